This design comes from an exercise in tuning for small area and a short achievable clock period on the open sky130 flow, not from production work.
At most, simulation tests tie the RTL to the original design; equivalence was not proved.
Runs are listed by start time; runs that overlapped did not see each other's results, and the first one shown may already differ from the original design.
The series may have gaps, and a smaller design here may also do less where the tests do not look.
No functional check of the RTL was part of runs 2, 3, 9, 12, 15, 16, 19, 25, 39 and 41 to 43.
Power is estimated from default activity; no workload was simulated.

==> flow/design.v <==
module sig_altmult_add
(
	input signed [15:0] dataa, datab, datac, datad,
	input 		clock, aclr,
	output reg 	[32:0] result
);
	reg signed	[15:0] dataa_reg, datab_reg, datac_reg, datad_reg;
	reg signed	[31:0] mult0_result, mult1_result;
	always @ (posedge clock or posedge aclr) begin
    	if (aclr) begin
			dataa_reg <= {16{1'b0}};
			datab_reg <= {16{1'b0}};
			datac_reg <= {16{1'b0}};
			datad_reg <= {16{1'b0}};
			mult0_result <= {32{1'b0}};
			mult1_result <= {32{1'b0}};
			result <= {33{1'b0}};
		end
		else begin
			dataa_reg <= dataa;
			datab_reg <= datab;
			datac_reg <= datac;
			datad_reg <= datad;
			mult0_result <= dataa_reg * datab_reg;
			mult1_result <= datac_reg * datad_reg;
			result <= mult0_result + mult1_result;
		end
	end
endmodule
==> flow/run.sh <==
#!/bin/bash
# synth_recipe.tcl (not shown) runs the flow's synth.tcl, then flattens the netlist and writes it again
# the make line also repeats each setting of config.mk as NAME=value (left out here)
make -C /OpenROAD-flow-scripts/flow DESIGN_CONFIG=/design/flow/config.mk WORK_HOME=/design/flow/orfs CLKGATE_MAP_FILE= SYNTH_SCRIPT=/design/flow/synth_recipe.tcl finish
==> flow/config.mk <==
export PLATFORM = sky130hd
export DESIGN_NAME = sig_altmult_add
export DESIGN_NICKNAME = sig_altmult_add
export VERILOG_FILES = /design/flow/design.v
export SDC_FILE = /design/flow/constraint.sdc
export NUM_CORES = 4
export LEC_CHECK = 0
export CAP_MARGIN = 20
export CORE_MARGIN = 2
export CORE_UTILIZATION = 40
export SLEW_MARGIN = 20
==> flow/constraint.sdc <==
create_clock -name core_clock -period 7.0 [get_ports {clock}]
set_input_delay 1.4000 -clock core_clock [delete_from_list [all_inputs] [get_ports {clock}]]
set_output_delay 1.4000 -clock core_clock [all_outputs]
set_load 0.01 [all_outputs]
==> impl_metrics.toml, run 1 <==
[finish]
n_antenna_cell = 0
reg.largest.list = "result x33, mult0_result x32, mult1_result x32"
drive_gt1_frac = 0.0310
area_growth_pct = 9.93
largest_register = "result"
fin_nets = 3449
finish.utilization = 0.445
largest_reg_flops = 33

[logic_synthesis]
synth-edff-count = 0
syn_inst = 2596
netlist_area_um2 = 25500
syn_area_per_cell_um2 = 9.83
synthSimpleGateAreaFrac = 0.136
synth_top_area_frac = 0.412
ys_seq_area_frac = 0.158
synth_ff_type = "dfrtp_1"
synth_area_leaders = "fa_1, dfrtp_1, ha_1"
synth.ff_latch_count = 161
synthArstFlopShare = 1.00
synth_top_cell_by_area = "fa_1"
synthXorXnorAreaFrac = 0.0305
synth_cell_types = 71
synth_warnings = 1
synth.net_count = 3383
synth_top_family_by_area = "adder cells"
synth_compound_area_frac = 0.0637
yosys.area_share.adder = 0.508
muxShareOfSynthArea = 0.00196

[critical_path]
crit_top_cell = "fa_1"
cp_data_arrival_time_ps = 7030
slowest_stage = "dfrtp_1"
cp-end-kind = "flip-flop"
crit_fanout = 16
path_cells = "nand2_1 > fa_1 > inv_1 > fa_1 > inv_1 > fa_1 > inv_1 > fa_1 > fa_1 > inv_1 > fa_1 > inv_1 > ha_1 > a21o_1 > a21o_1 > a221o_1 > a21oi_1 > a21oi_1 > o21ai_1 > nor4bb_1 > a311o_1"
cp.required_ps = 7360
cpPeakStageDelay_ps = 800
worstSetupPathType = "reg -> reg"
cp-start-kind = "flip-flop"

[timing]
worst_hold_slack_ps = 492
slew_headroom = 0.481
finalCritPeriodShare = 0.953
slew_viol_final = 0
skew_ps = 22.2
setup_viol = 0
fmax_mhz = 150
tightest_slew_ps = 779
setup_tns_ps = 0
rsz0062_at_grt = "false"
post-route-min-period_ps = 6670
finalHoldViolations = 0

[place]
port_buffers = 98
globalplace.congestion = 0.877
detailed_place_hpwl_mm = 47.4

[clocking]
cts_tree = "yes"
clk_pin_slew_ps = 80
cts_buffer_depth = 2
clock_latency_ps = 490
ctsHtreeMaxLevel = 4
clock_sinks = 161
cts_made_buffers = 17
root_buffer = "clkbuf_16"
cts_setup_buffers = 0

[global_route]
grt_max_degree = 61
grt.total_usage = 0.188
grt_pass1_vias = 19600
antenna_found_initial = 1
grt_pass1_wl_mm = 98.2
global_route.overflow_total = 0

[floorplan]
fp.dieW_um = 257
initial_core_util = 0.405
die_area_um2 = 65900
coreArea_um2 = 63100
ios = 99
die_h_um = 257
rows = 92

[outcome]
run_status = "complete, no violations"

[min_path]
holdCritPathClass = "reg -> reg"

[route]
drc_errors = 0
viasPerCell = 4.95
wl_per_cell_um = 16.1
postRouteWirelength_mm = 56.7
ant_nets = 0
drt_iter0_drc = 895
vias = 17400
drt-pass1-iter-count = 5

[job]
cap_violations = 0
Yosys cell counts, types with 10 or more instances:
library cell,n
o21a_1,15
and2_1,246
ha_1,196
fa_1,525
dfrtp_1,161
xnor2_1,66
nor3_1,20
a21oi_1,59
nand3_1,17
nor2_1,75
xor2_1,23
a211oi_1,10
a21o_1,37
clkbuf_1,69
inv_1,617
a31oi_1,13
nand2b_1,17
o21ai_0,31
nand2_1,275
nor2b_1,12
repair_timing:
item,in CTS,in global routing
gates resized for setup,0,2
hold buffers,0,0
setup endpoints to repair,0,1
endpoints found under the hold margin,0,0
per-stage QoR:
step	setup slack, ps	cells	cell area (um2)
after detailed placement	329	3489	27500
after CTS	271	3521	28100
after global placement	469	3489	27500
after floorplan	721	2596	25500
final	332	3521	28100
after global routing	16.1	3521	28100
routing by layer:
layer  track usage  up-vias  routed length [um]
li1              -     7901                   -
met1         0.241     9060               23800
met2         0.327      378               29100
met3        0.0288       76                2720
met4        0.0568        0                1160
met5             0        -                   0
worst max-delay path: cells and delay by family, from the launching register on:
kind	cells	cell delay, ps
AOI/OAI and AO/OA	7	1890
adders and majority gates	7	3300
buffers and inverters	5	250
DFF	1	800
and+or+nand+nor	2	280
final timing paths:
kind                                           start                    endpoint  slack [ps]  cells after the start
setup reg to reg              datab_reg[9]$_DFF_PP0_  mult0_result[29]$_DFF_PP0_         330                     21
min in group asynchronous                       aclr         result[0]$_DFF_PP0_        1370                      2
setup / recovery              datab_reg[9]$_DFF_PP0_  mult0_result[29]$_DFF_PP0_         330                     21
hold / removal             mult0_result[0]$_DFF_PP0_         result[0]$_DFF_PP0_         490                      1
max in group asynchronous                       aclr     datac_reg[13]$_DFF_PP0_        4390                      3
hold reg to reg            mult0_result[0]$_DFF_PP0_         result[0]$_DFF_PP0_         490                      1
logic make-up (layout without fill, tap and decap cells):
| logic type | after synthesis | count (layout) |
|---|---|---|
| compound gates | 232 | 232 |
| xor+xnor | 89 | 89 |
| fa+ha+maj | 721 | 721 |
| buf+inv | 693 | 772 |
| flops | 161 | 161 |
| mux | 5 | 5 |
| simple gates | 695 | 695 |
layout make-up:
class	instances	area, um2
repair buffers	123	1170
clock inverters	15	170
flip-flops and latches	161	4030
well taps	846	1060
fillers	6110	35000
inverters	617	2320
clock buffers	17	425
multi-input cells	1742	18900
cell usage in the layout (no fill, tap or decap), types with 15 or more instances in the layout:
cell type,netlist,final
clkbuf_16,0,17
o21a_1,15,15
nor3_1,20,20
a21o_1,37,37
o21ai_0,31,31
nand2b_1,17,17
a21oi_1,59,59
nor2_1,75,75
clkdlybuf4s50_1,0,98
buf_4,2,25
and2_1,246,246
inv_1,617,616
xnor2_1,66,66
fa_1,525,525
xor2_1,23,23
nand2_1,275,275
ha_1,196,196
nand3_1,17,17
dfrtp_1,161,159
Power of run 1 is left out: the tool's default activity adds up to more than one toggle a clock period on the data nets, which glitch-free logic cannot reach.
==> run 2: too many edits to list; what changed since run 1 <==
flow/design.v: 29 -> 2104 lines; modules unchanged: 0
  sig_altmult_add: edited, 29 -> 2104 lines, shown in part
==> module sig_altmult_add, changes in run 2, first 47 of 2124 lines <==
@@ -4,26 +4,2101 @@
 	input 		clock, aclr,
 	output reg 	[32:0] result
 );
-	reg signed	[15:0] dataa_reg, datab_reg, datac_reg, datad_reg;
-	reg signed	[31:0] mult0_result, mult1_result;
-	always @ (posedge clock or posedge aclr) begin
-    	if (aclr) begin
-			dataa_reg <= {16{1'b0}};
-			datab_reg <= {16{1'b0}};
-			datac_reg <= {16{1'b0}};
-			datad_reg <= {16{1'b0}};
-			mult0_result <= {32{1'b0}};
-			mult1_result <= {32{1'b0}};
-			result <= {33{1'b0}};
-		end
-		else begin
-			dataa_reg <= dataa;
-			datab_reg <= datab;
-			datac_reg <= datac;
-			datad_reg <= datad;
-			mult0_result <= dataa_reg * datab_reg;
-			mult1_result <= datac_reg * datad_reg;
-			result <= mult0_result + mult1_result;
-		end
-	end
+  reg [15:0] a_r, b_r, c_r, d_r;
+  reg [85:0] t_r;
+  reg v1, v2;
+  wire m0_one0, m0_two0, m0_neg0;
+  wire m0_pp0_0;
+  wire m0_pp0_1;
+  wire m0_pp0_2;
+  wire m0_pp0_3;
+  wire m0_pp0_4;
+  wire m0_pp0_5;
+  wire m0_pp0_6;
+  wire m0_pp0_7;
+  wire m0_pp0_8;
+  wire m0_pp0_9;
+  wire m0_pp0_10;
+  wire m0_pp0_11;
+  wire m0_pp0_12;
+  wire m0_pp0_13;
+  wire m0_pp0_14;
+  wire m0_pp0_15;
+  wire m0_pp0_16;
--- a/flow/config.mk
+++ b/flow/config.mk
@@ -5,6 +5,7 @@
 export SDC_FILE = /design/flow/constraint.sdc
 export NUM_CORES = 4
 export LEC_CHECK = 0
+export ABC_AREA = 1
 export CAP_MARGIN = 20
 export CORE_MARGIN = 2
 export CORE_UTILIZATION = 40
==> impl_metrics.toml, run 2 <==
[outcome]
run_status = "complete, no violations"

[timing]
slew_viol_final = 0
rsz0062_at_grt = "false"
post-route-min-period_ps = 4890
fmax_mhz = 204
setup_tns_ps = 0
setup_viol = 0
finalHoldViolations = 0
skew_ps = 12.7
tightest_slew_ps = 913
finalCritPeriodShare = 0.699
slew_headroom = 0.392

[critical_path]
cp-end-kind = "flip-flop"
cp-start-kind = "flip-flop"
crit_fanout = 15
reg2regPathDepth = 9
worstSetupPathType = "reg -> reg"
r2r-start = "d_r[5]$_DFF_P_"
cp_data_arrival_time_ps = 5250
cp.required_ps = 7360
crit_start = "d_r[5]$_DFF_P_"

[logic_synthesis]
synth.net_count = 2109
syn_inst = 1755
synth-edff-count = 0
syn_area_per_cell_um2 = 9.33
synth_top_cell_by_area = "fa_1"
synth_cell_types = 35
netlist_area_um2 = 16400
synth_top_area_frac = 0.280
synth_most_common_cell = "inv_1"
synthArstFlopShare = 0.189
synth.ff_latch_count = 185
synth_ff_type = "dfxtp_1"
synth_warnings = 1
yosys-top-cells-count = "inv_1, xor2_1, o22ai_1"
ys_seq_area_frac = 0.237
synth_area_leaders = "fa_1, dfxtp_1, xor2_1"

[floorplan]
die_area_um2 = 42600
initial_core_util = 0.403
die_h_um = 206
fp.dieW_um = 206
rows = 74
ios = 99
coreArea_um2 = 40600

[finish]
n_antenna_cell = 0
final_common_cell = "inv_1"
area_growth_pct = 10.6
reg.largest.list = "t_r x86, result x33"
largest_reg_flops = 86
largest_register = "t_r"
fin_nets = 2126
final_cell_mix = "inv_1, xor2_1, o22ai_1, fa_1, dfxtp_1"
drive_gt1_frac = 0.0504

[min_path]
holdCritPathClass = "reg -> reg"
min_from = "v1$_DFF_PP0_"
whs_path_depth = 0

[global_route]
global_route.overflow_total = 0
grt_max_degree = 36
grt_pass1_vias = 12200
antenna_found_initial = 0
grt.total_usage = 0.228
grt_pass1_wl_mm = 72.8

[clocking]
cts_setup_buffers = 0
root_buffer = "clkbuf_16"
post_cts_resized = 0
cts_made_buffers = 17
cts_tree = "yes"
clock_sinks = 185
holdBufCountCts = 0
cts_buffer_depth = 2
clock_latency_ps = 480
clk_pin_slew_ps = 80
ctsHtreeMaxLevel = 4

[route]
postRouteWirelength_mm = 47.0
drt-pass1-iter-count = 5
wl_met1_mm = 21.5
wl_per_cell_um = 20.3
dr_wl_met3_mm = 4.58
top_layer_used = "met4"
route.met2.wl_mm = 20.1
drc_errors = 0
drt_iter0_drc = 1260
vias = 12300
ant_nets = 0
viasPerCell = 5.32

[job]
cap_violations = 0

[place]
port_buffers = 98
detailed_place_hpwl_mm = 36.1
globalplace.congestion = 0.941
run 2: cell count changes after synthesis, moves of 65 or more:
| cell | change |
|---|---|
| and2_1 | -245 |
| dfrtp_1 | -126 |
| dfxtp_1 | +150 |
| fa_1 | -296 |
| ha_1 | -137 |
| inv_1 | -309 |
| nand2_1 | -132 |
| o22ai_1 | +237 |
| xnor2_1 | -65 |
| xor2_1 | +232 |
run 2: final timing paths:
kind | end | slack [ps]
hold / removal | v2$_DFF_PP0_ | 350
min in group asynchronous | result[14]$_DFF_PP0_ | 1340
setup reg to reg | t_r[13]$_DFF_P_ | 2110
setup / recovery | t_r[13]$_DFF_P_ | 2110
hold reg to reg | v2$_DFF_PP0_ | 350
max in group asynchronous | result[22]$_DFF_PP0_ | 5320
run 2: routing by layer:
metal  GRT usage  vias up
met5           0        -
met4      0.0592        0
met3      0.0553       62
met2       0.332      584
met1       0.337     6092
li1            -     5595
run 2: logic make-up after synthesis:
kind of cell | share of synthesized area
other | 0.000229
adders and majority gates | 0.325
AOI/OAI and AO/OA | 0.124
buffers and inverters | 0.106
DFF | 0.237
xor gates and xnor gates | 0.137
and+or+nand+nor | 0.0707
run 2: critical path, cell delays in order, from the launching register on:
cell     delay [ps]
dfxtp_1         840
inv_1           610
o21ai_2         810
o22ai_1         170
xor2_1          200
fa_1            540
fa_1            570
inv_1            60
fa_1            460
fa_1            490
run 2: area by class of cell:
cell class / count / area (um2)
Clock buffer: 17 / 425
Clock inverter: 15 / 190
Fill cell: 3889 / 22500
Inverter: 322 / 1210
Multi-Input combinational cell: 1147 / 10800
Sequential cell: 185 / 3880
Tap cell: 532 / 666
Timing Repair Buffer: 99 / 988
run 2: stage by stage:
stage / utilization / hold slack, ps / setup slack (ps) / cells / cell area [um2]
floorplan: - / 331 / 3480 / 1755 / 16400
global placement: 0.431 / 333 / 2300 / 2285 / 17500
detailed placement: 0.431 / 336 / 2210 / 2285 / 17500
CTS: 0.446 / 355 / 2200 / 2317 / 18100
global route: 0.446 / 376 / 2070 / 2317 / 18100
finish: 0.446 / 350 / 2110 / 2317 / 18100
Power of run 2 is not shown: the default activity estimate is doubtful for this run.
==> run 3: changes to the inputs <==
--- a/flow/config.mk
+++ b/flow/config.mk
@@ -8,5 +8,5 @@
 export ABC_AREA = 1
 export CAP_MARGIN = 20
 export CORE_MARGIN = 2
-export CORE_UTILIZATION = 40
+export CORE_UTILIZATION = 65
 export SLEW_MARGIN = 20
==> impl_metrics.toml, run 3 <==
[outcome]
run_status = "complete, no violations"

[logic_synthesis]
synth.net_count = 2109
synth-edff-count = 0
ys_seq_area_frac = 0.237
syn_inst = 1755
syn_area_per_cell_um2 = 9.33
yosys-top-cells-count = "inv_1, xor2_1, o22ai_1"
netlist_area_um2 = 16400
synth.ff_latch_count = 185
synth_warnings = 1
synth_top_cell_by_area = "fa_1"
synth_most_common_cell = "inv_1"
synthArstFlopShare = 0.189
synth_area_leaders = "fa_1, dfxtp_1, xor2_1"
synth_cell_types = 35
synth_ff_type = "dfxtp_1"
synth_top_area_frac = 0.280

[clocking]
clock_latency_ps = 460
cts_made_buffers = 17
cts_tree = "yes"
post_cts_resized = 0
clock_sinks = 185
root_buffer = "clkbuf_16"
holdBufCountCts = 0
clk_pin_slew_ps = 80
cts_setup_buffers = 0
cts_buffer_depth = 2
ctsHtreeMaxLevel = 4

[finish]
largest_register = "t_r"
area_growth_pct = 8.92
final_common_cell = "inv_1"
reg.largest.list = "t_r x86, result x33"
fill_cells = 1940
register_area_um2 = 3880
finish.utilization = 0.715
largest_reg_flops = 86
final_cell_mix = "inv_1, xor2_1, o22ai_1, fa_1, dfxtp_1"
drive_gt1_frac = 0.0499
multi_input_area_um2 = 10800
n_antenna_cell = 0
fin_nets = 2126

[floorplan]
rows = 58
initial_core_util = 0.656
coreArea_um2 = 25000
ios = 99
fp.dieW_um = 163
die_area_um2 = 26500
die_h_um = 163

[route]
wl_per_cell_um = 21.9
wl_met1_mm = 19.2
top_layer_used = "met4"
postRouteWirelength_mm = 46.4
drt-pass1-iter-count = 5
vias = 12600
ant_nets = 0
drt_iter0_drc = 1120
dr_wl_met3_mm = 5.74
drc_errors = 0
viasPerCell = 5.97
route.met2.wl_mm = 20.1

[critical_path]
crit_family = "adder cells"
worstSetupPathType = "reg -> reg"
cp.required_ps = 7330
path_cells = "inv_1 > o21ai_2 > o22ai_1 > xor2_1 > fa_1 > inv_1 > fa_1 > fa_1 > inv_1 > fa_1"
cp-start-kind = "flip-flop"
crit_fanout = 15
slowest_stage = "dfxtp_1"
cp_data_arrival_time_ps = 5040
crit_top_cell = "fa_1"
cpPeakStageDelay_ps = 760
worstPathBufferInverterCount = 3
cp-end-kind = "flip-flop"

[global_route]
grt_pass1_wl_mm = 72.1
global_route.overflow_total = 0
grt.total_usage = 0.362
antenna_found_initial = 0
grt_pass1_vias = 12600
grt_max_degree = 22

[timing]
tightest_slew_ps = 863
setup_tns_ps = 0
fmax_mhz = 212
slew_headroom = 0.425
worst_hold_slack_ps = 367
skew_ps = 24.6
finalCritPeriodShare = 0.673
post-route-min-period_ps = 4710
setup_viol = 0
rsz0062_at_grt = "false"
slew_viol_final = 0
finalHoldViolations = 0

[job]
cap_violations = 0

[place]
detailed_place_hpwl_mm = 34.9
port_buffers = 98
globalplace.congestion = 1.08

[min_path]
holdCritPathClass = "reg -> reg"
[run 3: cell counts after synthesis]
No cell type changed its count.
[run 3: final timing paths]
check	startpoint	endpoint	slack, ps	depth (start not counted)
max in group asynchronous	aclr	result[27]$_DFF_PP0_	4970	3
hold reg to reg	v1$_DFF_PP0_	v2$_DFF_PP0_	370	0
setup / recovery	b_r[13]$_DFF_P_	t_r[46]$_DFF_P_	2290	10
min in group asynchronous	aclr	result[8]$_DFF_PP0_	1310	2
setup reg to reg	b_r[13]$_DFF_P_	t_r[46]$_DFF_P_	2290	10
hold / removal	v1$_DFF_PP0_	v2$_DFF_PP0_	370	0
[run 3: logic make-up after synthesis]
group,after synthesis,synth area share
other cells,1,0.000229
simple gates,272,0.0707
compound gates,330,0.124
xor+xnor,256,0.137
flops,185,0.237
fa+ha+maj,288,0.325
buf+inv,423,0.106
[run 3: metrics by stage]
stage / instance area [um2] / setup slack [ps] / cells
2_1_floorplan: 16400 / 3480 / 1755
3_3_place_gp: 17200 / 2420 / 2083
3_5_place_dp: 17200 / 2340 / 2083
4_1_cts: 17800 / 2330 / 2115
5_1_grt: 17800 / 2090 / 2115
6_report: 17800 / 2290 / 2115
[run 3: layout make-up]
class                           count  share of cell area
Tap cell                          330              0.0231
Timing Repair Buffer               99              0.0554
Multi-Input combinational cell   1147               0.603
Sequential cell                   185               0.217
Clock inverter                     14             0.00891
Inverter                          322              0.0678
Clock buffer                       18              0.0241
[run 3: metal layers]
metal / track usage / vias up
li1: - / 5609
met1: 0.515 / 6118
met2: 0.546 / 801
met3: 0.0965 / 108
met4: 0.108 / 0
met5: 0 / -
[run 3: worst register-to-register path: stages, from the launching register on]
cell,delay (ps)
dfxtp_1,760
inv_1,560
o21ai_2,720
o22ai_1,170
xor2_1,220
fa_1,600
inv_1,90
fa_1,450
fa_1,540
inv_1,50
fa_1,440
Power of run 3 is not shown: the default activity estimate is doubtful for this run.
--- run 4: outline of the changes from run 3 ---
flow/design.v: 2104 -> 2101 lines; modules unchanged: 0
  sig_altmult_add: edited, 2104 -> 2101 lines, not shown
--- a/flow/config.mk
+++ b/flow/config.mk
@@ -8,5 +8,6 @@
 export ABC_AREA = 1
 export CAP_MARGIN = 20
 export CORE_MARGIN = 2
-export CORE_UTILIZATION = 65
+export CORE_UTILIZATION = 40
+export SETUP_SLACK_MARGIN = 4.0
 export SLEW_MARGIN = 20
==> impl_metrics.toml, run 4 <==
[outcome]
run_status = "complete, no violations"

[route]
drt-pass1-iter-count = 6
drc_errors = 0
drt_iter0_drc = 1392
wl_per_cell_um = 22.0
viasPerCell = 5.39
postRouteWirelength_mm = 58.0
ant_nets = 0
vias = 14200

[finish]
area_growth_pct = 39.0
final_common_cell = "inv_1"
fin_nets = 2443
reg.largest.list = "t_r x92, result x33"
drive_gt1_frac = 0.340
final_cell_mix = "inv_1, xor2_1, buf_4, fa_1, o22ai_1"
largest_reg_flops = 92
largest_register = "t_r"
n_antenna_cell = 0
fill_cells = 3548

[timing]
slew_headroom = 0.511
tightest_slew_ps = 725
skew_ps = 18.1
rsz0062_at_grt = "true"
finalCritPeriodShare = 0.436
setup_tns_ps = 0
slew_viol_final = 0
setup_viol = 0
post-route-min-period_ps = 3050
setup_slack_ps = 3950
finalHoldViolations = 0
fmax_mhz = 328

[logic_synthesis]
synth.net_count = 2112
synth_ff_type = "dfxtp_1"
yosys-top-cells-count = "inv_1, xor2_1, o22ai_1"
synth.ff_latch_count = 207
synth_top_cell_by_area = "fa_1"
netlist_area_um2 = 16700
synth_most_common_cell = "inv_1"
syn_inst = 1758
synth_warnings = 1
ys_seq_area_frac = 0.258
synth-edff-count = 0
synth_area_leaders = "fa_1, dfxtp_1, xor2_1"
synth_top_area_frac = 0.274
synth_cell_types = 34
syn_area_per_cell_um2 = 9.52
synthArstFlopShare = 0.169

[critical_path]
slowest_stage = "fa_2"
cp-start-kind = "flip-flop"
cp.required_ps = 7490
crit_family = "adder cells"
crit_fanout = 7
worstSetupPathType = "reg -> reg"
cpPeakStageDelay_ps = 530
path_cells = "clkinvlp_4 > buf_6 > o22ai_4 > xor2_2 > fa_1 > inv_1 > fa_1 > fa_2 > fa_2"
worstPathBufferInverterCount = 3
r2r_slack_ps = 3950
cp_data_arrival_time_ps = 3540
cp-end-kind = "flip-flop"

[global_route]
grt.busiest_layer = "met2"
grt_pass1_wl_mm = 85.5
grt_use_met1 = 0.341
grt_use_met2 = 0.405
grtUsageMet3 = 0.0682
grt_pass1_vias = 14300
global_route.overflow_total = 0
grt.total_usage = 0.258
grt_max_degree = 36
antenna_found_initial = 0

[floorplan]
rows = 74
coreArea_um2 = 41100
die_area_um2 = 43500
die_h_um = 209
ios = 99
fp.dieW_um = 209
initial_core_util = 0.407

[clocking]
ctsHtreeMaxLevel = 1
holdBufCountCts = 0
root_buffer = "clkbuf_16"
clock_sinks = 207
clk_pin_slew_ps = 70
cts_made_buffers = 25
cts_tree = "yes"
clock_latency_ps = 550
cts_buffer_depth = 3

[place]
detailed_place_hpwl_mm = 39.3
globalplace.congestion = 0.949
place_worst_setup_slack_ps = 3360
port_buffers = 98

[min_path]
holdCritPathClass = "reg -> reg"

[job]
cap_violations = 0
==> run 4: cell count changes in the layout (fill, tap and decap cells not counted), moves of 29 or more <==
cell,delta
buf_12,+32
buf_4,+229
clkinvlp_4,+73
dfxtp_1,-42
dfxtp_2,+35
dfxtp_4,+29
fa_1,-46
fa_2,+46
inv_1,-55
nand2_1,-51
o22ai_1,-73
o22ai_2,+65
xor2_2,+38
==> run 4: final cells by class <==
cell class | instances | area (um2) | share of cell area
Clock inverter | 8 | 126 | 0.00543
Timing Repair inverter | 7 | 45.0 | 0.00194
Clock buffer | 36 | 739 | 0.0318
Tap cell | 532 | 666 | 0.0286
Sequential cell | 207 | 4470 | 0.192
Inverter | 355 | 1600 | 0.0690
Multi-Input combinational cell | 1109 | 12000 | 0.515
Timing Repair Buffer | 384 | 3620 | 0.156
==> run 4: stage by stage <==
step	utilization	instance area, um2	hold WS [ps]	std cells
after detailed placement	0.440	18100	337	2304
after global routing	0.566	23300	367	2638
after global placement	0.440	18100	331	2304
final	0.566	23300	347	2638
after floorplan	-	16800	331	1758
after CTS	0.522	21500	349	2565
==> run 4: repair_timing <==
item	CTS	global route
resized for setup	184	266
setup endpoints to repair	76	54
pin swaps	23	72
setup buffers	212	70
gates cloned	5	3
==> run 4: cell families after synthesis <==
family                   count (synthesis)  share of synthesized area
AO/OA/AOI/OAI                          313                      0.113
XOR/XNOR                               301                      0.158
adder cells (fa/ha/maj)                288                      0.318
buffers and inverters                  443                      0.102
flip-flops                             207                      0.258
other                                    1                   0.000224
AND/OR/NAND/NOR                        205                     0.0518
==> run 4: metal layers <==
| metal | wire length, um | up-vias | part of all wire |
|---|---|---|---|
| li1 | - | 6162 | - |
| met1 | 23400 | 6982 | 0.40 |
| met2 | 25500 | 870 | 0.44 |
| met3 | 6270 | 209 | 0.11 |
| met4 | 2780 | 0 | 0.048 |
| met5 | 0 | - | 0 |
==> run 4: worst paths after layout <==
kind                                        end                start  cells past startpoint
max                             t_r[42]$_DFF_P_  m0_one_r[2]$_DFF_P_                      9
min                                v2$_DFF_PP0_         v1$_DFF_PP0_                      0
max reg2reg                     t_r[42]$_DFF_P_  m0_one_r[2]$_DFF_P_                      9
min reg2reg                        v2$_DFF_PP0_         v1$_DFF_PP0_                      0
max in group asynchronous  result[22]$_DFF_PP0_                 aclr                      3
min in group asynchronous  result[15]$_DFF_PP0_                 aclr                      3
Power of run 4 is not shown: the default activity estimate is doubtful for this run.
==> run 5: changes to the inputs <==
--- a/flow/config.mk
+++ b/flow/config.mk
@@ -9,5 +9,5 @@
 export CAP_MARGIN = 20
 export CORE_MARGIN = 2
 export CORE_UTILIZATION = 40
-export SETUP_SLACK_MARGIN = 4.0
+export SETUP_SLACK_MARGIN = 3.5
 export SLEW_MARGIN = 20
==> impl_metrics.toml, run 5 <==
[logic_synthesis]
synth_cell_types = 34
yosys-top-cells-count = "inv_1, xor2_1, o22ai_1"
syn_area_per_cell_um2 = 9.52
synth_warnings = 1
synth_most_common_cell = "inv_1"
ys_seq_area_frac = 0.258
synth.net_count = 2112
synth-edff-count = 0
synth.ff_latch_count = 207
syn_inst = 1758
netlist_area_um2 = 16700
synth_area_leaders = "fa_1, dfxtp_1, xor2_1"
synth_top_area_frac = 0.274
synth_ff_type = "dfxtp_1"
synthArstFlopShare = 0.169
synth_top_cell_by_area = "fa_1"

[critical_path]
worstSetupPathType = "reg -> reg"
cp-start-kind = "flip-flop"
crit_top_cell = "fa_1"
rr_endpoint = "t_r[42]$_DFF_P_"
slowest_stage = "dfxtp_1"
cp.required_ps = 7420
r2r_slack_ps = 3530
cpPeakStageDelay_ps = 570
crit_fanout = 12
r2r-start = "m0_neg_r[1]$_DFF_P_"
reg2regPathDepth = 7
path_cells = "inv_1 > xor2_1 > fa_1 > fa_1 > inv_1 > fa_1 > fa_1"
cp_data_arrival_time_ps = 3890
cp-end-kind = "flip-flop"

[timing]
post-route-min-period_ps = 3470
tightest_slew_ps = 755
rsz0062_at_grt = "true"
slew_headroom = 0.496
finalHoldViolations = 0
fmax_mhz = 288
setup_tns_ps = 0
finalCritPeriodShare = 0.496
slew_viol_final = 0
setup_viol = 0
skew_ps = 25.7

[clocking]
clock_sinks = 207
clk_pin_slew_ps = 60
cts_buffer_depth = 3
root_buffer = "clkbuf_16"
clock_latency_ps = 550
cts_made_buffers = 25
holdBufCountCts = 0
cts_tree = "yes"
ctsHtreeMaxLevel = 1

[job]
cap_violations = 0

[global_route]
grt_max_degree = 36
grt.total_usage = 0.234
global_route.overflow_total = 0
grt_pass1_wl_mm = 77.0
antenna_found_initial = 1
grt_pass1_vias = 12700

[floorplan]
rows = 74
die_area_um2 = 43500
coreArea_um2 = 41100
initial_core_util = 0.407
die_h_um = 209
ios = 99
fp.dieW_um = 209

[finish]
n_antenna_cell = 0
final_common_cell = "inv_1"
largest_reg_flops = 92
final_cell_mix = "inv_1, xor2_1, o22ai_1, fa_1, dfxtp_1"
largest_register = "t_r"
area_growth_pct = 13.4
fin_nets = 2161
drive_gt1_frac = 0.0488
reg.largest.list = "t_r x92, result x33"

[min_path]
holdCritPathClass = "reg -> reg"
min_from = "v1$_DFF_PP0_"
whs_path_depth = 0
worstHoldEndpoint = "v2$_DFF_PP0_"

[place]
port_buffers = 98
detailed_place_hpwl_mm = 39.1
globalplace.congestion = 0.945

[outcome]
run_status = "complete, no violations"

[route]
viasPerCell = 5.22
postRouteWirelength_mm = 50.1
drt_iter0_drc = 1006
drt-pass1-iter-count = 5
vias = 12300
wl_per_cell_um = 21.3
drc_errors = 0
ant_nets = 0
run 5: cell count changes in the layout (fill, tap and decap cells not counted), moves of 46 or more:
cell        previous run  this run
inv_1                253       338
fa_1                 183       229
fa_2                  46         0
dfxtp_1              108       170
buf_4                230        12
o22ai_2               65         0
clkinvlp_4            73         5
o22ai_1              165       240
run 5: final cells by class:
cell class,instances,area (um2)
Clock inverter,8,100
Timing Repair Buffer,110,1070
Sequential cell,207,4320
Fill cell,3964,22100
Clock buffer,36,749
Tap cell,532,666
Inverter,355,1350
Multi-Input combinational cell,1108,10700
run 5: kinds of logic after synthesis:
kind of cell	Yosys count	share of synthesized area
simple gates	205	0.0518
other cells	1	0.000224
buf+inv	443	0.102
compound gates	313	0.113
fa+ha+maj	288	0.318
flops	207	0.258
xor+xnor	301	0.158
run 5: timing repair:
item / in CTS / in global routing
endpoints found under the hold margin: 0 / 0
setup buffers: 2 / 7
gates resized for setup: 2 / 6
endpoints found under the setup margin: 9 / 8
run 5: metal layers:
layer	global-route usage	vias up	routed length, um
met2	0.355	578	21400
met4	0.0665	0	1460
met1	0.320	5998	21500
met5	0	-	0
met3	0.0731	98	5720
li1	-	5629	-
run 5: how the worst max path moves through the flow:
| stage | from | end | slack [ps] | cells past startpoint |
|---|---|---|---|---|
| floorplan | m0_neg_r[3]$_DFF_P_ | t_r[42]$_DFF_P_ | 3880 | 9 |
| global placement | m1_neg_r[0]$_DFF_P_ | t_r[29]$_DFF_P_ | 3400 | 7 |
| detailed placement | m1_neg_r[0]$_DFF_P_ | t_r[29]$_DFF_P_ | 3320 | 7 |
| CTS | m0_neg_r[3]$_DFF_P_ | t_r[42]$_DFF_P_ | 3540 | 7 |
| global route | m0_neg_r[1]$_DFF_P_ | t_r[42]$_DFF_P_ | 3470 | 7 |
| finish | m0_neg_r[1]$_DFF_P_ | t_r[42]$_DFF_P_ | 3530 | 7 |
run 5: worst max-delay path: cells and delay by family, from the launching register on:
kind       cells  cell delay, ps
buf+inv        2             500
fa+ha+maj      4            1970
flops          1             570
xor+xnor       1             300
run 5: per-stage QoR:
step           std cells  hold WS (ps)  setup WS (ps)   util  instance area [um2]
2_1_floorplan       1758           331           3880      -                16700
3_3_place_gp        2303           332           3400  0.439                18000
3_5_place_dp        2303           336           3320  0.439                18000
4_1_cts             2349           350           3540  0.460                18900
5_1_grt             2356           354           3470  0.462                19000
6_report            2356           350           3530  0.462                19000
Power of run 5 is not shown: the default activity estimate is doubtful for this run.
==> run 6: changes to the inputs <==
--- a/flow/config.mk
+++ b/flow/config.mk
@@ -8,6 +8,7 @@
 export ABC_AREA = 1
 export CAP_MARGIN = 20
 export CORE_MARGIN = 2
-export CORE_UTILIZATION = 40
+export CORE_UTILIZATION = 60
+export CTS_BUF_LIST = sky130_fd_sc_hd__clkbuf_4 sky130_fd_sc_hd__clkbuf_8
 export SETUP_SLACK_MARGIN = 3.5
 export SLEW_MARGIN = 20
==> impl_metrics.toml, run 6 <==
[critical_path]
cp-end-kind = "flip-flop"
rr_endpoint = "t_r[70]$_DFF_P_"
reg2regPathDepth = 7
worstSetupPathType = "reg -> reg"
crit_fanout = 11
r2r_slack_ps = 3570
cp.required_ps = 7410
cp-start-kind = "flip-flop"
cp_data_arrival_time_ps = 3850
r2r-start = "m1_neg_r[2]$_DFF_P_"

[finish]
area_growth_pct = 12.9
drive_gt1_frac = 0.0720
largest_reg_flops = 92
final_common_cell = "inv_1"
reg.largest.list = "t_r x92, result x33"
n_antenna_cell = 0
finish.utilization = 0.684
largest_register = "t_r"
final_cell_mix = "inv_1, xor2_1, o22ai_1, fa_1, dfxtp_1"
fin_nets = 2186

[logic_synthesis]
yosys.area_share.adder = 0.318
ys_seq_area_frac = 0.258
syn_inst = 1758
muxShareOfSynthArea = 0
synth_ff_type = "dfxtp_1"
synth_most_common_cell = "inv_1"
synthXorXnorAreaFrac = 0.158
synthSimpleGateAreaFrac = 0.0518
synth_compound_area_frac = 0.113
synthArstFlopShare = 0.169
netlist_area_um2 = 16700
synth_warnings = 1
synth_top_family_by_area = "adder cells"
synth_top_cell_by_area = "fa_1"
yosys-top-cells-count = "inv_1, xor2_1, o22ai_1"
synth_area_leaders = "fa_1, dfxtp_1, xor2_1"
syn_area_per_cell_um2 = 9.52
synth_cell_types = 34
synth_top_area_frac = 0.274
synth.ff_latch_count = 207
synth.net_count = 2112
synth-edff-count = 0

[floorplan]
initial_core_util = 0.606
die_area_um2 = 29200
fp.dieW_um = 171
coreArea_um2 = 27600
rows = 61
ios = 99
die_h_um = 171

[global_route]
grt_pass1_vias = 12300
global_route.overflow_total = 0
grt_max_degree = 36
grt_pass1_wl_mm = 72.9
grt.total_usage = 0.332
antenna_found_initial = 0

[timing]
setup_tns_ps = 0
finalHoldViolations = 0
slew_headroom = 0.403
tightest_slew_ps = 896
finalCritPeriodShare = 0.491
setup_viol = 0
rsz0062_at_grt = "true"
skew_ps = 44.8
post-route-min-period_ps = 3430
fmax_mhz = 291
slew_viol_final = 0

[clocking]
cts_made_buffers = 38
cts_tree = "yes"
clock_latency_ps = 580
ctsHtreeMaxLevel = 2
clock_sinks = 207
cts_buffer_depth = 3
root_buffer = "clkbuf_8"
clk_pin_slew_ps = 70

[place]
detailed_place_hpwl_mm = 35.8
port_buffers = 98
globalplace.congestion = 1.00

[min_path]
worstHoldEndpoint = "v2$_DFF_PP0_"
holdCritPathClass = "reg -> reg"
min_from = "v1$_DFF_PP0_"
whs_path_depth = 0

[route]
drt-pass1-iter-count = 6
vias = 12500
drc_errors = 0
wl_per_cell_um = 21.0
postRouteWirelength_mm = 47.0
ant_nets = 0
viasPerCell = 5.59
drt_iter0_drc = 1173

[outcome]
run_status = "complete, no violations"

[job]
cap_violations = 0
run 6: cell counts after synthesis:
Identical to the previous run, type by type.
run 6: layer usage:
layer  vias to the layer above  global-route usage  share of wire
li1                       5681                   -              -
met1                      6024               0.472           0.43
met2                       701               0.486           0.42
met3                       111               0.112           0.12
met4                         0              0.0910          0.029
met5                         -                   0              0
run 6: stage by stage:
step                worst slack (ps)  area (um2)  hold slack [ps]  cells
finish                          3570       18900              360   2238
global route                    3470       18900              376   2238
CTS                             3560       18700              364   2215
detailed placement              3480       17800              341   2147
global placement                3490       17800              336   2147
floorplan                       3880       16700              331   1758
run 6: logic make-up (layout without fill, tap and decap cells):
family                     count (synthesis)  count (layout)
AOI/OAI and AO/OA                        313             313
other                                      1               1
adders and majority gates                288             288
and+or+nand+nor                          205             205
xor gates and xnor gates                 301             301
DFF                                      207             207
buffers and inverters                    443             545
run 6: worst max-delay path by stage:
stage                                    from         endpoint  slack [ps]  cells past startpoint
after floorplan           m0_neg_r[3]$_DFF_P_  t_r[42]$_DFF_P_        3880                      9
after global placement    m0_neg_r[2]$_DFF_P_  t_r[42]$_DFF_P_        3490                      7
after detailed placement  m0_neg_r[2]$_DFF_P_  t_r[42]$_DFF_P_        3480                      7
after CTS                 m0_neg_r[4]$_DFF_P_  t_r[42]$_DFF_P_        3560                      7
after global routing      m1_neg_r[0]$_DFF_P_  t_r[29]$_DFF_P_        3470                      8
final                     m1_neg_r[2]$_DFF_P_  t_r[70]$_DFF_P_        3570                      7
run 6: final cells by class:
class,count,area (um2)
clock inverters,18,231
flip-flops and latches,207,4330
inverters,355,1350
repair buffers,122,1160
well taps,378,473
fillers,2274,8730
clock buffers,50,644
multi-input cells,1108,10700
run 6: worst max-delay path: stages, from the launching register on:
cell     delay (ps)
dfxtp_1         620
inv_1           440
xor2_1          500
fa_1            530
fa_1            460
inv_1           100
fa_1            200
fa_1            430
run 6: repair_timing:
item / CTS / global route
hold buffers: 0 / 0
resized for setup: 1 / 9
setup endpoints to repair: 2 / 10
setup buffers: 0 / 23
Power of run 6 is not shown: the default activity estimate is doubtful for this run.
==> run 7: changes to the inputs <==
--- a/flow/config.mk
+++ b/flow/config.mk
@@ -8,7 +8,6 @@
 export ABC_AREA = 1
 export CAP_MARGIN = 20
 export CORE_MARGIN = 2
-export CORE_UTILIZATION = 60
-export CTS_BUF_LIST = sky130_fd_sc_hd__clkbuf_4 sky130_fd_sc_hd__clkbuf_8
-export SETUP_SLACK_MARGIN = 3.5
+export CORE_UTILIZATION = 40
+export SETUP_SLACK_MARGIN = 3.0
 export SLEW_MARGIN = 20
==> impl_metrics.toml, run 7 <==
[logic_synthesis]
synth_warnings = 1
synth.ff_latch_count = 207
synthArstFlopShare = 0.169
synth.net_count = 2112
yosys-top-cells-count = "inv_1, xor2_1, o22ai_1"
synth_top_cell_by_area = "fa_1"
synth_top_area_frac = 0.274
syn_inst = 1758
syn_area_per_cell_um2 = 9.52
netlist_area_um2 = 16700
synth_cell_types = 34
synth-edff-count = 0
synth_area_leaders = "fa_1, dfxtp_1, xor2_1"
synth_ff_type = "dfxtp_1"
ys_seq_area_frac = 0.258
synth_most_common_cell = "inv_1"

[timing]
rsz0062_at_grt = "false"
setup_tns_ps = 0
fmax_mhz = 271
finalHoldViolations = 0
setup_viol = 0
tightest_slew_ps = 790
slew_viol_final = 0
finalCritPeriodShare = 0.526
slew_headroom = 0.472
skew_ps = 26.1
post-route-min-period_ps = 3690

[critical_path]
crit_fanout = 11
crit_top_cell = "fa_1"
crit_family = "adder cells"
worstPathBufferInverterCount = 2
cp.required_ps = 7430
cp_data_arrival_time_ps = 4120
r2r_slack_ps = 3310
worstSetupPathType = "reg -> reg"
cp-end-kind = "flip-flop"
cp-start-kind = "flip-flop"
cp.depth = 7
reg2regPathDepth = 7
r2r-start = "m1_neg_r[0]$_DFF_P_"
cpPeakStageDelay_ps = 760
slowest_stage = "dfxtp_1"
path_cells = "inv_1 > xor2_1 > fa_1 > fa_1 > fa_1 > inv_1 > fa_1"
rr_endpoint = "t_r[29]$_DFF_P_"

[route]
drt_iter0_drc = 1107
dr_wl_met3_mm = 5.63
drc_errors = 0
drt-pass1-iter-count = 6
vias = 12300
ant_nets = 0
viasPerCell = 5.25
top_layer_used = "met4"
route.met2.wl_mm = 21.3
wl_met1_mm = 21.6
postRouteWirelength_mm = 49.9
wl_per_cell_um = 21.3

[clocking]
clock_sinks = 207
clk_pin_slew_ps = 70
cts_tree = "yes"
clock_latency_ps = 550
cts_made_buffers = 25
ctsHtreeMaxLevel = 1
holdBufCountCts = 0
cts_setup_buffers = 0
root_buffer = "clkbuf_16"
cts_buffer_depth = 3
post_cts_resized = 0

[finish]
register_area_um2 = 4320
final_cell_mix = "inv_1, xor2_1, o22ai_1, fa_1, dfxtp_1"
largest_register = "t_r"
multi_input_area_um2 = 10700
n_antenna_cell = 0
drive_gt1_frac = 0.0408
area_growth_pct = 12.8
largest_reg_flops = 92
reg.largest.list = "t_r x92, result x33"
fin_nets = 2152
finish.utilization = 0.459
final_common_cell = "inv_1"
fill_cells = 3969
fin_cells = 2347

[min_path]
holdCritPathClass = "reg -> reg"
whs_path_depth = 0
worstHoldEndpoint = "v2$_DFF_PP0_"
min_from = "v1$_DFF_PP0_"

[floorplan]
coreArea_um2 = 41100
rows = 74
fp.dieW_um = 209
die_area_um2 = 43500
initial_core_util = 0.407
die_h_um = 209
ios = 99

[global_route]
grt_pass1_wl_mm = 77.1
antenna_found_initial = 1
grt.total_usage = 0.234
grt_pass1_vias = 12700
global_route.overflow_total = 0
grt_max_degree = 36

[place]
port_buffers = 98
detailed_place_hpwl_mm = 39.1
place_inst = 2303
globalplace.congestion = 0.945

[outcome]
run_status = "complete, no violations"

[job]
cap_violations = 0
==> run 7: cell counts after synthesis <==
Identical to the previous run, type by type.
==> run 7: cell type report <==
type                    instances  share of cell area
multi-input cells            1108               0.567
flip-flops and latches        207               0.229
inverters                     355              0.0706
repair buffers                101              0.0531
clock buffers                  36              0.0397
well taps                     532              0.0352
clock inverters                 8             0.00530
==> run 7: worst max path at each step <==
stage / start / endpoint / slack [ps]
2_1_floorplan: m0_neg_r[3]$_DFF_P_ / t_r[42]$_DFF_P_ / 3880
3_3_place_gp: m1_neg_r[0]$_DFF_P_ / t_r[29]$_DFF_P_ / 3400
3_5_place_dp: m1_neg_r[0]$_DFF_P_ / t_r[29]$_DFF_P_ / 3320
4_1_cts: m1_neg_r[0]$_DFF_P_ / t_r[29]$_DFF_P_ / 3320
5_1_grt: m1_neg_r[0]$_DFF_P_ / t_r[29]$_DFF_P_ / 3260
6_report: m1_neg_r[0]$_DFF_P_ / t_r[29]$_DFF_P_ / 3310
==> run 7: cells by family after synthesis <==
family          synth area share
compound gates             0.113
flops                      0.258
simple gates              0.0518
fa+ha+maj                  0.318
buf+inv                    0.102
xor+xnor                   0.158
other cells             0.000224
==> run 7: through the flow <==
| stage | setup slack [ps] | area (um2) | hold WS [ps] |
|---|---|---|---|
| after floorplan | 3880 | 16700 | 331 |
| after global placement | 3400 | 18000 | 332 |
| after detailed placement | 3320 | 18000 | 336 |
| after CTS | 3320 | 18900 | 350 |
| after global routing | 3260 | 18900 | 354 |
| final | 3310 | 18900 | 349 |
==> run 7: per-layer routing <==
| layer | track usage | vias up |
|---|---|---|
| li1 | - | 5601 |
| met1 | 0.321 | 6044 |
| met2 | 0.354 | 570 |
| met3 | 0.0734 | 105 |
| met4 | 0.0660 | 0 |
| met5 | 0 | - |
Power of run 7 is not shown: the default activity estimate is doubtful for this run.
==> run 8: changes to the inputs <==
==> flow/flow/run.sh (new file) <==
#!/bin/bash
# The standard layout (standard.sh), with two changes: Yosys's generic
# pre-mapping abc pass is skipped (SYNTH_ARGS=-noabc) so the full adders it
# extracts keep their natural polarity, and the ports are buffered with
# buf_1 cells. The make output goes to run_make.log, each tool's log to
# orfs/logs/.
set -uo pipefail
bash standard.sh "SYNTH_ARGS=-noabc" "BUFFER_PORTS_ARGS=-buffer_cell sky130_fd_sc_hd__buf_1" finish > run_make.log 2>&1
status=$?
tail -20 run_make.log
exit $status
==> flow/standard.sh (new file) <==
#!/bin/bash
# synth_recipe.tcl (not shown) runs the flow's synth.tcl, then flattens the netlist and writes it again
# the make line also repeats each setting of config.mk as NAME=value (left out here)
make -C /OpenROAD-flow-scripts/flow DESIGN_CONFIG=/design/flow/config.mk WORK_HOME=/design/flow/orfs CLKGATE_MAP_FILE= SYNTH_SCRIPT=/design/flow/synth_recipe.tcl "${@:-finish}"
--- a/flow/config.mk
+++ b/flow/config.mk
@@ -5,9 +5,8 @@
 export SDC_FILE = /design/flow/constraint.sdc
 export NUM_CORES = 4
 export LEC_CHECK = 0
-export ABC_AREA = 1
 export CAP_MARGIN = 20
 export CORE_MARGIN = 2
 export CORE_UTILIZATION = 40
-export SETUP_SLACK_MARGIN = 3.0
+export SETUP_SLACK_MARGIN = 3.5
 export SLEW_MARGIN = 20
removed: flow/run.sh
==> impl_metrics.toml, run 8 <==
[place]
port_buffers = 98
globalplace.congestion = 0.939
place_worst_setup_slack_ps = 3540
detailed_place_hpwl_mm = 32.4
place_inst = 1927

[clocking]
clock_latency_ps = 540
holdBufCountCts = 0
ctsHtreeMaxLevel = 1
cts_buffer_depth = 3
cts_made_buffers = 24
root_buffer = "clkbuf_16"
clock_sinks = 207
cts_tree = "yes"
clk_pin_slew_ps = 60
cts_setup_buffers = 0

[critical_path]
crit_fanout = 16
worstSetupPathType = "reg -> reg"
cp_data_arrival_time_ps = 3800
cp.required_ps = 7400
cp-end-kind = "flip-flop"
cp-start-kind = "flip-flop"

[logic_synthesis]
synth_ff_type = "dfxtp_1"
syn_area_per_cell_um2 = 11.2
synth_top_cell_by_area = "fa_1"
synth_cell_types = 47
synth.ff_latch_count = 207
synth_area_leaders = "fa_1, dfxtp_1, xnor2_1"
syn_inst = 1439
netlist_area_um2 = 16100
synth_most_common_cell = "xnor2_1"
synth-edff-count = 0
synth.net_count = 1804
yosys-top-cells-count = "xnor2_1, a22oi_1, fa_1"
synthArstFlopShare = 0.169
synth_top_area_frac = 0.286
synth_warnings = 1
ys_seq_area_frac = 0.268

[global_route]
grt_max_degree = 36
global_route.overflow_total = 0
grt_pass1_vias = 11200
grt_use_met1 = 0.316
antenna_found_initial = 0
grt.busiest_layer = "met2"
grtUsageMet3 = 0.0469
grt_use_met2 = 0.318
grt_pass1_wl_mm = 68.8
grt.total_usage = 0.215

[timing]
fmax_mhz = 294
finalHoldViolations = 0
tightest_slew_ps = 968
slew_viol_final = 0
post-route-min-period_ps = 3400
rsz0062_at_grt = "false"
setup_slack_ps = 3600
setup_tns_ps = 0
setup_viol = 0
finalCritPeriodShare = 0.486
slew_headroom = 0.354
skew_ps = 14.6

[finish]
reg.largest.list = "t_r x92, result x33"
area_growth_pct = 8.77
largest_reg_flops = 92
fin_cells = 1971
fin_nets = 1793
final_cell_mix = "xnor2_1, a22oi_1, fa_1, dfxtp_1, buf_1"
finish.utilization = 0.441
drive_gt1_frac = 0.0498
n_antenna_cell = 0
largest_register = "t_r"
final_common_cell = "xnor2_1"
fill_cells = 3758

[route]
drc_errors = 0
wl_per_cell_um = 22.6
vias = 10900
ant_nets = 0
drt_iter0_drc = 1382
viasPerCell = 5.53
postRouteWirelength_mm = 44.6
drt-pass1-iter-count = 6

[floorplan]
rows = 73
ios = 99
die_h_um = 205
fp.dieW_um = 205
die_area_um2 = 41900
coreArea_um2 = 39700
initial_core_util = 0.406

[min_path]
holdCritPathClass = "reg -> reg"

[outcome]
run_status = "complete, no violations"

[job]
cap_violations = 0
## run 8: cell types whose count changed after synthesis, sizes merged, moves of 32 or more
| cell | delta |
|---|---|
| o22ai | -240 |
| clkbuf | +104 |
| xor2 | -237 |
| nand2 | -84 |
| inv | -304 |
| xnor2 | +242 |
| a21oi | -32 |
| a22oi | +241 |
| nor2 | -35 |
| buf | -47 |
## run 8: path summary, 6_finish.rpt
check	start	endpoint	slack [ps]	cells after the start
worst max-delay path	m1_two_r[4]$_DFF_P_	t_r[42]$_DFF_P_	3600	6
worst min-delay path	v1$_DFF_PP0_	v2$_DFF_PP0_	350	0
max in group asynchronous	aclr	result[0]$_DFF_PP0_	5750	3
worst max register to register	m1_two_r[4]$_DFF_P_	t_r[42]$_DFF_P_	3600	6
min in group asynchronous	aclr	result[32]$_DFF_PP0_	920	3
worst min register to register	v1$_DFF_PP0_	v2$_DFF_PP0_	350	0
## run 8: cell type report
class / count / area, um2 / share of cell area
sequential: 207 / 4330 / 0.247
timing repair buffer: 108 / 443 / 0.0253
clock inverter: 10 / 118 / 0.00671
clock buffer: 34 / 719 / 0.0410
inverter: 50 / 188 / 0.0107
tap: 525 / 657 / 0.0375
multi-input combinational: 1037 / 11100 / 0.632
## run 8: metrics by stage
step	area (um2)	hold WS, ps
floorplan	16100	331
global placement	16700	332
detailed placement	16700	335
CTS	17500	348
global route	17500	361
finish	17500	345
## run 8: cells by family (layout without fill, tap and decap cells)
family | count (synthesis) | count (layout) | synth area share
AO/OA/AOI/OAI | 323 | 323 | 0.148
flip-flops | 207 | 207 | 0.268
XOR/XNOR | 306 | 306 | 0.166
buffers and inverters | 195 | 202 | 0.0454
adder cells (fa/ha/maj) | 299 | 299 | 0.339
AND/OR/NAND/NOR | 108 | 108 | 0.0331
other | 1 | 1 | 0.000233
## run 8: worst max-delay path, stage by stage (launching register included)
cell and delay (ps):
dfxtp_1 950, a22oi_1 230, xnor2_1 200, fa_1 460, fa_1 460, fa_1 510
fa_1 460
## run 8: what timing repair did
item	4_1_cts	5_1_grt
endpoints found under the hold margin	0	0
gates resized for setup	0	5
endpoints found under the setup margin	0	9
## run 8: per-layer routing
metal | share of wire | vias to the layer above
li1 | - | 4804
met1 | 0.45 | 5442
met2 | 0.43 | 574
met3 | 0.099 | 73
met4 | 0.021 | 0
met5 | 0 | -
Power of run 8 is not shown: the default activity estimate is doubtful for this run.
==> run 9: too many edits to list; what changed since run 8 <==
flow/design.v: 2101 -> 2093 lines; modules unchanged: 0
  sig_altmult_add: edited, 2101 -> 2093 lines, not shown
==> impl_metrics.toml, run 9 <==
[route]
drt-pass1-iter-count = 6
vias = 11000
drc_errors = 0
ant_nets = 0
wl_per_cell_um = 21.5
viasPerCell = 5.50
postRouteWirelength_mm = 42.8
drt_iter0_drc = 1208

[timing]
setup_viol = 0
slew_viol_final = 0
skew_ps = 11.4
worst_hold_slack_ps = 347
rsz0062_at_grt = "true"
slew_headroom = 0.278
setup_tns_ps = 0
fmax_mhz = 282
setup_slack_ps = 3450
finalCritPeriodShare = 0.507
post-route-min-period_ps = 3550
finalHoldViolations = 0
tightest_slew_ps = 1080

[power_and_ir_drop]
powerDensity_nw_per_um2 = 522
total_leakage_power_uw = 0.00687
peakVddDrop_uv = 300

[outcome]
run_status = "complete, no violations"

[logic_synthesis]
syn_area_per_cell_um2 = 11.2
synth.ff_latch_count = 208
synth_area_leaders = "fa_1, dfxtp_1, xnor2_1"
synth_cell_types = 42
synth_ff_type = "dfxtp_1"
syn_inst = 1466
synth_top_area_frac = 0.286
synthArstFlopShare = 0.173
synth_top_cell_by_area = "fa_1"
synth-edff-count = 0
synth.net_count = 1834
synth_warnings = 1
yosys-top-cells-count = "xnor2_1, a22oi_1, fa_1"
netlist_area_um2 = 16400
synth_most_common_cell = "xnor2_1"
ys_seq_area_frac = 0.265

[floorplan]
rows = 74
coreArea_um2 = 40600
ios = 99
initial_core_util = 0.403
die_h_um = 206
die_area_um2 = 42600
fp.dieW_um = 206

[place]
detailed_place_hpwl_mm = 31.8
globalplace.congestion = 0.919
place_inst = 1942
placed_cell_area_um2 = 16800
place_worst_setup_slack_ps = 3360
port_buffers = 98

[finish]
final_common_cell = "xnor2_1"
fill_cells = 3768
multi_input_area_um2 = 11200
n_antenna_cell = 0
fin_cells = 1994
final_cell_mix = "xnor2_1, a22oi_1, fa_1, dfxtp_1, buf_1"
largest_reg_flops = 92
area_growth_pct = 8.66
register_area_um2 = 4350
largest_register = "t_r"
fin_area_um2 = 17800
reg.largest.list = "t_r x92, s_r x33"
fin_nets = 1813
drive_gt1_frac = 0.0581

[global_route]
grt_max_degree = 37
grt.total_usage = 0.204
antenna_found_initial = 0
grt_pass1_wl_mm = 66.4
grt_pass1_vias = 11200
global_route.overflow_total = 0

[clocking]
clock_sinks = 208
clk_pin_slew_ps = 60
cts_made_buffers = 23
cts_buffer_depth = 3
ctsHtreeMaxLevel = 1
clock_latency_ps = 540
cts_tree = "yes"
root_buffer = "clkbuf_16"
holdBufCountCts = 0

[critical_path]
cpPeakStageDelay_ps = 360
path_cells = "nand4_1 > nor4_4 > and3_4 > and2_4 > nand3_2 > xnor2_2 > buf_2"
cp.required_ps = 5600
cp-end-kind = "output pin"
worstPathBufferInverterCount = 1
worstSetupPathType = "reg -> out"
crit_fanout = 3
crit_family = "simple AND/OR/NAND/NOR gates"
cp-start-kind = "flip-flop"
r2r_slack_ps = 3530
cp_data_arrival_time_ps = 2150
slowest_stage = "dfrtp_1"

[job]
cap_violations = 0

[min_path]
holdCritPathClass = "reg -> reg"
-- run 9: cell types whose count changed after synthesis, moves of 4 or more --
cell,before,now
and2_1,7,14
buf_2,0,15
nor2_1,31,20
xnor2_1,256,263
fa_1,230,234
clkbuf_1,144,129
buf_4,0,17
nor3_1,4,8
-- run 9: stage by stage --
stage           util  total power (uW)
6_report       0.438              9290
5_1_grt        0.438             10300
3_3_place_gp   0.413              7630
3_5_place_dp   0.413              7750
4_1_cts        0.436              9200
2_1_floorplan      -              6210
-- run 9: logic make-up after synthesis --
| logic type | after synthesis | share of synthesized area |
|---|---|---|
| xor+xnor | 314 | 0.168 |
| compound gates | 307 | 0.135 |
| fa+ha+maj | 302 | 0.338 |
| buf+inv | 215 | 0.0543 |
| flops | 208 | 0.265 |
| simple gates | 117 | 0.0377 |
| mux | 2 | 0.00122 |
| other cells | 1 | 0.000229 |
-- run 9: final timing paths --
check                                     from  depth (start not counted)                end
max                          s_r[26]$_DFF_PP0_                          7         result[32]
max in group asynchronous                 aclr                          3   s_r[4]$_DFF_PP0_
min reg2reg                       v1$_DFF_PP0_                          0       v2$_DFF_PP0_
max reg2reg                m1_two_r[5]$_DFF_P_                          6    t_r[46]$_DFF_P_
min in group asynchronous                 aclr                          3  s_r[28]$_DFF_PP0_
min                               v1$_DFF_PP0_                          0       v2$_DFF_PP0_
-- run 9: repair_timing --
item	in CTS	in global routing
buffers inserted	6	3
resized for setup	10	12
setup endpoints to repair	9	15
pin swaps	9	5
-- run 9: where the power goes --
group          switching, uW  internal, uW
Clock                    512           820
Sequential               348          1680
Combinational           3060          2870
Total                   3920          5370
-- run 9: layout make-up --
cell class	instances	area share
timing repair buffer	118	0.0298
clock inverter	15	0.0131
sequential	208	0.245
multi-input combinational	1043	0.630
clock buffer	27	0.0343
tap	532	0.0374
inverter	51	0.0108
-- run 9: metal layers --
metal / vias up / GRT usage / part of all wire
met2: 526 / 0.304 / 0.43
li1: 4834 / - / -
met5: - / 0 / 0
met4: 0 / 0.0541 / 0.016
met1: 5537 / 0.295 / 0.46
met3: 61 / 0.0484 / 0.092
-- run 9: worst register-to-register path, cell delays in order, from the launching register on --
cell and delay (ps):
dfxtp_1 890, a22oi_1 240, xnor2_1 210, fa_1 530, fa_1 530, fa_1 400, fa_1 540
==> run 10: changes to the inputs <==
==> flow/design.v: back to that of run 4 <==
--- a/flow/config.mk
+++ b/flow/config.mk
@@ -8,5 +8,8 @@
 export CAP_MARGIN = 20
 export CORE_MARGIN = 2
 export CORE_UTILIZATION = 40
+export CTS_BUF_LIST = sky130_fd_sc_hd__clkbuf_4
+export CTS_CLUSTER_DIAMETER = 50
+export CTS_CLUSTER_SIZE = 10
 export SETUP_SLACK_MARGIN = 3.5
 export SLEW_MARGIN = 20
==> impl_metrics.toml, run 10 <==
[critical_path]
path_cells = "a22oi_1 > xnor2_1 > fa_1 > fa_1 > fa_1 > fa_1"
cp-end-kind = "flip-flop"
crit_family = "adder cells"
reg2regPathDepth = 6
worstPathBufferInverterCount = 0
cp-start-kind = "flip-flop"
slowest_stage = "dfxtp_1"
cpPeakStageDelay_ps = 980
worstSetupPathType = "reg -> reg"
cp.depth = 6
crit_fanout = 17
crit_top_cell = "fa_1"
cp.required_ps = 7590
cp_data_arrival_time_ps = 4050

[finish]
largest_reg_flops = 92
largest_register = "t_r"
finish.utilization = 0.433
area_growth_pct = 6.61
final_cell_mix = "xnor2_1, a22oi_1, fa_1, dfxtp_1, buf_1"
reg.largest.list = "t_r x92, result x33"
fin_nets = 1800
final_common_cell = "xnor2_1"
fill_cells = 3811
drive_gt1_frac = 0.0571

[route]
drt_iter0_drc = 1205
postRouteWirelength_mm = 44.6
wl_per_cell_um = 22.5
vias = 11000
viasPerCell = 5.54
drc_errors = 0
drt-pass1-iter-count = 6
ant_nets = 0

[floorplan]
die_area_um2 = 41900
ios = 99
fp.dieW_um = 205
initial_core_util = 0.406
die_h_um = 205
coreArea_um2 = 39700
rows = 73

[clocking]
cts_made_buffers = 31
root_buffer = "clkbuf_4"
clock_latency_ps = 810
clk_pin_slew_ps = 110
cts_buffer_depth = 3
cts_setup_buffers = 0
cts_tree = "yes"
post_cts_resized = 0
holdBufCountCts = 0
ctsHtreeMaxLevel = 1
clock_sinks = 207

[timing]
finalHoldViolations = 0
finalCritPeriodShare = 0.494
worst_hold_slack_ps = 360
setup_tns_ps = 0
slew_headroom = 0.342
slew_viol_final = 0
skew_ps = 97.2
setup_viol = 0
fmax_mhz = 289
rsz0062_at_grt = "true"
tightest_slew_ps = 986
post-route-min-period_ps = 3460

[global_route]
grt_use_met1 = 0.315
grtUsageMet3 = 0.0511
grt_use_met2 = 0.313
grt.busiest_layer = "met1"
grt_pass1_vias = 11200
global_route.overflow_total = 0
grt_pass1_wl_mm = 68.6
grt_max_degree = 36
grt.total_usage = 0.215
antenna_found_initial = 1

[min_path]
whs_path_depth = 0
holdCritPathClass = "reg -> reg"

[logic_synthesis]
synth_area_leaders = "fa_1, dfxtp_1, xnor2_1"
synth_warnings = 1
synthArstFlopShare = 0.169
yosys-top-cells-count = "xnor2_1, a22oi_1, fa_1"
synth_top_area_frac = 0.286
synth_top_cell_by_area = "fa_1"
ys_seq_area_frac = 0.268
synth_most_common_cell = "xnor2_1"
synth_cell_types = 47
synth_ff_type = "dfxtp_1"
synth.net_count = 1804
synth.ff_latch_count = 207
netlist_area_um2 = 16100
syn_inst = 1439
synth-edff-count = 0
syn_area_per_cell_um2 = 11.2

[place]
detailed_place_hpwl_mm = 32.4
globalplace.congestion = 0.939
port_buffers = 98

[outcome]
run_status = "complete, no violations"

[job]
cap_violations = 0
## run 10: cell families after synthesis
logic type,share of synthesized area
simple gates,0.0331
xor+xnor,0.166
compound gates,0.148
buf+inv,0.0454
flops,0.268
other cells,0.000233
fa+ha+maj,0.339
## run 10: worst paths after layout
| kind | startpoint | endpoint | slack [ps] |
|---|---|---|---|
| setup / recovery | m1_one_r[4]$_DFF_P_ | t_r[54]$_DFF_P_ | 3540 |
| hold / removal | v1$_DFF_PP0_ | v2$_DFF_PP0_ | 360 |
| setup reg to reg | m1_one_r[4]$_DFF_P_ | t_r[54]$_DFF_P_ | 3540 |
| hold reg to reg | v1$_DFF_PP0_ | v2$_DFF_PP0_ | 360 |
| max in group asynchronous | aclr | result[22]$_DFF_PP0_ | 5960 |
| min in group asynchronous | aclr | result[8]$_DFF_PP0_ | 650 |
## run 10: area by class of cell
| class | count | area, um2 | share of cell area |
|---|---|---|---|
| tap | 525 | 657 | 0.0382 |
| clock buffer | 36 | 270 | 0.0157 |
| multi-input combinational | 1037 | 11100 | 0.645 |
| antenna | 1 | 2.50 | 0.000146 |
| timing repair buffer | 108 | 443 | 0.0258 |
| inverter | 50 | 188 | 0.0109 |
| sequential | 207 | 4330 | 0.252 |
| clock inverter | 16 | 201 | 0.0117 |
## run 10: stage by stage
| stage | setup WS (ps) | cells | area (um2) |
|---|---|---|---|
| floorplan | 3700 | 1439 | 16100 |
| global placement | 3560 | 1927 | 16700 |
| detailed placement | 3540 | 1927 | 16700 |
| CTS | 3540 | 1979 | 17100 |
| global route | 3480 | 1980 | 17200 |
| finish | 3540 | 1980 | 17200 |
## run 10: per-layer routing
layer | vias up | wire length [um] | share of wire
met5 | - | 0 | 0
met4 | 0 | 1150 | 0.026
met3 | 93 | 4440 | 0.099
met2 | 586 | 19100 | 0.43
met1 | 5466 | 20000 | 0.45
li1 | 4832 | - | -
Power of run 10 is not shown: the default activity estimate is doubtful for this run.
==> run 11: changes to the inputs <==
--- a/flow/config.mk
+++ b/flow/config.mk
@@ -8,8 +8,6 @@
 export CAP_MARGIN = 20
 export CORE_MARGIN = 2
 export CORE_UTILIZATION = 40
-export CTS_BUF_LIST = sky130_fd_sc_hd__clkbuf_4
-export CTS_CLUSTER_DIAMETER = 50
-export CTS_CLUSTER_SIZE = 10
+export CTS_BUF_LIST = sky130_fd_sc_hd__clkbuf_8
 export SETUP_SLACK_MARGIN = 3.5
 export SLEW_MARGIN = 20
==> impl_metrics.toml, run 11 <==
[outcome]
run_status = "complete, no violations"

[logic_synthesis]
synthArstFlopShare = 0.169
syn_inst = 1439
synth_top_area_frac = 0.286
synth-edff-count = 0
synth.ff_latch_count = 207
syn_area_per_cell_um2 = 11.2
synth_top_cell_by_area = "fa_1"
synth.net_count = 1804
ys_seq_area_frac = 0.268
netlist_area_um2 = 16100
synth_most_common_cell = "xnor2_1"
synth_warnings = 1
synth_area_leaders = "fa_1, dfxtp_1, xnor2_1"
synth_cell_types = 47
yosys-top-cells-count = "xnor2_1, a22oi_1, fa_1"
synth_ff_type = "dfxtp_1"

[clocking]
cts_setup_buffers = 0
clock_sinks = 207
cts_made_buffers = 38
ctsHtreeMaxLevel = 2
cts_tree = "yes"
clk_pin_slew_ps = 60
cts_buffer_depth = 3
root_buffer = "clkbuf_8"
post_cts_resized = 0
holdBufCountCts = 0
clock_latency_ps = 570

[finish]
final_cell_mix = "xnor2_1, a22oi_1, fa_1, dfxtp_1, buf_1"
drive_gt1_frac = 0.0632
final_common_cell = "xnor2_1"
largest_reg_flops = 92
fill_cells = 3792
finish.utilization = 0.440
area_growth_pct = 8.55
reg.largest.list = "t_r x92, result x33"
n_antenna_cell = 0
largest_register = "t_r"
fin_nets = 1807

[timing]
finalCritPeriodShare = 0.487
worst_hold_slack_ps = 346
skew_ps = 22.8
setup_viol = 0
post-route-min-period_ps = 3410
rsz0062_at_grt = "false"
tightest_slew_ps = 1020
slew_headroom = 0.322
slew_viol_final = 0
fmax_mhz = 293
finalHoldViolations = 0
setup_tns_ps = 0

[floorplan]
die_h_um = 205
coreArea_um2 = 39700
die_area_um2 = 41900
initial_core_util = 0.406
ios = 99
rows = 73
fp.dieW_um = 205

[route]
postRouteWirelength_mm = 44.7
wl_per_cell_um = 22.4
wl_met1_mm = 19.8
viasPerCell = 5.54
drc_errors = 0
top_layer_used = "met4"
route.met2.wl_mm = 19.2
ant_nets = 0
drt-pass1-iter-count = 6
drt_iter0_drc = 1190
dr_wl_met3_mm = 4.57
vias = 11100

[critical_path]
cpPeakStageDelay_ps = 870
cp-end-kind = "flip-flop"
cp_data_arrival_time_ps = 3840
worstPathBufferInverterCount = 1
crit_fanout = 16
crit_family = "adder cells"
slowest_stage = "dfxtp_1"
path_cells = "a22oi_1 > xor2_1 > fa_1 > inv_1 > fa_1 > fa_1 > fa_1"
cp.required_ps = 7440
worstSetupPathType = "reg -> reg"
cp-start-kind = "flip-flop"
crit_top_cell = "fa_1"

[global_route]
grt_max_degree = 36
grt_pass1_vias = 11300
antenna_found_initial = 0
global_route.overflow_total = 0
grt.total_usage = 0.217
grt_pass1_wl_mm = 68.8

[place]
globalplace.congestion = 0.939
detailed_place_hpwl_mm = 32.4
port_buffers = 98

[job]
cap_violations = 0

[min_path]
holdCritPathClass = "reg -> reg"
-- run 11: cell types whose count changed in the layout (fill, tap and decap cells not counted), sizes merged --
cell / previous run / this run
clkinv: 7 / 11
bufinv: 4 / 3
clkbuf: 36 / 43
diode: 1 / 0
inv: 52 / 59
-- run 11: layout make-up --
class / instances / area, um2 / share of cell area
multi-input combinational: 1037 / 11100 / 0.633
timing repair buffer: 108 / 443 / 0.0253
clock inverter: 26 / 220 / 0.0126
clock buffer: 43 / 592 / 0.0338
sequential: 207 / 4330 / 0.247
inverter: 50 / 188 / 0.0107
tap: 525 / 657 / 0.0375
-- run 11: worst paths after layout --
kind	start	end	slack, ps	cells after the start
setup / recovery	a_r[5]$_DFF_P_	t_r[70]$_DFF_P_	3590	7
hold / removal	v1$_DFF_PP0_	v2$_DFF_PP0_	350	0
setup reg to reg	a_r[5]$_DFF_P_	t_r[70]$_DFF_P_	3590	7
hold reg to reg	v1$_DFF_PP0_	v2$_DFF_PP0_	350	0
max in group asynchronous	aclr	result[0]$_DFF_PP0_	5760	3
min in group asynchronous	aclr	result[32]$_DFF_PP0_	900	3
-- run 11: logic make-up (layout without fill, tap and decap cells) --
group           after synthesis  count (layout)  synth area share
compound gates              323             323             0.148
xor+xnor                    306             306             0.166
fa+ha+maj                   299             299             0.339
buf+inv                     195             227            0.0454
flops                       207             207             0.268
other cells                   1               1          0.000233
simple gates                108             108            0.0331
-- run 11: through the flow --
step,setup slack (ps),instances,cell area [um2]
after floorplan,3700,1439,16100
after global placement,3560,1927,16700
after detailed placement,3540,1927,16700
after CTS,3560,1996,17500
after global routing,3500,1996,17500
final,3590,1996,17500
-- run 11: layer usage --
metal	vias to the layer above	track usage
li1	4840	-
met1	5530	0.313
met2	610	0.318
met3	80	0.0542
met4	0	0.0660
met5	-	0
-- run 11: worst reg2reg max path, delay by kind of cell (launching register included) --
kind / cells / cell delay (ps)
xor gates and xnor gates: 1 / 250
AOI/OAI and AO/OA: 1 / 230
buffers and inverters: 1 / 50
adders and majority gates: 4 / 1890
DFF: 1 / 870
Power of run 11 is not shown: the default activity estimate is doubtful for this run.
## Run 12: large edit since run 11, in outline
flow/design.v: 2101 -> 2095 lines; modules unchanged: 0
  sig_altmult_add: edited, 2101 -> 2095 lines, not shown
==> flow/flow/run.sh (replaced) <==
#!/bin/bash
set -uo pipefail
here=$(pwd)
bash standard.sh "SYNTH_ARGS=-noabc" \
  "BUFFER_PORTS_ARGS=-buffer_cell sky130_fd_sc_hd__buf_1" \
  "POST_FLOORPLAN_TCL=$here/flow/upsize.tcl" finish > run_make.log 2>&1
status=$?
tail -20 run_make.log
exit $status
==> flow/flow/upsize.tcl (new file) <==
foreach inst [get_cells -quiet {a_r* c_r* m0_* m1_*}] {
  if {[get_property [get_lib_cells -of_objects $inst] name] == "sky130_fd_sc_hd__dfxtp_1"} {
    replace_cell $inst sky130_fd_sc_hd__dfxtp_4
  }
}
--- a/flow/config.mk
+++ b/flow/config.mk
@@ -8,6 +8,5 @@
 export CAP_MARGIN = 20
 export CORE_MARGIN = 2
 export CORE_UTILIZATION = 40
-export CTS_BUF_LIST = sky130_fd_sc_hd__clkbuf_8
 export SETUP_SLACK_MARGIN = 3.5
 export SLEW_MARGIN = 20
==> impl_metrics.toml, run 12 <==
[logic_synthesis]
ys_seq_area_frac = 0.261
synth_compound_area_frac = 0.146
syn_area_per_cell_um2 = 11.1
synth.ff_latch_count = 201
muxShareOfSynthArea = 0.00125
synth-edff-count = 0
yosys.area_share.adder = 0.340
synth_top_area_frac = 0.287
synth_top_family_by_area = "adder cells"
synth.net_count = 1815
yosys-top-cells-count = "xnor2_1, a22oi_1, fa_1"
synthArstFlopShare = 0.174
netlist_area_um2 = 16100
synth_top_cell_by_area = "fa_1"
synth_warnings = 1
synth_cell_types = 52
syn_inst = 1450
synthXorXnorAreaFrac = 0.164
synth_area_leaders = "fa_1, dfxtp_1, xnor2_1"
synth_most_common_cell = "xnor2_1"
synth_ff_type = "dfxtp_1"
synthSimpleGateAreaFrac = 0.0410

[critical_path]
reg2regPathDepth = 11
cpPeakStageDelay_ps = 500
worstPathBufferInverterCount = 1
path_cells = "ha_1 > fa_1 > fa_1 > ha_1 > a21o_1 > a221o_2 > a211oi_2 > nor2_1 > o41ai_4 > buf_4 > o211ai_1"
slowest_stage = "fa_1"
crit_fanout = 4
crit_family = "adder cells"
cp-end-kind = "flip-flop"
worstSetupPathType = "reg -> reg"
r2r-start = "t_r[36]$_DFF_P_"
cp.required_ps = 7410
cp-start-kind = "flip-flop"
crit_start = "t_r[36]$_DFF_P_"
cp.depth = 11
cp_data_arrival_time_ps = 3740

[floorplan]
die_h_um = 204
ios = 99
rows = 73
fp.dieW_um = 204
coreArea_um2 = 39700
initial_core_util = 0.404
die_area_um2 = 41800

[finish]
fill_cells = 3665
fin_nets = 1797
area_growth_pct = 10.1
reg.largest.list = "t_r x86, result x33"
final_cell_mix = "xnor2_1, a22oi_1, fa_1, buf_1, dfxtp_1"
n_antenna_cell = 0
final_common_cell = "xnor2_1"
drive_gt1_frac = 0.0905
largest_register = "t_r"
largest_reg_flops = 86

[clocking]
cts_buffer_depth = 3
cts_made_buffers = 23
clock_sinks = 201
ctsHtreeMaxLevel = 1
cts_tree = "yes"
clock_latency_ps = 530
clk_pin_slew_ps = 60
root_buffer = "clkbuf_16"

[route]
drt_iter0_drc = 1159
route.met2.wl_mm = 19.1
dr_wl_met3_mm = 4.63
wl_per_cell_um = 22.3
wl_met1_mm = 19.6
drc_errors = 0
drt-pass1-iter-count = 5
top_layer_used = "met5"
viasPerCell = 5.57
postRouteWirelength_mm = 44.1
vias = 11000
ant_nets = 0

[global_route]
grt_pass1_vias = 11500
global_route.overflow_total = 0
grt_max_degree = 36
grt.total_usage = 0.215
grt_pass1_wl_mm = 69.5
antenna_found_initial = 2

[timing]
slew_viol_final = 0
rsz0062_at_grt = "true"
skew_ps = 10.8
tightest_slew_ps = 566
slew_headroom = 0.623
setup_tns_ps = 0
finalCritPeriodShare = 0.475
finalHoldViolations = 0
fmax_mhz = 301
post-route-min-period_ps = 3330
worst_hold_slack_ps = 348
setup_viol = 0

[job]
cap_violations = 0

[min_path]
whs_path_depth = 0
min_from = "v1$_DFF_PP0_"
holdCritPathClass = "reg -> reg"

[place]
detailed_place_hpwl_mm = 32.3
port_buffers = 98
globalplace.congestion = 0.910

[outcome]
run_status = "complete, no violations"
[run 12: changes by cell type in the layout (fill, tap and decap cells not counted), moves of 4 or more]
cell	delta
clkinv_2	-4
xnor2_1	-5
a21o_1	-5
nor2_1	-5
nand2_1	+5
dfxtp_4	+80
dfxtp_2	-8
clkbuf_16	+26
dfxtp_1	-78
clkbuf_1	+8
buf_4	-6
clkbuf_8	-42
[run 12: path summary, 6_finish.rpt]
kind | end | slack (ps)
worst max-delay path | result[31]$_DFF_PP0_ | 3670
worst min-delay path | v2$_DFF_PP0_ | 350
worst max register to register | result[31]$_DFF_PP0_ | 3670
worst min register to register | v2$_DFF_PP0_ | 350
max in group asynchronous | result[29]$_DFF_PP0_ | 5750
min in group asynchronous | result[13]$_DFF_PP0_ | 950
[run 12: final cells by class]
type / instances / area [um2] / share of cell area
clock buffers: 35 / 694 / 0.0392
clock inverters: 6 / 80.1 / 0.00452
inverters: 53 / 199 / 0.0112
multi-input cells: 1051 / 11200 / 0.631
flip-flops and latches: 201 / 4500 / 0.254
well taps: 525 / 657 / 0.0371
repair buffers: 102 / 398 / 0.0225
[run 12: cell families (layout without fill, tap and decap cells)]
| group | count (synthesis) | in the layout |
|---|---|---|
| DFF | 201 | 201 |
| adders and majority gates | 299 | 299 |
| muxes | 2 | 2 |
| AOI/OAI and AO/OA | 320 | 320 |
| other | 1 | 1 |
| and+or+nand+nor | 129 | 129 |
| buffers and inverters | 198 | 196 |
| xor gates and xnor gates | 300 | 300 |
[run 12: what timing repair did]
item | 4_1_cts | 5_1_grt
hold buffers | 0 | 0
gates resized for setup | 0 | 6
endpoints found under the setup margin | 0 | 9
setup buffers | 0 | 2
hold endpoints to repair | 0 | 0
[run 12: per-layer routing]
layer	vias to the layer above	track usage
met1	5520	0.313
met2	566	0.323
met5	-	0
li1	4841	-
met3	64	0.0494
met4	4	0.0505
[run 12: through the flow]
| stage | cell area [um2] | util | cells | setup WS (ps) |
|---|---|---|---|---|
| after floorplan | 16100 | - | 1450 | 3610 |
| after global placement | 16900 | 0.425 | 1930 | 3600 |
| after detailed placement | 16900 | 0.425 | 1930 | 3530 |
| after CTS | 17600 | 0.444 | 1971 | 3520 |
| after global routing | 17700 | 0.445 | 1973 | 3460 |
| final | 17700 | 0.445 | 1973 | 3670 |
Power of run 12 is not shown: the default activity estimate is doubtful for this run.
==> run 13: changes to the inputs <==
==> flow/design.v: back to that of run 4 <==
==> impl_metrics.toml, run 13 <==
[finish]
n_antenna_cell = 0
final_cell_mix = "xnor2_1, a22oi_1, fa_1, buf_1, dfxtp_1"
fin_area_um2 = 17700
fin_nets = 1784
finish.utilization = 0.447
reg.largest.list = "t_r x92, result x33"
final_common_cell = "xnor2_1"
largest_register = "t_r"
largest_reg_flops = 92
area_growth_pct = 10.1
drive_gt1_frac = 0.0926

[route]
top_layer_used = "met4"
drt-pass1-iter-count = 6
route.met2.wl_mm = 18.8
drc_errors = 0
dr_wl_met3_mm = 4.06
viasPerCell = 5.50
vias = 10800
wl_met1_mm = 19.3
postRouteWirelength_mm = 42.9
ant_nets = 0
wl_per_cell_um = 21.8
drt_iter0_drc = 1167

[timing]
fmax_mhz = 302
slew_viol_final = 0
setup_tns_ps = 0
setup_viol = 0
rsz0062_at_grt = "false"
slew_headroom = 0.496
skew_ps = 9.75
finalHoldViolations = 0
tightest_slew_ps = 752
finalCritPeriodShare = 0.474
worst_hold_slack_ps = 346
post-route-min-period_ps = 3310

[critical_path]
worstSetupPathType = "reg -> reg"
cp-end-kind = "flip-flop"
path_cells = "ha_1 > fa_1 > fa_1 > ha_1 > a21o_1 > o21bai_1 > o2111ai_1 > a21oi_1 > a41o_4 > a41oi_4 > xor2_1 > nor2_1"
slowest_stage = "fa_1"
cp-start-kind = "flip-flop"
cpPeakStageDelay_ps = 470
cp.required_ps = 7400
crit_fanout = 7
cp_data_arrival_time_ps = 3710

[logic_synthesis]
synth-edff-count = 0
synth_top_family_by_area = "adder cells"
synth.net_count = 1804
yosys-top-cells-count = "xnor2_1, a22oi_1, fa_1"
synth_compound_area_frac = 0.148
syn_area_per_cell_um2 = 11.2
syn_inst = 1439
yosys.area_share.adder = 0.339
netlist_area_um2 = 16100
synth_most_common_cell = "xnor2_1"
synthArstFlopShare = 0.169
synth_area_leaders = "fa_1, dfxtp_1, xnor2_1"
synth_top_cell_by_area = "fa_1"
synthSimpleGateAreaFrac = 0.0331
synth_ff_type = "dfxtp_1"
synth_cell_types = 47
synth_top_area_frac = 0.286
muxShareOfSynthArea = 0
synth.ff_latch_count = 207
ys_seq_area_frac = 0.268
synthXorXnorAreaFrac = 0.166
synth_warnings = 1

[floorplan]
die_area_um2 = 41900
coreArea_um2 = 39700
rows = 73
initial_core_util = 0.406
fp.dieW_um = 205
ios = 99
die_h_um = 205

[global_route]
antenna_found_initial = 0
grt_max_degree = 36
grt.total_usage = 0.208
grt_pass1_vias = 11100
global_route.overflow_total = 0
grt_pass1_wl_mm = 67.5

[clocking]
clock_sinks = 207
holdBufCountCts = 0
cts_tree = "yes"
cts_buffer_depth = 3
clk_pin_slew_ps = 60
cts_made_buffers = 24
ctsHtreeMaxLevel = 1
clock_latency_ps = 530
root_buffer = "clkbuf_16"

[outcome]
run_status = "complete, no violations"

[place]
globalplace.congestion = 0.948
placed_cell_area_um2 = 16900
port_buffers = 98
detailed_place_hpwl_mm = 31.9

[min_path]
holdCritPathClass = "reg -> reg"

[job]
cap_violations = 0
[run 13: timing repair]
| action | in CTS | in global routing |
|---|---|---|
| setup buffers | 0 | 0 |
| setup endpoints to repair | 0 | 1 |
| resized for setup | 0 | 1 |
[run 13: final timing paths]
kind | slack, ps | endpoint | cells after the start | from
min in group asynchronous | 910 | result[31]$_DFF_PP0_ | 3 | aclr
setup / recovery | 3690 | result[27]$_DFF_PP0_ | 12 | t_r[52]$_DFF_P_
hold / removal | 350 | v2$_DFF_PP0_ | 0 | v1$_DFF_PP0_
setup reg to reg | 3690 | result[27]$_DFF_PP0_ | 12 | t_r[52]$_DFF_P_
hold reg to reg | 350 | v2$_DFF_PP0_ | 0 | v1$_DFF_PP0_
max in group asynchronous | 5760 | result[2]$_DFF_PP0_ | 3 | aclr
[run 13: layer usage]
layer / GRT usage / vias to the layer above
li1: - / 4786
met1: 0.307 / 5453
met2: 0.311 / 508
met3: 0.0457 / 43
met4: 0.0497 / 0
met5: 0 / -
[run 13: through the flow]
step                      instances  setup WS (ps)
after detailed placement       1918           3660
after global placement         1918           3740
after CTS                      1962           3650
final                          1962           3690
after floorplan                1439           3700
after global routing           1962           3520
[run 13: worst max-delay path: cells and delay by family (launching register included)]
family | cells | cell delay [ps]
AND/OR/NAND/NOR | 1 | 60
AO/OA/AOI/OAI | 6 | 1120
flip-flops | 1 | 310
adder cells (fa/ha/maj) | 4 | 1520
XOR/XNOR | 1 | 170
[run 13: kinds of logic (layout without fill, tap and decap cells)]
group / after synthesis / after routing
compound gates: 323 / 323
xor+xnor: 306 / 306
fa+ha+maj: 299 / 299
flops: 207 / 207
buf+inv: 195 / 193
simple gates: 108 / 108
other cells: 1 / 1
[run 13: layout make-up]
cell class,instances,area [um2]
fillers,3701,22000
multi-input cells,1037,11100
flip-flops and latches,207,4620
clock buffers,35,724
well taps,525,657
repair buffers,99,375
inverters,50,188
clock inverters,9,104
Power of run 13 is not shown: the default activity estimate is doubtful for this run.
==> run 14: changes to the inputs <==
--- a/flow/config.mk
+++ b/flow/config.mk
@@ -8,5 +8,5 @@
 export CAP_MARGIN = 20
 export CORE_MARGIN = 2
 export CORE_UTILIZATION = 40
-export SETUP_SLACK_MARGIN = 3.5
+export SETUP_SLACK_MARGIN = 3.65
 export SLEW_MARGIN = 20
==> impl_metrics.toml, run 14 <==
[outcome]
run_status = "complete, no violations"

[timing]
finalCritPeriodShare = 0.458
slew_viol_final = 0
rsz0062_at_grt = "false"
skew_ps = 8.65
finalHoldViolations = 0
setup_tns_ps = 0
setup_viol = 0
worst_hold_slack_ps = 346
slew_headroom = 0.494
fmax_mhz = 312
post-route-min-period_ps = 3210
tightest_slew_ps = 754

[place]
globalplace.congestion = 0.948
port_buffers = 98
detailed_place_hpwl_mm = 31.9

[logic_synthesis]
synth_most_common_cell = "xnor2_1"
synth.net_count = 1804
netlist_area_um2 = 16100
synth.ff_latch_count = 207
synth_area_leaders = "fa_1, dfxtp_1, xnor2_1"
synth_ff_type = "dfxtp_1"
syn_area_per_cell_um2 = 11.2
synth_top_cell_by_area = "fa_1"
synth-edff-count = 0
synthArstFlopShare = 0.169
synth_warnings = 1
synth_top_area_frac = 0.286
syn_inst = 1439
synth_cell_types = 47
yosys-top-cells-count = "xnor2_1, a22oi_1, fa_1"
ys_seq_area_frac = 0.268

[critical_path]
cp_data_arrival_time_ps = 3600
rr_endpoint = "result[30]$_DFF_PP0_"
r2r_slack_ps = 3790
worstSetupPathType = "reg -> reg"
cp.required_ps = 7400
cp-end-kind = "flip-flop"
r2r-start = "t_r[52]$_DFF_P_"
cp-start-kind = "flip-flop"
crit_fanout = 7
reg2regPathDepth = 12

[min_path]
min_from = "v1$_DFF_PP0_"
whs_path_depth = 0
worstHoldEndpoint = "v2$_DFF_PP0_"
holdCritPathClass = "reg -> reg"

[finish]
n_antenna_cell = 0
largest_reg_flops = 92
fin_nets = 1787
area_growth_pct = 10.6
largest_register = "t_r"
final_cell_mix = "xnor2_1, a22oi_1, fa_1, buf_1, dfxtp_1"
final_common_cell = "xnor2_1"
reg.largest.list = "t_r x92, result x33"
drive_gt1_frac = 0.0979

[floorplan]
fp.dieW_um = 205
die_area_um2 = 41900
die_h_um = 205
rows = 73
initial_core_util = 0.406
ios = 99
coreArea_um2 = 39700

[clocking]
clock_sinks = 207
cts_tree = "yes"
clk_pin_slew_ps = 60
root_buffer = "clkbuf_16"
ctsHtreeMaxLevel = 1
cts_made_buffers = 24
clock_latency_ps = 530
cts_buffer_depth = 3

[global_route]
grt_pass1_vias = 11100
grt.total_usage = 0.209
global_route.overflow_total = 0
grt_max_degree = 36
grt_pass1_wl_mm = 67.5
antenna_found_initial = 0

[route]
postRouteWirelength_mm = 43.1
drt_iter0_drc = 1150
wl_per_cell_um = 21.9
drc_errors = 0
ant_nets = 0
drt-pass1-iter-count = 6
viasPerCell = 5.50
vias = 10800

[job]
cap_violations = 0
run 14: metal layers:
layer,up-vias,track usage,share of wire
met3,52,0.0457,0.096
met5,-,0,0
met2,510,0.311,0.44
met1,5462,0.307,0.45
met4,0,0.0497,0.017
li1,4787,-,-
run 14: area by class of cell:
cell class                 count  area (um2)
timing repair buffer         102         398
sequential                   207        4620
tap                          525         657
clock buffer                  35         724
inverter                      50         188
multi-input combinational   1037       11100
clock inverter                 9         104
fill                        3696       21900
run 14: worst max-delay path, cell delays in order (launching register included):
cell and delay (ps):
dfxtp_1 310, ha_1 300, fa_1 390, fa_1 540
ha_4 230, a21o_1 180, o21bai_1 160, o2111ai_1 100
a21oi_1 110, a41o_4 290, a41oi_1 240, xor2_1 170
nor2_1 50
run 14: worst max-delay path by stage:
stage / from / endpoint / depth (start not counted)
after floorplan: m0_neg_r[4]$_DFF_P_ / t_r[46]$_DFF_P_ / 7
after global placement: t_r[52]$_DFF_P_ / result[27]$_DFF_PP0_ / 12
after detailed placement: t_r[52]$_DFF_P_ / result[27]$_DFF_PP0_ / 12
after CTS: t_r[43]$_DFF_P_ / result[27]$_DFF_PP0_ / 12
after global routing: t_r[52]$_DFF_P_ / result[30]$_DFF_PP0_ / 12
final: t_r[52]$_DFF_P_ / result[30]$_DFF_PP0_ / 12
run 14: cell families (layout without fill, tap and decap cells):
kind of cell,after synthesis,count (layout),share of synthesized area
compound gates,323,323,0.148
xor+xnor,306,306,0.166
fa+ha+maj,299,299,0.339
buf+inv,195,196,0.0454
flops,207,207,0.268
other cells,1,1,0.000233
simple gates,108,108,0.0331
run 14: metrics by stage:
stage | area [um2] | worst slack (ps) | cells | utilization
2_1_floorplan | 16100 | 3700 | 1439 | -
3_3_place_gp | 16900 | 3740 | 1918 | 0.426
3_5_place_dp | 16900 | 3660 | 1918 | 0.426
4_1_cts | 17700 | 3680 | 1962 | 0.447
5_1_grt | 17800 | 3660 | 1965 | 0.449
6_report | 17800 | 3790 | 1965 | 0.449
run 14: what timing repair did:
action | CTS | global route
setup endpoints to repair | 1 | 8
pin swaps | 0 | 7
setup buffers | 0 | 3
hold buffers | 0 | 0
resized for setup | 1 | 7
Power of run 14 is not shown: the default activity estimate is doubtful for this run.
--- run 15: outline of the changes from run 14 ---
flow/design.v: 2101 -> 2093 lines; modules unchanged: 0
  sig_altmult_add: edited, 2101 -> 2093 lines, not shown
--- a/flow/config.mk
+++ b/flow/config.mk
@@ -8,5 +8,5 @@
 export CAP_MARGIN = 20
 export CORE_MARGIN = 2
 export CORE_UTILIZATION = 40
-export SETUP_SLACK_MARGIN = 3.65
+export SETUP_SLACK_MARGIN = 3.8
 export SLEW_MARGIN = 20
==> impl_metrics.toml, run 15 <==
[outcome]
run_status = "complete, no violations"

[timing]
post-route-min-period_ps = 3570
setup_viol = 0
fmax_mhz = 281
worst_hold_slack_ps = 351
setup_tns_ps = 0
rsz0062_at_grt = "true"
finalHoldViolations = 0
finalCritPeriodShare = 0.509
skew_ps = 15.3
slew_viol_final = 0

[floorplan]
rows = 73
ios = 99
die_area_um2 = 42300
fp.dieW_um = 206
die_h_um = 206
initial_core_util = 0.408
coreArea_um2 = 39900

[finish]
reg.largest.list = "t_r x92, s_r x33"
fin_area_um2 = 18200
largest_register = "t_r"
final_common_cell = "xnor2_1"
finish.utilization = 0.457
fill_cells = 3683
area_growth_pct = 12.1
fin_nets = 1830
largest_reg_flops = 92
n_antenna_cell = 0
final_cell_mix = "xnor2_1, a22oi_1, fa_1, dfxtp_1, buf_1"
drive_gt1_frac = 0.125

[route]
wl_per_cell_um = 21.3
viasPerCell = 5.48
ant_nets = 0
drc_errors = 0
vias = 11000
drt-pass1-iter-count = 6
postRouteWirelength_mm = 42.7
drt_iter0_drc = 943

[logic_synthesis]
synth_top_area_frac = 0.288
synth-edff-count = 0
synth_cell_types = 44
synthArstFlopShare = 0.0144
synth.net_count = 1837
synth.ff_latch_count = 209
synth_top_cell_by_area = "fa_1"
yosys-top-cells-count = "xnor2_1, a22oi_1, fa_1"
synth_area_leaders = "fa_1, dfxtp_1, xnor2_1"
ys_seq_area_frac = 0.258
syn_area_per_cell_um2 = 11.1
syn_inst = 1469
netlist_area_um2 = 16300
synth_warnings = 1
synth_most_common_cell = "xnor2_1"
synth_ff_type = "dfxtp_1"

[global_route]
grt_pass1_vias = 11800
grt_pass1_wl_mm = 68.1
grt_max_degree = 34
global_route.overflow_total = 0
grt.total_usage = 0.209
antenna_found_initial = 1

[place]
placed_cell_area_um2 = 17000
port_buffers = 98
globalplace.congestion = 0.854
detailed_place_hpwl_mm = 31.4

[critical_path]
cp_data_arrival_time_ps = 2170
cp-end-kind = "output pin"
worstSetupPathType = "reg -> out"
crit_fanout = 3
cp.required_ps = 5600
cp-start-kind = "flip-flop"

[clocking]
cts_made_buffers = 25
holdBufCountCts = 0
clk_pin_slew_ps = 60
clock_sinks = 209
ctsHtreeMaxLevel = 1
cts_buffer_depth = 3
root_buffer = "clkbuf_16"
clock_latency_ps = 540
cts_tree = "yes"

[job]
cap_violations = 0

[min_path]
holdCritPathClass = "reg -> reg"

[power_and_ir_drop]
peakVddDrop_uv = 410
powerDensity_nw_per_um2 = 539
total_leakage_power_uw = 0.00681
-- run 15: per-stage QoR --
stage,setup WS [ps],std cells,power (uW)
after floorplan,3870,1469,6210
after global placement,3600,1945,7770
after detailed placement,3590,1945,7900
after CTS,3380,1997,9570
after global routing,3310,2005,10900
final,3440,2005,9830
-- run 15: metal layers --
layer	vias up	track usage	routed length, um
met5	-	0	9
met4	2	0.0689	1270
met3	88	0.0293	2750
met2	406	0.353	21200
met1	5601	0.275	17500
li1	4899	-	-
-- run 15: cell type report --
class                   count  area, um2  area share
clock buffers              32        726      0.0398
multi-input cells        1060      11500       0.628
well taps                 525        657      0.0360
inverters                  53        199      0.0109
flip-flops and latches    209       4520       0.248
repair buffers            113        502      0.0275
clock inverters            13        179     0.00981
-- run 15: critical path, cell delays in order, from the launching register on --
cell	delay (ps)
dfxtp_2	360
nand4_4	110
nor4_4	350
nand4_2	180
or3_4	350
a21boi_2	120
buf_2	150
-- run 15: what timing repair did --
item	CTS	global route
endpoints found under the setup margin	39	21
setup buffers	7	8
gates resized for setup	22	35
pin swaps	10	16
cloned	0	0
-- run 15: worst paths after layout --
kind | from | to | slack (ps) | depth (start not counted)
setup reg to reg | t_r[39]$_DFF_P_ | s_r[26]$_DFF_P_ | 3820 | 10
hold reg to reg | v2$_DFF_PP0_ | v3$_DFF_PP0_ | 350 | 0
hold / removal | v2$_DFF_PP0_ | v3$_DFF_PP0_ | 350 | 0
min in group asynchronous | aclr | v1$_DFF_PP0_ | 690 | 2
setup / recovery | s_r[25]$_DFF_P_ | result[32] | 3440 | 6
max in group asynchronous | aclr | v3$_DFF_PP0_ | 6170 | 2
-- run 15: cell families (layout without fill, tap and decap cells) --
logic type                 Yosys count  count (layout)  share of synthesized area
adders and majority gates          302             302                      0.340
DFF                                209             209                      0.258
buffers and inverters              200             211                     0.0474
AOI/OAI and AO/OA                  316             316                      0.139
xor gates and xnor gates           317             317                      0.171
other                                1               1                   0.000230
and+or+nand+nor                    124             124                     0.0444
-- run 15: where the power goes --
| part | internal (uW) | switching (uW) |
|---|---|---|
| sequential | 1770 | 384 |
| clock | 881 | 508 |
| combinational | 3050 | 3240 |
| total | 5700 | 4130 |
## Run 16: large edit since run 15, in outline
flow/design.v: 2093 -> 2104 lines; modules unchanged: 0
  sig_altmult_add: edited, 2093 -> 2104 lines, not shown
==> impl_metrics.toml, run 16 <==
[finish]
largest_register = "t_r"
drive_gt1_frac = 0.110
area_growth_pct = 11.2
fin_area_um2 = 17900
final_common_cell = "xnor2_1"
fill_cells = 3667
final_cell_mix = "xnor2_1, a22oi_1, fa_1, dfxtp_1, buf_1"
reg.largest.list = "t_r x92, s_r x33"
fin_nets = 1808
n_antenna_cell = 0
largest_reg_flops = 92

[outcome]
run_status = "complete, no violations"

[global_route]
antenna_found_initial = 0
grt_max_degree = 34
grt_pass1_vias = 11400
grt_pass1_wl_mm = 68.6
grt.total_usage = 0.212
global_route.overflow_total = 0

[critical_path]
cp-start-kind = "flip-flop"
path_cells = "ha_4 > fa_2 > fa_2 > ha_4 > nand4_1 > a21oi_1 > or3_1 > a21oi_2 > a31oi_1 > a211o_1 > a21oi_2 > xnor2_1"
cpPeakStageDelay_ps = 560
worstSetupPathType = "reg -> reg"
cp-end-kind = "flip-flop"
slowest_stage = "fa_2"
crit_family = "adder cells"
crit_fanout = 3
cp_data_arrival_time_ps = 3790
worstPathBufferInverterCount = 0
cp.required_ps = 7460

[logic_synthesis]
synth_warnings = 1
synthArstFlopShare = 0.0144
synth.net_count = 1826
synth_cell_types = 46
synth.ff_latch_count = 208
synth-edff-count = 0
yosys-top-cells-count = "xnor2_1, a22oi_1, fa_1"
synth_top_area_frac = 0.286
syn_inst = 1461
synth_area_leaders = "fa_1, dfxtp_1, xnor2_1"
synth_ff_type = "dfxtp_1"
ys_seq_area_frac = 0.260
synth_top_cell_by_area = "fa_1"
netlist_area_um2 = 16100
syn_area_per_cell_um2 = 11.0
synth_most_common_cell = "xnor2_1"

[route]
vias = 10900
drt_iter0_drc = 1115
drc_errors = 0
wl_per_cell_um = 22.1
ant_nets = 0
viasPerCell = 5.51
drt-pass1-iter-count = 6
postRouteWirelength_mm = 43.8

[floorplan]
die_area_um2 = 41800
rows = 73
ios = 99
initial_core_util = 0.405
fp.dieW_um = 205
coreArea_um2 = 39700
die_h_um = 205

[clocking]
cts_made_buffers = 24
cts_tree = "yes"
clk_pin_slew_ps = 60
ctsHtreeMaxLevel = 1
clock_latency_ps = 540
root_buffer = "clkbuf_16"
clock_sinks = 208
cts_buffer_depth = 3

[place]
placed_cell_area_um2 = 16900
globalplace.congestion = 0.902
detailed_place_hpwl_mm = 32.0
port_buffers = 98

[timing]
slew_viol_final = 0
rsz0062_at_grt = "true"
setup_tns_ps = 0
finalCritPeriodShare = 0.475
finalHoldViolations = 0
setup_viol = 0
fmax_mhz = 301
skew_ps = 14.8
post-route-min-period_ps = 3330

[job]
cap_violations = 0

[min_path]
holdCritPathClass = "reg -> reg"
run 16: changes by cell type in the layout (fill, tap and decap cells not counted), moves of 7 or more:
cell     previous run  this run
nor2_1             11        19
dfxtp_1           115       122
buf_4              13         3
buf_1              87        98
buf_2               9         0
run 16: what timing repair did:
action	CTS	global route
hold buffers	0	0
hold endpoints to repair	0	0
setup buffers	3	1
setup endpoints to repair	43	11
pin swaps	12	4
resized for setup	19	11
run 16: per-stage QoR:
stage	setup WS, ps	utilization	hold WS, ps	std cells
after floorplan	3820	-	331	1461
after global placement	3600	0.425	336	1938
after detailed placement	3560	0.425	337	1938
after CTS	3640	0.449	351	1984
after global routing	3560	0.450	360	1985
final	3670	0.450	348	1985
run 16: worst reg2reg max path, delay by kind of cell (launching register included):
kind,cells,cell delay [ps]
adder cells (fa/ha/maj),4,1450
AO/OA/AOI/OAI,5,860
AND/OR/NAND/NOR,2,510
flip-flops,1,330
XOR/XNOR,1,120
run 16: logic make-up (layout without fill, tap and decap cells):
kind of cell | Yosys count | count (layout) | share of synthesized area
compound gates | 313 | 313 | 0.141
xor+xnor | 307 | 307 | 0.167
fa+ha+maj | 299 | 299 | 0.340
buf+inv | 197 | 196 | 0.0460
flops | 208 | 208 | 0.260
mux | 1 | 1 | 0.000622
other cells | 1 | 1 | 0.000233
simple gates | 135 | 135 | 0.0455
run 16: routing by layer:
layer | global-route usage | part of all wire
met1 | 0.308 | 0.45
met2 | 0.315 | 0.43
met3 | 0.0501 | 0.096
met4 | 0.0611 | 0.020
met5 | 0 | 0
run 16: path summary, 6_finish.rpt:
kind                            startpoint         endpoint  slack [ps]  cells past startpoint
max                        t_r[52]$_DFF_P_  s_r[26]$_DFF_P_        3670                     12
min                           v2$_DFF_PP0_     v3$_DFF_PP0_         350                      0
max reg2reg                t_r[52]$_DFF_P_  s_r[26]$_DFF_P_        3670                     12
min reg2reg                   v2$_DFF_PP0_     v3$_DFF_PP0_         350                      0
max in group asynchronous             aclr     v3$_DFF_PP0_        6160                      2
min in group asynchronous             aclr     v1$_DFF_PP0_         700                      2
run 16: layout make-up:
class | instances | area [um2] | share of cell area
inverters | 51 | 191 | 0.0107
clock buffers | 32 | 702 | 0.0392
multi-input cells | 1056 | 11300 | 0.633
repair buffers | 102 | 402 | 0.0224
flip-flops and latches | 208 | 4480 | 0.251
well taps | 525 | 657 | 0.0367
clock inverters | 11 | 123 | 0.00685
Power of run 16 is not shown: the default activity estimate is doubtful for this run.
==> run 17: changes to the inputs <==
--- a/flow/design.v
+++ b/flow/design.v
@@ -707,92 +707,120 @@
   wire c422;
   wire s423;
   wire c424;
-  wire s425;
-  wire c426;
-  wire s427;
-  wire c428;
-  wire s429;
-  wire c430;
-  wire s431;
-  wire c432;
-  wire s433;
-  wire c434;
-  wire s435;
-  wire c436;
-  wire s437;
-  wire c438;
+  wire q425;
+  wire q426;
+  wire co427;
+  wire s428;
+  wire c429;
+  wire s430;
+  wire c431;
+  wire s432;
+  wire c433;
+  wire s434;
+  wire c435;
+  wire q436;
+  wire q437;
+  wire co438;
   wire s439;
   wire c440;
-  wire s441;
-  wire c442;
-  wire s443;
-  wire c444;
-  wire s445;
-  wire c446;
-  wire s447;
-  wire c448;
+  wire q441;
+  wire q442;
+  wire co443;
+  wire s444;
+  wire c445;
+  wire q446;
+  wire q447;
+  wire co448;
   wire s449;
   wire c450;
-  wire s451;
-  wire c452;
-  wire s453;
-  wire c454;
-  wire s455;
-  wire c456;
-  wire s457;
-  wire c458;
+  wire q451;
+  wire q452;
+  wire co453;
+  wire s454;
+  wire c455;
+  wire q456;
+  wire q457;
+  wire co458;
   wire s459;
   wire c460;
-  wire s461;
-  wire c462;
-  wire s463;
-  wire c464;
-  wire s465;
-  wire c466;
-  wire s467;
-  wire c468;
+  wire q461;
+  wire q462;
+  wire co463;
+  wire s464;
+  wire c465;
+  wire q466;
+  wire q467;
+  wire co468;
   wire s469;
   wire c470;
-  wire s471;
-  wire c472;
-  wire s473;
-  wire c474;
-  wire s475;
-  wire c476;
-  wire s477;
-  wire c478;
+  wire q471;
+  wire q472;
+  wire co473;
+  wire s474;
+  wire c475;
+  wire q476;
+  wire q477;
+  wire co478;
   wire s479;
   wire c480;
-  wire s481;
-  wire c482;
-  wire s483;
-  wire c484;
-  wire s485;
-  wire c486;
-  wire s487;
-  wire c488;
+  wire q481;
+  wire q482;
+  wire co483;
+  wire s484;
+  wire c485;
+  wire q486;
+  wire q487;
+  wire co488;
   wire s489;
   wire c490;
-  wire s491;
-  wire c492;
-  wire s493;
-  wire c494;
-  wire s495;
-  wire c496;
-  wire s497;
-  wire c498;
+  wire q491;
+  wire q492;
+  wire co493;
+  wire s494;
+  wire c495;
+  wire q496;
+  wire q497;
+  wire co498;
   wire s499;
   wire c500;
-  wire s501;
-  wire c502;
-  wire s503;
-  wire c504;
-  wire s505;
-  wire c506;
-  wire s507;
-  wire c508;
+  wire q501;
+  wire q502;
+  wire co503;
+  wire s504;
+  wire c505;
+  wire q506;
+  wire q507;
+  wire co508;
   wire s509;
   wire c510;
+  wire q511;
+  wire q512;
+  wire co513;
+  wire s514;
+  wire c515;
+  wire q516;
+  wire q517;
+  wire co518;
+  wire s519;
+  wire c520;
+  wire s521;
+  wire c522;
+  wire s523;
+  wire c524;
+  wire q525;
+  wire q526;
+  wire co527;
+  wire s528;
+  wire c529;
+  wire s530;
+  wire c531;
+  wire q532;
+  wire q533;
+  wire co534;
+  wire s535;
+  wire c536;
+  wire s537;
+  wire c538;
   wire [32:0] g0, p0;
   wire cg1_1;
   wire cp1_1;
@@ -1701,94 +1729,122 @@
   assign c422 = (t_r[56] & t_r[57]) | (t_r[56] & t_r[58]) | (t_r[57] & t_r[58]);
   assign s423 = t_r[61] ^ t_r[62];
   assign c424 = t_r[61] & t_r[62];
-  assign s425 = t_r[14] ^ t_r[15];
-  assign c426 = t_r[14] & t_r[15];
-  assign s427 = t_r[18] ^ t_r[19];
-  assign c428 = t_r[18] & t_r[19];
-  assign s429 = t_r[21] ^ t_r[22];
-  assign c430 = t_r[21] & t_r[22];
-  assign s431 = t_r[24] ^ t_r[25];
-  assign c432 = t_r[24] & t_r[25];
-  assign s433 = t_r[27] ^ t_r[28];
-  assign c434 = t_r[27] & t_r[28];
-  assign s435 = t_r[32] ^ t_r[33] ^ t_r[34];
-  assign c436 = (t_r[32] & t_r[33]) | (t_r[32] & t_r[34]) | (t_r[33] & t_r[34]);
-  assign s437 = t_r[37] ^ t_r[38] ^ c410;
-  assign c438 = (t_r[37] & t_r[38]) | (t_r[37] & c410) | (t_r[38] & c410);
-  assign s439 = t_r[41] ^ t_r[42] ^ c412;
-  assign c440 = (t_r[41] & t_r[42]) | (t_r[41] & c412) | (t_r[42] & c412);
-  assign s441 = t_r[45] ^ t_r[46] ^ c414;
-  assign c442 = (t_r[45] & t_r[46]) | (t_r[45] & c414) | (t_r[46] & c414);
-  assign s443 = t_r[50] ^ t_r[51] ^ c416;
-  assign c444 = (t_r[50] & t_r[51]) | (t_r[50] & c416) | (t_r[51] & c416);
-  assign s445 = t_r[54] ^ t_r[55] ^ s419;
-  assign c446 = (t_r[54] & t_r[55]) | (t_r[54] & s419) | (t_r[55] & s419);
-  assign s447 = t_r[59] ^ t_r[60] ^ c420;
-  assign c448 = (t_r[59] & t_r[60]) | (t_r[59] & c420) | (t_r[60] & c420);
-  assign s449 = t_r[63] ^ t_r[64] ^ s423;
-  assign c450 = (t_r[63] & t_r[64]) | (t_r[63] & s423) | (t_r[64] & s423);
-  assign s451 = t_r[65] ^ t_r[66] ^ t_r[67];
-  assign c452 = (t_r[65] & t_r[66]) | (t_r[65] & t_r[67]) | (t_r[66] & t_r[67]);
-  assign s453 = t_r[68] ^ t_r[69];
-  assign c454 = t_r[68] & t_r[69];
-  assign s455 = t_r[71] ^ t_r[72] ^ t_r[73];
-  assign c456 = (t_r[71] & t_r[72]) | (t_r[71] & t_r[73]) | (t_r[72] & t_r[73]);
-  assign s457 = t_r[75] ^ t_r[76];
-  assign c458 = t_r[75] & t_r[76];
-  assign s459 = t_r[5] ^ t_r[6];
-  assign c460 = t_r[5] & t_r[6];
-  assign s461 = t_r[8] ^ t_r[9];
-  assign c462 = t_r[8] & t_r[9];
-  assign s463 = t_r[10] ^ t_r[11];
-  assign c464 = t_r[10] & t_r[11];
-  assign s465 = t_r[12] ^ t_r[13];
-  assign c466 = t_r[12] & t_r[13];
-  assign s467 = t_r[16] ^ t_r[17] ^ s425;
-  assign c468 = (t_r[16] & t_r[17]) | (t_r[16] & s425) | (t_r[17] & s425);
-  assign s469 = t_r[20] ^ c426 ^ s427;
-  assign c470 = (t_r[20] & c426) | (t_r[20] & s427) | (c426 & s427);
-  assign s471 = t_r[23] ^ c428 ^ s429;
-  assign c472 = (t_r[23] & c428) | (t_r[23] & s429) | (c428 & s429);
-  assign s473 = t_r[26] ^ c430 ^ s431;
-  assign c474 = (t_r[26] & c430) | (t_r[26] & s431) | (c430 & s431);
-  assign s475 = t_r[29] ^ c432 ^ s433;
-  assign c476 = (t_r[29] & c432) | (t_r[29] & s433) | (c432 & s433);
-  assign s477 = c434 ^ s409 ^ s435;
-  assign c478 = (c434 & s409) | (c434 & s435) | (s409 & s435);
-  assign s479 = s411 ^ c436 ^ s437;
-  assign c480 = (s411 & c436) | (s411 & s437) | (c436 & s437);
-  assign s481 = s413 ^ c438 ^ s439;
-  assign c482 = (s413 & c438) | (s413 & s439) | (c438 & s439);
-  assign s483 = s415 ^ c440 ^ s441;
-  assign c484 = (s415 & c440) | (s415 & s441) | (c440 & s441);
-  assign s485 = s417 ^ c442 ^ s443;
-  assign c486 = (s417 & c442) | (s417 & s443) | (c442 & s443);
-  assign s487 = c418 ^ c444 ^ s445;
-  assign c488 = (c418 & c444) | (c418 & s445) | (c444 & s445);
-  assign s489 = s421 ^ c446 ^ s447;
-  assign c490 = (s421 & c446) | (s421 & s447) | (c446 & s447);
-  assign s491 = c422 ^ c448 ^ s449;
-  assign c492 = (c422 & c448) | (c422 & s449) | (c448 & s449);
-  assign s493 = c424 ^ s451 ^ c450;
-  assign c494 = (c424 & s451) | (c424 & c450) | (s451 & c450);
-  assign s495 = t_r[70] ^ s453 ^ c452;
-  assign c496 = (t_r[70] & s453) | (t_r[70] & c452) | (s453 & c452);
-  assign s497 = t_r[74] ^ c454 ^ s455;
-  assign c498 = (t_r[74] & c454) | (t_r[74] & s455) | (c454 & s455);
-  assign s499 = t_r[77] ^ s457 ^ c456;
-  assign c500 = (t_r[77] & s457) | (t_r[77] & c456) | (s457 & c456);
-  assign s501 = t_r[78] ^ t_r[79] ^ c458;
-  assign c502 = (t_r[78] & t_r[79]) | (t_r[78] & c458) | (t_r[79] & c458);
-  assign s503 = t_r[80] ^ t_r[81];
-  assign c504 = t_r[80] & t_r[81];
-  assign s505 = t_r[82] ^ t_r[83] ^ t_r[84];
-  assign c506 = (t_r[82] & t_r[83]) | (t_r[82] & t_r[84]) | (t_r[83] & t_r[84]);
-  assign s507 = t_r[85] ^ t_r[86];
-  assign c508 = t_r[85] & t_r[86];
-  assign s509 = t_r[88] ^ t_r[89];
-  assign c510 = t_r[88] & t_r[89];
-  assign row0 = {1'b1, t_r[91], t_r[90], t_r[87], s507, c504, s503, s501, c498, c496, s495, s493, c490, s489, c486, c484, c482, c480, c478, c476, c474, c472, c470, c468, c466, c464, c462, c460, t_r[7], t_r[4], t_r[3], t_r[2], t_r[0]};
-  assign row1 = {1'b0, c510, s509, c508, c506, s505, c502, c500, s499, s497, c494, c492, s491, c488, s487, s485, s483, s481, s479, s477, s475, s473, s471, s469, s467, s465, s463, s461, s459, 1'b0, 1'b0, 1'b0, t_r[1]};
+  assign q425 = t_r[5] ^ t_r[6];
+  assign q426 = q425 ^ t_r[7] ^ 1'b0;
+  assign co427 = q425 ? t_r[7] : t_r[5];
+  assign s428 = q426 ^ 1'b0;
+  assign c429 = q426 ? 1'b0 : 1'b0;
+  assign s430 = t_r[8] ^ t_r[9] ^ co427;
+  assign c431 = (t_r[8] & t_r[9]) | (t_r[8] & co427) | (t_r[9] & co427);
+  assign s432 = t_r[10] ^ t_r[11];
+  assign c433 = t_r[10] & t_r[11];
+  assign s434 = t_r[12] ^ t_r[13];
+  assign c435 = t_r[12] & t_r[13];
+  assign q436 = t_r[14] ^ t_r[15];
+  assign q437 = q436 ^ t_r[16] ^ t_r[17];
+  assign co438 = q436 ? t_r[16] : t_r[14];
+  assign s439 = q437 ^ 1'b0;
+  assign c440 = q437 ? 1'b0 : t_r[17];
+  assign q441 = t_r[18] ^ t_r[19];
+  assign q442 = q441 ^ t_r[20] ^ 1'b0;
+  assign co443 = q441 ? t_r[20] : t_r[18];
+  assign s444 = q442 ^ co438;
+  assign c445 = q442 ? co438 : 1'b0;
+  assign q446 = t_r[21] ^ t_r[22];
+  assign q447 = q446 ^ t_r[23] ^ 1'b0;
+  assign co448 = q446 ? t_r[23] : t_r[21];
+  assign s449 = q447 ^ co443;
+  assign c450 = q447 ? co443 : 1'b0;
+  assign q451 = t_r[24] ^ t_r[25];
+  assign q452 = q451 ^ t_r[26] ^ 1'b0;
+  assign co453 = q451 ? t_r[26] : t_r[24];
+  assign s454 = q452 ^ co448;
+  assign c455 = q452 ? co448 : 1'b0;
+  assign q456 = t_r[27] ^ t_r[28];
+  assign q457 = q456 ^ t_r[29] ^ 1'b0;
+  assign co458 = q456 ? t_r[29] : t_r[27];
+  assign s459 = q457 ^ co453;
+  assign c460 = q457 ? co453 : 1'b0;
+  assign q461 = t_r[32] ^ t_r[33];
+  assign q462 = q461 ^ t_r[34] ^ s409;
+  assign co463 = q461 ? t_r[34] : t_r[32];
+  assign s464 = q462 ^ co458;
+  assign c465 = q462 ? co458 : s409;
+  assign q466 = t_r[37] ^ t_r[38];
+  assign q467 = q466 ^ c410 ^ s411;
+  assign co468 = q466 ? c410 : t_r[37];
+  assign s469 = q467 ^ co463;
+  assign c470 = q467 ? co463 : s411;
+  assign q471 = t_r[41] ^ t_r[42];
+  assign q472 = q471 ^ c412 ^ s413;
+  assign co473 = q471 ? c412 : t_r[41];
+  assign s474 = q472 ^ co468;
+  assign c475 = q472 ? co468 : s413;
+  assign q476 = t_r[45] ^ t_r[46];
+  assign q477 = q476 ^ c414 ^ s415;
+  assign co478 = q476 ? c414 : t_r[45];
+  assign s479 = q477 ^ co473;
+  assign c480 = q477 ? co473 : s415;
+  assign q481 = t_r[50] ^ t_r[51];
+  assign q482 = q481 ^ c416 ^ s417;
+  assign co483 = q481 ? c416 : t_r[50];
+  assign s484 = q482 ^ co478;
+  assign c485 = q482 ? co478 : s417;
+  assign q486 = t_r[54] ^ t_r[55];
+  assign q487 = q486 ^ s419 ^ c418;
+  assign co488 = q486 ? s419 : t_r[54];
+  assign s489 = q487 ^ co483;
+  assign c490 = q487 ? co483 : c418;
+  assign q491 = t_r[59] ^ t_r[60];
+  assign q492 = q491 ^ c420 ^ s421;
+  assign co493 = q491 ? c420 : t_r[59];
+  assign s494 = q492 ^ co488;
+  assign c495 = q492 ? co488 : s421;
+  assign q496 = t_r[63] ^ t_r[64];
+  assign q497 = q496 ^ s423 ^ c422;
+  assign co498 = q496 ? s423 : t_r[63];
+  assign s499 = q497 ^ co493;
+  assign c500 = q497 ? co493 : c422;
+  assign q501 = t_r[65] ^ t_r[66];
+  assign q502 = q501 ^ t_r[67] ^ c424;
+  assign co503 = q501 ? t_r[67] : t_r[65];
+  assign s504 = q502 ^ co498;
+  assign c505 = q502 ? co498 : c424;
+  assign q506 = t_r[68] ^ t_r[69];
+  assign q507 = q506 ^ t_r[70] ^ 1'b0;
+  assign co508 = q506 ? t_r[70] : t_r[68];
+  assign s509 = q507 ^ co503;
+  assign c510 = q507 ? co503 : 1'b0;
+  assign q511 = t_r[71] ^ t_r[72];
+  assign q512 = q511 ^ t_r[73] ^ t_r[74];
+  assign co513 = q511 ? t_r[73] : t_r[71];
+  assign s514 = q512 ^ co508;
+  assign c515 = q512 ? co508 : t_r[74];
+  assign q516 = t_r[75] ^ t_r[76];
+  assign q517 = q516 ^ t_r[77] ^ 1'b0;
+  assign co518 = q516 ? t_r[77] : t_r[75];
+  assign s519 = q517 ^ co513;
+  assign c520 = q517 ? co513 : 1'b0;
+  assign s521 = t_r[78] ^ t_r[79] ^ co518;
+  assign c522 = (t_r[78] & t_r[79]) | (t_r[78] & co518) | (t_r[79] & co518);
+  assign s523 = t_r[80] ^ t_r[81];
+  assign c524 = t_r[80] & t_r[81];
+  assign q525 = t_r[82] ^ t_r[83];
+  assign q526 = q525 ^ t_r[84] ^ 1'b0;
+  assign co527 = q525 ? t_r[84] : t_r[82];
+  assign s528 = q526 ^ 1'b0;
+  assign c529 = q526 ? 1'b0 : 1'b0;
+  assign s530 = t_r[85] ^ t_r[86] ^ co527;
+  assign c531 = (t_r[85] & t_r[86]) | (t_r[85] & co527) | (t_r[86] & co527);
+  assign q532 = t_r[88] ^ t_r[89];
+  assign q533 = q532 ^ t_r[90] ^ 1'b0;
+  assign co534 = q532 ? t_r[90] : t_r[88];
+  assign s535 = q533 ^ 1'b0;
+  assign c536 = q533 ? 1'b0 : 1'b0;
+  assign s537 = t_r[91] ^ co534;
+  assign c538 = t_r[91] & co534;
+  assign row0 = {c538, c536, s535, c531, c529, c524, c522, c520, c515, c510, c505, c500, c495, c490, c485, c480, c475, c470, c465, c460, c455, c450, c445, c440, c435, c433, c431, c429, s428, t_r[4], t_r[3], t_r[2], t_r[0]};
+  assign row1 = {1'b1, s537, 1'b0, t_r[87], s530, s528, s523, s521, s519, s514, s509, s504, s499, s494, s489, s484, s479, s474, s469, s464, s459, s454, s449, s444, s439, s434, s432, s430, 1'b0, 1'b0, 1'b0, 1'b0, t_r[1]};
   assign g0 = row0 & row1;
   assign p0 = row0 ^ row1;
   assign cg1_1 = g0[1] | (p0[1] & g0[0]);
==> impl_metrics.toml, run 17 <==
[logic_synthesis]
synth_area_leaders = "dfxtp_1, fa_1, xnor2_1"
syn_area_per_cell_um2 = 10.8
synthArstFlopShare = 0.0144
netlist_area_um2 = 16300
syn_inst = 1511
ys_seq_area_frac = 0.256
synth_most_common_cell = "xnor2_1"
synth-edff-count = 0
yosys-top-cells-count = "xnor2_1, a22oi_1, dfxtp_1"
synth_warnings = 1
synth_cell_types = 54
synth_ff_type = "dfxtp_1"
synth.net_count = 1841
synth_top_area_frac = 0.252
synth_top_cell_by_area = "dfxtp_1"
synth.ff_latch_count = 208

[finish]
largest_register = "t_r"
reg.largest.list = "t_r x92, s_r x33"
drive_gt1_frac = 0.120
final_common_cell = "xnor2_1"
fin_nets = 1829
final_cell_mix = "xnor2_1, a22oi_1, fa_1, dfxtp_1, buf_1"
fill_cells = 3766
n_antenna_cell = 0
multi_input_area_um2 = 11600
largest_reg_flops = 92
register_area_um2 = 4480
area_growth_pct = 11.4

[floorplan]
initial_core_util = 0.407
die_area_um2 = 42400
fp.dieW_um = 206
die_h_um = 206
rows = 73
coreArea_um2 = 40000
ios = 99

[critical_path]
r2r-start = "t_r[52]$_DFF_P_"
crit_fanout = 5
worstPathBufferInverterCount = 0
slowest_stage = "or4b_1"
cpPeakStageDelay_ps = 520
cp-start-kind = "flip-flop"
cp.required_ps = 7470
cp-end-kind = "flip-flop"
worstSetupPathType = "reg -> reg"
crit_family = "simple AND/OR/NAND/NOR gates"
path_cells = "ha_4 > maj3_2 > xnor2_2 > xnor2_2 > ha_4 > and2_4 > a211o_1 > a31oi_4 > nand2b_4 > a31oi_4 > or4b_1 > nand4b_1"
rr_endpoint = "s_r[26]$_DFF_P_"
r2r_slack_ps = 3840
reg2regPathDepth = 12
cp_data_arrival_time_ps = 3630

[clocking]
ctsHtreeMaxLevel = 1
clock_sinks = 208
clock_latency_ps = 530
cts_made_buffers = 23
cts_tree = "yes"
root_buffer = "clkbuf_16"
cts_buffer_depth = 3
clk_pin_slew_ps = 60

[global_route]
grt_pass1_wl_mm = 67.8
antenna_found_initial = 0
grt_max_degree = 34
global_route.overflow_total = 0
grt.total_usage = 0.208
grt_pass1_vias = 11400

[min_path]
worstHoldEndpoint = "v3$_DFF_PP0_"
whs_path_depth = 0
holdCritPathClass = "reg -> reg"
min_from = "v2$_DFF_PP0_"

[route]
drt-pass1-iter-count = 6
drc_errors = 0
drt_iter0_drc = 1259
ant_nets = 0
wl_per_cell_um = 21.4
viasPerCell = 5.51
vias = 11200
postRouteWirelength_mm = 43.7

[outcome]
run_status = "complete, no violations"

[place]
globalplace.congestion = 0.909
detailed_place_hpwl_mm = 32.2
port_buffers = 98

[timing]
skew_ps = 13.2
fmax_mhz = 316
finalHoldViolations = 0
rsz0062_at_grt = "true"
finalCritPeriodShare = 0.452
post-route-min-period_ps = 3160
slew_viol_final = 0
setup_tns_ps = 0
setup_viol = 0

[job]
cap_violations = 0
-- run 17: cell types whose count changed in the layout (fill, tap and decap cells not counted), sizes merged, moves of 4 or more --
cell	previous run	this run
a21oi	16	12
and3	6	2
buf	102	108
clkinv	3	7
fa	230	203
ha	69	61
maj3	0	30
nand2	30	34
nand3	6	2
nor2	20	16
xnor2	255	311
-- run 17: what timing repair did --
action,CTS,global route
buffers inserted,1,9
pin swaps,5,26
hold endpoints to repair,0,0
setup endpoints to repair,41,12
hold buffers,0,0
resized for setup,9,39
-- run 17: how the worst max path moves through the flow --
stage / start / end / slack, ps / cells after the start
6_report: t_r[52]$_DFF_P_ / s_r[26]$_DFF_P_ / 3840 / 12
5_1_grt: t_r[52]$_DFF_P_ / s_r[26]$_DFF_P_ / 3750 / 12
4_1_cts: t_r[52]$_DFF_P_ / s_r[26]$_DFF_P_ / 3710 / 12
3_5_place_dp: t_r[52]$_DFF_P_ / s_r[26]$_DFF_P_ / 3610 / 12
3_3_place_gp: t_r[52]$_DFF_P_ / s_r[26]$_DFF_P_ / 3650 / 12
2_1_floorplan: m1_neg_r[7]$_DFF_P_ / t_r[46]$_DFF_P_ / 3820 / 7
-- run 17: area by class of cell --
class,count,area share
inverters,54,0.0112
repair buffers,108,0.0244
well taps,525,0.0362
flip-flops and latches,208,0.247
clock inverters,11,0.00365
clock buffers,30,0.0378
multi-input cells,1104,0.640
-- run 17: layer usage --
metal  wire length [um]  track usage  share of wire
met4               1040       0.0617          0.024
met5                  0            0              0
met2              19300        0.319           0.44
met1              19500        0.296           0.45
met3               3870       0.0421          0.089
-- run 17: logic make-up (layout without fill, tap and decap cells) --
group,Yosys count,after routing,share of synthesized area
xor gates and xnor gates,367,367,0.198
AOI/OAI and AO/OA,313,313,0.141
adders and majority gates,294,294,0.315
DFF,208,208,0.256
buffers and inverters,199,203,0.0458
and+or+nand+nor,129,129,0.0437
other,1,1,0.000230
-- run 17: per-stage QoR --
stage	std cells	cell area (um2)	util	setup slack (ps)	hold slack (ps)
final	2040	18200	0.454	3840	360
after global routing	2040	18200	0.454	3750	374
after CTS	2031	17900	0.447	3710	363
after detailed placement	1989	17100	0.427	3610	350
after global placement	1989	17100	0.427	3650	332
after floorplan	1511	16300	-	3820	331
Power of run 17 is not shown: the default activity estimate is doubtful for this run.
==> run 18: changes to the inputs <==
==> flow/design.v: back to that of run 4 <==
==> impl_metrics.toml, run 18 <==
[logic_synthesis]
ys_seq_area_frac = 0.268
muxShareOfSynthArea = 0
synth_top_area_frac = 0.286
synth_warnings = 1
synth_area_leaders = "fa_1, dfxtp_1, xnor2_1"
synth_compound_area_frac = 0.148
synth.net_count = 1804
synth_cell_types = 47
yosys.area_share.adder = 0.339
netlist_area_um2 = 16100
synth_ff_type = "dfxtp_1"
synthSimpleGateAreaFrac = 0.0331
synth-edff-count = 0
synthXorXnorAreaFrac = 0.166
synth_most_common_cell = "xnor2_1"
synth.ff_latch_count = 207
yosys-top-cells-count = "xnor2_1, a22oi_1, fa_1"
synth_top_cell_by_area = "fa_1"
syn_inst = 1439
synth_top_family_by_area = "adder cells"
synthArstFlopShare = 0.169
syn_area_per_cell_um2 = 11.2

[timing]
skew_ps = 16.8
rsz0062_at_grt = "true"
slew_headroom = 0.468
setup_slack_ps = 3840
finalCritPeriodShare = 0.452
setup_viol = 0
fmax_mhz = 316
slew_viol_final = 0
post-route-min-period_ps = 3160
finalHoldViolations = 0
tightest_slew_ps = 793
setup_tns_ps = 0

[place]
globalplace.congestion = 0.932
place_worst_setup_slack_ps = 3710
port_buffers = 98
placed_cell_area_um2 = 16900
detailed_place_hpwl_mm = 31.9

[global_route]
global_route.overflow_total = 0
grt_pass1_vias = 11100
grt.busiest_layer = "met2"
grt.total_usage = 0.210
antenna_found_initial = 0
grtUsageMet3 = 0.0589
grt_use_met2 = 0.311
grt_use_met1 = 0.298
grt_max_degree = 36
grt_pass1_wl_mm = 67.5

[critical_path]
cpPeakStageDelay_ps = 520
slowest_stage = "fa_1"
crit_family = "adder cells"
cp.required_ps = 7400
cp-start-kind = "flip-flop"
path_cells = "ha_4 > fa_1 > fa_1 > ha_4 > nand4_1 > or2_4 > o21ai_4 > a41o_4 > a41oi_2 > xor2_1 > nor2_1"
worstPathBufferInverterCount = 0
cp_data_arrival_time_ps = 3560
worstSetupPathType = "reg -> reg"
cp-end-kind = "flip-flop"
crit_fanout = 7

[floorplan]
coreArea_um2 = 39700
ios = 99
die_area_um2 = 41900
fp.dieW_um = 205
die_h_um = 205
rows = 73
initial_core_util = 0.406

[finish]
final_cell_mix = "xnor2_1, a22oi_1, fa_1, buf_1, dfxtp_1"
drive_gt1_frac = 0.118
largest_register = "t_r"
reg.largest.list = "t_r x92, result x33"
n_antenna_cell = 0
final_common_cell = "xnor2_1"
fin_area_um2 = 18000
largest_reg_flops = 92
area_growth_pct = 11.8
fin_nets = 1791
finish.utilization = 0.454

[route]
vias = 10800
viasPerCell = 5.46
drt_iter0_drc = 877
ant_nets = 0
postRouteWirelength_mm = 43.4
drt-pass1-iter-count = 6
drc_errors = 0
wl_per_cell_um = 22.0

[clocking]
cts_made_buffers = 24
root_buffer = "clkbuf_16"
holdBufCountCts = 0
clk_pin_slew_ps = 60
cts_buffer_depth = 3
clock_latency_ps = 540
clock_sinks = 207
ctsHtreeMaxLevel = 1
cts_tree = "yes"

[outcome]
run_status = "complete, no violations"

[min_path]
holdCritPathClass = "reg -> reg"

[job]
cap_violations = 0
-- run 18: logic make-up (layout without fill, tap and decap cells) --
kind of cell / count (synthesis) / after routing
XOR/XNOR: 306 / 306
other: 1 / 1
flip-flops: 207 / 207
buffers and inverters: 195 / 200
adder cells (fa/ha/maj): 299 / 299
AO/OA/AOI/OAI: 323 / 323
AND/OR/NAND/NOR: 108 / 108
-- run 18: layout make-up --
| type | instances | area [um2] |
|---|---|---|
| clock buffers | 35 | 747 |
| clock inverters | 9 | 62.6 |
| fillers | 3644 | 21700 |
| inverters | 50 | 188 |
| multi-input cells | 1037 | 11300 |
| flip-flops and latches | 207 | 4630 |
| well taps | 525 | 657 |
| repair buffers | 106 | 428 |
-- run 18: path summary, 6_finish.rpt --
path                                   endpoint  cells past startpoint            start  slack (ps)
max                        result[30]$_DFF_PP0_                     11  t_r[31]$_DFF_P_        3840
min                                v2$_DFF_PP0_                      0     v1$_DFF_PP0_         360
max reg2reg                result[30]$_DFF_PP0_                     11  t_r[31]$_DFF_P_        3840
min reg2reg                        v2$_DFF_PP0_                      0     v1$_DFF_PP0_         360
max in group asynchronous          v2$_DFF_PP0_                      3             aclr        5750
min in group asynchronous  result[24]$_DFF_PP0_                      3             aclr         910
-- run 18: routing by layer --
layer  routed length, um  vias up
met4                 920        0
met5                   0        -
met3                4360       50
met1               19400     5430
met2               18700      474
li1                    -     4803
-- run 18: through the flow --
step | cells | hold slack [ps]
after global placement | 1918 | 333
final | 1969 | 360
after detailed placement | 1918 | 336
after CTS | 1965 | 359
after floorplan | 1439 | 331
after global routing | 1969 | 368
-- run 18: repair_timing --
| action | in CTS | in global routing |
|---|---|---|
| setup buffers | 3 | 4 |
| resized for setup | 10 | 30 |
| setup endpoints to repair | 8 | 13 |
| endpoints found under the hold margin | 0 | 0 |
| pin swaps | 6 | 20 |
Power of run 18 is not shown: the default activity estimate is doubtful for this run.
--- run 19: outline of the changes from run 18 ---
flow/design.v: 2101 -> 2137 lines; modules unchanged: 0
  sig_altmult_add: edited, 2101 -> 2137 lines, shown in part
==> module sig_altmult_add, changes in run 19, first 72 of 1373 lines <==
@@ -6,8 +6,9 @@
 );
   reg [15:0] a_r, c_r;
   reg [7:0] m0_one_r, m0_two_r, m0_neg_r, m1_one_r, m1_two_r, m1_neg_r;
-  reg [91:0] t_r;
-  reg v1, v2;
+  reg [76:0] t_r;
+  reg [32:0] s_r;
+  reg v1, v2, v3;
   wire [7:0] one0, two0, neg0;
   wire [7:0] one1, two1, neg1;
   wire m0_pp0_0;
@@ -720,241 +721,265 @@
   wire c436;
   wire s437;
   wire c438;
-  wire s439;
-  wire c440;
-  wire s441;
-  wire c442;
-  wire s443;
-  wire c444;
-  wire s445;
-  wire c446;
-  wire s447;
-  wire c448;
-  wire s449;
-  wire c450;
-  wire s451;
-  wire c452;
-  wire s453;
-  wire c454;
+  wire q439;
+  wire q440;
+  wire co441;
+  wire s442;
+  wire c443;
+  wire s444;
+  wire c445;
+  wire s446;
+  wire c447;
+  wire s448;
+  wire c449;
+  wire s450;
+  wire c451;
+  wire q452;
+  wire q453;
+  wire co454;
   wire s455;
   wire c456;
-  wire s457;
-  wire c458;
-  wire s459;
-  wire c460;
-  wire s461;
-  wire c462;
-  wire s463;
-  wire c464;
+  wire q457;
+  wire q458;
+  wire co459;
+  wire s460;
+  wire c461;
+  wire q462;
+  wire q463;
+  wire co464;
   wire s465;
   wire c466;
-  wire s467;
-  wire c468;
-  wire s469;
-  wire c470;
--- a/flow/config.mk
+++ b/flow/config.mk
@@ -8,5 +8,5 @@
 export CAP_MARGIN = 20
 export CORE_MARGIN = 2
 export CORE_UTILIZATION = 40
-export SETUP_SLACK_MARGIN = 3.8
+export SETUP_SLACK_MARGIN = 4.1
 export SLEW_MARGIN = 20
==> impl_metrics.toml, run 19 <==
[logic_synthesis]
synth.ff_latch_count = 193
synth_ff_type = "dfxtp_1"
synth_top_cell_by_area = "fa_1"
ys_seq_area_frac = 0.244
synth.net_count = 1816
synth_most_common_cell = "xnor2_1"
synth_top_area_frac = 0.272
synthArstFlopShare = 0.0155
synth_cell_types = 41
syn_inst = 1476
synth-edff-count = 0
synth_warnings = 1
syn_area_per_cell_um2 = 10.8
netlist_area_um2 = 15900
synth_area_leaders = "fa_1, dfxtp_1, xnor2_1"
yosys-top-cells-count = "xnor2_1, a22oi_1, fa_1"

[critical_path]
r2r_slack_ps = 3900
r2r-start = "m0_two_r[1]$_DFF_P_"
cp_data_arrival_time_ps = 3440
crit_family = "adder cells"
worstPathBufferInverterCount = 0
cp-start-kind = "flip-flop"
cpPeakStageDelay_ps = 590
reg2regPathDepth = 7
crit_top_cell = "fa_1"
rr_endpoint = "t_r[38]$_DFF_P_"
crit_fanout = 16
path_cells = "a22oi_2 > xnor2_1 > fa_1 > fa_1 > fa_2 > fa_2 > fa_1"
cp.required_ps = 7340
worstSetupPathType = "reg -> reg"
cp-end-kind = "flip-flop"
slowest_stage = "fa_1"

[timing]
worst_hold_slack_ps = 356
slew_viol_final = 0
finalHoldViolations = 0
post-route-min-period_ps = 3100
tightest_slew_ps = 492
slew_headroom = 0.669
setup_tns_ps = 0
setup_viol = 0
finalCritPeriodShare = 0.443
fmax_mhz = 323
skew_ps = 12.4
rsz0062_at_grt = "true"

[finish]
fin_cells = 2086
n_antenna_cell = 0
area_growth_pct = 19.8
largest_reg_flops = 77
fin_nets = 1888
finish.utilization = 0.483
drive_gt1_frac = 0.277
final_common_cell = "xnor2_1"
largest_register = "t_r"
reg.largest.list = "t_r x77, s_r x33"
final_cell_mix = "xnor2_1, a22oi_1, fa_1, dfxtp_1, buf_1"

[job]
cap_violations = 0

[global_route]
grt_pass1_vias = 11300
grt.total_usage = 0.216
grt_pass1_wl_mm = 67.6
grt_max_degree = 21
antenna_found_initial = 0
global_route.overflow_total = 0

[route]
ant_nets = 0
drt_iter0_drc = 1080
drc_errors = 0
viasPerCell = 5.43
wl_per_cell_um = 21.2
postRouteWirelength_mm = 44.2
vias = 11300
drt-pass1-iter-count = 6

[clocking]
clock_sinks = 193
clk_pin_slew_ps = 70
cts_buffer_depth = 2
clock_latency_ps = 470
cts_made_buffers = 17
root_buffer = "clkbuf_16"
holdBufCountCts = 0
cts_tree = "yes"
ctsHtreeMaxLevel = 4

[floorplan]
ios = 99
rows = 73
fp.dieW_um = 203
coreArea_um2 = 39500
initial_core_util = 0.403
die_h_um = 203
die_area_um2 = 41400

[place]
detailed_place_hpwl_mm = 31.4
globalplace.congestion = 0.905
port_buffers = 98
place_inst = 1953

[power_and_ir_drop]
powerDensity_nw_per_um2 = 529
peakVddDrop_uv = 258
total_leakage_power_uw = 0.00691

[min_path]
holdCritPathClass = "reg -> reg"
whs_path_depth = 0
worstHoldEndpoint = "v3$_DFF_PP0_"
min_from = "v2$_DFF_PP0_"

[outcome]
run_status = "complete, no violations"
run 19: changes by cell type after synthesis, moves of 6 or more:
cell / previous run / this run
and2_1: 7 / 36
dfrtp_1: 35 / 3
dfxtp_1: 172 / 190
fa_1: 230 / 216
ha_1: 69 / 58
maj3_1: 0 / 19
nor2_1: 31 / 19
o21ai_0: 33 / 40
xnor2_1: 256 / 289
xor2_1: 50 / 56
run 19: logic make-up (layout without fill, tap and decap cells):
kind of cell	after synthesis	in the layout	share of synthesized area
xor gates and xnor gates	346	346	0.192
AOI/OAI and AO/OA	316	316	0.144
adders and majority gates	293	293	0.330
buffers and inverters	196	281	0.0463
DFF	193	193	0.244
and+or+nand+nor	131	131	0.0444
other	1	1	0.000236
run 19: final cells by class:
type | instances | area, um2
clock buffer | 17 | 425
clock inverter | 15 | 195
fill | 3637 | 20400
inverter | 50 | 188
multi-input combinational | 1087 | 12200
sequential | 193 | 4190
tap | 525 | 657
timing repair buffer | 199 | 1220
run 19: report_power, final:
part           leakage, uW  internal (uW)  switching [uW]
registers          0.00167           1620             354
clock network     0.000300            515             486
logic              0.00495           3570            3540
run 19: through the flow:
step / total power (uW) / cell area (um2) / setup WS, ps
6_report: 10100 / 19100 / 3900
5_1_grt: 11000 / 19100 / 3840
4_1_cts: 9660 / 18500 / 3920
3_5_place_dp: 7970 / 17000 / 3840
3_3_place_gp: 7840 / 17000 / 3880
2_1_floorplan: 6380 / 17000 / 3940
run 19: worst max-delay path by stage:
stage                     slack (ps)  cells after the start               to                 from
after global routing            3840                      7  t_r[38]$_DFF_P_  m0_two_r[3]$_DFF_P_
final                           3900                      7  t_r[38]$_DFF_P_  m0_two_r[1]$_DFF_P_
after detailed placement        3840                     10  s_r[32]$_DFF_P_      t_r[25]$_DFF_P_
after global placement          3880                     10  s_r[32]$_DFF_P_      t_r[24]$_DFF_P_
after floorplan                 3940                      9  t_r[38]$_DFF_P_      a_r[11]$_DFF_P_
after CTS                       3920                      8  t_r[45]$_DFF_P_      a_r[11]$_DFF_P_
run 19: what timing repair did:
action	in CTS	in global routing
pin swaps	42	36
setup endpoints to repair	70	56
buffers inserted	71	30
resized for setup	78	81
run 19: layer usage:
layer / up-vias / routed length, um / global-route usage
met1: 5672 / 20000 / 0.310
met3: 52 / 3490 / 0.0499
met5: - / 0 / 0
met4: 0 / 769 / 0.0568
li1: 5084 / - / -
met2: 512 / 20000 / 0.327
==> run 20: changes to the inputs <==
==> flow/design.v: back to that of run 17 <==
==> impl_metrics.toml, run 20 <==
[route]
postRouteWirelength_mm = 46.7
vias = 11800
drt_iter0_drc = 1220
viasPerCell = 5.53
drc_errors = 0
wl_per_cell_um = 21.9
ant_nets = 0
drt-pass1-iter-count = 6

[logic_synthesis]
ys_seq_area_frac = 0.256
netlist_area_um2 = 16300
synth_cell_types = 54
syn_inst = 1511
synthArstFlopShare = 0.0144
synth-edff-count = 0
synth_top_cell_by_area = "dfxtp_1"
synth_area_leaders = "dfxtp_1, fa_1, xnor2_1"
synth.net_count = 1841
synth_warnings = 1
synth_top_area_frac = 0.252
synth_ff_type = "dfxtp_1"
yosys-top-cells-count = "xnor2_1, a22oi_1, dfxtp_1"
synth_most_common_cell = "xnor2_1"
syn_area_per_cell_um2 = 10.8
synth.ff_latch_count = 208

[global_route]
grt_max_degree = 19
antenna_found_initial = 0
global_route.overflow_total = 0
grt_pass1_wl_mm = 69.9
grt.total_usage = 0.215
grt_pass1_vias = 11700

[critical_path]
worstSetupPathType = "reg -> reg"
r2r_slack_ps = 3940
cp-start-kind = "flip-flop"
slowest_stage = "a221o_2"
crit_fanout = 5
cp.required_ps = 7440
path_cells = "ha_4 > maj3_2 > xnor2_2 > xnor2_2 > ha_4 > and4_1 > a221o_2 > o21a_1 > o21a_4 > or4_4 > o311ai_2"
cpPeakStageDelay_ps = 420
cp_data_arrival_time_ps = 3500
cp-end-kind = "flip-flop"

[finish]
drive_gt1_frac = 0.233
fin_nets = 1919
final_cell_mix = "xnor2_1, a22oi_1, fa_1, dfxtp_1, buf_4"
n_antenna_cell = 0
largest_reg_flops = 92
largest_register = "t_r"
area_growth_pct = 19.3
reg.largest.list = "t_r x92, s_r x33"
final_common_cell = "xnor2_1"

[clocking]
clock_latency_ps = 530
ctsHtreeMaxLevel = 1
root_buffer = "clkbuf_16"
cts_tree = "yes"
holdBufCountCts = 0
clk_pin_slew_ps = 60
clock_sinks = 208
cts_buffer_depth = 3
cts_made_buffers = 24

[floorplan]
die_area_um2 = 42400
ios = 99
rows = 73
die_h_um = 206
fp.dieW_um = 206
initial_core_util = 0.407
coreArea_um2 = 40000

[timing]
setup_tns_ps = 0
setup_slack_ps = 3940
skew_ps = 11.0
fmax_mhz = 327
slew_headroom = 0.647
tightest_slew_ps = 524
setup_viol = 0
slew_viol_final = 0
finalHoldViolations = 0
rsz0062_at_grt = "true"
finalCritPeriodShare = 0.437
post-route-min-period_ps = 3060

[place]
place_worst_setup_slack_ps = 3770
port_buffers = 98
detailed_place_hpwl_mm = 32.3
globalplace.congestion = 0.910

[outcome]
run_status = "complete, no violations"

[job]
cap_violations = 0

[min_path]
holdCritPathClass = "reg -> reg"
==> run 20: changes by cell type after synthesis, sizes merged, moves of 4 or more <==
cell    before  now
buf          1    5
fa         216  203
dfxtp      190  205
maj3        19   30
clkbuf     145  140
inv         50   54
a21o         9    4
nand3        7    2
xnor2      289  311
o21ai       40   34
==> run 20: timing repair <==
| action | CTS | global route |
|---|---|---|
| resized for setup | 46 | 115 |
| pin swaps | 31 | 55 |
| setup endpoints to repair | 51 | 50 |
| cloned | 0 | 1 |
| buffers inserted | 15 | 83 |
==> run 20: area by class of cell <==
class / count / area (um2)
clock buffers: 32 / 713
clock inverters: 12 / 106
fillers: 3643 / 20600
inverters: 54 / 203
multi-input cells: 1104 / 12000
flip-flops and latches: 208 / 4490
well taps: 525 / 657
repair buffers: 197 / 1240
==> run 20: path summary, 6_finish.rpt <==
path,startpoint,end,cells after the start
worst max register to register,t_r[31]$_DFF_P_,s_r[19]$_DFF_P_,11
min in group asynchronous,aclr,v1$_DFF_PP0_,2
worst min register to register,v2$_DFF_PP0_,v3$_DFF_PP0_,0
max in group asynchronous,aclr,v3$_DFF_PP0_,2
worst max-delay path,t_r[31]$_DFF_P_,s_r[19]$_DFF_P_,11
worst min-delay path,v2$_DFF_PP0_,v3$_DFF_PP0_,0
==> run 20: critical path, delay by kind of cell (launching register included) <==
| kind | cells | cell delay (ps) |
|---|---|---|
| XOR/XNOR | 2 | 330 |
| AO/OA/AOI/OAI | 4 | 950 |
| flip-flops | 1 | 330 |
| AND/OR/NAND/NOR | 2 | 610 |
| adder cells (fa/ha/maj) | 3 | 730 |
==> run 20: per-layer routing <==
layer	vias up	GRT usage	wire, um
li1	5216	-	-
met1	5845	0.305	20300
met2	614	0.333	21200
met3	108	0.0442	4040
met4	0	0.0569	1230
met5	-	0	0
==> run 20: cell families (layout without fill, tap and decap cells) <==
logic type,Yosys count,after routing,synth area share
and+or+nand+nor,129,129,0.0437
AOI/OAI and AO/OA,313,313,0.141
adders and majority gates,294,294,0.315
xor gates and xnor gates,367,367,0.198
buffers and inverters,199,295,0.0458
other,1,1,0.000230
DFF,208,208,0.256
==> run 20: per-stage QoR <==
step / instance area [um2] / hold slack [ps] / std cells / utilization
finish: 19400 / 355 / 2132 / 0.486
global route: 19400 / 363 / 2132 / 0.486
CTS: 18400 / 360 / 2048 / 0.459
detailed placement: 17200 / 336 / 1989 / 0.430
global placement: 17200 / 337 / 1989 / 0.430
floorplan: 16600 / 331 / 1511 / -
Power of run 20 is not shown: the default activity estimate is doubtful for this run.
==> run 21: changes to the inputs <==
--- a/flow/config.mk
+++ b/flow/config.mk
@@ -8,5 +8,5 @@
 export CAP_MARGIN = 20
 export CORE_MARGIN = 2
 export CORE_UTILIZATION = 40
-export SETUP_SLACK_MARGIN = 4.1
+export SETUP_SLACK_MARGIN = 3.95
 export SLEW_MARGIN = 20
==> impl_metrics.toml, run 21 <==
[logic_synthesis]
synth_top_family_by_area = "adder cells"
synth-edff-count = 0
synth_warnings = 1
synthXorXnorAreaFrac = 0.198
synth_cell_types = 54
netlist_area_um2 = 16300
synth_ff_type = "dfxtp_1"
synth.ff_latch_count = 208
synth_area_leaders = "dfxtp_1, fa_1, xnor2_1"
yosys.area_share.adder = 0.315
synth_top_cell_by_area = "dfxtp_1"
yosys-top-cells-count = "xnor2_1, a22oi_1, dfxtp_1"
synth_compound_area_frac = 0.141
synth.net_count = 1841
synthArstFlopShare = 0.0144
synth_top_area_frac = 0.252
synth_most_common_cell = "xnor2_1"
muxShareOfSynthArea = 0
syn_area_per_cell_um2 = 10.8
syn_inst = 1511
synthSimpleGateAreaFrac = 0.0437
ys_seq_area_frac = 0.256

[finish]
area_growth_pct = 12.0
fin_nets = 1830
reg.largest.list = "t_r x92, s_r x33"
n_antenna_cell = 0
largest_reg_flops = 92
largest_register = "t_r"
drive_gt1_frac = 0.126
final_cell_mix = "xnor2_1, a22oi_1, fa_1, dfxtp_1, buf_1"
final_common_cell = "xnor2_1"

[route]
drt-pass1-iter-count = 6
vias = 11300
drt_iter0_drc = 1410
ant_nets = 0
viasPerCell = 5.51
postRouteWirelength_mm = 43.8
drc_errors = 0
wl_per_cell_um = 21.4

[clocking]
cts_buffer_depth = 3
ctsHtreeMaxLevel = 1
cts_tree = "yes"
clk_pin_slew_ps = 60
holdBufCountCts = 0
cts_made_buffers = 24
root_buffer = "clkbuf_16"
clock_latency_ps = 540
clock_sinks = 208

[global_route]
global_route.overflow_total = 0
grt_pass1_vias = 11500
antenna_found_initial = 0
grt_max_degree = 34
grt_pass1_wl_mm = 68.3
grt.total_usage = 0.210

[critical_path]
cp-end-kind = "flip-flop"
r2r_slack_ps = 3950
reg2regPathDepth = 11
worstSetupPathType = "reg -> reg"
cp.required_ps = 7470
crit_fanout = 4
cp_data_arrival_time_ps = 3520
cp-start-kind = "flip-flop"

[min_path]
holdCritPathClass = "reg -> reg"
whs_path_depth = 0

[floorplan]
die_h_um = 206
coreArea_um2 = 40000
fp.dieW_um = 206
initial_core_util = 0.407
ios = 99
die_area_um2 = 42400
rows = 73

[outcome]
run_status = "complete, no violations"

[place]
port_buffers = 98
globalplace.congestion = 0.881
place_worst_setup_slack_ps = 3720
detailed_place_hpwl_mm = 32.1

[timing]
tightest_slew_ps = 508
rsz0062_at_grt = "true"
skew_ps = 12.3
slew_viol_final = 0
finalHoldViolations = 0
slew_headroom = 0.658
setup_tns_ps = 0
post-route-min-period_ps = 3050
finalCritPeriodShare = 0.435
setup_slack_ps = 3950
fmax_mhz = 328
setup_viol = 0

[job]
cap_violations = 0
run 21: final cells by class:
cell class	count	area, um2
sequential	208	4490
multi-input combinational	1104	11700
tap	525	657
clock inverter	16	151
fill	3727	21800
clock buffer	28	651
timing repair buffer	108	447
inverter	54	203
run 21: metrics by stage:
| step | cells | hold WS (ps) | util | area, um2 |
|---|---|---|---|---|
| floorplan | 1511 | 331 | - | 16400 |
| CTS | 2039 | 349 | 0.453 | 18100 |
| detailed placement | 1989 | 336 | 0.428 | 17100 |
| global route | 2043 | 350 | 0.456 | 18300 |
| finish | 2043 | 348 | 0.456 | 18300 |
| global placement | 1989 | 334 | 0.428 | 17100 |
run 21: kinds of logic (layout without fill, tap and decap cells):
logic type	after synthesis	in the layout
simple gates	129	129
fa+ha+maj	294	294
xor+xnor	367	367
compound gates	313	313
flops	208	208
buf+inv	199	206
other cells	1	1
run 21: timing repair:
item | CTS | global route
setup endpoints to repair | 43 | 14
resized for setup | 33 | 21
pin swaps | 18 | 21
setup buffers | 6 | 4
endpoints found under the hold margin | 0 | 0
run 21: path summary, 6_finish.rpt:
| path | start | end |
|---|---|---|
| max in group asynchronous | aclr | v3$_DFF_PP0_ |
| hold / removal | v2$_DFF_PP0_ | v3$_DFF_PP0_ |
| min in group asynchronous | aclr | v1$_DFF_PP0_ |
| setup reg to reg | t_r[49]$_DFF_P_ | s_r[26]$_DFF_P_ |
| setup / recovery | t_r[49]$_DFF_P_ | s_r[26]$_DFF_P_ |
| hold reg to reg | v2$_DFF_PP0_ | v3$_DFF_PP0_ |
run 21: critical path, cell delays in order, from the launching register on:
cell	delay (ps)
dfxtp_2	320
fa_1	510
xnor2_1	160
xnor2_1	270
ha_4	270
a21o_1	160
a211o_1	320
a31oi_4	190
nand2b_4	160
a31oi_4	80
or4b_1	460
nand4b_1	90
run 21: per-layer routing:
metal	vias to the layer above	wire length [um]	GRT usage	part of all wire
li1	5046	-	-	-
met1	5588	19300	0.299	0.44
met2	536	19100	0.317	0.44
met3	84	4360	0.0527	0.10
met4	0	972	0.0574	0.022
met5	-	0	0	0
Power of run 21 is not shown: the default activity estimate is doubtful for this run.
==> run 22: changes to the inputs <==
==> flow/flow/upsize.tcl (replaced) <==
foreach inst [get_cells -quiet {a_r* c_r* m0_* m1_*}] {
  if {[get_property [get_lib_cells -of_objects $inst] name] == "sky130_fd_sc_hd__dfxtp_1"} {
    replace_cell $inst sky130_fd_sc_hd__dfxtp_2
  }
}
==> impl_metrics.toml, run 22 <==
[timing]
setup_slack_ps = 3940
post-route-min-period_ps = 3060
skew_ps = 10.5
slew_headroom = 0.553
setup_viol = 0
tightest_slew_ps = 671
setup_tns_ps = 0
fmax_mhz = 327
rsz0062_at_grt = "true"
finalHoldViolations = 0
finalCritPeriodShare = 0.437
slew_viol_final = 0

[clocking]
holdBufCountCts = 0
cts_made_buffers = 23
cts_buffer_depth = 3
root_buffer = "clkbuf_16"
cts_tree = "yes"
ctsHtreeMaxLevel = 1
clock_latency_ps = 530
clk_pin_slew_ps = 60
clock_sinks = 208

[critical_path]
path_cells = "ha_4 > xnor2_2 > xnor2_2 > maj3_2 > ha_4 > and4_1 > a221o_2 > o21a_1 > o21a_4 > or4_4 > o311ai_2"
cp-end-kind = "flip-flop"
cp_data_arrival_time_ps = 3490
reg2regPathDepth = 11
cpPeakStageDelay_ps = 430
cp.depth = 11
slowest_stage = "a221o_2"
r2r_slack_ps = 3940
worstPathBufferInverterCount = 0
worstSetupPathType = "reg -> reg"
cp.required_ps = 7440
cp-start-kind = "flip-flop"
crit_family = "compound AO/OA/AOI/OAI gates"
rr_endpoint = "s_r[19]$_DFF_P_"
crit_fanout = 5
r2r-start = "t_r[30]$_DFF_P_"

[global_route]
antenna_found_initial = 1
grt_pass1_wl_mm = 69.0
grt_max_degree = 34
grt.total_usage = 0.210
grt_pass1_vias = 11500
global_route.overflow_total = 0

[place]
port_buffers = 98
place_inst = 1989
detailed_place_hpwl_mm = 32.0
place_worst_setup_slack_ps = 3720
globalplace.congestion = 0.907

[route]
postRouteWirelength_mm = 44.2
wl_per_cell_um = 21.6
vias = 11400
viasPerCell = 5.59
drt_iter0_drc = 1148
drc_errors = 0
ant_nets = 0
drt-pass1-iter-count = 6

[floorplan]
fp.dieW_um = 206
coreArea_um2 = 40000
ios = 99
die_h_um = 206
rows = 73
die_area_um2 = 42400
initial_core_util = 0.407

[finish]
reg.largest.list = "t_r x92, s_r x33"
largest_register = "t_r"
largest_reg_flops = 92
finish.utilization = 0.459
final_cell_mix = "xnor2_1, a22oi_1, fa_1, dfxtp_1, buf_1"
fin_cells = 2044
final_common_cell = "xnor2_1"
register_area_um2 = 4450
n_antenna_cell = 0
multi_input_area_um2 = 11800
fin_nets = 1833
drive_gt1_frac = 0.136
fill_cells = 3708
area_growth_pct = 12.7

[logic_synthesis]
syn_inst = 1511
synth_top_cell_by_area = "dfxtp_1"
synthXorXnorAreaFrac = 0.198
ys_seq_area_frac = 0.256
synth_compound_area_frac = 0.141
synth_most_common_cell = "xnor2_1"
muxShareOfSynthArea = 0
synth_top_area_frac = 0.252
synth_warnings = 1
synth.net_count = 1841
synth-edff-count = 0
yosys.area_share.adder = 0.315
yosys-top-cells-count = "xnor2_1, a22oi_1, dfxtp_1"
synth.ff_latch_count = 208
synthSimpleGateAreaFrac = 0.0437
synth_ff_type = "dfxtp_1"
synth_area_leaders = "dfxtp_1, fa_1, xnor2_1"
netlist_area_um2 = 16300
synth_top_family_by_area = "adder cells"
synthArstFlopShare = 0.0144
syn_area_per_cell_um2 = 10.8
synth_cell_types = 54

[min_path]
worstHoldEndpoint = "v3$_DFF_PP0_"
holdCritPathClass = "reg -> reg"
min_from = "v2$_DFF_PP0_"
whs_path_depth = 0

[job]
cap_violations = 0

[outcome]
run_status = "complete, no violations"
[run 22: cell counts after synthesis]
Identical to the previous run, type by type.
[run 22: routing by layer]
layer / share of wire / up-vias / GRT usage
li1: - / 5049 / -
met1: 0.45 / 5744 / 0.304
met2: 0.44 / 538 / 0.317
met3: 0.089 / 100 / 0.0460
met4: 0.023 / 2 / 0.0569
met5: 0.00029 / - / 0
[run 22: worst max-delay path by stage]
stage | startpoint | to
floorplan | m1_neg_r[2]$_DFF_P_ | t_r[46]$_DFF_P_
detailed placement | t_r[35]$_DFF_P_ | s_r[32]$_DFF_P_
CTS | t_r[30]$_DFF_P_ | s_r[19]$_DFF_P_
global route | t_r[30]$_DFF_P_ | s_r[19]$_DFF_P_
global placement | t_r[30]$_DFF_P_ | s_r[21]$_DFF_P_
finish | t_r[30]$_DFF_P_ | s_r[19]$_DFF_P_
[run 22: cells by family (layout without fill, tap and decap cells)]
| group | after synthesis | count (layout) |
|---|---|---|
| other | 1 | 1 |
| AOI/OAI and AO/OA | 313 | 313 |
| adders and majority gates | 294 | 294 |
| buffers and inverters | 199 | 207 |
| xor gates and xnor gates | 367 | 367 |
| and+or+nand+nor | 129 | 129 |
| DFF | 208 | 208 |
[run 22: area by class of cell]
type | instances | area share
Clock inverter | 8 | 0.00708
Timing Repair Buffer | 112 | 0.0260
Sequential cell | 208 | 0.242
Multi-Input combinational cell | 1104 | 0.643
Inverter | 54 | 0.0110
Clock buffer | 33 | 0.0350
Tap cell | 525 | 0.0358
[run 22: timing repair]
| item | CTS | global route |
|---|---|---|
| pin swaps | 24 | 30 |
| setup endpoints to repair | 45 | 62 |
| resized for setup | 29 | 114 |
| buffers inserted | 6 | 8 |
| endpoints found under the hold margin | 0 | 0 |
[run 22: metrics by stage]
step / cell area [um2] / hold WS (ps)
2_1_floorplan: 16400 / 331
3_3_place_gp: 16900 / 338
3_5_place_dp: 16900 / 336
4_1_cts: 17900 / 349
5_1_grt: 18400 / 355
6_report: 18400 / 347
Power of run 22 is not shown: the default activity estimate is doubtful for this run.
==> run 23: changes to the inputs <==
==> flow/flow/upsize.tcl (replaced) <==
foreach inst [get_cells -quiet {a_r* c_r* m0_* m1_*}] {
  if {[get_property [get_lib_cells -of_objects $inst] name] == "sky130_fd_sc_hd__dfxtp_1"} {
    replace_cell $inst sky130_fd_sc_hd__dfxtp_4
  }
}
--- a/flow/config.mk
+++ b/flow/config.mk
@@ -7,6 +7,6 @@
 export LEC_CHECK = 0
 export CAP_MARGIN = 20
 export CORE_MARGIN = 2
-export CORE_UTILIZATION = 40
+export CORE_UTILIZATION = 55
 export SETUP_SLACK_MARGIN = 3.95
 export SLEW_MARGIN = 20
==> impl_metrics.toml, run 23 <==
[outcome]
run_status = "complete, no violations"

[timing]
slew_viol_final = 0
fmax_mhz = 321
finalCritPeriodShare = 0.444
setup_slack_ps = 3890
setup_viol = 0
setup_tns_ps = 0
tightest_slew_ps = 499
rsz0062_at_grt = "true"
skew_ps = 14.9
finalHoldViolations = 0
post-route-min-period_ps = 3110
slew_headroom = 0.664

[clocking]
root_buffer = "clkbuf_16"
clk_pin_slew_ps = 60
cts_buffer_depth = 3
cts_tree = "yes"
ctsHtreeMaxLevel = 1
holdBufCountCts = 0
cts_made_buffers = 24
clock_sinks = 208
clock_latency_ps = 540

[global_route]
grt_pass1_vias = 11100
antenna_found_initial = 0
grt_pass1_wl_mm = 67.0
grtUsageMet3 = 0.0676
grt_use_met1 = 0.433
grt.total_usage = 0.282
grt.busiest_layer = "met1"
grt_max_degree = 34
global_route.overflow_total = 0
grt_use_met2 = 0.405

[finish]
n_antenna_cell = 0
largest_register = "t_r"
final_cell_mix = "xnor2_1, a22oi_1, fa_1, dfxtp_1, buf_1"
fin_nets = 1855
final_common_cell = "xnor2_1"
reg.largest.list = "t_r x92, s_r x33"
drive_gt1_frac = 0.150
largest_reg_flops = 92
area_growth_pct = 13.2

[place]
globalplace.congestion = 0.905
port_buffers = 98
place_worst_setup_slack_ps = 3770
detailed_place_hpwl_mm = 30.9

[min_path]
whs_path_depth = 0
min_from = "v2$_DFF_PP0_"
holdCritPathClass = "reg -> reg"

[logic_synthesis]
synth_warnings = 1
yosys-top-cells-count = "xnor2_1, a22oi_1, dfxtp_1"
syn_area_per_cell_um2 = 10.8
synth_most_common_cell = "xnor2_1"
synth_cell_types = 54
synth.net_count = 1841
synth_top_area_frac = 0.252
synth_ff_type = "dfxtp_1"
synth_top_cell_by_area = "dfxtp_1"
synth-edff-count = 0
ys_seq_area_frac = 0.256
syn_inst = 1511
synth_area_leaders = "dfxtp_1, fa_1, xnor2_1"
synth.ff_latch_count = 208
netlist_area_um2 = 16300
synthArstFlopShare = 0.0144

[route]
postRouteWirelength_mm = 43.3
ant_nets = 0
drt-pass1-iter-count = 5
vias = 11300
viasPerCell = 5.85
drt_iter0_drc = 1084
drc_errors = 0
wl_per_cell_um = 22.4

[critical_path]
reg2regPathDepth = 11
worstSetupPathType = "reg -> reg"
rr_endpoint = "s_r[26]$_DFF_P_"
r2r-start = "t_r[49]$_DFF_P_"
slowest_stage = "fa_1"
cp.required_ps = 7470
r2r_slack_ps = 3890
crit_fanout = 4
worstSetupEndpoint = "s_r[26]$_DFF_P_"
cp-end-kind = "flip-flop"
path_cells = "fa_1 > xnor2_1 > xnor2_1 > ha_4 > a21o_1 > a211o_1 > a31oi_4 > nand2b_4 > a31oi_4 > or4b_1 > nand4b_1"
cp-start-kind = "flip-flop"
cpPeakStageDelay_ps = 510
cp_data_arrival_time_ps = 3580
crit_start = "t_r[49]$_DFF_P_"

[floorplan]
die_h_um = 176
die_area_um2 = 31000
coreArea_um2 = 29400
fp.dieW_um = 176
rows = 63
initial_core_util = 0.554
ios = 99

[job]
cap_violations = 0
run 23: layout make-up:
cell class / count / area [um2]
clock buffer: 34 / 722
clock inverter: 10 / 133
fill: 2383 / 10900
inverter: 54 / 203
multi-input combinational: 1104 / 11800
sequential: 208 / 4480
tap: 390 / 488
timing repair buffer: 133 / 659
run 23: worst min-delay path by stage:
stage,endpoint
detailed placement,v3$_DFF_PP0_
CTS,v2$_DFF_PP0_
global placement,v2$_DFF_PP0_
finish,v3$_DFF_PP0_
floorplan,v2$_DFF_PP0_
global route,v3$_DFF_PP0_
run 23: cells by family (layout without fill, tap and decap cells):
kind of cell | Yosys count | count (layout) | share of synthesized area
compound gates | 313 | 313 | 0.141
xor+xnor | 367 | 367 | 0.198
fa+ha+maj | 294 | 294 | 0.315
buf+inv | 199 | 231 | 0.0458
flops | 208 | 208 | 0.256
other cells | 1 | 1 | 0.000230
simple gates | 129 | 129 | 0.0437
run 23: per-stage QoR:
step           hold slack (ps)  instance area [um2]  utilization  std cells
2_1_floorplan              331                16400            -       1511
3_3_place_gp               336                16900        0.576       1854
3_5_place_dp               342                16900        0.576       1854
4_1_cts                    359                18000        0.612       1903
5_1_grt                    365                18500        0.628       1933
6_report                   355                18500        0.628       1933
run 23: what timing repair did:
action / 4_1_cts / 5_1_grt
pin swaps: 20 / 31
cloned: 0 / 0
buffers inserted: 5 / 30
setup endpoints to repair: 43 / 14
gates resized for setup: 28 / 45
run 23: metal layers:
| layer | wire [um] | vias to the layer above |
|---|---|---|
| li1 | - | 5097 |
| met1 | 20000 | 5629 |
| met3 | 4400 | 59 |
| met2 | 18100 | 515 |
| met5 | 0 | - |
| met4 | 806 | 0 |
run 23: worst max-delay path, delay by kind of cell (launching register included):
| kind | cells | cell delay (ps) |
|---|---|---|
| and+or+nand+nor | 3 | 790 |
| adders and majority gates | 2 | 770 |
| AOI/OAI and AO/OA | 4 | 750 |
| xor gates and xnor gates | 2 | 420 |
| DFF | 1 | 320 |
Power of run 23 is not shown: the default activity estimate is doubtful for this run.
==> run 24: changes to the inputs <==
--- a/flow/config.mk
+++ b/flow/config.mk
@@ -7,6 +7,9 @@
 export LEC_CHECK = 0
 export CAP_MARGIN = 20
 export CORE_MARGIN = 2
-export CORE_UTILIZATION = 55
-export SETUP_SLACK_MARGIN = 3.95
+export CORE_UTILIZATION = 40
+export CTS_BUF_LIST = sky130_fd_sc_hd__clkbuf_8
+export CTS_CLUSTER_DIAMETER = 60
+export CTS_CLUSTER_SIZE = 16
+export SETUP_SLACK_MARGIN = 4.05
 export SLEW_MARGIN = 20
==> impl_metrics.toml, run 24 <==
[finish]
final_cell_mix = "xnor2_1, a22oi_1, fa_1, dfxtp_1"
largest_reg_flops = 92
register_area_um2 = 4490
largest_register = "t_r"
final_common_cell = "xnor2_1"
fin_nets = 1910
reg.largest.list = "t_r x92, s_r x33"
drive_gt1_frac = 0.218
multi_input_area_um2 = 11800
fill_cells = 3705
finish.utilization = 0.475
n_antenna_cell = 0
area_growth_pct = 16.5

[timing]
slew_viol_final = 0
setup_tns_ps = 0
rsz0062_at_grt = "true"
skew_ps = 28.2
fmax_mhz = 325
post-route-min-period_ps = 3080
worst_hold_slack_ps = 364
finalCritPeriodShare = 0.440
setup_viol = 0
finalHoldViolations = 0

[critical_path]
cp-start-kind = "flip-flop"
cp.required_ps = 7510
path_cells = "fa_1 > xnor2_1 > xnor2_1 > ha_4 > a21o_1 > a211o_1 > a31oi_4 > nand2b_4 > a31oi_4 > or4b_1 > nand4b_1"
cpPeakStageDelay_ps = 500
cp_data_arrival_time_ps = 3590
cp-end-kind = "flip-flop"
crit_fanout = 3
worstSetupPathType = "reg -> reg"
slowest_stage = "fa_1"

[route]
top_layer_used = "met4"
wl_per_cell_um = 21.9
drc_errors = 0
viasPerCell = 5.49
wl_met1_mm = 19.8
vias = 11600
drt-pass1-iter-count = 8
postRouteWirelength_mm = 46.4
route.met2.wl_mm = 20.9
drt_iter0_drc = 1325
ant_nets = 0
dr_wl_met3_mm = 4.14

[logic_synthesis]
synth-edff-count = 0
synth_warnings = 1
syn_area_per_cell_um2 = 10.8
syn_inst = 1511
synth_top_area_frac = 0.252
synth_ff_type = "dfxtp_1"
ys_seq_area_frac = 0.256
netlist_area_um2 = 16300
synth_area_leaders = "dfxtp_1, fa_1, xnor2_1"
synth_top_cell_by_area = "dfxtp_1"
synth.ff_latch_count = 208
yosys-top-cells-count = "xnor2_1, a22oi_1, dfxtp_1"
synth_cell_types = 54
synth.net_count = 1841
synth_most_common_cell = "xnor2_1"
synthArstFlopShare = 0.0144

[floorplan]
die_area_um2 = 42400
coreArea_um2 = 40000
fp.dieW_um = 206
ios = 99
rows = 73
initial_core_util = 0.407
die_h_um = 206

[job]
cap_violations = 0

[clocking]
clk_pin_slew_ps = 90
clock_latency_ps = 580
cts_made_buffers = 22
root_buffer = "clkbuf_8"
clock_sinks = 208
holdBufCountCts = 0
cts_tree = "yes"
cts_buffer_depth = 3
ctsHtreeMaxLevel = 1

[min_path]
holdCritPathClass = "reg -> reg"

[place]
globalplace.congestion = 0.895
detailed_place_hpwl_mm = 32.3
port_buffers = 98

[global_route]
grt_pass1_wl_mm = 70.5
grt.total_usage = 0.216
global_route.overflow_total = 0
grt_max_degree = 19
grt_pass1_vias = 11700
antenna_found_initial = 0

[outcome]
run_status = "complete, no violations"
[run 24: cell counts after synthesis]
Identical to the previous run, type by type.
[run 24: area by class of cell]
type,count,area share
clock buffers,25,0.0181
repair buffers,190,0.0689
clock inverters,14,0.00837
well taps,525,0.0346
flip-flops and latches,208,0.236
multi-input cells,1104,0.623
inverters,54,0.0107
[run 24: metal layers]
| metal | up-vias | global-route usage |
|---|---|---|
| met5 | - | 0 |
| met4 | 0 | 0.0615 |
| met3 | 116 | 0.0424 |
| met2 | 578 | 0.337 |
| met1 | 5760 | 0.305 |
| li1 | 5189 | - |
[run 24: path summary, 6_finish.rpt]
kind | from | endpoint | slack (ps) | cells after the start
worst max register to register | t_r[47]$_DFF_P_ | s_r[26]$_DFF_P_ | 3920 | 11
max in group asynchronous | aclr | v3$_DFF_PP0_ | 6200 | 2
worst max-delay path | t_r[47]$_DFF_P_ | s_r[26]$_DFF_P_ | 3920 | 11
worst min register to register | v2$_DFF_PP0_ | v3$_DFF_PP0_ | 360 | 0
min in group asynchronous | aclr | v1$_DFF_PP0_ | 640 | 2
worst min-delay path | v2$_DFF_PP0_ | v3$_DFF_PP0_ | 360 | 0
[run 24: critical path: cells and delay by family (launching register included)]
kind | cells | cell delay, ps
DFF | 1 | 330
AOI/OAI and AO/OA | 4 | 760
xor gates and xnor gates | 2 | 420
adders and majority gates | 2 | 760
and+or+nand+nor | 3 | 760
[run 24: logic make-up (layout without fill, tap and decap cells)]
group | Yosys count | count (layout) | synth area share
compound gates | 313 | 313 | 0.141
xor+xnor | 367 | 367 | 0.198
fa+ha+maj | 294 | 294 | 0.315
buf+inv | 199 | 283 | 0.0458
flops | 208 | 208 | 0.256
other cells | 1 | 1 | 0.000230
simple gates | 129 | 129 | 0.0437
[run 24: repair_timing]
action                                  CTS  global route
pin swaps                                32            29
resized for setup                        66            80
buffers inserted                         16            75
gates cloned                              1             0
endpoints found under the setup margin   48            57
[run 24: through the flow]
stage                     instances  cell area [um2]  setup slack, ps
final                          2120            19000             3920
after CTS                      2045            18100             3850
after global placement         1989            17200             3850
after global routing           2120            19000             3820
after detailed placement       1989            17200             3780
after floorplan                1511            16500             4000
Power of run 24 is not shown: the default activity estimate is doubtful for this run.
==> run 25: changes to the inputs <==
--- a/flow/design.v
+++ b/flow/design.v
@@ -8,7 +8,7 @@
   reg [7:0] m0_one_r, m0_two_r, m0_neg_r, m1_one_r, m1_two_r, m1_neg_r;
   reg [91:0] t_r;
   reg [32:0] s_r;
-  reg v1, v2, v3;
+  reg v1, v2;
   wire [7:0] one0, two0, neg0;
   wire [7:0] one1, two1, neg1;
   wire m0_pp0_0;
@@ -2143,18 +2143,17 @@
     t_r[89] <= c292;
     t_r[90] <= c408;
     t_r[91] <= c178;
-    s_r <= sum;
   end
   always @(posedge clock or posedge aclr) begin
     if (aclr) begin
       v1 <= 1'b0;
       v2 <= 1'b0;
-      v3 <= 1'b0;
+      s_r <= {33{1'b0}};
     end else begin
       v1 <= 1'b1;
       v2 <= v1;
-      v3 <= v2;
+      s_r <= v2 ? sum : {33{1'b0}};
     end
   end
-  always @* result = s_r & {33{v3}};
+  always @* result = s_r;
 endmodule
--- a/flow/config.mk
+++ b/flow/config.mk
@@ -11,5 +11,5 @@
 export CTS_BUF_LIST = sky130_fd_sc_hd__clkbuf_8
 export CTS_CLUSTER_DIAMETER = 60
 export CTS_CLUSTER_SIZE = 16
-export SETUP_SLACK_MARGIN = 4.05
+export SETUP_SLACK_MARGIN = 3.95
 export SLEW_MARGIN = 20
==> impl_metrics.toml, run 25 <==
[min_path]
whs_path_depth = 0
holdCritPathClass = "reg -> reg"

[timing]
finalHoldViolations = 0
post-route-min-period_ps = 3080
fmax_mhz = 324
rsz0062_at_grt = "true"
slew_viol_final = 0
setup_viol = 0
finalCritPeriodShare = 0.441
skew_ps = 21.5
setup_tns_ps = 0
tightest_slew_ps = 692
slew_headroom = 0.539

[route]
ant_nets = 0
vias = 11300
drc_errors = 0
drt_iter0_drc = 1035
postRouteWirelength_mm = 44.1
drt-pass1-iter-count = 8
viasPerCell = 5.52
wl_per_cell_um = 21.6

[floorplan]
die_area_um2 = 42400
ios = 99
rows = 74
fp.dieW_um = 206
coreArea_um2 = 40600
initial_core_util = 0.403
die_h_um = 206

[global_route]
grt_use_met2 = 0.315
grt_pass1_vias = 11400
grt_pass1_wl_mm = 68.1
grt_use_met1 = 0.305
grt.total_usage = 0.209
grtUsageMet3 = 0.0426
grt_max_degree = 36
grt.busiest_layer = "met2"
global_route.overflow_total = 0
antenna_found_initial = 1

[logic_synthesis]
ys_seq_area_frac = 0.265
synth_top_area_frac = 0.249
synth.net_count = 1827
synth_most_common_cell = "xnor2_1"
synth_warnings = 1
netlist_area_um2 = 16300
synthArstFlopShare = 0.169
synth_ff_type = "dfxtp_1"
syn_inst = 1497
synth_cell_types = 54
synth-edff-count = 0
yosys-top-cells-count = "xnor2_1, a22oi_1, fa_1"
synth_top_cell_by_area = "fa_1"
syn_area_per_cell_um2 = 10.9
synth_area_leaders = "fa_1, dfxtp_1, xnor2_1"
synth.ff_latch_count = 207

[finish]
fin_nets = 1828
register_area_um2 = 4630
final_common_cell = "xnor2_1"
largest_register = "t_r"
largest_reg_flops = 92
reg.largest.list = "t_r x92, s_r x33"
drive_gt1_frac = 0.145
fill_cells = 3819
n_antenna_cell = 0
fin_cells = 2045
multi_input_area_um2 = 11700
area_growth_pct = 11.7
final_cell_mix = "xnor2_1, a22oi_1, fa_1, buf_1, dfxtp_1"

[outcome]
run_status = "complete, no violations"

[clocking]
cts_made_buffers = 21
cts_buffer_depth = 3
clock_latency_ps = 570
ctsHtreeMaxLevel = 1
clk_pin_slew_ps = 100
clock_sinks = 207
cts_tree = "yes"
root_buffer = "clkbuf_8"

[critical_path]
cp-end-kind = "flip-flop"
crit_fanout = 6
cp.required_ps = 7500
cp-start-kind = "flip-flop"
reg2regPathDepth = 12
cp_data_arrival_time_ps = 3590
worstSetupPathType = "reg -> reg"

[job]
cap_violations = 0

[place]
globalplace.congestion = 0.926
detailed_place_hpwl_mm = 32.1
port_buffers = 98
place_inst = 1984
## run 25: cell count changes after synthesis, moves of 6 or more
cell     delta
dfxtp_1    -33
dfrtp_1    +32
and2_1     -25
nor2_1      +7
nand2_1     +6
xor2_1      -6
## run 25: kinds of logic (layout without fill, tap and decap cells)
logic type | after synthesis | count (layout) | share of synthesized area
compound gates | 317 | 317 | 0.142
simple gates | 119 | 119 | 0.0381
fa+ha+maj | 294 | 294 | 0.314
buf+inv | 195 | 211 | 0.0448
flops | 207 | 207 | 0.265
mux | 3 | 3 | 0.00184
xor+xnor | 361 | 361 | 0.195
other cells | 1 | 1 | 0.000230
## run 25: worst max-delay path: stages, from the launching register on
cell	delay, ps
dfxtp_1	320
ha_2	200
xnor2_2	150
xnor2_2	170
maj3_2	350
ha_4	250
a21o_1	170
a21o_1	180
a21oi_2	210
o211ai_4	150
a221o_2	410
a2111o_1	370
nand3_1	80
## run 25: path summary, 6_finish.rpt
check / slack, ps / endpoint / from
max in group asynchronous: 5780 / s_r[18]$_DFF_PP0_ / aclr
worst min-delay path: 360 / v2$_DFF_PP0_ / v1$_DFF_PP0_
worst max register to register: 3920 / s_r[31]$_DFF_PP0_ / t_r[39]$_DFF_P_
worst max-delay path: 3920 / s_r[31]$_DFF_PP0_ / t_r[39]$_DFF_P_
worst min register to register: 360 / v2$_DFF_PP0_ / v1$_DFF_PP0_
min in group asynchronous: 880 / s_r[31]$_DFF_PP0_ / aclr
## run 25: timing repair
action                                  4_1_cts  5_1_grt
pin swaps                                    15       26
resized for setup                            13       54
gates cloned                                  0        0
hold buffers                                  0        0
buffers inserted                              6       17
endpoints found under the setup margin        8       18
## run 25: area by class of cell
| cell class | count | share of cell area |
|---|---|---|
| clock inverter | 17 | 0.0108 |
| inverter | 50 | 0.0103 |
| tap | 532 | 0.0365 |
| timing repair buffer | 123 | 0.0305 |
| clock buffer | 21 | 0.0159 |
| sequential | 207 | 0.254 |
| multi-input combinational | 1095 | 0.642 |
## run 25: metal layers
layer	wire (um)	vias up
met5	0	-
met4	796	0
met3	3940	58
met2	19600	521
met1	19800	5672
li1	-	5030
## run 25: through the flow
| stage | setup slack [ps] | hold slack (ps) | util | cell area (um2) |
|---|---|---|---|---|
| final | 3920 | 356 | 0.450 | 18200 |
| after global routing | 3800 | 365 | 0.450 | 18200 |
| after CTS | 3820 | 360 | 0.438 | 17800 |
| after detailed placement | 3760 | 337 | 0.424 | 17200 |
| after global placement | 3820 | 333 | 0.424 | 17200 |
| after floorplan | 3920 | 331 | - | 16400 |
Power of run 25 is not shown: the default activity estimate is doubtful for this run.
==> run 26: changes to the inputs <==
--- a/flow/design.v
+++ b/flow/design.v
@@ -8,7 +8,7 @@
   reg [7:0] m0_one_r, m0_two_r, m0_neg_r, m1_one_r, m1_two_r, m1_neg_r;
   reg [91:0] t_r;
   reg [32:0] s_r;
-  reg v1, v2;
+  reg v1, v2, v3;
   wire [7:0] one0, two0, neg0;
   wire [7:0] one1, two1, neg1;
   wire m0_pp0_0;
@@ -2143,17 +2143,18 @@
     t_r[89] <= c292;
     t_r[90] <= c408;
     t_r[91] <= c178;
+    s_r <= sum;
   end
   always @(posedge clock or posedge aclr) begin
     if (aclr) begin
       v1 <= 1'b0;
       v2 <= 1'b0;
-      s_r <= {33{1'b0}};
+      v3 <= 1'b0;
     end else begin
       v1 <= 1'b1;
       v2 <= v1;
-      s_r <= v2 ? sum : {33{1'b0}};
+      v3 <= v2;
     end
   end
-  always @* result = s_r;
+  always @* result = s_r & {33{v3}};
 endmodule
--- a/flow/config.mk
+++ b/flow/config.mk
@@ -13,3 +13,4 @@
 export CTS_CLUSTER_SIZE = 16
 export SETUP_SLACK_MARGIN = 3.95
 export SLEW_MARGIN = 20
+export TNS_END_PERCENT = 10
==> impl_metrics.toml, run 26 <==
[critical_path]
cp.required_ps = 7470
cp-end-kind = "flip-flop"
worstSetupPathType = "reg -> reg"
crit_fanout = 5
cp_data_arrival_time_ps = 3620
r2r_slack_ps = 3850
cp-start-kind = "flip-flop"

[logic_synthesis]
synth-edff-count = 0
synth_most_common_cell = "xnor2_1"
synthArstFlopShare = 0.0144
netlist_area_um2 = 16300
ys_seq_area_frac = 0.256
synth_top_area_frac = 0.252
synth_top_cell_by_area = "dfxtp_1"
synth_ff_type = "dfxtp_1"
yosys-top-cells-count = "xnor2_1, a22oi_1, dfxtp_1"
synth_cell_types = 54
synth.net_count = 1841
syn_inst = 1511
synth_area_leaders = "dfxtp_1, fa_1, xnor2_1"
synth.ff_latch_count = 208
syn_area_per_cell_um2 = 10.8
synth_warnings = 1

[floorplan]
ios = 99
die_h_um = 206
fp.dieW_um = 206
initial_core_util = 0.407
die_area_um2 = 42400
rows = 73
coreArea_um2 = 40000

[clocking]
cts_tree = "yes"
ctsHtreeMaxLevel = 1
cts_buffer_depth = 3
root_buffer = "clkbuf_8"
clock_latency_ps = 570
cts_made_buffers = 21
holdBufCountCts = 0
clock_sinks = 208
clk_pin_slew_ps = 100

[place]
globalplace.congestion = 0.904
detailed_place_hpwl_mm = 32.1
port_buffers = 98
place_inst = 1989
place_worst_setup_slack_ps = 3680

[route]
postRouteWirelength_mm = 43.4
ant_nets = 0
drt_iter0_drc = 1183
wl_per_cell_um = 21.4
viasPerCell = 5.49
drt-pass1-iter-count = 6
drc_errors = 0
vias = 11200

[job]
cap_violations = 0

[finish]
fin_cells = 2033
fin_nets = 1825
multi_input_area_um2 = 11600
register_area_um2 = 4490
reg.largest.list = "t_r x92, s_r x33"
drive_gt1_frac = 0.114
n_antenna_cell = 0
fill_cells = 3785
final_cell_mix = "xnor2_1, a22oi_1, fa_1, dfxtp_1, buf_1"
area_growth_pct = 9.60
largest_register = "t_r"
final_common_cell = "xnor2_1"
largest_reg_flops = 92

[timing]
worst_hold_slack_ps = 358
finalHoldViolations = 0
fmax_mhz = 318
setup_viol = 0
setup_slack_ps = 3850
rsz0062_at_grt = "true"
setup_tns_ps = 0
finalCritPeriodShare = 0.450
slew_viol_final = 0
skew_ps = 24.4
post-route-min-period_ps = 3150

[global_route]
grt_max_degree = 34
antenna_found_initial = 0
grt_pass1_vias = 11400
grt.total_usage = 0.208
grt_pass1_wl_mm = 68.0
global_route.overflow_total = 0

[outcome]
run_status = "complete, no violations"

[min_path]
holdCritPathClass = "reg -> reg"
-- run 26: cell types whose count changed after synthesis, moves of 6 or more --
| cell | before | now |
|---|---|---|
| dfxtp_1 | 172 | 205 |
| and2_1 | 9 | 34 |
| xor2_1 | 49 | 55 |
| dfrtp_1 | 35 | 3 |
| nor2_1 | 22 | 15 |
| nand2_1 | 40 | 34 |
-- run 26: area by class of cell --
| cell class | instances | area share |
|---|---|---|
| Multi-Input combinational cell | 1104 | 0.650 |
| Sequential cell | 208 | 0.251 |
| Tap cell | 525 | 0.0368 |
| Timing Repair Buffer | 106 | 0.0239 |
| Clock buffer | 22 | 0.0169 |
| Inverter | 54 | 0.0113 |
| Clock inverter | 14 | 0.00952 |
-- run 26: stage by stage --
| step | instance area, um2 | utilization |
|---|---|---|
| final | 17900 | 0.447 |
| after global routing | 17900 | 0.447 |
| after CTS | 17800 | 0.444 |
| after detailed placement | 17100 | 0.427 |
| after global placement | 17100 | 0.427 |
| after floorplan | 16300 | - |
-- run 26: kinds of logic after synthesis --
| family | share of synthesized area |
|---|---|
| and+or+nand+nor | 0.0437 |
| other | 0.000230 |
| AOI/OAI and AO/OA | 0.141 |
| buffers and inverters | 0.0458 |
| adders and majority gates | 0.315 |
| DFF | 0.256 |
| xor gates and xnor gates | 0.198 |
-- run 26: repair_timing --
action,4_1_cts,5_1_grt
setup buffers,8,0
endpoints found under the setup margin,46,21
pin swaps,25,8
resized for setup,26,19
-- run 26: critical path, stage by stage, from the launching register on --
cell,delay [ps]
dfxtp_2,320
ha_2,190
maj3_2,350
xnor2_2,210
xnor2_2,150
ha_4,240
and4_1,190
a221o_2,420
o21a_1,240
o21a_4,240
or4_1,400
o311ai_1,100
-- run 26: final timing paths --
| kind | start | cells after the start | endpoint |
|---|---|---|---|
| worst max-delay path | t_r[30]$_DFF_P_ | 11 | s_r[19]$_DFF_P_ |
| worst min-delay path | v2$_DFF_PP0_ | 0 | v3$_DFF_PP0_ |
| worst max register to register | t_r[30]$_DFF_P_ | 11 | s_r[19]$_DFF_P_ |
| worst min register to register | v2$_DFF_PP0_ | 0 | v3$_DFF_PP0_ |
| max in group asynchronous | aclr | 2 | v3$_DFF_PP0_ |
| min in group asynchronous | aclr | 2 | v2$_DFF_PP0_ |
-- run 26: routing by layer --
layer | vias to the layer above | wire length [um] | global-route usage
met4 | 0 | 751 | 0.0503
met3 | 57 | 3860 | 0.0410
met5 | - | 0 | 0
li1 | 5025 | - | -
met2 | 475 | 19300 | 0.321
met1 | 5608 | 19600 | 0.300
Power of run 26 is not shown: the default activity estimate is doubtful for this run.
==> run 27: changes to the inputs <==
--- a/flow/config.mk
+++ b/flow/config.mk
@@ -13,4 +13,4 @@
 export CTS_CLUSTER_SIZE = 16
 export SETUP_SLACK_MARGIN = 3.95
 export SLEW_MARGIN = 20
-export TNS_END_PERCENT = 10
+export TNS_END_PERCENT = 30
==> impl_metrics.toml, run 27 <==
[clocking]
clock_sinks = 208
clk_pin_slew_ps = 100
root_buffer = "clkbuf_8"
cts_buffer_depth = 3
cts_tree = "yes"
clock_latency_ps = 560
cts_made_buffers = 21
ctsHtreeMaxLevel = 1

[finish]
n_antenna_cell = 0
multi_input_area_um2 = 11600
largest_register = "t_r"
area_growth_pct = 9.56
final_common_cell = "xnor2_1"
reg.largest.list = "t_r x92, s_r x33"
drive_gt1_frac = 0.117
fill_cells = 3822
final_cell_mix = "xnor2_1, a22oi_1, fa_1, dfxtp_1, buf_1"
fin_nets = 1827
largest_reg_flops = 92
register_area_um2 = 4490

[global_route]
grt_pass1_vias = 11500
grt.total_usage = 0.209
global_route.overflow_total = 0
antenna_found_initial = 0
grt_max_degree = 34
grt_pass1_wl_mm = 68.4

[logic_synthesis]
synth-edff-count = 0
ys_seq_area_frac = 0.256
synthArstFlopShare = 0.0144
syn_area_per_cell_um2 = 10.8
synth_most_common_cell = "xnor2_1"
synth_top_area_frac = 0.252
syn_inst = 1511
synth.ff_latch_count = 208
synth_cell_types = 54
synth_ff_type = "dfxtp_1"
synth_warnings = 1
synth_top_cell_by_area = "dfxtp_1"
synth_area_leaders = "dfxtp_1, fa_1, xnor2_1"
synth.net_count = 1841
yosys-top-cells-count = "xnor2_1, a22oi_1, dfxtp_1"
netlist_area_um2 = 16300

[floorplan]
die_area_um2 = 42400
die_h_um = 206
rows = 73
coreArea_um2 = 40000
ios = 99
fp.dieW_um = 206
initial_core_util = 0.407

[critical_path]
cp-end-kind = "flip-flop"
worstSetupPathType = "reg -> reg"
cp-start-kind = "flip-flop"
cp_data_arrival_time_ps = 3610
slowest_stage = "fa_1"
path_cells = "fa_1 > xnor2_1 > xnor2_1 > ha_4 > a21o_1 > a211o_1 > a31oi_4 > nand2b_4 > a31oi_4 > or4b_4 > nand4b_1"
cpPeakStageDelay_ps = 520
crit_fanout = 3
worstPathBufferInverterCount = 0
cp.required_ps = 7510
crit_family = "compound AO/OA/AOI/OAI gates"

[job]
cap_violations = 0

[min_path]
holdCritPathClass = "reg -> reg"

[route]
drc_errors = 0
drt_iter0_drc = 1140
vias = 11200
postRouteWirelength_mm = 43.7
viasPerCell = 5.51
ant_nets = 0
drt-pass1-iter-count = 5
wl_per_cell_um = 21.5

[timing]
fmax_mhz = 322
post-route-min-period_ps = 3110
skew_ps = 22.9
rsz0062_at_grt = "true"
setup_tns_ps = 0
setup_viol = 0
slew_viol_final = 0
finalHoldViolations = 0
finalCritPeriodShare = 0.444

[place]
port_buffers = 98
globalplace.congestion = 0.908
detailed_place_hpwl_mm = 32.2

[outcome]
run_status = "complete, no violations"
-- run 27: area by class of cell --
cell class              count  area share
repair buffers            108      0.0250
flip-flops and latches    208       0.251
well taps                 525      0.0368
multi-input cells        1104       0.651
clock inverters            13     0.00638
clock buffers              23      0.0177
inverters                  54      0.0113
-- run 27: through the flow --
| step | setup slack [ps] | instances | instance area (um2) | hold slack, ps | utilization |
|---|---|---|---|---|---|
| final | 3890 | 2035 | 17900 | 357 | 0.446 |
| after global routing | 3800 | 2035 | 17900 | 369 | 0.446 |
| after CTS | 3830 | 2032 | 17700 | 355 | 0.443 |
| after detailed placement | 3660 | 1989 | 17100 | 336 | 0.427 |
| after global placement | 3730 | 1989 | 17100 | 334 | 0.427 |
| after floorplan | 3910 | 1511 | 16300 | 331 | - |
-- run 27: final timing paths --
kind | to | slack, ps | startpoint | depth (start not counted)
setup reg to reg | s_r[26]$_DFF_P_ | 3890 | t_r[47]$_DFF_P_ | 11
min in group asynchronous | v1$_DFF_PP0_ | 650 | aclr | 2
max in group asynchronous | v3$_DFF_PP0_ | 6210 | aclr | 2
hold reg to reg | v2$_DFF_PP0_ | 360 | v1$_DFF_PP0_ | 0
hold / removal | v2$_DFF_PP0_ | 360 | v1$_DFF_PP0_ | 0
setup / recovery | s_r[26]$_DFF_P_ | 3890 | t_r[47]$_DFF_P_ | 11
-- run 27: timing repair --
item / CTS / global route
buffers inserted: 7 / 3
resized for setup: 27 / 22
pin swaps: 22 / 27
endpoints found under the setup margin: 45 / 19
hold buffers: 0 / 0
-- run 27: kinds of logic after synthesis --
| kind of cell | Yosys count | synth area share |
|---|---|---|
| XOR/XNOR | 367 | 0.198 |
| AO/OA/AOI/OAI | 313 | 0.141 |
| buffers and inverters | 199 | 0.0458 |
| adder cells (fa/ha/maj) | 294 | 0.315 |
| flip-flops | 208 | 0.256 |
| other | 1 | 0.000230 |
| AND/OR/NAND/NOR | 129 | 0.0437 |
-- run 27: layer usage --
metal | global-route usage | vias to the layer above | share of wire
met1 | 0.302 | 5593 | 0.46
met5 | 0 | - | 0
met4 | 0.0584 | 0 | 0.023
met3 | 0.0394 | 75 | 0.084
li1 | - | 5031 | -
met2 | 0.319 | 512 | 0.43
Power of run 27 is not shown: the default activity estimate is doubtful for this run.
==> run 28: changes to the inputs <==
--- a/flow/config.mk
+++ b/flow/config.mk
@@ -13,4 +13,3 @@
 export CTS_CLUSTER_SIZE = 16
 export SETUP_SLACK_MARGIN = 3.95
 export SLEW_MARGIN = 20
-export TNS_END_PERCENT = 30
==> impl_metrics.toml, run 28 <==
[floorplan]
die_h_um = 206
die_area_um2 = 42400
rows = 73
fp.dieW_um = 206
initial_core_util = 0.407
ios = 99
coreArea_um2 = 40000

[place]
port_buffers = 98
globalplace.congestion = 0.881
detailed_place_hpwl_mm = 32.1
place_worst_setup_slack_ps = 3720

[clocking]
holdBufCountCts = 0
root_buffer = "clkbuf_8"
clock_sinks = 208
ctsHtreeMaxLevel = 1
clock_latency_ps = 580
clk_pin_slew_ps = 100
cts_buffer_depth = 3
cts_made_buffers = 21
cts_tree = "yes"

[route]
drc_errors = 0
drt-pass1-iter-count = 6
ant_nets = 0
postRouteWirelength_mm = 44.2
wl_per_cell_um = 21.6
vias = 11300
drt_iter0_drc = 1347
viasPerCell = 5.51

[logic_synthesis]
ys_seq_area_frac = 0.256
synth_area_leaders = "dfxtp_1, fa_1, xnor2_1"
synth-edff-count = 0
synth_warnings = 1
synth.ff_latch_count = 208
netlist_area_um2 = 16300
synth_cell_types = 54
synthArstFlopShare = 0.0144
synth.net_count = 1841
synth_most_common_cell = "xnor2_1"
synth_top_area_frac = 0.252
yosys-top-cells-count = "xnor2_1, a22oi_1, dfxtp_1"
syn_inst = 1511
synth_top_cell_by_area = "dfxtp_1"
synth_ff_type = "dfxtp_1"
syn_area_per_cell_um2 = 10.8

[min_path]
holdCritPathClass = "reg -> reg"
min_from = "v1$_DFF_PP0_"

[finish]
largest_reg_flops = 92
final_cell_mix = "xnor2_1, a22oi_1, fa_1, dfxtp_1, buf_1"
largest_register = "t_r"
final_common_cell = "xnor2_1"
drive_gt1_frac = 0.135
fill_cells = 3759
reg.largest.list = "t_r x92, s_r x33"
area_growth_pct = 10.9
fin_nets = 1841
n_antenna_cell = 0

[timing]
setup_tns_ps = 0
setup_viol = 0
rsz0062_at_grt = "true"
skew_ps = 41.7
fmax_mhz = 328
finalCritPeriodShare = 0.436
finalHoldViolations = 0
slew_viol_final = 0
post-route-min-period_ps = 3050
setup_slack_ps = 3950

[critical_path]
path_cells = "fa_1 > xnor2_1 > xnor2_1 > ha_4 > a21o_1 > a211o_1 > a31oi_4 > nand2b_4 > a31oi_4 > or4b_1 > nand4b_1"
slowest_stage = "fa_1"
cp-start-kind = "flip-flop"
cp.required_ps = 7510
r2r_slack_ps = 3950
cp-end-kind = "flip-flop"
crit_start = "t_r[49]$_DFF_P_"
cpPeakStageDelay_ps = 510
crit_fanout = 3
worstSetupPathType = "reg -> reg"
cp_data_arrival_time_ps = 3560
r2r-start = "t_r[49]$_DFF_P_"

[global_route]
grt_max_degree = 34
grt_pass1_vias = 11500
global_route.overflow_total = 0
antenna_found_initial = 0
grt_pass1_wl_mm = 68.5
grt.total_usage = 0.210

[job]
cap_violations = 0

[outcome]
run_status = "complete, no violations"
-- run 28: cell type report --
class | instances | area [um2] | area share
tap | 525 | 657 | 0.0363
clock buffer | 25 | 344 | 0.0190
clock inverter | 11 | 104 | 0.00574
inverter | 54 | 203 | 0.0112
multi-input combinational | 1104 | 11700 | 0.649
timing repair buffer | 122 | 552 | 0.0305
sequential | 208 | 4490 | 0.248
-- run 28: cell families after synthesis --
kind of cell,share of synthesized area
xor gates and xnor gates,0.198
AOI/OAI and AO/OA,0.141
adders and majority gates,0.315
DFF,0.256
buffers and inverters,0.0458
and+or+nand+nor,0.0437
other,0.000230
-- run 28: metrics by stage --
stage / hold slack [ps] / utilization / cell area [um2] / cells
global placement: 334 / 0.428 / 17100 / 1989
global route: 361 / 0.452 / 18100 / 2049
floorplan: 331 / - / 16400 / 1511
CTS: 355 / 0.446 / 17900 / 2041
finish: 351 / 0.452 / 18100 / 2049
detailed placement: 336 / 0.428 / 17100 / 1989
-- run 28: path summary, 6_finish.rpt --
path / cells after the start / endpoint
min in group asynchronous: 2 / v3$_DFF_PP0_
hold reg to reg: 0 / v2$_DFF_PP0_
setup / recovery: 11 / s_r[26]$_DFF_P_
hold / removal: 0 / v2$_DFF_PP0_
max in group asynchronous: 2 / v3$_DFF_PP0_
setup reg to reg: 11 / s_r[26]$_DFF_P_
-- run 28: metal layers --
metal  track usage  up-vias  wire (um)
li1              -     5062          -
met4        0.0566        0       1030
met5             0        -          0
met2         0.320      551      19300
met3        0.0509       84       4220
met1         0.299     5585      19700
-- run 28: critical path: cells and delay by family, from the launching register on --
kind | cells | cell delay, ps
fa+ha+maj | 2 | 770
flops | 1 | 330
xor+xnor | 2 | 410
compound gates | 4 | 750
simple gates | 3 | 720
-- run 28: timing repair --
action / in CTS / in global routing
resized for setup: 36 / 29
endpoints found under the setup margin: 43 / 29
pin swaps: 20 / 15
setup buffers: 16 / 8
Power of run 28 is not shown: the default activity estimate is doubtful for this run.
==> run 29: changes to the inputs <==
==> flow/flow/run.sh (replaced) <==
#!/bin/bash
# The standard layout (standard.sh), with two changes: Yosys's generic
# pre-mapping abc pass is skipped (SYNTH_ARGS=-noabc) so the full adders it
# extracts keep their natural polarity, and the ports are buffered with
# buf_1 cells. The make output goes to run_make.log, each tool's log to
# orfs/logs/.
set -uo pipefail
bash standard.sh "SYNTH_ARGS=-noabc" "BUFFER_PORTS_ARGS=-buffer_cell sky130_fd_sc_hd__buf_1" finish > run_make.log 2>&1
status=$?
tail -20 run_make.log
exit $status
removed: flow/flow/upsize.tcl
==> impl_metrics.toml, run 29 <==
[clocking]
cts_tree = "yes"
cts_buffer_depth = 3
clock_latency_ps = 590
clock_sinks = 208
ctsHtreeMaxLevel = 1
holdBufCountCts = 0
clk_pin_slew_ps = 100
root_buffer = "clkbuf_8"
cts_made_buffers = 22

[logic_synthesis]
syn_inst = 1511
syn_area_per_cell_um2 = 10.8
synth-edff-count = 0
synth_area_leaders = "dfxtp_1, fa_1, xnor2_1"
synth.net_count = 1841
synth_ff_type = "dfxtp_1"
synth_top_cell_by_area = "dfxtp_1"
synth_warnings = 1
ys_seq_area_frac = 0.256
synth_top_area_frac = 0.252
synth_cell_types = 54
netlist_area_um2 = 16300
synth.ff_latch_count = 208
synth_most_common_cell = "xnor2_1"
synthArstFlopShare = 0.0144
yosys-top-cells-count = "xnor2_1, a22oi_1, dfxtp_1"

[critical_path]
r2r_slack_ps = 3880
slowest_stage = "or4b_1"
cp.required_ps = 7530
reg2regPathDepth = 12
rr_endpoint = "s_r[26]$_DFF_P_"
path_cells = "ha_4 > maj3_2 > xnor2_2 > xnor2_2 > ha_4 > a21o_4 > a211o_1 > a31oi_4 > nand2b_4 > a31oi_4 > or4b_1 > nand4b_1"
crit_family = "adder cells"
cpPeakStageDelay_ps = 500
r2r-start = "t_r[53]$_DFF_P_"
cp-start-kind = "flip-flop"
cp_data_arrival_time_ps = 3650
cp-end-kind = "flip-flop"
worstPathBufferInverterCount = 0
crit_fanout = 3
worstSetupPathType = "reg -> reg"

[timing]
slew_viol_final = 0
slew_headroom = 0.600
finalHoldViolations = 0
tightest_slew_ps = 600
setup_viol = 0
setup_tns_ps = 0
rsz0062_at_grt = "true"
skew_ps = 27.1
fmax_mhz = 321
finalCritPeriodShare = 0.446
worst_hold_slack_ps = 361
post-route-min-period_ps = 3120

[route]
wl_per_cell_um = 22.2
postRouteWirelength_mm = 45.5
drt_iter0_drc = 1181
drc_errors = 0
drt-pass1-iter-count = 7
ant_nets = 0
viasPerCell = 5.58
vias = 11500

[finish]
fin_cells = 2052
reg.largest.list = "t_r x92, s_r x33"
drive_gt1_frac = 0.132
register_area_um2 = 4410
area_growth_pct = 10.6
fill_cells = 3764
finish.utilization = 0.451
fin_nets = 1843
final_cell_mix = "xnor2_1, a22oi_1, fa_1, dfxtp_1, buf_1"
n_antenna_cell = 0
largest_reg_flops = 92
largest_register = "t_r"
final_common_cell = "xnor2_1"
multi_input_area_um2 = 11700

[global_route]
grt_pass1_wl_mm = 69.7
antenna_found_initial = 0
grt.total_usage = 0.215
global_route.overflow_total = 0
grt_max_degree = 34
grt_pass1_vias = 11600

[place]
port_buffers = 98
detailed_place_hpwl_mm = 32.6
place_inst = 2000
globalplace.congestion = 0.935

[outcome]
run_status = "complete, no violations"

[floorplan]
initial_core_util = 0.407
die_area_um2 = 42400
rows = 73
die_h_um = 206
fp.dieW_um = 206
coreArea_um2 = 40000
ios = 99

[min_path]
whs_path_depth = 0
holdCritPathClass = "reg -> reg"
worstHoldEndpoint = "v2$_DFF_PP0_"
min_from = "v1$_DFF_PP0_"

[job]
cap_violations = 0
[run 29: cell counts after synthesis]
No cell type changed its count.
[run 29: worst reg2reg max path, cell delays in order, from the launching register on]
cell and delay (ps):
dfxtp_2 340, ha_4 240, maj3_2 340, xnor2_2 220, xnor2_2 150, ha_4 240, a21o_4 200, a211o_1 300
a31oi_4 190, nand2b_4 170, a31oi_4 100, or4b_1 500, nand4b_1 90
[run 29: cell type report]
cell class / instances / area share
Multi-Input combinational cell: 1104 / 0.651
Sequential cell: 208 / 0.245
Tap cell: 525 / 0.0364
Timing Repair Buffer: 123 / 0.0312
Clock buffer: 24 / 0.0183
Inverter: 54 / 0.0112
Clock inverter: 14 / 0.00694
[run 29: per-layer routing]
metal	global-route usage	vias up	wire (um)
li1	-	5064	-
met1	0.313	5709	20300
met2	0.321	596	20000
met3	0.0446	88	4200
met4	0.0617	0	957
met5	0	-	0
[run 29: cell families (layout without fill, tap and decap cells)]
group	after synthesis	after routing	share of synthesized area
XOR/XNOR	367	367	0.198
AO/OA/AOI/OAI	313	313	0.141
adder cells (fa/ha/maj)	294	294	0.315
flip-flops	208	208	0.256
buffers and inverters	199	215	0.0458
AND/OR/NAND/NOR	129	129	0.0437
other	1	1	0.000230
[run 29: worst max-delay path by stage]
stage                        start              end  slack (ps)  cells past startpoint
3_3_place_gp   m0_neg_r[7]$_DFF_P_  t_r[70]$_DFF_P_        3630                      6
3_5_place_dp   m0_neg_r[7]$_DFF_P_  t_r[55]$_DFF_P_        3580                      5
6_report           t_r[53]$_DFF_P_  s_r[26]$_DFF_P_        3880                     12
2_1_floorplan  m1_neg_r[2]$_DFF_P_  t_r[46]$_DFF_P_        3920                      7
5_1_grt            t_r[33]$_DFF_P_  s_r[19]$_DFF_P_        3760                     11
4_1_cts            t_r[53]$_DFF_P_  s_r[26]$_DFF_P_        3820                     12
[run 29: timing repair]
action,4_1_cts,5_1_grt
pin swaps,23,25
resized for setup,102,92
setup buffers,8,6
endpoints found under the setup margin,85,40
[run 29: through the flow]
stage | worst slack, ps | area (um2)
after floorplan | 3920 | 16400
final | 3880 | 18000
after CTS | 3820 | 17600
after global routing | 3760 | 18000
after detailed placement | 3580 | 16900
after global placement | 3630 | 16900
Power of run 29 is not shown: the default activity estimate is doubtful for this run.
==> run 30: changes to the inputs <==
--- a/flow/design.v
+++ b/flow/design.v
@@ -8,7 +8,7 @@
   reg [7:0] m0_one_r, m0_two_r, m0_neg_r, m1_one_r, m1_two_r, m1_neg_r;
   reg [91:0] t_r;
   reg [32:0] s_r;
-  reg v1, v2, v3;
+  reg v1, v2;
   wire [7:0] one0, two0, neg0;
   wire [7:0] one1, two1, neg1;
   wire m0_pp0_0;
@@ -822,168 +822,6 @@
   wire s537;
   wire c538;
   wire [32:0] g0, p0;
-  wire cg1_1;
-  wire cp1_1;
-  wire cg1_3;
-  wire cp1_3;
-  wire cg1_5;
-  wire cp1_5;
-  wire cg1_7;
-  wire cp1_7;
-  wire cg1_9;
-  wire cp1_9;
-  wire cg1_11;
-  wire cp1_11;
-  wire cg1_13;
-  wire cp1_13;
-  wire cg1_15;
-  wire cp1_15;
-  wire cg1_17;
-  wire cp1_17;
-  wire cg1_19;
-  wire cp1_19;
-  wire cg1_21;
-  wire cp1_21;
-  wire cg1_23;
-  wire cp1_23;
-  wire cg1_25;
-  wire cp1_25;
-  wire cg1_27;
-  wire cp1_27;
-  wire cg1_29;
-  wire cp1_29;
-  wire cg1_31;
-  wire cp1_31;
-  wire cg2_2;
-  wire cp2_2;
-  wire cg2_3;
-  wire cp2_3;
-  wire cg2_6;
-  wire cp2_6;
-  wire cg2_7;
-  wire cp2_7;
-  wire cg2_10;
-  wire cp2_10;
-  wire cg2_11;
-  wire cp2_11;
-  wire cg2_14;
-  wire cp2_14;
-  wire cg2_15;
-  wire cp2_15;
-  wire cg2_18;
-  wire cp2_18;
-  wire cg2_19;
-  wire cp2_19;
-  wire cg2_22;
-  wire cp2_22;
-  wire cg2_23;
-  wire cp2_23;
-  wire cg2_26;
-  wire cp2_26;
-  wire cg2_27;
-  wire cp2_27;
-  wire cg2_30;
-  wire cp2_30;
-  wire cg2_31;
-  wire cp2_31;
-  wire cg3_4;
-  wire cp3_4;
-  wire cg3_5;
-  wire cp3_5;
-  wire cg3_6;
-  wire cp3_6;
-  wire cg3_7;
-  wire cp3_7;
-  wire cg3_12;
-  wire cp3_12;
-  wire cg3_13;
-  wire cp3_13;
-  wire cg3_14;
-  wire cp3_14;
-  wire cg3_15;
-  wire cp3_15;
-  wire cg3_20;
-  wire cp3_20;
-  wire cg3_21;
-  wire cp3_21;
-  wire cg3_22;
-  wire cp3_22;
-  wire cg3_23;
-  wire cp3_23;
-  wire cg3_28;
-  wire cp3_28;
-  wire cg3_29;
-  wire cp3_29;
-  wire cg3_30;
-  wire cp3_30;
-  wire cg3_31;
-  wire cp3_31;
-  wire cg4_8;
-  wire cp4_8;
-  wire cg4_9;
-  wire cp4_9;
-  wire cg4_10;
-  wire cp4_10;
-  wire cg4_11;
-  wire cp4_11;
-  wire cg4_12;
-  wire cp4_12;
-  wire cg4_13;
-  wire cp4_13;
-  wire cg4_14;
-  wire cp4_14;
-  wire cg4_15;
-  wire cp4_15;
-  wire cg4_24;
-  wire cp4_24;
-  wire cg4_25;
-  wire cp4_25;
-  wire cg4_26;
-  wire cp4_26;
-  wire cg4_27;
-  wire cp4_27;
-  wire cg4_28;
-  wire cp4_28;
-  wire cg4_29;
-  wire cp4_29;
-  wire cg4_30;
-  wire cp4_30;
-  wire cg4_31;
-  wire cp4_31;
-  wire cg5_16;
-  wire cp5_16;
-  wire cg5_17;
-  wire cp5_17;
-  wire cg5_18;
-  wire cp5_18;
-  wire cg5_19;
-  wire cp5_19;
-  wire cg5_20;
-  wire cp5_20;
-  wire cg5_21;
-  wire cp5_21;
-  wire cg5_22;
-  wire cp5_22;
-  wire cg5_23;
-  wire cp5_23;
-  wire cg5_24;
-  wire cp5_24;
-  wire cg5_25;
-  wire cp5_25;
-  wire cg5_26;
-  wire cp5_26;
-  wire cg5_27;
-  wire cp5_27;
-  wire cg5_28;
-  wire cp5_28;
-  wire cg5_29;
-  wire cp5_29;
-  wire cg5_30;
-  wire cp5_30;
-  wire cg5_31;
-  wire cp5_31;
-  wire cg6_32;
-  wire cp6_32;
   wire [32:0] row0, row1, sum;
   assign one0[0] = datab[0] ^ 1'b0;
   assign two0[0] = (datab[1] ^ datab[0]) & ~(datab[0] ^ 1'b0);
@@ -1847,201 +1685,7 @@
   assign row1 = {1'b1, s537, 1'b0, t_r[87], s530, s528, s523, s521, s519, s514, s509, s504, s499, s494, s489, s484, s479, s474, s469, s464, s459, s454, s449, s444, s439, s434, s432, s430, 1'b0, 1'b0, 1'b0, 1'b0, t_r[1]};
   assign g0 = row0 & row1;
   assign p0 = row0 ^ row1;
-  assign cg1_1 = g0[1] | (p0[1] & g0[0]);
-  assign cp1_1 = p0[1] & p0[0];
-  assign cg1_3 = g0[3] | (p0[3] & g0[2]);
-  assign cp1_3 = p0[3] & p0[2];
-  assign cg1_5 = g0[5] | (p0[5] & g0[4]);
-  assign cp1_5 = p0[5] & p0[4];
-  assign cg1_7 = g0[7] | (p0[7] & g0[6]);
-  assign cp1_7 = p0[7] & p0[6];
-  assign cg1_9 = g0[9] | (p0[9] & g0[8]);
-  assign cp1_9 = p0[9] & p0[8];
-  assign cg1_11 = g0[11] | (p0[11] & g0[10]);
-  assign cp1_11 = p0[11] & p0[10];
-  assign cg1_13 = g0[13] | (p0[13] & g0[12]);
-  assign cp1_13 = p0[13] & p0[12];
-  assign cg1_15 = g0[15] | (p0[15] & g0[14]);
-  assign cp1_15 = p0[15] & p0[14];
-  assign cg1_17 = g0[17] | (p0[17] & g0[16]);
-  assign cp1_17 = p0[17] & p0[16];
-  assign cg1_19 = g0[19] | (p0[19] & g0[18]);
-  assign cp1_19 = p0[19] & p0[18];
-  assign cg1_21 = g0[21] | (p0[21] & g0[20]);
-  assign cp1_21 = p0[21] & p0[20];
-  assign cg1_23 = g0[23] | (p0[23] & g0[22]);
-  assign cp1_23 = p0[23] & p0[22];
-  assign cg1_25 = g0[25] | (p0[25] & g0[24]);
-  assign cp1_25 = p0[25] & p0[24];
-  assign cg1_27 = g0[27] | (p0[27] & g0[26]);
-  assign cp1_27 = p0[27] & p0[26];
-  assign cg1_29 = g0[29] | (p0[29] & g0[28]);
-  assign cp1_29 = p0[29] & p0[28];
-  assign cg1_31 = g0[31] | (p0[31] & g0[30]);
-  assign cp1_31 = p0[31] & p0[30];
-  assign cg2_2 = g0[2] | (p0[2] & cg1_1);
-  assign cp2_2 = p0[2] & cp1_1;
-  assign cg2_3 = cg1_3 | (cp1_3 & cg1_1);
-  assign cp2_3 = cp1_3 & cp1_1;
-  assign cg2_6 = g0[6] | (p0[6] & cg1_5);
-  assign cp2_6 = p0[6] & cp1_5;
-  assign cg2_7 = cg1_7 | (cp1_7 & cg1_5);
-  assign cp2_7 = cp1_7 & cp1_5;
-  assign cg2_10 = g0[10] | (p0[10] & cg1_9);
-  assign cp2_10 = p0[10] & cp1_9;
-  assign cg2_11 = cg1_11 | (cp1_11 & cg1_9);
-  assign cp2_11 = cp1_11 & cp1_9;
-  assign cg2_14 = g0[14] | (p0[14] & cg1_13);
-  assign cp2_14 = p0[14] & cp1_13;
-  assign cg2_15 = cg1_15 | (cp1_15 & cg1_13);
-  assign cp2_15 = cp1_15 & cp1_13;
-  assign cg2_18 = g0[18] | (p0[18] & cg1_17);
-  assign cp2_18 = p0[18] & cp1_17;
-  assign cg2_19 = cg1_19 | (cp1_19 & cg1_17);
-  assign cp2_19 = cp1_19 & cp1_17;
-  assign cg2_22 = g0[22] | (p0[22] & cg1_21);
-  assign cp2_22 = p0[22] & cp1_21;
-  assign cg2_23 = cg1_23 | (cp1_23 & cg1_21);
-  assign cp2_23 = cp1_23 & cp1_21;
-  assign cg2_26 = g0[26] | (p0[26] & cg1_25);
-  assign cp2_26 = p0[26] & cp1_25;
-  assign cg2_27 = cg1_27 | (cp1_27 & cg1_25);
-  assign cp2_27 = cp1_27 & cp1_25;
-  assign cg2_30 = g0[30] | (p0[30] & cg1_29);
-  assign cp2_30 = p0[30] & cp1_29;
-  assign cg2_31 = cg1_31 | (cp1_31 & cg1_29);
-  assign cp2_31 = cp1_31 & cp1_29;
-  assign cg3_4 = g0[4] | (p0[4] & cg2_3);
-  assign cp3_4 = p0[4] & cp2_3;
-  assign cg3_5 = cg1_5 | (cp1_5 & cg2_3);
-  assign cp3_5 = cp1_5 & cp2_3;
-  assign cg3_6 = cg2_6 | (cp2_6 & cg2_3);
-  assign cp3_6 = cp2_6 & cp2_3;
-  assign cg3_7 = cg2_7 | (cp2_7 & cg2_3);
-  assign cp3_7 = cp2_7 & cp2_3;
-  assign cg3_12 = g0[12] | (p0[12] & cg2_11);
-  assign cp3_12 = p0[12] & cp2_11;
-  assign cg3_13 = cg1_13 | (cp1_13 & cg2_11);
-  assign cp3_13 = cp1_13 & cp2_11;
-  assign cg3_14 = cg2_14 | (cp2_14 & cg2_11);
-  assign cp3_14 = cp2_14 & cp2_11;
-  assign cg3_15 = cg2_15 | (cp2_15 & cg2_11);
-  assign cp3_15 = cp2_15 & cp2_11;
-  assign cg3_20 = g0[20] | (p0[20] & cg2_19);
-  assign cp3_20 = p0[20] & cp2_19;
-  assign cg3_21 = cg1_21 | (cp1_21 & cg2_19);
-  assign cp3_21 = cp1_21 & cp2_19;
-  assign cg3_22 = cg2_22 | (cp2_22 & cg2_19);
-  assign cp3_22 = cp2_22 & cp2_19;
-  assign cg3_23 = cg2_23 | (cp2_23 & cg2_19);
-  assign cp3_23 = cp2_23 & cp2_19;
-  assign cg3_28 = g0[28] | (p0[28] & cg2_27);
-  assign cp3_28 = p0[28] & cp2_27;
-  assign cg3_29 = cg1_29 | (cp1_29 & cg2_27);
-  assign cp3_29 = cp1_29 & cp2_27;
-  assign cg3_30 = cg2_30 | (cp2_30 & cg2_27);
-  assign cp3_30 = cp2_30 & cp2_27;
-  assign cg3_31 = cg2_31 | (cp2_31 & cg2_27);
-  assign cp3_31 = cp2_31 & cp2_27;
-  assign cg4_8 = g0[8] | (p0[8] & cg3_7);
-  assign cp4_8 = p0[8] & cp3_7;
-  assign cg4_9 = cg1_9 | (cp1_9 & cg3_7);
-  assign cp4_9 = cp1_9 & cp3_7;
-  assign cg4_10 = cg2_10 | (cp2_10 & cg3_7);
-  assign cp4_10 = cp2_10 & cp3_7;
-  assign cg4_11 = cg2_11 | (cp2_11 & cg3_7);
-  assign cp4_11 = cp2_11 & cp3_7;
-  assign cg4_12 = cg3_12 | (cp3_12 & cg3_7);
-  assign cp4_12 = cp3_12 & cp3_7;
-  assign cg4_13 = cg3_13 | (cp3_13 & cg3_7);
-  assign cp4_13 = cp3_13 & cp3_7;
-  assign cg4_14 = cg3_14 | (cp3_14 & cg3_7);
-  assign cp4_14 = cp3_14 & cp3_7;
-  assign cg4_15 = cg3_15 | (cp3_15 & cg3_7);
-  assign cp4_15 = cp3_15 & cp3_7;
-  assign cg4_24 = g0[24] | (p0[24] & cg3_23);
-  assign cp4_24 = p0[24] & cp3_23;
-  assign cg4_25 = cg1_25 | (cp1_25 & cg3_23);
-  assign cp4_25 = cp1_25 & cp3_23;
-  assign cg4_26 = cg2_26 | (cp2_26 & cg3_23);
-  assign cp4_26 = cp2_26 & cp3_23;
-  assign cg4_27 = cg2_27 | (cp2_27 & cg3_23);
-  assign cp4_27 = cp2_27 & cp3_23;
-  assign cg4_28 = cg3_28 | (cp3_28 & cg3_23);
-  assign cp4_28 = cp3_28 & cp3_23;
-  assign cg4_29 = cg3_29 | (cp3_29 & cg3_23);
-  assign cp4_29 = cp3_29 & cp3_23;
-  assign cg4_30 = cg3_30 | (cp3_30 & cg3_23);
-  assign cp4_30 = cp3_30 & cp3_23;
-  assign cg4_31 = cg3_31 | (cp3_31 & cg3_23);
-  assign cp4_31 = cp3_31 & cp3_23;
-  assign cg5_16 = g0[16] | (p0[16] & cg4_15);
-  assign cp5_16 = p0[16] & cp4_15;
-  assign cg5_17 = cg1_17 | (cp1_17 & cg4_15);
-  assign cp5_17 = cp1_17 & cp4_15;
-  assign cg5_18 = cg2_18 | (cp2_18 & cg4_15);
-  assign cp5_18 = cp2_18 & cp4_15;
-  assign cg5_19 = cg2_19 | (cp2_19 & cg4_15);
-  assign cp5_19 = cp2_19 & cp4_15;
-  assign cg5_20 = cg3_20 | (cp3_20 & cg4_15);
-  assign cp5_20 = cp3_20 & cp4_15;
-  assign cg5_21 = cg3_21 | (cp3_21 & cg4_15);
-  assign cp5_21 = cp3_21 & cp4_15;
-  assign cg5_22 = cg3_22 | (cp3_22 & cg4_15);
-  assign cp5_22 = cp3_22 & cp4_15;
-  assign cg5_23 = cg3_23 | (cp3_23 & cg4_15);
-  assign cp5_23 = cp3_23 & cp4_15;
-  assign cg5_24 = cg4_24 | (cp4_24 & cg4_15);
-  assign cp5_24 = cp4_24 & cp4_15;
-  assign cg5_25 = cg4_25 | (cp4_25 & cg4_15);
-  assign cp5_25 = cp4_25 & cp4_15;
-  assign cg5_26 = cg4_26 | (cp4_26 & cg4_15);
-  assign cp5_26 = cp4_26 & cp4_15;
-  assign cg5_27 = cg4_27 | (cp4_27 & cg4_15);
-  assign cp5_27 = cp4_27 & cp4_15;
-  assign cg5_28 = cg4_28 | (cp4_28 & cg4_15);
-  assign cp5_28 = cp4_28 & cp4_15;
-  assign cg5_29 = cg4_29 | (cp4_29 & cg4_15);
-  assign cp5_29 = cp4_29 & cp4_15;
-  assign cg5_30 = cg4_30 | (cp4_30 & cg4_15);
-  assign cp5_30 = cp4_30 & cp4_15;
-  assign cg5_31 = cg4_31 | (cp4_31 & cg4_15);
-  assign cp5_31 = cp4_31 & cp4_15;
-  assign cg6_32 = g0[32] | (p0[32] & cg5_31);
-  assign cp6_32 = p0[32] & cp5_31;
-  assign sum[0] = p0[0];
-  assign sum[1] = p0[1] ^ g0[0];
-  assign sum[2] = p0[2] ^ cg1_1;
-  assign sum[3] = p0[3] ^ cg2_2;
-  assign sum[4] = p0[4] ^ cg2_3;
-  assign sum[5] = p0[5] ^ cg3_4;
-  assign sum[6] = p0[6] ^ cg3_5;
-  assign sum[7] = p0[7] ^ cg3_6;
-  assign sum[8] = p0[8] ^ cg3_7;
-  assign sum[9] = p0[9] ^ cg4_8;
-  assign sum[10] = p0[10] ^ cg4_9;
-  assign sum[11] = p0[11] ^ cg4_10;
-  assign sum[12] = p0[12] ^ cg4_11;
-  assign sum[13] = p0[13] ^ cg4_12;
-  assign sum[14] = p0[14] ^ cg4_13;
-  assign sum[15] = p0[15] ^ cg4_14;
-  assign sum[16] = p0[16] ^ cg4_15;
-  assign sum[17] = p0[17] ^ cg5_16;
-  assign sum[18] = p0[18] ^ cg5_17;
-  assign sum[19] = p0[19] ^ cg5_18;
-  assign sum[20] = p0[20] ^ cg5_19;
-  assign sum[21] = p0[21] ^ cg5_20;
-  assign sum[22] = p0[22] ^ cg5_21;
-  assign sum[23] = p0[23] ^ cg5_22;
-  assign sum[24] = p0[24] ^ cg5_23;
-  assign sum[25] = p0[25] ^ cg5_24;
-  assign sum[26] = p0[26] ^ cg5_25;
-  assign sum[27] = p0[27] ^ cg5_26;
-  assign sum[28] = p0[28] ^ cg5_27;
-  assign sum[29] = p0[29] ^ cg5_28;
-  assign sum[30] = p0[30] ^ cg5_29;
-  assign sum[31] = p0[31] ^ cg5_30;
-  assign sum[32] = p0[32] ^ cg5_31;
+  assign sum = row0 + row1;
   always @(posedge clock) begin
     a_r <= dataa;
     c_r <= datac;
@@ -2143,18 +1787,17 @@
     t_r[89] <= c292;
     t_r[90] <= c408;
     t_r[91] <= c178;
-    s_r <= sum;
   end
   always @(posedge clock or posedge aclr) begin
     if (aclr) begin
       v1 <= 1'b0;
       v2 <= 1'b0;
-      v3 <= 1'b0;
+      s_r <= {33{1'b0}};
     end else begin
       v1 <= 1'b1;
       v2 <= v1;
-      v3 <= v2;
+      s_r <= v2 ? sum : {33{1'b0}};
     end
   end
-  always @* result = s_r & {33{v3}};
+  always @* result = s_r;
 endmodule
==> flow/flow/run.sh (replaced) <==
#!/bin/bash
set -uo pipefail
here=$(pwd)
bash standard.sh "SYNTH_ARGS=-noabc" \
  "BUFFER_PORTS_ARGS=-buffer_cell sky130_fd_sc_hd__buf_1" \
  "POST_FLOORPLAN_TCL=$here/flow/upsize.tcl" finish > run_make.log 2>&1
status=$?
tail -20 run_make.log
exit $status
==> flow/flow/upsize.tcl (new file) <==
foreach inst [get_cells -quiet {a_r* c_r* m0_* m1_*}] {
  if {[get_property [get_lib_cells -of_objects $inst] name] == "sky130_fd_sc_hd__dfxtp_1"} {
    replace_cell $inst sky130_fd_sc_hd__dfxtp_4
  }
}
==> impl_metrics.toml, run 30 <==
[outcome]
run_status = "complete, no violations"

[floorplan]
coreArea_um2 = 41000
die_area_um2 = 43400
rows = 74
die_h_um = 208
fp.dieW_um = 208
ios = 99
initial_core_util = 0.408

[route]
drt-pass1-iter-count = 6
vias = 11700
postRouteWirelength_mm = 45.6
wl_per_cell_um = 21.8
drc_errors = 0
ant_nets = 0
viasPerCell = 5.57
drt_iter0_drc = 1155

[logic_synthesis]
synth.net_count = 1887
synthArstFlopShare = 0.169
synth.ff_latch_count = 207
synth_most_common_cell = "xnor2_1"
synth_cell_types = 58
ys_seq_area_frac = 0.258
synth_area_leaders = "fa_1, dfxtp_1, xnor2_1"
synth_ff_type = "dfxtp_1"
netlist_area_um2 = 16700
syn_area_per_cell_um2 = 10.7
synth_warnings = 1
synth_top_cell_by_area = "fa_1"
synth-edff-count = 0
synth_top_area_frac = 0.241
yosys-top-cells-count = "xnor2_1, a22oi_1, fa_1"
syn_inst = 1561

[timing]
skew_ps = 19.0
setup_tns_ps = 0
fmax_mhz = 338
slew_viol_final = 0
setup_viol = 0
finalHoldViolations = 0
rsz0062_at_grt = "true"
post-route-min-period_ps = 2950
finalCritPeriodShare = 0.422

[critical_path]
worstSetupPathType = "reg -> reg"
cp-start-kind = "flip-flop"
r2r_slack_ps = 4050
crit_start = "t_r[61]$_DFF_P_"
cp.required_ps = 7490
cp-end-kind = "flip-flop"
reg2regPathDepth = 12
worstSetupEndpoint = "s_r[26]$_DFF_PP0_"
cp_data_arrival_time_ps = 3450
rr_endpoint = "s_r[26]$_DFF_PP0_"
crit_fanout = 4
r2r-start = "t_r[61]$_DFF_P_"

[finish]
final_cell_mix = "xnor2_1, a22oi_1, fa_1, buf_1, dfxtp_1"
fin_cells = 2093
final_common_cell = "xnor2_1"
reg.largest.list = "t_r x92, s_r x33"
largest_reg_flops = 92
fin_nets = 1871
area_growth_pct = 10.1
finish.utilization = 0.449
largest_register = "t_r"
n_antenna_cell = 0
drive_gt1_frac = 0.129

[global_route]
grt.busiest_layer = "met2"
grt_use_met2 = 0.325
grtUsageMet3 = 0.0439
grt_pass1_wl_mm = 71.5
grt_max_degree = 42
grt.total_usage = 0.209
antenna_found_initial = 0
grt_use_met1 = 0.296
grt_pass1_vias = 11900
global_route.overflow_total = 0

[place]
place_inst = 2042
globalplace.congestion = 0.907
detailed_place_hpwl_mm = 33.4
port_buffers = 98

[clocking]
clk_pin_slew_ps = 90
cts_made_buffers = 23
clock_sinks = 207
cts_tree = "yes"
cts_buffer_depth = 3
holdBufCountCts = 0
ctsHtreeMaxLevel = 1
root_buffer = "clkbuf_8"
clock_latency_ps = 600

[job]
cap_violations = 0

[min_path]
holdCritPathClass = "reg -> reg"
## run 30: repair_timing
| action | 4_1_cts | 5_1_grt |
|---|---|---|
| setup endpoints to repair | 6 | 13 |
| pin swaps | 7 | 23 |
| resized for setup | 16 | 45 |
| buffers inserted | 2 | 8 |
## run 30: worst max-delay path, cell delays in order, from the launching register on
cell	delay, ps
dfxtp_2	340
ha_4	250
maj3_2	330
xnor2_2	200
xnor2_2	150
ha_4	250
a21oi_2	160
o21ai_1	100
a21o_1	180
a221o_1	330
a41oi_4	290
xnor2_1	90
and2_1	160
## run 30: area by class of cell
cell class / count / area (um2)
inverter: 56 / 210
clock buffer: 25 / 344
timing repair buffer: 110 / 458
tap: 532 / 666
multi-input combinational: 1147 / 11900
clock inverter: 16 / 203
fill: 3842 / 22600
sequential: 207 / 4620
## run 30: worst min-delay path by stage
stage,depth (start not counted),slack [ps],endpoint,from
floorplan,0,330,v2$_DFF_PP0_,v1$_DFF_PP0_
global placement,0,330,v2$_DFF_PP0_,v1$_DFF_PP0_
detailed placement,0,340,v2$_DFF_PP0_,v1$_DFF_PP0_
CTS,0,360,v2$_DFF_PP0_,v1$_DFF_PP0_
global route,0,360,v2$_DFF_PP0_,v1$_DFF_PP0_
finish,0,360,v2$_DFF_PP0_,v1$_DFF_PP0_
## run 30: logic make-up after synthesis
family                     Yosys count  share of synthesized area
muxes                                6                    0.00359
adders and majority gates          290                      0.303
AOI/OAI and AO/OA                  343                      0.149
buffers and inverters              207                     0.0471
DFF                                207                      0.258
other                                1                   0.000224
and+or+nand+nor                    140                     0.0461
xor gates and xnor gates           367                      0.193
## run 30: layer usage
metal / wire [um] / share of wire
met1: 20200 / 0.44
met2: 20500 / 0.45
met4: 939 / 0.021
met5: 0 / 0
met3: 3990 / 0.088
## run 30: per-stage QoR
step / worst slack [ps] / hold slack, ps / instance area [um2]
2_1_floorplan: 3920 / 331 / 16700
3_3_place_gp: 3780 / 333 / 17500
3_5_place_dp: 3780 / 343 / 17500
4_1_cts: 3970 / 362 / 18100
5_1_grt: 3920 / 364 / 18400
6_report: 4050 / 355 / 18400
Power of run 30 is not shown: the default activity estimate is doubtful for this run.
==> run 31: changes to the inputs <==
==> flow/design.v: back to that of run 17 <==
--- a/flow/config.mk
+++ b/flow/config.mk
@@ -8,8 +8,8 @@
 export CAP_MARGIN = 20
 export CORE_MARGIN = 2
 export CORE_UTILIZATION = 40
-export CTS_BUF_LIST = sky130_fd_sc_hd__clkbuf_8
-export CTS_CLUSTER_DIAMETER = 60
-export CTS_CLUSTER_SIZE = 16
+export CTS_BUF_LIST = sky130_fd_sc_hd__clkbuf_16
+export CTS_CLUSTER_DIAMETER = 100
+export CTS_CLUSTER_SIZE = 28
 export SETUP_SLACK_MARGIN = 3.95
 export SLEW_MARGIN = 20
==> impl_metrics.toml, run 31 <==
[logic_synthesis]
synth-edff-count = 0
yosys-top-cells-count = "xnor2_1, a22oi_1, dfxtp_1"
synthArstFlopShare = 0.0144
synth.ff_latch_count = 208
synth_cell_types = 54
synth_ff_type = "dfxtp_1"
netlist_area_um2 = 16300
synth_area_leaders = "dfxtp_1, fa_1, xnor2_1"
syn_inst = 1511
syn_area_per_cell_um2 = 10.8
synth_top_area_frac = 0.252
synth_warnings = 1
synth_top_cell_by_area = "dfxtp_1"
synth_most_common_cell = "xnor2_1"
synth.net_count = 1841
ys_seq_area_frac = 0.256

[critical_path]
cp-start-kind = "flip-flop"
cp.required_ps = 7450
crit_start = "t_r[49]$_DFF_P_"
r2r_slack_ps = 3940
worstSetupPathType = "reg -> reg"
rr_endpoint = "s_r[26]$_DFF_P_"
cp_data_arrival_time_ps = 3510
cp-end-kind = "flip-flop"
r2r-start = "t_r[49]$_DFF_P_"
reg2regPathDepth = 11
crit_fanout = 4

[floorplan]
coreArea_um2 = 40000
initial_core_util = 0.407
fp.dieW_um = 206
die_h_um = 206
rows = 73
die_area_um2 = 42400
ios = 99

[clocking]
clock_latency_ps = 500
root_buffer = "clkbuf_16"
cts_tree = "yes"
cts_made_buffers = 12
ctsHtreeMaxLevel = 1
clk_pin_slew_ps = 100
cts_buffer_depth = 3
clock_sinks = 208

[timing]
finalCritPeriodShare = 0.437
post-route-min-period_ps = 3060
fmax_mhz = 327
rsz0062_at_grt = "true"
skew_ps = 25.9
slew_viol_final = 0
setup_tns_ps = 0
finalHoldViolations = 0
setup_viol = 0

[route]
drc_errors = 0
vias = 11100
wl_per_cell_um = 21.5
ant_nets = 0
viasPerCell = 5.50
postRouteWirelength_mm = 43.4
drt_iter0_drc = 1313
drt-pass1-iter-count = 5

[min_path]
worstHoldEndpoint = "v3$_DFF_PP0_"
whs_path_depth = 0
min_from = "v2$_DFF_PP0_"
holdCritPathClass = "reg -> reg"

[place]
port_buffers = 98
detailed_place_hpwl_mm = 32.1
placed_cell_area_um2 = 17100
globalplace.congestion = 0.881
place_inst = 1989

[global_route]
grt_max_degree = 34
global_route.overflow_total = 0
grt.total_usage = 0.208
grt_pass1_vias = 11400
grt_pass1_wl_mm = 67.6
antenna_found_initial = 0

[finish]
fill_cells = 3770
fin_area_um2 = 17800
drive_gt1_frac = 0.105
area_growth_pct = 9.16
fin_nets = 1816
n_antenna_cell = 0
fin_cells = 2017
final_cell_mix = "xnor2_1, a22oi_1, fa_1, dfxtp_1, buf_1"
largest_reg_flops = 92
final_common_cell = "xnor2_1"
reg.largest.list = "t_r x92, s_r x33"
largest_register = "t_r"

[outcome]
run_status = "complete, no violations"

[job]
cap_violations = 0
-- run 31: worst max-delay path, cell delays in order (launching register included) --
cell and delay, ps:
dfxtp_2 340, fa_1 510, xnor2_1 160, xnor2_1 270
ha_4 270, a21o_1 160, a211o_1 320, a31oi_4 180
nand2b_4 160, a31oi_4 90, or4b_1 470, nand4b_1 90
-- run 31: kinds of logic (layout without fill, tap and decap cells) --
kind of cell    count (synthesis)  count (layout)  synth area share
simple gates                  129             129            0.0437
other cells                     1               1          0.000230
buf+inv                       199             180            0.0458
fa+ha+maj                     294             294             0.315
flops                         208             208             0.256
compound gates                313             313             0.141
xor+xnor                      367             367             0.198
-- run 31: timing repair --
| item | 4_1_cts | 5_1_grt |
|---|---|---|
| gates resized for setup | 27 | 19 |
| endpoints found under the setup margin | 43 | 43 |
| pin swaps | 17 | 21 |
| hold buffers | 0 | 0 |
| setup buffers | 6 | 2 |
-- run 31: worst max path at each step --
stage                           end  slack [ps]  cells past startpoint
floorplan           t_r[46]$_DFF_P_        3920                      7
finish              s_r[26]$_DFF_P_        3940                     11
global route        s_r[32]$_DFF_P_        3790                     12
CTS                 s_r[26]$_DFF_P_        3870                     12
global placement    s_r[21]$_DFF_P_        3790                     11
detailed placement  s_r[21]$_DFF_P_        3720                     11
-- run 31: area by class of cell --
| cell class | count | area (um2) | share of cell area |
|---|---|---|---|
| repair buffers | 106 | 428 | 0.0240 |
| flip-flops and latches | 208 | 4490 | 0.252 |
| multi-input cells | 1104 | 11600 | 0.653 |
| inverters | 54 | 203 | 0.0114 |
| well taps | 525 | 657 | 0.0369 |
| clock inverters | 6 | 55.1 | 0.00309 |
| clock buffers | 14 | 350 | 0.0197 |
-- run 31: layer usage --
layer  global-route usage  routed length [um]  vias to the layer above
met5                    0                   0                        -
met4               0.0559                 925                        0
li1                     -                   -                     5000
met1                0.298               19600                     5580
met3               0.0471                3660                       65
met2                0.316               19200                      440
-- run 31: stage by stage --
step | setup WS (ps) | util | hold slack (ps)
after global placement | 3790 | 0.428 | 334
after CTS | 3870 | 0.442 | 358
after detailed placement | 3720 | 0.428 | 336
after global routing | 3790 | 0.445 | 362
final | 3940 | 0.445 | 359
after floorplan | 3920 | - | 331
Power of run 31 is not shown: the default activity estimate is doubtful for this run.
==> run 32: changes to the inputs <==
==> flow/design.v: back to that of run 30 <==
--- a/flow/config.mk
+++ b/flow/config.mk
@@ -11,5 +11,5 @@
 export CTS_BUF_LIST = sky130_fd_sc_hd__clkbuf_16
 export CTS_CLUSTER_DIAMETER = 100
 export CTS_CLUSTER_SIZE = 28
-export SETUP_SLACK_MARGIN = 3.95
+export SETUP_SLACK_MARGIN = 4.1
 export SLEW_MARGIN = 20
==> impl_metrics.toml, run 32 <==
[logic_synthesis]
synth_area_leaders = "fa_1, dfxtp_1, xnor2_1"
synth_most_common_cell = "xnor2_1"
synth_ff_type = "dfxtp_1"
ys_seq_area_frac = 0.258
synth.net_count = 1887
synthArstFlopShare = 0.169
synth.ff_latch_count = 207
netlist_area_um2 = 16700
syn_inst = 1561
synth_top_cell_by_area = "fa_1"
synth_top_area_frac = 0.241
synth-edff-count = 0
synth_warnings = 1
synth_cell_types = 58
yosys-top-cells-count = "xnor2_1, a22oi_1, fa_1"
syn_area_per_cell_um2 = 10.7

[timing]
skew_ps = 25.9
worst_hold_slack_ps = 360
slew_viol_final = 0
rsz0062_at_grt = "true"
setup_tns_ps = 0
post-route-min-period_ps = 2960
fmax_mhz = 338
finalHoldViolations = 0
setup_viol = 0
finalCritPeriodShare = 0.423

[finish]
largest_register = "t_r"
fill_cells = 3740
n_antenna_cell = 0
finish.utilization = 0.466
drive_gt1_frac = 0.191
final_cell_mix = "xnor2_1, a22oi_1, fa_1, buf_1, dfxtp_1"
largest_reg_flops = 92
fin_area_um2 = 19100
area_growth_pct = 14.4
final_common_cell = "xnor2_1"
reg.largest.list = "t_r x92, s_r x33"
fin_nets = 1937

[route]
postRouteWirelength_mm = 47.1
vias = 12100
drt-pass1-iter-count = 6
wl_per_cell_um = 21.9
drt_iter0_drc = 1254
ant_nets = 0
viasPerCell = 5.61
drc_errors = 0

[floorplan]
die_h_um = 208
coreArea_um2 = 41000
initial_core_util = 0.408
ios = 99
rows = 74
fp.dieW_um = 208
die_area_um2 = 43400

[critical_path]
cp-end-kind = "flip-flop"
crit_start = "t_r[52]$_DFF_P_"
cp-start-kind = "flip-flop"
cpPeakStageDelay_ps = 390
r2r-start = "t_r[52]$_DFF_P_"
worstPathBufferInverterCount = 0
worstSetupPathType = "reg -> reg"
crit_family = "adder cells"
slowest_stage = "maj3_1"
crit_fanout = 5
cp.required_ps = 7410
r2r_slack_ps = 4040
path_cells = "ha_1 > maj3_1 > maj3_2 > ha_2 > a21oi_2 > o21ai_1 > a21o_1 > a221o_1 > a41oi_4 > xnor2_1 > and2_1"
cp_data_arrival_time_ps = 3370

[place]
globalplace.congestion = 0.891
detailed_place_hpwl_mm = 33.3
port_buffers = 98
placed_cell_area_um2 = 17500

[global_route]
grt_max_degree = 42
antenna_found_initial = 0
grt.total_usage = 0.209
grt_pass1_vias = 11900
grt_pass1_wl_mm = 71.3
global_route.overflow_total = 0

[min_path]
holdCritPathClass = "reg -> reg"
min_from = "v1$_DFF_PP0_"

[clocking]
cts_made_buffers = 12
clk_pin_slew_ps = 110
cts_buffer_depth = 3
cts_tree = "yes"
root_buffer = "clkbuf_16"
clock_latency_ps = 510
clock_sinks = 207
holdBufCountCts = 0
ctsHtreeMaxLevel = 1

[outcome]
run_status = "complete, no violations"

[job]
cap_violations = 0
==> run 32: cell count changes in the layout (fill, tap and decap cells not counted), sizes merged, moves of 6 or more <==
cell   previous run  this run
nand2            34        45
dfxtp           205       172
buf             106       186
dfrtp             3        35
nand3             2         8
and2             34        22
a21oi            12        25
mux2i             0         6
o21ai            34        42
==> run 32: logic make-up after synthesis <==
group           count (synthesis)  share of synthesized area
mux                             6                    0.00359
buf+inv                       207                     0.0471
fa+ha+maj                     290                      0.303
other cells                     1                   0.000224
compound gates                343                      0.149
xor+xnor                      367                      0.193
simple gates                  140                     0.0461
flops                         207                      0.258
==> run 32: repair_timing <==
action | in CTS | in global routing
pin swaps | 18 | 45
gates resized for setup | 31 | 94
setup buffers | 21 | 66
endpoints found under the setup margin | 17 | 37
==> run 32: cell type report <==
cell class	instances	area [um2]	area share
flip-flops and latches	207	4630	0.242
clock inverters	7	53.8	0.00281
clock buffers	13	325	0.0170
multi-input cells	1147	12100	0.635
well taps	532	666	0.0348
repair buffers	187	1110	0.0580
inverters	56	210	0.0110
==> run 32: path summary, 6_finish.rpt <==
path	cells past startpoint	endpoint
max	11	s_r[26]$_DFF_PP0_
min	0	v2$_DFF_PP0_
max reg2reg	11	s_r[26]$_DFF_PP0_
min reg2reg	0	v2$_DFF_PP0_
max in group asynchronous	3	s_r[9]$_DFF_PP0_
min in group asynchronous	3	s_r[17]$_DFF_PP0_
==> run 32: per-stage QoR <==
stage / std cells / worst slack [ps]
detailed placement: 2042 / 3880
CTS: 2083 / 4020
finish: 2149 / 4040
global route: 2149 / 3920
global placement: 2042 / 3920
floorplan: 1561 / 4070
==> run 32: metal layers <==
layer	vias up	part of all wire	wire, um	track usage
met2	601	0.45	21200	0.324
met5	-	0	0	0
met4	0	0.027	1270	0.0595
met3	101	0.084	3940	0.0356
met1	6011	0.44	20700	0.299
li1	5344	-	-	-
Power of run 32 is not shown: the default activity estimate is doubtful for this run.
==> run 33: changes to the inputs <==
--- a/flow/config.mk
+++ b/flow/config.mk
@@ -11,5 +11,6 @@
 export CTS_BUF_LIST = sky130_fd_sc_hd__clkbuf_16
 export CTS_CLUSTER_DIAMETER = 100
 export CTS_CLUSTER_SIZE = 28
-export SETUP_SLACK_MARGIN = 4.1
+export PLACE_DENSITY = 0.8
+export SETUP_SLACK_MARGIN = 3.95
 export SLEW_MARGIN = 20
==> impl_metrics.toml, run 33 <==
[logic_synthesis]
synthArstFlopShare = 0.169
synth_ff_type = "dfxtp_1"
netlist_area_um2 = 16700
synth.net_count = 1887
synth-edff-count = 0
synth_warnings = 1
yosys-top-cells-count = "xnor2_1, a22oi_1, fa_1"
syn_inst = 1561
synth_top_cell_by_area = "fa_1"
synth_cell_types = 58
synth_most_common_cell = "xnor2_1"
synth.ff_latch_count = 207
synth_top_area_frac = 0.241
syn_area_per_cell_um2 = 10.7
ys_seq_area_frac = 0.258
synth_area_leaders = "fa_1, dfxtp_1, xnor2_1"

[clocking]
clk_pin_slew_ps = 100
root_buffer = "clkbuf_16"
cts_tree = "yes"
clock_sinks = 207
clock_latency_ps = 500
ctsHtreeMaxLevel = 1
cts_made_buffers = 12
cts_buffer_depth = 3

[floorplan]
ios = 99
coreArea_um2 = 41000
fp.dieW_um = 208
die_area_um2 = 43400
initial_core_util = 0.408
die_h_um = 208
rows = 74

[route]
vias = 11900
viasPerCell = 5.72
postRouteWirelength_mm = 44.9
drc_errors = 0
drt_iter0_drc = 1195
ant_nets = 0
wl_per_cell_um = 21.6
drt-pass1-iter-count = 8

[place]
globalplace.congestion = 0.953
detailed_place_hpwl_mm = 32.9
port_buffers = 98

[timing]
fmax_mhz = 334
finalCritPeriodShare = 0.428
slew_viol_final = 0
rsz0062_at_grt = "true"
skew_ps = 17.0
post-route-min-period_ps = 3000
worst_hold_slack_ps = 358
setup_tns_ps = 0
setup_viol = 0
finalHoldViolations = 0

[job]
cap_violations = 0

[global_route]
grt_max_degree = 42
antenna_found_initial = 1
grt.total_usage = 0.205
grt_pass1_vias = 12300
global_route.overflow_total = 0
grt_pass1_wl_mm = 70.7

[critical_path]
crit_fanout = 4
cp-start-kind = "flip-flop"
cpPeakStageDelay_ps = 370
cp_data_arrival_time_ps = 3390
reg2regPathDepth = 12
worstSetupPathType = "reg -> reg"
path_cells = "ha_4 > xnor2_2 > xnor2_2 > maj3_2 > ha_4 > a21oi_4 > o21ai_2 > a21o_1 > a221o_1 > a41oi_4 > xnor2_1 > and2_1"
cp-end-kind = "flip-flop"
r2r_slack_ps = 4000
cp.required_ps = 7390
slowest_stage = "a221o_1"

[finish]
final_common_cell = "xnor2_1"
n_antenna_cell = 0
largest_register = "t_r"
final_cell_mix = "xnor2_1, a22oi_1, fa_1, buf_1, dfxtp_1"
largest_reg_flops = 92
fin_nets = 1864
reg.largest.list = "t_r x92, s_r x33"
drive_gt1_frac = 0.127
area_growth_pct = 10.1

[min_path]
holdCritPathClass = "reg -> reg"
whs_path_depth = 0

[outcome]
run_status = "complete, no violations"
[run 33: metal layers]
metal / vias to the layer above / track usage / part of all wire
met5: - / 0 / 0.00036
met4: 2 / 0.0727 / 0.030
met3: 116 / 0.0533 / 0.10
met2: 669 / 0.328 / 0.46
met1: 5879 / 0.270 / 0.41
li1: 5206 / - / -
[run 33: worst max-delay path, delay by kind of cell (launching register included)]
kind / cells / cell delay (ps)
flip-flops: 1 / 340
adder cells (fa/ha/maj): 3 / 890
XOR/XNOR: 3 / 440
AO/OA/AOI/OAI: 5 / 1080
AND/OR/NAND/NOR: 1 / 160
[run 33: area by class of cell]
cell class	count	area, um2
clock inverter	7	63.8
clock buffer	13	325
sequential	207	4630
fill	3683	22600
tap	532	666
multi-input combinational	1147	12000
inverter	56	210
timing repair buffer	114	488
[run 33: repair_timing]
action / CTS / global route
setup endpoints to repair: 7 / 16
gates resized for setup: 17 / 65
hold buffers: 0 / 0
pin swaps: 5 / 35
buffers inserted: 3 / 11
[run 33: cell families (layout without fill, tap and decap cells)]
logic type | count (synthesis) | after routing | share of synthesized area
buf+inv | 207 | 190 | 0.0471
flops | 207 | 207 | 0.258
other cells | 1 | 1 | 0.000224
fa+ha+maj | 290 | 290 | 0.303
mux | 6 | 6 | 0.00359
simple gates | 140 | 140 | 0.0461
compound gates | 343 | 343 | 0.149
xor+xnor | 367 | 367 | 0.193
[run 33: path summary, 6_finish.rpt]
path	from	to
max	t_r[61]$_DFF_P_	s_r[26]$_DFF_PP0_
min	v1$_DFF_PP0_	v2$_DFF_PP0_
min in group asynchronous	aclr	s_r[13]$_DFF_PP0_
min reg2reg	v1$_DFF_PP0_	v2$_DFF_PP0_
max in group asynchronous	aclr	s_r[5]$_DFF_PP0_
max reg2reg	t_r[61]$_DFF_P_	s_r[26]$_DFF_PP0_
[run 33: per-stage QoR]
| stage | util | std cells | setup slack (ps) | area, um2 |
|---|---|---|---|---|
| final | 0.449 | 2076 | 4000 | 18400 |
| after global routing | 0.449 | 2076 | 3880 | 18400 |
| after CTS | 0.439 | 2065 | 3930 | 18000 |
| after floorplan | - | 1561 | 3920 | 16700 |
| after detailed placement | 0.426 | 2042 | 3740 | 17500 |
| after global placement | 0.426 | 2042 | 3820 | 17500 |
Power of run 33 is not shown: the default activity estimate is doubtful for this run.
==> run 34: changes to the inputs <==
--- a/flow/config.mk
+++ b/flow/config.mk
@@ -11,6 +11,5 @@
 export CTS_BUF_LIST = sky130_fd_sc_hd__clkbuf_16
 export CTS_CLUSTER_DIAMETER = 100
 export CTS_CLUSTER_SIZE = 28
-export PLACE_DENSITY = 0.8
-export SETUP_SLACK_MARGIN = 3.95
+export SETUP_SLACK_MARGIN = 3.85
 export SLEW_MARGIN = 20
==> impl_metrics.toml, run 34 <==
[logic_synthesis]
synth_cell_types = 58
syn_inst = 1561
ys_seq_area_frac = 0.258
synth_compound_area_frac = 0.149
synth-edff-count = 0
synthSimpleGateAreaFrac = 0.0461
synth_ff_type = "dfxtp_1"
muxShareOfSynthArea = 0.00359
synth_top_area_frac = 0.241
synth_most_common_cell = "xnor2_1"
synth_area_leaders = "fa_1, dfxtp_1, xnor2_1"
synthArstFlopShare = 0.169
netlist_area_um2 = 16700
synthXorXnorAreaFrac = 0.193
syn_area_per_cell_um2 = 10.7
synth.ff_latch_count = 207
yosys-top-cells-count = "xnor2_1, a22oi_1, fa_1"
synth_top_family_by_area = "adder cells"
yosys.area_share.adder = 0.303
synth_top_cell_by_area = "fa_1"
synth.net_count = 1887
synth_warnings = 1

[min_path]
holdCritPathClass = "reg -> reg"

[finish]
area_growth_pct = 8.11
largest_reg_flops = 92
n_antenna_cell = 0
fin_area_um2 = 18100
final_cell_mix = "xnor2_1, a22oi_1, fa_1, buf_1, dfxtp_1"
largest_register = "t_r"
fin_nets = 1853
final_common_cell = "xnor2_1"
fin_cells = 2065
drive_gt1_frac = 0.0933
reg.largest.list = "t_r x92, s_r x33"

[clocking]
cts_tree = "yes"
clock_latency_ps = 510
clk_pin_slew_ps = 110
cts_buffer_depth = 3
cts_made_buffers = 13
holdBufCountCts = 0
root_buffer = "clkbuf_16"
ctsHtreeMaxLevel = 1
clock_sinks = 207

[critical_path]
cp-end-kind = "flip-flop"
cp-start-kind = "flip-flop"
crit_fanout = 4
cp_data_arrival_time_ps = 3420
worstSetupPathType = "reg -> reg"
cp.required_ps = 7380

[timing]
setup_tns_ps = 0
slew_viol_final = 0
post-route-min-period_ps = 3040
rsz0062_at_grt = "true"
skew_ps = 24.4
setup_viol = 0
fmax_mhz = 329
finalCritPeriodShare = 0.434
worst_hold_slack_ps = 367
finalHoldViolations = 0

[global_route]
grt_pass1_vias = 11600
grt_pass1_wl_mm = 69.6
grt_max_degree = 42
antenna_found_initial = 0
global_route.overflow_total = 0
grt.total_usage = 0.204

[route]
ant_nets = 0
postRouteWirelength_mm = 44.5
drt-pass1-iter-count = 6
viasPerCell = 5.54
vias = 11400
drc_errors = 0
drt_iter0_drc = 1205
wl_per_cell_um = 21.6

[place]
globalplace.congestion = 0.945
place_inst = 2042
detailed_place_hpwl_mm = 33.3
placed_cell_area_um2 = 17500
port_buffers = 98

[floorplan]
initial_core_util = 0.408
coreArea_um2 = 41000
die_h_um = 208
rows = 74
ios = 99
fp.dieW_um = 208
die_area_um2 = 43400

[outcome]
run_status = "complete, no violations"

[job]
cap_violations = 0
run 34: cell counts after synthesis:
No cell type changed its count.
run 34: routing by layer:
metal	vias to the layer above	GRT usage	part of all wire	routed length (um)
li1	5171	-	-	-
met1	5723	0.294	0.45	20300
met2	484	0.312	0.44	19700
met3	57	0.0403	0.084	3760
met4	0	0.0543	0.018	811
met5	-	0	0	0
run 34: cell families after synthesis:
logic type,after synthesis
muxes,6
AOI/OAI and AO/OA,343
buffers and inverters,207
adders and majority gates,290
other,1
and+or+nand+nor,140
DFF,207
xor gates and xnor gates,367
run 34: what timing repair did:
item / CTS / global route
pin swaps: 4 / 9
endpoints found under the setup margin: 4 / 10
setup buffers: 1 / 1
resized for setup: 7 / 22
hold endpoints to repair: 0 / 0
run 34: critical path, cell delays in order, from the launching register on:
cell and delay (ps):
dfxtp_1 320, ha_1 310, maj3_2 320, xnor2_1 140, xnor2_1 240, ha_4 260, a21oi_2 130, o21ai_0 130
a21o_1 190, a221o_1 350, a41oi_4 280, o21ai_1 110, mux2i_1 130
run 34: path summary, 6_finish.rpt:
check                      depth (start not counted)                 to  slack [ps]       startpoint
hold / removal                                     0       v2$_DFF_PP0_         370     v1$_DFF_PP0_
max in group asynchronous                          3  s_r[30]$_DFF_PP0_        5720             aclr
hold reg to reg                                    0       v2$_DFF_PP0_         370     v1$_DFF_PP0_
setup reg to reg                                  12  s_r[30]$_DFF_PP0_        3960  t_r[61]$_DFF_P_
setup / recovery                                  12  s_r[30]$_DFF_PP0_        3960  t_r[61]$_DFF_P_
min in group asynchronous                          3  s_r[13]$_DFF_PP0_         950             aclr
run 34: through the flow:
stage | setup WS, ps | util
final | 3960 | 0.441
after global routing | 3810 | 0.441
after CTS | 3860 | 0.438
after detailed placement | 3770 | 0.426
after global placement | 3770 | 0.426
after floorplan | 3890 | -
run 34: area by class of cell:
cell class / count / area, um2
Multi-Input combinational cell: 1147 / 11800
Fill cell: 3875 / 22900
Tap cell: 532 / 666
Sequential cell: 207 / 4620
Timing Repair Buffer: 102 / 398
Clock inverter: 8 / 88.8
Clock buffer: 13 / 325
Inverter: 56 / 210
Power of run 34 is not shown: the default activity estimate is doubtful for this run.
==> run 35: changes to the inputs <==
--- a/flow/config.mk
+++ b/flow/config.mk
@@ -9,7 +9,7 @@
 export CORE_MARGIN = 2
 export CORE_UTILIZATION = 40
 export CTS_BUF_LIST = sky130_fd_sc_hd__clkbuf_16
-export CTS_CLUSTER_DIAMETER = 100
-export CTS_CLUSTER_SIZE = 28
-export SETUP_SLACK_MARGIN = 3.85
+export CTS_CLUSTER_DIAMETER = 120
+export CTS_CLUSTER_SIZE = 33
+export SETUP_SLACK_MARGIN = 3.95
 export SLEW_MARGIN = 20
==> impl_metrics.toml, run 35 <==
[floorplan]
ios = 99
coreArea_um2 = 41000
die_h_um = 208
rows = 74
die_area_um2 = 43400
fp.dieW_um = 208
initial_core_util = 0.408

[global_route]
grt.total_usage = 0.207
grt_pass1_wl_mm = 71.0
grt_max_degree = 42
grt_pass1_vias = 11800
antenna_found_initial = 0
global_route.overflow_total = 0

[clocking]
cts_made_buffers = 11
cts_tree = "yes"
ctsHtreeMaxLevel = 1
clk_pin_slew_ps = 120
root_buffer = "clkbuf_16"
clock_sinks = 207
clock_latency_ps = 500
cts_buffer_depth = 3

[finish]
final_cell_mix = "xnor2_1, a22oi_1, fa_1, buf_1, dfxtp_1"
fin_nets = 1857
n_antenna_cell = 0
fill_cells = 3847
reg.largest.list = "t_r x92, s_r x33"
drive_gt1_frac = 0.111
finish.utilization = 0.444
largest_reg_flops = 92
area_growth_pct = 8.90
fin_area_um2 = 18200
largest_register = "t_r"
final_common_cell = "xnor2_1"

[logic_synthesis]
synth_cell_types = 58
synth_top_cell_by_area = "fa_1"
ys_seq_area_frac = 0.258
synth_warnings = 1
syn_area_per_cell_um2 = 10.7
syn_inst = 1561
synth.ff_latch_count = 207
synth_most_common_cell = "xnor2_1"
synth-edff-count = 0
synthArstFlopShare = 0.169
synth_top_area_frac = 0.241
synth_ff_type = "dfxtp_1"
yosys-top-cells-count = "xnor2_1, a22oi_1, fa_1"
synth_area_leaders = "fa_1, dfxtp_1, xnor2_1"
netlist_area_um2 = 16700
synth.net_count = 1887

[timing]
skew_ps = 26.0
fmax_mhz = 336
setup_viol = 0
finalCritPeriodShare = 0.425
slew_viol_final = 0
setup_tns_ps = 0
post-route-min-period_ps = 2970
worst_hold_slack_ps = 365
rsz0062_at_grt = "true"
finalHoldViolations = 0

[critical_path]
crit_start = "t_r[35]$_DFF_P_"
rr_endpoint = "s_r[27]$_DFF_PP0_"
slowest_stage = "maj3_2"
r2r-start = "t_r[35]$_DFF_P_"
worstSetupEndpoint = "s_r[27]$_DFF_PP0_"
cp.required_ps = 7410
cp-start-kind = "flip-flop"
cp_data_arrival_time_ps = 3380
worstSetupPathType = "reg -> reg"
cp-end-kind = "flip-flop"
reg2regPathDepth = 12
r2r_slack_ps = 4030
crit_fanout = 7
path_cells = "ha_1 > maj3_2 > xnor2_2 > xnor2_1 > ha_4 > a21o_1 > a21oi_2 > o21bai_1 > a21o_1 > a221oi_2 > xnor2_1 > and2_1"
cpPeakStageDelay_ps = 340

[route]
drt_iter0_drc = 1075
postRouteWirelength_mm = 45.2
ant_nets = 0
vias = 11500
drt-pass1-iter-count = 6
viasPerCell = 5.58
drc_errors = 0
wl_per_cell_um = 21.8

[place]
placed_cell_area_um2 = 17500
globalplace.congestion = 0.907
detailed_place_hpwl_mm = 33.4
port_buffers = 98

[job]
cap_violations = 0

[outcome]
run_status = "complete, no violations"

[min_path]
holdCritPathClass = "reg -> reg"
min_from = "v1$_DFF_PP0_"
-- run 35: cell counts after synthesis --
No cell type changed its count.
-- run 35: worst min path at each step --
stage / to / slack (ps) / cells past startpoint
3_5_place_dp: v2$_DFF_PP0_ / 340 / 0
3_3_place_gp: v2$_DFF_PP0_ / 330 / 0
6_report: v2$_DFF_PP0_ / 370 / 0
4_1_cts: v2$_DFF_PP0_ / 370 / 0
2_1_floorplan: v2$_DFF_PP0_ / 330 / 0
5_1_grt: v2$_DFF_PP0_ / 370 / 0
-- run 35: cell type report --
cell class,count,area [um2],share of cell area
multi-input combinational,1147,11900,0.653
inverter,56,210,0.0115
clock inverter,6,108,0.00591
clock buffer,11,275,0.0151
sequential,207,4620,0.254
timing repair buffer,108,443,0.0243
tap,532,666,0.0366
-- run 35: kinds of logic (layout without fill, tap and decap cells) --
group                      Yosys count  count (layout)  synth area share
adders and majority gates          290             290             0.303
buffers and inverters              207             181            0.0471
xor gates and xnor gates           367             367             0.193
DFF                                207             207             0.258
other                                1               1          0.000224
muxes                                6               6           0.00359
AOI/OAI and AO/OA                  343             343             0.149
and+or+nand+nor                    140             140            0.0461
-- run 35: repair_timing --
action,in CTS,in global routing
setup endpoints to repair,6,11
buffers inserted,1,7
resized for setup,15,43
pin swaps,7,22
cloned,0,0
hold buffers,0,0
-- run 35: metal layers --
| metal | up-vias | part of all wire | global-route usage |
|---|---|---|---|
| met5 | - | 0 | 0 |
| met4 | 0 | 0.017 | 0.0432 |
| met3 | 66 | 0.091 | 0.0394 |
| met2 | 546 | 0.45 | 0.325 |
| met1 | 5741 | 0.44 | 0.297 |
| li1 | 5174 | - | - |
-- run 35: worst max-delay path: cells and delay by family, from the launching register on --
| kind | cells | cell delay, ps |
|---|---|---|
| adder cells (fa/ha/maj) | 3 | 850 |
| AND/OR/NAND/NOR | 1 | 150 |
| flip-flops | 1 | 320 |
| XOR/XNOR | 3 | 520 |
| AO/OA/AOI/OAI | 5 | 1030 |
-- run 35: through the flow --
step	worst slack (ps)	instances
CTS	3950	2060
global route	3900	2067
global placement	3780	2042
floorplan	3920	1561
detailed placement	3780	2042
finish	4030	2067
Power of run 35 is not shown: the default activity estimate is doubtful for this run.
==> run 36: changes to the inputs <==
--- a/flow/config.mk
+++ b/flow/config.mk
@@ -9,7 +9,7 @@
 export CORE_MARGIN = 2
 export CORE_UTILIZATION = 40
 export CTS_BUF_LIST = sky130_fd_sc_hd__clkbuf_16
-export CTS_CLUSTER_DIAMETER = 120
-export CTS_CLUSTER_SIZE = 33
-export SETUP_SLACK_MARGIN = 3.95
+export CTS_CLUSTER_DIAMETER = 100
+export CTS_CLUSTER_SIZE = 28
+export SETUP_SLACK_MARGIN = 4.0
 export SLEW_MARGIN = 20
==> impl_metrics.toml, run 36 <==
[outcome]
run_status = "complete, no violations"

[min_path]
holdCritPathClass = "reg -> reg"
min_from = "v1$_DFF_PP0_"
whs_path_depth = 0
worstHoldEndpoint = "v2$_DFF_PP0_"

[floorplan]
initial_core_util = 0.408
die_area_um2 = 43400
rows = 74
coreArea_um2 = 41000
fp.dieW_um = 208
ios = 99
die_h_um = 208

[finish]
final_common_cell = "xnor2_1"
largest_reg_flops = 92
final_cell_mix = "xnor2_1, a22oi_1, fa_1, buf_1, dfxtp_1"
n_antenna_cell = 0
largest_register = "t_r"
fin_nets = 1880
area_growth_pct = 11.0
reg.largest.list = "t_r x92, s_r x33"
fill_cells = 3801
drive_gt1_frac = 0.140

[clocking]
ctsHtreeMaxLevel = 1
holdBufCountCts = 0
clock_latency_ps = 510
root_buffer = "clkbuf_16"
clock_sinks = 207
clk_pin_slew_ps = 100
cts_made_buffers = 13
cts_buffer_depth = 3
cts_tree = "yes"

[global_route]
grt_pass1_wl_mm = 70.0
antenna_found_initial = 0
global_route.overflow_total = 0
grt_max_degree = 42
grt.total_usage = 0.205
grt_pass1_vias = 11600

[route]
vias = 11600
drc_errors = 0
viasPerCell = 5.54
drt-pass1-iter-count = 6
wl_per_cell_um = 21.5
ant_nets = 0
postRouteWirelength_mm = 45.0
drt_iter0_drc = 1067

[timing]
finalCritPeriodShare = 0.421
rsz0062_at_grt = "true"
setup_viol = 0
setup_tns_ps = 0
fmax_mhz = 339
post-route-min-period_ps = 2950
setup_slack_ps = 4050
finalHoldViolations = 0
slew_viol_final = 0
skew_ps = 31.7

[logic_synthesis]
synthArstFlopShare = 0.169
synth_top_area_frac = 0.241
synth_cell_types = 58
ys_seq_area_frac = 0.258
syn_inst = 1561
synth_most_common_cell = "xnor2_1"
synth-edff-count = 0
synth_warnings = 1
synth.ff_latch_count = 207
syn_area_per_cell_um2 = 10.7
synth_top_cell_by_area = "fa_1"
netlist_area_um2 = 16700
synth.net_count = 1887
synth_ff_type = "dfxtp_1"
synth_area_leaders = "fa_1, dfxtp_1, xnor2_1"
yosys-top-cells-count = "xnor2_1, a22oi_1, fa_1"

[job]
cap_violations = 0

[place]
detailed_place_hpwl_mm = 33.3
place_worst_setup_slack_ps = 3760
port_buffers = 98
globalplace.congestion = 0.921

[critical_path]
cp.required_ps = 7390
r2r_slack_ps = 4050
reg2regPathDepth = 7
cp_data_arrival_time_ps = 3340
cp-end-kind = "flip-flop"
rr_endpoint = "t_r[79]$_DFF_P_"
crit_fanout = 13
worstSetupPathType = "reg -> reg"
cp-start-kind = "flip-flop"
r2r-start = "a_r[12]$_DFF_P_"
[run 36: area by class of cell]
class                      instances  area, um2  share of cell area
timing repair buffer             129        601              0.0324
multi-input combinational       1147      12000               0.649
tap                              532        666              0.0359
sequential                       207       4620               0.249
clock buffer                      13        325              0.0175
inverter                          56        210              0.0113
clock inverter                     8       91.3             0.00492
[run 36: kinds of logic after synthesis]
group	Yosys count	synth area share
AO/OA/AOI/OAI	343	0.149
XOR/XNOR	367	0.193
adder cells (fa/ha/maj)	290	0.303
buffers and inverters	207	0.0471
flip-flops	207	0.258
multiplexers	6	0.00359
other	1	0.000224
AND/OR/NAND/NOR	140	0.0461
[run 36: how the worst max path moves through the flow]
stage          slack (ps)                end  cells after the start           startpoint
2_1_floorplan        3980    t_r[46]$_DFF_P_                      8  m0_one_r[0]$_DFF_P_
3_3_place_gp         3780  s_r[30]$_DFF_PP0_                     12      t_r[61]$_DFF_P_
3_5_place_dp         3760  s_r[28]$_DFF_PP0_                     12      t_r[61]$_DFF_P_
4_1_cts              4000  s_r[28]$_DFF_PP0_                     11      t_r[39]$_DFF_P_
5_1_grt              3930  s_r[26]$_DFF_PP0_                     12      t_r[61]$_DFF_P_
6_report             4050    t_r[79]$_DFF_P_                      7      a_r[12]$_DFF_P_
[run 36: stage by stage]
| stage | hold slack, ps | cells | utilization | area (um2) |
|---|---|---|---|---|
| 3_5_place_dp | 336 | 2042 | 0.426 | 17500 |
| 3_3_place_gp | 332 | 2042 | 0.426 | 17500 |
| 4_1_cts | 361 | 2066 | 0.440 | 18100 |
| 5_1_grt | 371 | 2092 | 0.453 | 18600 |
| 6_report | 356 | 2092 | 0.453 | 18600 |
| 2_1_floorplan | 331 | 1561 | - | 16800 |
[run 36: critical path, stage by stage (launching register included)]
cell and delay [ps]:
dfxtp_4 410, buf_4 170, a22oi_1 220, xnor2_1 130
fa_1 460, fa_1 560, fa_1 440, fa_1 450
[run 36: repair_timing]
action                                  in CTS  in global routing
setup buffers                                3                 26
gates resized for setup                     26                 60
pin swaps                                   15                 45
endpoints found under the setup margin       8                 14
hold endpoints to repair                     0                  0
[run 36: per-layer routing]
metal  part of all wire  global-route usage  vias to the layer above
met4              0.016              0.0434                        0
met2               0.45               0.323                      458
met5                  0                   0                        -
met1               0.45               0.297                     5845
li1                   -                   -                     5230
met3              0.081              0.0326                       50
Power of run 36 is not shown: the default activity estimate is doubtful for this run.
==> run 37: changes to the inputs <==
--- a/flow/config.mk
+++ b/flow/config.mk
@@ -11,5 +11,5 @@
 export CTS_BUF_LIST = sky130_fd_sc_hd__clkbuf_16
 export CTS_CLUSTER_DIAMETER = 100
 export CTS_CLUSTER_SIZE = 28
-export SETUP_SLACK_MARGIN = 4.0
+export SETUP_SLACK_MARGIN = 3.95
 export SLEW_MARGIN = 20
==> impl_metrics.toml, run 37 <==
[finish]
final_common_cell = "xnor2_1"
n_antenna_cell = 0
reg.largest.list = "t_r x92, s_r x33"
drive_gt1_frac = 0.119
area_growth_pct = 9.43
fin_nets = 1860
largest_reg_flops = 92
largest_register = "t_r"
final_cell_mix = "xnor2_1, a22oi_1, fa_1, buf_1, dfxtp_1"
finish.utilization = 0.446

[logic_synthesis]
synth_top_area_frac = 0.241
synth_ff_type = "dfxtp_1"
synth_most_common_cell = "xnor2_1"
synth-edff-count = 0
yosys-top-cells-count = "xnor2_1, a22oi_1, fa_1"
synthArstFlopShare = 0.169
synthSimpleGateAreaFrac = 0.0461
yosys.area_share.adder = 0.303
muxShareOfSynthArea = 0.00359
synth.net_count = 1887
synthXorXnorAreaFrac = 0.193
synth.ff_latch_count = 207
syn_inst = 1561
synth_warnings = 1
synth_compound_area_frac = 0.149
synth_cell_types = 58
ys_seq_area_frac = 0.258
synth_top_cell_by_area = "fa_1"
netlist_area_um2 = 16700
synth_area_leaders = "fa_1, dfxtp_1, xnor2_1"
synth_top_family_by_area = "adder cells"
syn_area_per_cell_um2 = 10.7

[clocking]
root_buffer = "clkbuf_16"
cts_buffer_depth = 3
clock_latency_ps = 510
cts_made_buffers = 13
ctsHtreeMaxLevel = 1
clk_pin_slew_ps = 100
cts_tree = "yes"
clock_sinks = 207
holdBufCountCts = 0

[timing]
setup_tns_ps = 0
finalHoldViolations = 0
rsz0062_at_grt = "true"
finalCritPeriodShare = 0.423
slew_viol_final = 0
post-route-min-period_ps = 2960
fmax_mhz = 338
setup_viol = 0
skew_ps = 26.2

[route]
viasPerCell = 5.61
vias = 11600
wl_per_cell_um = 22.0
ant_nets = 0
drc_errors = 0
postRouteWirelength_mm = 45.5
drt-pass1-iter-count = 6
drt_iter0_drc = 1069

[global_route]
grt.total_usage = 0.208
global_route.overflow_total = 0
grt_max_degree = 42
grt_pass1_wl_mm = 71.1
grt_pass1_vias = 11800
antenna_found_initial = 0

[place]
port_buffers = 98
globalplace.congestion = 0.907
detailed_place_hpwl_mm = 33.4

[floorplan]
rows = 74
fp.dieW_um = 208
initial_core_util = 0.408
die_h_um = 208
ios = 99
coreArea_um2 = 41000
die_area_um2 = 43400

[critical_path]
path_cells = "ha_1 > xnor2_2 > xnor2_1 > maj3_1 > ha_4 > a21o_1 > a21oi_2 > o21bai_1 > a21o_1 > a221oi_2 > xnor2_1 > and2_1"
cp-end-kind = "flip-flop"
slowest_stage = "maj3_1"
cpPeakStageDelay_ps = 410
cp-start-kind = "flip-flop"
cp.required_ps = 7400
cp_data_arrival_time_ps = 3360
worstSetupPathType = "reg -> reg"
crit_fanout = 7

[job]
cap_violations = 0

[min_path]
holdCritPathClass = "reg -> reg"

[outcome]
run_status = "complete, no violations"
-- run 37: cell counts after synthesis --
No cell type changed its count.
-- run 37: final timing paths --
kind                                 startpoint           endpoint  slack, ps  cells past startpoint
worst max-delay path            t_r[35]$_DFF_P_  s_r[27]$_DFF_PP0_       4040                     12
worst min-delay path               v1$_DFF_PP0_       v2$_DFF_PP0_        360                      0
worst max register to register  t_r[35]$_DFF_P_  s_r[27]$_DFF_PP0_       4040                     12
worst min register to register     v1$_DFF_PP0_       v2$_DFF_PP0_        360                      0
max in group asynchronous                  aclr  s_r[28]$_DFF_PP0_       5730                      3
min in group asynchronous                  aclr  s_r[15]$_DFF_PP0_        950                      3
-- run 37: final cells by class --
cell class	count	area, um2
fill	3843	22700
multi-input combinational	1147	11900
sequential	207	4620
tap	532	666
timing repair buffer	109	450
clock buffer	14	350
inverter	56	210
clock inverter	7	68.8
-- run 37: worst max-delay path: cells and delay by family (launching register included) --
family	cells	cell delay, ps
AO/OA/AOI/OAI	5	1050
adder cells (fa/ha/maj)	3	930
flip-flops	1	320
XOR/XNOR	3	390
AND/OR/NAND/NOR	1	150
-- run 37: through the flow --
stage | hold WS, ps | cells | cell area, um2 | setup slack, ps
2_1_floorplan | 331 | 1561 | 16700 | 3920
3_3_place_gp | 333 | 2042 | 17500 | 3780
3_5_place_dp | 343 | 2042 | 17500 | 3780
4_1_cts | 367 | 2065 | 18000 | 3960
5_1_grt | 369 | 2072 | 18300 | 3920
6_report | 361 | 2072 | 18300 | 4040
-- run 37: routing by layer --
metal  vias up  share of wire  routed length (um)  track usage
met5         -              0                   0            0
li1       5189              -                   -            -
met1      5822           0.44               20200        0.297
met4         0          0.019                 852       0.0491
met3        72          0.088                4000       0.0392
met2       537           0.45               20500        0.325
-- run 37: what timing repair did --
item	in CTS	in global routing
setup buffers	2	7
setup endpoints to repair	6	13
resized for setup	16	51
hold endpoints to repair	0	0
pin swaps	7	25
-- run 37: cell families (layout without fill, tap and decap cells) --
kind of cell             Yosys count  count (layout)
AO/OA/AOI/OAI                    343             343
XOR/XNOR                         367             367
adder cells (fa/ha/maj)          290             290
buffers and inverters            207             186
flip-flops                       207             207
multiplexers                       6               6
other                              1               1
AND/OR/NAND/NOR                  140             140
Power of run 37 is not shown: the default activity estimate is doubtful for this run.
==> run 38: changes to the inputs <==
--- a/flow/config.mk
+++ b/flow/config.mk
@@ -11,5 +11,6 @@
 export CTS_BUF_LIST = sky130_fd_sc_hd__clkbuf_16
 export CTS_CLUSTER_DIAMETER = 100
 export CTS_CLUSTER_SIZE = 28
+export GPL_ROUTABILITY_DRIVEN = 0
 export SETUP_SLACK_MARGIN = 3.95
 export SLEW_MARGIN = 20
==> impl_metrics.toml, run 38 <==
[critical_path]
worstSetupPathType = "reg -> reg"
cp-end-kind = "flip-flop"
cp.required_ps = 7380
cp-start-kind = "flip-flop"
r2r-start = "t_r[30]$_DFF_P_"
r2r_slack_ps = 4000
rr_endpoint = "s_r[32]$_DFF_PP0_"
crit_fanout = 5
reg2regPathDepth = 12
cp_data_arrival_time_ps = 3380

[logic_synthesis]
synth_ff_type = "dfxtp_1"
synth_most_common_cell = "xnor2_1"
synthXorXnorAreaFrac = 0.193
synthArstFlopShare = 0.169
yosys-top-cells-count = "xnor2_1, a22oi_1, fa_1"
yosys.area_share.adder = 0.303
synth_top_cell_by_area = "fa_1"
synth.net_count = 1887
muxShareOfSynthArea = 0.00359
synth_compound_area_frac = 0.149
synth_area_leaders = "fa_1, dfxtp_1, xnor2_1"
synth_cell_types = 58
synthSimpleGateAreaFrac = 0.0461
syn_inst = 1561
synth_top_area_frac = 0.241
synth-edff-count = 0
synth_warnings = 1
synth.ff_latch_count = 207
netlist_area_um2 = 16700
synth_top_family_by_area = "adder cells"
syn_area_per_cell_um2 = 10.7
ys_seq_area_frac = 0.258

[global_route]
grt_max_degree = 42
grt.total_usage = 0.205
global_route.overflow_total = 0
antenna_found_initial = 0
grt_pass1_vias = 11800
grt_pass1_wl_mm = 70.5

[timing]
post-route-min-period_ps = 3000
finalHoldViolations = 0
slew_viol_final = 0
finalCritPeriodShare = 0.428
rsz0062_at_grt = "true"
setup_viol = 0
skew_ps = 24.9
setup_tns_ps = 0
fmax_mhz = 334

[finish]
largest_reg_flops = 92
largest_register = "t_r"
finish.utilization = 0.446
final_cell_mix = "xnor2_1, a22oi_1, fa_1, buf_1, dfxtp_1"
drive_gt1_frac = 0.112
area_growth_pct = 9.30
fin_nets = 1862
fill_cells = 3820
reg.largest.list = "t_r x92, s_r x33"
multi_input_area_um2 = 11900
register_area_um2 = 4620
final_common_cell = "xnor2_1"
n_antenna_cell = 0

[clocking]
ctsHtreeMaxLevel = 1
clock_latency_ps = 510
clk_pin_slew_ps = 110
cts_buffer_depth = 3
clock_sinks = 207
cts_made_buffers = 13
holdBufCountCts = 0
cts_tree = "yes"
root_buffer = "clkbuf_16"

[floorplan]
ios = 99
rows = 74
coreArea_um2 = 41000
die_area_um2 = 43400
initial_core_util = 0.408
die_h_um = 208
fp.dieW_um = 208

[route]
postRouteWirelength_mm = 44.8
viasPerCell = 5.62
drc_errors = 0
vias = 11700
drt_iter0_drc = 977
ant_nets = 0
drt-pass1-iter-count = 5
wl_per_cell_um = 21.6

[place]
port_buffers = 98
detailed_place_hpwl_mm = 33.1

[outcome]
run_status = "complete, no violations"

[min_path]
min_from = "v1$_DFF_PP0_"
holdCritPathClass = "reg -> reg"
whs_path_depth = 0
worstHoldEndpoint = "v2$_DFF_PP0_"

[job]
cap_violations = 0
==> run 38: cell counts after synthesis <==
Identical to the previous run, type by type.
==> run 38: cell families after synthesis <==
logic type,after synthesis
adder cells (fa/ha/maj),290
other,1
multiplexers,6
AND/OR/NAND/NOR,140
flip-flops,207
buffers and inverters,207
AO/OA/AOI/OAI,343
XOR/XNOR,367
==> run 38: what timing repair did <==
action / CTS / global route
resized for setup: 23 / 33
setup endpoints to repair: 7 / 13
buffers inserted: 3 / 8
pin swaps: 6 / 21
==> run 38: per-stage QoR <==
step	std cells	instance area [um2]	worst slack, ps	hold WS [ps]
finish	2074	18300	4000	365
global route	2074	18300	3920	378
CTS	2066	18000	3930	368
detailed placement	2042	17500	3720	343
global placement	2042	17500	3810	331
floorplan	1561	16700	3920	331
==> run 38: worst max-delay path by stage <==
stage,start,endpoint,slack (ps),cells after the start
final,t_r[30]$_DFF_P_,s_r[32]$_DFF_PP0_,4000,12
after global routing,t_r[43]$_DFF_P_,s_r[30]$_DFF_PP0_,3920,12
after CTS,t_r[61]$_DFF_P_,s_r[30]$_DFF_PP0_,3930,12
after detailed placement,t_r[61]$_DFF_P_,s_r[32]$_DFF_PP0_,3720,12
after global placement,t_r[61]$_DFF_P_,s_r[30]$_DFF_PP0_,3810,12
after floorplan,m1_neg_r[2]$_DFF_P_,t_r[46]$_DFF_P_,3920,7
==> run 38: area by class of cell <==
| type | count | area share |
|---|---|---|
| multi-input combinational | 1147 | 0.651 |
| clock inverter | 8 | 0.00486 |
| inverter | 56 | 0.0115 |
| clock buffer | 13 | 0.0178 |
| timing repair buffer | 111 | 0.0255 |
| sequential | 207 | 0.253 |
| tap | 532 | 0.0364 |
==> run 38: critical path, stage by stage (launching register included) <==
cell     delay (ps)
dfxtp_1         320
ha_1            220
xnor2_1         260
xnor2_2         120
maj3_1          410
ha_4            260
a21oi_2         130
o21ai_2          80
a21o_1          200
a221o_1         330
a41oi_4         290
o22ai_2         120
mux2i_1         130
==> run 38: per-layer routing <==
layer  vias up  wire (um)  track usage
li1       5197          -            -
met5         -          0            0
met1      5834      19900        0.296
met3        70       3920       0.0343
met4         0        973       0.0556
met2       561      20000        0.319
Power of run 38 is not shown: the default activity estimate is doubtful for this run.
--- run 39: outline of the changes from run 38 ---
flow/design.v: 1803 -> 1793 lines; modules unchanged: 0
  sig_altmult_add: edited, 1803 -> 1793 lines, shown in part
==> module sig_altmult_add, changes in run 39, first 69 of 849 lines <==
@@ -6,7 +6,7 @@
 );
   reg [15:0] a_r, c_r;
   reg [7:0] m0_one_r, m0_two_r, m0_neg_r, m1_one_r, m1_two_r, m1_neg_r;
-  reg [91:0] t_r;
+  reg [85:0] t_r;
   reg [32:0] s_r;
   reg v1, v2;
   wire [7:0] one0, two0, neg0;
@@ -707,120 +707,118 @@
   wire c422;
   wire s423;
   wire c424;
-  wire q425;
-  wire q426;
-  wire co427;
-  wire s428;
-  wire c429;
-  wire s430;
-  wire c431;
+  wire s425;
+  wire c426;
+  wire s427;
+  wire c428;
+  wire q429;
+  wire q430;
+  wire co431;
   wire s432;
   wire c433;
   wire s434;
   wire c435;
-  wire q436;
-  wire q437;
-  wire co438;
-  wire s439;
-  wire c440;
-  wire q441;
-  wire q442;
-  wire co443;
-  wire s444;
-  wire c445;
-  wire q446;
-  wire q447;
-  wire co448;
-  wire s449;
-  wire c450;
-  wire q451;
-  wire q452;
-  wire co453;
-  wire s454;
-  wire c455;
-  wire q456;
-  wire q457;
-  wire co458;
-  wire s459;
-  wire c460;
-  wire q461;
-  wire q462;
-  wire co463;
-  wire s464;
-  wire c465;
-  wire q466;
-  wire q467;
-  wire co468;
-  wire s469;
-  wire c470;
-  wire q471;
-  wire q472;
-  wire co473;
--- a/flow/config.mk
+++ b/flow/config.mk
@@ -11,6 +11,5 @@
 export CTS_BUF_LIST = sky130_fd_sc_hd__clkbuf_16
 export CTS_CLUSTER_DIAMETER = 100
 export CTS_CLUSTER_SIZE = 28
-export GPL_ROUTABILITY_DRIVEN = 0
 export SETUP_SLACK_MARGIN = 3.95
 export SLEW_MARGIN = 20
==> impl_metrics.toml, run 39 <==
[global_route]
grt_pass1_vias = 11800
grt.total_usage = 0.208
grt_pass1_wl_mm = 71.2
antenna_found_initial = 0
global_route.overflow_total = 0
grt_max_degree = 36

[critical_path]
crit_fanout = 15
cp-start-kind = "flip-flop"
worstPathBufferInverterCount = 2
cp_data_arrival_time_ps = 3360
cpPeakStageDelay_ps = 520
crit_family = "adder cells"
worstSetupPathType = "reg -> reg"
cp.required_ps = 7370
cp-end-kind = "flip-flop"
slowest_stage = "fa_1"
path_cells = "buf_4 > a22oi_1 > xor2_1 > fa_1 > inv_1 > fa_1 > fa_1 > fa_1"
crit_top_cell = "fa_1"

[logic_synthesis]
synthArstFlopShare = 0.174
syn_area_per_cell_um2 = 10.6
synthXorXnorAreaFrac = 0.190
synth_compound_area_frac = 0.153
synth_top_cell_by_area = "fa_1"
synth-edff-count = 0
synth_cell_types = 54
muxShareOfSynthArea = 0.00302
synth_most_common_cell = "xnor2_1"
yosys.area_share.adder = 0.308
synth.ff_latch_count = 201
synth_ff_type = "dfxtp_1"
synth_warnings = 1
synth_top_area_frac = 0.247
synth_top_family_by_area = "adder cells"
synthSimpleGateAreaFrac = 0.0472
synth.net_count = 1901
ys_seq_area_frac = 0.253
synth_area_leaders = "fa_1, dfxtp_1, xnor2_1"
yosys-top-cells-count = "xnor2_1, a22oi_1, fa_1"
netlist_area_um2 = 16600
syn_inst = 1571

[finish]
final_cell_mix = "xnor2_1, a22oi_1, fa_1, buf_1, dfxtp_1"
largest_register = "t_r"
register_area_um2 = 4500
fill_cells = 3903
final_common_cell = "xnor2_1"
n_antenna_cell = 0
largest_reg_flops = 86
area_growth_pct = 8.57
drive_gt1_frac = 0.0977
fin_nets = 1870
reg.largest.list = "t_r x86, s_r x33"
multi_input_area_um2 = 11800

[timing]
setup_slack_ps = 4010
skew_ps = 22.4
rsz0062_at_grt = "true"
setup_tns_ps = 0
slew_headroom = 0.511
finalHoldViolations = 0
tightest_slew_ps = 733
setup_viol = 0
finalCritPeriodShare = 0.427
post-route-min-period_ps = 2990
fmax_mhz = 335
slew_viol_final = 0

[route]
drt-pass1-iter-count = 5
drt_iter0_drc = 1284
drc_errors = 0
viasPerCell = 5.62
ant_nets = 0
wl_per_cell_um = 21.8
vias = 11700
postRouteWirelength_mm = 45.2

[clocking]
root_buffer = "clkbuf_16"
ctsHtreeMaxLevel = 1
clock_latency_ps = 500
cts_tree = "yes"
cts_made_buffers = 12
holdBufCountCts = 0
clock_sinks = 201
clk_pin_slew_ps = 100
cts_buffer_depth = 3

[place]
detailed_place_hpwl_mm = 33.6
globalplace.congestion = 0.910
place_worst_setup_slack_ps = 3690
port_buffers = 98

[outcome]
run_status = "complete, no violations"

[floorplan]
initial_core_util = 0.405
rows = 74
ios = 99
die_area_um2 = 43100
coreArea_um2 = 40900
die_h_um = 208
fp.dieW_um = 208

[min_path]
holdCritPathClass = "reg -> reg"

[job]
cap_violations = 0
-- run 39: changes by cell type after synthesis, moves of 4 or more --
cell	previous run	this run
nor3_1	2	9
dfxtp_1	172	166
fa_1	201	205
and2_1	22	8
a21oi_1	25	20
nand2_1	44	48
nor2_1	12	34
inv_1	56	49
a21o_1	9	15
maj3_1	30	26
xnor2_1	314	304
clkbuf_1	148	154
o21ai_0	37	42
-- run 39: cell families (layout without fill, tap and decap cells) --
family / Yosys count / in the layout
DFF: 201 / 201
AOI/OAI and AO/OA: 355 / 355
xor gates and xnor gates: 358 / 358
other: 1 / 1
buffers and inverters: 204 / 179
adders and majority gates: 290 / 290
muxes: 5 / 5
and+or+nand+nor: 157 / 157
-- run 39: what timing repair did --
action                                  CTS  global route
gates resized for setup                   9            36
endpoints found under the setup margin   13            16
pin swaps                                 2            15
buffers inserted                          1            10
-- run 39: metrics by stage --
step | std cells | cell area (um2) | util | hold WS, ps
final | 2078 | 18000 | 0.440 | 365
after global routing | 2078 | 18000 | 0.440 | 400
after CTS | 2068 | 17800 | 0.435 | 367
after detailed placement | 2047 | 17300 | 0.424 | 347
after global placement | 2047 | 17300 | 0.424 | 333
after floorplan | 1571 | 16700 | - | 331
-- run 39: final cells by class --
| cell class | instances | share of cell area |
|---|---|---|
| multi-input cells | 1166 | 0.656 |
| clock inverters | 7 | 0.00382 |
| clock buffers | 13 | 0.0181 |
| well taps | 532 | 0.0370 |
| repair buffers | 110 | 0.0254 |
| inverters | 49 | 0.0102 |
| flip-flops and latches | 201 | 0.250 |
-- run 39: per-layer routing --
layer  track usage  part of all wire
met1         0.298              0.45
met2         0.321              0.44
met3        0.0461             0.093
met4        0.0487             0.022
met5             0                 0
-- run 39: final timing paths --
path | slack [ps] | cells past startpoint | endpoint | from
max | 4010 | 8 | t_r[46]$_DFF_P_ | m0_one_r[1]$_DFF_P_
min | 360 | 0 | v2$_DFF_PP0_ | v1$_DFF_PP0_
max reg2reg | 4010 | 8 | t_r[46]$_DFF_P_ | m0_one_r[1]$_DFF_P_
min reg2reg | 360 | 0 | v2$_DFF_PP0_ | v1$_DFF_PP0_
max in group asynchronous | 5700 | 3 | s_r[19]$_DFF_PP0_ | aclr
min in group asynchronous | 970 | 3 | s_r[4]$_DFF_PP0_ | aclr
-- run 39: worst register-to-register path, delay by kind of cell (launching register included) --
family          cells  cell delay (ps)
fa+ha+maj           4             1810
flops               1              420
buf+inv             2              310
compound gates      1              200
xor+xnor            1              120
Power of run 39 is not shown: the default activity estimate is doubtful for this run.
==> run 40: changes to the inputs <==
--- a/flow/design.v
+++ b/flow/design.v
@@ -1439,74 +1439,74 @@
   assign c296 = (s11 & s9) | (s11 & c182) | (s9 & c182);
   assign s297 = s15 ^ c184 ^ s185;
   assign c298 = (s15 & c184) | (s15 & s185) | (c184 & s185);
-  assign s299 = c186 ^ s187 ^ s189;
-  assign c300 = (c186 & s187) | (c186 & s189) | (s187 & s189);
-  assign s301 = s25 ^ c188 ^ c190;
-  assign c302 = (s25 & c188) | (s25 & c190) | (c188 & c190);
+  assign s299 = s187 ^ c186 ^ s189;
+  assign c300 = (s187 & c186) | (s187 & s189) | (c186 & s189);
+  assign s301 = s25 ^ c188 ^ s191;
+  assign c302 = (s25 & c188) | (s25 & s191) | (c188 & s191);
   assign s303 = c192 ^ c194 ^ s195;
   assign c304 = (c192 & c194) | (c192 & s195) | (c194 & s195);
-  assign s305 = s37 ^ s39 ^ c196;
-  assign c306 = (s37 & s39) | (s37 & c196) | (s39 & c196);
-  assign s307 = c198 ^ s199 ^ s201;
-  assign c308 = (c198 & s199) | (c198 & s201) | (s199 & s201);
-  assign s309 = c200 ^ c202 ^ s203;
-  assign c310 = (c200 & c202) | (c200 & s203) | (c202 & s203);
+  assign s305 = s37 ^ s39 ^ s199;
+  assign c306 = (s37 & s39) | (s37 & s199) | (s39 & s199);
+  assign s307 = c196 ^ c198 ^ s201;
+  assign c308 = (c196 & c198) | (c196 & s201) | (c198 & s201);
+  assign s309 = c200 ^ s203 ^ c202;
+  assign c310 = (c200 & s203) | (c200 & c202) | (s203 & c202);
   assign s311 = s53 ^ s55 ^ c204;
   assign c312 = (s53 & s55) | (s53 & c204) | (s55 & c204);
-  assign s313 = c206 ^ c208 ^ s209;
-  assign c314 = (c206 & c208) | (c206 & s209) | (c208 & s209);
-  assign s315 = s65 ^ c210 ^ c212;
-  assign c316 = (s65 & c210) | (s65 & c212) | (c210 & c212);
-  assign s317 = s213 ^ s215 ^ s217;
-  assign c318 = (s213 & s215) | (s213 & s217) | (s215 & s217);
+  assign s313 = s209 ^ c206 ^ c208;
+  assign c314 = (s209 & c206) | (s209 & c208) | (c206 & c208);
+  assign s315 = s65 ^ c210 ^ s213;
+  assign c316 = (s65 & c210) | (s65 & s213) | (c210 & s213);
+  assign s317 = c212 ^ s215 ^ s217;
+  assign c318 = (c212 & s215) | (c212 & s217) | (s215 & s217);
   assign s319 = s71 ^ s73 ^ c214;
   assign c320 = (s71 & s73) | (s71 & c214) | (s73 & c214);
-  assign s321 = c216 ^ c218 ^ s219;
-  assign c322 = (c216 & c218) | (c216 & s219) | (c218 & s219);
+  assign s321 = s219 ^ s221 ^ c216;
+  assign c322 = (s219 & s221) | (s219 & c216) | (s221 & c216);
   assign s323 = s85 ^ c220 ^ c222;
   assign c324 = (s85 & c220) | (s85 & c222) | (c220 & c222);
-  assign s325 = c224 ^ s225 ^ s227;
-  assign c326 = (c224 & s225) | (c224 & s227) | (s225 & s227);
-  assign s327 = c226 ^ c228 ^ c230;
-  assign c328 = (c226 & c228) | (c226 & c230) | (c228 & c230);
-  assign s329 = s231 ^ s233 ^ s235;
-  assign c330 = (s231 & s233) | (s231 & s235) | (s233 & s235);
+  assign s325 = s225 ^ c224 ^ s227;
+  assign c326 = (s225 & c224) | (s225 & s227) | (c224 & s227);
+  assign s327 = c226 ^ s231 ^ s233;
+  assign c328 = (c226 & s231) | (c226 & s233) | (s231 & s233);
+  assign s329 = c228 ^ c230 ^ s235;
+  assign c330 = (c228 & c230) | (c228 & s235) | (c230 & s235);
   assign s331 = s97 ^ s99 ^ c232;
   assign c332 = (s97 & s99) | (s97 & c232) | (s99 & c232);
-  assign s333 = c234 ^ c236 ^ c238;
-  assign c334 = (c234 & c236) | (c234 & c238) | (c236 & c238);
-  assign s335 = s239 ^ s241 ^ s243;
-  assign c336 = (s239 & s241) | (s239 & s243) | (s241 & s243);
+  assign s333 = c234 ^ s239 ^ s241;
+  assign c334 = (c234 & s239) | (c234 & s241) | (s239 & s241);
+  assign s335 = c236 ^ c238 ^ s243;
+  assign c336 = (c236 & c238) | (c236 & s243) | (c238 & s243);
   assign s337 = s115 ^ c240 ^ c242;
   assign c338 = (s115 & c240) | (s115 & c242) | (c240 & c242);
-  assign s339 = c244 ^ s245 ^ s247;
-  assign c340 = (c244 & s245) | (c244 & s247) | (s245 & s247);
-  assign s341 = s125 ^ c246 ^ c248;
-  assign c342 = (s125 & c246) | (s125 & c248) | (c246 & c248);
-  assign s343 = c250 ^ s251 ^ s253;
-  assign c344 = (c250 & s251) | (c250 & s253) | (s251 & s253);
-  assign s345 = c252 ^ c254 ^ c256;
-  assign c346 = (c252 & c254) | (c252 & c256) | (c254 & c256);
-  assign s347 = s257 ^ s259 ^ s261;
-  assign c348 = (s257 & s259) | (s257 & s261) | (s259 & s261);
-  assign s349 = c258 ^ c260 ^ c262;
-  assign c350 = (c258 & c260) | (c258 & c262) | (c260 & c262);
-  assign s351 = s263 ^ s265 ^ s267;
-  assign c352 = (s263 & s265) | (s263 & s267) | (s265 & s267);
+  assign s339 = s245 ^ c244 ^ s247;
+  assign c340 = (s245 & c244) | (s245 & s247) | (c244 & s247);
+  assign s341 = s125 ^ c246 ^ s251;
+  assign c342 = (s125 & c246) | (s125 & s251) | (c246 & s251);
+  assign s343 = c248 ^ c250 ^ s253;
+  assign c344 = (c248 & c250) | (c248 & s253) | (c250 & s253);
+  assign s345 = c252 ^ s257 ^ c254;
+  assign c346 = (c252 & s257) | (c252 & c254) | (s257 & c254);
+  assign s347 = c256 ^ s259 ^ s261;
+  assign c348 = (c256 & s259) | (c256 & s261) | (s259 & s261);
+  assign s349 = c258 ^ s263 ^ c260;
+  assign c350 = (c258 & s263) | (c258 & c260) | (s263 & c260);
+  assign s351 = c262 ^ s265 ^ s267;
+  assign c352 = (c262 & s265) | (c262 & s267) | (s265 & s267);
   assign s353 = s145 ^ s147 ^ c264;
   assign c354 = (s145 & s147) | (s145 & c264) | (s147 & c264);
-  assign s355 = c266 ^ c268 ^ s269;
-  assign c356 = (c266 & c268) | (c266 & s269) | (c268 & s269);
+  assign s355 = s269 ^ c266 ^ c268;
+  assign c356 = (s269 & c266) | (s269 & c268) | (c266 & c268);
   assign s357 = s151 ^ s153 ^ c270;
   assign c358 = (s151 & s153) | (s151 & c270) | (s153 & c270);
-  assign s359 = c272 ^ s273 ^ s275;
-  assign c360 = (c272 & s273) | (c272 & s275) | (s273 & s275);
-  assign s361 = s157 ^ c274 ^ c276;
-  assign c362 = (s157 & c274) | (s157 & c276) | (c274 & c276);
+  assign s359 = s273 ^ c272 ^ s275;
+  assign c360 = (s273 & c272) | (s273 & s275) | (c272 & s275);
+  assign s361 = s157 ^ c274 ^ s277;
+  assign c362 = (s157 & c274) | (s157 & s277) | (c274 & s277);
   assign s363 = s161 ^ s163 ^ c278;
   assign c364 = (s161 & s163) | (s161 & c278) | (s163 & c278);
-  assign s365 = s165 ^ s167 ^ c282;
-  assign c366 = (s165 & s167) | (s165 & c282) | (s167 & c282);
+  assign s365 = s165 ^ s167 ^ s283;
+  assign c366 = (s165 & s167) | (s165 & s283) | (s167 & s283);
   assign s367 = s169 ^ s171 ^ c284;
   assign c368 = (s169 & s171) | (s169 & c284) | (s171 & c284);
   assign s369 = s173 ^ c286 ^ s287;
@@ -1515,50 +1515,50 @@
   assign c372 = (s175 & c288) | (s175 & s289) | (c288 & s289);
   assign s373 = s7 ^ s181 ^ c294;
   assign c374 = (s7 & s181) | (s7 & c294) | (s181 & c294);
-  assign s375 = s191 ^ s193 ^ c300;
-  assign c376 = (s191 & s193) | (s191 & c300) | (s193 & c300);
+  assign s375 = c190 ^ s193 ^ c300;
+  assign c376 = (c190 & s193) | (c190 & c300) | (s193 & c300);
   assign s377 = s197 ^ c302 ^ s303;
   assign c378 = (s197 & c302) | (s197 & s303) | (c302 & s303);
   assign s379 = c304 ^ s305 ^ s307;
   assign c380 = (c304 & s305) | (c304 & s307) | (s305 & s307);
   assign s381 = s205 ^ s207 ^ c306;
   assign c382 = (s205 & s207) | (s205 & c306) | (s207 & c306);
-  assign s383 = s211 ^ c310 ^ s311;
-  assign c384 = (s211 & c310) | (s211 & s311) | (c310 & s311);
+  assign s383 = s211 ^ s311 ^ c310;
+  assign c384 = (s211 & s311) | (s211 & c310) | (s311 & c310);
   assign s385 = c312 ^ c314 ^ s315;
   assign c386 = (c312 & c314) | (c312 & s315) | (c314 & s315);
-  assign s387 = s221 ^ s223 ^ c316;
-  assign c388 = (s221 & s223) | (s221 & c316) | (s223 & c316);
-  assign s389 = c318 ^ s319 ^ s321;
-  assign c390 = (c318 & s319) | (c318 & s321) | (s319 & s321);
-  assign s391 = s229 ^ c320 ^ c322;
-  assign c392 = (s229 & c320) | (s229 & c322) | (c320 & c322);
+  assign s387 = c218 ^ s223 ^ s319;
+  assign c388 = (c218 & s223) | (c218 & s319) | (s223 & s319);
+  assign s389 = c316 ^ c318 ^ s321;
+  assign c390 = (c316 & c318) | (c316 & s321) | (c318 & s321);
+  assign s391 = s229 ^ c320 ^ s323;
+  assign c392 = (s229 & c320) | (s229 & s323) | (c320 & s323);
   assign s393 = s237 ^ c324 ^ c326;
   assign c394 = (s237 & c324) | (s237 & c326) | (c324 & c326);
-  assign s395 = c328 ^ c330 ^ s331;
-  assign c396 = (c328 & c330) | (c328 & s331) | (c330 & s331);
-  assign s397 = s249 ^ c332 ^ c334;
-  assign c398 = (s249 & c332) | (s249 & c334) | (c332 & c334);
-  assign s399 = c336 ^ s337 ^ s339;
-  assign c400 = (c336 & s337) | (c336 & s339) | (s337 & s339);
+  assign s395 = s331 ^ c328 ^ c330;
+  assign c396 = (s331 & c328) | (s331 & c330) | (c328 & c330);
+  assign s397 = s249 ^ c332 ^ s337;
+  assign c398 = (s249 & c332) | (s249 & s337) | (c332 & s337);
+  assign s399 = c334 ^ c336 ^ s339;
+  assign c400 = (c334 & c336) | (c334 & s339) | (c336 & s339);
   assign s401 = s255 ^ c338 ^ c340;
   assign c402 = (s255 & c338) | (s255 & c340) | (c338 & c340);
   assign s403 = c342 ^ c344 ^ s345;
   assign c404 = (c342 & c344) | (c342 & s345) | (c344 & s345);
   assign s405 = c346 ^ c348 ^ s349;
   assign c406 = (c346 & c348) | (c346 & s349) | (c348 & s349);
-  assign s407 = s271 ^ c350 ^ c352;
-  assign c408 = (s271 & c350) | (s271 & c352) | (c350 & c352);
-  assign s409 = c354 ^ c356 ^ s357;
-  assign c410 = (c354 & c356) | (c354 & s357) | (c356 & s357);
-  assign s411 = s277 ^ s279 ^ c358;
-  assign c412 = (s277 & s279) | (s277 & c358) | (s279 & c358);
-  assign s413 = c280 ^ s281 ^ c362;
-  assign c414 = (c280 & s281) | (c280 & c362) | (s281 & c362);
-  assign s415 = s283 ^ c364 ^ s365;
-  assign c416 = (s283 & c364) | (s283 & s365) | (c364 & s365);
-  assign s417 = s285 ^ c366 ^ s367;
-  assign c418 = (s285 & c366) | (s285 & s367) | (c366 & s367);
+  assign s407 = s271 ^ s353 ^ c350;
+  assign c408 = (s271 & s353) | (s271 & c350) | (s353 & c350);
+  assign s409 = c354 ^ s357 ^ c356;
+  assign c410 = (c354 & s357) | (c354 & c356) | (s357 & c356);
+  assign s411 = c276 ^ s279 ^ c358;
+  assign c412 = (c276 & s279) | (c276 & c358) | (s279 & c358);
+  assign s413 = c280 ^ s281 ^ s363;
+  assign c414 = (c280 & s281) | (c280 & s363) | (s281 & s363);
+  assign s415 = c282 ^ c364 ^ s365;
+  assign c416 = (c282 & c364) | (c282 & s365) | (c364 & s365);
+  assign s417 = s285 ^ s367 ^ c366;
+  assign c418 = (s285 & s367) | (s285 & c366) | (s367 & c366);
   assign s419 = c290 ^ s291 ^ c372;
   assign c420 = (c290 & s291) | (c290 & c372) | (s291 & c372);
   assign s421 = t_r[31] ^ t_r[32];
@@ -1711,8 +1711,8 @@
     t_r[17] <= s379;
     t_r[18] <= c308;
     t_r[19] <= s309;
-    t_r[20] <= c380;
-    t_r[21] <= s381;
+    t_r[20] <= s381;
+    t_r[21] <= c380;
     t_r[22] <= s313;
     t_r[23] <= c382;
     t_r[24] <= s383;
@@ -1722,11 +1722,11 @@
     t_r[28] <= c386;
     t_r[29] <= s387;
     t_r[30] <= s389;
-    t_r[31] <= s323;
+    t_r[31] <= c322;
     t_r[32] <= s325;
     t_r[33] <= c388;
-    t_r[34] <= c390;
-    t_r[35] <= s391;
+    t_r[34] <= s391;
+    t_r[35] <= c390;
     t_r[36] <= s327;
     t_r[37] <= s329;
     t_r[38] <= c392;
@@ -1749,7 +1749,7 @@
     t_r[55] <= s351;
     t_r[56] <= c404;
     t_r[57] <= s405;
-    t_r[58] <= s353;
+    t_r[58] <= c352;
     t_r[59] <= s355;
     t_r[60] <= c406;
     t_r[61] <= s407;
@@ -1760,7 +1760,7 @@
     t_r[66] <= s361;
     t_r[67] <= c410;
     t_r[68] <= s411;
-    t_r[69] <= s363;
+    t_r[69] <= c362;
     t_r[70] <= c412;
     t_r[71] <= s413;
     t_r[72] <= c414;
==> impl_metrics.toml, run 40 <==
[timing]
slew_headroom = 0.523
finalCritPeriodShare = 0.430
finalHoldViolations = 0
worst_hold_slack_ps = 361
post-route-min-period_ps = 3010
setup_tns_ps = 0
slew_viol_final = 0
rsz0062_at_grt = "true"
fmax_mhz = 332
tightest_slew_ps = 715
skew_ps = 32.3
setup_viol = 0

[floorplan]
ios = 99
initial_core_util = 0.405
coreArea_um2 = 40900
die_area_um2 = 43100
die_h_um = 208
rows = 74
fp.dieW_um = 208

[critical_path]
worstSetupPathType = "reg -> reg"
cp-end-kind = "flip-flop"
crit_fanout = 3
cp-start-kind = "flip-flop"
cp.required_ps = 7420
cp_data_arrival_time_ps = 3430

[logic_synthesis]
synth.ff_latch_count = 201
synth-edff-count = 0
yosys-top-cells-count = "xnor2_1, a22oi_1, fa_1"
syn_inst = 1571
syn_area_per_cell_um2 = 10.6
synth_ff_type = "dfxtp_1"
synthArstFlopShare = 0.174
synth.net_count = 1901
synth_area_leaders = "fa_1, dfxtp_1, xnor2_1"
ys_seq_area_frac = 0.253
netlist_area_um2 = 16600
synth_top_cell_by_area = "fa_1"
synth_warnings = 1
synth_cell_types = 54
synth_most_common_cell = "xnor2_1"
synth_top_area_frac = 0.247

[finish]
reg.largest.list = "t_r x86, s_r x33"
n_antenna_cell = 0
drive_gt1_frac = 0.0897
area_growth_pct = 8.16
final_cell_mix = "xnor2_1, a22oi_1, fa_1, buf_1, dfxtp_1"
register_area_um2 = 4500
final_common_cell = "xnor2_1"
multi_input_area_um2 = 11800
finish.utilization = 0.438
largest_register = "t_r"
fin_nets = 1863
fill_cells = 3918
largest_reg_flops = 86

[global_route]
grt.total_usage = 0.210
grt_pass1_vias = 12000
grt_max_degree = 36
grt_pass1_wl_mm = 71.7
antenna_found_initial = 0
global_route.overflow_total = 0

[clocking]
cts_tree = "yes"
root_buffer = "clkbuf_16"
cts_made_buffers = 12
clock_sinks = 201
clock_latency_ps = 510
clk_pin_slew_ps = 100
cts_buffer_depth = 3
ctsHtreeMaxLevel = 1

[route]
vias = 11700
ant_nets = 0
viasPerCell = 5.66
wl_per_cell_um = 21.9
postRouteWirelength_mm = 45.3
drt_iter0_drc = 1212
drc_errors = 0
drt-pass1-iter-count = 6

[place]
globalplace.congestion = 0.892
detailed_place_hpwl_mm = 33.8
port_buffers = 98

[min_path]
holdCritPathClass = "reg -> reg"

[job]
cap_violations = 0

[outcome]
run_status = "complete, no violations"
## run 40: cell counts after synthesis
No cell type changed its count.
## run 40: layer usage
metal  routed length, um  track usage  up-vias
li1                    -            -     5222
met1               20600        0.309     5838
met2               19500        0.310      581
met3                3920       0.0365       86
met4                1310       0.0739        0
met5                   0            0        -
## run 40: cell type report
cell class | instances | share of cell area
Multi-Input combinational cell | 1166 | 0.657
Sequential cell | 201 | 0.251
Timing Repair Buffer | 103 | 0.0226
Tap cell | 532 | 0.0371
Clock buffer | 13 | 0.0181
Clock inverter | 7 | 0.00384
Inverter | 49 | 0.0103
## run 40: final timing paths
check | from | to | slack [ps] | depth (start not counted)
max in group asynchronous | aclr | s_r[29]$_DFF_PP0_ | 5710 | 3
hold / removal | v1$_DFF_PP0_ | v2$_DFF_PP0_ | 360 | 0
min in group asynchronous | aclr | s_r[5]$_DFF_PP0_ | 940 | 3
setup reg to reg | t_r[6]$_DFF_P_ | s_r[27]$_DFF_PP0_ | 3990 | 10
hold reg to reg | v1$_DFF_PP0_ | v2$_DFF_PP0_ | 360 | 0
setup / recovery | t_r[6]$_DFF_P_ | s_r[27]$_DFF_PP0_ | 3990 | 10
## run 40: repair_timing
| action | CTS | global route |
|---|---|---|
| pin swaps | 2 | 14 |
| buffers inserted | 0 | 4 |
| hold buffers | 0 | 0 |
| gates resized for setup | 9 | 29 |
| hold endpoints to repair | 0 | 0 |
| endpoints found under the setup margin | 11 | 14 |
## run 40: worst max-delay path, cell delays in order (launching register included)
cell,delay [ps]
dfxtp_2,340
maj3_2,320
fa_2,410
ha_4,180
a21oi_2,140
nor2b_1,80
o311a_1,380
or2_4,260
a311o_1,410
a21boi_1,190
mux2i_1,230
## run 40: metrics by stage
stage | instances | cell area, um2 | setup WS, ps
2_1_floorplan | 1571 | 16700 | 3950
3_3_place_gp | 2047 | 17300 | 3820
3_5_place_dp | 2047 | 17300 | 3740
4_1_cts | 2067 | 17800 | 3900
5_1_grt | 2071 | 17900 | 3870
6_report | 2071 | 17900 | 3990
## run 40: kinds of logic (layout without fill, tap and decap cells)
logic type	after synthesis	in the layout	share of synthesized area
compound gates	355	355	0.153
mux	5	5	0.00302
other cells	1	1	0.000226
flops	201	201	0.253
fa+ha+maj	290	290	0.308
xor+xnor	358	358	0.190
buf+inv	204	172	0.0462
simple gates	157	157	0.0472
Power of run 40 is not shown: the default activity estimate is doubtful for this run.
==> run 41: changes to the inputs <==
--- a/flow/design.v
+++ b/flow/design.v
@@ -6,7 +6,7 @@
 );
   reg [15:0] a_r, c_r;
   reg [7:0] m0_one_r, m0_two_r, m0_neg_r, m1_one_r, m1_two_r, m1_neg_r;
-  reg [85:0] t_r;
+  reg [76:0] t_r;
   reg [32:0] s_r;
   reg v1, v2;
   wire [7:0] one0, two0, neg0;
@@ -711,114 +711,112 @@
   wire c426;
   wire s427;
   wire c428;
-  wire q429;
-  wire q430;
-  wire co431;
-  wire s432;
-  wire c433;
-  wire s434;
-  wire c435;
-  wire s436;
-  wire c437;
-  wire s438;
-  wire c439;
-  wire s440;
-  wire c441;
+  wire s429;
+  wire c430;
+  wire s431;
+  wire c432;
+  wire s433;
+  wire c434;
+  wire s435;
+  wire c436;
+  wire s437;
+  wire c438;
+  wire q439;
+  wire q440;
+  wire co441;
   wire s442;
   wire c443;
-  wire q444;
-  wire q445;
-  wire co446;
-  wire s447;
-  wire c448;
-  wire q449;
-  wire q450;
-  wire co451;
-  wire s452;
-  wire c453;
-  wire q454;
-  wire q455;
-  wire co456;
-  wire s457;
-  wire c458;
-  wire q459;
-  wire q460;
-  wire co461;
-  wire s462;
-  wire c463;
-  wire q464;
-  wire q465;
-  wire co466;
-  wire s467;
-  wire c468;
-  wire q469;
-  wire q470;
-  wire co471;
-  wire s472;
-  wire c473;
-  wire q474;
-  wire q475;
-  wire co476;
-  wire s477;
-  wire c478;
-  wire q479;
-  wire q480;
-  wire co481;
-  wire s482;
-  wire c483;
-  wire q484;
-  wire q485;
-  wire co486;
-  wire s487;
-  wire c488;
-  wire q489;
-  wire q490;
-  wire co491;
-  wire s492;
-  wire c493;
-  wire q494;
-  wire q495;
-  wire co496;
-  wire s497;
-  wire c498;
-  wire q499;
-  wire q500;
-  wire co501;
-  wire s502;
-  wire c503;
-  wire q504;
-  wire q505;
-  wire co506;
-  wire s507;
-  wire c508;
-  wire q509;
-  wire q510;
-  wire co511;
-  wire s512;
-  wire c513;
-  wire q514;
-  wire q515;
-  wire co516;
+  wire s444;
+  wire c445;
+  wire s446;
+  wire c447;
+  wire s448;
+  wire c449;
+  wire s450;
+  wire c451;
+  wire q452;
+  wire q453;
+  wire co454;
+  wire s455;
+  wire c456;
+  wire q457;
+  wire q458;
+  wire co459;
+  wire s460;
+  wire c461;
+  wire q462;
+  wire q463;
+  wire co464;
+  wire s465;
+  wire c466;
+  wire q467;
+  wire q468;
+  wire co469;
+  wire s470;
+  wire c471;
+  wire q472;
+  wire q473;
+  wire co474;
+  wire s475;
+  wire c476;
+  wire q477;
+  wire q478;
+  wire co479;
+  wire s480;
+  wire c481;
+  wire q482;
+  wire q483;
+  wire co484;
+  wire s485;
+  wire c486;
+  wire q487;
+  wire q488;
+  wire co489;
+  wire s490;
+  wire c491;
+  wire q492;
+  wire q493;
+  wire co494;
+  wire s495;
+  wire c496;
+  wire q497;
+  wire q498;
+  wire co499;
+  wire s500;
+  wire c501;
+  wire q502;
+  wire q503;
+  wire co504;
+  wire s505;
+  wire c506;
+  wire q507;
+  wire q508;
+  wire co509;
+  wire s510;
+  wire c511;
+  wire q512;
+  wire q513;
+  wire co514;
+  wire s515;
+  wire c516;
   wire s517;
   wire c518;
   wire s519;
   wire c520;
-  wire s521;
-  wire c522;
-  wire q523;
-  wire q524;
-  wire co525;
+  wire q521;
+  wire q522;
+  wire co523;
+  wire s524;
+  wire c525;
   wire s526;
   wire c527;
-  wire s528;
-  wire c529;
-  wire q530;
-  wire q531;
-  wire co532;
+  wire q528;
+  wire q529;
+  wire co530;
+  wire s531;
+  wire c532;
   wire s533;
   wire c534;
-  wire s535;
-  wire c536;
   wire [32:0] g0, p0;
   wire [32:0] row0, row1, sum;
   assign one0[0] = datab[0] ^ 1'b0;
@@ -1561,124 +1559,122 @@
   assign c418 = (s285 & s367) | (s285 & c366) | (s367 & c366);
   assign s419 = c290 ^ s291 ^ c372;
   assign c420 = (c290 & s291) | (c290 & c372) | (s291 & c372);
-  assign s421 = t_r[31] ^ t_r[32];
-  assign c422 = t_r[31] & t_r[32];
-  assign s423 = t_r[36] ^ t_r[37];
-  assign c424 = t_r[36] & t_r[37];
-  assign s425 = t_r[40] ^ t_r[41];
-  assign c426 = t_r[40] & t_r[41];
-  assign s427 = t_r[47] ^ t_r[48];
-  assign c428 = t_r[47] & t_r[48];
-  assign q429 = t_r[5] ^ t_r[6];
-  assign q430 = q429 ^ t_r[7] ^ 1'b0;
-  assign co431 = q429 ? t_r[7] : t_r[5];
-  assign s432 = q430 ^ 1'b0;
-  assign c433 = q430 ? 1'b0 : 1'b0;
-  assign s434 = t_r[8] ^ t_r[9] ^ co431;
-  assign c435 = (t_r[8] & t_r[9]) | (t_r[8] & co431) | (t_r[9] & co431);
-  assign s436 = t_r[10] ^ t_r[11];
-  assign c437 = t_r[10] & t_r[11];
-  assign s438 = t_r[12] ^ t_r[13];
-  assign c439 = t_r[12] & t_r[13];
-  assign s440 = t_r[14] ^ t_r[15];
-  assign c441 = t_r[14] & t_r[15];
-  assign s442 = t_r[16] ^ t_r[17];
-  assign c443 = t_r[16] & t_r[17];
-  assign q444 = t_r[18] ^ t_r[19];
-  assign q445 = q444 ^ t_r[20] ^ t_r[21];
-  assign co446 = q444 ? t_r[20] : t_r[18];
-  assign s447 = q445 ^ 1'b0;
-  assign c448 = q445 ? 1'b0 : t_r[21];
-  assign q449 = t_r[22] ^ t_r[23];
-  assign q450 = q449 ^ t_r[24] ^ 1'b0;
-  assign co451 = q449 ? t_r[24] : t_r[22];
-  assign s452 = q450 ^ co446;
-  assign c453 = q450 ? co446 : 1'b0;
-  assign q454 = t_r[25] ^ t_r[26];
-  assign q455 = q454 ^ t_r[27] ^ 1'b0;
-  assign co456 = q454 ? t_r[27] : t_r[25];
-  assign s457 = q455 ^ co451;
-  assign c458 = q455 ? co451 : 1'b0;
-  assign q459 = t_r[28] ^ t_r[29];
-  assign q460 = q459 ^ t_r[30] ^ 1'b0;
-  assign co461 = q459 ? t_r[30] : t_r[28];
-  assign s462 = q460 ^ co456;
-  assign c463 = q460 ? co456 : 1'b0;
-  assign q464 = t_r[33] ^ t_r[34];
-  assign q465 = q464 ^ t_r[35] ^ s421;
-  assign co466 = q464 ? t_r[35] : t_r[33];
-  assign s467 = q465 ^ co461;
-  assign c468 = q465 ? co461 : s421;
-  assign q469 = t_r[38] ^ t_r[39];
-  assign q470 = q469 ^ c422 ^ s423;
-  assign co471 = q469 ? c422 : t_r[38];
-  assign s472 = q470 ^ co466;
-  assign c473 = q470 ? co466 : s423;
-  assign q474 = t_r[42] ^ t_r[43];
-  assign q475 = q474 ^ c424 ^ s425;
-  assign co476 = q474 ? c424 : t_r[42];
-  assign s477 = q475 ^ co471;
-  assign c478 = q475 ? co471 : s425;
-  assign q479 = t_r[44] ^ t_r[45];
-  assign q480 = q479 ^ t_r[46] ^ c426;
-  assign co481 = q479 ? t_r[46] : t_r[44];
-  assign s482 = q480 ^ co476;
-  assign c483 = q480 ? co476 : c426;
-  assign q484 = t_r[49] ^ t_r[50];
-  assign q485 = q484 ^ t_r[51] ^ s427;
-  assign co486 = q484 ? t_r[51] : t_r[49];
-  assign s487 = q485 ^ co481;
-  assign c488 = q485 ? co481 : s427;
-  assign q489 = t_r[52] ^ t_r[53];
-  assign q490 = q489 ^ t_r[54] ^ c428;
-  assign co491 = q489 ? t_r[54] : t_r[52];
-  assign s492 = q490 ^ co486;
-  assign c493 = q490 ? co486 : c428;
-  assign q494 = t_r[55] ^ t_r[56];
-  assign q495 = q494 ^ t_r[57] ^ 1'b0;
-  assign co496 = q494 ? t_r[57] : t_r[55];
-  assign s497 = q495 ^ co491;
-  assign c498 = q495 ? co491 : 1'b0;
-  assign q499 = t_r[58] ^ t_r[59];
-  assign q500 = q499 ^ t_r[60] ^ t_r[61];
-  assign co501 = q499 ? t_r[60] : t_r[58];
-  assign s502 = q500 ^ co496;
-  assign c503 = q500 ? co496 : t_r[61];
-  assign q504 = t_r[62] ^ t_r[63];
-  assign q505 = q504 ^ t_r[64] ^ 1'b0;
-  assign co506 = q504 ? t_r[64] : t_r[62];
-  assign s507 = q505 ^ co501;
-  assign c508 = q505 ? co501 : 1'b0;
-  assign q509 = t_r[65] ^ t_r[66];
-  assign q510 = q509 ^ t_r[67] ^ t_r[68];
-  assign co511 = q509 ? t_r[67] : t_r[65];
-  assign s512 = q510 ^ co506;
-  assign c513 = q510 ? co506 : t_r[68];
-  assign q514 = t_r[69] ^ t_r[70];
-  assign q515 = q514 ^ t_r[71] ^ 1'b0;
-  assign co516 = q514 ? t_r[71] : t_r[69];
-  assign s517 = q515 ^ co511;
-  assign c518 = q515 ? co511 : 1'b0;
-  assign s519 = t_r[72] ^ t_r[73] ^ co516;
-  assign c520 = (t_r[72] & t_r[73]) | (t_r[72] & co516) | (t_r[73] & co516);
-  assign s521 = t_r[74] ^ t_r[75];
-  assign c522 = t_r[74] & t_r[75];
-  assign q523 = t_r[76] ^ t_r[77];
-  assign q524 = q523 ^ t_r[78] ^ 1'b0;
-  assign co525 = q523 ? t_r[78] : t_r[76];
-  assign s526 = q524 ^ 1'b0;
-  assign c527 = q524 ? 1'b0 : 1'b0;
-  assign s528 = t_r[79] ^ t_r[80] ^ co525;
-  assign c529 = (t_r[79] & t_r[80]) | (t_r[79] & co525) | (t_r[80] & co525);
-  assign q530 = t_r[82] ^ t_r[83];
-  assign q531 = q530 ^ t_r[84] ^ 1'b0;
-  assign co532 = q530 ? t_r[84] : t_r[82];
-  assign s533 = q531 ^ 1'b0;
-  assign c534 = q531 ? 1'b0 : 1'b0;
-  assign s535 = t_r[85] ^ co532;
-  assign c536 = t_r[85] & co532;
-  assign row0 = {c536, c534, s533, c529, c527, c522, c520, c518, c513, c508, c503, c498, c493, c488, c483, c478, c473, c468, c463, c458, c453, c448, c443, c441, c439, c437, c435, c433, s432, t_r[4], t_r[3], t_r[2], t_r[0]};
-  assign row1 = {1'b1, s535, 1'b0, t_r[81], s528, s526, s521, s519, s517, s512, s507, s502, s497, s492, s487, s482, s477, s472, s467, s462, s457, s452, s447, s442, s440, s438, s436, s434, 1'b0, 1'b0, 1'b0, 1'b0, t_r[1]};
+  assign s421 = s183 ^ s295 ^ c374;
+  assign c422 = (s183 & s295) | (s183 & c374) | (s295 & c374);
+  assign s423 = c322 ^ s325 ^ c388;
+  assign c424 = (c322 & s325) | (c322 & c388) | (s325 & c388);
+  assign s425 = s327 ^ s329 ^ c392;
+  assign c426 = (s327 & s329) | (s327 & c392) | (s329 & c392);
+  assign s427 = s333 ^ s335 ^ c394;
+  assign c428 = (s333 & s335) | (s333 & c394) | (s335 & c394);
+  assign s429 = s341 ^ s343 ^ c398;
+  assign c430 = (s341 & s343) | (s341 & c398) | (s343 & c398);
+  assign s431 = c360 ^ s361 ^ c410;
+  assign c432 = (c360 & s361) | (c360 & c410) | (s361 & c410);
+  assign s433 = c362 ^ c412 ^ s413;
+  assign c434 = (c362 & c412) | (c362 & s413) | (c412 & s413);
+  assign s435 = c368 ^ s369 ^ c418;
+  assign c436 = (c368 & s369) | (c368 & c418) | (s369 & c418);
+  assign s437 = s177 ^ c292 ^ c420;
+  assign c438 = (s177 & c292) | (s177 & c420) | (c292 & c420);
+  assign q439 = t_r[6] ^ t_r[7];
+  assign q440 = q439 ^ t_r[8] ^ 1'b0;
+  assign co441 = q439 ? t_r[8] : t_r[6];
+  assign s442 = q440 ^ 1'b0;
+  assign c443 = q440 ? 1'b0 : 1'b0;
+  assign s444 = t_r[10] ^ t_r[9] ^ co441;
+  assign c445 = (t_r[10] & t_r[9]) | (t_r[10] & co441) | (t_r[9] & co441);
+  assign s446 = t_r[11] ^ t_r[12];
+  assign c447 = t_r[11] & t_r[12];
+  assign s448 = t_r[13] ^ t_r[14];
+  assign c449 = t_r[13] & t_r[14];
+  assign s450 = t_r[15] ^ t_r[16];
+  assign c451 = t_r[15] & t_r[16];
+  assign q452 = t_r[17] ^ t_r[18];
+  assign q453 = q452 ^ t_r[19] ^ t_r[20];
+  assign co454 = q452 ? t_r[19] : t_r[17];
+  assign s455 = q453 ^ 1'b0;
+  assign c456 = q453 ? 1'b0 : t_r[20];
+  assign q457 = t_r[21] ^ t_r[22];
+  assign q458 = q457 ^ t_r[23] ^ 1'b0;
+  assign co459 = q457 ? t_r[23] : t_r[21];
+  assign s460 = q458 ^ co454;
+  assign c461 = q458 ? co454 : 1'b0;
+  assign q462 = t_r[24] ^ t_r[25];
+  assign q463 = q462 ^ t_r[26] ^ 1'b0;
+  assign co464 = q462 ? t_r[26] : t_r[24];
+  assign s465 = q463 ^ co459;
+  assign c466 = q463 ? co459 : 1'b0;
+  assign q467 = t_r[27] ^ t_r[28];
+  assign q468 = q467 ^ t_r[29] ^ 1'b0;
+  assign co469 = q467 ? t_r[29] : t_r[27];
+  assign s470 = q468 ^ co464;
+  assign c471 = q468 ? co464 : 1'b0;
+  assign q472 = t_r[30] ^ t_r[31];
+  assign q473 = q472 ^ t_r[32] ^ 1'b0;
+  assign co474 = q472 ? t_r[32] : t_r[30];
+  assign s475 = q473 ^ co469;
+  assign c476 = q473 ? co469 : 1'b0;
+  assign q477 = t_r[33] ^ t_r[34];
+  assign q478 = q477 ^ t_r[35] ^ 1'b0;
+  assign co479 = q477 ? t_r[35] : t_r[33];
+  assign s480 = q478 ^ co474;
+  assign c481 = q478 ? co474 : 1'b0;
+  assign q482 = t_r[36] ^ t_r[37];
+  assign q483 = q482 ^ t_r[38] ^ 1'b0;
+  assign co484 = q482 ? t_r[38] : t_r[36];
+  assign s485 = q483 ^ co479;
+  assign c486 = q483 ? co479 : 1'b0;
+  assign q487 = t_r[39] ^ t_r[40];
+  assign q488 = q487 ^ t_r[41] ^ t_r[42];
+  assign co489 = q487 ? t_r[41] : t_r[39];
+  assign s490 = q488 ^ co484;
+  assign c491 = q488 ? co484 : t_r[42];
+  assign q492 = t_r[43] ^ t_r[44];
+  assign q493 = q492 ^ t_r[45] ^ 1'b0;
+  assign co494 = q492 ? t_r[45] : t_r[43];
+  assign s495 = q493 ^ co489;
+  assign c496 = q493 ? co489 : 1'b0;
+  assign q497 = t_r[46] ^ t_r[47];
+  assign q498 = q497 ^ t_r[48] ^ t_r[49];
+  assign co499 = q497 ? t_r[48] : t_r[46];
+  assign s500 = q498 ^ co494;
+  assign c501 = q498 ? co494 : t_r[49];
+  assign q502 = t_r[50] ^ t_r[51];
+  assign q503 = q502 ^ t_r[52] ^ 1'b0;
+  assign co504 = q502 ? t_r[52] : t_r[50];
+  assign s505 = q503 ^ co499;
+  assign c506 = q503 ? co499 : 1'b0;
+  assign q507 = t_r[53] ^ t_r[54];
+  assign q508 = q507 ^ t_r[55] ^ t_r[56];
+  assign co509 = q507 ? t_r[55] : t_r[53];
+  assign s510 = q508 ^ co504;
+  assign c511 = q508 ? co504 : t_r[56];
+  assign q512 = t_r[57] ^ t_r[58];
+  assign q513 = q512 ^ t_r[59] ^ 1'b0;
+  assign co514 = q512 ? t_r[59] : t_r[57];
+  assign s515 = q513 ^ co509;
+  assign c516 = q513 ? co509 : 1'b0;
+  assign s517 = t_r[60] ^ t_r[61] ^ co514;
+  assign c518 = (t_r[60] & t_r[61]) | (t_r[60] & co514) | (t_r[61] & co514);
+  assign s519 = t_r[62] ^ t_r[63];
+  assign c520 = t_r[62] & t_r[63];
+  assign q521 = t_r[64] ^ t_r[65];
+  assign q522 = q521 ^ t_r[66] ^ 1'b0;
+  assign co523 = q521 ? t_r[66] : t_r[64];
+  assign s524 = q522 ^ 1'b0;
+  assign c525 = q522 ? 1'b0 : 1'b0;
+  assign s526 = t_r[67] ^ t_r[68] ^ co523;
+  assign c527 = (t_r[67] & t_r[68]) | (t_r[67] & co523) | (t_r[68] & co523);
+  assign q528 = t_r[70] ^ t_r[71];
+  assign q529 = q528 ^ t_r[72] ^ 1'b0;
+  assign co530 = q528 ? t_r[72] : t_r[70];
+  assign s531 = q529 ^ 1'b0;
+  assign c532 = q529 ? 1'b0 : 1'b0;
+  assign s533 = t_r[73] ^ co530;
+  assign c534 = t_r[73] & co530;
+  assign row0 = {1'b1, t_r[75], c534, c532, s531, c527, c525, c520, c518, c516, c511, c506, c501, c496, c491, c486, c481, c476, c471, c466, c461, c456, c451, c449, c447, c445, c443, s442, t_r[5], t_r[4], t_r[3], t_r[2], t_r[0]};
+  assign row1 = {1'b0, t_r[76], t_r[74], s533, 1'b0, t_r[69], s526, s524, s519, s517, s515, s510, s505, s500, s495, s490, s485, s480, s475, s470, s465, s460, s455, s450, s448, s446, s444, 1'b0, 1'b0, 1'b0, 1'b0, 1'b0, t_r[1]};
   assign g0 = row0 & row1;
   assign p0 = row0 ^ row1;
   assign sum = row0 + row1;
@@ -1696,87 +1692,78 @@
     t_r[2] <= s179;
     t_r[3] <= s293;
     t_r[4] <= s373;
-    t_r[5] <= s183;
-    t_r[6] <= s295;
-    t_r[7] <= c374;
-    t_r[8] <= c296;
-    t_r[9] <= s297;
-    t_r[10] <= c298;
-    t_r[11] <= s299;
-    t_r[12] <= s301;
-    t_r[13] <= s375;
-    t_r[14] <= c376;
-    t_r[15] <= s377;
-    t_r[16] <= c378;
-    t_r[17] <= s379;
-    t_r[18] <= c308;
-    t_r[19] <= s309;
-    t_r[20] <= s381;
-    t_r[21] <= c380;
-    t_r[22] <= s313;
-    t_r[23] <= c382;
-    t_r[24] <= s383;
-    t_r[25] <= s317;
-    t_r[26] <= c384;
-    t_r[27] <= s385;
-    t_r[28] <= c386;
-    t_r[29] <= s387;
-    t_r[30] <= s389;
-    t_r[31] <= c322;
-    t_r[32] <= s325;
-    t_r[33] <= c388;
-    t_r[34] <= s391;
-    t_r[35] <= c390;
-    t_r[36] <= s327;
-    t_r[37] <= s329;
-    t_r[38] <= c392;
-    t_r[39] <= s393;
-    t_r[40] <= s333;
-    t_r[41] <= s335;
-    t_r[42] <= c394;
-    t_r[43] <= s395;
-    t_r[44] <= c396;
-    t_r[45] <= s397;
-    t_r[46] <= s399;
-    t_r[47] <= s341;
-    t_r[48] <= s343;
-    t_r[49] <= c398;
-    t_r[50] <= c400;
-    t_r[51] <= s401;
-    t_r[52] <= s347;
-    t_r[53] <= c402;
-    t_r[54] <= s403;
-    t_r[55] <= s351;
-    t_r[56] <= c404;
-    t_r[57] <= s405;
-    t_r[58] <= c352;
-    t_r[59] <= s355;
-    t_r[60] <= c406;
-    t_r[61] <= s407;
-    t_r[62] <= s359;
-    t_r[63] <= c408;
-    t_r[64] <= s409;
-    t_r[65] <= c360;
-    t_r[66] <= s361;
-    t_r[67] <= c410;
-    t_r[68] <= s411;
-    t_r[69] <= c362;
-    t_r[70] <= c412;
-    t_r[71] <= s413;
-    t_r[72] <= c414;
-    t_r[73] <= s415;
-    t_r[74] <= c416;
-    t_r[75] <= s417;
-    t_r[76] <= c368;
-    t_r[77] <= s369;
-    t_r[78] <= c418;
-    t_r[79] <= c370;
-    t_r[80] <= s371;
-    t_r[81] <= s419;
-    t_r[82] <= s177;
-    t_r[83] <= c292;
-    t_r[84] <= c420;
-    t_r[85] <= c178;
+    t_r[5] <= s421;
+    t_r[6] <= c296;
+    t_r[7] <= s297;
+    t_r[8] <= c422;
+    t_r[9] <= c298;
+    t_r[10] <= s299;
+    t_r[11] <= s301;
+    t_r[12] <= s375;
+    t_r[13] <= c376;
+    t_r[14] <= s377;
+    t_r[15] <= c378;
+    t_r[16] <= s379;
+    t_r[17] <= c308;
+    t_r[18] <= s309;
+    t_r[19] <= s381;
+    t_r[20] <= c380;
+    t_r[21] <= s313;
+    t_r[22] <= c382;
+    t_r[23] <= s383;
+    t_r[24] <= s317;
+    t_r[25] <= c384;
+    t_r[26] <= s385;
+    t_r[27] <= c386;
+    t_r[28] <= s387;
+    t_r[29] <= s389;
+    t_r[30] <= s391;
+    t_r[31] <= c390;
+    t_r[32] <= s423;
+    t_r[33] <= s393;
+    t_r[34] <= c424;
+    t_r[35] <= s425;
+    t_r[36] <= s395;
+    t_r[37] <= c426;
+    t_r[38] <= s427;
+    t_r[39] <= c396;
+    t_r[40] <= s397;
+    t_r[41] <= s399;
+    t_r[42] <= c428;
+    t_r[43] <= c400;
+    t_r[44] <= s401;
+    t_r[45] <= s429;
+    t_r[46] <= s347;
+    t_r[47] <= c402;
+    t_r[48] <= s403;
+    t_r[49] <= c430;
+    t_r[50] <= s351;
+    t_r[51] <= c404;
+    t_r[52] <= s405;
+    t_r[53] <= c352;
+    t_r[54] <= s355;
+    t_r[55] <= c406;
+    t_r[56] <= s407;
+    t_r[57] <= s359;
+    t_r[58] <= c408;
+    t_r[59] <= s409;
+    t_r[60] <= s411;
+    t_r[61] <= s431;
+    t_r[62] <= c432;
+    t_r[63] <= s433;
+    t_r[64] <= c414;
+    t_r[65] <= s415;
+    t_r[66] <= c434;
+    t_r[67] <= c416;
+    t_r[68] <= s417;
+    t_r[69] <= s435;
+    t_r[70] <= c370;
+    t_r[71] <= s371;
+    t_r[72] <= c436;
+    t_r[73] <= s419;
+    t_r[74] <= s437;
+    t_r[75] <= c178;
+    t_r[76] <= c438;
   end
   always @(posedge clock or posedge aclr) begin
     if (aclr) begin
==> impl_metrics.toml, run 41 <==
[timing]
slew_viol_final = 0
finalCritPeriodShare = 0.450
setup_tns_ps = 0
slew_headroom = 0.400
skew_ps = 13.6
tightest_slew_ps = 900
finalHoldViolations = 0
rsz0062_at_grt = "true"
setup_viol = 0
fmax_mhz = 318
post-route-min-period_ps = 3150

[clocking]
root_buffer = "clkbuf_16"
clk_pin_slew_ps = 70
cts_tree = "yes"
ctsHtreeMaxLevel = 4
clock_latency_ps = 470
cts_buffer_depth = 2
cts_made_buffers = 17
clock_sinks = 192

[route]
drt_iter0_drc = 1389
vias = 12600
postRouteWirelength_mm = 50.0
ant_nets = 0
viasPerCell = 5.65
drc_errors = 0
wl_per_cell_um = 22.4
drt-pass1-iter-count = 6

[floorplan]
rows = 73
coreArea_um2 = 39900
die_h_um = 205
ios = 99
fp.dieW_um = 205
die_area_um2 = 42200
initial_core_util = 0.407

[logic_synthesis]
syn_inst = 1520
synth_top_area_frac = 0.264
synth_cell_types = 53
synth_top_cell_by_area = "fa_1"
synth_most_common_cell = "xnor2_1"
ys_seq_area_frac = 0.247
synth_warnings = 1
synth-edff-count = 0
yosys-top-cells-count = "xnor2_1, a22oi_1, fa_1"
netlist_area_um2 = 16200
synth_area_leaders = "fa_1, dfxtp_1, xnor2_1"
synth.ff_latch_count = 192
synthArstFlopShare = 0.182
syn_area_per_cell_um2 = 10.7
synth.net_count = 1856
synth_ff_type = "dfxtp_1"

[critical_path]
cp-start-kind = "flip-flop"
slowest_stage = "fa_2"
worstSetupPathType = "reg -> reg"
cp-end-kind = "flip-flop"
cpPeakStageDelay_ps = 600
cp.required_ps = 7350
crit_top_cell = "fa_2"
crit_fanout = 8
cp_data_arrival_time_ps = 3500
path_cells = "buf_6 > buf_6 > a22oi_2 > xnor2_2 > fa_2 > fa_2 > fa_2 > fa_2"

[finish]
n_antenna_cell = 0
area_growth_pct = 22.7
reg.largest.list = "t_r x77, s_r x33"
fin_nets = 2027
largest_reg_flops = 77
drive_gt1_frac = 0.283
final_cell_mix = "xnor2_1, a22oi_1, buf_4, fa_1, buf_1"
final_common_cell = "xnor2_1"
largest_register = "t_r"
fill_cells = 3535

[global_route]
grt_pass1_vias = 12000
grt_max_degree = 39
grt_pass1_wl_mm = 72.1
global_route.overflow_total = 0
antenna_found_initial = 0
grt.total_usage = 0.228

[place]
port_buffers = 98
detailed_place_hpwl_mm = 33.5
globalplace.congestion = 0.899

[outcome]
run_status = "complete, no violations"

[job]
cap_violations = 0

[min_path]
holdCritPathClass = "reg -> reg"
==> run 41: repair_timing <==
action,CTS,global route
buffers inserted,52,151
setup endpoints to repair,18,47
resized for setup,10,134
pin swaps,2,56
hold buffers,0,0
==> run 41: metrics by stage <==
stage | utilization | std cells | area (um2) | hold slack (ps) | worst slack (ps)
2_1_floorplan | - | 1520 | 16900 | 331 | 3910
3_3_place_gp | 0.429 | 1994 | 17100 | 335 | 3870
3_5_place_dp | 0.429 | 1994 | 17100 | 339 | 3850
4_1_cts | 0.455 | 2077 | 18200 | 356 | 3900
5_1_grt | 0.499 | 2228 | 19900 | 363 | 3790
6_report | 0.499 | 2228 | 19900 | 352 | 3850
==> run 41: cell families after synthesis <==
| family | Yosys count | synth area share |
|---|---|---|
| flops | 192 | 0.247 |
| other cells | 1 | 0.000231 |
| xor+xnor | 345 | 0.187 |
| compound gates | 339 | 0.148 |
| mux | 5 | 0.00308 |
| buf+inv | 201 | 0.0476 |
| fa+ha+maj | 289 | 0.319 |
| simple gates | 148 | 0.0482 |
==> run 41: worst max-delay path: cells and delay by family (launching register included) <==
family          cells  cell delay (ps)
compound gates      1              210
xor+xnor            1              120
fa+ha+maj           4             2060
buf+inv             2              260
flops               1              390
==> run 41: worst paths after layout <==
path,cells past startpoint,from,slack (ps),end
max reg2reg,8,a_r[7]$_DFF_P_,3850,t_r[14]$_DFF_P_
min,0,v1$_DFF_PP0_,350,v2$_DFF_PP0_
max,8,a_r[7]$_DFF_P_,3850,t_r[14]$_DFF_P_
max in group asynchronous,3,aclr,5680,s_r[12]$_DFF_PP0_
min reg2reg,0,v1$_DFF_PP0_,350,v2$_DFF_PP0_
min in group asynchronous,3,aclr,990,s_r[31]$_DFF_PP0_
==> run 41: cell type report <==
| type | count | area, um2 | share of cell area |
|---|---|---|---|
| clock buffers | 18 | 450 | 0.0226 |
| well taps | 525 | 657 | 0.0330 |
| repair buffers | 302 | 2050 | 0.103 |
| clock inverters | 13 | 123 | 0.00615 |
| multi-input cells | 1127 | 12100 | 0.609 |
| flip-flops and latches | 192 | 4320 | 0.217 |
| inverters | 51 | 191 | 0.00961 |
==> run 41: layer usage <==
metal  share of wire  up-vias  track usage
met3            0.10      139       0.0630
met4           0.031        0       0.0704
met1            0.42     6235        0.317
met5               0        -            0
li1                -     5451            -
met2            0.45      772        0.346
Power of run 41 is not shown: the default activity estimate is doubtful for this run.
==> run 42: changes to the inputs <==
--- a/flow/design.v
+++ b/flow/design.v
@@ -6,7 +6,7 @@
 );
   reg [15:0] a_r, c_r;
   reg [7:0] m0_one_r, m0_two_r, m0_neg_r, m1_one_r, m1_two_r, m1_neg_r;
-  reg [76:0] t_r;
+  reg [85:0] t_r;
   reg [32:0] s_r;
   reg v1, v2;
   wire [7:0] one0, two0, neg0;
@@ -721,102 +721,78 @@
   wire c436;
   wire s437;
   wire c438;
-  wire q439;
-  wire q440;
-  wire co441;
-  wire s442;
-  wire c443;
-  wire s444;
-  wire c445;
-  wire s446;
-  wire c447;
-  wire s448;
-  wire c449;
-  wire s450;
-  wire c451;
-  wire q452;
-  wire q453;
-  wire co454;
+  wire s439;
+  wire c440;
+  wire s441;
+  wire c442;
+  wire s443;
+  wire c444;
+  wire s445;
+  wire c446;
+  wire s447;
+  wire c448;
+  wire s449;
+  wire c450;
+  wire s451;
+  wire c452;
+  wire s453;
+  wire c454;
   wire s455;
   wire c456;
-  wire q457;
-  wire q458;
-  wire co459;
-  wire s460;
-  wire c461;
-  wire q462;
-  wire q463;
-  wire co464;
+  wire s457;
+  wire c458;
+  wire s459;
+  wire c460;
+  wire s461;
+  wire c462;
+  wire s463;
+  wire c464;
   wire s465;
   wire c466;
-  wire q467;
-  wire q468;
-  wire co469;
-  wire s470;
-  wire c471;
-  wire q472;
-  wire q473;
-  wire co474;
+  wire s467;
+  wire c468;
+  wire s469;
+  wire c470;
+  wire s471;
+  wire c472;
+  wire s473;
+  wire c474;
   wire s475;
   wire c476;
-  wire q477;
-  wire q478;
-  wire co479;
-  wire s480;
-  wire c481;
-  wire q482;
-  wire q483;
-  wire co484;
+  wire s477;
+  wire c478;
+  wire s479;
+  wire c480;
+  wire s481;
+  wire c482;
+  wire s483;
+  wire c484;
   wire s485;
   wire c486;
-  wire q487;
-  wire q488;
-  wire co489;
-  wire s490;
-  wire c491;
-  wire q492;
-  wire q493;
-  wire co494;
+  wire s487;
+  wire c488;
+  wire s489;
+  wire c490;
+  wire s491;
+  wire c492;
+  wire s493;
+  wire c494;
   wire s495;
   wire c496;
-  wire q497;
-  wire q498;
-  wire co499;
-  wire s500;
-  wire c501;
-  wire q502;
-  wire q503;
-  wire co504;
+  wire s497;
+  wire c498;
+  wire s499;
+  wire c500;
+  wire s501;
+  wire c502;
+  wire s503;
+  wire c504;
   wire s505;
   wire c506;
-  wire q507;
-  wire q508;
-  wire co509;
-  wire s510;
-  wire c511;
-  wire q512;
-  wire q513;
-  wire co514;
-  wire s515;
-  wire c516;
-  wire s517;
-  wire c518;
-  wire s519;
-  wire c520;
-  wire q521;
-  wire q522;
-  wire co523;
-  wire s524;
-  wire c525;
-  wire s526;
-  wire c527;
-  wire q528;
-  wire q529;
-  wire co530;
-  wire s531;
-  wire c532;
-  wire s533;
-  wire c534;
+  wire s507;
+  wire c508;
+  wire s509;
+  wire c510;
   wire [32:0] g0, p0;
   wire [32:0] row0, row1, sum;
   assign one0[0] = datab[0] ^ 1'b0;
@@ -1559,122 +1535,98 @@
   assign c418 = (s285 & s367) | (s285 & c366) | (s367 & c366);
   assign s419 = c290 ^ s291 ^ c372;
   assign c420 = (c290 & s291) | (c290 & c372) | (s291 & c372);
-  assign s421 = s183 ^ s295 ^ c374;
-  assign c422 = (s183 & s295) | (s183 & c374) | (s295 & c374);
-  assign s423 = c322 ^ s325 ^ c388;
-  assign c424 = (c322 & s325) | (c322 & c388) | (s325 & c388);
-  assign s425 = s327 ^ s329 ^ c392;
-  assign c426 = (s327 & s329) | (s327 & c392) | (s329 & c392);
-  assign s427 = s333 ^ s335 ^ c394;
-  assign c428 = (s333 & s335) | (s333 & c394) | (s335 & c394);
-  assign s429 = s341 ^ s343 ^ c398;
-  assign c430 = (s341 & s343) | (s341 & c398) | (s343 & c398);
-  assign s431 = c360 ^ s361 ^ c410;
-  assign c432 = (c360 & s361) | (c360 & c410) | (s361 & c410);
-  assign s433 = c362 ^ c412 ^ s413;
-  assign c434 = (c362 & c412) | (c362 & s413) | (c412 & s413);
-  assign s435 = c368 ^ s369 ^ c418;
-  assign c436 = (c368 & s369) | (c368 & c418) | (s369 & c418);
-  assign s437 = s177 ^ c292 ^ c420;
-  assign c438 = (s177 & c292) | (s177 & c420) | (c292 & c420);
-  assign q439 = t_r[6] ^ t_r[7];
-  assign q440 = q439 ^ t_r[8] ^ 1'b0;
-  assign co441 = q439 ? t_r[8] : t_r[6];
-  assign s442 = q440 ^ 1'b0;
-  assign c443 = q440 ? 1'b0 : 1'b0;
-  assign s444 = t_r[10] ^ t_r[9] ^ co441;
-  assign c445 = (t_r[10] & t_r[9]) | (t_r[10] & co441) | (t_r[9] & co441);
-  assign s446 = t_r[11] ^ t_r[12];
-  assign c447 = t_r[11] & t_r[12];
-  assign s448 = t_r[13] ^ t_r[14];
-  assign c449 = t_r[13] & t_r[14];
-  assign s450 = t_r[15] ^ t_r[16];
-  assign c451 = t_r[15] & t_r[16];
-  assign q452 = t_r[17] ^ t_r[18];
-  assign q453 = q452 ^ t_r[19] ^ t_r[20];
-  assign co454 = q452 ? t_r[19] : t_r[17];
-  assign s455 = q453 ^ 1'b0;
-  assign c456 = q453 ? 1'b0 : t_r[20];
-  assign q457 = t_r[21] ^ t_r[22];
-  assign q458 = q457 ^ t_r[23] ^ 1'b0;
-  assign co459 = q457 ? t_r[23] : t_r[21];
-  assign s460 = q458 ^ co454;
-  assign c461 = q458 ? co454 : 1'b0;
-  assign q462 = t_r[24] ^ t_r[25];
-  assign q463 = q462 ^ t_r[26] ^ 1'b0;
-  assign co464 = q462 ? t_r[26] : t_r[24];
-  assign s465 = q463 ^ co459;
-  assign c466 = q463 ? co459 : 1'b0;
-  assign q467 = t_r[27] ^ t_r[28];
-  assign q468 = q467 ^ t_r[29] ^ 1'b0;
-  assign co469 = q467 ? t_r[29] : t_r[27];
-  assign s470 = q468 ^ co464;
-  assign c471 = q468 ? co464 : 1'b0;
-  assign q472 = t_r[30] ^ t_r[31];
-  assign q473 = q472 ^ t_r[32] ^ 1'b0;
-  assign co474 = q472 ? t_r[32] : t_r[30];
-  assign s475 = q473 ^ co469;
-  assign c476 = q473 ? co469 : 1'b0;
-  assign q477 = t_r[33] ^ t_r[34];
-  assign q478 = q477 ^ t_r[35] ^ 1'b0;
-  assign co479 = q477 ? t_r[35] : t_r[33];
-  assign s480 = q478 ^ co474;
-  assign c481 = q478 ? co474 : 1'b0;
-  assign q482 = t_r[36] ^ t_r[37];
-  assign q483 = q482 ^ t_r[38] ^ 1'b0;
-  assign co484 = q482 ? t_r[38] : t_r[36];
-  assign s485 = q483 ^ co479;
-  assign c486 = q483 ? co479 : 1'b0;
-  assign q487 = t_r[39] ^ t_r[40];
-  assign q488 = q487 ^ t_r[41] ^ t_r[42];
-  assign co489 = q487 ? t_r[41] : t_r[39];
-  assign s490 = q488 ^ co484;
-  assign c491 = q488 ? co484 : t_r[42];
-  assign q492 = t_r[43] ^ t_r[44];
-  assign q493 = q492 ^ t_r[45] ^ 1'b0;
-  assign co494 = q492 ? t_r[45] : t_r[43];
-  assign s495 = q493 ^ co489;
-  assign c496 = q493 ? co489 : 1'b0;
-  assign q497 = t_r[46] ^ t_r[47];
-  assign q498 = q497 ^ t_r[48] ^ t_r[49];
-  assign co499 = q497 ? t_r[48] : t_r[46];
-  assign s500 = q498 ^ co494;
-  assign c501 = q498 ? co494 : t_r[49];
-  assign q502 = t_r[50] ^ t_r[51];
-  assign q503 = q502 ^ t_r[52] ^ 1'b0;
-  assign co504 = q502 ? t_r[52] : t_r[50];
-  assign s505 = q503 ^ co499;
-  assign c506 = q503 ? co499 : 1'b0;
-  assign q507 = t_r[53] ^ t_r[54];
-  assign q508 = q507 ^ t_r[55] ^ t_r[56];
-  assign co509 = q507 ? t_r[55] : t_r[53];
-  assign s510 = q508 ^ co504;
-  assign c511 = q508 ? co504 : t_r[56];
-  assign q512 = t_r[57] ^ t_r[58];
-  assign q513 = q512 ^ t_r[59] ^ 1'b0;
-  assign co514 = q512 ? t_r[59] : t_r[57];
-  assign s515 = q513 ^ co509;
-  assign c516 = q513 ? co509 : 1'b0;
-  assign s517 = t_r[60] ^ t_r[61] ^ co514;
-  assign c518 = (t_r[60] & t_r[61]) | (t_r[60] & co514) | (t_r[61] & co514);
-  assign s519 = t_r[62] ^ t_r[63];
-  assign c520 = t_r[62] & t_r[63];
-  assign q521 = t_r[64] ^ t_r[65];
-  assign q522 = q521 ^ t_r[66] ^ 1'b0;
-  assign co523 = q521 ? t_r[66] : t_r[64];
-  assign s524 = q522 ^ 1'b0;
-  assign c525 = q522 ? 1'b0 : 1'b0;
-  assign s526 = t_r[67] ^ t_r[68] ^ co523;
-  assign c527 = (t_r[67] & t_r[68]) | (t_r[67] & co523) | (t_r[68] & co523);
-  assign q528 = t_r[70] ^ t_r[71];
-  assign q529 = q528 ^ t_r[72] ^ 1'b0;
-  assign co530 = q528 ? t_r[72] : t_r[70];
-  assign s531 = q529 ^ 1'b0;
-  assign c532 = q529 ? 1'b0 : 1'b0;
-  assign s533 = t_r[73] ^ co530;
-  assign c534 = t_r[73] & co530;
-  assign row0 = {1'b1, t_r[75], c534, c532, s531, c527, c525, c520, c518, c516, c511, c506, c501, c496, c491, c486, c481, c476, c471, c466, c461, c456, c451, c449, c447, c445, c443, s442, t_r[5], t_r[4], t_r[3], t_r[2], t_r[0]};
-  assign row1 = {1'b0, t_r[76], t_r[74], s533, 1'b0, t_r[69], s526, s524, s519, s517, s515, s510, s505, s500, s495, s490, s485, s480, s475, s470, s465, s460, s455, s450, s448, s446, s444, 1'b0, 1'b0, 1'b0, 1'b0, 1'b0, t_r[1]};
+  assign s421 = t_r[31] ^ t_r[32];
+  assign c422 = t_r[31] & t_r[32];
+  assign s423 = t_r[36] ^ t_r[37];
+  assign c424 = t_r[36] & t_r[37];
+  assign s425 = t_r[40] ^ t_r[41];
+  assign c426 = t_r[40] & t_r[41];
+  assign s427 = t_r[47] ^ t_r[48];
+  assign c428 = t_r[47] & t_r[48];
+  assign s429 = t_r[18] ^ t_r[19];
+  assign c430 = t_r[18] & t_r[19];
+  assign s431 = t_r[22] ^ t_r[23];
+  assign c432 = t_r[22] & t_r[23];
+  assign s433 = t_r[25] ^ t_r[26];
+  assign c434 = t_r[25] & t_r[26];
+  assign s435 = t_r[28] ^ t_r[29];
+  assign c436 = t_r[28] & t_r[29];
+  assign s437 = t_r[33] ^ t_r[34] ^ t_r[35];
+  assign c438 = (t_r[33] & t_r[34]) | (t_r[33] & t_r[35]) | (t_r[34] & t_r[35]);
+  assign s439 = t_r[38] ^ t_r[39] ^ c422;
+  assign c440 = (t_r[38] & t_r[39]) | (t_r[38] & c422) | (t_r[39] & c422);
+  assign s441 = t_r[42] ^ t_r[43] ^ c424;
+  assign c442 = (t_r[42] & t_r[43]) | (t_r[42] & c424) | (t_r[43] & c424);
+  assign s443 = t_r[44] ^ t_r[45] ^ t_r[46];
+  assign c444 = (t_r[44] & t_r[45]) | (t_r[44] & t_r[46]) | (t_r[45] & t_r[46]);
+  assign s445 = t_r[49] ^ t_r[50] ^ t_r[51];
+  assign c446 = (t_r[49] & t_r[50]) | (t_r[49] & t_r[51]) | (t_r[50] & t_r[51]);
+  assign s447 = t_r[52] ^ t_r[53] ^ t_r[54];
+  assign c448 = (t_r[52] & t_r[53]) | (t_r[52] & t_r[54]) | (t_r[53] & t_r[54]);
+  assign s449 = t_r[55] ^ t_r[56];
+  assign c450 = t_r[55] & t_r[56];
+  assign s451 = t_r[58] ^ t_r[59] ^ t_r[60];
+  assign c452 = (t_r[58] & t_r[59]) | (t_r[58] & t_r[60]) | (t_r[59] & t_r[60]);
+  assign s453 = t_r[62] ^ t_r[63];
+  assign c454 = t_r[62] & t_r[63];
+  assign s455 = t_r[65] ^ t_r[66] ^ t_r[67];
+  assign c456 = (t_r[65] & t_r[66]) | (t_r[65] & t_r[67]) | (t_r[66] & t_r[67]);
+  assign s457 = t_r[69] ^ t_r[70];
+  assign c458 = t_r[69] & t_r[70];
+  assign s459 = t_r[5] ^ t_r[6];
+  assign c460 = t_r[5] & t_r[6];
+  assign s461 = t_r[8] ^ t_r[9];
+  assign c462 = t_r[8] & t_r[9];
+  assign s463 = t_r[10] ^ t_r[11];
+  assign c464 = t_r[10] & t_r[11];
+  assign s465 = t_r[12] ^ t_r[13];
+  assign c466 = t_r[12] & t_r[13];
+  assign s467 = t_r[14] ^ t_r[15];
+  assign c468 = t_r[14] & t_r[15];
+  assign s469 = t_r[16] ^ t_r[17];
+  assign c470 = t_r[16] & t_r[17];
+  assign s471 = t_r[20] ^ t_r[21] ^ s429;
+  assign c472 = (t_r[20] & t_r[21]) | (t_r[20] & s429) | (t_r[21] & s429);
+  assign s473 = t_r[24] ^ c430 ^ s431;
+  assign c474 = (t_r[24] & c430) | (t_r[24] & s431) | (c430 & s431);
+  assign s475 = t_r[27] ^ c432 ^ s433;
+  assign c476 = (t_r[27] & c432) | (t_r[27] & s433) | (c432 & s433);
+  assign s477 = t_r[30] ^ c434 ^ s435;
+  assign c478 = (t_r[30] & c434) | (t_r[30] & s435) | (c434 & s435);
+  assign s479 = c436 ^ s421 ^ s437;
+  assign c480 = (c436 & s421) | (c436 & s437) | (s421 & s437);
+  assign s481 = s423 ^ c438 ^ s439;
+  assign c482 = (s423 & c438) | (s423 & s439) | (c438 & s439);
+  assign s483 = s425 ^ c440 ^ s441;
+  assign c484 = (s425 & c440) | (s425 & s441) | (c440 & s441);
+  assign s485 = c426 ^ s443 ^ c442;
+  assign c486 = (c426 & s443) | (c426 & c442) | (s443 & c442);
+  assign s487 = s427 ^ c444 ^ s445;
+  assign c488 = (s427 & c444) | (s427 & s445) | (c444 & s445);
+  assign s489 = c428 ^ c446 ^ s447;
+  assign c490 = (c428 & c446) | (c428 & s447) | (c446 & s447);
+  assign s491 = t_r[57] ^ s449 ^ c448;
+  assign c492 = (t_r[57] & s449) | (t_r[57] & c448) | (s449 & c448);
+  assign s493 = t_r[61] ^ c450 ^ s451;
+  assign c494 = (t_r[61] & c450) | (t_r[61] & s451) | (c450 & s451);
+  assign s495 = t_r[64] ^ s453 ^ c452;
+  assign c496 = (t_r[64] & s453) | (t_r[64] & c452) | (s453 & c452);
+  assign s497 = t_r[68] ^ c454 ^ s455;
+  assign c498 = (t_r[68] & c454) | (t_r[68] & s455) | (c454 & s455);
+  assign s499 = t_r[71] ^ s457 ^ c456;
+  assign c500 = (t_r[71] & s457) | (t_r[71] & c456) | (s457 & c456);
+  assign s501 = t_r[72] ^ t_r[73] ^ c458;
+  assign c502 = (t_r[72] & t_r[73]) | (t_r[72] & c458) | (t_r[73] & c458);
+  assign s503 = t_r[74] ^ t_r[75];
+  assign c504 = t_r[74] & t_r[75];
+  assign s505 = t_r[76] ^ t_r[77] ^ t_r[78];
+  assign c506 = (t_r[76] & t_r[77]) | (t_r[76] & t_r[78]) | (t_r[77] & t_r[78]);
+  assign s507 = t_r[79] ^ t_r[80];
+  assign c508 = t_r[79] & t_r[80];
+  assign s509 = t_r[82] ^ t_r[83];
+  assign c510 = t_r[82] & t_r[83];
+  assign row0 = {1'b1, t_r[85], t_r[84], t_r[81], s507, c504, s503, s501, c498, c496, c494, c492, c490, c488, s487, c484, c482, c480, c478, c476, c474, c472, c470, c468, c466, c464, c462, c460, t_r[7], t_r[4], t_r[3], t_r[2], t_r[0]};
+  assign row1 = {1'b0, c510, s509, c508, c506, s505, c502, c500, s499, s497, s495, s493, s491, s489, c486, s485, s483, s481, s479, s477, s475, s473, s471, s469, s467, s465, s463, s461, s459, 1'b0, 1'b0, 1'b0, t_r[1]};
   assign g0 = row0 & row1;
   assign p0 = row0 ^ row1;
   assign sum = row0 + row1;
@@ -1692,78 +1644,87 @@
     t_r[2] <= s179;
     t_r[3] <= s293;
     t_r[4] <= s373;
-    t_r[5] <= s421;
-    t_r[6] <= c296;
-    t_r[7] <= s297;
-    t_r[8] <= c422;
-    t_r[9] <= c298;
-    t_r[10] <= s299;
-    t_r[11] <= s301;
-    t_r[12] <= s375;
-    t_r[13] <= c376;
-    t_r[14] <= s377;
-    t_r[15] <= c378;
-    t_r[16] <= s379;
-    t_r[17] <= c308;
-    t_r[18] <= s309;
-    t_r[19] <= s381;
-    t_r[20] <= c380;
-    t_r[21] <= s313;
-    t_r[22] <= c382;
-    t_r[23] <= s383;
-    t_r[24] <= s317;
-    t_r[25] <= c384;
-    t_r[26] <= s385;
-    t_r[27] <= c386;
-    t_r[28] <= s387;
-    t_r[29] <= s389;
-    t_r[30] <= s391;
-    t_r[31] <= c390;
-    t_r[32] <= s423;
-    t_r[33] <= s393;
-    t_r[34] <= c424;
-    t_r[35] <= s425;
-    t_r[36] <= s395;
-    t_r[37] <= c426;
-    t_r[38] <= s427;
-    t_r[39] <= c396;
-    t_r[40] <= s397;
-    t_r[41] <= s399;
-    t_r[42] <= c428;
-    t_r[43] <= c400;
-    t_r[44] <= s401;
-    t_r[45] <= s429;
-    t_r[46] <= s347;
-    t_r[47] <= c402;
-    t_r[48] <= s403;
-    t_r[49] <= c430;
-    t_r[50] <= s351;
-    t_r[51] <= c404;
-    t_r[52] <= s405;
-    t_r[53] <= c352;
-    t_r[54] <= s355;
-    t_r[55] <= c406;
-    t_r[56] <= s407;
-    t_r[57] <= s359;
-    t_r[58] <= c408;
-    t_r[59] <= s409;
-    t_r[60] <= s411;
-    t_r[61] <= s431;
-    t_r[62] <= c432;
-    t_r[63] <= s433;
-    t_r[64] <= c414;
-    t_r[65] <= s415;
-    t_r[66] <= c434;
-    t_r[67] <= c416;
-    t_r[68] <= s417;
-    t_r[69] <= s435;
-    t_r[70] <= c370;
-    t_r[71] <= s371;
-    t_r[72] <= c436;
-    t_r[73] <= s419;
-    t_r[74] <= s437;
-    t_r[75] <= c178;
-    t_r[76] <= c438;
+    t_r[5] <= s183;
+    t_r[6] <= s295;
+    t_r[7] <= c374;
+    t_r[8] <= c296;
+    t_r[9] <= s297;
+    t_r[10] <= c298;
+    t_r[11] <= s299;
+    t_r[12] <= s301;
+    t_r[13] <= s375;
+    t_r[14] <= c376;
+    t_r[15] <= s377;
+    t_r[16] <= c378;
+    t_r[17] <= s379;
+    t_r[18] <= c308;
+    t_r[19] <= s309;
+    t_r[20] <= s381;
+    t_r[21] <= c380;
+    t_r[22] <= s313;
+    t_r[23] <= c382;
+    t_r[24] <= s383;
+    t_r[25] <= s317;
+    t_r[26] <= c384;
+    t_r[27] <= s385;
+    t_r[28] <= c386;
+    t_r[29] <= s387;
+    t_r[30] <= s389;
+    t_r[31] <= c322;
+    t_r[32] <= s325;
+    t_r[33] <= c388;
+    t_r[34] <= s391;
+    t_r[35] <= c390;
+    t_r[36] <= s327;
+    t_r[37] <= s329;
+    t_r[38] <= c392;
+    t_r[39] <= s393;
+    t_r[40] <= s333;
+    t_r[41] <= s335;
+    t_r[42] <= c394;
+    t_r[43] <= s395;
+    t_r[44] <= c396;
+    t_r[45] <= s397;
+    t_r[46] <= s399;
+    t_r[47] <= s341;
+    t_r[48] <= s343;
+    t_r[49] <= c398;
+    t_r[50] <= c400;
+    t_r[51] <= s401;
+    t_r[52] <= s347;
+    t_r[53] <= c402;
+    t_r[54] <= s403;
+    t_r[55] <= s351;
+    t_r[56] <= c404;
+    t_r[57] <= s405;
+    t_r[58] <= c352;
+    t_r[59] <= s355;
+    t_r[60] <= c406;
+    t_r[61] <= s407;
+    t_r[62] <= s359;
+    t_r[63] <= c408;
+    t_r[64] <= s409;
+    t_r[65] <= c360;
+    t_r[66] <= s361;
+    t_r[67] <= c410;
+    t_r[68] <= s411;
+    t_r[69] <= c362;
+    t_r[70] <= c412;
+    t_r[71] <= s413;
+    t_r[72] <= c414;
+    t_r[73] <= s415;
+    t_r[74] <= c416;
+    t_r[75] <= s417;
+    t_r[76] <= c368;
+    t_r[77] <= s369;
+    t_r[78] <= c418;
+    t_r[79] <= c370;
+    t_r[80] <= s371;
+    t_r[81] <= s419;
+    t_r[82] <= s177;
+    t_r[83] <= c292;
+    t_r[84] <= c420;
+    t_r[85] <= c178;
   end
   always @(posedge clock or posedge aclr) begin
     if (aclr) begin
==> impl_metrics.toml, run 42 <==
[outcome]
run_status = "complete, no violations"

[logic_synthesis]
synth-edff-count = 0
synth.ff_latch_count = 201
syn_area_per_cell_um2 = 10.8
synthArstFlopShare = 0.174
synth.net_count = 1884
synth_most_common_cell = "xnor2_1"
synth_area_leaders = "fa_1, dfxtp_1, xnor2_1"
yosys-top-cells-count = "xnor2_1, a22oi_1, fa_1"
syn_inst = 1523
synth_warnings = 1
synth_top_cell_by_area = "fa_1"
netlist_area_um2 = 16400
synth_cell_types = 53
ys_seq_area_frac = 0.256
synth_top_area_frac = 0.277
synth_ff_type = "dfxtp_1"

[route]
postRouteWirelength_mm = 45.9
vias = 11500
ant_nets = 0
drt_iter0_drc = 1258
viasPerCell = 5.55
wl_per_cell_um = 22.1
drt-pass1-iter-count = 6
drc_errors = 0

[global_route]
grt_use_met2 = 0.328
grtUsageMet3 = 0.0490
grt_max_degree = 36
grt_use_met1 = 0.311
grt.total_usage = 0.215
grt_pass1_vias = 11600
antenna_found_initial = 1
grt.busiest_layer = "met2"
global_route.overflow_total = 0
grt_pass1_wl_mm = 70.4

[finish]
area_growth_pct = 12.2
n_antenna_cell = 0
largest_register = "t_r"
final_cell_mix = "xnor2_1, a22oi_1, fa_1, buf_1, dfxtp_1"
reg.largest.list = "t_r x86, s_r x33"
final_common_cell = "xnor2_1"
fin_nets = 1898
largest_reg_flops = 86
drive_gt1_frac = 0.138

[timing]
tightest_slew_ps = 586
setup_tns_ps = 0
slew_viol_final = 0
skew_ps = 27.1
post-route-min-period_ps = 3000
fmax_mhz = 333
slew_headroom = 0.609
finalHoldViolations = 0
setup_viol = 0
finalCritPeriodShare = 0.429
rsz0062_at_grt = "true"

[critical_path]
crit_top_cell = "fa_1"
slowest_stage = "fa_1"
rr_endpoint = "t_r[46]$_DFF_P_"
cp-end-kind = "flip-flop"
cp.required_ps = 7400
cpPeakStageDelay_ps = 530
r2r_slack_ps = 4000
worstSetupPathType = "reg -> reg"
cp_data_arrival_time_ps = 3400
cp-start-kind = "flip-flop"
reg2regPathDepth = 7
path_cells = "buf_4 > a22oi_1 > xnor2_1 > fa_1 > fa_1 > fa_1 > fa_1"
crit_fanout = 9
r2r-start = "m0_one_r[2]$_DFF_P_"

[clocking]
cts_made_buffers = 14
cts_buffer_depth = 3
clk_pin_slew_ps = 100
clock_sinks = 201
cts_tree = "yes"
root_buffer = "clkbuf_16"
clock_latency_ps = 520
ctsHtreeMaxLevel = 1

[floorplan]
fp.dieW_um = 206
die_area_um2 = 42600
ios = 99
coreArea_um2 = 40600
initial_core_util = 0.403
rows = 74
die_h_um = 206

[job]
cap_violations = 0

[min_path]
holdCritPathClass = "reg -> reg"
whs_path_depth = 0
min_from = "v1$_DFF_PP0_"
worstHoldEndpoint = "v2$_DFF_PP0_"

[place]
globalplace.congestion = 0.902
port_buffers = 98
detailed_place_hpwl_mm = 33.5
[run 42: how the worst max path moves through the flow]
| stage | startpoint | endpoint | depth (start not counted) |
|---|---|---|---|
| 4_1_cts | t_r[36]$_DFF_P_ | s_r[30]$_DFF_PP0_ | 11 |
| 3_3_place_gp | t_r[31]$_DFF_P_ | s_r[30]$_DFF_PP0_ | 11 |
| 3_5_place_dp | t_r[31]$_DFF_P_ | s_r[30]$_DFF_PP0_ | 11 |
| 6_report | m0_one_r[2]$_DFF_P_ | t_r[46]$_DFF_P_ | 7 |
| 5_1_grt | t_r[32]$_DFF_P_ | s_r[30]$_DFF_PP0_ | 11 |
| 2_1_floorplan | a_r[1]$_DFF_P_ | t_r[46]$_DFF_P_ | 8 |
[run 42: logic make-up (layout without fill, tap and decap cells)]
logic type | after synthesis | after routing | share of synthesized area
and+or+nand+nor | 156 | 156 | 0.0457
muxes | 3 | 3 | 0.00183
AOI/OAI and AO/OA | 358 | 358 | 0.157
buffers and inverters | 201 | 223 | 0.0461
xor gates and xnor gates | 308 | 308 | 0.165
DFF | 201 | 201 | 0.256
other | 1 | 1 | 0.000229
adders and majority gates | 295 | 295 | 0.329
[run 42: timing repair]
action | CTS | global route
pin swaps | 5 | 19
setup endpoints to repair | 10 | 18
hold buffers | 0 | 0
setup buffers | 0 | 49
resized for setup | 27 | 48
[run 42: worst max-delay path, delay by kind of cell, from the launching register on]
kind | cells | cell delay (ps)
buffers and inverters | 1 | 190
XOR/XNOR | 1 | 160
AO/OA/AOI/OAI | 1 | 220
flip-flops | 1 | 400
adder cells (fa/ha/maj) | 4 | 1920
[run 42: metal layers]
layer,share of wire,vias to the layer above
met5,0,-
met4,0.015,0
met3,0.10,46
met2,0.44,549
met1,0.44,5775
li1,-,5167
[run 42: through the flow]
stage | instance area [um2] | setup slack [ps] | instances | hold slack (ps) | utilization
2_1_floorplan | 16500 | 3910 | 1523 | 331 | -
3_3_place_gp | 17200 | 3720 | 2004 | 333 | 0.423
3_5_place_dp | 17200 | 3680 | 2004 | 336 | 0.423
4_1_cts | 17800 | 3920 | 2028 | 360 | 0.437
5_1_grt | 18400 | 3870 | 2077 | 375 | 0.453
6_report | 18400 | 4000 | 2077 | 359 | 0.453
[run 42: layout make-up]
| cell class | count | area (um2) |
|---|---|---|
| Fill cell | 3793 | 22200 |
| Multi-Input combinational cell | 1121 | 11700 |
| Sequential cell | 201 | 4500 |
| Timing Repair Buffer | 149 | 801 |
| Tap cell | 532 | 666 |
| Clock buffer | 15 | 375 |
| Inverter | 50 | 188 |
| Clock inverter | 9 | 128 |
Power of run 42 is not shown: the default activity estimate is doubtful for this run.
==> run 43: changes to the inputs <==
--- a/flow/design.v
+++ b/flow/design.v
@@ -8,7 +8,7 @@
   reg [7:0] m0_one_r, m0_two_r, m0_neg_r, m1_one_r, m1_two_r, m1_neg_r;
   reg [85:0] t_r;
   reg [32:0] s_r;
-  reg v1, v2;
+  reg v1, v2, v3;
   wire [7:0] one0, two0, neg0;
   wire [7:0] one1, two1, neg1;
   wire m0_pp0_0;
@@ -711,88 +711,114 @@
   wire c426;
   wire s427;
   wire c428;
-  wire s429;
-  wire c430;
-  wire s431;
-  wire c432;
-  wire s433;
-  wire c434;
-  wire s435;
-  wire c436;
-  wire s437;
-  wire c438;
-  wire s439;
-  wire c440;
-  wire s441;
-  wire c442;
-  wire s443;
-  wire c444;
-  wire s445;
-  wire c446;
+  wire q429;
+  wire q430;
+  wire co431;
+  wire s432;
+  wire c433;
+  wire s434;
+  wire c435;
+  wire s436;
+  wire c437;
+  wire s438;
+  wire c439;
+  wire s440;
+  wire c441;
+  wire s442;
+  wire c443;
+  wire q444;
+  wire q445;
+  wire co446;
   wire s447;
   wire c448;
-  wire s449;
-  wire c450;
-  wire s451;
-  wire c452;
-  wire s453;
-  wire c454;
-  wire s455;
-  wire c456;
+  wire q449;
+  wire q450;
+  wire co451;
+  wire s452;
+  wire c453;
+  wire q454;
+  wire q455;
+  wire co456;
   wire s457;
   wire c458;
-  wire s459;
-  wire c460;
-  wire s461;
-  wire c462;
-  wire s463;
-  wire c464;
-  wire s465;
-  wire c466;
+  wire q459;
+  wire q460;
+  wire co461;
+  wire s462;
+  wire c463;
+  wire q464;
+  wire q465;
+  wire co466;
   wire s467;
   wire c468;
-  wire s469;
-  wire c470;
-  wire s471;
-  wire c472;
-  wire s473;
-  wire c474;
-  wire s475;
-  wire c476;
+  wire q469;
+  wire q470;
+  wire co471;
+  wire s472;
+  wire c473;
+  wire q474;
+  wire q475;
+  wire co476;
   wire s477;
   wire c478;
-  wire s479;
-  wire c480;
-  wire s481;
-  wire c482;
-  wire s483;
-  wire c484;
-  wire s485;
-  wire c486;
+  wire q479;
+  wire q480;
+  wire co481;
+  wire s482;
+  wire c483;
+  wire q484;
+  wire q485;
+  wire co486;
   wire s487;
   wire c488;
-  wire s489;
-  wire c490;
-  wire s491;
-  wire c492;
-  wire s493;
-  wire c494;
-  wire s495;
-  wire c496;
+  wire q489;
+  wire q490;
+  wire co491;
+  wire s492;
+  wire c493;
+  wire q494;
+  wire q495;
+  wire co496;
   wire s497;
   wire c498;
-  wire s499;
-  wire c500;
-  wire s501;
-  wire c502;
-  wire s503;
-  wire c504;
-  wire s505;
-  wire c506;
+  wire q499;
+  wire q500;
+  wire co501;
+  wire s502;
+  wire c503;
+  wire q504;
+  wire q505;
+  wire co506;
   wire s507;
   wire c508;
-  wire s509;
-  wire c510;
+  wire q509;
+  wire q510;
+  wire co511;
+  wire s512;
+  wire c513;
+  wire q514;
+  wire q515;
+  wire co516;
+  wire s517;
+  wire c518;
+  wire s519;
+  wire c520;
+  wire s521;
+  wire c522;
+  wire q523;
+  wire q524;
+  wire co525;
+  wire s526;
+  wire c527;
+  wire s528;
+  wire c529;
+  wire q530;
+  wire q531;
+  wire co532;
+  wire s533;
+  wire c534;
+  wire s535;
+  wire c536;
   wire [32:0] g0, p0;
   wire [32:0] row0, row1, sum;
   assign one0[0] = datab[0] ^ 1'b0;
@@ -1543,90 +1569,116 @@
   assign c426 = t_r[40] & t_r[41];
   assign s427 = t_r[47] ^ t_r[48];
   assign c428 = t_r[47] & t_r[48];
-  assign s429 = t_r[18] ^ t_r[19];
-  assign c430 = t_r[18] & t_r[19];
-  assign s431 = t_r[22] ^ t_r[23];
-  assign c432 = t_r[22] & t_r[23];
-  assign s433 = t_r[25] ^ t_r[26];
-  assign c434 = t_r[25] & t_r[26];
-  assign s435 = t_r[28] ^ t_r[29];
-  assign c436 = t_r[28] & t_r[29];
-  assign s437 = t_r[33] ^ t_r[34] ^ t_r[35];
-  assign c438 = (t_r[33] & t_r[34]) | (t_r[33] & t_r[35]) | (t_r[34] & t_r[35]);
-  assign s439 = t_r[38] ^ t_r[39] ^ c422;
-  assign c440 = (t_r[38] & t_r[39]) | (t_r[38] & c422) | (t_r[39] & c422);
-  assign s441 = t_r[42] ^ t_r[43] ^ c424;
-  assign c442 = (t_r[42] & t_r[43]) | (t_r[42] & c424) | (t_r[43] & c424);
-  assign s443 = t_r[44] ^ t_r[45] ^ t_r[46];
-  assign c444 = (t_r[44] & t_r[45]) | (t_r[44] & t_r[46]) | (t_r[45] & t_r[46]);
-  assign s445 = t_r[49] ^ t_r[50] ^ t_r[51];
-  assign c446 = (t_r[49] & t_r[50]) | (t_r[49] & t_r[51]) | (t_r[50] & t_r[51]);
-  assign s447 = t_r[52] ^ t_r[53] ^ t_r[54];
-  assign c448 = (t_r[52] & t_r[53]) | (t_r[52] & t_r[54]) | (t_r[53] & t_r[54]);
-  assign s449 = t_r[55] ^ t_r[56];
-  assign c450 = t_r[55] & t_r[56];
-  assign s451 = t_r[58] ^ t_r[59] ^ t_r[60];
-  assign c452 = (t_r[58] & t_r[59]) | (t_r[58] & t_r[60]) | (t_r[59] & t_r[60]);
-  assign s453 = t_r[62] ^ t_r[63];
-  assign c454 = t_r[62] & t_r[63];
-  assign s455 = t_r[65] ^ t_r[66] ^ t_r[67];
-  assign c456 = (t_r[65] & t_r[66]) | (t_r[65] & t_r[67]) | (t_r[66] & t_r[67]);
-  assign s457 = t_r[69] ^ t_r[70];
-  assign c458 = t_r[69] & t_r[70];
-  assign s459 = t_r[5] ^ t_r[6];
-  assign c460 = t_r[5] & t_r[6];
-  assign s461 = t_r[8] ^ t_r[9];
-  assign c462 = t_r[8] & t_r[9];
-  assign s463 = t_r[10] ^ t_r[11];
-  assign c464 = t_r[10] & t_r[11];
-  assign s465 = t_r[12] ^ t_r[13];
-  assign c466 = t_r[12] & t_r[13];
-  assign s467 = t_r[14] ^ t_r[15];
-  assign c468 = t_r[14] & t_r[15];
-  assign s469 = t_r[16] ^ t_r[17];
-  assign c470 = t_r[16] & t_r[17];
-  assign s471 = t_r[20] ^ t_r[21] ^ s429;
-  assign c472 = (t_r[20] & t_r[21]) | (t_r[20] & s429) | (t_r[21] & s429);
-  assign s473 = t_r[24] ^ c430 ^ s431;
-  assign c474 = (t_r[24] & c430) | (t_r[24] & s431) | (c430 & s431);
-  assign s475 = t_r[27] ^ c432 ^ s433;
-  assign c476 = (t_r[27] & c432) | (t_r[27] & s433) | (c432 & s433);
-  assign s477 = t_r[30] ^ c434 ^ s435;
-  assign c478 = (t_r[30] & c434) | (t_r[30] & s435) | (c434 & s435);
-  assign s479 = c436 ^ s421 ^ s437;
-  assign c480 = (c436 & s421) | (c436 & s437) | (s421 & s437);
-  assign s481 = s423 ^ c438 ^ s439;
-  assign c482 = (s423 & c438) | (s423 & s439) | (c438 & s439);
-  assign s483 = s425 ^ c440 ^ s441;
-  assign c484 = (s425 & c440) | (s425 & s441) | (c440 & s441);
-  assign s485 = c426 ^ s443 ^ c442;
-  assign c486 = (c426 & s443) | (c426 & c442) | (s443 & c442);
-  assign s487 = s427 ^ c444 ^ s445;
-  assign c488 = (s427 & c444) | (s427 & s445) | (c444 & s445);
-  assign s489 = c428 ^ c446 ^ s447;
-  assign c490 = (c428 & c446) | (c428 & s447) | (c446 & s447);
-  assign s491 = t_r[57] ^ s449 ^ c448;
-  assign c492 = (t_r[57] & s449) | (t_r[57] & c448) | (s449 & c448);
-  assign s493 = t_r[61] ^ c450 ^ s451;
-  assign c494 = (t_r[61] & c450) | (t_r[61] & s451) | (c450 & s451);
-  assign s495 = t_r[64] ^ s453 ^ c452;
-  assign c496 = (t_r[64] & s453) | (t_r[64] & c452) | (s453 & c452);
-  assign s497 = t_r[68] ^ c454 ^ s455;
-  assign c498 = (t_r[68] & c454) | (t_r[68] & s455) | (c454 & s455);
-  assign s499 = t_r[71] ^ s457 ^ c456;
-  assign c500 = (t_r[71] & s457) | (t_r[71] & c456) | (s457 & c456);
-  assign s501 = t_r[72] ^ t_r[73] ^ c458;
-  assign c502 = (t_r[72] & t_r[73]) | (t_r[72] & c458) | (t_r[73] & c458);
-  assign s503 = t_r[74] ^ t_r[75];
-  assign c504 = t_r[74] & t_r[75];
-  assign s505 = t_r[76] ^ t_r[77] ^ t_r[78];
-  assign c506 = (t_r[76] & t_r[77]) | (t_r[76] & t_r[78]) | (t_r[77] & t_r[78]);
-  assign s507 = t_r[79] ^ t_r[80];
-  assign c508 = t_r[79] & t_r[80];
-  assign s509 = t_r[82] ^ t_r[83];
-  assign c510 = t_r[82] & t_r[83];
-  assign row0 = {1'b1, t_r[85], t_r[84], t_r[81], s507, c504, s503, s501, c498, c496, c494, c492, c490, c488, s487, c484, c482, c480, c478, c476, c474, c472, c470, c468, c466, c464, c462, c460, t_r[7], t_r[4], t_r[3], t_r[2], t_r[0]};
-  assign row1 = {1'b0, c510, s509, c508, c506, s505, c502, c500, s499, s497, s495, s493, s491, s489, c486, s485, s483, s481, s479, s477, s475, s473, s471, s469, s467, s465, s463, s461, s459, 1'b0, 1'b0, 1'b0, t_r[1]};
+  assign q429 = t_r[5] ^ t_r[6];
+  assign q430 = q429 ^ t_r[7] ^ 1'b0;
+  assign co431 = q429 ? t_r[7] : t_r[5];
+  assign s432 = q430 ^ 1'b0;
+  assign c433 = q430 ? 1'b0 : 1'b0;
+  assign s434 = t_r[8] ^ t_r[9] ^ co431;
+  assign c435 = (t_r[8] & t_r[9]) | (t_r[8] & co431) | (t_r[9] & co431);
+  assign s436 = t_r[10] ^ t_r[11];
+  assign c437 = t_r[10] & t_r[11];
+  assign s438 = t_r[12] ^ t_r[13];
+  assign c439 = t_r[12] & t_r[13];
+  assign s440 = t_r[14] ^ t_r[15];
+  assign c441 = t_r[14] & t_r[15];
+  assign s442 = t_r[16] ^ t_r[17];
+  assign c443 = t_r[16] & t_r[17];
+  assign q444 = t_r[18] ^ t_r[19];
+  assign q445 = q444 ^ t_r[20] ^ t_r[21];
+  assign co446 = q444 ? t_r[20] : t_r[18];
+  assign s447 = q445 ^ 1'b0;
+  assign c448 = q445 ? 1'b0 : t_r[21];
+  assign q449 = t_r[22] ^ t_r[23];
+  assign q450 = q449 ^ t_r[24] ^ 1'b0;
+  assign co451 = q449 ? t_r[24] : t_r[22];
+  assign s452 = q450 ^ co446;
+  assign c453 = q450 ? co446 : 1'b0;
+  assign q454 = t_r[25] ^ t_r[26];
+  assign q455 = q454 ^ t_r[27] ^ 1'b0;
+  assign co456 = q454 ? t_r[27] : t_r[25];
+  assign s457 = q455 ^ co451;
+  assign c458 = q455 ? co451 : 1'b0;
+  assign q459 = t_r[28] ^ t_r[29];
+  assign q460 = q459 ^ t_r[30] ^ 1'b0;
+  assign co461 = q459 ? t_r[30] : t_r[28];
+  assign s462 = q460 ^ co456;
+  assign c463 = q460 ? co456 : 1'b0;
+  assign q464 = t_r[33] ^ t_r[34];
+  assign q465 = q464 ^ t_r[35] ^ s421;
+  assign co466 = q464 ? t_r[35] : t_r[33];
+  assign s467 = q465 ^ co461;
+  assign c468 = q465 ? co461 : s421;
+  assign q469 = t_r[38] ^ t_r[39];
+  assign q470 = q469 ^ c422 ^ s423;
+  assign co471 = q469 ? c422 : t_r[38];
+  assign s472 = q470 ^ co466;
+  assign c473 = q470 ? co466 : s423;
+  assign q474 = t_r[42] ^ t_r[43];
+  assign q475 = q474 ^ c424 ^ s425;
+  assign co476 = q474 ? c424 : t_r[42];
+  assign s477 = q475 ^ co471;
+  assign c478 = q475 ? co471 : s425;
+  assign q479 = t_r[44] ^ t_r[45];
+  assign q480 = q479 ^ t_r[46] ^ c426;
+  assign co481 = q479 ? t_r[46] : t_r[44];
+  assign s482 = q480 ^ co476;
+  assign c483 = q480 ? co476 : c426;
+  assign q484 = t_r[49] ^ t_r[50];
+  assign q485 = q484 ^ t_r[51] ^ s427;
+  assign co486 = q484 ? t_r[51] : t_r[49];
+  assign s487 = q485 ^ co481;
+  assign c488 = q485 ? co481 : s427;
+  assign q489 = t_r[52] ^ t_r[53];
+  assign q490 = q489 ^ t_r[54] ^ c428;
+  assign co491 = q489 ? t_r[54] : t_r[52];
+  assign s492 = q490 ^ co486;
+  assign c493 = q490 ? co486 : c428;
+  assign q494 = t_r[55] ^ t_r[56];
+  assign q495 = q494 ^ t_r[57] ^ 1'b0;
+  assign co496 = q494 ? t_r[57] : t_r[55];
+  assign s497 = q495 ^ co491;
+  assign c498 = q495 ? co491 : 1'b0;
+  assign q499 = t_r[58] ^ t_r[59];
+  assign q500 = q499 ^ t_r[60] ^ t_r[61];
+  assign co501 = q499 ? t_r[60] : t_r[58];
+  assign s502 = q500 ^ co496;
+  assign c503 = q500 ? co496 : t_r[61];
+  assign q504 = t_r[62] ^ t_r[63];
+  assign q505 = q504 ^ t_r[64] ^ 1'b0;
+  assign co506 = q504 ? t_r[64] : t_r[62];
+  assign s507 = q505 ^ co501;
+  assign c508 = q505 ? co501 : 1'b0;
+  assign q509 = t_r[65] ^ t_r[66];
+  assign q510 = q509 ^ t_r[67] ^ t_r[68];
+  assign co511 = q509 ? t_r[67] : t_r[65];
+  assign s512 = q510 ^ co506;
+  assign c513 = q510 ? co506 : t_r[68];
+  assign q514 = t_r[69] ^ t_r[70];
+  assign q515 = q514 ^ t_r[71] ^ 1'b0;
+  assign co516 = q514 ? t_r[71] : t_r[69];
+  assign s517 = q515 ^ co511;
+  assign c518 = q515 ? co511 : 1'b0;
+  assign s519 = t_r[72] ^ t_r[73] ^ co516;
+  assign c520 = (t_r[72] & t_r[73]) | (t_r[72] & co516) | (t_r[73] & co516);
+  assign s521 = t_r[74] ^ t_r[75];
+  assign c522 = t_r[74] & t_r[75];
+  assign q523 = t_r[76] ^ t_r[77];
+  assign q524 = q523 ^ t_r[78] ^ 1'b0;
+  assign co525 = q523 ? t_r[78] : t_r[76];
+  assign s526 = q524 ^ 1'b0;
+  assign c527 = q524 ? 1'b0 : 1'b0;
+  assign s528 = t_r[79] ^ t_r[80] ^ co525;
+  assign c529 = (t_r[79] & t_r[80]) | (t_r[79] & co525) | (t_r[80] & co525);
+  assign q530 = t_r[82] ^ t_r[83];
+  assign q531 = q530 ^ t_r[84] ^ 1'b0;
+  assign co532 = q530 ? t_r[84] : t_r[82];
+  assign s533 = q531 ^ 1'b0;
+  assign c534 = q531 ? 1'b0 : 1'b0;
+  assign s535 = t_r[85] ^ co532;
+  assign c536 = t_r[85] & co532;
+  assign row0 = {c536, c534, s533, c529, c527, c522, c520, c518, c513, c508, c503, c498, c493, c488, c483, c478, c473, c468, c463, c458, c453, c448, c443, c441, c439, c437, c435, c433, s432, t_r[4], t_r[3], t_r[2], t_r[0]};
+  assign row1 = {1'b1, s535, 1'b0, t_r[81], s528, s526, s521, s519, s517, s512, s507, s502, s497, s492, s487, s482, s477, s472, s467, s462, s457, s452, s447, s442, s440, s438, s436, s434, 1'b0, 1'b0, 1'b0, 1'b0, t_r[1]};
   assign g0 = row0 & row1;
   assign p0 = row0 ^ row1;
   assign sum = row0 + row1;
@@ -1725,17 +1777,18 @@
     t_r[83] <= c292;
     t_r[84] <= c420;
     t_r[85] <= c178;
+    s_r <= sum;
   end
   always @(posedge clock or posedge aclr) begin
     if (aclr) begin
       v1 <= 1'b0;
       v2 <= 1'b0;
-      s_r <= {33{1'b0}};
+      v3 <= 1'b0;
     end else begin
       v1 <= 1'b1;
       v2 <= v1;
-      s_r <= v2 ? sum : {33{1'b0}};
+      v3 <= v2;
     end
   end
-  always @* result = s_r;
+  always @* result = s_r & {33{v3}};
 endmodule
==> impl_metrics.toml, run 43 <==
[logic_synthesis]
yosys.area_share.adder = 0.311
synth_most_common_cell = "xnor2_1"
muxShareOfSynthArea = 0
synth-edff-count = 0
synth_compound_area_frac = 0.148
synth_top_area_frac = 0.250
synthArstFlopShare = 0.0149
synth_cell_types = 50
synth_area_leaders = "fa_1, dfxtp_1, xnor2_1"
syn_area_per_cell_um2 = 10.5
ys_seq_area_frac = 0.247
synth_warnings = 1
synth.net_count = 1895
synthSimpleGateAreaFrac = 0.0514
syn_inst = 1565
synth_top_cell_by_area = "fa_1"
netlist_area_um2 = 16400
synth_ff_type = "dfxtp_1"
synth_top_family_by_area = "adder cells"
synthXorXnorAreaFrac = 0.197
yosys-top-cells-count = "xnor2_1, a22oi_1, fa_1"
synth.ff_latch_count = 202

[timing]
setup_viol = 0
skew_ps = 23.9
fmax_mhz = 334
finalCritPeriodShare = 0.428
post-route-min-period_ps = 2990
tightest_slew_ps = 524
slew_headroom = 0.651
finalHoldViolations = 0
setup_tns_ps = 0
slew_viol_final = 0
rsz0062_at_grt = "true"

[clocking]
cts_made_buffers = 13
clock_sinks = 202
cts_tree = "yes"
clk_pin_slew_ps = 100
holdBufCountCts = 0
ctsHtreeMaxLevel = 1
clock_latency_ps = 510
root_buffer = "clkbuf_16"
cts_buffer_depth = 3

[route]
vias = 11600
wl_per_cell_um = 21.3
postRouteWirelength_mm = 44.1
drt-pass1-iter-count = 6
viasPerCell = 5.58
drt_iter0_drc = 1311
ant_nets = 0
drc_errors = 0

[finish]
multi_input_area_um2 = 11800
fin_nets = 1866
fill_cells = 3816
final_cell_mix = "xnor2_1, a22oi_1, fa_1, dfxtp_1, buf_1"
n_antenna_cell = 0
finish.utilization = 0.439
largest_register = "t_r"
final_common_cell = "xnor2_1"
largest_reg_flops = 86
fin_cells = 2074
drive_gt1_frac = 0.0901
register_area_um2 = 4370
area_growth_pct = 8.64
fin_area_um2 = 17800
reg.largest.list = "t_r x86, s_r x33"

[critical_path]
crit_fanout = 17
cp-end-kind = "flip-flop"
cp.required_ps = 7400
r2r_slack_ps = 4010
cp_data_arrival_time_ps = 3390
cp-start-kind = "flip-flop"
worstSetupPathType = "reg -> reg"

[floorplan]
rows = 74
fp.dieW_um = 207
die_h_um = 207
ios = 99
die_area_um2 = 42700
coreArea_um2 = 40600
initial_core_util = 0.404

[global_route]
grt_max_degree = 34
grt.total_usage = 0.209
grt_pass1_wl_mm = 69.0
grt_pass1_vias = 11700
antenna_found_initial = 0
global_route.overflow_total = 0

[place]
port_buffers = 98
detailed_place_hpwl_mm = 32.7
place_inst = 2046
placed_cell_area_um2 = 17200
globalplace.congestion = 0.909

[min_path]
holdCritPathClass = "reg -> reg"

[job]
cap_violations = 0

[outcome]
run_status = "complete, no violations"
[run 43: kinds of logic (layout without fill, tap and decap cells)]
| logic type | Yosys count | count (layout) |
|---|---|---|
| other cells | 1 | 1 |
| flops | 202 | 202 |
| buf+inv | 202 | 179 |
| xor+xnor | 366 | 366 |
| simple gates | 160 | 160 |
| fa+ha+maj | 290 | 290 |
| compound gates | 344 | 344 |
[run 43: repair_timing]
| item | 4_1_cts | 5_1_grt |
|---|---|---|
| endpoints found under the hold margin | 0 | 0 |
| buffers inserted | 2 | 5 |
| setup endpoints to repair | 40 | 38 |
| gates cloned | 0 | 0 |
| resized for setup | 12 | 28 |
| pin swaps | 8 | 15 |
[run 43: area by class of cell]
class	count	area share
multi-input combinational	1161	0.660
tap	532	0.0373
inverter	53	0.0111
sequential	202	0.245
clock inverter	8	0.00526
clock buffer	13	0.0182
timing repair buffer	105	0.0236
[run 43: critical path, stage by stage (launching register included)]
cell	delay (ps)
dfxtp_4	430
o21ai_0	250
xor2_1	210
fa_1	480
fa_1	460
fa_1	620
fa_1	420
[run 43: path summary, 6_finish.rpt]
kind                                     start  cells after the start         endpoint
min in group asynchronous                 aclr                      2     v3$_DFF_PP0_
min reg2reg                       v2$_DFF_PP0_                      0     v3$_DFF_PP0_
max reg2reg                m1_one_r[0]$_DFF_P_                      6  t_r[46]$_DFF_P_
min                               v2$_DFF_PP0_                      0     v3$_DFF_PP0_
max in group asynchronous                 aclr                      2     v3$_DFF_PP0_
max                        m1_one_r[0]$_DFF_P_                      6  t_r[46]$_DFF_P_
[run 43: per-layer routing]
metal,part of all wire,up-vias,GRT usage
li1,-,5199,-
met1,0.45,5722,0.305
met2,0.44,562,0.320
met3,0.087,84,0.0353
met4,0.022,0,0.0559
met5,0,-,0
[run 43: per-stage QoR]
step                setup slack [ps]  hold WS [ps]
global placement                3890           335
CTS                             3950           363
floorplan                       3950           331
global route                    3880           367
detailed placement              3840           339
finish                          4010           359
Power of run 43 is not shown: the default activity estimate is doubtful for this run.

## afterwards: timing with drivers on the ports
The flow's constraints put no driver on any port. The routed layouts listed below were extracted and timed again, unchanged, in two steps. Step 1 sets driving cells, clkbuf_16 on the clock port and buf_2 on the other inputs (assumed; they add their load-dependent delay and slew). Step 2 adds t to the input delays and takes it off the output delays; t is the mean of the earliest and latest rising clock arrival at the registers after step 1. Input paths then give back, and output paths get back, about the clock's delay inside the block. Slacks: ideal / step 1 / step 2; pairs: ideal / step 1.
| run | t (ns) | setup slack, ns | clock arrival spread, ns | worst register clock-pin slew, ns |
|---|---|---|---|---|
| run 1 | 0.539 | 0.332 / 0.332 / 0.332 | 0.023 / 0.022 | 0.08 / 0.08 |
| run 2 | 0.527 | 2.108 / 2.108 / 2.108 | 0.013 / 0.012 | 0.08 / 0.08 |
| run 3 | 0.499 | 2.286 / 2.286 / 2.286 | 0.026 / 0.027 | 0.09 / 0.09 |
| run 4 | 0.591 | 3.949 / 3.949 / 3.949 | 0.018 / 0.018 | 0.07 / 0.07 |
| run 5 | 0.590 | 3.529 / 3.529 / 3.529 | 0.025 / 0.026 | 0.07 / 0.07 |
| run 6 | 0.599 | 3.565 / 3.565 / 3.565 | 0.044 / 0.044 | 0.07 / 0.07 |
| run 7 | 0.589 | 3.315 / 3.315 / 3.315 | 0.026 / 0.026 | 0.07 / 0.07 |
| run 8 | 0.580 | 3.597 / 3.597 / 3.597 | 0.014 / 0.014 | 0.07 / 0.07 |
| run 9 | 0.587 | 3.454 / 3.403 / 3.532 | 0.011 / 0.011 | 0.06 / 0.06 |
| run 10 | 0.806 | 3.543 / 3.543 / 3.543 | 0.097 / 0.097 | 0.11 / 0.11 |
| run 11 | 0.605 | 3.592 / 3.592 / 3.592 | 0.024 / 0.023 | 0.07 / 0.07 |
| run 12 | 0.575 | 3.672 / 3.672 / 3.672 | 0.011 / 0.011 | 0.06 / 0.06 |
| run 13 | 0.577 | 3.685 / 3.685 / 3.685 | 0.010 / 0.010 | 0.06 / 0.06 |
| run 14 | 0.575 | 3.794 / 3.794 / 3.794 | 0.010 / 0.009 | 0.06 / 0.06 |
| run 15 | 0.584 | 3.435 / 3.384 / 3.818 | 0.016 / 0.016 | 0.06 / 0.06 |
| run 16 | 0.581 | 3.673 / 3.673 / 3.673 | 0.015 / 0.016 | 0.06 / 0.06 |
| run 17 | 0.577 | 3.836 / 3.836 / 3.836 | 0.014 / 0.013 | 0.07 / 0.07 |
| run 18 | 0.582 | 3.836 / 3.836 / 3.836 | 0.017 / 0.016 | 0.07 / 0.07 |
| run 19 | 0.513 | 3.902 / 3.902 / 3.902 | 0.013 / 0.012 | 0.08 / 0.08 |
| run 20 | 0.577 | 3.943 / 3.943 / 3.943 | 0.011 / 0.011 | 0.06 / 0.06 |
| run 21 | 0.584 | 3.955 / 3.955 / 3.955 | 0.014 / 0.014 | 0.06 / 0.06 |
| run 22 | 0.571 | 3.942 / 3.942 / 3.942 | 0.013 / 0.013 | 0.06 / 0.06 |
| run 23 | 0.587 | 3.889 / 3.889 / 3.889 | 0.015 / 0.015 | 0.06 / 0.06 |
| run 24 | 0.610 | 3.919 / 3.919 / 3.919 | 0.029 / 0.028 | 0.10 / 0.10 |
| run 25 | 0.605 | 3.915 / 3.915 / 3.915 | 0.022 / 0.022 | 0.10 / 0.10 |
| run 26 | 0.606 | 3.851 / 3.851 / 3.851 | 0.025 / 0.024 | 0.10 / 0.10 |
| run 27 | 0.598 | 3.894 / 3.894 / 3.894 | 0.024 / 0.024 | 0.10 / 0.10 |
| run 28 | 0.611 | 3.950 / 3.909 / 3.950 | 0.043 / 0.043 | 0.10 / 0.10 |
| run 29 | 0.621 | 3.881 / 3.881 / 3.881 | 0.031 / 0.031 | 0.10 / 0.10 |
| run 30 | 0.644 | 4.045 / 4.045 / 4.045 | 0.019 / 0.020 | 0.09 / 0.09 |
| run 31 | 0.541 | 3.943 / 3.943 / 3.943 | 0.026 / 0.026 | 0.10 / 0.10 |
| run 32 | 0.545 | 4.041 / 4.041 / 4.041 | 0.026 / 0.026 | 0.11 / 0.11 |
| run 33 | 0.544 | 4.003 / 4.003 / 4.003 | 0.018 / 0.018 | 0.11 / 0.11 |
| run 34 | 0.552 | 3.964 / 3.964 / 3.964 | 0.024 / 0.024 | 0.11 / 0.11 |
| run 35 | 0.536 | 4.026 / 4.026 / 4.026 | 0.028 / 0.029 | 0.12 / 0.12 |
| run 36 | 0.544 | 4.053 / 4.053 / 4.053 | 0.031 / 0.032 | 0.10 / 0.10 |
| run 37 | 0.546 | 4.040 / 4.040 / 4.040 | 0.026 / 0.027 | 0.11 / 0.11 |
| run 38 | 0.546 | 4.001 / 4.001 / 4.001 | 0.026 / 0.026 | 0.11 / 0.11 |
| run 39 | 0.541 | 4.013 / 4.013 / 4.013 | 0.022 / 0.022 | 0.10 / 0.10 |
| run 40 | 0.549 | 3.988 / 3.988 / 3.988 | 0.033 / 0.032 | 0.10 / 0.10 |
| run 41 | 0.516 | 3.852 / 3.852 / 3.852 | 0.014 / 0.013 | 0.08 / 0.08 |
| run 42 | 0.557 | 3.997 / 3.997 / 3.997 | 0.030 / 0.030 | 0.10 / 0.10 |
| run 43 | 0.546 | 4.007 / 4.007 / 4.007 | 0.026 / 0.025 | 0.10 / 0.10 |
After both steps every run listed still meets setup and hold.
